This design comes from an exercise in tuning for small area and a short achievable clock period on the open sky130 flow, not from production work. At most, simulation tests tie the RTL to the original design; equivalence was not proved. The runs stand in the order in which they began. Some may have run side by side, so a run need not build on the results above it, and the first need not be the original design. The series may have gaps, and a smaller design here may also do less where the tests do not look. For runs 2 to 6, 20 to 22 and 24, only the layout was checked, not whether the RTL still works. Power is estimated from default activity; no workload was simulated.

### flow/constraint.sdc
create_clock -name core_clock -period 6.8 [get_ports {clk_i}]
set_input_delay 1.3600 -clock core_clock [delete_from_list [all_inputs] [get_ports {clk_i}]]
set_output_delay 1.3600 -clock core_clock [all_outputs]
set_load 0.01 [all_outputs]
### flow/config.mk
export PLATFORM = sky130hd
export DESIGN_NAME = matrix_multiplier
export DESIGN_NICKNAME = matrix_multiplier
export VERILOG_FILES = /design/flow/design.v
export SDC_FILE = /design/flow/constraint.sdc
export NUM_CORES = 4
export LEC_CHECK = 0
export CAP_MARGIN = 20
export CORE_MARGIN = 2
export CORE_UTILIZATION = 40
export SLEW_MARGIN = 20
### flow/run.sh
#!/bin/bash
# synth_recipe.tcl (not shown) runs the flow's synth.tcl, then flattens the netlist and writes it again
# the make line also repeats each setting of config.mk as NAME=value (left out here)
make -C /OpenROAD-flow-scripts/flow DESIGN_CONFIG=/design/flow/config.mk WORK_HOME=/design/flow/orfs CLKGATE_MAP_FILE= SYNTH_SCRIPT=/design/flow/synth_recipe.tcl finish
### flow/design.v
`timescale 1ns/1ps
module matrix_multiplier #(
  parameter int DATA_WIDTH = 8,
  parameter int A_ROWS = 2,
  parameter int B_COLUMNS = 2,
  parameter int A_COLUMNS_B_ROWS = 2,
  parameter int C_DATA_WIDTH = (2 * DATA_WIDTH) + $clog2(A_COLUMNS_B_ROWS)
) (
  input                           clk_i,
  input                           reset_i,
  input                           valid_i,
  output logic                    valid_o,
  input        [A_ROWS * A_COLUMNS_B_ROWS * DATA_WIDTH-1:0]   a_i,
  input        [A_COLUMNS_B_ROWS * B_COLUMNS * DATA_WIDTH-1:0] b_i,
  output logic [A_ROWS * B_COLUMNS * C_DATA_WIDTH-1:0]         c_o
);
  logic [C_DATA_WIDTH-1:0] c_calc[A_ROWS * B_COLUMNS];
  always @(*) begin : multiply
    logic [C_DATA_WIDTH-1:0] c_element;
    for (int i = 0; i < A_ROWS; i = i + 1) begin : C_ROWS
      for (int j = 0; j < B_COLUMNS; j = j + 1) begin : C_COLUMNS
        c_element = 0;
        for (int k = 0; k < A_COLUMNS_B_ROWS; k = k + 1) begin : DOT_PRODUCT
          c_element = c_element + (a_i[((i * A_COLUMNS_B_ROWS) + k) * DATA_WIDTH +: DATA_WIDTH] * b_i[((k * B_COLUMNS) + j) * DATA_WIDTH +: DATA_WIDTH]);
        end
        c_calc[(i * B_COLUMNS) + j] = c_element;
      end
    end
  end
  always @(posedge clk_i) begin : proc_reg
    if (reset_i) begin
      valid_o <= 1'b0;
      for (int idx = 0; idx < (A_ROWS * B_COLUMNS); idx++) begin
        c_o[idx * C_DATA_WIDTH +: C_DATA_WIDTH] <= '0;
      end
    end else begin
      valid_o <= valid_i;
      for (int idx = 0; idx < (A_ROWS * B_COLUMNS); idx++) begin
        c_o[idx * C_DATA_WIDTH +: C_DATA_WIDTH] <= c_calc[idx];
      end
    end
  end
endmodule
==> results_dict.tcl, run 1 <==
set metrics [dict create \
    status "finished clean" \
    slowest_delay_ns 0.51 \
    htree_levels 3 \
    worst_ep_arrival_time_ns 6.89 \
    synth_cells 2189 \
    synth_compound_area_share_pct 5.451 \
    synth_xor_area_share_pct 0.8884 \
    fin_tns_setup_ns 0 \
    hold_path_class "primary input to flop" \
    synth_edf_count 0 \
    slowest_stage "fa_1" \
    drc 0 \
    wl_per_cell_um 15.00 \
    setup_viol 0 \
    initialDrtViolationCount 624 \
    first_global_vias 16270 \
    ys_warn_count 2 \
    clockBufferDepth 2 \
    dr.pass1.iters 7 \
    clkSinkCount 69 \
    layout-drive-gt1-share_pct 11.53 \
    numCtsBuffers 9 \
    yosys.area_share.simple_pct 18.33 \
    synth_nets 2904 \
    fin_nets 3219 \
    diodes 0 \
    synthFlopType "dfxtp_1" \
    cts-root-buf "clkbuf_16" \
    critPathCapture "c_o[50]$_SDFF_PP0_" \
    synth_area_per_cell_um2 9.008 \
    path_delay_family "adder cells" \
    layoutNonFillerInstCount 3171 \
    fmax_ghz 0.1508 \
    gp_congestion 0.8839 \
    num_vias 14710 \
    place_inst 3156 \
    final_common_cell "inv_1" \
    path_common_cell "fa_1" \
    gr-usage-all-layers_pct 20.13 \
    maxCapViolCount 0 \
    die_y_um 226.0 \
    ys_ff_latch 69 \
    hold_viol_final 0 \
    path_cells "clkdlybuf4s50_1, buf_12, and2_1, fa_1, inv_1, fa_1, fa_1, inv_1, fa_1, fa_1, inv_1, fa_1, inv_1, ha_1, a21o_1, a31o_1, a221o_1, a221oi_2, mux2_1" \
    synthMuxAreaShare_pct 0.9138 \
    final.min_clock_period_ns 6.631 \
    layout_common_cells "inv_1 (530), fa_1 (388), and2_1 (339)" \
    grt_pass1_wl_um 81110 \
    synthAdderAreaFrac_pct 55.89 \
    path_class "primary input to flop" \
    drv_slew 0 \
    cp-start-kind "primary input" \
    synth_cell_type_count 53 \
    grt_max_degree 50 \
    crit_start "a_i[20]" \
    synthArstFlopShare_pct 0 \
    slew_headroom_pct 57.15 \
    start_util_pct 40.36 \
    rsz0062_at_grt "false" \
    portBuffers 135 \
    crit_cells 19 \
    cts_tree "done" \
    critPathCaptureType "flop" \
    cp_max_fo 16 \
    clkTransAtPathRegs_ns 0.06 \
    synth_top_family_by_area "adder cells" \
    worstHoldStart "reset_i" \
    path_buf_inv 6 \
    core_area_mm2 0.04885 \
    via_per_inst 4.638 \
    ios 136 \
    gr-total-overflow 0 \
    die_area_mm2 0.05109 \
    die_width_um 226.0 \
    crit_required_ns 7.06 \
    worstMarginPinSlew_ns 0.6407 \
    dpl.hpwl_um 42450 \
    synth.cell_area_mm2 0.01972 \
    post-route-period-util_pct 97.52 \
    num_rows 81 \
    grt_antenna_before_repair 2 \
    drt-total-wl_um 47570 \
    ant_nets 0 \
    yosysSeqAreaShare_pct 7.006 \
    syn_to_final_growth_pct 22.14 \
]
-- layout make-up --
class,instances,area [µm²]
Inverter,530,1989
Sequential cell,69,1381
Clock buffer,12,246.5
Clock inverter,2,35.03
Multi-Input combinational cell,1515,16090
Fill cell,4664,24770
Timing Repair Buffer,379,3506
Tap cell,664,830.8
-- kinds of logic after synthesis --
family | after synthesis
xor+xnor | 20
mux | 16
simple gates | 676
compound gates | 155
buf+inv | 605
flops | 69
fa+ha+maj | 648
-- metal layers --
layer	part of all wire, %	track usage, %
met3	3.8	2.342
met1	46	26.94
met5	0	0
met4	2.2	5.709
met2	48	34.37
-- cells in the mapped netlist, types with 2 or more instances --
cell	n	area [µm²]
a2111oi_2	2	30.03
a211o_1	4	35.03
a211oi_1	21	157.7
a21boi_0	2	15.01
a21o_1	21	157.7
a21oi_1	29	145.1
a221oi_1	2	17.52
a31o_2	2	17.52
a31oi_1	4	25.02
a41oi_1	4	35.03
and2_1	339	2121
and3_1	11	68.82
and4_1	4	35.03
clkbuf_1	74	277.8
dfxtp_1	69	1381
fa_1	388	7767
ha_1	260	3253
inv_1	530	1989
mux2_1	3	33.78
mux2_2	13	146.4
nand2_1	190	713.2
nand2b_1	6	37.54
nand3_1	13	65.06
nand4_1	3	18.77
nor2_1	50	187.7
nor2b_1	36	225.2
nor3_1	12	60.06
o2111ai_1	2	17.52
o211ai_1	3	22.52
o21a_1	11	82.58
o21ai_0	26	130.1
o21bai_1	3	22.52
o22ai_1	6	37.54
o31a_1	2	17.52
or2_2	6	37.54
or3_1	2	12.51
or4_1	2	15.01
xnor2_1	13	113.9
xor2_1	7	61.31
-- timing repair --
item / 4_1_cts / 5_1_grt
resized for setup: 0 / 17
hold buffers: 0 / 0
setup endpoints to repair: 0 / 13
setup buffers: 0 / 1
-- per-stage QoR --
stage | instance area (µm²) | utilization (%) | hold slack (ns) | worst slack [ns]
floorplan | 19720 | - | 1.488 | 0.2952
global placement | 23750 | 48.62 | 1.794 | -0.2399
detailed placement | 23750 | 48.62 | 1.788 | -0.2850
CTS | 24030 | 49.20 | 1.385 | 0.1175
global route | 24080 | 49.30 | 1.423 | 0.005734
finish | 24080 | 49.30 | 1.398 | 0.1686
-- state kept, by name, summed over array words and instances (netlist names) --
signal and count:
valid_o 1, c_o 68
-- worst min-delay path by stage --
stage                              end  slack (ns)  depth (start not counted)
finish              c_o[29]$_SDFF_PP0_        1.40                          2
global route        c_o[29]$_SDFF_PP0_        1.42                          2
CTS                 c_o[29]$_SDFF_PP0_        1.38                          2
detailed placement  c_o[29]$_SDFF_PP0_        1.79                          2
global placement    c_o[29]$_SDFF_PP0_        1.79                          2
floorplan           valid_o$_SDFF_PP0_        1.49                          1
Power of run 1 is not shown: the default activity estimate is doubtful for this run.
==> run 2: too many edits to list; what changed since run 1 <==
flow/design.v: 43 -> 1236 lines; modules unchanged: 0
  matrix_multiplier: edited, 42 -> 1225 lines, shown in part
  mm_fa: new, 4 lines
  mm_xn: new, 3 lines
  mm_or: new, 3 lines
==> module matrix_multiplier, changes in run 2, first 24 of 1238 lines <==
@@ -13,30 +13,1213 @@
   input        [A_COLUMNS_B_ROWS * B_COLUMNS * DATA_WIDTH-1:0] b_i,
   output logic [A_ROWS * B_COLUMNS * C_DATA_WIDTH-1:0]         c_o
 );
-  logic [C_DATA_WIDTH-1:0] c_calc[A_ROWS * B_COLUMNS];
-  always @(*) begin : multiply
-    logic [C_DATA_WIDTH-1:0] c_element;
-    for (int i = 0; i < A_ROWS; i = i + 1) begin : C_ROWS
-      for (int j = 0; j < B_COLUMNS; j = j + 1) begin : C_COLUMNS
-        c_element = 0;
-        for (int k = 0; k < A_COLUMNS_B_ROWS; k = k + 1) begin : DOT_PRODUCT
-          c_element = c_element + (a_i[((i * A_COLUMNS_B_ROWS) + k) * DATA_WIDTH +: DATA_WIDTH] * b_i[((k * B_COLUMNS) + j) * DATA_WIDTH +: DATA_WIDTH]);
-        end
-        c_calc[(i * B_COLUMNS) + j] = c_element;
-      end
-    end
+  logic [31:0] a_q, b_q;
+  wire pp0_1, pp0_2, pp0_3, pp0_4, pp0_5, pp0_6, pp0_7, pp0_8, pp0_9, pp0_10, pp0_11, pp0_12, pp0_13, pp0_14, pp0_15, pp0_16;
+  wire pp0_17, pp0_18, pp0_19, pp0_20, pp0_21, pp0_22, pp0_23, pp0_24, pp0_25, pp0_26, pp0_27, pp0_28, pp0_29, pp0_30, pp0_31, pp0_32;
+  wire pp0_33, pp0_34, pp0_35, pp0_36, pp0_37, pp0_38, pp0_39, pp0_40, pp0_41, pp0_42, pp0_43, pp0_44, pp0_45, pp0_46, pp0_47, pp0_48;
+  wire pp0_49, pp0_50, pp0_51, pp0_52, pp0_53, pp0_54, pp0_55, pp0_56, pp0_57, pp0_58, pp0_59, pp0_60, pp0_61, pp0_62, pp0_63, pp0_64;
+  wire pp0_65, pp0_66, pp0_67, pp0_68, pp0_69, pp0_70, pp0_71, pp0_72, pp0_73, pp0_74, pp0_75, pp0_76, pp0_77, pp0_78, pp0_79, pp0_80;
+  wire pp0_81, pp0_82, pp0_83, pp0_84, pp0_85, pp0_86, pp0_87, pp0_88, pp0_89, pp0_90, pp0_91, pp0_92, pp0_93, pp0_94, pp0_95, pp0_96;
+  wire pp0_97, pp0_98, pp0_99, pp0_100, pp0_101, pp0_102, pp0_103, pp0_104, pp0_105, pp0_106, pp0_107, pp0_108, pp0_109, pp0_110, pp0_111, pp0_112;
==> module mm_fa as of run 2 <==
module mm_fa (input a, input b, input c, output s, output co);
  assign s = a ^ b ^ c;
  assign co = (a & b) | (a & c) | (b & c);
endmodule
==> module mm_xn as of run 2 <==
module mm_xn (input a, input b, output y);
  assign y = ~(a ^ b);
endmodule
==> module mm_or as of run 2 <==
module mm_or (input a, input b, output y);
  assign y = a | b;
endmodule
--- a/flow/config.mk
+++ b/flow/config.mk
@@ -9,3 +9,4 @@
 export CORE_MARGIN = 2
 export CORE_UTILIZATION = 40
 export SLEW_MARGIN = 20
+export SYNTH_HIERARCHICAL = 1
==> run 2 against run 1 <==
Still clean. Synthesized cell count fell by 22%. Global-route usage up 1.5 points. Critical path depth down 8. Cell area decreased by 18%. Fmax is 39% higher. Critical endpoint is now c_o[33]. Largest cell class unchanged. Highest routed layer unchanged.
==> results_dict.tcl, run 2 <==
set metrics [dict create \
    status "finished clean" \
    post-route-period-util_pct 70.15 \
    grt_pass1_wl_um 74460 \
    clockBufferDepth 2 \
    gp_congestion 0.8678 \
    synth.largest_area_cell "fa_1" \
    path_class "flop to primary output" \
    gr-total-overflow 0 \
    synthArstFlopShare_pct 0 \
    worstMarginPinSlew_ns 1.035 \
    num_vias 12370 \
    cts_hold_buf 0 \
    cts-root-buf "clkbuf_16" \
    final_cell_area_mm2 0.01979 \
    dr.pass1.iters 6 \
    grt_max_degree 17 \
    slew_headroom_pct 30.91 \
    r2r-start "a_q[1]$_DFF_P_" \
    gr-usage-all-layers_pct 21.62 \
    min_to "v_q[1]$_SDFF_PP0_" \
    place_inst 2295 \
    drc 0 \
    start_util_pct 40.64 \
    reg.largest.list "a_q (32), b_q (32), v_q (2)" \
    synth_cell_type_count 56 \
    synth_area_per_cell_um2 10.31 \
    ys_warn_count 7 \
    power_density_mw_per_mm2 438.8 \
    drt-total-wl_um 46670 \
    drv_slew 0 \
    rsz0062_at_grt "false" \
    r2r_end "cse1_981$_DFF_P_" \
    fin_tns_setup_ns 0 \
    synth_common_cells "nand2_1 (542), fa_1 (388), dfxtp_1 (194)" \
    fin_nets 2252 \
    cts_tree "done" \
    synth_edf_count 0 \
    clkTransAtPathRegs_ns 0.08 \
    clk_latency_ns 0.47 \
    fin_skew_ns 0.01368 \
    first_global_vias 13640 \
    layoutNonFillerInstCount 2327 \
    power_uw 8686 \
    dpl.hpwl_um 35140 \
    core_area_mm2 0.04317 \
    p_leak_uw 0.007258 \
    via_per_inst 5.318 \
    num_rows 76 \
    numCtsBuffers 17 \
    maxCapViolCount 0 \
    fin_ws_ns 2.030 \
    setup_viol 0 \
    syn_to_final_growth_pct 12.83 \
    worstHoldStart "v_q[0]$_SDFF_PP0_" \
    ios 136 \
    final.min_clock_period_ns 4.770 \
    post_dp_cell_area_mm2 0.01918 \
    die_width_um 213.4 \
    hold_viol_final 0 \
    layout-drive-gt1-share_pct 2.470 \
    wl_per_cell_um 20.05 \
    cts_resized 0 \
    critPathCaptureType "primary output" \
    yosysSeqAreaShare_pct 22.14 \
    yosysMostFrequentCell "nand2_1" \
    initialDrtViolationCount 730 \
    crit_required_ns 5.44 \
    ir_drop_mv 0.3620 \
    hold_path_class "flop to flop" \
    die_area_mm2 0.04555 \
    synth_cells 1701 \
    cp_max_fo 4 \
    ant_nets 0 \
    dp_worst_setup_slack_ns 2.424 \
    cp-start-kind "flop" \
    postCtsSetupRepairBufs 0 \
    rrSetupSlack_ns 2.52 \
    holdPathStages 1 \
    clkSinkCount 194 \
    htree_levels 4 \
    grt_antenna_before_repair 0 \
    layout_common_cells "nand2_1 (542), fa_1 (388), dfxtp_1 (194)" \
    worst_ep_arrival_time_ns 3.41 \
    synth_top_area_share_pct 44.28 \
    r2r_cells 7 \
    fmax_ghz 0.2096 \
    synth.cell_area_mm2 0.01754 \
    ys_ff_latch 194 \
    final_common_cell "nand2_1" \
    synth_nets 2224 \
    synthFlopType "dfxtp_1" \
    portBuffers 135 \
    die_y_um 213.4 \
    ys_top_cells_by_area "fa_1 (44%), dfxtp_1 (22%), nand2_1 (12%)" \
]
-- run 2: report_power, final --
part / leakage [µW] / internal, µW / total [µW] / switching (µW)
Clock: 0.000297 / 615 / 1100 / 483
Combinational: 0.00533 / 2970 / 5880 / 2910
Sequential: 0.00163 / 1490 / 1710 / 221
-- run 2: layout make-up --
class | instances | area [µm²]
well taps | 585 | 732.0
inverters | 31 | 116.4
diodes | 1 | 2.502
repair buffers | 141 | 1396
clock inverters | 13 | 185.2
flip-flops and latches | 194 | 3884
fillers | 4051 | 23380
multi-input cells | 1344 | 13050
clock buffers | 18 | 429.2
-- run 2: modules after synthesis (local to each module, per instance) --
module / cells / cell area [µm²] / flip-flops and latches / times used
mm_xn: 1 / 8.758 / 0 / 36
matrix_multiplier: 1245 / 9315 / 194 / 1
mm_fa: 1 / 20.02 / 0 / 384
mm_or: 1 / 6.256 / 0 / 36
-- run 2: worst max-delay path: stages, from the launching register on --
cell             delay (ns)
dfxtp_1                0.31
inv_1                  0.10
ha_1                   0.15
inv_1                  0.04
fa_1                   0.39
a21oi_1                0.20
o21ai_1                0.12
a22o_1                 0.26
a311o_1                0.41
a31o_1                 0.23
a21oi_1                0.16
clkdlybuf4s50_1        0.55
-- run 2: worst max path at each step --
stage	start	endpoint
2_1_floorplan	a_q[16]$_DFF_P_	cse2_1221$_DFF_P_
3_3_place_gp	cse2_1207$_DFF_P_	c_o[50]
3_5_place_dp	cse2_1207$_DFF_P_	c_o[50]
4_1_cts	cse2_1207$_DFF_P_	c_o[50]
5_1_grt	cse2_1207$_DFF_P_	c_o[50]
6_report	cse1_965$_DFF_P_	c_o[33]
-- run 2: cells by family after synthesis --
kind of cell	count (synthesis)	synth area share, %
simple gates	650	15.14
fa+ha+maj	456	49.13
flops	194	22.14
buf+inv	163	3.488
compound gates	149	5.649
xor+xnor	87	4.343
mux	2	0.1141
-- run 2: per-layer routing --
metal  global-route usage, %  wire [µm]  up-vias
li1                        -          -     5345
met1                   28.63      19560     6423
met2                   35.78      22780      534
met3                   4.277       3276       72
met4                   7.064       1047        0
met5                       0          0        -
-- run 2: per-stage QoR --
stage | util (%) | hold WS [ns]
after floorplan | - | 0.4138
after global placement | 44.42 | 0.4245
after detailed placement | 44.42 | 0.4472
after CTS | 45.84 | 0.4610
after global routing | 45.84 | 0.4727
final | 45.85 | 0.4535
--- run 3: outline of the changes from run 2 ---
flow/design.v: 1236 -> 1097 lines; modules unchanged: 3
  matrix_multiplier: edited, 1225 -> 1086 lines, shown in part
==> module matrix_multiplier as of run 3, first 23 of 1086 lines <==
module matrix_multiplier #(
  parameter int DATA_WIDTH = 8,
  parameter int A_ROWS = 2,
  parameter int B_COLUMNS = 2,
  parameter int A_COLUMNS_B_ROWS = 2,
  parameter int C_DATA_WIDTH = (2 * DATA_WIDTH) + $clog2(A_COLUMNS_B_ROWS)
) (
  input                           clk_i,
  input                           reset_i,
  input                           valid_i,
  output logic                    valid_o,
  input        [A_ROWS * A_COLUMNS_B_ROWS * DATA_WIDTH-1:0]   a_i,
  input        [A_COLUMNS_B_ROWS * B_COLUMNS * DATA_WIDTH-1:0] b_i,
  output logic [A_ROWS * B_COLUMNS * C_DATA_WIDTH-1:0]         c_o
);
  wire pp0_1, pp0_2, pp0_3, pp0_4, pp0_5, pp0_6, pp0_7, pp0_8, pp0_9, pp0_10, pp0_11, pp0_12, pp0_13, pp0_14, pp0_15, pp0_16;
  wire pp0_17, pp0_18, pp0_19, pp0_20, pp0_21, pp0_22, pp0_23, pp0_24, pp0_25, pp0_26, pp0_27, pp0_28, pp0_29, pp0_30, pp0_31, pp0_32;
  wire pp0_33, pp0_34, pp0_35, pp0_36, pp0_37, pp0_38, pp0_39, pp0_40, pp0_41, pp0_42, pp0_43, pp0_44, pp0_45, pp0_46, pp0_47, pp0_48;
  wire pp0_49, pp0_50, pp0_51, pp0_52, pp0_53, pp0_54, pp0_55, pp0_56, pp0_57, pp0_58, pp0_59, pp0_60, pp0_61, pp0_62, pp0_63, pp0_64;
  wire pp0_65, pp0_66, pp0_67, pp0_68, pp0_69, pp0_70, pp0_71, pp0_72, pp0_73, pp0_74, pp0_75, pp0_76, pp0_77, pp0_78, pp0_79, pp0_80;
  wire pp0_81, pp0_82, pp0_83, pp0_84, pp0_85, pp0_86, pp0_87, pp0_88, pp0_89, pp0_90, pp0_91, pp0_92, pp0_93, pp0_94, pp0_95, pp0_96;
  wire pp0_97, pp0_98, pp0_99, pp0_100, pp0_101, pp0_102, pp0_103, pp0_104, pp0_105, pp0_106, pp0_107, pp0_108, pp0_109, pp0_110, pp0_111, pp0_112;
  wire pp0_113, pp0_114, pp0_115, pp0_116, pp0_117, pp0_118, pp0_119, pp0_120, pp0_121, pp0_122, pp0_123, pp0_124, pp0_125, pp0_126, pp0_127, pp0_128;
==> run 3 against run 2 <==
Via count down 0.27%. Setup slack worse by 1.7 ns. Clock-buffer cell count down 6. Critical path type is now primary input to flop.
==> results_dict.tcl, run 3 <==
set metrics [dict create \
    yosysMostFrequentCell "nand2_1" \
    drv_slew 0 \
    yosysSeqAreaShare_pct 8.959 \
    num_rows 71 \
    reg.largest.list "c_o (68), v_q (1)" \
    layout-drive-gt1-share_pct 7.762 \
    ys_top_cells_by_area "fa_1 (50%), nand2_1 (13%), dfxtp_1 (9.0%)" \
    die_area_mm2 0.04013 \
    gr-total-overflow 0 \
    dpl.hpwl_um 34470 \
    cts_hold_buf 0 \
    cts_resized 0 \
    portBuffers 135 \
    clockBufferDepth 2 \
    grt_use_met1_pct 27.94 \
    use_met2_pct 35.96 \
    path_common_cell "fa_1" \
    gr-usage-all-layers_pct 21.39 \
    grt_pass1_wl_um 67880 \
    start_util_pct 40.74 \
    synth_area_per_cell_um2 9.390 \
    status "finished clean" \
    synth_top_area_share_pct 50.38 \
    synth_nets 2165 \
    fin_nets 2298 \
    cts-root-buf "clkbuf_16" \
    wl_per_cell_um 18.23 \
    largest_reg_flops 68 \
    syn_to_final_growth_pct 18.25 \
    via_per_inst 5.391 \
    critPathCaptureType "flop" \
    synth_cells 1642 \
    drt-total-wl_um 41740 \
    postCtsSetupRepairBufs 0 \
    die_width_um 200.3 \
    cts_tree "done" \
    slew_headroom_pct 58.63 \
    fmax_ghz 0.1555 \
    slowest_stage "clkdlybuf4s50_1" \
    synth.cell_area_mm2 0.01542 \
    synth.largest_area_cell "fa_1" \
    fillerInstances 3624 \
    final.min_clock_period_ns 6.429 \
    dr.pass1.iters 7 \
    grt_antenna_before_repair 1 \
    worstMarginPinSlew_ns 0.6185 \
    diodes 0 \
    synth_cell_type_count 56 \
    core_area_mm2 0.03784 \
    synthArstFlopShare_pct 0 \
    regArea_mm2 0.001381 \
    worst_ep_arrival_time_ns 6.71 \
    crit_required_ns 7.08 \
    ant_nets 0 \
    synthFlopType "dfxtp_1" \
    htree_levels 3 \
    top_usage_layer "met2" \
    maxCapViolCount 0 \
    worstHoldStart "reset_i" \
    path_cells "clkdlybuf4s50_1, nand2_1, fa_1, fa_1, fa_1, fa_1, fa_1, fa_1, ha_1, a21oi_1, o21ai_1, or4_1, o211ai_1" \
    final_common_cell "nand2_1" \
    clkSinkCount 69 \
    initialDrtViolationCount 739 \
    hold_path_class "primary input to flop" \
    post-route-period-util_pct 94.54 \
    ios 136 \
    grt_max_degree 17 \
    layout_common_cells "nand2_1 (544), fa_1 (388), clkdlybuf4s50_1 (135)" \
    numCtsBuffers 9 \
    cp_max_fo 8 \
    path_class "primary input to flop" \
    ys_ff_latch 69 \
    crit_start "b_i[6]" \
    rsz0062_at_grt "false" \
    hold_viol_final 0 \
    grtUsageMet3_pct 4.133 \
    clkTransAtPathRegs_ns 0.05 \
    first_global_vias 13260 \
    slowest_delay_ns 0.76 \
    path_buf_inv 1 \
    gp_congestion 0.8584 \
    drc 0 \
    synth_common_cells "nand2_1 (544), fa_1 (388), clkbuf_1 (121)" \
    path_delay_family "adder cells" \
    cp-start-kind "primary input" \
    ys_warn_count 7 \
    setup_viol 0 \
    die_y_um 200.3 \
    synth_edf_count 0 \
    fin_tns_setup_ns 0 \
    multi_input_area_mm2 0.01345 \
    regMostFlops "c_o" \
    num_vias 12340 \
]
-- run 3: kinds of logic (layout without fill, tap and decap cells) --
logic type                 after synthesis  in the layout  share of synthesized area [%]
muxes                                    3              3                         0.1948
DFF                                     69             69                          8.959
xor gates and xnor gates                74             74                          4.204
AOI/OAI and AO/OA                      186            186                          8.180
and+or+nand+nor                        699            699                          18.75
buffers and inverters                  155            291                          3.822
adders and majority gates              456            456                          55.90
-- run 3: through the flow --
step                      util [%]  cells  instance area, µm²  setup slack, ns  hold slack (ns)
after floorplan                  -   1642               15420           0.4295            1.432
after global placement       47.43   2275               17950          0.07344            1.900
after detailed placement     47.43   2275               17950          0.03644            1.918
after CTS                    48.18   2289               18230           0.4047            1.534
after global routing         48.18   2289               18230           0.1022            1.548
final                        48.18   2289               18230           0.3711            1.558
-- run 3: metal layers --
| metal | vias to the layer above | routed length, µm | share of wire [%] |
|---|---|---|---|
| met1 | 6292 | 17060 | 41 |
| li1 | 5492 | - | - |
| met5 | - | 0 | 0 |
| met3 | 79 | 3012 | 7.2 |
| met2 | 478 | 20620 | 49 |
| met4 | 0 | 1046 | 2.5 |
-- run 3: cell type report --
| type | instances | area share (%) |
|---|---|---|
| multi-input cells | 1418 | 73.76 |
| inverters | 26 | 0.5353 |
| repair buffers | 251 | 13.08 |
| clock inverters | 2 | 0.1921 |
| well taps | 511 | 3.507 |
| clock buffers | 12 | 1.352 |
| flip-flops and latches | 69 | 7.576 |
-- run 3: per-module statistics from Yosys (local to each module, per instance) --
| module | cell area (µm²) | times used | flip-flops and latches |
|---|---|---|---|
| matrix_multiplier | 7191 | 1 | 69 |
| mm_fa | 20.02 | 384 | 0 |
| mm_or | 6.256 | 36 | 0 |
| mm_xn | 8.758 | 36 | 0 |
-- run 3: path summary, 6_finish.rpt --
check / end / slack [ns] / cells after the start
max: c_o[49]$_DFF_P_ / 0.37 / 13
min: v_q$_SDFF_PP0_ / 1.56 / 2
Power of run 3 is not shown: the default activity estimate is doubtful for this run.
--- run 4: outline of the changes from run 3 ---
flow/design.v: 1097 -> 1576 lines; modules unchanged: 3
  matrix_multiplier: edited, 1086 -> 1565 lines, shown in part
==> module matrix_multiplier as of run 4, first 24 of 1565 lines <==
module matrix_multiplier #(
  parameter int DATA_WIDTH = 8,
  parameter int A_ROWS = 2,
  parameter int B_COLUMNS = 2,
  parameter int A_COLUMNS_B_ROWS = 2,
  parameter int C_DATA_WIDTH = (2 * DATA_WIDTH) + $clog2(A_COLUMNS_B_ROWS)
) (
  input                           clk_i,
  input                           reset_i,
  input                           valid_i,
  output logic                    valid_o,
  input        [A_ROWS * A_COLUMNS_B_ROWS * DATA_WIDTH-1:0]   a_i,
  input        [A_COLUMNS_B_ROWS * B_COLUMNS * DATA_WIDTH-1:0] b_i,
  output logic [A_ROWS * B_COLUMNS * C_DATA_WIDTH-1:0]         c_o
);
  logic [31:0] a_q, b_q;
  wire pp0_1, pp0_2, pp0_3, pp0_4, pp0_5, pp0_6, pp0_7, pp0_8, pp0_9, pp0_10, pp0_11, pp0_12, pp0_13, pp0_14, pp0_15, pp0_16;
  wire pp0_17, pp0_18, pp0_19, pp0_20, pp0_21, pp0_22, pp0_23, pp0_24, pp0_25, pp0_26, pp0_27, pp0_28, pp0_29, pp0_30, pp0_31, pp0_32;
  wire pp0_33, pp0_34, pp0_35, pp0_36, pp0_37, pp0_38, pp0_39, pp0_40, pp0_41, pp0_42, pp0_43, pp0_44, pp0_45, pp0_46, pp0_47, pp0_48;
  wire pp0_49, pp0_50, pp0_51, pp0_52, pp0_53, pp0_54, pp0_55, pp0_56, pp0_57, pp0_58, pp0_59, pp0_60, pp0_61, pp0_62, pp0_63, pp0_64;
  wire pp0_65, pp0_66, pp0_67, pp0_68, pp0_69, pp0_70, pp0_71, pp0_72, pp0_73, pp0_74, pp0_75, pp0_76, pp0_77, pp0_78, pp0_79, pp0_80;
  wire pp0_81, pp0_82, pp0_83, pp0_84, pp0_85, pp0_86, pp0_87, pp0_88, pp0_89, pp0_90, pp0_91, pp0_92, pp0_93, pp0_94, pp0_95, pp0_96;
  wire pp0_97, pp0_98, pp0_99, pp0_100, pp0_101, pp0_102, pp0_103, pp0_104, pp0_105, pp0_106, pp0_107, pp0_108, pp0_109, pp0_110, pp0_111, pp0_112;
  wire pp0_113, pp0_114, pp0_115, pp0_116, pp0_117, pp0_118, pp0_119, pp0_120, pp0_121, pp0_122, pp0_123, pp0_124, pp0_125, pp0_126, pp0_127, pp0_128;
==> run 4 against run 3 <==
Fmax increased by 130%. Sequential share of layout area up 32 points. Via count grew 21%. Worst hold slack worse by 1.2 ns. Non-clock buffer count shrank 111. Wire length grew 44%. Largest cell class unchanged. Highest routed layer is now met5.
==> results_dict.tcl, run 4 <==
set metrics [dict create \
    status "finished clean" \
    gr-total-overflow 0 \
    htree_levels 2 \
    synth_top_area_share_pct 46.10 \
    synthArstFlopShare_pct 0 \
    ys_warn_count 7 \
    synth_top_family_by_area "adder cells" \
    setup_viol 0 \
    slew_headroom_pct 27.42 \
    ys_top_cells_by_area "dfxtp_1 (46%), fa_1 (31%), nand2_1 (8.0%)" \
    start_util_pct 40.35 \
    cts_resized 0 \
    path_delay_family "buffers and inverters" \
    die_area_mm2 0.06544 \
    die_y_um 255.8 \
    dpl.hpwl_um 43640 \
    clk_latency_ns 0.63 \
    slowest_delay_ns 0.54 \
    synth_area_per_cell_um2 12.12 \
    clkSinkCount 584 \
    fin_nets 2687 \
    cp-start-kind "flop" \
    p_leak_uw 0.01126 \
    slowest_stage "clkdlybuf4s50_1" \
    num_rows 92 \
    path_buf_inv 1 \
    synth_edf_count 0 \
    synth_xor_area_share_pct 3.004 \
    portBuffers 135 \
    synthFlopType "dfxtp_1" \
    clkTransAtPathRegs_ns 0.06 \
    reg.largest.list "c_o (68), a_q (32), b_q (32)" \
    final.min_clock_period_ns 2.851 \
    worst_ep_arrival_time_ns 1.49 \
    synth_cell_type_count 56 \
    layout-drive-gt1-share_pct 5.377 \
    synth_cells 2093 \
    ios 136 \
    maxCapViolCount 0 \
    dr.pass1.iters 5 \
    synth.largest_area_cell "dfxtp_1" \
    numCtsBuffers 61 \
    synthAdderAreaFrac_pct 33.98 \
    syn_to_final_growth_pct 16.10 \
    grt_max_degree 17 \
    synthMuxAreaShare_pct 0.07893 \
    path_class "flop to primary output" \
    crit_required_ns 5.44 \
    hold_viol_final 0 \
    rsz0062_at_grt "false" \
    post-route-period-util_pct 41.92 \
    fmax_ghz 0.3508 \
    yosysMostFrequentCell "dfxtp_1" \
    path_cells "clkdlybuf4s50_1" \
    worstMarginPinSlew_ns 1.087 \
    final_common_cell "dfxtp_1" \
    clockBufferDepth 3 \
    cts_tree "done" \
    fin_skew_ns 0.03604 \
    grt_antenna_before_repair 5 \
    gp_congestion 0.8416 \
    ir_drop_mv 0.2400 \
    synth_compound_area_share_pct 3.907 \
    largest_reg_flops 68 \
    post-route-util_pct 46.85 \
    drv_slew 0 \
    power_density_mw_per_mm2 441.4 \
    cts-root-buf "clkbuf_16" \
    cp_max_fo 1 \
    fin_tns_setup_ns 0 \
    postCtsSetupRepairBufs 0 \
    layout_common_cells "dfxtp_1 (584), nand2_1 (542), fa_1 (388)" \
    wl_per_cell_um 19.67 \
    yosysSeqAreaShare_pct 46.10 \
    synth.cell_area_mm2 0.02536 \
    cts_hold_buf 0 \
    grt_pass1_wl_um 94160 \
    synth_nets 2616 \
    drt-total-wl_um 60200 \
    core_area_mm2 0.06285 \
    yosys.area_share.simple_pct 10.52 \
    hold_path_class "flop to flop" \
    synth_common_cells "dfxtp_1 (584), nand2_1 (542), fa_1 (388)" \
    num_vias 14870 \
    via_per_inst 4.860 \
    first_global_vias 16280 \
    ys_ff_latch 584 \
    gr-usage-all-layers_pct 18.74 \
    die_width_um 255.8 \
    initialDrtViolationCount 987 \
    regMostFlops "c_o" \
    hold_slack_ns 0.3263 \
    critPathCaptureType "primary output" \
    ant_nets 0 \
    drc 0 \
]
==> run 4: cell types whose count changed after synthesis, sizes merged, moves of 6 or more <==
cell	delta
a21o	+6
o21ai	-12
dfxtp	+515
o211ai	-13
a211oi	-10
a21oi	-7
xnor2	+8
nor2	-25
clkbuf	+7
and2	-6
nor2b	+7
nand3	-13
==> run 4: metal layers <==
| layer | wire length, µm | track usage [%] |
|---|---|---|
| met2 | 28150 | 29.85 |
| met4 | 1736 | 6.270 |
| met1 | 26650 | 25.59 |
| met3 | 3645 | 3.872 |
| met5 | 8 | 0 |
==> run 4: layout make-up <==
class                   instances  area [µm²]
diodes                          1       2.502
clock buffers                  81        1763
clock inverters                31       365.4
fillers                      5640       33400
inverters                      31       116.4
multi-input cells            1346       13060
flip-flops and latches        584       11690
well taps                     846        1059
repair buffers                140        1389
==> run 4: cell families after synthesis <==
group / count (synthesis)
and+or+nand+nor: 652
buffers and inverters: 163
DFF: 584
AOI/OAI and AO/OA: 149
muxes: 2
xor gates and xnor gates: 87
adders and majority gates: 456
==> run 4: path summary, 6_finish.rpt <==
path                           from                 to  slack [ns]  cells after the start
hold / removal    r3e3_1588$_DFF_P_  cse3_1770$_DFF_P_        0.33                      0
setup reg to reg    b_q[15]$_DFF_P_  r3e3_1629$_DFF_P_        4.16                      4
setup / recovery    c_o[13]$_DFF_P_            c_o[13]        3.95                      1
hold reg to reg   r3e3_1588$_DFF_P_  cse3_1770$_DFF_P_        0.33                      0
==> run 4: power breakdown <==
group          internal [µW]  leakage, µW  switching (µW)
clock network           2050      0.00104            1420
logic                   2300      0.00533            2510
registers               4280      0.00489             433
==> run 4: metrics by stage <==
stage,area (µm²),power (µW),std cells,setup slack (ns)
after global routing,29440,13980,3059,3.878
final,29450,13000,3060,3.949
after CTS,29440,13200,3059,3.890
after global placement,27310,9594,2947,4.235
after floorplan,25360,7953,2093,4.303
after detailed placement,27310,9659,2947,4.154
==> run 4: Yosys stat by module (local to each module, per instance) <==
module | cells | cell area (µm²) | copies in the design
mm_xn | 1 | 8.758 | 36
mm_or | 1 | 6.256 | 36
mm_fa | 1 | 20.02 | 384
matrix_multiplier | 1637 | 17140 | 1
==> run 5, diff against run 4 <==
==> flow/design.v: back to that of run 2 <==
--- a/flow/config.mk
+++ b/flow/config.mk
@@ -5,8 +5,10 @@
 export SDC_FILE = /design/flow/constraint.sdc
 export NUM_CORES = 4
 export LEC_CHECK = 0
+export ABC_CLOCK_PERIOD_IN_PS = 3800
 export CAP_MARGIN = 20
 export CORE_MARGIN = 2
 export CORE_UTILIZATION = 40
+export SETUP_SLACK_MARGIN = 3.0
 export SLEW_MARGIN = 20
 export SYNTH_HIERARCHICAL = 1
==> run 5 against run 4 <==
Sequential cell count down 390. Total power down 29%. Sequential power down 63%. Die area down 30%. Sequential share of layout area down 21 points.
==> results_dict.tcl, run 5 <==
set metrics [dict create \
    cts_tree "done" \
    diodes 0 \
    synth_cells 1701 \
    power_density_mw_per_mm2 425.2 \
    final.min_clock_period_ns 4.197 \
    cp_max_fo 4 \
    synth.cell_area_mm2 0.01754 \
    slew_headroom_pct 35.94 \
    fmax_ghz 0.2382 \
    power_uw 9181 \
    synthFlopType "dfxtp_1" \
    drt-total-wl_um 50320 \
    clkSinkCount 194 \
    status "finished clean" \
    dr.pass1.iters 7 \
    worst_ep_arrival_time_ns 2.84 \
    cts-root-buf "clkbuf_16" \
    htree_levels 4 \
    syn_to_final_growth_pct 23.07 \
    grt_antenna_before_repair 0 \
    reg.largest.list "a_q (32), b_q (32), v_q (2)" \
    fin_nets 2386 \
    layout-drive-gt1-share_pct 20.96 \
    gr-usage-all-layers_pct 22.50 \
    num_rows 76 \
    grt_pass1_wl_um 76590 \
    synth_common_cells "nand2_1 (542), fa_1 (388), dfxtp_1 (194)" \
    grt_max_degree 17 \
    maxCapViolCount 0 \
    initialDrtViolationCount 758 \
    ir_drop_mv 0.3451 \
    synth_nets 2224 \
    fin_skew_ns 0.01514 \
    ys_warn_count 7 \
    core_area_mm2 0.04317 \
    start_util_pct 40.64 \
    numCtsBuffers 17 \
    hold_path_class "flop to flop" \
    crit_required_ns 5.44 \
    cts_hold_buf 0 \
    fin_tns_setup_ns 0 \
    die_area_mm2 0.04555 \
    die_y_um 213.4 \
    worstMarginPinSlew_ns 0.9595 \
    ios 136 \
    yosysSeqAreaShare_pct 22.14 \
    gr-total-overflow 0 \
    post-route-period-util_pct 61.73 \
    portBuffers 135 \
    gp_congestion 0.8503 \
    wl_per_cell_um 20.46 \
    synth_area_per_cell_um2 10.31 \
    p_leak_uw 0.008105 \
    ys_top_cells_by_area "fa_1 (44%), dfxtp_1 (22%), nand2_1 (12%)" \
    via_per_inst 5.278 \
    ant_nets 0 \
    rsz0062_at_grt "true" \
    setup_viol 0 \
    cp-start-kind "flop" \
    clkTransAtPathRegs_ns 0.07 \
    num_vias 12990 \
    dpl.hpwl_um 35110 \
    final_common_cell "nand2_1" \
    rrSetupSlack_ns 3.05 \
    clockBufferDepth 2 \
    synth_edf_count 0 \
    first_global_vias 14190 \
    synth_cell_type_count 56 \
    yosysMostFrequentCell "nand2_1" \
    die_width_um 213.4 \
    layout_common_cells "nand2_1 (540), fa_1 (381), dfxtp_1 (122)" \
    clk_latency_ns 0.47 \
    hold_viol_final 0 \
    ys_ff_latch 194 \
    path_class "flop to primary output" \
    synth.largest_area_cell "fa_1" \
    critPathCaptureType "primary output" \
    synth_top_area_share_pct 44.28 \
    drc 0 \
    synthArstFlopShare_pct 0 \
    drv_slew 0 \
]
==> run 5: changes by cell type after synthesis, sizes merged <==
cell / change
dfxtp: -390
nor2b: -2
==> run 5: report_power, final <==
group / switching [µW] / total (µW) / internal, µW
Sequential: 238 / 1730 / 1490
Combinational: 3250 / 6280 / 3030
Clock: 473 / 1170 / 702
Total: 3960 / 9180 / 5220
==> run 5: worst max-delay path, cell delays in order (launching register included) <==
cell and delay [ns]:
dfxtp_2 0.32, inv_2 0.08, ha_4 0.13, inv_2 0.03, fa_2 0.36, a21oi_4 0.17
o21ai_2 0.08, a22o_1 0.25, a311o_1 0.41, a31o_1 0.24, a21oi_2 0.14, buf_2 0.15
==> run 5: final cells by class <==
type | count | area [µm²]
Fill cell | 3937 | 21580
Multi-Input combinational cell | 1344 | 13710
Tap cell | 585 | 732.0
Timing Repair Buffer | 275 | 2325
Clock buffer | 20 | 446.7
Sequential cell | 194 | 4029
Inverter | 31 | 123.9
Clock inverter | 11 | 222.7
==> run 5: worst paths after layout <==
check / to / start / cells past startpoint
hold reg to reg: v_q[1]$_SDFF_PP0_ / v_q[0]$_SDFF_PP0_ / 1
setup reg to reg: cse0_735$_DFF_P_ / b_q[6]$_DFF_P_ / 8
setup / recovery: c_o[33] / cse1_966$_DFF_P_ / 11
hold / removal: v_q[1]$_SDFF_PP0_ / v_q[0]$_SDFF_PP0_ / 1
==> run 5: cell families after synthesis <==
family	count (synthesis)	share of synthesized area [%]
AO/OA/AOI/OAI	149	5.649
XOR/XNOR	87	4.343
adder cells (fa/ha/maj)	456	49.13
buffers and inverters	163	3.488
flip-flops	194	22.14
multiplexers	2	0.1141
AND/OR/NAND/NOR	650	15.14
==> run 5: metal layers <==
layer | vias to the layer above | share of wire [%] | global-route usage (%)
li1 | 5629 | - | -
met1 | 6732 | 41 | 28.46
met2 | 529 | 49 | 37.86
met3 | 95 | 7.1 | 4.862
met4 | 0 | 2.9 | 8.716
met5 | - | 0 | 0
==> run 5: what timing repair did <==
action,in CTS,in global routing
setup endpoints to repair,102,98
gates cloned,0,1
setup buffers,70,63
pin swaps,74,71
resized for setup,337,100
==> run 5: through the flow <==
step           worst slack (ns)  instances  utilization [%]  hold slack [ns]  instance area [µm²]
2_1_floorplan             2.994       1701                -           0.4138                17730
3_3_place_gp              2.529       2295            44.42           0.4271                19180
3_5_place_dp              2.536       2295            44.42           0.4366                19180
4_1_cts                   2.630       2396            48.25           0.4569                20830
5_1_grt                   2.486       2460            50.01           0.4657                21590
6_report                  2.603       2460            50.01           0.4506                21590
==> run 5: modules after synthesis (local to each module, per instance) <==
module             flops+latches  cells inside  copies in the design  cell area [µm²]
mm_or                          0             1                    36            6.256
mm_xn                          0             1                    36            8.758
matrix_multiplier            194          1245                     1             9315
mm_fa                          0             1                   384            20.02
==> run 6: too many edits to list; what changed since run 5 <==
flow/design.v: 1236 -> 1284 lines; modules unchanged: 3
  matrix_multiplier: edited, 1225 -> 1273 lines, shown in part
==> module matrix_multiplier as of run 6, first 24 of 1273 lines <==
module matrix_multiplier #(
  parameter int DATA_WIDTH = 8,
  parameter int A_ROWS = 2,
  parameter int B_COLUMNS = 2,
  parameter int A_COLUMNS_B_ROWS = 2,
  parameter int C_DATA_WIDTH = (2 * DATA_WIDTH) + $clog2(A_COLUMNS_B_ROWS)
) (
  input                           clk_i,
  input                           reset_i,
  input                           valid_i,
  output logic                    valid_o,
  input        [A_ROWS * A_COLUMNS_B_ROWS * DATA_WIDTH-1:0]   a_i,
  input        [A_COLUMNS_B_ROWS * B_COLUMNS * DATA_WIDTH-1:0] b_i,
  output logic [A_ROWS * B_COLUMNS * C_DATA_WIDTH-1:0]         c_o
);
  logic [31:0] a_q, b_q;
  wire pp0_1, pp0_2, pp0_3, pp0_4, pp0_5, pp0_6, pp0_7, pp0_8, pp0_9, pp0_10, pp0_11, pp0_12, pp0_13, pp0_14, pp0_15, pp0_16;
  wire pp0_17, pp0_18, pp0_19, pp0_20, pp0_21, pp0_22, pp0_23, pp0_24, pp0_25, pp0_26, pp0_27, pp0_28, pp0_29, pp0_30, pp0_31, pp0_32;
  wire pp0_33, pp0_34, pp0_35, pp0_36, pp0_37, pp0_38, pp0_39, pp0_40, pp0_41, pp0_42, pp0_43, pp0_44, pp0_45, pp0_46, pp0_47, pp0_48;
  wire pp0_49, pp0_50, pp0_51, pp0_52, pp0_53, pp0_54, pp0_55, pp0_56, pp0_57, pp0_58, pp0_59, pp0_60, pp0_61, pp0_62, pp0_63, pp0_64;
  wire pp0_65, pp0_66, pp0_67, pp0_68, pp0_69, pp0_70, pp0_71, pp0_72, pp0_73, pp0_74, pp0_75, pp0_76, pp0_77, pp0_78, pp0_79, pp0_80;
  wire pp0_81, pp0_82, pp0_83, pp0_84, pp0_85, pp0_86, pp0_87, pp0_88, pp0_89, pp0_90, pp0_91, pp0_92, pp0_93, pp0_94, pp0_95, pp0_96;
  wire pp0_97, pp0_98, pp0_99, pp0_100, pp0_101, pp0_102, pp0_103, pp0_104, pp0_105, pp0_106, pp0_107, pp0_108, pp0_109, pp0_110, pp0_111, pp0_112;
  wire pp0_113, pp0_114, pp0_115, pp0_116, pp0_117, pp0_118, pp0_119, pp0_120, pp0_121, pp0_122, pp0_123, pp0_124, pp0_125, pp0_126, pp0_127, pp0_128;
--- a/flow/config.mk
+++ b/flow/config.mk
@@ -5,10 +5,10 @@
 export SDC_FILE = /design/flow/constraint.sdc
 export NUM_CORES = 4
 export LEC_CHECK = 0
-export ABC_CLOCK_PERIOD_IN_PS = 3800
+export ABC_CLOCK_PERIOD_IN_PS = 3200
 export CAP_MARGIN = 20
 export CORE_MARGIN = 2
 export CORE_UTILIZATION = 40
-export SETUP_SLACK_MARGIN = 3.0
+export SETUP_SLACK_MARGIN = 3.6
 export SLEW_MARGIN = 20
 export SYNTH_HIERARCHICAL = 1
==> run 6 against run 5 <==
Total power increased by 26%. Non-clock buffer count decreased by 139. Critical path depth decreased by 6. Sequential share of layout area increased by 7.8 points. Largest cell class unchanged.
==> results_dict.tcl, run 6 <==
set metrics [dict create \
    cts-root-buf "clkbuf_16" \
    worst_ep_arrival_time_ns 3.50 \
    drv_slew 0 \
    worstHoldStart "r4e0_315$_DFF_P_" \
    fmax_ghz 0.3243 \
    dr.pass1.iters 18 \
    num_vias 12110 \
    r2r-start "a_q[31]$_DFF_P_" \
    synth_area_per_cell_um2 11.14 \
    layoutNonFillerInstCount 2379 \
    grt_pass1_wl_um 72860 \
    via_per_inst 5.091 \
    critPathCaptureType "flop" \
    maxCapViolCount 0 \
    ys_warn_count 7 \
    hold_path_class "flop to flop" \
    power_density_mw_per_mm2 527.2 \
    fin_skew_ns 0.02583 \
    wl_per_cell_um 18.91 \
    worstMarginPinSlew_ns 0.7464 \
    cts_tree "done" \
    fin_tns_setup_ns 0 \
    r2r_end "r4e2_1117$_DFF_P_" \
    crit_required_ns 7.21 \
    ant_nets 0 \
    power_uw 11610 \
    gr-usage-all-layers_pct 18.91 \
    r2r_cells 5 \
    hold_viol_final 0 \
    synth.largest_area_cell "fa_1" \
    place_inst 2316 \
    cp-start-kind "flop" \
    fin_nets 2265 \
    die_area_mm2 0.04919 \
    synth_common_cells "nand2_1 (530), fa_1 (408), dfxtp_1 (287)" \
    status "finished clean" \
    yosysMostFrequentCell "nand2_1" \
    reg.largest.list "c_o (68), a_q (32), b_q (32)" \
    ys_ff_latch 287 \
    synth_cell_type_count 47 \
    gr-total-overflow 0 \
    slew_headroom_pct 50.17 \
    gp_congestion 0.8264 \
    numCtsBuffers 35 \
    synth_nets 2222 \
    synthFlopType "dfxtp_1" \
    post-route-period-util_pct 45.34 \
    holdPathStages 1 \
    final_common_cell "nand2_1" \
    cp_max_fo 16 \
    start_util_pct 40.66 \
    die_y_um 221.8 \
    cts_hold_buf 0 \
    postCtsSetupRepairBufs 0 \
    drc 0 \
    clkSinkCount 287 \
    htree_levels 2 \
    largest_reg_flops 68 \
    clkTransAtPathRegs_ns 0.06 \
    synthArstFlopShare_pct 0 \
    path_class "flop to flop" \
    grt_max_degree 17 \
    synth_top_area_share_pct 43.05 \
    yosysSeqAreaShare_pct 30.28 \
    crit_start "a_q[31]$_DFF_P_" \
    ir_drop_mv 0.3072 \
    post_dp_cell_area_mm2 0.02060 \
    p_leak_uw 0.008155 \
    first_global_vias 13500 \
    final.min_clock_period_ns 3.083 \
    num_rows 79 \
    rrSetupSlack_ns 3.72 \
    initialDrtViolationCount 805 \
    synth.cell_area_mm2 0.01897 \
    drt-total-wl_um 44990 \
    core_area_mm2 0.04665 \
    min_to "c_o[0]$_DFF_P_" \
    ios 136 \
    rsz0062_at_grt "false" \
    clockBufferDepth 3 \
    dpl.hpwl_um 33110 \
    final_cell_area_mm2 0.02202 \
    setup_viol 0 \
    grt_antenna_before_repair 0 \
    synth_cells 1703 \
    syn_to_final_growth_pct 16.06 \
    die_width_um 221.8 \
    layout_common_cells "nand2_1 (530), fa_1 (408), dfxtp_1 (225)" \
    portBuffers 135 \
    clk_latency_ns 0.55 \
    ys_top_cells_by_area "fa_1 (43%), dfxtp_1 (30%), nand2_1 (10%)" \
    synth_edf_count 0 \
    post-route-util_pct 47.19 \
    regMostFlops "c_o" \
    layout-drive-gt1-share_pct 8.521 \
    diodes 0 \
]
==> run 6: worst max-delay path by stage <==
stage	slack (ns)	end
floorplan	3.79	r4e2_1091$_DFF_P_
global placement	3.50	r4e3_1491$_DFF_P_
detailed placement	3.51	r4e2_1096$_DFF_P_
CTS	3.60	r4e2_1093$_DFF_P_
global route	3.61	r4e2_1117$_DFF_P_
finish	3.72	r4e2_1117$_DFF_P_
==> run 6: per-stage QoR <==
step	hold WS (ns)	worst slack, ns
2_1_floorplan	0.3379	3.791
5_1_grt	0.3632	3.614
6_report	0.3562	3.717
3_3_place_gp	0.3403	3.499
4_1_cts	0.3560	3.601
3_5_place_dp	0.3415	3.511
==> run 6: critical path, cell delays in order (launching register included) <==
cell     delay [ns]
dfxtp_1        0.80
nand2_1        0.15
fa_1           0.54
fa_1           0.47
fa_1           0.52
fa_1           0.48
==> run 6: what timing repair did <==
| item | in CTS | in global routing |
|---|---|---|
| endpoints found under the hold margin | 0 | 0 |
| setup endpoints to repair | 66 | 74 |
| resized for setup | 41 | 21 |
==> run 6: cell type report <==
| cell class | count | area (µm²) |
|---|---|---|
| multi-input cells | 1238 | 12560 |
| well taps | 607 | 759.5 |
| fillers | 4243 | 24640 |
| repair buffers | 136 | 1359 |
| clock inverters | 21 | 355.3 |
| clock buffers | 42 | 984.7 |
| inverters | 48 | 180.2 |
| flip-flops and latches | 287 | 5823 |
==> run 6: where the power goes <==
part | internal, µW | leakage, µW | switching, µW | total, µW
Sequential | 2390 | 0.00241 | 377 | 2760
Combinational | 3160 | 0.00510 | 3530 | 6700
Clock | 1380 | 0.000646 | 767 | 2150
==> run 6: logic make-up after synthesis <==
kind of cell	count (synthesis)	synth area share [%]
muxes	1	0.05276
adders and majority gates	452	45.95
xor gates and xnor gates	63	2.908
and+or+nand+nor	629	13.67
DFF	287	30.28
AOI/OAI and AO/OA	93	3.601
buffers and inverters	178	3.528
==> run 6: routing by layer <==
layer,up-vias,share of wire [%],global-route usage [%]
met5,-,0,0
met2,469,49,31.19
met3,96,7.0,4.121
met1,6266,42,24.63
met4,0,2.7,6.779
li1,5280,-,-
==> run 6: per-module statistics from Yosys (local to each module, per instance) <==
module	flip-flops and latches	cell area, µm²	cells
matrix_multiplier	287	10340	1227
mm_xn	0	8.758	1
mm_fa	0	20.02	1
mm_or	0	6.256	1
--- run 7: outline of the changes from run 6 ---
flow/design.v: 1284 -> 1446 lines; modules unchanged: 3
  matrix_multiplier: edited, 1273 -> 1435 lines, shown in part
==> module matrix_multiplier as of run 7, first 24 of 1435 lines <==
module matrix_multiplier #(
  parameter int DATA_WIDTH = 8,
  parameter int A_ROWS = 2,
  parameter int B_COLUMNS = 2,
  parameter int A_COLUMNS_B_ROWS = 2,
  parameter int C_DATA_WIDTH = (2 * DATA_WIDTH) + $clog2(A_COLUMNS_B_ROWS)
) (
  input                           clk_i,
  input                           reset_i,
  input                           valid_i,
  output logic                    valid_o,
  input        [A_ROWS * A_COLUMNS_B_ROWS * DATA_WIDTH-1:0]   a_i,
  input        [A_COLUMNS_B_ROWS * B_COLUMNS * DATA_WIDTH-1:0] b_i,
  output logic [A_ROWS * B_COLUMNS * C_DATA_WIDTH-1:0]         c_o
);
  logic [31:0] a_q, b_q;
  wire pp0_1, pp0_2, pp0_3, pp0_4, pp0_5, pp0_6, pp0_7, pp0_8, pp0_9, pp0_10, pp0_11, pp0_12, pp0_13, pp0_14, pp0_15, pp0_16;
  wire pp0_17, pp0_18, pp0_19, pp0_20, pp0_21, pp0_22, pp0_23, pp0_24, pp0_25, pp0_26, pp0_27, pp0_28, pp0_29, pp0_30, pp0_31, pp0_32;
  wire pp0_33, pp0_34, pp0_35, pp0_36, pp0_37, pp0_38, pp0_39, pp0_40, pp0_41, pp0_42, pp0_43, pp0_44, pp0_45, pp0_46, pp0_47, pp0_48;
  wire pp0_49, pp0_50, pp0_51, pp0_52, pp0_53, pp0_54, pp0_55, pp0_56, pp0_57, pp0_58, pp0_59, pp0_60, pp0_61, pp0_62, pp0_63, pp0_64;
  wire pp0_65, pp0_66, pp0_67, pp0_68, pp0_69, pp0_70, pp0_71, pp0_72, pp0_73, pp0_74, pp0_75, pp0_76, pp0_77, pp0_78, pp0_79, pp0_80;
  wire pp0_81, pp0_82, pp0_83, pp0_84, pp0_85, pp0_86, pp0_87, pp0_88, pp0_89, pp0_90, pp0_91, pp0_92, pp0_93, pp0_94, pp0_95, pp0_96;
  wire pp0_97, pp0_98, pp0_99, pp0_100, pp0_101, pp0_102, pp0_103, pp0_104, pp0_105, pp0_106, pp0_107, pp0_108, pp0_109, pp0_110, pp0_111, pp0_112;
  wire pp0_113, pp0_114, pp0_115, pp0_116, pp0_117, pp0_118, pp0_119, pp0_120, pp0_121, pp0_122, pp0_123, pp0_124, pp0_125, pp0_126, pp0_127, pp0_128;
--- a/flow/config.mk
+++ b/flow/config.mk
@@ -5,10 +5,10 @@
 export SDC_FILE = /design/flow/constraint.sdc
 export NUM_CORES = 4
 export LEC_CHECK = 0
-export ABC_CLOCK_PERIOD_IN_PS = 3200
+export ABC_CLOCK_PERIOD_IN_PS = 2200
 export CAP_MARGIN = 20
 export CORE_MARGIN = 2
 export CORE_UTILIZATION = 40
-export SETUP_SLACK_MARGIN = 3.6
+export SETUP_SLACK_MARGIN = 4.6
 export SLEW_MARGIN = 20
 export SYNTH_HIERARCHICAL = 1
==> run 7 against run 6 <==
Clock skew down 0.0099 ns. Worst hold slack worse by 0.030 ns. Die area up 16%. Cell area up 34%. Total power down 2.7%. Still clean on timing, DRC and antenna. Synthesized cell count up 9.2%. Global-route usage up 2.6 points.
==> results_dict.tcl, run 7 <==
set metrics [dict create \
    ir_drop_mv 0.2190 \
    cts-root-buf "clkbuf_16" \
    dpl.hpwl_um 36130 \
    setup_viol 0 \
    num_vias 15000 \
    synth_cell_type_count 45 \
    fmax_ghz 0.4201 \
    critPathCapture "c_o[34]" \
    yosysSeqAreaShare_pct 40.19 \
    ant_nets 0 \
    largest_reg_flops 68 \
    synth_top_area_share_pct 40.19 \
    r2r-start "a_q[27]$_DFF_P_" \
    slowest_delay_ns 0.31 \
    portBuffers 135 \
    power_density_mw_per_mm2 382.7 \
    layout-drive-gt1-share_pct 30.92 \
    hold_viol_final 0 \
    gp_congestion 0.8428 \
    synth_area_per_cell_um2 11.89 \
    via_per_inst 5.202 \
    power_frac_seq_pct 35.2 \
    maxCapViolCount 0 \
    grt_max_degree 17 \
    ios 136 \
    clk_latency_ns 0.58 \
    power_frac_comb_pct 41.3 \
    htree_levels 2 \
    synth.cell_area_mm2 0.02212 \
    reg.largest.list "c_o (68), a_q (32), b_q (32)" \
    fin_ws_ns 4.420 \
    status "finished clean" \
    clockPowerShare_pct 23.6 \
    p_int_uw 7454 \
    syn_to_final_growth_pct 33.48 \
    diodes 0 \
    crit_cells 1 \
    multi_input_area_mm2 0.01325 \
    critPathCaptureType "primary output" \
    crit_required_ns 5.44 \
    drv_slew 0 \
    crit_start "c_o[34]$_DFF_P_" \
    synth_cells 1860 \
    final.min_clock_period_ns 2.380 \
    path_buf_inv 1 \
    die_area_mm2 0.05719 \
    cts_tree "done" \
    slew_headroom_pct 60.66 \
    cp_max_fo 1 \
    first_global_vias 16250 \
    p_sw_share_pct 34.04 \
    path_class "flop to primary output" \
    final_cell_area_mm2 0.02952 \
    p_switching_uw 3846 \
    synthFlopType "dfxtp_1" \
    numCtsBuffers 47 \
    ys_ff_latch 444 \
    hold_path_class "flop to flop" \
    path_cells "buf_2" \
    post-route-period-util_pct 35.00 \
    num_rows 86 \
    synth.largest_area_cell "dfxtp_1" \
    die_y_um 239.2 \
    slowest_stage "dfxtp_1" \
    ys_warn_count 7 \
    clockBufferDepth 3 \
    fillerInstances 4463 \
    worstMarginPinSlew_ns 0.5840 \
    fin_tns_setup_ns 0 \
    clkTransAtPathRegs_ns 0.06 \
    initialDrtViolationCount 1608 \
    cts_hold_buf 0 \
    hold_slack_ns 0.3262 \
    rrSetupSlack_ns 4.45 \
    fin_nets 2664 \
    ys_top_cells_by_area "dfxtp_1 (40%), fa_1 (37%), nand2_1 (8.8%)" \
    wl_per_cell_um 21.27 \
    dp_worst_setup_slack_ns 3.950 \
    rsz0062_at_grt "true" \
    synthArstFlopShare_pct 0 \
    cp-start-kind "flop" \
    core_area_mm2 0.05488 \
    regArea_mm2 0.009186 \
    worst_ep_arrival_time_ns 1.02 \
    synth_edf_count 0 \
    drc 0 \
    post_dp_cell_area_mm2 0.02410 \
    gr-usage-all-layers_pct 21.52 \
    grt_antenna_before_repair 4 \
    r2r_cells 6 \
    dr.pass1.iters 5 \
    r2r_end "r3e3_1586$_DFF_P_" \
    synth_nets 2379 \
    path_delay_family "flip-flops" \
    start_util_pct 40.31 \
    grt_pass1_wl_um 91750 \
    drt-total-wl_um 61350 \
    gr-total-overflow 0 \
    die_width_um 239.2 \
    fin_skew_ns 0.01589 \
    regMostFlops "c_o" \
    clkSinkCount 444 \
    synth_common_cells "nand2_1 (518), dfxtp_1 (444), fa_1 (404)" \
    p_leak_uw 0.01152 \
    yosysMostFrequentCell "nand2_1" \
    final_common_cell "nand2_1" \
    layout_common_cells "nand2_1 (411), fa_1 (337), dfxtp_1 (334)" \
]
-- run 7: cell types whose count changed in the layout (fill, tap and decap cells not counted), sizes merged, moves of 10 or more --
cell / change
clkbuf: +19
clkdlybuf4s50: -69
xnor2: +12
nand2: -12
nor2: +13
buf: +297
inv: -10
dfxtp: +157
-- run 7: modules after synthesis (local to each module, per instance) --
module / area, µm² / copies in the design
matrix_multiplier: 13570 / 1
mm_xn: 8.758 / 36
mm_or: 6.256 / 36
mm_fa: 20.02 / 400
-- run 7: worst min path at each step --
stage	startpoint	end	slack, ns	depth (start not counted)
after global routing	r3e0_292$_DFF_P_	cse0_397$_DFF_P_	0.33	0
after global placement	r3e2_1139$_DFF_P_	cse2_1244$_DFF_P_	0.31	0
after floorplan	r3e0_291$_DFF_P_	cse0_396$_DFF_P_	0.31	0
after CTS	r3e2_1138$_DFF_P_	cse2_1243$_DFF_P_	0.33	0
final	r3e0_292$_DFF_P_	cse0_397$_DFF_P_	0.33	0
after detailed placement	r3e2_1138$_DFF_P_	cse2_1243$_DFF_P_	0.31	0
-- run 7: timing repair --
action                                  4_1_cts  5_1_grt
buffers inserted                            196       31
endpoints found under the setup margin      216      168
pin swaps                                    72       76
cloned                                        2        0
gates resized for setup                     581      178
-- run 7: routing by layer --
layer / part of all wire (%) / wire (µm) / vias up / track usage (%)
met5: 0.10 / 62 / - / 0
met4: 3.5 / 2122 / 8 / 7.803
met3: 12 / 7523 / 195 / 6.882
met2: 47 / 28650 / 924 / 34.24
met1: 37 / 22990 / 7563 / 27.59
li1: - / - / 6313 / -
-- run 7: layout make-up --
class | instances | area share (%)
clock buffers | 61 | 4.577
inverters | 37 | 0.4704
flip-flops and latches | 444 | 31.11
clock inverters | 23 | 0.9281
well taps | 704 | 2.983
repair buffers | 364 | 15.04
multi-input cells | 1251 | 44.89
-- run 7: kinds of logic (layout without fill, tap and decap cells) --
group / Yosys count / after routing / share of synthesized area [%]
fa+ha+maj: 452 / 452 / 39.28
buf+inv: 165 / 485 / 2.800
xor+xnor: 70 / 70 / 2.772
flops: 444 / 444 / 40.19
compound gates: 99 / 99 / 3.162
simple gates: 630 / 630 / 11.80
-- run 7: metrics by stage --
step           instances  util [%]  power (µW)
2_1_floorplan       1860         -        7041
3_3_place_gp        2571     43.91        8316
3_5_place_dp        2571     43.91        8420
4_1_cts             2853     52.06       11270
5_1_grt             2884     53.80       12190
6_report            2884     53.80       11300
-- run 7: worst register-to-register path, stage by stage (launching register included) --
cell,delay [ns]
dfxtp_4,0.39
buf_4,0.12
buf_6,0.10
nand2_1,0.08
fa_1,0.50
fa_2,0.61
fa_1,0.42
-- run 7: power by group through the flow --
stage / logic (µW) / clock network (µW) / registers, µW
final: 4660 / 2660 / 3970
after global routing: 5270 / 2840 / 4070
after CTS: 4560 / 2740 / 3970
after detailed placement: 4320 / 0 / 4100
after global placement: 4230 / 0 / 4080
after floorplan: 3070 / 0 / 3970
==> run 8, diff against run 7 <==
--- a/flow/config.mk
+++ b/flow/config.mk
@@ -5,10 +5,10 @@
 export SDC_FILE = /design/flow/constraint.sdc
 export NUM_CORES = 4
 export LEC_CHECK = 0
-export ABC_CLOCK_PERIOD_IN_PS = 2200
+export ABC_CLOCK_PERIOD_IN_PS = 2600
 export CAP_MARGIN = 20
 export CORE_MARGIN = 2
 export CORE_UTILIZATION = 40
-export SETUP_SLACK_MARGIN = 4.6
+export SETUP_SLACK_MARGIN = 4.2
 export SLEW_MARGIN = 20
 export SYNTH_HIERARCHICAL = 1
==> run 8 against run 7 <==
Still clean. Synthesized area did not move. Via count fell by 11%. Wire length fell by 21%. Cell area fell by 13%. Clock skew rose by 0.0085 ns. Global-route usage fell by 3.7 points. Sequential share of layout area rose by 4.0 points. Total power fell by 4.3%. Utilization fell by 7.3 points. Critical endpoint is now c_o[17]. Largest cell class unchanged.
==> results_dict.tcl, run 8 <==
set metrics [dict create \
    diodes 0 \
    grt_antenna_before_repair 0 \
    start_util_pct 40.31 \
    path_delay_family "flip-flops" \
    power_density_mw_per_mm2 423.4 \
    path_class "flop to primary output" \
    fin_skew_ns 0.02437 \
    synth.largest_area_cell "dfxtp_1" \
    ant_nets 0 \
    synthArstFlopShare_pct 0 \
    path_cells "dlygate4sd2_1" \
    first_global_vias 15060 \
    slowest_stage "dfxtp_1" \
    ys_top_cells_by_area "dfxtp_1 (40%), fa_1 (37%), nand2_1 (8.8%)" \
    post-route-util_pct 46.55 \
    worst_ep_arrival_time_ns 1.18 \
    fillerInstances 5029 \
    status "finished clean" \
    clkTransAtPathRegs_ns 0.06 \
    num_rows 86 \
    regMostFlops "c_o" \
    synth_nets 2379 \
    crit_required_ns 5.44 \
    initialDrtViolationCount 925 \
    portBuffers 135 \
    die_area_mm2 0.05719 \
    slowest_delay_ns 0.32 \
    cts-root-buf "clkbuf_16" \
    dpl.hpwl_um 35770 \
    fin_tns_setup_ns 0 \
    dr.pass1.iters 6 \
    cts_resized 128 \
    hold_viol_final 0 \
    post-route-period-util_pct 37.33 \
    path_buf_inv 1 \
    power_uw 10820 \
    syn_to_final_growth_pct 15.48 \
    die_width_um 239.2 \
    worstMarginPinSlew_ns 0.4784 \
    ys_ff_latch 444 \
    synth_edf_count 0 \
    clockBufferDepth 3 \
    final.min_clock_period_ns 2.539 \
    synth.cell_area_mm2 0.02212 \
    gr-total-overflow 0 \
    clk_latency_ns 0.59 \
    gr-usage-all-layers_pct 17.80 \
    hold_path_class "flop to flop" \
    fmax_ghz 0.3939 \
    p_leak_uw 0.009728 \
    regArea_mm2 0.008966 \
    grt_pass1_wl_um 79060 \
    htree_levels 2 \
    ys_warn_count 7 \
    maxCapViolCount 0 \
    drt-total-wl_um 48690 \
    slew_headroom_pct 68.11 \
    drv_slew 0 \
    cp_max_fo 1 \
    cts_hold_buf 0 \
    via_per_inst 5.013 \
    yosysMostFrequentCell "nand2_1" \
    hold_slack_ns 0.3135 \
    synth_top_area_share_pct 40.19 \
    wl_per_cell_um 18.30 \
    reg.largest.list "c_o (68), a_q (32), b_q (32)" \
    rsz0062_at_grt "false" \
    cp-start-kind "flop" \
    cts_tree "done" \
    synth_cells 1860 \
    gp_congestion 0.8241 \
    postCtsSetupRepairBufs 0 \
    ios 136 \
    numCtsBuffers 49 \
    setup_viol 0 \
    rrSetupSlack_ns 4.30 \
    synthFlopType "dfxtp_1" \
    die_y_um 239.2 \
    largest_reg_flops 68 \
    layout-drive-gt1-share_pct 7.716 \
    synth_cell_type_count 45 \
    fin_nets 2439 \
    clkSinkCount 444 \
    core_area_mm2 0.05488 \
    final_common_cell "nand2_1" \
    critPathCaptureType "primary output" \
    layout_common_cells "nand2_1 (518), fa_1 (404), dfxtp_1 (382)" \
    yosysSeqAreaShare_pct 40.19 \
    synth_common_cells "nand2_1 (518), dfxtp_1 (444), fa_1 (404)" \
    synth_area_per_cell_um2 11.89 \
    num_vias 13340 \
    drc 0 \
    grt_max_degree 17 \
    multi_input_area_mm2 0.01261 \
    ir_drop_mv 0.2072 \
]
-- run 8: cell counts after synthesis --
No cell type changed its count.
-- run 8: cells by family (layout without fill, tap and decap cells) --
| family | Yosys count | count (layout) | share of synthesized area (%) |
|---|---|---|---|
| xor+xnor | 70 | 70 | 2.772 |
| simple gates | 630 | 630 | 11.80 |
| flops | 444 | 444 | 40.19 |
| compound gates | 99 | 99 | 3.162 |
| buf+inv | 165 | 262 | 2.800 |
| fa+ha+maj | 452 | 452 | 39.28 |
-- run 8: path summary, 6_finish.rpt --
kind                      from                end  depth (start not counted)
max            c_o[17]$_DFF_P_            c_o[17]                          1
min reg2reg  r3e2_1137$_DFF_P_  cse2_1242$_DFF_P_                          0
min          r3e2_1137$_DFF_P_  cse2_1242$_DFF_P_                          0
max reg2reg     b_q[6]$_DFF_P_  r3e2_1149$_DFF_P_                          4
-- run 8: layer usage --
layer  share of wire, %  wire, µm  GRT usage (%)  up-vias
met2                 50     24540          30.70      474
li1                   -         -              -     5828
met4                2.5      1198          5.890        0
met5                  0         0              0        -
met3                6.0      2944          2.979       90
met1                 41     20010          22.76     6947
-- run 8: final cells by class --
| class | count | share of cell area, % |
|---|---|---|
| tap | 704 | 3.448 |
| clock inverter | 15 | 0.7690 |
| sequential | 444 | 35.10 |
| multi-input combinational | 1251 | 49.37 |
| timing repair buffer | 137 | 5.016 |
| clock buffer | 73 | 5.751 |
| inverter | 37 | 0.5437 |
-- run 8: stage by stage --
stage	worst slack (ns)	instances	cell area, µm²
2_1_floorplan	4.303	1860	22120
3_3_place_gp	4.037	2573	23890
3_5_place_dp	3.990	2573	23890
4_1_cts	4.203	2661	25540
5_1_grt	4.213	2661	25540
6_report	4.261	2661	25540
-- run 8: Yosys stat by module (local to each module, per instance) --
module             area [µm²]  cells inside  copies in the design  flip-flops and latches
mm_xn                   8.758             1                    36                       0
mm_or                   6.256             1                    36                       0
matrix_multiplier       13570          1388                     1                     444
mm_fa                   20.02             1                   400                       0
-- run 8: power by group --
group / total (µW) / internal [µW] / switching (µW)
Clock: 2690 / 1640 / 1050
Combinational: 4120 / 1980 / 2140
Sequential: 4000 / 3550 / 458
Total: 10800 / 7170 / 3650
==> run 9, diff against run 8 <==
--- a/flow/config.mk
+++ b/flow/config.mk
@@ -5,10 +5,8 @@
 export SDC_FILE = /design/flow/constraint.sdc
 export NUM_CORES = 4
 export LEC_CHECK = 0
-export ABC_CLOCK_PERIOD_IN_PS = 2600
 export CAP_MARGIN = 20
 export CORE_MARGIN = 2
 export CORE_UTILIZATION = 40
-export SETUP_SLACK_MARGIN = 4.2
 export SLEW_MARGIN = 20
 export SYNTH_HIERARCHICAL = 1
==> run 9 against run 8 <==
Still clean. Clock power hardly changed. First-iteration DRC count up 5.9%. Synthesized area unchanged. Critical path depth unchanged. Utilization barely moved. Global-route usage hardly changed.
==> results_dict.tcl, run 9 <==
set metrics [dict create \
    regMostFlops "c_o" \
    synth_edf_count 0 \
    synth_cells 1860 \
    fin_nets 2439 \
    maxCapViolCount 0 \
    status "finished clean" \
    synth.cell_area_mm2 0.02212 \
    path_cells "clkdlybuf4s50_1" \
    diodes 0 \
    clockBufferDepth 3 \
    cts_hold_buf 0 \
    portBuffers 135 \
    ys_warn_count 7 \
    synth_common_cells "nand2_1 (518), dfxtp_1 (444), fa_1 (404)" \
    grt_pass1_wl_um 78980 \
    ant_nets 0 \
    crit_required_ns 5.44 \
    numCtsBuffers 49 \
    synth_area_per_cell_um2 11.89 \
    path_delay_family "buffers and inverters" \
    post-route-period-util_pct 41.42 \
    die_y_um 239.2 \
    worstMarginPinSlew_ns 0.8846 \
    fmax_ghz 0.3550 \
    ios 136 \
    final_cell_area_mm2 0.02555 \
    clkTransAtPathRegs_ns 0.06 \
    slowest_stage "clkdlybuf4s50_1" \
    drc 0 \
    fin_tns_setup_ns 0 \
    synth_top_area_share_pct 40.19 \
    cts_tree "done" \
    path_class "flop to primary output" \
    p_leak_uw 0.009618 \
    grt_max_degree 17 \
    gr-usage-all-layers_pct 17.78 \
    drv_slew 0 \
    path_buf_inv 1 \
    dr.pass1.iters 5 \
    ys_ff_latch 444 \
    yosysMostFrequentCell "nand2_1" \
    power_uw 10950 \
    synth.largest_area_cell "dfxtp_1" \
    final.min_clock_period_ns 2.817 \
    layoutNonFillerInstCount 2661 \
    die_width_um 239.2 \
    ir_drop_mv 0.2076 \
    fin_skew_ns 0.02243 \
    post_dp_cell_area_mm2 0.02389 \
    cp_max_fo 1 \
    layout-drive-gt1-share_pct 4.548 \
    synth_nets 2379 \
    cts-root-buf "clkbuf_16" \
    slew_headroom_pct 40.95 \
    initialDrtViolationCount 980 \
    wl_per_cell_um 18.29 \
    cp-start-kind "flop" \
    hold_viol_final 0 \
    rsz0062_at_grt "false" \
    htree_levels 2 \
    core_area_mm2 0.05488 \
    first_global_vias 15030 \
    largest_reg_flops 68 \
    postCtsSetupRepairBufs 0 \
    num_rows 86 \
    final_common_cell "nand2_1" \
    hold_path_class "flop to flop" \
    reg.largest.list "c_o (68), a_q (32), b_q (32)" \
    setup_viol 0 \
    clk_latency_ns 0.59 \
    die_area_mm2 0.05719 \
    via_per_inst 5.028 \
    worst_ep_arrival_time_ns 1.46 \
    clkSinkCount 444 \
    ys_top_cells_by_area "dfxtp_1 (40%), fa_1 (37%), nand2_1 (8.8%)" \
    layout_common_cells "nand2_1 (518), dfxtp_1 (444), fa_1 (404)" \
    cts_resized 0 \
    fin_ws_ns 3.983 \
    power_density_mw_per_mm2 428.7 \
    syn_to_final_growth_pct 15.52 \
    synth_cell_type_count 45 \
    yosysSeqAreaShare_pct 40.19 \
    synthFlopType "dfxtp_1" \
    dp_worst_setup_slack_ns 3.990 \
    num_vias 13380 \
    synthArstFlopShare_pct 0 \
    gr-total-overflow 0 \
    grt_antenna_before_repair 0 \
    gp_congestion 0.8241 \
    critPathCaptureType "primary output" \
    dpl.hpwl_um 35770 \
    drt-total-wl_um 48660 \
    start_util_pct 40.31 \
    slowest_delay_ns 0.54 \
    place_inst 2573 \
]
run 9: power breakdown:
part           internal, µW  switching [µW]
combinational          2110            2140
sequential             3540             466
clock                  1640            1050
total                  7300            3650
run 9: area by class of cell:
type | instances | area [µm²]
Fill cell | 5006 | 29330
Multi-Input combinational cell | 1251 | 12610
Sequential cell | 444 | 8889
Clock buffer | 73 | 1469
Timing Repair Buffer | 137 | 1366
Tap cell | 704 | 880.8
Clock inverter | 15 | 196.4
Inverter | 37 | 138.9
run 9: metrics by stage:
step / hold slack, ns / utilization (%)
after global placement: 0.3125 / 43.52
after floorplan: 0.3096 / -
after global routing: 0.3227 / 46.56
after detailed placement: 0.3132 / 43.52
final: 0.3146 / 46.56
after CTS: 0.3181 / 46.56
run 9: logic make-up (layout without fill, tap and decap cells):
| kind of cell | count (synthesis) | in the layout | share of synthesized area (%) |
|---|---|---|---|
| and+or+nand+nor | 630 | 630 | 11.80 |
| adders and majority gates | 452 | 452 | 39.28 |
| DFF | 444 | 444 | 40.19 |
| buffers and inverters | 165 | 262 | 2.800 |
| AOI/OAI and AO/OA | 99 | 99 | 3.162 |
| xor gates and xnor gates | 70 | 70 | 2.772 |
run 9: worst paths after layout:
path	slack [ns]	depth (start not counted)	from	end
worst min-delay path	0.31	0	r3e2_1137$_DFF_P_	cse2_1242$_DFF_P_
worst max-delay path	3.98	1	c_o[17]$_DFF_P_	c_o[17]
worst min register to register	0.31	0	r3e2_1137$_DFF_P_	cse2_1242$_DFF_P_
worst max register to register	3.99	4	a_q[25]$_DFF_P_	r3e3_1575$_DFF_P_
run 9: modules after synthesis (local to each module, per instance):
| module | cells | cell area [µm²] | times used | flops+latches |
|---|---|---|---|---|
| mm_or | 1 | 6.256 | 36 | 0 |
| mm_fa | 1 | 20.02 | 400 | 0 |
| mm_xn | 1 | 8.758 | 36 | 0 |
| matrix_multiplier | 1388 | 13570 | 1 | 444 |
run 9: worst register-to-register path: stages (launching register included):
cell     delay (ns)
dfxtp_1        0.89
nand2_1        0.21
fa_1           0.55
fa_1           0.59
fa_1           0.45
run 9: metal layers:
layer,vias up,part of all wire (%),global-route usage [%]
met4,0,2.4,5.890
met1,7012,41,22.77
met5,-,0,0
li1,5826,-,-
met2,457,51,30.64
met3,84,6.5,2.979
==> run 10, diff against run 9 <==
==> flow/flow/run.sh (new file) <==
#!/bin/bash
# Own flow: the standard layout (standard.sh), with the ports buffered by
# plain buf_1 cells instead of the delay-buffer cell buffer_ports picks itself.
# Every input and output port still gets its own buffer.
set -euo pipefail
export BUFFER_PORTS_ARGS="-buffer_cell sky130_fd_sc_hd__buf_1"
bash standard.sh > standard.log 2>&1
==> flow/standard.sh (new file) <==
#!/bin/bash
# synth_recipe.tcl (not shown) runs the flow's synth.tcl, then flattens the netlist and writes it again
# the make line also repeats each setting of config.mk as NAME=value (left out here)
make -C /OpenROAD-flow-scripts/flow DESIGN_CONFIG=/design/flow/config.mk WORK_HOME=/design/flow/orfs CLKGATE_MAP_FILE= SYNTH_SCRIPT=/design/flow/synth_recipe.tcl "${@:-finish}"
--- a/flow/config.mk
+++ b/flow/config.mk
@@ -5,8 +5,10 @@
 export SDC_FILE = /design/flow/constraint.sdc
 export NUM_CORES = 4
 export LEC_CHECK = 0
+export ABC_CLOCK_PERIOD_IN_PS = 2600
 export CAP_MARGIN = 20
 export CORE_MARGIN = 2
 export CORE_UTILIZATION = 40
+export SETUP_SLACK_MARGIN = 4.2
 export SLEW_MARGIN = 20
 export SYNTH_HIERARCHICAL = 1
removed: flow/run.sh
==> run 10 against run 9 <==
Wire length down 1.2%. Clock-buffer cell count down 11. First-iteration DRC count up 8.9%. Fmax up 13%. Register-to-register slack better by 0.32 ns. Worst hold slack better by 0.0098 ns. Non-clock buffer count unchanged. Critical path depth up 3. Still clean. Total power down 1.1%.
==> results_dict.tcl, run 10 <==
set metrics [dict create \
    status "finished clean" \
    fin_nets 2440 \
    clkTransAtPathRegs_ns 0.06 \
    synth_edf_count 0 \
    portBuffers 135 \
    synthFlopType "dfxtp_1" \
    synth.cell_area_mm2 0.02212 \
    clockPowerShare_pct 26.1 \
    regMostFlops "c_o" \
    wl_per_cell_um 18.03 \
    crit_required_ns 7.28 \
    routed.top_layer "met4" \
    power_frac_comb_pct 36.9 \
    postCtsSetupRepairBufs 0 \
    cp_max_fo 16 \
    wl_met2_um 23430 \
    dr.pass1.iters 5 \
    htree_levels 2 \
    holdPathStages 0 \
    die_width_um 239.2 \
    first_global_vias 15000 \
    slew_headroom_pct 65.24 \
    r2r_end "r3e0_296$_DFF_P_" \
    post-route-period-util_pct 36.65 \
    setup_viol 0 \
    r2r-start "a_q[3]$_DFF_P_" \
    cts_resized 58 \
    die_area_mm2 0.05719 \
    hold_path_class "flop to flop" \
    synth_common_cells "nand2_1 (518), dfxtp_1 (444), fa_1 (404)" \
    grt_antenna_before_repair 0 \
    worstMarginPinSlew_ns 0.5169 \
    core_area_mm2 0.05488 \
    final_common_cell "nand2_1" \
    diodes 0 \
    yosysSeqAreaShare_pct 40.19 \
    final_cell_area_mm2 0.02489 \
    ios 136 \
    hold_viol_final 0 \
    maxCapViolCount 0 \
    grt_pass1_wl_um 77560 \
    gp_congestion 0.8561 \
    num_vias 13480 \
    p_int_uw 7097 \
    reg.largest.list "c_o (68), a_q (32), b_q (32)" \
    synthArstFlopShare_pct 0 \
    worstHoldStart "r3e3_1608$_DFF_P_" \
    path_cells "nand2_1, fa_1, fa_1, fa_1" \
    slowest_stage "fa_1" \
    dp_worst_setup_slack_ns 3.992 \
    fin_skew_ns 0.02213 \
    layout-drive-gt1-share_pct 8.308 \
    gr-total-overflow 0 \
    cts_tree "done" \
    synth_cell_type_count 45 \
    p_switching_uw 3739 \
    numCtsBuffers 50 \
    met1_length_um 18800 \
    clockBufferDepth 3 \
    synth_area_per_cell_um2 11.89 \
    start_util_pct 40.31 \
    rsz0062_at_grt "false" \
    clkSinkCount 444 \
    wl_met3_um 4058 \
    fin_ws_ns 4.308 \
    drc 0 \
    path_delay_family "adder cells" \
    initialDrtViolationCount 1067 \
    grt_max_degree 17 \
    p_leak_uw 0.009294 \
    p_sw_share_pct 34.50 \
    cp-start-kind "flop" \
    synth_top_area_share_pct 40.19 \
    num_rows 86 \
    ys_warn_count 7 \
    multi_input_area_mm2 0.01261 \
    cts-root-buf "clkbuf_16" \
    post_dp_cell_area_mm2 0.02304 \
    ys_ff_latch 444 \
    via_per_inst 5.054 \
    slowest_delay_ns 0.63 \
    drv_slew 0 \
    synth_nets 2379 \
    critPathCaptureType "flop" \
    min_to "cse3_1691$_DFF_P_" \
    cts_hold_buf 0 \
    r2r_cells 4 \
    fmax_ghz 0.4012 \
    ir_drop_mv 0.2523 \
    fin_tns_setup_ns 0 \
    power_density_mw_per_mm2 435.3 \
    regArea_mm2 0.008969 \
    power_uw 10840 \
    rrSetupSlack_ns 4.31 \
    yosysMostFrequentCell "nand2_1" \
    fillerInstances 5003 \
    syn_to_final_growth_pct 12.54 \
    synth.largest_area_cell "dfxtp_1" \
    gr-usage-all-layers_pct 17.57 \
    largest_reg_flops 68 \
    drt-total-wl_um 48080 \
    path_buf_inv 0 \
    ys_top_cells_by_area "dfxtp_1 (40%), fa_1 (37%), nand2_1 (8.8%)" \
    power_frac_seq_pct 37.0 \
    ant_nets 0 \
    layout_common_cells "nand2_1 (518), fa_1 (404), dfxtp_1 (382)" \
    worst_ep_arrival_time_ns 2.97 \
    die_y_um 239.2 \
    synth_cells 1860 \
    path_common_cell "fa_1" \
    final.min_clock_period_ns 2.492 \
    dpl.hpwl_um 35460 \
    clk_latency_ns 0.60 \
    path_class "flop to flop" \
]
run 10: worst max-delay path by stage:
stage	startpoint	to	slack, ns	cells after the start
final	a_q[3]$_DFF_P_	r3e0_296$_DFF_P_	4.31	4
after detailed placement	a_q[25]$_DFF_P_	r3e3_1575$_DFF_P_	3.99	4
after global placement	a_q[25]$_DFF_P_	r3e2_1152$_DFF_P_	4.03	4
after global routing	a_q[25]$_DFF_P_	r3e3_1575$_DFF_P_	4.22	4
after floorplan	a_q[16]$_DFF_P_	r3e2_1140$_DFF_P_	4.30	6
after CTS	a_q[12]$_DFF_P_	r3e1_745$_DFF_P_	4.20	4
run 10: stage by stage:
stage / hold WS, ns / instances / utilization, %
2_1_floorplan: 0.3096 / 1860 / -
3_3_place_gp: 0.3113 / 2573 / 41.99
3_5_place_dp: 0.3121 / 2573 / 41.99
4_1_cts: 0.3244 / 2666 / 45.35
5_1_grt: 0.3306 / 2666 / 45.36
6_report: 0.3245 / 2666 / 45.36
run 10: metal layers:
metal | track usage (%) | vias up
li1 | - | 5849
met1 | 21.82 | 6882
met2 | 29.16 | 612
met3 | 4.561 | 132
met4 | 7.216 | 0
met5 | 0.2597 | -
run 10: cells by family (layout without fill, tap and decap cells):
kind of cell	Yosys count	in the layout	synth area share, %
AND/OR/NAND/NOR	630	630	11.80
adder cells (fa/ha/maj)	452	452	39.28
flip-flops	444	444	40.19
buffers and inverters	165	267	2.800
AO/OA/AOI/OAI	99	99	3.162
XOR/XNOR	70	70	2.772
run 10: final cells by class:
cell class / count / area share (%)
multi-input combinational: 1251 / 50.66
tap: 704 / 3.539
timing repair buffer: 137 / 2.096
sequential: 444 / 36.03
clock inverter: 31 / 1.588
inverter: 37 / 0.5579
clock buffer: 62 / 5.529
run 10: per-module statistics from Yosys (local to each module, per instance):
module / flops+latches / area (µm²) / copies in the design / cells
matrix_multiplier: 444 / 13570 / 1 / 1388
mm_fa: 0 / 20.02 / 400 / 1
mm_or: 0 / 6.256 / 36 / 1
mm_xn: 0 / 8.758 / 36 / 1
run 10: power by group through the flow:
stage / Clock, µW / Sequential (µW) / Combinational (µW)
floorplan: 0 / 3970 / 3010
global placement: 0 / 4060 / 4030
detailed placement: 0 / 4080 / 4120
CTS: 2910 / 4030 / 4150
global route: 3020 / 4110 / 4690
finish: 2830 / 4010 / 4000
==> run 11, diff against run 10 <==
--- a/flow/config.mk
+++ b/flow/config.mk
@@ -5,10 +5,12 @@
 export SDC_FILE = /design/flow/constraint.sdc
 export NUM_CORES = 4
 export LEC_CHECK = 0
-export ABC_CLOCK_PERIOD_IN_PS = 2600
+export ABC_CLOCK_PERIOD_IN_PS = 2500
 export CAP_MARGIN = 20
 export CORE_MARGIN = 2
 export CORE_UTILIZATION = 40
-export SETUP_SLACK_MARGIN = 4.2
+export CTS_CLUSTER_DIAMETER = 80
+export CTS_CLUSTER_SIZE = 28
+export SETUP_SLACK_MARGIN = 4.3
 export SLEW_MARGIN = 20
 export SYNTH_HIERARCHICAL = 1
==> run 11 against run 10 <==
Worst hold slack gained 0.0088 ns. Register-to-register slack gained 0.03 ns. Sequential share of layout area increased by 0.97 points. Largest cell class unchanged. Global-route usage shrank 0.34 points. Clock-buffer cell count decreased by 32. Non-clock buffer count unchanged. Die area unchanged. Synthesized area did not move. Critical endpoint is now r3e3_1586$_DFF_P_.
==> results_dict.tcl, run 11 <==
set metrics [dict create \
    synth_edf_count 0 \
    synthArstFlopShare_pct 0 \
    synth.cell_area_mm2 0.02212 \
    hold_path_class "flop to flop" \
    via_per_inst 5.046 \
    cts-root-buf "clkbuf_16" \
    yosys.area_share.simple_pct 11.80 \
    ys_ff_latch 444 \
    synthAdderAreaFrac_pct 39.28 \
    ir_drop_mv 0.2262 \
    synth_top_family_by_area "adder cells" \
    clockBufferDepth 3 \
    wl_per_cell_um 18.14 \
    num_rows 86 \
    ant_nets 0 \
    postCtsSetupRepairBufs 0 \
    synth_cell_type_count 45 \
    regArea_mm2 0.009039 \
    worstMarginPinSlew_ns 0.5130 \
    clkTransAtPathRegs_ns 0.09 \
    fillerInstances 5027 \
    yosysMostFrequentCell "nand2_1" \
    path_buf_inv 0 \
    final.min_clock_period_ns 2.460 \
    drv_slew 0 \
    die_width_um 239.2 \
    synth_top_area_share_pct 40.19 \
    grt_max_degree 29 \
    synth_common_cells "nand2_1 (518), dfxtp_1 (444), fa_1 (404)" \
    path_delay_family "adder cells" \
    hold_viol_final 0 \
    synthMuxAreaShare_pct 0 \
    synthFlopType "dfxtp_1" \
    rsz0062_at_grt "true" \
    gp_congestion 0.8561 \
    diodes 0 \
    core_area_mm2 0.05488 \
    layoutNonFillerInstCount 2625 \
    portBuffers 135 \
    syn_to_final_growth_pct 10.45 \
    crit_required_ns 7.29 \
    cts_tree "done" \
    synth.largest_area_cell "dfxtp_1" \
    clkSinkCount 444 \
    grt_pass1_wl_um 76420 \
    fin_tns_setup_ns 0 \
    slew_headroom_pct 65.51 \
    cp_max_fo 16 \
    r2r-start "a_q[21]$_DFF_P_" \
    power_density_mw_per_mm2 413.8 \
    synth_area_per_cell_um2 11.89 \
    fin_nets 2420 \
    synth_cells 1860 \
    htree_levels 1 \
    yosysSeqAreaShare_pct 40.19 \
    multi_input_area_mm2 0.01261 \
    dpl.hpwl_um 35460 \
    slowest_delay_ns 0.61 \
    place_inst 2573 \
    critPathCaptureType "flop" \
    ios 136 \
    setup_viol 0 \
    clk_latency_ns 0.62 \
    numCtsBuffers 30 \
    dr.pass1.iters 5 \
    synth_nets 2379 \
    ys_top_cells_by_area "dfxtp_1 (40%), fa_1 (37%), nand2_1 (8.8%)" \
    ys_warn_count 7 \
    fmax_ghz 0.4065 \
    cp-start-kind "flop" \
    layout_common_cells "nand2_1 (518), fa_1 (404), dfxtp_1 (380)" \
    fin_skew_ns 0.02126 \
    largest_reg_flops 68 \
    gr-total-overflow 0 \
    first_global_vias 14700 \
    drc 0 \
    synth_compound_area_share_pct 3.162 \
    status "finished clean" \
    worstHoldStart "r3e2_1138$_DFF_P_" \
    die_area_mm2 0.05719 \
    p_leak_uw 0.009113 \
    worst_ep_arrival_time_ns 2.95 \
    reg.largest.list "c_o (68), a_q (32), b_q (32)" \
    gr-usage-all-layers_pct 17.23 \
    initialDrtViolationCount 1058 \
    slowest_stage "dfxtp_2" \
    die_y_um 239.2 \
    post-route-period-util_pct 36.18 \
    layout-drive-gt1-share_pct 8.850 \
    crit_start "a_q[21]$_DFF_P_" \
    grt_antenna_before_repair 0 \
    num_vias 13250 \
    path_class "flop to flop" \
    start_util_pct 40.31 \
    regMostFlops "c_o" \
    synth_xor_area_share_pct 2.772 \
    drt-total-wl_um 47610 \
    path_common_cell "fa_1" \
    path_cells "nand2_1, fa_1, fa_1, fa_1" \
    final_common_cell "nand2_1" \
    maxCapViolCount 0 \
]
run 11: cell counts after synthesis:
Identical to the previous run, type by type.
run 11: stage by stage:
step	hold WS, ns	worst slack [ns]	cell area (µm²)	total power, µW	util (%)
after floorplan	0.3096	4.303	22120	6972	-
after global placement	0.3113	4.026	23040	8092	41.99
after detailed placement	0.3121	3.992	23040	8202	41.99
after CTS	0.3294	4.287	24330	10340	44.34
after global routing	0.3243	4.296	24430	11070	44.52
final	0.3333	4.340	24430	10110	44.52
run 11: what timing repair did:
item,4_1_cts,5_1_grt
gates resized for setup,85,49
hold buffers,0,0
setup endpoints to repair,151,67
run 11: layout make-up:
type	count	share of cell area, %
clock inverters	22	1.787
clock buffers	30	3.073
flip-flops and latches	444	37.00
multi-input cells	1251	51.62
well taps	704	3.605
inverters	37	0.5685
repair buffers	137	2.351
run 11: power by group:
group / leakage (µW) / total, µW / internal (µW) / switching (µW)
clock network: 0.000549 / 2080 / 956 / 1130
registers: 0.00373 / 4000 / 3530 / 462
logic: 0.00483 / 4030 / 1890 / 2140
total: 0.00911 / 10100 / 6380 / 3730
run 11: logic make-up (layout without fill, tap and decap cells):
kind of cell | after synthesis | in the layout
XOR/XNOR | 70 | 70
AO/OA/AOI/OAI | 99 | 99
AND/OR/NAND/NOR | 630 | 630
buffers and inverters | 165 | 226
flip-flops | 444 | 444
adder cells (fa/ha/maj) | 452 | 452
run 11: path summary, 6_finish.rpt:
| check | end | depth (start not counted) | slack (ns) |
|---|---|---|---|
| hold / removal | cse2_1243$_DFF_P_ | 0 | 0.33 |
| setup reg to reg | r3e3_1586$_DFF_P_ | 4 | 4.34 |
| hold reg to reg | cse2_1243$_DFF_P_ | 0 | 0.33 |
| setup / recovery | r3e3_1586$_DFF_P_ | 4 | 4.34 |
run 11: routing by layer:
| metal | GRT usage [%] | up-vias | share of wire (%) | wire length [µm] |
|---|---|---|---|---|
| li1 | - | 5772 | - | - |
| met1 | 21.78 | 6760 | 39 | 18620 |
| met2 | 29.07 | 600 | 49 | 23280 |
| met3 | 4.192 | 113 | 8.7 | 4123 |
| met4 | 5.587 | 0 | 3.3 | 1589 |
| met5 | 0 | - | 0 | 0 |
run 11: per-module statistics from Yosys (local to each module, per instance):
module             flip-flops and latches  area (µm²)  copies in the design  cells inside
matrix_multiplier                     444       13570                     1          1388
mm_fa                                   0       20.02                   400             1
mm_xn                                   0       8.758                    36             1
mm_or                                   0       6.256                    36             1
==> run 12, diff against run 11 <==
--- a/flow/config.mk
+++ b/flow/config.mk
@@ -5,12 +5,12 @@
 export SDC_FILE = /design/flow/constraint.sdc
 export NUM_CORES = 4
 export LEC_CHECK = 0
-export ABC_CLOCK_PERIOD_IN_PS = 2500
+export ABC_CLOCK_PERIOD_IN_PS = 2350
 export CAP_MARGIN = 20
 export CORE_MARGIN = 2
 export CORE_UTILIZATION = 40
 export CTS_CLUSTER_DIAMETER = 80
 export CTS_CLUSTER_SIZE = 28
-export SETUP_SLACK_MARGIN = 4.3
+export SETUP_SLACK_MARGIN = 4.45
 export SLEW_MARGIN = 20
 export SYNTH_HIERARCHICAL = 1
==> run 12 against run 11 <==
Still clean. Worst hold slack worse by 0.019 ns. Synthesized area stayed put. Clock-buffer cell count is 1 higher. Wire length is 13% higher. Synthesized cell count stayed put. Setup slack worse by 0.013 ns. Total power is 2.0% higher. Critical endpoint is now c_o[53].
==> results_dict.tcl, run 12 <==
set metrics [dict create \
    synth_common_cells "nand2_1 (518), dfxtp_1 (444), fa_1 (404)" \
    setup_viol 0 \
    drc 0 \
    rrSetupSlack_ns 4.44 \
    slowest_stage "dfxtp_1" \
    rsz0062_at_grt "true" \
    start_util_pct 40.31 \
    fin_tns_setup_ns 0 \
    diodes 0 \
    synth_area_per_cell_um2 11.89 \
    via_per_inst 5.132 \
    path_delay_family "flip-flops" \
    gp_congestion 0.8263 \
    initialDrtViolationCount 1227 \
    gr-total-overflow 0 \
    cts_tree "done" \
    path_buf_inv 1 \
    slowest_delay_ns 0.36 \
    clkSinkCount 444 \
    post-route-util_pct 47.40 \
    syn_to_final_growth_pct 17.59 \
    dpl.hpwl_um 35530 \
    grt_max_degree 29 \
    ir_drop_mv 0.2365 \
    path_class "flop to primary output" \
    clk_latency_ns 0.62 \
    cp-start-kind "flop" \
    yosysMostFrequentCell "nand2_1" \
    synthArstFlopShare_pct 0 \
    synth_top_area_share_pct 40.19 \
    core_area_mm2 0.05488 \
    die_width_um 239.2 \
    p_leak_uw 0.009933 \
    ios 136 \
    final_common_cell "nand2_1" \
    status "finished clean" \
    layout_common_cells "nand2_1 (517), fa_1 (404), dfxtp_1 (351)" \
    reg.largest.list "c_o (68), a_q (32), b_q (32)" \
    hold_slack_ns 0.3146 \
    numCtsBuffers 29 \
    fmax_ghz 0.4044 \
    ys_top_cells_by_area "dfxtp_1 (40%), fa_1 (37%), nand2_1 (8.8%)" \
    power_density_mw_per_mm2 396.5 \
    worst_ep_arrival_time_ns 1.11 \
    synth_cells 1860 \
    critPathCaptureType "primary output" \
    wl_per_cell_um 19.78 \
    layout-drive-gt1-share_pct 16.18 \
    post-route-period-util_pct 36.37 \
    first_global_vias 14990 \
    ys_ff_latch 444 \
    slew_headroom_pct 66.29 \
    path_cells "buf_2" \
    clkTransAtPathRegs_ns 0.10 \
    hold_viol_final 0 \
    portBuffers 135 \
    synth_cell_type_count 45 \
    synth.largest_area_cell "dfxtp_1" \
    power_uw 10310 \
    regMostFlops "c_o" \
    drt-total-wl_um 53900 \
    ys_warn_count 7 \
    htree_levels 1 \
    grt_antenna_before_repair 0 \
    num_vias 13990 \
    dr.pass1.iters 5 \
    largest_reg_flops 68 \
    cp_max_fo 1 \
    hold_path_class "flop to flop" \
    synth.cell_area_mm2 0.02212 \
    fin_nets 2520 \
    maxCapViolCount 0 \
    worstMarginPinSlew_ns 0.5014 \
    gr-usage-all-layers_pct 17.61 \
    grt_pass1_wl_um 78190 \
    num_rows 86 \
    drv_slew 0 \
    ant_nets 0 \
    synth_nets 2379 \
    yosysSeqAreaShare_pct 40.19 \
    synthFlopType "dfxtp_1" \
    crit_required_ns 5.44 \
    cts-root-buf "clkbuf_16" \
    clockBufferDepth 3 \
    final.min_clock_period_ns 2.473 \
    fin_skew_ns 0.03323 \
    synth_edf_count 0 \
    die_area_mm2 0.05719 \
    die_y_um 239.2 \
]
==> run 12: cell types whose count changed in the layout (fill, tap and decap cells not counted), moves of 7 or more <==
cell      before  now
buf_2         22   40
dfxtp_2       36   29
buf_6          0   46
dfxtp_1      380  351
buf_4          2   43
buf_12         0   35
buf_1         93   66
clkbuf_2      20    0
dfxtp_4       28   64
==> run 12: worst register-to-register path, stage by stage (launching register included) <==
cell	delay (ns)
dfxtp_4	0.52
nand2_1	0.17
fa_1	0.55
fa_1	0.52
fa_1	0.54
==> run 12: where the power goes <==
| group | total (µW) | internal [µW] | switching, µW |
|---|---|---|---|
| logic | 4290 | 2070 | 2220 |
| registers | 3980 | 3540 | 437 |
| clock network | 2050 | 970 | 1080 |
| total | 10300 | 6580 | 3730 |
==> run 12: worst paths after layout <==
| check | startpoint | end | cells after the start |
|---|---|---|---|
| setup / recovery | c_o[53]$_DFF_P_ | c_o[53] | 1 |
| hold reg to reg | r3e0_293$_DFF_P_ | cse0_398$_DFF_P_ | 0 |
| setup reg to reg | a_q[5]$_DFF_P_ | r3e1_754$_DFF_P_ | 4 |
| hold / removal | r3e0_293$_DFF_P_ | cse0_398$_DFF_P_ | 0 |
==> run 12: repair_timing <==
item / in CTS / in global routing
pin swaps: 0 / 15
endpoints found under the setup margin: 203 / 123
resized for setup: 234 / 45
buffers inserted: 12 / 91
cloned: 0 / 0
hold buffers: 0 / 0
==> run 12: cell families (layout without fill, tap and decap cells) <==
| kind of cell | Yosys count | in the layout | share of synthesized area, % |
|---|---|---|---|
| compound gates | 99 | 99 | 3.162 |
| xor+xnor | 70 | 70 | 2.772 |
| fa+ha+maj | 452 | 452 | 39.28 |
| buf+inv | 165 | 326 | 2.800 |
| flops | 444 | 444 | 40.19 |
| simple gates | 630 | 630 | 11.80 |
==> run 12: routing by layer <==
layer  GRT usage, %  wire length, µm
met1          22.65            20860
met2          30.09            26060
met3          3.580             5378
met4          5.114             1602
met5              0                0
==> run 12: Yosys stat by module (local to each module, per instance) <==
| module | flops+latches | area [µm²] | cells inside |
|---|---|---|---|
| matrix_multiplier | 444 | 13570 | 1388 |
| mm_fa | 0 | 20.02 | 1 |
| mm_xn | 0 | 8.758 | 1 |
| mm_or | 0 | 6.256 | 1 |
==> run 12: cell type report <==
class	count	area, µm²
tap	704	880.8
sequential	444	9165
inverter	37	138.9
multi-input combinational	1251	12610
clock buffer	31	753.2
timing repair buffer	238	2078
fill	4860	28870
clock inverter	20	380.4
==> run 12: stage by stage <==
step	cell area [µm²]	setup WS (ns)	instances
after floorplan	22410	4.451	1860
after global placement	23030	3.998	2571
after detailed placement	23030	4.008	2571
after CTS	24780	4.338	2634
after global routing	26010	4.267	2725
final	26010	4.327	2725
==> run 13, diff against run 12 <==
==> flow/flow/run.sh (replaced) <==
#!/bin/bash
# Own flow: the standard layout (standard.sh), with the ports buffered by
# plain buf_1 cells instead of the delay-buffer cell buffer_ports picks itself
# (every input and output port still gets its own buffer), and a clock tree
# built without dummy loads.
set -euo pipefail
export BUFFER_PORTS_ARGS="-buffer_cell sky130_fd_sc_hd__buf_1"
export CTS_ARGS="-sink_clustering_enable -repair_clock_nets -sink_clustering_size 28 -sink_clustering_max_diameter 80 -dont_use_dummy_load"
bash standard.sh > standard.log 2>&1
==> run 13 against run 12 <==
Global-route usage fell by 0.088 points. Sequential share of layout area rose by 0.37 points. Worst hold slack improved by 0.0052 ns. Critical path type unchanged. Critical endpoint is now c_o[36].
==> results_dict.tcl, run 13 <==
set metrics [dict create \
    fin_ws_ns 4.347 \
    layout_common_cells "nand2_1 (518), fa_1 (402), dfxtp_1 (351)" \
    synthArstFlopShare_pct 0 \
    synth.largest_area_cell "dfxtp_1" \
    synth.cell_area_mm2 0.02212 \
    path_delay_family "flip-flops" \
    p_switching_uw 3495 \
    gr-total-overflow 0 \
    first_global_vias 14930 \
    place_inst 2571 \
    ant_nets 0 \
    power_frac_seq_pct 40.4 \
    start_util_pct 40.31 \
    core_area_mm2 0.05488 \
    cp-start-kind "flop" \
    slowest_delay_ns 0.35 \
    layout-drive-gt1-share_pct 16.06 \
    crit_start "c_o[36]$_DFF_P_" \
    clockPowerShare_pct 16.2 \
    hold_slack_ns 0.3198 \
    dpl.hpwl_um 35530 \
    clkTransAtPathRegs_ns 0.10 \
    final_cell_area_mm2 0.02574 \
    fillerInstances 4900 \
    ys_warn_count 7 \
    cp_max_fo 1 \
    synth_area_per_cell_um2 11.89 \
    clk_latency_ns 0.62 \
    final_common_cell "nand2_1" \
    post_dp_cell_area_mm2 0.02303 \
    fin_nets 2538 \
    clkSinkCount 444 \
    hold_viol_final 0 \
    yosysMostFrequentCell "nand2_1" \
    drc 0 \
    gp_congestion 0.8263 \
    synth_cells 1860 \
    num_vias 14040 \
    critPathCaptureType "primary output" \
    path_cells "buf_2" \
    synth_edf_count 0 \
    die_width_um 239.2 \
    grt_pass1_wl_um 77770 \
    p_leak_uw 0.009835 \
    ys_ff_latch 444 \
    num_rows 86 \
    power_frac_comb_pct 43.4 \
    yosysSeqAreaShare_pct 40.19 \
    diodes 0 \
    path_buf_inv 1 \
    fmax_ghz 0.4076 \
    final.min_clock_period_ns 2.453 \
    power_density_mw_per_mm2 383.3 \
    p_int_uw 6371 \
    rsz0062_at_grt "true" \
    synth_common_cells "nand2_1 (518), dfxtp_1 (444), fa_1 (404)" \
    synthFlopType "dfxtp_1" \
    drv_slew 0 \
    initialDrtViolationCount 1214 \
    path_class "flop to primary output" \
    synth_cell_type_count 45 \
    gr-usage-all-layers_pct 17.52 \
    maxCapViolCount 0 \
    slowest_stage "dfxtp_1" \
    hold_path_class "flop to flop" \
    ios 136 \
    portBuffers 135 \
    grt_max_degree 29 \
    syn_to_final_growth_pct 16.36 \
    post-route-period-util_pct 36.08 \
    worstHoldStart "r3e0_293$_DFF_P_" \
    p_sw_share_pct 35.43 \
    dp_worst_setup_slack_ns 4.008 \
    status "finished clean" \
    cts_tree "done" \
    grt_antenna_before_repair 0 \
    worst_ep_arrival_time_ns 1.09 \
    crit_required_ns 5.44 \
    numCtsBuffers 29 \
    setup_viol 0 \
    slew_headroom_pct 66.53 \
    die_area_mm2 0.05719 \
    cts-root-buf "clkbuf_16" \
    die_y_um 239.2 \
    fin_skew_ns 0.06012 \
    worstMarginPinSlew_ns 0.4979 \
    r2r-start "b_q[30]$_DFF_P_" \
    clockBufferDepth 3 \
    synth_top_area_share_pct 40.19 \
    synth_nets 2379 \
    htree_levels 1 \
    ys_top_cells_by_area "dfxtp_1 (40%), fa_1 (37%), nand2_1 (8.8%)" \
    largest_reg_flops 68 \
    wl_per_cell_um 19.68 \
    fin_tns_setup_ns 0 \
    dr.pass1.iters 5 \
    drt-total-wl_um 53560 \
    ir_drop_mv 0.2360 \
    regMostFlops "c_o" \
    via_per_inst 5.161 \
    reg.largest.list "c_o (68), a_q (32), b_q (32)" \
    layoutNonFillerInstCount 2721 \
]
run 13: repair_timing:
action                                 CTS  global route
setup endpoints to repair              203           121
hold buffers                             0             0
pin swaps                                0            22
endpoints found under the hold margin    0             0
gates resized for setup                234            53
setup buffers                           22            99
run 13: kinds of logic after synthesis:
| group | after synthesis | share of synthesized area [%] |
|---|---|---|
| AO/OA/AOI/OAI | 99 | 3.162 |
| buffers and inverters | 165 | 2.800 |
| adder cells (fa/ha/maj) | 452 | 39.28 |
| AND/OR/NAND/NOR | 630 | 11.80 |
| flip-flops | 444 | 40.19 |
| XOR/XNOR | 70 | 2.772 |
run 13: worst register-to-register path, stage by stage (launching register included):
cell and delay (ns):
dfxtp_4 0.45, buf_4 0.23, nand2_1 0.10, fa_1 0.55, fa_1 0.45, fa_1 0.48
run 13: final cells by class:
class | instances | area [µm²] | area share [%]
Timing Repair Buffer | 256 | 2212 | 8.595
Tap cell | 704 | 880.8 | 3.422
Inverter | 37 | 138.9 | 0.5396
Multi-Input combinational cell | 1251 | 12620 | 49.02
Clock buffer | 29 | 725.7 | 2.820
Sequential cell | 444 | 9165 | 35.61
run 13: power groups by stage:
stage | Sequential [µW] | Combinational (µW) | Clock [µW]
global placement | 4070 | 4000 | 0
floorplan | 3970 | 3030 | 0
global route | 4080 | 4980 | 1760
detailed placement | 4080 | 4080 | 0
finish | 3990 | 4290 | 1590
CTS | 4030 | 4250 | 1660
run 13: modules after synthesis (local to each module, per instance):
module,flops+latches,copies in the design,cells inside
matrix_multiplier,444,1,1388
mm_fa,0,400,1
mm_or,0,36,1
mm_xn,0,36,1
run 13: final timing paths:
check | to | slack, ns | cells after the start
max | c_o[36] | 4.35 | 1
min | cse0_398$_DFF_P_ | 0.32 | 0
max reg2reg | r3e3_1572$_DFF_P_ | 4.42 | 5
min reg2reg | cse0_398$_DFF_P_ | 0.32 | 0
run 13: layer usage:
layer	routed length, µm	vias up	track usage (%)
li1	-	6001	-
met1	20960	7203	22.49
met2	26060	712	30.03
met3	4940	126	3.510
met4	1596	0	5.095
met5	0	-	0
run 13: through the flow:
step	power, µW	util (%)
after floorplan	6992	-
after global placement	8065	41.96
after detailed placement	8156	41.96
after CTS	9933	44.58
after global routing	10810	46.90
final	9866	46.90
==> run 14, diff against run 13 <==
==> flow/flow/run.sh (replaced) <==
#!/bin/bash
# Own flow: the standard layout (standard.sh), with the ports buffered by
# plain buf_1 cells instead of the delay-buffer cell buffer_ports picks itself.
# Every input and output port still gets its own buffer.
set -euo pipefail
export BUFFER_PORTS_ARGS="-buffer_cell sky130_fd_sc_hd__buf_1"
bash standard.sh > standard.log 2>&1
==> flow/config.mk (replaced) <==
export PLATFORM = sky130hd
export DESIGN_NAME = matrix_multiplier
export DESIGN_NICKNAME = matrix_multiplier
export VERILOG_FILES = /design/flow/design.v
export SDC_FILE = /design/flow/constraint.sdc
export NUM_CORES = 4
export LEC_CHECK = 0
export ABC_CLOCK_PERIOD_IN_PS = 2400
export CAP_MARGIN = 20
export CORE_MARGIN = 2
export CORE_UTILIZATION = 70
export PLACE_DENSITY = 0.8
export SETUP_SLACK_MARGIN = 4.4
export SLEW_MARGIN = 20
export SYNTH_HIERARCHICAL = 1
==> run 14 against run 13 <==
First-iteration DRC count is 0.41% higher. Cell area is 4.1% lower. Critical path depth stayed put. Critical path type unchanged. Still clean on timing, DRC and antenna. Die area is 42% lower.
==> results_dict.tcl, run 14 <==
set metrics [dict create \
    synth_cell_type_count 45 \
    rrSetupSlack_ns 4.38 \
    worstMarginPinSlew_ns 0.4566 \
    final.min_clock_period_ns 2.421 \
    die_width_um 181.8 \
    gp_congestion 0.8944 \
    grt_max_degree 17 \
    grt_antenna_before_repair 0 \
    yosysMostFrequentCell "nand2_1" \
    clockBufferDepth 3 \
    worst_ep_arrival_time_ns 1.06 \
    r2r_end "r3e0_306$_DFF_P_" \
    fin_nets 2442 \
    dr.pass1.iters 6 \
    cts_tree "done" \
    ios 136 \
    p_switching_uw 3696 \
    hold_viol_final 0 \
    p_sw_share_pct 34.30 \
    ys_top_cells_by_area "dfxtp_1 (40%), fa_1 (37%), nand2_1 (8.8%)" \
    fin_skew_ns 0.02990 \
    hold_path_class "flop to flop" \
    gr-usage-all-layers_pct 30.53 \
    cp_max_fo 1 \
    synthArstFlopShare_pct 0 \
    post-route-period-util_pct 35.61 \
    fmax_ghz 0.4130 \
    clk_latency_ns 0.58 \
    num_vias 14100 \
    clkSinkCount 444 \
    layoutNonFillerInstCount 2361 \
    portBuffers 135 \
    crit_required_ns 5.44 \
    synth.largest_area_cell "dfxtp_1" \
    layout-drive-gt1-share_pct 11.43 \
    drc 0 \
    final_cell_area_mm2 0.02467 \
    p_leak_uw 0.009485 \
    final_common_cell "nand2_1" \
    hold_slack_ns 0.3180 \
    r2r_cells 4 \
    synth_common_cells "nand2_1 (518), dfxtp_1 (444), fa_1 (404)" \
    path_delay_family "flip-flops" \
    power_density_mw_per_mm2 436.7 \
    syn_to_final_growth_pct 11.56 \
    path_cells "clkbuf_2" \
    path_class "flop to primary output" \
    synth_top_area_share_pct 40.19 \
    gr-total-overflow 0 \
    holdPathStages 0 \
    maxCapViolCount 0 \
    slew_headroom_pct 69.30 \
    synth_area_per_cell_um2 11.89 \
    p_int_uw 7080 \
    wl_per_cell_um 20.98 \
    rsz0062_at_grt "true" \
    multi_input_area_mm2 0.01261 \
    ant_nets 0 \
    clkTransAtPathRegs_ns 0.07 \
    cts-root-buf "clkbuf_16" \
    r2r-start "a_q[9]$_DFF_P_" \
    ys_ff_latch 444 \
    fin_tns_setup_ns 0 \
    post_dp_cell_area_mm2 0.02266 \
    largest_reg_flops 68 \
    slowest_delay_ns 0.35 \
    fillerInstances 1828 \
    num_rows 65 \
    ys_warn_count 7 \
    initialDrtViolationCount 1219 \
    power_frac_comb_pct 38.3 \
    status "finished clean" \
    clockPowerShare_pct 24.5 \
    reg.largest.list "c_o (68), a_q (32), b_q (32)" \
    htree_levels 2 \
    path_buf_inv 1 \
    regArea_mm2 0.009120 \
    grt_pass1_wl_um 76930 \
    dpl.hpwl_um 32720 \
    die_y_um 181.8 \
    regMostFlops "c_o" \
    synth_edf_count 0 \
    cts_hold_buf 0 \
    numCtsBuffers 45 \
    worstHoldStart "r3e1_715$_DFF_P_" \
    via_per_inst 5.970 \
    ir_drop_mv 0.2767 \
    drv_slew 0 \
    drt-total-wl_um 49540 \
    synth.cell_area_mm2 0.02212 \
    synthFlopType "dfxtp_1" \
    first_global_vias 15390 \
    core_area_mm2 0.03131 \
    start_util_pct 70.64 \
    cp-start-kind "flop" \
    place_inst 2270 \
    critPathCaptureType "primary output" \
    setup_viol 0 \
    power_frac_seq_pct 37.2 \
    synth_cells 1860 \
    synth_nets 2379 \
    slowest_stage "dfxtp_1" \
    diodes 0 \
    die_area_mm2 0.03304 \
    layout_common_cells "nand2_1 (518), fa_1 (404), dfxtp_1 (379)" \
    min_to "cse1_820$_DFF_P_" \
    yosysSeqAreaShare_pct 40.19 \
]
==> run 14: cell count changes in the layout (fill, tap and decap cells not counted), sizes merged <==
cell and change:
bufinv +6, inv +3, clkinvlp +1, buf -143, clkinv +12, clkbuf +63
==> run 14: area by class of cell <==
type | count | share of cell area (%)
multi-input combinational | 1251 | 51.11
sequential | 444 | 36.96
clock buffer | 61 | 5.385
timing repair buffer | 144 | 2.819
tap | 402 | 2.038
clock inverter | 22 | 1.126
inverter | 37 | 0.5629
==> run 14: worst max path at each step <==
stage | startpoint | to | depth (start not counted)
after detailed placement | a_q[13]$_DFF_P_ | r3e1_754$_DFF_P_ | 4
after global placement | b_q[3]$_DFF_P_ | r3e0_294$_DFF_P_ | 4
after global routing | a_q[7]$_DFF_P_ | r3e1_749$_DFF_P_ | 4
after CTS | a_q[12]$_DFF_P_ | r3e1_749$_DFF_P_ | 4
after floorplan | a_q[19]$_DFF_P_ | r3e2_1168$_DFF_P_ | 6
final | c_o[2]$_DFF_P_ | c_o[2] | 1
==> run 14: power by group through the flow <==
| stage | Clock [µW] | Sequential [µW] | Combinational [µW] |
|---|---|---|---|
| floorplan | 0 | 3970 | 3010 |
| global placement | 0 | 4030 | 3850 |
| detailed placement | 0 | 4060 | 4020 |
| CTS | 2670 | 4020 | 4140 |
| global route | 2780 | 4090 | 4720 |
| finish | 2640 | 4010 | 4130 |
==> run 14: cells by family after synthesis <==
| group | Yosys count | share of synthesized area [%] |
|---|---|---|
| compound gates | 99 | 3.162 |
| simple gates | 630 | 11.80 |
| buf+inv | 165 | 2.800 |
| xor+xnor | 70 | 2.772 |
| flops | 444 | 40.19 |
| fa+ha+maj | 452 | 39.28 |
==> run 14: timing repair <==
| item | in CTS | in global routing |
|---|---|---|
| endpoints found under the setup margin | 159 | 122 |
| pin swaps | 0 | 0 |
| buffers inserted | 0 | 8 |
| gates resized for setup | 108 | 81 |
==> run 14: stage by stage <==
stage / setup slack [ns] / total power [µW] / utilization [%]
floorplan: 4.400 / 6978 / -
global placement: 4.105 / 7885 / 72.36
detailed placement: 4.026 / 8078 / 72.36
CTS: 4.334 / 10830 / 78.00
global route: 4.342 / 11590 / 78.81
finish: 4.379 / 10780 / 78.81
==> run 14: Yosys stat by module, one instance, submodules excluded <==
module / cells inside / flip-flops and latches
matrix_multiplier: 1388 / 444
mm_fa: 1 / 0
mm_or: 1 / 0
mm_xn: 1 / 0
==> run 14: metal layers <==
metal	GRT usage [%]	routed length (µm)	part of all wire, %
met5	0	0	0
met4	15.67	2459	5.0
met3	6.859	4804	9.7
met2	52.48	25330	51
met1	36.41	16950	34
==> run 15, diff against run 14 <==
--- a/flow/config.mk
+++ b/flow/config.mk
@@ -8,8 +8,7 @@
 export ABC_CLOCK_PERIOD_IN_PS = 2400
 export CAP_MARGIN = 20
 export CORE_MARGIN = 2
-export CORE_UTILIZATION = 70
-export PLACE_DENSITY = 0.8
+export CORE_UTILIZATION = 60
 export SETUP_SLACK_MARGIN = 4.4
 export SLEW_MARGIN = 20
 export SYNTH_HIERARCHICAL = 1
==> run 15 against run 14 <==
First-iteration DRC count down 47%. Wire length down 5.8%. Non-clock buffer count down 5. Clock-buffer cell count up 1. Clock skew down 0.011 ns. Critical endpoint is now c_o[17]. Still clean. Critical path type unchanged. Die area up 16%. Synthesized area unchanged. Clock power up 11%. Register-to-register slack better by 0.07 ns.
==> results_dict.tcl, run 15 <==
set metrics [dict create \
    setup_viol 0 \
    cts_hold_buf 0 \
    synthFlopType "dfxtp_1" \
    num_vias 13270 \
    wl_per_cell_um 19.24 \
    synth_cell_type_count 45 \
    reg.largest.list "c_o (68), a_q (32), b_q (32)" \
    min_to "cse1_820$_DFF_P_" \
    ir_drop_mv 0.3940 \
    fmax_ghz 0.4209 \
    dp_worst_setup_slack_ns 4.065 \
    power_density_mw_per_mm2 440.3 \
    yosysSeqAreaShare_pct 40.19 \
    ios 136 \
    start_util_pct 60.71 \
    slowest_delay_ns 0.33 \
    maxCapViolCount 0 \
    crit_required_ns 5.44 \
    dr.pass1.iters 5 \
    numCtsBuffers 47 \
    layout_common_cells "nand2_1 (518), fa_1 (404), dfxtp_1 (368)" \
    drv_slew 0 \
    final_cell_area_mm2 0.02498 \
    synth_top_area_share_pct 40.19 \
    worstHoldStart "r3e1_715$_DFF_P_" \
    status "finished clean" \
    post-route-period-util_pct 34.94 \
    p_leak_uw 0.009560 \
    p_int_uw 7367 \
    ys_warn_count 7 \
    initialDrtViolationCount 651 \
    fin_skew_ns 0.01892 \
    path_delay_family "flip-flops" \
    die_y_um 196 \
    fin_ws_ns 4.424 \
    critPathCaptureType "primary output" \
    slowest_stage "dfxtp_2" \
    synthArstFlopShare_pct 0 \
    num_rows 70 \
    synth_nets 2379 \
    p_sw_share_pct 33.01 \
    clkTransAtPathRegs_ns 0.06 \
    gr-total-overflow 0 \
    grt_antenna_before_repair 0 \
    cp_max_fo 1 \
    rsz0062_at_grt "true" \
    drc 0 \
    synth.largest_area_cell "dfxtp_1" \
    p_switching_uw 3631 \
    post_dp_cell_area_mm2 0.02275 \
    clk_latency_ns 0.58 \
    first_global_vias 14680 \
    die_width_um 196 \
    layout-drive-gt1-share_pct 12.21 \
    r2r-start "b_q[4]$_DFF_P_" \
    r2r_cells 4 \
    worstMarginPinSlew_ns 0.4731 \
    via_per_inst 5.470 \
    die_area_mm2 0.03842 \
    clockBufferDepth 3 \
    hold_path_class "flop to flop" \
    path_cells "buf_6" \
    power_frac_comb_pct 36.9 \
    core_area_mm2 0.03643 \
    clockPowerShare_pct 26.7 \
    fin_tns_setup_ns 0 \
    ys_top_cells_by_area "dfxtp_1 (40%), fa_1 (37%), nand2_1 (8.8%)" \
    synth.cell_area_mm2 0.02212 \
    holdPathStages 0 \
    gr-usage-all-layers_pct 25.62 \
    syn_to_final_growth_pct 12.93 \
    synth_cells 1860 \
    final_common_cell "nand2_1" \
    crit_start "c_o[17]$_DFF_P_" \
    cts-root-buf "clkbuf_16" \
    drt-total-wl_um 46650 \
    diodes 0 \
    grt_pass1_wl_um 75350 \
    htree_levels 2 \
    synth_edf_count 0 \
    ant_nets 0 \
    hold_viol_final 0 \
    synth_common_cells "nand2_1 (518), dfxtp_1 (444), fa_1 (404)" \
    synth_area_per_cell_um2 11.89 \
    slew_headroom_pct 68.19 \
    ys_ff_latch 444 \
    largest_reg_flops 68 \
    fin_nets 2439 \
    path_class "flop to primary output" \
    dpl.hpwl_um 33600 \
    grt_max_degree 17 \
    worst_ep_arrival_time_ns 1.02 \
    power_frac_seq_pct 36.4 \
    portBuffers 135 \
    yosysMostFrequentCell "nand2_1" \
    clkSinkCount 444 \
    layoutNonFillerInstCount 2425 \
    cts_tree "done" \
    rrSetupSlack_ns 4.45 \
    gp_congestion 0.8773 \
    cp-start-kind "flop" \
    final.min_clock_period_ns 2.376 \
    regMostFlops "c_o" \
    power_uw 11000 \
    r2r_end "r3e0_296$_DFF_P_" \
    path_buf_inv 1 \
    place_inst 2337 \
]
## run 15: cell counts after synthesis
No cell type changed its count.
## run 15: worst max-delay path by stage
stage / end / slack [ns] / depth (start not counted)
5_1_grt: c_o[1] / 4.40 / 1
2_1_floorplan: r3e2_1168$_DFF_P_ / 4.40 / 6
3_3_place_gp: r3e1_740$_DFF_P_ / 4.06 / 4
4_1_cts: c_o[17] / 4.39 / 1
6_report: c_o[17] / 4.42 / 1
3_5_place_dp: r3e3_1563$_DFF_P_ / 4.07 / 4
## run 15: kinds of logic (layout without fill, tap and decap cells)
family,count (synthesis),in the layout,share of synthesized area (%)
adders and majority gates,452,452,39.28
and+or+nand+nor,630,630,11.80
xor gates and xnor gates,70,70,2.772
AOI/OAI and AO/OA,99,99,3.162
DFF,444,444,40.19
buffers and inverters,165,262,2.800
## run 15: area by class of cell
type	instances	area, µm²
well taps	468	585.6
fillers	2695	11460
clock inverters	24	466.7
clock buffers	62	1345
multi-input cells	1251	12610
flip-flops and latches	444	9136
repair buffers	139	695.7
inverters	37	138.9
## run 15: power by group through the flow
| stage | Combinational, µW | Clock, µW | Sequential [µW] |
|---|---|---|---|
| final | 4060 | 2940 | 4000 |
| after global routing | 4710 | 3100 | 4100 |
| after CTS | 4120 | 3000 | 4010 |
| after detailed placement | 4020 | 0 | 4070 |
| after global placement | 3920 | 0 | 4050 |
| after floorplan | 3010 | 0 | 3970 |
## run 15: Yosys stat by module (local to each module, per instance)
module,area (µm²),flip-flops and latches
matrix_multiplier,13570,444
mm_fa,20.02,0
mm_or,6.256,0
mm_xn,8.758,0
## run 15: metal layers
layer | global-route usage [%] | up-vias | part of all wire (%)
met2 | 44.08 | 507 | 51
li1 | - | 5839 | -
met4 | 9.877 | 0 | 3.3
met5 | 0 | - | 0
met3 | 5.003 | 106 | 6.7
met1 | 32.33 | 6813 | 39
## run 15: stage by stage
| stage | hold WS, ns | util [%] |
|---|---|---|
| after floorplan | 0.3096 | - |
| after global placement | 0.3107 | 62.43 |
| after detailed placement | 0.3136 | 62.43 |
| after CTS | 0.3249 | 68.09 |
| after global routing | 0.3227 | 68.56 |
| final | 0.3204 | 68.56 |
## run 15: timing repair
item / 4_1_cts / 5_1_grt
gates cloned: 0 / 0
endpoints found under the hold margin: 0 / 0
setup buffers: 0 / 2
gates resized for setup: 161 / 57
pin swaps: 0 / 0
setup endpoints to repair: 203 / 92
==> run 16, diff against run 15 <==
--- a/flow/config.mk
+++ b/flow/config.mk
@@ -8,7 +8,8 @@
 export ABC_CLOCK_PERIOD_IN_PS = 2400
 export CAP_MARGIN = 20
 export CORE_MARGIN = 2
-export CORE_UTILIZATION = 60
+export CORE_UTILIZATION = 40
+export CTS_BUF_LIST = sky130_fd_sc_hd__clkbuf_4 sky130_fd_sc_hd__clkbuf_8 sky130_fd_sc_hd__clkbuf_16
 export SETUP_SLACK_MARGIN = 4.4
 export SLEW_MARGIN = 20
 export SYNTH_HIERARCHICAL = 1
==> run 16 against run 15 <==
Still clean. Critical endpoint is now c_o[44]. Total power increased by 0.32%. Utilization decreased by 22 points. Die area increased by 49%.
==> results_dict.tcl, run 16 <==
set metrics [dict create \
    status "finished clean" \
    reg.largest.list "c_o (68), a_q (32), b_q (32)" \
    grt_pass1_wl_um 77760 \
    synth.cell_area_mm2 0.02212 \
    rrSetupSlack_ns 4.44 \
    portBuffers 135 \
    numCtsBuffers 49 \
    initialDrtViolationCount 1030 \
    fin_skew_ns 0.03136 \
    gp_congestion 0.8489 \
    synthArstFlopShare_pct 0 \
    ys_ff_latch 444 \
    synth_cell_type_count 45 \
    fmax_ghz 0.4199 \
    layout_common_cells "nand2_1 (518), fa_1 (404), dfxtp_1 (354)" \
    hold_viol_final 0 \
    synth_top_family_by_area "adder cells" \
    drv_slew 0 \
    path_buf_inv 1 \
    slew_headroom_pct 67.99 \
    path_cells "buf_6" \
    gr-total-overflow 0 \
    p_leak_uw 0.009577 \
    hold_slack_ns 0.3105 \
    cts-root-buf "clkbuf_16" \
    critPathCaptureType "primary output" \
    final.min_clock_period_ns 2.382 \
    fin_tns_setup_ns 0 \
    synth_cells 1860 \
    slowest_delay_ns 0.32 \
    clk_latency_ns 0.60 \
    synth_compound_area_share_pct 3.162 \
    die_width_um 239.2 \
    yosys.area_share.simple_pct 11.80 \
    ys_warn_count 7 \
    cts_tree "done" \
    worstMarginPinSlew_ns 0.4761 \
    cts_hold_buf 0 \
    htree_levels 2 \
    clockBufferDepth 3 \
    num_vias 13390 \
    via_per_inst 5.031 \
    die_y_um 239.2 \
    path_delay_family "flip-flops" \
    crit_cells 1 \
    diodes 0 \
    synth_xor_area_share_pct 2.772 \
    synthAdderAreaFrac_pct 39.28 \
    final_common_cell "nand2_1" \
    layout-drive-gt1-share_pct 13.28 \
    grt_max_degree 17 \
    num_rows 86 \
    start_util_pct 40.31 \
    grt_antenna_before_repair 0 \
    ant_nets 0 \
    synthFlopType "dfxtp_1" \
    post-route-period-util_pct 35.02 \
    setup_viol 0 \
    synthMuxAreaShare_pct 0 \
    maxCapViolCount 0 \
    die_area_mm2 0.05719 \
    synth_area_per_cell_um2 11.89 \
    clkSinkCount 444 \
    hold_path_class "flop to flop" \
    slowest_stage "dfxtp_2" \
    dr.pass1.iters 5 \
    clkTransAtPathRegs_ns 0.06 \
    wl_per_cell_um 18.05 \
    gr-usage-all-layers_pct 17.56 \
    synth_common_cells "nand2_1 (518), dfxtp_1 (444), fa_1 (404)" \
    ios 136 \
    power_density_mw_per_mm2 435.4 \
    dpl.hpwl_um 35290 \
    first_global_vias 15140 \
    regMostFlops "c_o" \
    synth_edf_count 0 \
    ys_top_cells_by_area "dfxtp_1 (40%), fa_1 (37%), nand2_1 (8.8%)" \
    yosysSeqAreaShare_pct 40.19 \
    path_class "flop to primary output" \
    rsz0062_at_grt "true" \
    fin_nets 2437 \
    holdPathStages 0 \
    synth_nets 2379 \
    synth_top_area_share_pct 40.19 \
    r2r_cells 4 \
    ir_drop_mv 0.2398 \
    synth.largest_area_cell "dfxtp_1" \
    syn_to_final_growth_pct 14.56 \
    largest_reg_flops 68 \
    core_area_mm2 0.05488 \
    postCtsSetupRepairBufs 0 \
    drc 0 \
    cp-start-kind "flop" \
    crit_required_ns 5.44 \
    drt-total-wl_um 48040 \
    worst_ep_arrival_time_ns 1.02 \
    yosysMostFrequentCell "nand2_1" \
    cp_max_fo 1 \
]
[run 16: cell counts after synthesis]
No cell type changed its count.
[run 16: Yosys stat by module, one instance, submodules excluded]
module	cell area, µm²	copies in the design
mm_xn	8.758	36
mm_fa	20.02	400
matrix_multiplier	13570	1
mm_or	6.256	36
[run 16: per-stage QoR]
stage | utilization, % | power (µW) | cells | instance area (µm²) | setup slack [ns]
2_1_floorplan | - | 6978 | 1860 | 22200 | 4.400
3_3_place_gp | 41.96 | 8081 | 2571 | 23030 | 4.064
3_5_place_dp | 41.96 | 8173 | 2571 | 23030 | 4.032
4_1_cts | 45.88 | 11240 | 2662 | 25180 | 4.372
5_1_grt | 46.17 | 11990 | 2662 | 25340 | 4.385
6_report | 46.17 | 11030 | 2662 | 25340 | 4.418
[run 16: worst paths after layout]
path                     start                end
max            c_o[44]$_DFF_P_            c_o[44]
min          r3e2_1185$_DFF_P_  cse2_1268$_DFF_P_
max reg2reg     b_q[4]$_DFF_P_   r3e0_296$_DFF_P_
min reg2reg  r3e2_1185$_DFF_P_  cse2_1268$_DFF_P_
[run 16: per-layer routing]
layer  vias up  GRT usage, %  share of wire, %  routed length [µm]
li1       5839             -                 -                   -
met1      6925         21.95                40               19290
met2       533         30.31                50               24040
met3        96         3.464               7.1                3392
met4         0         6.212               2.7                1316
met5         -             0                 0                   0
[run 16: layout make-up]
class	count	area (µm²)
fill	4984	29540
multi-input combinational	1251	12610
sequential	444	9156
clock buffer	61	1370
tap	704	880.8
timing repair buffer	135	768.2
clock inverter	30	414.1
inverter	37	138.9
[run 16: cells by family after synthesis]
family	count (synthesis)
simple gates	630
buf+inv	165
compound gates	99
xor+xnor	70
fa+ha+maj	452
flops	444
[run 16: power breakdown]
part           internal, µW  leakage [µW]  switching, µW
Combinational          2000       0.00496           2140
Sequential             3550       0.00375            477
Clock                  1780      0.000875           1090
Total                  7330       0.00958           3710
[run 16: timing repair]
item                                    4_1_cts  5_1_grt
endpoints found under the hold margin         0        0
gates resized for setup                     193       57
endpoints found under the setup margin      201      121
==> run 17, diff against run 16 <==
--- a/flow/config.mk
+++ b/flow/config.mk
@@ -9,7 +9,7 @@
 export CAP_MARGIN = 20
 export CORE_MARGIN = 2
 export CORE_UTILIZATION = 40
-export CTS_BUF_LIST = sky130_fd_sc_hd__clkbuf_4 sky130_fd_sc_hd__clkbuf_8 sky130_fd_sc_hd__clkbuf_16
+export CTS_BUF_LIST = sky130_fd_sc_hd__clkbuf_8
 export SETUP_SLACK_MARGIN = 4.4
 export SLEW_MARGIN = 20
 export SYNTH_HIERARCHICAL = 1
==> run 17 against run 16 <==
Worst hold slack got worse by 0.0061 ns. Global-route usage increased by 0.20 points. Cell area about the same. Sequential cell count is the same. Via count increased by 1.6%. Clock skew about the same. Total power is 2.5% lower. Largest power group unchanged. Synthesized cell count is the same. Register-to-register slack improved by 0.03 ns. Die area is the same. Clock-buffer cell count increased by 30. Critical path type unchanged. Still clean on timing, DRC and antenna. Synthesized area unchanged.
==> results_dict.tcl, run 17 <==
set metrics [dict create \
    path_delay_family "flip-flops" \
    grt_use_met1_pct 21.71 \
    crit_cells 1 \
    regMostFlops "c_o" \
    drt-total-wl_um 49220 \
    multi_input_area_mm2 0.01261 \
    core_area_mm2 0.05488 \
    fin_tns_setup_ns 0 \
    gp_congestion 0.8489 \
    power_uw 10760 \
    final.min_clock_period_ns 2.445 \
    power_density_mw_per_mm2 424.9 \
    final_common_cell "nand2_1" \
    top_usage_layer "met2" \
    start_util_pct 40.31 \
    slowest_delay_ns 0.32 \
    ios 136 \
    synth.cell_area_mm2 0.02212 \
    clk_latency_ns 0.65 \
    path_class "flop to primary output" \
    cts-root-buf "clkbuf_8" \
    slowest_stage "dfxtp_1" \
    worstMarginPinSlew_ns 0.4761 \
    reg.largest.list "c_o (68), a_q (32), b_q (32)" \
    holdPathStages 0 \
    die_width_um 239.2 \
    synth_area_per_cell_um2 11.89 \
    ant_nets 0 \
    p_sw_share_pct 34.51 \
    rsz0062_at_grt "true" \
    r2r-start "a_q[1]$_DFF_P_" \
    hold_path_class "flop to flop" \
    synth_cell_type_count 45 \
    path_buf_inv 1 \
    status "finished clean" \
    post_dp_cell_area_mm2 0.02303 \
    dpl.hpwl_um 35290 \
    path_cells "buf_2" \
    regArea_mm2 0.009161 \
    grt_antenna_before_repair 0 \
    layout_common_cells "nand2_1 (518), fa_1 (404), dfxtp_1 (352)" \
    r2r_cells 4 \
    cp_max_fo 1 \
    cts_hold_buf 0 \
    wl_per_cell_um 18.14 \
    use_met2_pct 30.00 \
    slew_headroom_pct 67.99 \
    clkTransAtPathRegs_ns 0.06 \
    cp-start-kind "flop" \
    synth_top_area_share_pct 40.19 \
    synth_nets 2379 \
    maxCapViolCount 0 \
    grt_max_degree 17 \
    hold_viol_final 0 \
    power_frac_comb_pct 38.6 \
    largest_reg_flops 68 \
    min_to "cse1_820$_DFF_P_" \
    ys_top_cells_by_area "dfxtp_1 (40%), fa_1 (37%), nand2_1 (8.8%)" \
    p_switching_uw 3711 \
    fin_skew_ns 0.03113 \
    drv_slew 0 \
    die_area_mm2 0.05719 \
    worst_ep_arrival_time_ns 1.09 \
    num_vias 13600 \
    fillerInstances 5047 \
    diodes 0 \
    layout-drive-gt1-share_pct 14.73 \
    drc 0 \
    synth.largest_area_cell "dfxtp_1" \
    grtUsageMet3_pct 5.035 \
    ys_warn_count 7 \
    ir_drop_mv 0.1985 \
    clockPowerShare_pct 24.0 \
    p_leak_uw 0.009643 \
    grt_pass1_wl_um 78180 \
    clockBufferDepth 3 \
    synth_edf_count 0 \
    critPathCaptureType "primary output" \
    synthFlopType "dfxtp_1" \
    r2r_end "r3e1_734$_DFF_P_" \
    via_per_inst 5.013 \
    yosysMostFrequentCell "nand2_1" \
    worstHoldStart "r3e1_715$_DFF_P_" \
    place_inst 2571 \
    die_y_um 239.2 \
    initialDrtViolationCount 968 \
    post-route-period-util_pct 35.96 \
    p_int_uw 7044 \
    rrSetupSlack_ns 4.47 \
    fin_nets 2471 \
    htree_levels 3 \
    gr-usage-all-layers_pct 17.76 \
    layoutNonFillerInstCount 2713 \
    cts_tree "done" \
    first_global_vias 15360 \
    fmax_ghz 0.4090 \
    synth_common_cells "nand2_1 (518), dfxtp_1 (444), fa_1 (404)" \
    final_cell_area_mm2 0.02531 \
    power_frac_seq_pct 37.4 \
    setup_viol 0 \
    numCtsBuffers 77 \
    yosysSeqAreaShare_pct 40.19 \
    synthArstFlopShare_pct 0 \
    synth_cells 1860 \
    num_rows 86 \
    crit_required_ns 5.44 \
    clkSinkCount 444 \
    syn_to_final_growth_pct 14.45 \
    portBuffers 135 \
    dr.pass1.iters 5 \
    gr-total-overflow 0 \
    ys_ff_latch 444 \
]
## run 17: cell count changes in the layout (fill, tap and decap cells not counted), moves of 3 or more
cell / before / now
clkbuf_16: 51 / 0
inv_6: 3 / 0
clkinv_4: 4 / 1
clkbuf_8: 3 / 92
clkinvlp_4: 5 / 9
buf_12: 0 / 3
inv_1: 37 / 54
clkbuf_4: 7 / 0
## run 17: final cells by class
class | count | share of cell area, %
Multi-Input combinational cell | 1251 | 49.82
Sequential cell | 444 | 36.19
Clock buffer | 91 | 4.948
Tap cell | 704 | 3.480
Timing Repair Buffer | 141 | 3.415
Clock inverter | 45 | 1.601
Inverter | 37 | 0.5486
## run 17: worst reg2reg max path, stage by stage, from the launching register on
cell	delay, ns
dfxtp_4	0.49
nand2_1	0.14
fa_1	0.53
fa_1	0.53
fa_1	0.48
## run 17: kinds of logic (layout without fill, tap and decap cells)
kind of cell | after synthesis | count (layout) | share of synthesized area [%]
flops | 444 | 444 | 40.19
xor+xnor | 70 | 70 | 2.772
simple gates | 630 | 630 | 11.80
compound gates | 99 | 99 | 3.162
fa+ha+maj | 452 | 452 | 39.28
buf+inv | 165 | 314 | 2.800
## run 17: per-module statistics from Yosys (local to each module, per instance)
module,area [µm²],cells inside,flip-flops and latches,times used
matrix_multiplier,13570,1388,444,1
mm_fa,20.02,1,0,400
mm_or,6.256,1,0,36
mm_xn,8.758,1,0,36
## run 17: per-stage QoR
stage	hold slack [ns]	setup WS, ns	utilization [%]
3_5_place_dp	0.3132	4.032	41.96
3_3_place_gp	0.3108	4.064	41.96
6_report	0.3044	4.355	46.13
4_1_cts	0.3121	4.264	45.68
2_1_floorplan	0.3096	4.400	-
5_1_grt	0.3193	4.272	46.13
## run 17: worst max path at each step
| stage | start | to |
|---|---|---|
| after floorplan | a_q[19]$_DFF_P_ | r3e2_1168$_DFF_P_ |
| after global placement | b_q[4]$_DFF_P_ | r3e0_296$_DFF_P_ |
| after detailed placement | b_q[4]$_DFF_P_ | r3e0_296$_DFF_P_ |
| after CTS | c_o[44]$_DFF_P_ | c_o[44] |
| after global routing | c_o[51]$_DFF_P_ | c_o[51] |
| final | c_o[51]$_DFF_P_ | c_o[51] |
## run 17: power by group through the flow
| stage | logic (µW) | registers, µW | clock network, µW |
|---|---|---|---|
| 6_report | 4150 | 4030 | 2580 |
| 5_1_grt | 4820 | 4120 | 2800 |
| 4_1_cts | 4240 | 4040 | 2680 |
| 3_5_place_dp | 4100 | 4080 | 0 |
| 3_3_place_gp | 4020 | 4060 | 0 |
| 2_1_floorplan | 3010 | 3970 | 0 |
## run 17: routing by layer
metal / up-vias / wire length (µm) / share of wire, %
met5: - / 0 / 0
met4: 0 / 1279 / 2.6
met3: 101 / 4079 / 8.3
met2: 570 / 24360 / 49
met1: 7019 / 19500 / 40
li1: 5911 / - / -
## run 17: what timing repair did
item                                    in CTS  in global routing
cloned                                       0                  0
endpoints found under the setup margin     202                156
gates resized for setup                    203                 51
setup buffers                                0                  6
==> run 18, diff against run 17 <==
--- a/flow/config.mk
+++ b/flow/config.mk
@@ -9,7 +9,6 @@
 export CAP_MARGIN = 20
 export CORE_MARGIN = 2
 export CORE_UTILIZATION = 40
-export CTS_BUF_LIST = sky130_fd_sc_hd__clkbuf_8
 export SETUP_SLACK_MARGIN = 4.4
 export SLEW_MARGIN = 20
 export SYNTH_HIERARCHICAL = 1
==> run 18 against run 17 <==
Sequential cell count is the same. Fmax grew 2.7%. Combinational power is essentially flat. Synthesized cell count is the same.
==> results_dict.tcl, run 18 <==
set metrics [dict create \
    crit_required_ns 5.44 \
    gp_congestion 0.8489 \
    cts-root-buf "clkbuf_16" \
    r2r-start "b_q[4]$_DFF_P_" \
    num_vias 13430 \
    via_per_inst 5.045 \
    synthAdderAreaFrac_pct 39.28 \
    synth_compound_area_share_pct 3.162 \
    hold_path_class "flop to flop" \
    wl_per_cell_um 18.10 \
    grt_antenna_before_repair 0 \
    post-route-period-util_pct 35.03 \
    synth_cells 1860 \
    fin_skew_ns 0.03083 \
    largest_reg_flops 68 \
    synth_cell_type_count 45 \
    num_rows 86 \
    ys_warn_count 7 \
    grt_max_degree 17 \
    regMostFlops "c_o" \
    r2r_cells 4 \
    cts_tree "done" \
    synthArstFlopShare_pct 0 \
    ios 136 \
    ys_top_cells_by_area "dfxtp_1 (40%), fa_1 (37%), nand2_1 (8.8%)" \
    maxCapViolCount 0 \
    gr-total-overflow 0 \
    layout-drive-gt1-share_pct 12.97 \
    fin_ws_ns 4.418 \
    core_area_mm2 0.05488 \
    drv_slew 0 \
    cts_hold_buf 0 \
    ant_nets 0 \
    slew_headroom_pct 67.99 \
    worstHoldStart "r3e2_1185$_DFF_P_" \
    clk_latency_ns 0.60 \
    synth_area_per_cell_um2 11.89 \
    layout_common_cells "nand2_1 (518), fa_1 (404), dfxtp_1 (353)" \
    first_global_vias 15150 \
    slowest_delay_ns 0.32 \
    die_area_mm2 0.05719 \
    dpl.hpwl_um 35290 \
    ys_ff_latch 444 \
    final.min_clock_period_ns 2.382 \
    r2r_end "r3e0_296$_DFF_P_" \
    synthFlopType "dfxtp_1" \
    rrSetupSlack_ns 4.44 \
    start_util_pct 40.31 \
    holdPathStages 0 \
    setup_viol 0 \
    synth_top_family_by_area "adder cells" \
    cp-start-kind "flop" \
    fin_tns_setup_ns 0 \
    postCtsSetupRepairBufs 0 \
    synth_nets 2379 \
    numCtsBuffers 49 \
    synth_xor_area_share_pct 2.772 \
    path_cells "buf_6" \
    reg.largest.list "c_o (68), a_q (32), b_q (32)" \
    clockBufferDepth 3 \
    syn_to_final_growth_pct 14.45 \
    drc 0 \
    cp_max_fo 1 \
    diodes 0 \
    gr-usage-all-layers_pct 17.59 \
    synth_common_cells "nand2_1 (518), dfxtp_1 (444), fa_1 (404)" \
    synth_edf_count 0 \
    power_uw 11010 \
    htree_levels 2 \
    worstMarginPinSlew_ns 0.4761 \
    slowest_stage "dfxtp_2" \
    power_density_mw_per_mm2 434.8 \
    yosysSeqAreaShare_pct 40.19 \
    clkTransAtPathRegs_ns 0.06 \
    hold_viol_final 0 \
    critPathCaptureType "primary output" \
    initialDrtViolationCount 978 \
    yosys.area_share.simple_pct 11.80 \
    fin_nets 2437 \
    p_leak_uw 0.009553 \
    min_to "cse2_1268$_DFF_P_" \
    path_class "flop to primary output" \
    fillerInstances 4989 \
    fmax_ghz 0.4198 \
    path_buf_inv 1 \
    crit_start "c_o[44]$_DFF_P_" \
    synth_top_area_share_pct 40.19 \
    portBuffers 135 \
    die_y_um 239.2 \
    ir_drop_mv 0.2258 \
    synth.cell_area_mm2 0.02212 \
    rsz0062_at_grt "true" \
    synthMuxAreaShare_pct 0 \
    drt-total-wl_um 48190 \
    worst_ep_arrival_time_ns 1.02 \
    path_delay_family "flip-flops" \
    dp_worst_setup_slack_ns 4.032 \
    die_width_um 239.2 \
    grt_pass1_wl_um 77910 \
    final_common_cell "nand2_1" \
    yosysMostFrequentCell "nand2_1" \
    clkSinkCount 444 \
    status "finished clean" \
    dr.pass1.iters 5 \
    synth.largest_area_cell "dfxtp_1" \
]
## run 18: cell counts after synthesis
Identical to the previous run, type by type.
## run 18: cell type report
cell class                      instances  area, µm²  share of cell area (%)
Timing Repair Buffer                  135      768.2                   3.035
Inverter                               37      138.9                  0.5486
Multi-Input combinational cell       1251      12610                   49.82
Clock buffer                           61       1344                   5.308
Sequential cell                       444       9158                   36.18
Tap cell                              704      880.8                   3.480
Clock inverter                         30      414.1                   1.636
## run 18: how the worst max path moves through the flow
stage               slack, ns           endpoint  cells past startpoint
global route             4.38            c_o[43]                      1
global placement         4.06   r3e0_296$_DFF_P_                      4
floorplan                4.40  r3e2_1168$_DFF_P_                      6
detailed placement       4.03   r3e0_296$_DFF_P_                      4
finish                   4.42            c_o[44]                      1
CTS                      4.37            c_o[44]                      1
## run 18: logic make-up after synthesis
kind of cell / Yosys count
xor gates and xnor gates: 70
AOI/OAI and AO/OA: 99
adders and majority gates: 452
and+or+nand+nor: 630
DFF: 444
buffers and inverters: 165
## run 18: timing repair
| action | 4_1_cts | 5_1_grt |
|---|---|---|
| cloned | 0 | 0 |
| gates resized for setup | 196 | 55 |
| endpoints found under the setup margin | 201 | 121 |
## run 18: per-layer routing
metal	up-vias	global-route usage, %	share of wire, %
met5	-	0	0
met2	545	30.37	50
met3	93	3.395	7.4
met1	6954	22.06	40
met4	0	6.117	2.7
li1	5837	-	-
## run 18: worst register-to-register path, delay by kind of cell (launching register included)
family / cells / cell delay, ns
fa+ha+maj: 3 / 1.58
flops: 1 / 0.51
simple gates: 1 / 0.14
## run 18: report_power, final
part / switching, µW / internal (µW) / total [µW] / leakage [µW]
sequential: 479 / 3550 / 4030 / 0.00375
combinational: 2140 / 2000 / 4130 / 0.00496
clock: 1090 / 1750 / 2840 / 0.000852
total: 3710 / 7300 / 11000 / 0.00955
## run 18: modules after synthesis, one instance, submodules excluded
module	copies in the design	cells inside	flops+latches
matrix_multiplier	1	1388	444
mm_fa	400	1	0
mm_or	36	1	0
mm_xn	36	1	0
## run 18: stage by stage
stage | std cells | area [µm²] | utilization [%] | hold slack, ns
after global routing | 2662 | 25310 | 46.13 | 0.3240
after floorplan | 1860 | 22200 | - | 0.3096
final | 2662 | 25310 | 46.13 | 0.3110
after global placement | 2571 | 23030 | 41.96 | 0.3108
after detailed placement | 2571 | 23030 | 41.96 | 0.3132
after CTS | 2662 | 25150 | 45.84 | 0.3108
==> run 19, diff against run 18 <==
--- a/flow/config.mk
+++ b/flow/config.mk
@@ -5,6 +5,7 @@
 export SDC_FILE = /design/flow/constraint.sdc
 export NUM_CORES = 4
 export LEC_CHECK = 0
+export ABC_AREA = 1
 export ABC_CLOCK_PERIOD_IN_PS = 2400
 export CAP_MARGIN = 20
 export CORE_MARGIN = 2
==> run 19 against run 18 <==
Combinational power is 8.2% higher. Synthesized area is 5.2% higher. Fmax is 0.31% lower. Via count is 13% higher. Clock-buffer cell count stayed put. Synthesized cell count is 25% higher. Utilization hardly changed. Cell area is 4.9% higher. Critical endpoint is now c_o[0]. Highest routed layer unchanged.
==> results_dict.tcl, run 19 <==
set metrics [dict create \
    ios 136 \
    dp_worst_setup_slack_ns 4.044 \
    wl_per_cell_um 16.06 \
    post-route-period-util_pct 35.14 \
    worstMarginPinSlew_ns 0.4223 \
    initialDrtViolationCount 991 \
    synthArstFlopShare_pct 0 \
    hold_path_class "flop to flop" \
    cts_hold_buf 0 \
    worst_ep_arrival_time_ns 1.03 \
    yosysSeqAreaShare_pct 38.21 \
    die_area_mm2 0.06009 \
    fin_skew_ns 0.02840 \
    fin_nets 2908 \
    slowest_stage "dfxtp_2" \
    regMostFlops "c_o" \
    fillerInstances 5266 \
    first_global_vias 16650 \
    synth_area_per_cell_um2 10.01 \
    ys_warn_count 7 \
    cts-root-buf "clkbuf_16" \
    dr.pass1.iters 5 \
    ys_ff_latch 444 \
    cp_max_fo 1 \
    cts_tree "done" \
    synth_xor_area_share_pct 0.7531 \
    yosys.area_share.simple_pct 16.49 \
    via_per_inst 4.754 \
    ir_drop_mv 0.2107 \
    holdPathStages 0 \
    critPathCaptureType "primary output" \
    r2r_cells 4 \
    synth_cells 2324 \
    path_buf_inv 1 \
    clkTransAtPathRegs_ns 0.06 \
    reg.largest.list "c_o (68), a_q (32), b_q (32)" \
    grt_antenna_before_repair 0 \
    path_cells "buf_6" \
    synthMuxAreaShare_pct 0 \
    regArea_mm2 0.009161 \
    clk_latency_ns 0.60 \
    rsz0062_at_grt "true" \
    crit_cells 1 \
    final.min_clock_period_ns 2.389 \
    drc 0 \
    layout-drive-gt1-share_pct 10.93 \
    synth_nets 2843 \
    path_class "flop to primary output" \
    setup_viol 0 \
    ant_nets 0 \
    gr-total-overflow 0 \
    fin_ws_ns 4.411 \
    diodes 0 \
    path_delay_family "flip-flops" \
    drt-total-wl_um 51220 \
    synthAdderAreaFrac_pct 37.35 \
    power_density_mw_per_mm2 422.9 \
    numCtsBuffers 50 \
    maxCapViolCount 0 \
    yosysMostFrequentCell "nand2_1" \
    crit_required_ns 5.44 \
    start_util_pct 40.39 \
    clkSinkCount 444 \
    syn_to_final_growth_pct 14.15 \
    fin_tns_setup_ns 0 \
    synthFlopType "dfxtp_1" \
    status "finished clean" \
    num_rows 88 \
    grt_pass1_wl_um 83400 \
    final_common_cell "nand2_1" \
    core_area_mm2 0.05759 \
    gp_congestion 0.8530 \
    gr-usage-all-layers_pct 17.64 \
    fmax_ghz 0.4185 \
    die_width_um 245.1 \
    synth_edf_count 0 \
    synth_compound_area_share_pct 0.7316 \
    layout_common_cells "nand2_1 (852), fa_1 (404), dfxtp_1 (350)" \
    p_leak_uw 0.01157 \
    hold_viol_final 0 \
    clockBufferDepth 3 \
    cp-start-kind "flop" \
    synth.cell_area_mm2 0.02326 \
    portBuffers 135 \
    ys_top_cells_by_area "dfxtp_1 (38%), fa_1 (35%), nand2_1 (14%)" \
    die_y_um 245.1 \
    multi_input_area_mm2 0.01287 \
    dpl.hpwl_um 38450 \
    synth.largest_area_cell "dfxtp_1" \
    synth_top_area_share_pct 38.21 \
    grt_max_degree 17 \
    synth_top_family_by_area "adder cells" \
    drv_slew 0 \
    slew_headroom_pct 71.85 \
    post-route-util_pct 46.11 \
    synth_common_cells "nand2_1 (852), dfxtp_1 (444), fa_1 (404)" \
    synth_cell_type_count 22 \
    slowest_delay_ns 0.32 \
    num_vias 15160 \
    htree_levels 2 \
    largest_reg_flops 68 \
]
==> run 19: changes by cell type after synthesis, sizes merged, moves of 13 or more <==
cell	change
nand4	+13
a21o	-14
o21ai	-15
nand2	+342
nor2	+25
nand3	+28
or2	-33
xnor2	-52
nor2b	-15
inv	+231
==> run 19: final cells by class <==
class	count	area share [%]
clock inverter	27	1.286
tap	765	3.605
inverter	272	3.845
multi-input combinational	1480	48.47
timing repair buffer	141	3.195
clock buffer	61	5.094
sequential	444	34.50
==> run 19: worst paths after layout <==
check	start	endpoint	slack, ns
min	r3e1_715$_DFF_P_	cse1_820$_DFF_P_	0.31
max reg2reg	b_q[3]$_DFF_P_	r3e0_294$_DFF_P_	4.45
min reg2reg	r3e1_715$_DFF_P_	cse1_820$_DFF_P_	0.31
max	c_o[0]$_DFF_P_	c_o[0]	4.41
==> run 19: cells by family after synthesis <==
family / count (synthesis)
simple gates: 976
fa+ha+maj: 452
flops: 444
buf+inv: 400
compound gates: 32
xor+xnor: 20
==> run 19: power by group <==
group / internal [µW] / switching [µW] / leakage (µW)
Sequential: 3540 / 483 / 0.00375
Clock: 1650 / 1090 / 0.000817
Combinational: 1940 / 2530 / 0.00701
==> run 19: per-stage QoR <==
stage	power [µW]	hold WS (ns)	cells	instance area, µm²
2_1_floorplan	7196	0.3096	2324	23340
3_3_place_gp	8411	0.3101	3097	24250
3_5_place_dp	8503	0.3121	3097	24250
4_1_cts	11430	0.3012	3185	26280
5_1_grt	12330	0.3170	3190	26550
6_report	11230	0.3058	3190	26550
==> run 19: per-module statistics from Yosys (local to each module, per instance) <==
module,times used,cell area (µm²),cells inside,flip-flops and latches
mm_fa,400,20.02,1,0
matrix_multiplier,1,14170,1636,444
mm_xn,36,18.77,5,0
mm_or,36,11.26,3,0
==> run 19: routing by layer <==
layer | GRT usage [%] | wire, µm | share of wire [%]
met2 | 30.21 | 25460 | 50
met4 | 6.062 | 1451 | 2.8
met3 | 3.827 | 4000 | 7.8
met5 | 0 | 0 | 0
met1 | 22.02 | 20310 | 40
==> run 19: repair_timing <==
item	4_1_cts	5_1_grt
setup endpoints to repair	202	141
buffers inserted	0	5
resized for setup	185	71
endpoints found under the hold margin	0	0
==> run 20, diff against run 19 <==
--- a/flow/design.v
+++ b/flow/design.v
@@ -36,92 +36,91 @@
   wire s0_289, c0_290, s0_340, c0_341, s0_342, c0_343, s0_344, c0_345, s0_346, c0_347, s0_348, c0_349, s0_350, c0_351, s0_352, c0_353;
   wire s0_354, c0_355, s0_356, c0_357, s0_358, c0_359, s0_360, c0_361, s0_362, c0_363, s0_364, c0_365, s0_366, c0_367, s0_368, c0_369;
   wire s0_370, c0_371, s0_372, c0_373, s0_374, c0_375, s0_376, c0_377, s0_378, c0_379, s0_380, c0_381, s0_382, c0_383, s0_384, c0_385;
-  wire s0_386, c0_387, s0_388, c0_389, s0_390, c0_391, s0_392, c0_393, s0_394, c0_395, pp1_424, pp1_425, pp1_426, pp1_427, pp1_428, pp1_429;
-  wire pp1_430, pp1_431, pp1_432, pp1_433, pp1_434, pp1_435, pp1_436, pp1_437, pp1_438, pp1_439, pp1_440, pp1_441, pp1_442, pp1_443, pp1_444, pp1_445;
-  wire pp1_446, pp1_447, pp1_448, pp1_449, pp1_450, pp1_451, pp1_452, pp1_453, pp1_454, pp1_455, pp1_456, pp1_457, pp1_458, pp1_459, pp1_460, pp1_461;
-  wire pp1_462, pp1_463, pp1_464, pp1_465, pp1_466, pp1_467, pp1_468, pp1_469, pp1_470, pp1_471, pp1_472, pp1_473, pp1_474, pp1_475, pp1_476, pp1_477;
-  wire pp1_478, pp1_479, pp1_480, pp1_481, pp1_482, pp1_483, pp1_484, pp1_485, pp1_486, pp1_487, pp1_488, pp1_489, pp1_490, pp1_491, pp1_492, pp1_493;
-  wire pp1_494, pp1_495, pp1_496, pp1_497, pp1_498, pp1_499, pp1_500, pp1_501, pp1_502, pp1_503, pp1_504, pp1_505, pp1_506, pp1_507, pp1_508, pp1_509;
-  wire pp1_510, pp1_511, pp1_512, pp1_513, pp1_514, pp1_515, pp1_516, pp1_517, pp1_518, pp1_519, pp1_520, pp1_521, pp1_522, pp1_523, pp1_524, pp1_525;
-  wire pp1_526, pp1_527, pp1_528, pp1_529, pp1_530, pp1_531, pp1_532, pp1_533, pp1_534, pp1_535, pp1_536, pp1_537, pp1_538, pp1_539, pp1_540, pp1_541;
-  wire pp1_542, pp1_543, pp1_544, pp1_545, pp1_546, pp1_547, pp1_548, pp1_549, pp1_550, pp1_551, s1_552, c1_553, s1_554, c1_555, s1_556, c1_557;
-  wire s1_558, c1_559, s1_560, c1_561, s1_562, c1_563, s1_564, c1_565, s1_566, c1_567, s1_568, c1_569, s1_570, c1_571, s1_572, c1_573;
-  wire s1_574, c1_575, s1_576, c1_577, s1_578, c1_579, s1_580, c1_581, s1_582, c1_583, s1_584, c1_585, s1_586, c1_587, s1_588, c1_589;
-  wire s1_590, c1_591, s1_592, c1_593, s1_594, c1_595, s1_596, c1_597, s1_598, c1_599, s1_600, c1_601, s1_602, c1_603, s1_604, c1_605;
-  wire s1_606, c1_607, s1_608, c1_609, s1_610, c1_611, s1_612, c1_613, s1_614, c1_615, s1_616, c1_617, s1_618, c1_619, s1_620, c1_621;
-  wire s1_622, c1_623, s1_624, c1_625, s1_626, c1_627, s1_628, c1_629, s1_630, c1_631, s1_632, c1_633, s1_634, c1_635, s1_636, c1_637;
-  wire s1_638, c1_639, s1_640, c1_641, s1_642, c1_643, s1_644, c1_645, s1_646, c1_647, s1_648, c1_649, s1_650, c1_651, s1_652, c1_653;
-  wire s1_654, c1_655, s1_656, c1_657, s1_658, c1_659, s1_660, c1_661, s1_662, c1_663, s1_664, c1_665, s1_666, c1_667, s1_668, c1_669;
-  wire s1_670, c1_671, s1_672, c1_673, s1_674, c1_675, s1_676, c1_677, s1_678, c1_679, s1_680, c1_681, s1_682, c1_683, s1_684, c1_685;
-  wire s1_686, c1_687, s1_688, c1_689, s1_690, c1_691, s1_692, c1_693, s1_694, c1_695, s1_696, c1_697, s1_698, c1_699, s1_700, c1_701;
-  wire s1_702, c1_703, s1_704, c1_705, s1_706, c1_707, s1_708, c1_709, s1_710, c1_711, s1_712, c1_713, s1_763, c1_764, s1_765, c1_766;
-  wire s1_767, c1_768, s1_769, c1_770, s1_771, c1_772, s1_773, c1_774, s1_775, c1_776, s1_777, c1_778, s1_779, c1_780, s1_781, c1_782;
-  wire s1_783, c1_784, s1_785, c1_786, s1_787, c1_788, s1_789, c1_790, s1_791, c1_792, s1_793, c1_794, s1_795, c1_796, s1_797, c1_798;
-  wire s1_799, c1_800, s1_801, c1_802, s1_803, c1_804, s1_805, c1_806, s1_807, c1_808, s1_809, c1_810, s1_811, c1_812, s1_813, c1_814;
-  wire s1_815, c1_816, s1_817, c1_818, pp2_847, pp2_848, pp2_849, pp2_850, pp2_851, pp2_852, pp2_853, pp2_854, pp2_855, pp2_856, pp2_857, pp2_858;
-  wire pp2_859, pp2_860, pp2_861, pp2_862, pp2_863, pp2_864, pp2_865, pp2_866, pp2_867, pp2_868, pp2_869, pp2_870, pp2_871, pp2_872, pp2_873, pp2_874;
-  wire pp2_875, pp2_876, pp2_877, pp2_878, pp2_879, pp2_880, pp2_881, pp2_882, pp2_883, pp2_884, pp2_885, pp2_886, pp2_887, pp2_888, pp2_889, pp2_890;
-  wire pp2_891, pp2_892, pp2_893, pp2_894, pp2_895, pp2_896, pp2_897, pp2_898, pp2_899, pp2_900, pp2_901, pp2_902, pp2_903, pp2_904, pp2_905, pp2_906;
-  wire pp2_907, pp2_908, pp2_909, pp2_910, pp2_911, pp2_912, pp2_913, pp2_914, pp2_915, pp2_916, pp2_917, pp2_918, pp2_919, pp2_920, pp2_921, pp2_922;
-  wire pp2_923, pp2_924, pp2_925, pp2_926, pp2_927, pp2_928, pp2_929, pp2_930, pp2_931, pp2_932, pp2_933, pp2_934, pp2_935, pp2_936, pp2_937, pp2_938;
-  wire pp2_939, pp2_940, pp2_941, pp2_942, pp2_943, pp2_944, pp2_945, pp2_946, pp2_947, pp2_948, pp2_949, pp2_950, pp2_951, pp2_952, pp2_953, pp2_954;
-  wire pp2_955, pp2_956, pp2_957, pp2_958, pp2_959, pp2_960, pp2_961, pp2_962, pp2_963, pp2_964, pp2_965, pp2_966, pp2_967, pp2_968, pp2_969, pp2_970;
-  wire pp2_971, pp2_972, pp2_973, pp2_974, s2_975, c2_976, s2_977, c2_978, s2_979, c2_980, s2_981, c2_982, s2_983, c2_984, s2_985, c2_986;
-  wire s2_987, c2_988, s2_989, c2_990, s2_991, c2_992, s2_993, c2_994, s2_995, c2_996, s2_997, c2_998, s2_999, c2_1000, s2_1001, c2_1002;
-  wire s2_1003, c2_1004, s2_1005, c2_1006, s2_1007, c2_1008, s2_1009, c2_1010, s2_1011, c2_1012, s2_1013, c2_1014, s2_1015, c2_1016, s2_1017, c2_1018;
-  wire s2_1019, c2_1020, s2_1021, c2_1022, s2_1023, c2_1024, s2_1025, c2_1026, s2_1027, c2_1028, s2_1029, c2_1030, s2_1031, c2_1032, s2_1033, c2_1034;
-  wire s2_1035, c2_1036, s2_1037, c2_1038, s2_1039, c2_1040, s2_1041, c2_1042, s2_1043, c2_1044, s2_1045, c2_1046, s2_1047, c2_1048, s2_1049, c2_1050;
-  wire s2_1051, c2_1052, s2_1053, c2_1054, s2_1055, c2_1056, s2_1057, c2_1058, s2_1059, c2_1060, s2_1061, c2_1062, s2_1063, c2_1064, s2_1065, c2_1066;
-  wire s2_1067, c2_1068, s2_1069, c2_1070, s2_1071, c2_1072, s2_1073, c2_1074, s2_1075, c2_1076, s2_1077, c2_1078, s2_1079, c2_1080, s2_1081, c2_1082;
-  wire s2_1083, c2_1084, s2_1085, c2_1086, s2_1087, c2_1088, s2_1089, c2_1090, s2_1091, c2_1092, s2_1093, c2_1094, s2_1095, c2_1096, s2_1097, c2_1098;
-  wire s2_1099, c2_1100, s2_1101, c2_1102, s2_1103, c2_1104, s2_1105, c2_1106, s2_1107, c2_1108, s2_1109, c2_1110, s2_1111, c2_1112, s2_1113, c2_1114;
-  wire s2_1115, c2_1116, s2_1117, c2_1118, s2_1119, c2_1120, s2_1121, c2_1122, s2_1123, c2_1124, s2_1125, c2_1126, s2_1127, c2_1128, s2_1129, c2_1130;
-  wire s2_1131, c2_1132, s2_1133, c2_1134, s2_1135, c2_1136, s2_1186, c2_1187, s2_1188, c2_1189, s2_1190, c2_1191, s2_1192, c2_1193, s2_1194, c2_1195;
-  wire s2_1196, c2_1197, s2_1198, c2_1199, s2_1200, c2_1201, s2_1202, c2_1203, s2_1204, c2_1205, s2_1206, c2_1207, s2_1208, c2_1209, s2_1210, c2_1211;
-  wire s2_1212, c2_1213, s2_1214, c2_1215, s2_1216, c2_1217, s2_1218, c2_1219, s2_1220, c2_1221, s2_1222, c2_1223, s2_1224, c2_1225, s2_1226, c2_1227;
-  wire s2_1228, c2_1229, s2_1230, c2_1231, s2_1232, c2_1233, s2_1234, c2_1235, s2_1236, c2_1237, s2_1238, c2_1239, s2_1240, c2_1241, pp3_1270, pp3_1271;
-  wire pp3_1272, pp3_1273, pp3_1274, pp3_1275, pp3_1276, pp3_1277, pp3_1278, pp3_1279, pp3_1280, pp3_1281, pp3_1282, pp3_1283, pp3_1284, pp3_1285, pp3_1286, pp3_1287;
-  wire pp3_1288, pp3_1289, pp3_1290, pp3_1291, pp3_1292, pp3_1293, pp3_1294, pp3_1295, pp3_1296, pp3_1297, pp3_1298, pp3_1299, pp3_1300, pp3_1301, pp3_1302, pp3_1303;
-  wire pp3_1304, pp3_1305, pp3_1306, pp3_1307, pp3_1308, pp3_1309, pp3_1310, pp3_1311, pp3_1312, pp3_1313, pp3_1314, pp3_1315, pp3_1316, pp3_1317, pp3_1318, pp3_1319;
-  wire pp3_1320, pp3_1321, pp3_1322, pp3_1323, pp3_1324, pp3_1325, pp3_1326, pp3_1327, pp3_1328, pp3_1329, pp3_1330, pp3_1331, pp3_1332, pp3_1333, pp3_1334, pp3_1335;
-  wire pp3_1336, pp3_1337, pp3_1338, pp3_1339, pp3_1340, pp3_1341, pp3_1342, pp3_1343, pp3_1344, pp3_1345, pp3_1346, pp3_1347, pp3_1348, pp3_1349, pp3_1350, pp3_1351;
-  wire pp3_1352, pp3_1353, pp3_1354, pp3_1355, pp3_1356, pp3_1357, pp3_1358, pp3_1359, pp3_1360, pp3_1361, pp3_1362, pp3_1363, pp3_1364, pp3_1365, pp3_1366, pp3_1367;
-  wire pp3_1368, pp3_1369, pp3_1370, pp3_1371, pp3_1372, pp3_1373, pp3_1374, pp3_1375, pp3_1376, pp3_1377, pp3_1378, pp3_1379, pp3_1380, pp3_1381, pp3_1382, pp3_1383;
-  wire pp3_1384, pp3_1385, pp3_1386, pp3_1387, pp3_1388, pp3_1389, pp3_1390, pp3_1391, pp3_1392, pp3_1393, pp3_1394, pp3_1395, pp3_1396, pp3_1397, s3_1398, c3_1399;
-  wire s3_1400, c3_1401, s3_1402, c3_1403, s3_1404, c3_1405, s3_1406, c3_1407, s3_1408, c3_1409, s3_1410, c3_1411, s3_1412, c3_1413, s3_1414, c3_1415;
-  wire s3_1416, c3_1417, s3_1418, c3_1419, s3_1420, c3_1421, s3_1422, c3_1423, s3_1424, c3_1425, s3_1426, c3_1427, s3_1428, c3_1429, s3_1430, c3_1431;
-  wire s3_1432, c3_1433, s3_1434, c3_1435, s3_1436, c3_1437, s3_1438, c3_1439, s3_1440, c3_1441, s3_1442, c3_1443, s3_1444, c3_1445, s3_1446, c3_1447;
-  wire s3_1448, c3_1449, s3_1450, c3_1451, s3_1452, c3_1453, s3_1454, c3_1455, s3_1456, c3_1457, s3_1458, c3_1459, s3_1460, c3_1461, s3_1462, c3_1463;
-  wire s3_1464, c3_1465, s3_1466, c3_1467, s3_1468, c3_1469, s3_1470, c3_1471, s3_1472, c3_1473, s3_1474, c3_1475, s3_1476, c3_1477, s3_1478, c3_1479;
-  wire s3_1480, c3_1481, s3_1482, c3_1483, s3_1484, c3_1485, s3_1486, c3_1487, s3_1488, c3_1489, s3_1490, c3_1491, s3_1492, c3_1493, s3_1494, c3_1495;
-  wire s3_1496, c3_1497, s3_1498, c3_1499, s3_1500, c3_1501, s3_1502, c3_1503, s3_1504, c3_1505, s3_1506, c3_1507, s3_1508, c3_1509, s3_1510, c3_1511;
-  wire s3_1512, c3_1513, s3_1514, c3_1515, s3_1516, c3_1517, s3_1518, c3_1519, s3_1520, c3_1521, s3_1522, c3_1523, s3_1524, c3_1525, s3_1526, c3_1527;
-  wire s3_1528, c3_1529, s3_1530, c3_1531, s3_1532, c3_1533, s3_1534, c3_1535, s3_1536, c3_1537, s3_1538, c3_1539, s3_1540, c3_1541, s3_1542, c3_1543;
-  wire s3_1544, c3_1545, s3_1546, c3_1547, s3_1548, c3_1549, s3_1550, c3_1551, s3_1552, c3_1553, s3_1554, c3_1555, s3_1556, c3_1557, s3_1558, c3_1559;
-  wire s3_1609, c3_1610, s3_1611, c3_1612, s3_1613, c3_1614, s3_1615, c3_1616, s3_1617, c3_1618, s3_1619, c3_1620, s3_1621, c3_1622, s3_1623, c3_1624;
-  wire s3_1625, c3_1626, s3_1627, c3_1628, s3_1629, c3_1630, s3_1631, c3_1632, s3_1633, c3_1634, s3_1635, c3_1636, s3_1637, c3_1638, s3_1639, c3_1640;
-  wire s3_1641, c3_1642, s3_1643, c3_1644, s3_1645, c3_1646, s3_1647, c3_1648, s3_1649, c3_1650, s3_1651, c3_1652, s3_1653, c3_1654, s3_1655, c3_1656;
-  wire s3_1657, c3_1658, s3_1659, c3_1660, s3_1661, c3_1662, s3_1663, c3_1664;
+  wire s0_386, c0_387, s0_388, c0_389, s0_390, c0_391, s0_392, c0_393, s0_394, c0_395, s0_396, c0_397, pp1_424, pp1_425, pp1_426, pp1_427;
+  wire pp1_428, pp1_429, pp1_430, pp1_431, pp1_432, pp1_433, pp1_434, pp1_435, pp1_436, pp1_437, pp1_438, pp1_439, pp1_440, pp1_441, pp1_442, pp1_443;
+  wire pp1_444, pp1_445, pp1_446, pp1_447, pp1_448, pp1_449, pp1_450, pp1_451, pp1_452, pp1_453, pp1_454, pp1_455, pp1_456, pp1_457, pp1_458, pp1_459;
+  wire pp1_460, pp1_461, pp1_462, pp1_463, pp1_464, pp1_465, pp1_466, pp1_467, pp1_468, pp1_469, pp1_470, pp1_471, pp1_472, pp1_473, pp1_474, pp1_475;
+  wire pp1_476, pp1_477, pp1_478, pp1_479, pp1_480, pp1_481, pp1_482, pp1_483, pp1_484, pp1_485, pp1_486, pp1_487, pp1_488, pp1_489, pp1_490, pp1_491;
+  wire pp1_492, pp1_493, pp1_494, pp1_495, pp1_496, pp1_497, pp1_498, pp1_499, pp1_500, pp1_501, pp1_502, pp1_503, pp1_504, pp1_505, pp1_506, pp1_507;
+  wire pp1_508, pp1_509, pp1_510, pp1_511, pp1_512, pp1_513, pp1_514, pp1_515, pp1_516, pp1_517, pp1_518, pp1_519, pp1_520, pp1_521, pp1_522, pp1_523;
+  wire pp1_524, pp1_525, pp1_526, pp1_527, pp1_528, pp1_529, pp1_530, pp1_531, pp1_532, pp1_533, pp1_534, pp1_535, pp1_536, pp1_537, pp1_538, pp1_539;
+  wire pp1_540, pp1_541, pp1_542, pp1_543, pp1_544, pp1_545, pp1_546, pp1_547, pp1_548, pp1_549, pp1_550, pp1_551, s1_552, c1_553, s1_554, c1_555;
+  wire s1_556, c1_557, s1_558, c1_559, s1_560, c1_561, s1_562, c1_563, s1_564, c1_565, s1_566, c1_567, s1_568, c1_569, s1_570, c1_571;
+  wire s1_572, c1_573, s1_574, c1_575, s1_576, c1_577, s1_578, c1_579, s1_580, c1_581, s1_582, c1_583, s1_584, c1_585, s1_586, c1_587;
+  wire s1_588, c1_589, s1_590, c1_591, s1_592, c1_593, s1_594, c1_595, s1_596, c1_597, s1_598, c1_599, s1_600, c1_601, s1_602, c1_603;
+  wire s1_604, c1_605, s1_606, c1_607, s1_608, c1_609, s1_610, c1_611, s1_612, c1_613, s1_614, c1_615, s1_616, c1_617, s1_618, c1_619;
+  wire s1_620, c1_621, s1_622, c1_623, s1_624, c1_625, s1_626, c1_627, s1_628, c1_629, s1_630, c1_631, s1_632, c1_633, s1_634, c1_635;
+  wire s1_636, c1_637, s1_638, c1_639, s1_640, c1_641, s1_642, c1_643, s1_644, c1_645, s1_646, c1_647, s1_648, c1_649, s1_650, c1_651;
+  wire s1_652, c1_653, s1_654, c1_655, s1_656, c1_657, s1_658, c1_659, s1_660, c1_661, s1_662, c1_663, s1_664, c1_665, s1_666, c1_667;
+  wire s1_668, c1_669, s1_670, c1_671, s1_672, c1_673, s1_674, c1_675, s1_676, c1_677, s1_678, c1_679, s1_680, c1_681, s1_682, c1_683;
+  wire s1_684, c1_685, s1_686, c1_687, s1_688, c1_689, s1_690, c1_691, s1_692, c1_693, s1_694, c1_695, s1_696, c1_697, s1_698, c1_699;
+  wire s1_700, c1_701, s1_702, c1_703, s1_704, c1_705, s1_706, c1_707, s1_708, c1_709, s1_710, c1_711, s1_712, c1_713, s1_763, c1_764;
+  wire s1_765, c1_766, s1_767, c1_768, s1_769, c1_770, s1_771, c1_772, s1_773, c1_774, s1_775, c1_776, s1_777, c1_778, s1_779, c1_780;
+  wire s1_781, c1_782, s1_783, c1_784, s1_785, c1_786, s1_787, c1_788, s1_789, c1_790, s1_791, c1_792, s1_793, c1_794, s1_795, c1_796;
+  wire s1_797, c1_798, s1_799, c1_800, s1_801, c1_802, s1_803, c1_804, s1_805, c1_806, s1_807, c1_808, s1_809, c1_810, s1_811, c1_812;
+  wire s1_813, c1_814, s1_815, c1_816, s1_817, c1_818, s1_819, c1_820, pp2_847, pp2_848, pp2_849, pp2_850, pp2_851, pp2_852, pp2_853, pp2_854;
+  wire pp2_855, pp2_856, pp2_857, pp2_858, pp2_859, pp2_860, pp2_861, pp2_862, pp2_863, pp2_864, pp2_865, pp2_866, pp2_867, pp2_868, pp2_869, pp2_870;
+  wire pp2_871, pp2_872, pp2_873, pp2_874, pp2_875, pp2_876, pp2_877, pp2_878, pp2_879, pp2_880, pp2_881, pp2_882, pp2_883, pp2_884, pp2_885, pp2_886;
+  wire pp2_887, pp2_888, pp2_889, pp2_890, pp2_891, pp2_892, pp2_893, pp2_894, pp2_895, pp2_896, pp2_897, pp2_898, pp2_899, pp2_900, pp2_901, pp2_902;
+  wire pp2_903, pp2_904, pp2_905, pp2_906, pp2_907, pp2_908, pp2_909, pp2_910, pp2_911, pp2_912, pp2_913, pp2_914, pp2_915, pp2_916, pp2_917, pp2_918;
+  wire pp2_919, pp2_920, pp2_921, pp2_922, pp2_923, pp2_924, pp2_925, pp2_926, pp2_927, pp2_928, pp2_929, pp2_930, pp2_931, pp2_932, pp2_933, pp2_934;
+  wire pp2_935, pp2_936, pp2_937, pp2_938, pp2_939, pp2_940, pp2_941, pp2_942, pp2_943, pp2_944, pp2_945, pp2_946, pp2_947, pp2_948, pp2_949, pp2_950;
+  wire pp2_951, pp2_952, pp2_953, pp2_954, pp2_955, pp2_956, pp2_957, pp2_958, pp2_959, pp2_960, pp2_961, pp2_962, pp2_963, pp2_964, pp2_965, pp2_966;
+  wire pp2_967, pp2_968, pp2_969, pp2_970, pp2_971, pp2_972, pp2_973, pp2_974, s2_975, c2_976, s2_977, c2_978, s2_979, c2_980, s2_981, c2_982;
+  wire s2_983, c2_984, s2_985, c2_986, s2_987, c2_988, s2_989, c2_990, s2_991, c2_992, s2_993, c2_994, s2_995, c2_996, s2_997, c2_998;
+  wire s2_999, c2_1000, s2_1001, c2_1002, s2_1003, c2_1004, s2_1005, c2_1006, s2_1007, c2_1008, s2_1009, c2_1010, s2_1011, c2_1012, s2_1013, c2_1014;
+  wire s2_1015, c2_1016, s2_1017, c2_1018, s2_1019, c2_1020, s2_1021, c2_1022, s2_1023, c2_1024, s2_1025, c2_1026, s2_1027, c2_1028, s2_1029, c2_1030;
+  wire s2_1031, c2_1032, s2_1033, c2_1034, s2_1035, c2_1036, s2_1037, c2_1038, s2_1039, c2_1040, s2_1041, c2_1042, s2_1043, c2_1044, s2_1045, c2_1046;
+  wire s2_1047, c2_1048, s2_1049, c2_1050, s2_1051, c2_1052, s2_1053, c2_1054, s2_1055, c2_1056, s2_1057, c2_1058, s2_1059, c2_1060, s2_1061, c2_1062;
+  wire s2_1063, c2_1064, s2_1065, c2_1066, s2_1067, c2_1068, s2_1069, c2_1070, s2_1071, c2_1072, s2_1073, c2_1074, s2_1075, c2_1076, s2_1077, c2_1078;
+  wire s2_1079, c2_1080, s2_1081, c2_1082, s2_1083, c2_1084, s2_1085, c2_1086, s2_1087, c2_1088, s2_1089, c2_1090, s2_1091, c2_1092, s2_1093, c2_1094;
+  wire s2_1095, c2_1096, s2_1097, c2_1098, s2_1099, c2_1100, s2_1101, c2_1102, s2_1103, c2_1104, s2_1105, c2_1106, s2_1107, c2_1108, s2_1109, c2_1110;
+  wire s2_1111, c2_1112, s2_1113, c2_1114, s2_1115, c2_1116, s2_1117, c2_1118, s2_1119, c2_1120, s2_1121, c2_1122, s2_1123, c2_1124, s2_1125, c2_1126;
+  wire s2_1127, c2_1128, s2_1129, c2_1130, s2_1131, c2_1132, s2_1133, c2_1134, s2_1135, c2_1136, s2_1186, c2_1187, s2_1188, c2_1189, s2_1190, c2_1191;
+  wire s2_1192, c2_1193, s2_1194, c2_1195, s2_1196, c2_1197, s2_1198, c2_1199, s2_1200, c2_1201, s2_1202, c2_1203, s2_1204, c2_1205, s2_1206, c2_1207;
+  wire s2_1208, c2_1209, s2_1210, c2_1211, s2_1212, c2_1213, s2_1214, c2_1215, s2_1216, c2_1217, s2_1218, c2_1219, s2_1220, c2_1221, s2_1222, c2_1223;
+  wire s2_1224, c2_1225, s2_1226, c2_1227, s2_1228, c2_1229, s2_1230, c2_1231, s2_1232, c2_1233, s2_1234, c2_1235, s2_1236, c2_1237, s2_1238, c2_1239;
+  wire s2_1240, c2_1241, s2_1242, c2_1243, pp3_1270, pp3_1271, pp3_1272, pp3_1273, pp3_1274, pp3_1275, pp3_1276, pp3_1277, pp3_1278, pp3_1279, pp3_1280, pp3_1281;
+  wire pp3_1282, pp3_1283, pp3_1284, pp3_1285, pp3_1286, pp3_1287, pp3_1288, pp3_1289, pp3_1290, pp3_1291, pp3_1292, pp3_1293, pp3_1294, pp3_1295, pp3_1296, pp3_1297;
+  wire pp3_1298, pp3_1299, pp3_1300, pp3_1301, pp3_1302, pp3_1303, pp3_1304, pp3_1305, pp3_1306, pp3_1307, pp3_1308, pp3_1309, pp3_1310, pp3_1311, pp3_1312, pp3_1313;
+  wire pp3_1314, pp3_1315, pp3_1316, pp3_1317, pp3_1318, pp3_1319, pp3_1320, pp3_1321, pp3_1322, pp3_1323, pp3_1324, pp3_1325, pp3_1326, pp3_1327, pp3_1328, pp3_1329;
+  wire pp3_1330, pp3_1331, pp3_1332, pp3_1333, pp3_1334, pp3_1335, pp3_1336, pp3_1337, pp3_1338, pp3_1339, pp3_1340, pp3_1341, pp3_1342, pp3_1343, pp3_1344, pp3_1345;
+  wire pp3_1346, pp3_1347, pp3_1348, pp3_1349, pp3_1350, pp3_1351, pp3_1352, pp3_1353, pp3_1354, pp3_1355, pp3_1356, pp3_1357, pp3_1358, pp3_1359, pp3_1360, pp3_1361;
+  wire pp3_1362, pp3_1363, pp3_1364, pp3_1365, pp3_1366, pp3_1367, pp3_1368, pp3_1369, pp3_1370, pp3_1371, pp3_1372, pp3_1373, pp3_1374, pp3_1375, pp3_1376, pp3_1377;
+  wire pp3_1378, pp3_1379, pp3_1380, pp3_1381, pp3_1382, pp3_1383, pp3_1384, pp3_1385, pp3_1386, pp3_1387, pp3_1388, pp3_1389, pp3_1390, pp3_1391, pp3_1392, pp3_1393;
+  wire pp3_1394, pp3_1395, pp3_1396, pp3_1397, s3_1398, c3_1399, s3_1400, c3_1401, s3_1402, c3_1403, s3_1404, c3_1405, s3_1406, c3_1407, s3_1408, c3_1409;
+  wire s3_1410, c3_1411, s3_1412, c3_1413, s3_1414, c3_1415, s3_1416, c3_1417, s3_1418, c3_1419, s3_1420, c3_1421, s3_1422, c3_1423, s3_1424, c3_1425;
+  wire s3_1426, c3_1427, s3_1428, c3_1429, s3_1430, c3_1431, s3_1432, c3_1433, s3_1434, c3_1435, s3_1436, c3_1437, s3_1438, c3_1439, s3_1440, c3_1441;
+  wire s3_1442, c3_1443, s3_1444, c3_1445, s3_1446, c3_1447, s3_1448, c3_1449, s3_1450, c3_1451, s3_1452, c3_1453, s3_1454, c3_1455, s3_1456, c3_1457;
+  wire s3_1458, c3_1459, s3_1460, c3_1461, s3_1462, c3_1463, s3_1464, c3_1465, s3_1466, c3_1467, s3_1468, c3_1469, s3_1470, c3_1471, s3_1472, c3_1473;
+  wire s3_1474, c3_1475, s3_1476, c3_1477, s3_1478, c3_1479, s3_1480, c3_1481, s3_1482, c3_1483, s3_1484, c3_1485, s3_1486, c3_1487, s3_1488, c3_1489;
+  wire s3_1490, c3_1491, s3_1492, c3_1493, s3_1494, c3_1495, s3_1496, c3_1497, s3_1498, c3_1499, s3_1500, c3_1501, s3_1502, c3_1503, s3_1504, c3_1505;
+  wire s3_1506, c3_1507, s3_1508, c3_1509, s3_1510, c3_1511, s3_1512, c3_1513, s3_1514, c3_1515, s3_1516, c3_1517, s3_1518, c3_1519, s3_1520, c3_1521;
+  wire s3_1522, c3_1523, s3_1524, c3_1525, s3_1526, c3_1527, s3_1528, c3_1529, s3_1530, c3_1531, s3_1532, c3_1533, s3_1534, c3_1535, s3_1536, c3_1537;
+  wire s3_1538, c3_1539, s3_1540, c3_1541, s3_1542, c3_1543, s3_1544, c3_1545, s3_1546, c3_1547, s3_1548, c3_1549, s3_1550, c3_1551, s3_1552, c3_1553;
+  wire s3_1554, c3_1555, s3_1556, c3_1557, s3_1558, c3_1559, s3_1609, c3_1610, s3_1611, c3_1612, s3_1613, c3_1614, s3_1615, c3_1616, s3_1617, c3_1618;
+  wire s3_1619, c3_1620, s3_1621, c3_1622, s3_1623, c3_1624, s3_1625, c3_1626, s3_1627, c3_1628, s3_1629, c3_1630, s3_1631, c3_1632, s3_1633, c3_1634;
+  wire s3_1635, c3_1636, s3_1637, c3_1638, s3_1639, c3_1640, s3_1641, c3_1642, s3_1643, c3_1644, s3_1645, c3_1646, s3_1647, c3_1648, s3_1649, c3_1650;
+  wire s3_1651, c3_1652, s3_1653, c3_1654, s3_1655, c3_1656, s3_1657, c3_1658, s3_1659, c3_1660, s3_1661, c3_1662, s3_1663, c3_1664, s3_1665, c3_1666;
   logic r3e0_291, r3e0_292, r3e0_293, r3e0_294, r3e0_295, r3e0_296, r3e0_297, r3e0_298, r3e0_299, r3e0_300, r3e0_301, r3e0_302, r3e0_303, r3e0_304, r3e0_305, r3e0_306;
   logic r3e0_307, r3e0_308, r3e0_309, r3e0_310, r3e0_311, r3e0_312, r3e0_313, r3e0_314, r3e0_315, r3e0_316, r3e0_317, r3e0_318, r3e0_319, r3e0_320, r3e0_321, r3e0_322;
   logic r3e0_323, r3e0_324, r3e0_325, r3e0_326, r3e0_327, r3e0_328, r3e0_329, r3e0_330, r3e0_331, r3e0_332, r3e0_333, r3e0_334, r3e0_335, r3e0_336, r3e0_337, r3e0_338;
-  logic r3e0_339, cse0_396, cse0_397, cse0_398, cse0_399, cse0_400, cse0_401, cse0_402, cse0_403, cse0_404, cse0_405, cse0_406, cse0_407, cse0_408, cse0_409, cse0_410;
-  logic cse0_411, cse0_412, cse0_413, cse0_414, cse0_415, cse0_416, cse0_417, cse0_418, cse0_419, cse0_420, cse0_421, cse0_422, cse0_423, r3e1_714, r3e1_715, r3e1_716;
-  logic r3e1_717, r3e1_718, r3e1_719, r3e1_720, r3e1_721, r3e1_722, r3e1_723, r3e1_724, r3e1_725, r3e1_726, r3e1_727, r3e1_728, r3e1_729, r3e1_730, r3e1_731, r3e1_732;
-  logic r3e1_733, r3e1_734, r3e1_735, r3e1_736, r3e1_737, r3e1_738, r3e1_739, r3e1_740, r3e1_741, r3e1_742, r3e1_743, r3e1_744, r3e1_745, r3e1_746, r3e1_747, r3e1_748;
-  logic r3e1_749, r3e1_750, r3e1_751, r3e1_752, r3e1_753, r3e1_754, r3e1_755, r3e1_756, r3e1_757, r3e1_758, r3e1_759, r3e1_760, r3e1_761, r3e1_762, cse1_819, cse1_820;
-  logic cse1_821, cse1_822, cse1_823, cse1_824, cse1_825, cse1_826, cse1_827, cse1_828, cse1_829, cse1_830, cse1_831, cse1_832, cse1_833, cse1_834, cse1_835, cse1_836;
-  logic cse1_837, cse1_838, cse1_839, cse1_840, cse1_841, cse1_842, cse1_843, cse1_844, cse1_845, cse1_846, r3e2_1137, r3e2_1138, r3e2_1139, r3e2_1140, r3e2_1141, r3e2_1142;
-  logic r3e2_1143, r3e2_1144, r3e2_1145, r3e2_1146, r3e2_1147, r3e2_1148, r3e2_1149, r3e2_1150, r3e2_1151, r3e2_1152, r3e2_1153, r3e2_1154, r3e2_1155, r3e2_1156, r3e2_1157, r3e2_1158;
-  logic r3e2_1159, r3e2_1160, r3e2_1161, r3e2_1162, r3e2_1163, r3e2_1164, r3e2_1165, r3e2_1166, r3e2_1167, r3e2_1168, r3e2_1169, r3e2_1170, r3e2_1171, r3e2_1172, r3e2_1173, r3e2_1174;
-  logic r3e2_1175, r3e2_1176, r3e2_1177, r3e2_1178, r3e2_1179, r3e2_1180, r3e2_1181, r3e2_1182, r3e2_1183, r3e2_1184, r3e2_1185, cse2_1242, cse2_1243, cse2_1244, cse2_1245, cse2_1246;
-  logic cse2_1247, cse2_1248, cse2_1249, cse2_1250, cse2_1251, cse2_1252, cse2_1253, cse2_1254, cse2_1255, cse2_1256, cse2_1257, cse2_1258, cse2_1259, cse2_1260, cse2_1261, cse2_1262;
-  logic cse2_1263, cse2_1264, cse2_1265, cse2_1266, cse2_1267, cse2_1268, cse2_1269, r3e3_1560, r3e3_1561, r3e3_1562, r3e3_1563, r3e3_1564, r3e3_1565, r3e3_1566, r3e3_1567, r3e3_1568;
-  logic r3e3_1569, r3e3_1570, r3e3_1571, r3e3_1572, r3e3_1573, r3e3_1574, r3e3_1575, r3e3_1576, r3e3_1577, r3e3_1578, r3e3_1579, r3e3_1580, r3e3_1581, r3e3_1582, r3e3_1583, r3e3_1584;
-  logic r3e3_1585, r3e3_1586, r3e3_1587, r3e3_1588, r3e3_1589, r3e3_1590, r3e3_1591, r3e3_1592, r3e3_1593, r3e3_1594, r3e3_1595, r3e3_1596, r3e3_1597, r3e3_1598, r3e3_1599, r3e3_1600;
-  logic r3e3_1601, r3e3_1602, r3e3_1603, r3e3_1604, r3e3_1605, r3e3_1606, r3e3_1607, r3e3_1608, cse3_1665, cse3_1666, cse3_1667, cse3_1668, cse3_1669, cse3_1670, cse3_1671, cse3_1672;
-  logic cse3_1673, cse3_1674, cse3_1675, cse3_1676, cse3_1677, cse3_1678, cse3_1679, cse3_1680, cse3_1681, cse3_1682, cse3_1683, cse3_1684, cse3_1685, cse3_1686, cse3_1687, cse3_1688;
-  logic cse3_1689, cse3_1690, cse3_1691, cse3_1692;
+  logic r3e0_339, cse0_398, cse0_399, cse0_400, cse0_401, cse0_402, cse0_403, cse0_404, cse0_405, cse0_406, cse0_407, cse0_408, cse0_409, cse0_410, cse0_411, cse0_412;
+  logic cse0_413, cse0_414, cse0_415, cse0_416, cse0_417, cse0_418, cse0_419, cse0_420, cse0_421, cse0_422, cse0_423, r3e1_714, r3e1_715, r3e1_716, r3e1_717, r3e1_718;
+  logic r3e1_719, r3e1_720, r3e1_721, r3e1_722, r3e1_723, r3e1_724, r3e1_725, r3e1_726, r3e1_727, r3e1_728, r3e1_729, r3e1_730, r3e1_731, r3e1_732, r3e1_733, r3e1_734;
+  logic r3e1_735, r3e1_736, r3e1_737, r3e1_738, r3e1_739, r3e1_740, r3e1_741, r3e1_742, r3e1_743, r3e1_744, r3e1_745, r3e1_746, r3e1_747, r3e1_748, r3e1_749, r3e1_750;
+  logic r3e1_751, r3e1_752, r3e1_753, r3e1_754, r3e1_755, r3e1_756, r3e1_757, r3e1_758, r3e1_759, r3e1_760, r3e1_761, r3e1_762, cse1_821, cse1_822, cse1_823, cse1_824;
+  logic cse1_825, cse1_826, cse1_827, cse1_828, cse1_829, cse1_830, cse1_831, cse1_832, cse1_833, cse1_834, cse1_835, cse1_836, cse1_837, cse1_838, cse1_839, cse1_840;
+  logic cse1_841, cse1_842, cse1_843, cse1_844, cse1_845, cse1_846, r3e2_1137, r3e2_1138, r3e2_1139, r3e2_1140, r3e2_1141, r3e2_1142, r3e2_1143, r3e2_1144, r3e2_1145, r3e2_1146;
+  logic r3e2_1147, r3e2_1148, r3e2_1149, r3e2_1150, r3e2_1151, r3e2_1152, r3e2_1153, r3e2_1154, r3e2_1155, r3e2_1156, r3e2_1157, r3e2_1158, r3e2_1159, r3e2_1160, r3e2_1161, r3e2_1162;
+  logic r3e2_1163, r3e2_1164, r3e2_1165, r3e2_1166, r3e2_1167, r3e2_1168, r3e2_1169, r3e2_1170, r3e2_1171, r3e2_1172, r3e2_1173, r3e2_1174, r3e2_1175, r3e2_1176, r3e2_1177, r3e2_1178;
+  logic r3e2_1179, r3e2_1180, r3e2_1181, r3e2_1182, r3e2_1183, r3e2_1184, r3e2_1185, cse2_1244, cse2_1245, cse2_1246, cse2_1247, cse2_1248, cse2_1249, cse2_1250, cse2_1251, cse2_1252;
+  logic cse2_1253, cse2_1254, cse2_1255, cse2_1256, cse2_1257, cse2_1258, cse2_1259, cse2_1260, cse2_1261, cse2_1262, cse2_1263, cse2_1264, cse2_1265, cse2_1266, cse2_1267, cse2_1268;
+  logic cse2_1269, r3e3_1560, r3e3_1561, r3e3_1562, r3e3_1563, r3e3_1564, r3e3_1565, r3e3_1566, r3e3_1567, r3e3_1568, r3e3_1569, r3e3_1570, r3e3_1571, r3e3_1572, r3e3_1573, r3e3_1574;
+  logic r3e3_1575, r3e3_1576, r3e3_1577, r3e3_1578, r3e3_1579, r3e3_1580, r3e3_1581, r3e3_1582, r3e3_1583, r3e3_1584, r3e3_1585, r3e3_1586, r3e3_1587, r3e3_1588, r3e3_1589, r3e3_1590;
+  logic r3e3_1591, r3e3_1592, r3e3_1593, r3e3_1594, r3e3_1595, r3e3_1596, r3e3_1597, r3e3_1598, r3e3_1599, r3e3_1600, r3e3_1601, r3e3_1602, r3e3_1603, r3e3_1604, r3e3_1605, r3e3_1606;
+  logic r3e3_1607, r3e3_1608, cse3_1667, cse3_1668, cse3_1669, cse3_1670, cse3_1671, cse3_1672, cse3_1673, cse3_1674, cse3_1675, cse3_1676, cse3_1677, cse3_1678, cse3_1679, cse3_1680;
+  logic cse3_1681, cse3_1682, cse3_1683, cse3_1684, cse3_1685, cse3_1686, cse3_1687, cse3_1688, cse3_1689, cse3_1690, cse3_1691, cse3_1692;
   assign pp0_1 = ~(a_q[0] & b_q[0]);
   assign pp0_2 = ~(a_q[0] & b_q[1]);
   assign pp0_3 = ~(a_q[0] & b_q[2]);
@@ -335,39 +334,39 @@
   mm_fa u_s0_289 (.a(s0_253), .b(c0_202), .c(c0_252), .s(s0_289), .co(c0_290));
   mm_xn u_s0_340 (.a(r3e0_294), .b(r3e0_295), .y(s0_340));
   mm_or u_c0_341 (.a(r3e0_294), .b(r3e0_295), .y(c0_341));
-  mm_xn u_s0_342 (.a(r3e0_306), .b(r3e0_307), .y(s0_342));
-  mm_or u_c0_343 (.a(r3e0_306), .b(r3e0_307), .y(c0_343));
-  mm_fa u_s0_344 (.a(r3e0_311), .b(r3e0_312), .c(r3e0_313), .s(s0_344), .co(c0_345));
-  mm_xn u_s0_346 (.a(r3e0_314), .b(r3e0_315), .y(s0_346));
-  mm_or u_c0_347 (.a(r3e0_314), .b(r3e0_315), .y(c0_347));
-  mm_fa u_s0_348 (.a(r3e0_317), .b(r3e0_318), .c(r3e0_319), .s(s0_348), .co(c0_349));
-  mm_xn u_s0_350 (.a(r3e0_320), .b(r3e0_321), .y(s0_350));
-  mm_or u_c0_351 (.a(r3e0_320), .b(r3e0_321), .y(c0_351));
-  mm_fa u_s0_352 (.a(r3e0_322), .b(r3e0_323), .c(r3e0_324), .s(s0_352), .co(c0_353));
-  mm_fa u_s0_354 (.a(r3e0_326), .b(r3e0_327), .c(r3e0_328), .s(s0_354), .co(c0_355));
-  mm_xn u_s0_356 (.a(r3e0_296), .b(r3e0_297), .y(s0_356));
-  mm_or u_c0_357 (.a(r3e0_296), .b(r3e0_297), .y(c0_357));
-  mm_fa u_s0_358 (.a(r3e0_299), .b(r3e0_300), .c(r3e0_301), .s(s0_358), .co(c0_359));
-  mm_xn u_s0_360 (.a(r3e0_303), .b(r3e0_304), .y(s0_360));
-  mm_or u_c0_361 (.a(r3e0_303), .b(r3e0_304), .y(c0_361));
-  mm_fa u_s0_362 (.a(s0_342), .b(r3e0_308), .c(r3e0_309), .s(s0_362), .co(c0_363));
-  mm_fa u_s0_364 (.a(s0_344), .b(s0_346), .c(r3e0_316), .s(s0_364), .co(c0_365));
-  mm_fa u_s0_366 (.a(s0_348), .b(s0_350), .c(c0_345), .s(s0_366), .co(c0_367));
-  mm_fa u_s0_368 (.a(s0_352), .b(r3e0_325), .c(c0_349), .s(s0_368), .co(c0_369));
-  mm_fa u_s0_370 (.a(s0_354), .b(r3e0_329), .c(r3e0_330), .s(s0_370), .co(c0_371));
-  mm_fa u_s0_372 (.a(r3e0_331), .b(r3e0_332), .c(r3e0_333), .s(s0_372), .co(c0_373));
-  mm_xn u_s0_374 (.a(s0_356), .b(r3e0_298), .y(s0_374));
-  mm_or u_c0_375 (.a(s0_356), .b(r3e0_298), .y(c0_375));
-  mm_fa u_s0_376 (.a(s0_358), .b(r3e0_302), .c(c0_357), .s(s0_376), .co(c0_377));
-  mm_fa u_s0_378 (.a(s0_360), .b(r3e0_305), .c(c0_359), .s(s0_378), .co(c0_379));
-  mm_fa u_s0_380 (.a(s0_362), .b(r3e0_310), .c(c0_361), .s(s0_380), .co(c0_381));
-  mm_fa u_s0_382 (.a(s0_364), .b(c0_343), .c(c0_363), .s(s0_382), .co(c0_383));
-  mm_fa u_s0_384 (.a(s0_366), .b(c0_347), .c(c0_365), .s(s0_384), .co(c0_385));
-  mm_fa u_s0_386 (.a(s0_368), .b(c0_351), .c(c0_367), .s(s0_386), .co(c0_387));
-  mm_fa u_s0_388 (.a(s0_370), .b(c0_353), .c(c0_369), .s(s0_388), .co(c0_389));
-  mm_fa u_s0_390 (.a(s0_372), .b(c0_355), .c(c0_371), .s(s0_390), .co(c0_391));
-  mm_fa u_s0_392 (.a(r3e0_334), .b(r3e0_335), .c(c0_373), .s(s0_392), .co(c0_393));
-  mm_fa u_s0_394 (.a(r3e0_336), .b(r3e0_337), .c(r3e0_338), .s(s0_394), .co(c0_395));
+  mm_fa u_s0_342 (.a(r3e0_296), .b(r3e0_297), .c(r3e0_298), .s(s0_342), .co(c0_343));
+  mm_xn u_s0_344 (.a(c0_341), .b(s0_342), .y(s0_344));
+  mm_or u_c0_345 (.a(c0_341), .b(s0_342), .y(c0_345));
+  mm_fa u_s0_346 (.a(r3e0_299), .b(r3e0_300), .c(r3e0_301), .s(s0_346), .co(c0_347));
+  mm_fa u_s0_348 (.a(r3e0_302), .b(c0_343), .c(s0_346), .s(s0_348), .co(c0_349));
+  mm_xn u_s0_350 (.a(c0_345), .b(s0_348), .y(s0_350));
+  mm_or u_c0_351 (.a(c0_345), .b(s0_348), .y(c0_351));
+  mm_fa u_s0_352 (.a(r3e0_303), .b(r3e0_304), .c(r3e0_305), .s(s0_352), .co(c0_353));
+  mm_fa u_s0_354 (.a(c0_347), .b(s0_352), .c(c0_349), .s(s0_354), .co(c0_355));
+  mm_fa u_s0_356 (.a(r3e0_306), .b(r3e0_307), .c(r3e0_308), .s(s0_356), .co(c0_357));
+  mm_fa u_s0_358 (.a(r3e0_309), .b(r3e0_310), .c(c0_353), .s(s0_358), .co(c0_359));
+  mm_xn u_s0_360 (.a(s0_356), .b(s0_358), .y(s0_360));
+  mm_or u_c0_361 (.a(s0_356), .b(s0_358), .y(c0_361));
+  mm_fa u_s0_362 (.a(r3e0_311), .b(r3e0_312), .c(r3e0_313), .s(s0_362), .co(c0_363));
+  mm_fa u_s0_364 (.a(r3e0_314), .b(r3e0_315), .c(r3e0_316), .s(s0_364), .co(c0_365));
+  mm_fa u_s0_366 (.a(c0_357), .b(s0_362), .c(s0_364), .s(s0_366), .co(c0_367));
+  mm_xn u_s0_368 (.a(c0_359), .b(s0_366), .y(s0_368));
+  mm_or u_c0_369 (.a(c0_359), .b(s0_366), .y(c0_369));
+  mm_fa u_s0_370 (.a(r3e0_317), .b(r3e0_318), .c(r3e0_319), .s(s0_370), .co(c0_371));
+  mm_fa u_s0_372 (.a(r3e0_320), .b(r3e0_321), .c(c0_363), .s(s0_372), .co(c0_373));
+  mm_fa u_s0_374 (.a(c0_365), .b(s0_370), .c(c0_367), .s(s0_374), .co(c0_375));
+  mm_xn u_s0_376 (.a(s0_372), .b(c0_369), .y(s0_376));
+  mm_or u_c0_377 (.a(s0_372), .b(c0_369), .y(c0_377));
+  mm_fa u_s0_378 (.a(r3e0_322), .b(r3e0_323), .c(r3e0_324), .s(s0_378), .co(c0_379));
+  mm_fa u_s0_380 (.a(r3e0_325), .b(c0_371), .c(s0_378), .s(s0_380), .co(c0_381));
+  mm_fa u_s0_382 (.a(c0_373), .b(s0_380), .c(c0_375), .s(s0_382), .co(c0_383));
+  mm_fa u_s0_384 (.a(r3e0_326), .b(r3e0_327), .c(r3e0_328), .s(s0_384), .co(c0_385));
+  mm_fa u_s0_386 (.a(r3e0_329), .b(r3e0_330), .c(c0_379), .s(s0_386), .co(c0_387));
+  mm_fa u_s0_388 (.a(s0_384), .b(c0_381), .c(s0_386), .s(s0_388), .co(c0_389));
+  mm_fa u_s0_390 (.a(r3e0_331), .b(r3e0_332), .c(r3e0_333), .s(s0_390), .co(c0_391));
+  mm_fa u_s0_392 (.a(c0_385), .b(s0_390), .c(c0_387), .s(s0_392), .co(c0_393));
+  mm_fa u_s0_394 (.a(r3e0_334), .b(r3e0_335), .c(c0_391), .s(s0_394), .co(c0_395));
+  mm_fa u_s0_396 (.a(r3e0_336), .b(r3e0_337), .c(r3e0_338), .s(s0_396), .co(c0_397));
   assign pp1_424 = ~(a_q[0] & b_q[8]);
   assign pp1_425 = ~(a_q[0] & b_q[9]);
   assign pp1_426 = ~(a_q[0] & b_q[10]);
@@ -581,39 +580,39 @@
   mm_fa u_s1_712 (.a(s1_676), .b(c1_625), .c(c1_675), .s(s1_712), .co(c1_713));
   mm_xn u_s1_763 (.a(r3e1_717), .b(r3e1_718), .y(s1_763));
   mm_or u_c1_764 (.a(r3e1_717), .b(r3e1_718), .y(c1_764));
-  mm_xn u_s1_765 (.a(r3e1_729), .b(r3e1_730), .y(s1_765));
-  mm_or u_c1_766 (.a(r3e1_729), .b(r3e1_730), .y(c1_766));
-  mm_fa u_s1_767 (.a(r3e1_734), .b(r3e1_735), .c(r3e1_736), .s(s1_767), .co(c1_768));
-  mm_xn u_s1_769 (.a(r3e1_737), .b(r3e1_738), .y(s1_769));
-  mm_or u_c1_770 (.a(r3e1_737), .b(r3e1_738), .y(c1_770));
-  mm_fa u_s1_771 (.a(r3e1_740), .b(r3e1_741), .c(r3e1_742), .s(s1_771), .co(c1_772));
-  mm_xn u_s1_773 (.a(r3e1_743), .b(r3e1_744), .y(s1_773));
-  mm_or u_c1_774 (.a(r3e1_743), .b(r3e1_744), .y(c1_774));
-  mm_fa u_s1_775 (.a(r3e1_745), .b(r3e1_746), .c(r3e1_747), .s(s1_775), .co(c1_776));
-  mm_fa u_s1_777 (.a(r3e1_749), .b(r3e1_750), .c(r3e1_751), .s(s1_777), .co(c1_778));
-  mm_xn u_s1_779 (.a(r3e1_719), .b(r3e1_720), .y(s1_779));
-  mm_or u_c1_780 (.a(r3e1_719), .b(r3e1_720), .y(c1_780));
-  mm_fa u_s1_781 (.a(r3e1_722), .b(r3e1_723), .c(r3e1_724), .s(s1_781), .co(c1_782));
-  mm_xn u_s1_783 (.a(r3e1_726), .b(r3e1_727), .y(s1_783));
-  mm_or u_c1_784 (.a(r3e1_726), .b(r3e1_727), .y(c1_784));
-  mm_fa u_s1_785 (.a(s1_765), .b(r3e1_731), .c(r3e1_732), .s(s1_785), .co(c1_786));
-  mm_fa u_s1_787 (.a(s1_767), .b(s1_769), .c(r3e1_739), .s(s1_787), .co(c1_788));
-  mm_fa u_s1_789 (.a(s1_771), .b(s1_773), .c(c1_768), .s(s1_789), .co(c1_790));
-  mm_fa u_s1_791 (.a(s1_775), .b(r3e1_748), .c(c1_772), .s(s1_791), .co(c1_792));
-  mm_fa u_s1_793 (.a(s1_777), .b(r3e1_752), .c(r3e1_753), .s(s1_793), .co(c1_794));
-  mm_fa u_s1_795 (.a(r3e1_754), .b(r3e1_755), .c(r3e1_756), .s(s1_795), .co(c1_796));
-  mm_xn u_s1_797 (.a(s1_779), .b(r3e1_721), .y(s1_797));
-  mm_or u_c1_798 (.a(s1_779), .b(r3e1_721), .y(c1_798));
-  mm_fa u_s1_799 (.a(s1_781), .b(r3e1_725), .c(c1_780), .s(s1_799), .co(c1_800));
-  mm_fa u_s1_801 (.a(s1_783), .b(r3e1_728), .c(c1_782), .s(s1_801), .co(c1_802));
-  mm_fa u_s1_803 (.a(s1_785), .b(r3e1_733), .c(c1_784), .s(s1_803), .co(c1_804));
-  mm_fa u_s1_805 (.a(s1_787), .b(c1_766), .c(c1_786), .s(s1_805), .co(c1_806));
-  mm_fa u_s1_807 (.a(s1_789), .b(c1_770), .c(c1_788), .s(s1_807), .co(c1_808));
-  mm_fa u_s1_809 (.a(s1_791), .b(c1_774), .c(c1_790), .s(s1_809), .co(c1_810));
-  mm_fa u_s1_811 (.a(s1_793), .b(c1_776), .c(c1_792), .s(s1_811), .co(c1_812));
-  mm_fa u_s1_813 (.a(s1_795), .b(c1_778), .c(c1_794), .s(s1_813), .co(c1_814));
-  mm_fa u_s1_815 (.a(r3e1_757), .b(r3e1_758), .c(c1_796), .s(s1_815), .co(c1_816));
-  mm_fa u_s1_817 (.a(r3e1_759), .b(r3e1_760), .c(r3e1_761), .s(s1_817), .co(c1_818));
+  mm_fa u_s1_765 (.a(r3e1_719), .b(r3e1_720), .c(r3e1_721), .s(s1_765), .co(c1_766));
+  mm_xn u_s1_767 (.a(c1_764), .b(s1_765), .y(s1_767));
+  mm_or u_c1_768 (.a(c1_764), .b(s1_765), .y(c1_768));
+  mm_fa u_s1_769 (.a(r3e1_722), .b(r3e1_723), .c(r3e1_724), .s(s1_769), .co(c1_770));
+  mm_fa u_s1_771 (.a(r3e1_725), .b(c1_766), .c(s1_769), .s(s1_771), .co(c1_772));
+  mm_xn u_s1_773 (.a(c1_768), .b(s1_771), .y(s1_773));
+  mm_or u_c1_774 (.a(c1_768), .b(s1_771), .y(c1_774));
+  mm_fa u_s1_775 (.a(r3e1_726), .b(r3e1_727), .c(r3e1_728), .s(s1_775), .co(c1_776));
+  mm_fa u_s1_777 (.a(c1_770), .b(s1_775), .c(c1_772), .s(s1_777), .co(c1_778));
+  mm_fa u_s1_779 (.a(r3e1_729), .b(r3e1_730), .c(r3e1_731), .s(s1_779), .co(c1_780));
+  mm_fa u_s1_781 (.a(r3e1_732), .b(r3e1_733), .c(c1_776), .s(s1_781), .co(c1_782));
+  mm_xn u_s1_783 (.a(s1_779), .b(s1_781), .y(s1_783));
+  mm_or u_c1_784 (.a(s1_779), .b(s1_781), .y(c1_784));
+  mm_fa u_s1_785 (.a(r3e1_734), .b(r3e1_735), .c(r3e1_736), .s(s1_785), .co(c1_786));
+  mm_fa u_s1_787 (.a(r3e1_737), .b(r3e1_738), .c(r3e1_739), .s(s1_787), .co(c1_788));
+  mm_fa u_s1_789 (.a(c1_780), .b(s1_785), .c(s1_787), .s(s1_789), .co(c1_790));
+  mm_xn u_s1_791 (.a(c1_782), .b(s1_789), .y(s1_791));
+  mm_or u_c1_792 (.a(c1_782), .b(s1_789), .y(c1_792));
+  mm_fa u_s1_793 (.a(r3e1_740), .b(r3e1_741), .c(r3e1_742), .s(s1_793), .co(c1_794));
+  mm_fa u_s1_795 (.a(r3e1_743), .b(r3e1_744), .c(c1_786), .s(s1_795), .co(c1_796));
+  mm_fa u_s1_797 (.a(c1_788), .b(s1_793), .c(c1_790), .s(s1_797), .co(c1_798));
+  mm_xn u_s1_799 (.a(s1_795), .b(c1_792), .y(s1_799));
+  mm_or u_c1_800 (.a(s1_795), .b(c1_792), .y(c1_800));
+  mm_fa u_s1_801 (.a(r3e1_745), .b(r3e1_746), .c(r3e1_747), .s(s1_801), .co(c1_802));
+  mm_fa u_s1_803 (.a(r3e1_748), .b(c1_794), .c(s1_801), .s(s1_803), .co(c1_804));
+  mm_fa u_s1_805 (.a(c1_796), .b(s1_803), .c(c1_798), .s(s1_805), .co(c1_806));
+  mm_fa u_s1_807 (.a(r3e1_749), .b(r3e1_750), .c(r3e1_751), .s(s1_807), .co(c1_808));
+  mm_fa u_s1_809 (.a(r3e1_752), .b(r3e1_753), .c(c1_802), .s(s1_809), .co(c1_810));
+  mm_fa u_s1_811 (.a(s1_807), .b(c1_804), .c(s1_809), .s(s1_811), .co(c1_812));
+  mm_fa u_s1_813 (.a(r3e1_754), .b(r3e1_755), .c(r3e1_756), .s(s1_813), .co(c1_814));
+  mm_fa u_s1_815 (.a(c1_808), .b(s1_813), .c(c1_810), .s(s1_815), .co(c1_816));
+  mm_fa u_s1_817 (.a(r3e1_757), .b(r3e1_758), .c(c1_814), .s(s1_817), .co(c1_818));
+  mm_fa u_s1_819 (.a(r3e1_759), .b(r3e1_760), .c(r3e1_761), .s(s1_819), .co(c1_820));
   assign pp2_847 = ~(a_q[16] & b_q[0]);
   assign pp2_848 = ~(a_q[16] & b_q[1]);
   assign pp2_849 = ~(a_q[16] & b_q[2]);
@@ -827,39 +826,39 @@
   mm_fa u_s2_1135 (.a(s2_1099), .b(c2_1048), .c(c2_1098), .s(s2_1135), .co(c2_1136));
   mm_xn u_s2_1186 (.a(r3e2_1140), .b(r3e2_1141), .y(s2_1186));
   mm_or u_c2_1187 (.a(r3e2_1140), .b(r3e2_1141), .y(c2_1187));
-  mm_xn u_s2_1188 (.a(r3e2_1152), .b(r3e2_1153), .y(s2_1188));
-  mm_or u_c2_1189 (.a(r3e2_1152), .b(r3e2_1153), .y(c2_1189));
-  mm_fa u_s2_1190 (.a(r3e2_1157), .b(r3e2_1158), .c(r3e2_1159), .s(s2_1190), .co(c2_1191));
-  mm_xn u_s2_1192 (.a(r3e2_1160), .b(r3e2_1161), .y(s2_1192));
-  mm_or u_c2_1193 (.a(r3e2_1160), .b(r3e2_1161), .y(c2_1193));
-  mm_fa u_s2_1194 (.a(r3e2_1163), .b(r3e2_1164), .c(r3e2_1165), .s(s2_1194), .co(c2_1195));
-  mm_xn u_s2_1196 (.a(r3e2_1166), .b(r3e2_1167), .y(s2_1196));
-  mm_or u_c2_1197 (.a(r3e2_1166), .b(r3e2_1167), .y(c2_1197));
-  mm_fa u_s2_1198 (.a(r3e2_1168), .b(r3e2_1169), .c(r3e2_1170), .s(s2_1198), .co(c2_1199));
-  mm_fa u_s2_1200 (.a(r3e2_1172), .b(r3e2_1173), .c(r3e2_1174), .s(s2_1200), .co(c2_1201));
-  mm_xn u_s2_1202 (.a(r3e2_1142), .b(r3e2_1143), .y(s2_1202));
-  mm_or u_c2_1203 (.a(r3e2_1142), .b(r3e2_1143), .y(c2_1203));
-  mm_fa u_s2_1204 (.a(r3e2_1145), .b(r3e2_1146), .c(r3e2_1147), .s(s2_1204), .co(c2_1205));
-  mm_xn u_s2_1206 (.a(r3e2_1149), .b(r3e2_1150), .y(s2_1206));
-  mm_or u_c2_1207 (.a(r3e2_1149), .b(r3e2_1150), .y(c2_1207));
-  mm_fa u_s2_1208 (.a(s2_1188), .b(r3e2_1154), .c(r3e2_1155), .s(s2_1208), .co(c2_1209));
-  mm_fa u_s2_1210 (.a(s2_1190), .b(s2_1192), .c(r3e2_1162), .s(s2_1210), .co(c2_1211));
-  mm_fa u_s2_1212 (.a(s2_1194), .b(s2_1196), .c(c2_1191), .s(s2_1212), .co(c2_1213));
-  mm_fa u_s2_1214 (.a(s2_1198), .b(r3e2_1171), .c(c2_1195), .s(s2_1214), .co(c2_1215));
-  mm_fa u_s2_1216 (.a(s2_1200), .b(r3e2_1175), .c(r3e2_1176), .s(s2_1216), .co(c2_1217));
-  mm_fa u_s2_1218 (.a(r3e2_1177), .b(r3e2_1178), .c(r3e2_1179), .s(s2_1218), .co(c2_1219));
-  mm_xn u_s2_1220 (.a(s2_1202), .b(r3e2_1144), .y(s2_1220));
-  mm_or u_c2_1221 (.a(s2_1202), .b(r3e2_1144), .y(c2_1221));
-  mm_fa u_s2_1222 (.a(s2_1204), .b(r3e2_1148), .c(c2_1203), .s(s2_1222), .co(c2_1223));
-  mm_fa u_s2_1224 (.a(s2_1206), .b(r3e2_1151), .c(c2_1205), .s(s2_1224), .co(c2_1225));
-  mm_fa u_s2_1226 (.a(s2_1208), .b(r3e2_1156), .c(c2_1207), .s(s2_1226), .co(c2_1227));
-  mm_fa u_s2_1228 (.a(s2_1210), .b(c2_1189), .c(c2_1209), .s(s2_1228), .co(c2_1229));
-  mm_fa u_s2_1230 (.a(s2_1212), .b(c2_1193), .c(c2_1211), .s(s2_1230), .co(c2_1231));
-  mm_fa u_s2_1232 (.a(s2_1214), .b(c2_1197), .c(c2_1213), .s(s2_1232), .co(c2_1233));
-  mm_fa u_s2_1234 (.a(s2_1216), .b(c2_1199), .c(c2_1215), .s(s2_1234), .co(c2_1235));
-  mm_fa u_s2_1236 (.a(s2_1218), .b(c2_1201), .c(c2_1217), .s(s2_1236), .co(c2_1237));
-  mm_fa u_s2_1238 (.a(r3e2_1180), .b(r3e2_1181), .c(c2_1219), .s(s2_1238), .co(c2_1239));
-  mm_fa u_s2_1240 (.a(r3e2_1182), .b(r3e2_1183), .c(r3e2_1184), .s(s2_1240), .co(c2_1241));
+  mm_fa u_s2_1188 (.a(r3e2_1142), .b(r3e2_1143), .c(r3e2_1144), .s(s2_1188), .co(c2_1189));
+  mm_xn u_s2_1190 (.a(c2_1187), .b(s2_1188), .y(s2_1190));
+  mm_or u_c2_1191 (.a(c2_1187), .b(s2_1188), .y(c2_1191));
+  mm_fa u_s2_1192 (.a(r3e2_1145), .b(r3e2_1146), .c(r3e2_1147), .s(s2_1192), .co(c2_1193));
+  mm_fa u_s2_1194 (.a(r3e2_1148), .b(c2_1189), .c(s2_1192), .s(s2_1194), .co(c2_1195));
+  mm_xn u_s2_1196 (.a(c2_1191), .b(s2_1194), .y(s2_1196));
+  mm_or u_c2_1197 (.a(c2_1191), .b(s2_1194), .y(c2_1197));
+  mm_fa u_s2_1198 (.a(r3e2_1149), .b(r3e2_1150), .c(r3e2_1151), .s(s2_1198), .co(c2_1199));
+  mm_fa u_s2_1200 (.a(c2_1193), .b(s2_1198), .c(c2_1195), .s(s2_1200), .co(c2_1201));
+  mm_fa u_s2_1202 (.a(r3e2_1152), .b(r3e2_1153), .c(r3e2_1154), .s(s2_1202), .co(c2_1203));
+  mm_fa u_s2_1204 (.a(r3e2_1155), .b(r3e2_1156), .c(c2_1199), .s(s2_1204), .co(c2_1205));
+  mm_xn u_s2_1206 (.a(s2_1202), .b(s2_1204), .y(s2_1206));
+  mm_or u_c2_1207 (.a(s2_1202), .b(s2_1204), .y(c2_1207));
+  mm_fa u_s2_1208 (.a(r3e2_1157), .b(r3e2_1158), .c(r3e2_1159), .s(s2_1208), .co(c2_1209));
+  mm_fa u_s2_1210 (.a(r3e2_1160), .b(r3e2_1161), .c(r3e2_1162), .s(s2_1210), .co(c2_1211));
+  mm_fa u_s2_1212 (.a(c2_1203), .b(s2_1208), .c(s2_1210), .s(s2_1212), .co(c2_1213));
+  mm_xn u_s2_1214 (.a(c2_1205), .b(s2_1212), .y(s2_1214));
+  mm_or u_c2_1215 (.a(c2_1205), .b(s2_1212), .y(c2_1215));
+  mm_fa u_s2_1216 (.a(r3e2_1163), .b(r3e2_1164), .c(r3e2_1165), .s(s2_1216), .co(c2_1217));
+  mm_fa u_s2_1218 (.a(r3e2_1166), .b(r3e2_1167), .c(c2_1209), .s(s2_1218), .co(c2_1219));
+  mm_fa u_s2_1220 (.a(c2_1211), .b(s2_1216), .c(c2_1213), .s(s2_1220), .co(c2_1221));
+  mm_xn u_s2_1222 (.a(s2_1218), .b(c2_1215), .y(s2_1222));
+  mm_or u_c2_1223 (.a(s2_1218), .b(c2_1215), .y(c2_1223));
+  mm_fa u_s2_1224 (.a(r3e2_1168), .b(r3e2_1169), .c(r3e2_1170), .s(s2_1224), .co(c2_1225));
+  mm_fa u_s2_1226 (.a(r3e2_1171), .b(c2_1217), .c(s2_1224), .s(s2_1226), .co(c2_1227));
+  mm_fa u_s2_1228 (.a(c2_1219), .b(s2_1226), .c(c2_1221), .s(s2_1228), .co(c2_1229));
+  mm_fa u_s2_1230 (.a(r3e2_1172), .b(r3e2_1173), .c(r3e2_1174), .s(s2_1230), .co(c2_1231));
+  mm_fa u_s2_1232 (.a(r3e2_1175), .b(r3e2_1176), .c(c2_1225), .s(s2_1232), .co(c2_1233));
+  mm_fa u_s2_1234 (.a(s2_1230), .b(c2_1227), .c(s2_1232), .s(s2_1234), .co(c2_1235));
+  mm_fa u_s2_1236 (.a(r3e2_1177), .b(r3e2_1178), .c(r3e2_1179), .s(s2_1236), .co(c2_1237));
+  mm_fa u_s2_1238 (.a(c2_1231), .b(s2_1236), .c(c2_1233), .s(s2_1238), .co(c2_1239));
+  mm_fa u_s2_1240 (.a(r3e2_1180), .b(r3e2_1181), .c(c2_1237), .s(s2_1240), .co(c2_1241));
+  mm_fa u_s2_1242 (.a(r3e2_1182), .b(r3e2_1183), .c(r3e2_1184), .s(s2_1242), .co(c2_1243));
   assign pp3_1270 = ~(a_q[16] & b_q[8]);
   assign pp3_1271 = ~(a_q[16] & b_q[9]);
   assign pp3_1272 = ~(a_q[16] & b_q[10]);
@@ -1073,47 +1072,299 @@
   mm_fa u_s3_1558 (.a(s3_1522), .b(c3_1471), .c(c3_1521), .s(s3_1558), .co(c3_1559));
   mm_xn u_s3_1609 (.a(r3e3_1563), .b(r3e3_1564), .y(s3_1609));
   mm_or u_c3_1610 (.a(r3e3_1563), .b(r3e3_1564), .y(c3_1610));
-  mm_xn u_s3_1611 (.a(r3e3_1575), .b(r3e3_1576), .y(s3_1611));
-  mm_or u_c3_1612 (.a(r3e3_1575), .b(r3e3_1576), .y(c3_1612));
-  mm_fa u_s3_1613 (.a(r3e3_1580), .b(r3e3_1581), .c(r3e3_1582), .s(s3_1613), .co(c3_1614));
-  mm_xn u_s3_1615 (.a(r3e3_1583), .b(r3e3_1584), .y(s3_1615));
-  mm_or u_c3_1616 (.a(r3e3_1583), .b(r3e3_1584), .y(c3_1616));
-  mm_fa u_s3_1617 (.a(r3e3_1586), .b(r3e3_1587), .c(r3e3_1588), .s(s3_1617), .co(c3_1618));
-  mm_xn u_s3_1619 (.a(r3e3_1589), .b(r3e3_1590), .y(s3_1619));
-  mm_or u_c3_1620 (.a(r3e3_1589), .b(r3e3_1590), .y(c3_1620));
-  mm_fa u_s3_1621 (.a(r3e3_1591), .b(r3e3_1592), .c(r3e3_1593), .s(s3_1621), .co(c3_1622));
-  mm_fa u_s3_1623 (.a(r3e3_1595), .b(r3e3_1596), .c(r3e3_1597), .s(s3_1623), .co(c3_1624));
-  mm_xn u_s3_1625 (.a(r3e3_1565), .b(r3e3_1566), .y(s3_1625));
-  mm_or u_c3_1626 (.a(r3e3_1565), .b(r3e3_1566), .y(c3_1626));
-  mm_fa u_s3_1627 (.a(r3e3_1568), .b(r3e3_1569), .c(r3e3_1570), .s(s3_1627), .co(c3_1628));
-  mm_xn u_s3_1629 (.a(r3e3_1572), .b(r3e3_1573), .y(s3_1629));
-  mm_or u_c3_1630 (.a(r3e3_1572), .b(r3e3_1573), .y(c3_1630));
-  mm_fa u_s3_1631 (.a(s3_1611), .b(r3e3_1577), .c(r3e3_1578), .s(s3_1631), .co(c3_1632));
-  mm_fa u_s3_1633 (.a(s3_1613), .b(s3_1615), .c(r3e3_1585), .s(s3_1633), .co(c3_1634));
-  mm_fa u_s3_1635 (.a(s3_1617), .b(s3_1619), .c(c3_1614), .s(s3_1635), .co(c3_1636));
-  mm_fa u_s3_1637 (.a(s3_1621), .b(r3e3_1594), .c(c3_1618), .s(s3_1637), .co(c3_1638));
-  mm_fa u_s3_1639 (.a(s3_1623), .b(r3e3_1598), .c(r3e3_1599), .s(s3_1639), .co(c3_1640));
-  mm_fa u_s3_1641 (.a(r3e3_1600), .b(r3e3_1601), .c(r3e3_1602), .s(s3_1641), .co(c3_1642));
-  mm_xn u_s3_1643 (.a(s3_1625), .b(r3e3_1567), .y(s3_1643));
-  mm_or u_c3_1644 (.a(s3_1625), .b(r3e3_1567), .y(c3_1644));
-  mm_fa u_s3_1645 (.a(s3_1627), .b(r3e3_1571), .c(c3_1626), .s(s3_1645), .co(c3_1646));
-  mm_fa u_s3_1647 (.a(s3_1629), .b(r3e3_1574), .c(c3_1628), .s(s3_1647), .co(c3_1648));
-  mm_fa u_s3_1649 (.a(s3_1631), .b(r3e3_1579), .c(c3_1630), .s(s3_1649), .co(c3_1650));
-  mm_fa u_s3_1651 (.a(s3_1633), .b(c3_1612), .c(c3_1632), .s(s3_1651), .co(c3_1652));
-  mm_fa u_s3_1653 (.a(s3_1635), .b(c3_1616), .c(c3_1634), .s(s3_1653), .co(c3_1654));
-  mm_fa u_s3_1655 (.a(s3_1637), .b(c3_1620), .c(c3_1636), .s(s3_1655), .co(c3_1656));
-  mm_fa u_s3_1657 (.a(s3_1639), .b(c3_1622), .c(c3_1638), .s(s3_1657), .co(c3_1658));
-  mm_fa u_s3_1659 (.a(s3_1641), .b(c3_1624), .c(c3_1640), .s(s3_1659), .co(c3_1660));
-  mm_fa u_s3_1661 (.a(r3e3_1603), .b(r3e3_1604), .c(c3_1642), .s(s3_1661), .co(c3_1662));
-  mm_fa u_s3_1663 (.a(r3e3_1605), .b(r3e3_1606), .c(r3e3_1607), .s(s3_1663), .co(c3_1664));
-  wire [17:0] sum0n = {1'b1, cse0_422, cse0_420, cse0_418, cse0_416, cse0_414, cse0_412, cse0_410, cse0_408, cse0_406, cse0_404, cse0_402, cse0_400, cse0_399, cse0_398, cse0_397, cse0_396, 1'b1} + {1'b1, cse0_423, cse0_421, cse0_419, cse0_417, cse0_415, cse0_413, cse0_411, cse0_409, cse0_407, cse0_405, cse0_403, cse0_401, 1'b1, 1'b1, 1'b1, 1'b1, 1'b1};
-  wire [16:0] sum0 = ~sum0n[17:1];
-  wire [17:0] sum1n = {1'b1, cse1_845, cse1_843, cse1_841, cse1_839, cse1_837, cse1_835, cse1_833, cse1_831, cse1_829, cse1_827, cse1_825, cse1_823, cse1_822, cse1_821, cse1_820, cse1_819, 1'b1} + {1'b1, cse1_846, cse1_844, cse1_842, cse1_840, cse1_838, cse1_836, cse1_834, cse1_832, cse1_830, cse1_828, cse1_826, cse1_824, 1'b1, 1'b1, 1'b1, 1'b1, 1'b1};
-  wire [16:0] sum1 = ~sum1n[17:1];
-  wire [17:0] sum2n = {1'b1, cse2_1268, cse2_1266, cse2_1264, cse2_1262, cse2_1260, cse2_1258, cse2_1256, cse2_1254, cse2_1252, cse2_1250, cse2_1248, cse2_1246, cse2_1245, cse2_1244, cse2_1243, cse2_1242, 1'b1} + {1'b1, cse2_1269, cse2_1267, cse2_1265, cse2_1263, cse2_1261, cse2_1259, cse2_1257, cse2_1255, cse2_1253, cse2_1251, cse2_1249, cse2_1247, 1'b1, 1'b1, 1'b1, 1'b1, 1'b1};
-  wire [16:0] sum2 = ~sum2n[17:1];
-  wire [17:0] sum3n = {1'b1, cse3_1691, cse3_1689, cse3_1687, cse3_1685, cse3_1683, cse3_1681, cse3_1679, cse3_1677, cse3_1675, cse3_1673, cse3_1671, cse3_1669, cse3_1668, cse3_1667, cse3_1666, cse3_1665, 1'b1} + {1'b1, cse3_1692, cse3_1690, cse3_1688, cse3_1686, cse3_1684, cse3_1682, cse3_1680, cse3_1678, cse3_1676, cse3_1674, cse3_1672, cse3_1670, 1'b1, 1'b1, 1'b1, 1'b1, 1'b1};
-  wire [16:0] sum3 = ~sum3n[17:1];
+  mm_fa u_s3_1611 (.a(r3e3_1565), .b(r3e3_1566), .c(r3e3_1567), .s(s3_1611), .co(c3_1612));
+  mm_xn u_s3_1613 (.a(c3_1610), .b(s3_1611), .y(s3_1613));
+  mm_or u_c3_1614 (.a(c3_1610), .b(s3_1611), .y(c3_1614));
+  mm_fa u_s3_1615 (.a(r3e3_1568), .b(r3e3_1569), .c(r3e3_1570), .s(s3_1615), .co(c3_1616));
+  mm_fa u_s3_1617 (.a(r3e3_1571), .b(c3_1612), .c(s3_1615), .s(s3_1617), .co(c3_1618));
+  mm_xn u_s3_1619 (.a(c3_1614), .b(s3_1617), .y(s3_1619));
+  mm_or u_c3_1620 (.a(c3_1614), .b(s3_1617), .y(c3_1620));
+  mm_fa u_s3_1621 (.a(r3e3_1572), .b(r3e3_1573), .c(r3e3_1574), .s(s3_1621), .co(c3_1622));
+  mm_fa u_s3_1623 (.a(c3_1616), .b(s3_1621), .c(c3_1618), .s(s3_1623), .co(c3_1624));
+  mm_fa u_s3_1625 (.a(r3e3_1575), .b(r3e3_1576), .c(r3e3_1577), .s(s3_1625), .co(c3_1626));
+  mm_fa u_s3_1627 (.a(r3e3_1578), .b(r3e3_1579), .c(c3_1622), .s(s3_1627), .co(c3_1628));
+  mm_xn u_s3_1629 (.a(s3_1625), .b(s3_1627), .y(s3_1629));
+  mm_or u_c3_1630 (.a(s3_1625), .b(s3_1627), .y(c3_1630));
+  mm_fa u_s3_1631 (.a(r3e3_1580), .b(r3e3_1581), .c(r3e3_1582), .s(s3_1631), .co(c3_1632));
+  mm_fa u_s3_1633 (.a(r3e3_1583), .b(r3e3_1584), .c(r3e3_1585), .s(s3_1633), .co(c3_1634));
+  mm_fa u_s3_1635 (.a(c3_1626), .b(s3_1631), .c(s3_1633), .s(s3_1635), .co(c3_1636));
+  mm_xn u_s3_1637 (.a(c3_1628), .b(s3_1635), .y(s3_1637));
+  mm_or u_c3_1638 (.a(c3_1628), .b(s3_1635), .y(c3_1638));
+  mm_fa u_s3_1639 (.a(r3e3_1586), .b(r3e3_1587), .c(r3e3_1588), .s(s3_1639), .co(c3_1640));
+  mm_fa u_s3_1641 (.a(r3e3_1589), .b(r3e3_1590), .c(c3_1632), .s(s3_1641), .co(c3_1642));
+  mm_fa u_s3_1643 (.a(c3_1634), .b(s3_1639), .c(c3_1636), .s(s3_1643), .co(c3_1644));
+  mm_xn u_s3_1645 (.a(s3_1641), .b(c3_1638), .y(s3_1645));
+  mm_or u_c3_1646 (.a(s3_1641), .b(c3_1638), .y(c3_1646));
+  mm_fa u_s3_1647 (.a(r3e3_1591), .b(r3e3_1592), .c(r3e3_1593), .s(s3_1647), .co(c3_1648));
+  mm_fa u_s3_1649 (.a(r3e3_1594), .b(c3_1640), .c(s3_1647), .s(s3_1649), .co(c3_1650));
+  mm_fa u_s3_1651 (.a(c3_1642), .b(s3_1649), .c(c3_1644), .s(s3_1651), .co(c3_1652));
+  mm_fa u_s3_1653 (.a(r3e3_1595), .b(r3e3_1596), .c(r3e3_1597), .s(s3_1653), .co(c3_1654));
+  mm_fa u_s3_1655 (.a(r3e3_1598), .b(r3e3_1599), .c(c3_1648), .s(s3_1655), .co(c3_1656));
+  mm_fa u_s3_1657 (.a(s3_1653), .b(c3_1650), .c(s3_1655), .s(s3_1657), .co(c3_1658));
+  mm_fa u_s3_1659 (.a(r3e3_1600), .b(r3e3_1601), .c(r3e3_1602), .s(s3_1659), .co(c3_1660));
+  mm_fa u_s3_1661 (.a(c3_1654), .b(s3_1659), .c(c3_1656), .s(s3_1661), .co(c3_1662));
+  mm_fa u_s3_1663 (.a(r3e3_1603), .b(r3e3_1604), .c(c3_1660), .s(s3_1663), .co(c3_1664));
+  mm_fa u_s3_1665 (.a(r3e3_1605), .b(r3e3_1606), .c(r3e3_1607), .s(s3_1665), .co(c3_1666));
+  wire a0_g0 = 1'b1 & 1'b1;
+  wire a0_p0 = 1'b1 ^ 1'b1;
+  wire a0_g1 = cse0_404 & cse0_405;
+  wire a0_p1 = cse0_404 ^ cse0_405;
+  wire a0_g2 = cse0_406 & cse0_407;
+  wire a0_p2 = cse0_406 ^ cse0_407;
+  wire a0_g3 = cse0_408 & cse0_409;
+  wire a0_p3 = cse0_408 ^ cse0_409;
+  wire a0_g4 = cse0_410 & cse0_411;
+  wire a0_p4 = cse0_410 ^ cse0_411;
+  wire a0_g5 = cse0_412 & cse0_413;
+  wire a0_p5 = cse0_412 ^ cse0_413;
+  wire a0_g6 = cse0_414 & cse0_415;
+  wire a0_p6 = cse0_414 ^ cse0_415;
+  wire a0_g7 = cse0_416 & cse0_417;
+  wire a0_p7 = cse0_416 ^ cse0_417;
+  wire a0_g8 = cse0_418 & cse0_419;
+  wire a0_p8 = cse0_418 ^ cse0_419;
+  wire a0_g9 = cse0_420 & cse0_421;
+  wire a0_p9 = cse0_420 ^ cse0_421;
+  wire a0_g10 = cse0_422 & cse0_423;
+  wire a0_p10 = cse0_422 ^ cse0_423;
+  wire a0_g11 = 1'b1 & 1'b1;
+  wire a0_p11 = 1'b1 ^ 1'b1;
+  wire a0_G1 = a0_g1 | (a0_p1 & a0_g0);
+  wire a0_P1 = a0_p1 & a0_p0;
+  wire a0_G2 = a0_g3 | (a0_p3 & a0_g2);
+  wire a0_P2 = a0_p3 & a0_p2;
+  wire a0_G3 = a0_g5 | (a0_p5 & a0_g4);
+  wire a0_P3 = a0_p5 & a0_p4;
+  wire a0_G4 = a0_g7 | (a0_p7 & a0_g6);
+  wire a0_P4 = a0_p7 & a0_p6;
+  wire a0_G5 = a0_g9 | (a0_p9 & a0_g8);
+  wire a0_P5 = a0_p9 & a0_p8;
+  wire a0_G6 = a0_g11 | (a0_p11 & a0_g10);
+  wire a0_P6 = a0_p11 & a0_p10;
+  wire a0_G7 = a0_g2 | (a0_p2 & a0_G1);
+  wire a0_P7 = a0_p2 & a0_P1;
+  wire a0_G8 = a0_G2 | (a0_P2 & a0_G1);
+  wire a0_P8 = a0_P2 & a0_P1;
+  wire a0_G9 = a0_g6 | (a0_p6 & a0_G3);
+  wire a0_P9 = a0_p6 & a0_P3;
+  wire a0_G10 = a0_G4 | (a0_P4 & a0_G3);
+  wire a0_P10 = a0_P4 & a0_P3;
+  wire a0_G11 = a0_g10 | (a0_p10 & a0_G5);
+  wire a0_P11 = a0_p10 & a0_P5;
+  wire a0_G12 = a0_G6 | (a0_P6 & a0_G5);
+  wire a0_P12 = a0_P6 & a0_P5;
+  wire a0_G13 = a0_g4 | (a0_p4 & a0_G8);
+  wire a0_P13 = a0_p4 & a0_P8;
+  wire a0_G14 = a0_G3 | (a0_P3 & a0_G8);
+  wire a0_P14 = a0_P3 & a0_P8;
+  wire a0_G15 = a0_G9 | (a0_P9 & a0_G8);
+  wire a0_P15 = a0_P9 & a0_P8;
+  wire a0_G16 = a0_G10 | (a0_P10 & a0_G8);
+  wire a0_P16 = a0_P10 & a0_P8;
+  wire a0_G17 = a0_g8 | (a0_p8 & a0_G16);
+  wire a0_P17 = a0_p8 & a0_P16;
+  wire a0_G18 = a0_G5 | (a0_P5 & a0_G16);
+  wire a0_P18 = a0_P5 & a0_P16;
+  wire a0_G19 = a0_G11 | (a0_P11 & a0_G16);
+  wire a0_P19 = a0_P11 & a0_P16;
+  wire a0_G20 = a0_G12 | (a0_P12 & a0_G16);
+  wire a0_P20 = a0_P12 & a0_P16;
+  wire [16:0] sum0 = {~(a0_p11 ^ a0_G19), ~(a0_p10 ^ a0_G18), ~(a0_p9 ^ a0_G17), ~(a0_p8 ^ a0_G16), ~(a0_p7 ^ a0_G15), ~(a0_p6 ^ a0_G14), ~(a0_p5 ^ a0_G13), ~(a0_p4 ^ a0_G8), ~(a0_p3 ^ a0_G7), ~(a0_p2 ^ a0_G1), ~(a0_p1 ^ a0_g0), ~cse0_403, ~cse0_402, ~cse0_401, ~cse0_400, ~cse0_399, ~cse0_398};
+  wire a1_g0 = 1'b1 & 1'b1;
+  wire a1_p0 = 1'b1 ^ 1'b1;
+  wire a1_g1 = cse1_827 & cse1_828;
+  wire a1_p1 = cse1_827 ^ cse1_828;
+  wire a1_g2 = cse1_829 & cse1_830;
+  wire a1_p2 = cse1_829 ^ cse1_830;
+  wire a1_g3 = cse1_831 & cse1_832;
+  wire a1_p3 = cse1_831 ^ cse1_832;
+  wire a1_g4 = cse1_833 & cse1_834;
+  wire a1_p4 = cse1_833 ^ cse1_834;
+  wire a1_g5 = cse1_835 & cse1_836;
+  wire a1_p5 = cse1_835 ^ cse1_836;
+  wire a1_g6 = cse1_837 & cse1_838;
+  wire a1_p6 = cse1_837 ^ cse1_838;
+  wire a1_g7 = cse1_839 & cse1_840;
+  wire a1_p7 = cse1_839 ^ cse1_840;
+  wire a1_g8 = cse1_841 & cse1_842;
+  wire a1_p8 = cse1_841 ^ cse1_842;
+  wire a1_g9 = cse1_843 & cse1_844;
+  wire a1_p9 = cse1_843 ^ cse1_844;
+  wire a1_g10 = cse1_845 & cse1_846;
+  wire a1_p10 = cse1_845 ^ cse1_846;
+  wire a1_g11 = 1'b1 & 1'b1;
+  wire a1_p11 = 1'b1 ^ 1'b1;
+  wire a1_G1 = a1_g1 | (a1_p1 & a1_g0);
+  wire a1_P1 = a1_p1 & a1_p0;
+  wire a1_G2 = a1_g3 | (a1_p3 & a1_g2);
+  wire a1_P2 = a1_p3 & a1_p2;
+  wire a1_G3 = a1_g5 | (a1_p5 & a1_g4);
+  wire a1_P3 = a1_p5 & a1_p4;
+  wire a1_G4 = a1_g7 | (a1_p7 & a1_g6);
+  wire a1_P4 = a1_p7 & a1_p6;
+  wire a1_G5 = a1_g9 | (a1_p9 & a1_g8);
+  wire a1_P5 = a1_p9 & a1_p8;
+  wire a1_G6 = a1_g11 | (a1_p11 & a1_g10);
+  wire a1_P6 = a1_p11 & a1_p10;
+  wire a1_G7 = a1_g2 | (a1_p2 & a1_G1);
+  wire a1_P7 = a1_p2 & a1_P1;
+  wire a1_G8 = a1_G2 | (a1_P2 & a1_G1);
+  wire a1_P8 = a1_P2 & a1_P1;
+  wire a1_G9 = a1_g6 | (a1_p6 & a1_G3);
+  wire a1_P9 = a1_p6 & a1_P3;
+  wire a1_G10 = a1_G4 | (a1_P4 & a1_G3);
+  wire a1_P10 = a1_P4 & a1_P3;
+  wire a1_G11 = a1_g10 | (a1_p10 & a1_G5);
+  wire a1_P11 = a1_p10 & a1_P5;
+  wire a1_G12 = a1_G6 | (a1_P6 & a1_G5);
+  wire a1_P12 = a1_P6 & a1_P5;
+  wire a1_G13 = a1_g4 | (a1_p4 & a1_G8);
+  wire a1_P13 = a1_p4 & a1_P8;
+  wire a1_G14 = a1_G3 | (a1_P3 & a1_G8);
+  wire a1_P14 = a1_P3 & a1_P8;
+  wire a1_G15 = a1_G9 | (a1_P9 & a1_G8);
+  wire a1_P15 = a1_P9 & a1_P8;
+  wire a1_G16 = a1_G10 | (a1_P10 & a1_G8);
+  wire a1_P16 = a1_P10 & a1_P8;
+  wire a1_G17 = a1_g8 | (a1_p8 & a1_G16);
+  wire a1_P17 = a1_p8 & a1_P16;
+  wire a1_G18 = a1_G5 | (a1_P5 & a1_G16);
+  wire a1_P18 = a1_P5 & a1_P16;
+  wire a1_G19 = a1_G11 | (a1_P11 & a1_G16);
+  wire a1_P19 = a1_P11 & a1_P16;
+  wire a1_G20 = a1_G12 | (a1_P12 & a1_G16);
+  wire a1_P20 = a1_P12 & a1_P16;
+  wire [16:0] sum1 = {~(a1_p11 ^ a1_G19), ~(a1_p10 ^ a1_G18), ~(a1_p9 ^ a1_G17), ~(a1_p8 ^ a1_G16), ~(a1_p7 ^ a1_G15), ~(a1_p6 ^ a1_G14), ~(a1_p5 ^ a1_G13), ~(a1_p4 ^ a1_G8), ~(a1_p3 ^ a1_G7), ~(a1_p2 ^ a1_G1), ~(a1_p1 ^ a1_g0), ~cse1_826, ~cse1_825, ~cse1_824, ~cse1_823, ~cse1_822, ~cse1_821};
+  wire a2_g0 = 1'b1 & 1'b1;
+  wire a2_p0 = 1'b1 ^ 1'b1;
+  wire a2_g1 = cse2_1250 & cse2_1251;
+  wire a2_p1 = cse2_1250 ^ cse2_1251;
+  wire a2_g2 = cse2_1252 & cse2_1253;
+  wire a2_p2 = cse2_1252 ^ cse2_1253;
+  wire a2_g3 = cse2_1254 & cse2_1255;
+  wire a2_p3 = cse2_1254 ^ cse2_1255;
+  wire a2_g4 = cse2_1256 & cse2_1257;
+  wire a2_p4 = cse2_1256 ^ cse2_1257;
+  wire a2_g5 = cse2_1258 & cse2_1259;
+  wire a2_p5 = cse2_1258 ^ cse2_1259;
+  wire a2_g6 = cse2_1260 & cse2_1261;
+  wire a2_p6 = cse2_1260 ^ cse2_1261;
+  wire a2_g7 = cse2_1262 & cse2_1263;
+  wire a2_p7 = cse2_1262 ^ cse2_1263;
+  wire a2_g8 = cse2_1264 & cse2_1265;
+  wire a2_p8 = cse2_1264 ^ cse2_1265;
+  wire a2_g9 = cse2_1266 & cse2_1267;
+  wire a2_p9 = cse2_1266 ^ cse2_1267;
+  wire a2_g10 = cse2_1268 & cse2_1269;
+  wire a2_p10 = cse2_1268 ^ cse2_1269;
+  wire a2_g11 = 1'b1 & 1'b1;
+  wire a2_p11 = 1'b1 ^ 1'b1;
+  wire a2_G1 = a2_g1 | (a2_p1 & a2_g0);
+  wire a2_P1 = a2_p1 & a2_p0;
+  wire a2_G2 = a2_g3 | (a2_p3 & a2_g2);
+  wire a2_P2 = a2_p3 & a2_p2;
+  wire a2_G3 = a2_g5 | (a2_p5 & a2_g4);
+  wire a2_P3 = a2_p5 & a2_p4;
+  wire a2_G4 = a2_g7 | (a2_p7 & a2_g6);
+  wire a2_P4 = a2_p7 & a2_p6;
+  wire a2_G5 = a2_g9 | (a2_p9 & a2_g8);
+  wire a2_P5 = a2_p9 & a2_p8;
+  wire a2_G6 = a2_g11 | (a2_p11 & a2_g10);
+  wire a2_P6 = a2_p11 & a2_p10;
+  wire a2_G7 = a2_g2 | (a2_p2 & a2_G1);
+  wire a2_P7 = a2_p2 & a2_P1;
+  wire a2_G8 = a2_G2 | (a2_P2 & a2_G1);
+  wire a2_P8 = a2_P2 & a2_P1;
+  wire a2_G9 = a2_g6 | (a2_p6 & a2_G3);
+  wire a2_P9 = a2_p6 & a2_P3;
+  wire a2_G10 = a2_G4 | (a2_P4 & a2_G3);
+  wire a2_P10 = a2_P4 & a2_P3;
+  wire a2_G11 = a2_g10 | (a2_p10 & a2_G5);
+  wire a2_P11 = a2_p10 & a2_P5;
+  wire a2_G12 = a2_G6 | (a2_P6 & a2_G5);
+  wire a2_P12 = a2_P6 & a2_P5;
+  wire a2_G13 = a2_g4 | (a2_p4 & a2_G8);
+  wire a2_P13 = a2_p4 & a2_P8;
+  wire a2_G14 = a2_G3 | (a2_P3 & a2_G8);
+  wire a2_P14 = a2_P3 & a2_P8;
+  wire a2_G15 = a2_G9 | (a2_P9 & a2_G8);
+  wire a2_P15 = a2_P9 & a2_P8;
+  wire a2_G16 = a2_G10 | (a2_P10 & a2_G8);
+  wire a2_P16 = a2_P10 & a2_P8;
+  wire a2_G17 = a2_g8 | (a2_p8 & a2_G16);
+  wire a2_P17 = a2_p8 & a2_P16;
+  wire a2_G18 = a2_G5 | (a2_P5 & a2_G16);
+  wire a2_P18 = a2_P5 & a2_P16;
+  wire a2_G19 = a2_G11 | (a2_P11 & a2_G16);
+  wire a2_P19 = a2_P11 & a2_P16;
+  wire a2_G20 = a2_G12 | (a2_P12 & a2_G16);
+  wire a2_P20 = a2_P12 & a2_P16;
+  wire [16:0] sum2 = {~(a2_p11 ^ a2_G19), ~(a2_p10 ^ a2_G18), ~(a2_p9 ^ a2_G17), ~(a2_p8 ^ a2_G16), ~(a2_p7 ^ a2_G15), ~(a2_p6 ^ a2_G14), ~(a2_p5 ^ a2_G13), ~(a2_p4 ^ a2_G8), ~(a2_p3 ^ a2_G7), ~(a2_p2 ^ a2_G1), ~(a2_p1 ^ a2_g0), ~cse2_1249, ~cse2_1248, ~cse2_1247, ~cse2_1246, ~cse2_1245, ~cse2_1244};
+  wire a3_g0 = 1'b1 & 1'b1;
+  wire a3_p0 = 1'b1 ^ 1'b1;
+  wire a3_g1 = cse3_1673 & cse3_1674;
+  wire a3_p1 = cse3_1673 ^ cse3_1674;
+  wire a3_g2 = cse3_1675 & cse3_1676;
+  wire a3_p2 = cse3_1675 ^ cse3_1676;
+  wire a3_g3 = cse3_1677 & cse3_1678;
+  wire a3_p3 = cse3_1677 ^ cse3_1678;
+  wire a3_g4 = cse3_1679 & cse3_1680;
+  wire a3_p4 = cse3_1679 ^ cse3_1680;
+  wire a3_g5 = cse3_1681 & cse3_1682;
+  wire a3_p5 = cse3_1681 ^ cse3_1682;
+  wire a3_g6 = cse3_1683 & cse3_1684;
+  wire a3_p6 = cse3_1683 ^ cse3_1684;
+  wire a3_g7 = cse3_1685 & cse3_1686;
+  wire a3_p7 = cse3_1685 ^ cse3_1686;
+  wire a3_g8 = cse3_1687 & cse3_1688;
+  wire a3_p8 = cse3_1687 ^ cse3_1688;
+  wire a3_g9 = cse3_1689 & cse3_1690;
+  wire a3_p9 = cse3_1689 ^ cse3_1690;
+  wire a3_g10 = cse3_1691 & cse3_1692;
+  wire a3_p10 = cse3_1691 ^ cse3_1692;
+  wire a3_g11 = 1'b1 & 1'b1;
+  wire a3_p11 = 1'b1 ^ 1'b1;
+  wire a3_G1 = a3_g1 | (a3_p1 & a3_g0);
+  wire a3_P1 = a3_p1 & a3_p0;
+  wire a3_G2 = a3_g3 | (a3_p3 & a3_g2);
+  wire a3_P2 = a3_p3 & a3_p2;
+  wire a3_G3 = a3_g5 | (a3_p5 & a3_g4);
+  wire a3_P3 = a3_p5 & a3_p4;
+  wire a3_G4 = a3_g7 | (a3_p7 & a3_g6);
+  wire a3_P4 = a3_p7 & a3_p6;
+  wire a3_G5 = a3_g9 | (a3_p9 & a3_g8);
+  wire a3_P5 = a3_p9 & a3_p8;
+  wire a3_G6 = a3_g11 | (a3_p11 & a3_g10);
+  wire a3_P6 = a3_p11 & a3_p10;
+  wire a3_G7 = a3_g2 | (a3_p2 & a3_G1);
+  wire a3_P7 = a3_p2 & a3_P1;
+  wire a3_G8 = a3_G2 | (a3_P2 & a3_G1);
+  wire a3_P8 = a3_P2 & a3_P1;
+  wire a3_G9 = a3_g6 | (a3_p6 & a3_G3);
+  wire a3_P9 = a3_p6 & a3_P3;
+  wire a3_G10 = a3_G4 | (a3_P4 & a3_G3);
+  wire a3_P10 = a3_P4 & a3_P3;
+  wire a3_G11 = a3_g10 | (a3_p10 & a3_G5);
+  wire a3_P11 = a3_p10 & a3_P5;
+  wire a3_G12 = a3_G6 | (a3_P6 & a3_G5);
+  wire a3_P12 = a3_P6 & a3_P5;
+  wire a3_G13 = a3_g4 | (a3_p4 & a3_G8);
+  wire a3_P13 = a3_p4 & a3_P8;
+  wire a3_G14 = a3_G3 | (a3_P3 & a3_G8);
+  wire a3_P14 = a3_P3 & a3_P8;
+  wire a3_G15 = a3_G9 | (a3_P9 & a3_G8);
+  wire a3_P15 = a3_P9 & a3_P8;
+  wire a3_G16 = a3_G10 | (a3_P10 & a3_G8);
+  wire a3_P16 = a3_P10 & a3_P8;
+  wire a3_G17 = a3_g8 | (a3_p8 & a3_G16);
+  wire a3_P17 = a3_p8 & a3_P16;
+  wire a3_G18 = a3_G5 | (a3_P5 & a3_G16);
+  wire a3_P18 = a3_P5 & a3_P16;
+  wire a3_G19 = a3_G11 | (a3_P11 & a3_G16);
+  wire a3_P19 = a3_P11 & a3_P16;
+  wire a3_G20 = a3_G12 | (a3_P12 & a3_G16);
+  wire a3_P20 = a3_P12 & a3_P16;
+  wire [16:0] sum3 = {~(a3_p11 ^ a3_G19), ~(a3_p10 ^ a3_G18), ~(a3_p9 ^ a3_G17), ~(a3_p8 ^ a3_G16), ~(a3_p7 ^ a3_G15), ~(a3_p6 ^ a3_G14), ~(a3_p5 ^ a3_G13), ~(a3_p4 ^ a3_G8), ~(a3_p3 ^ a3_G7), ~(a3_p2 ^ a3_G1), ~(a3_p1 ^ a3_g0), ~cse3_1672, ~cse3_1671, ~cse3_1670, ~cse3_1669, ~cse3_1668, ~cse3_1667};
   logic [3:0] v_q;
   always_ff @(posedge clk_i) begin
     if (reset_i) v_q <= '0;
@@ -1172,34 +1423,32 @@
     r3e0_337 <= c0_254;
     r3e0_338 <= c0_290;
     r3e0_339 <= c0_256;
-    cse0_396 <= r3e0_291;
-    cse0_397 <= r3e0_292;
-    cse0_398 <= r3e0_293;
-    cse0_399 <= s0_340;
-    cse0_400 <= s0_374;
-    cse0_401 <= c0_341;
-    cse0_402 <= s0_376;
-    cse0_403 <= c0_375;
-    cse0_404 <= s0_378;
-    cse0_405 <= c0_377;
-    cse0_406 <= s0_380;
-    cse0_407 <= c0_379;
-    cse0_408 <= s0_382;
-    cse0_409 <= c0_381;
-    cse0_410 <= s0_384;
-    cse0_411 <= c0_383;
-    cse0_412 <= s0_386;
-    cse0_413 <= c0_385;
+    cse0_398 <= r3e0_291;
+    cse0_399 <= r3e0_292;
+    cse0_400 <= r3e0_293;
+    cse0_401 <= s0_340;
+    cse0_402 <= s0_344;
+    cse0_403 <= s0_350;
+    cse0_404 <= c0_351;
+    cse0_405 <= s0_354;
+    cse0_406 <= s0_360;
+    cse0_407 <= c0_355;
+    cse0_408 <= c0_361;
+    cse0_409 <= s0_368;
+    cse0_410 <= s0_374;
+    cse0_411 <= s0_376;
+    cse0_412 <= c0_377;
+    cse0_413 <= s0_382;
     cse0_414 <= s0_388;
-    cse0_415 <= c0_387;
-    cse0_416 <= s0_390;
-    cse0_417 <= c0_389;
-    cse0_418 <= s0_392;
-    cse0_419 <= c0_391;
-    cse0_420 <= s0_394;
-    cse0_421 <= c0_393;
+    cse0_415 <= c0_383;
+    cse0_416 <= c0_389;
+    cse0_417 <= s0_392;
+    cse0_418 <= s0_394;
+    cse0_419 <= c0_393;
+    cse0_420 <= s0_396;
+    cse0_421 <= c0_395;
     cse0_422 <= r3e0_339;
-    cse0_423 <= c0_395;
+    cse0_423 <= c0_397;
     r3e1_714 <= s1_552;
     r3e1_715 <= s1_628;
     r3e1_716 <= s1_680;
@@ -1249,34 +1498,32 @@
     r3e1_760 <= c1_677;
     r3e1_761 <= c1_713;
     r3e1_762 <= c1_679;
-    cse1_819 <= r3e1_714;
-    cse1_820 <= r3e1_715;
-    cse1_821 <= r3e1_716;
-    cse1_822 <= s1_763;
-    cse1_823 <= s1_797;
-    cse1_824 <= c1_764;
-    cse1_825 <= s1_799;
-    cse1_826 <= c1_798;
-    cse1_827 <= s1_801;
-    cse1_828 <= c1_800;
-    cse1_829 <= s1_803;
-    cse1_830 <= c1_802;
-    cse1_831 <= s1_805;
-    cse1_832 <= c1_804;
-    cse1_833 <= s1_807;
-    cse1_834 <= c1_806;
-    cse1_835 <= s1_809;
-    cse1_836 <= c1_808;
+    cse1_821 <= r3e1_714;
+    cse1_822 <= r3e1_715;
+    cse1_823 <= r3e1_716;
+    cse1_824 <= s1_763;
+    cse1_825 <= s1_767;
+    cse1_826 <= s1_773;
+    cse1_827 <= c1_774;
+    cse1_828 <= s1_777;
+    cse1_829 <= s1_783;
+    cse1_830 <= c1_778;
+    cse1_831 <= c1_784;
+    cse1_832 <= s1_791;
+    cse1_833 <= s1_797;
+    cse1_834 <= s1_799;
+    cse1_835 <= c1_800;
+    cse1_836 <= s1_805;
     cse1_837 <= s1_811;
-    cse1_838 <= c1_810;
-    cse1_839 <= s1_813;
-    cse1_840 <= c1_812;
-    cse1_841 <= s1_815;
-    cse1_842 <= c1_814;
-    cse1_843 <= s1_817;
-    cse1_844 <= c1_816;
+    cse1_838 <= c1_806;
+    cse1_839 <= c1_812;
+    cse1_840 <= s1_815;
+    cse1_841 <= s1_817;
+    cse1_842 <= c1_816;
+    cse1_843 <= s1_819;
+    cse1_844 <= c1_818;
     cse1_845 <= r3e1_762;
-    cse1_846 <= c1_818;
+    cse1_846 <= c1_820;
     r3e2_1137 <= s2_975;
     r3e2_1138 <= s2_1051;
     r3e2_1139 <= s2_1103;
@@ -1326,34 +1573,32 @@
     r3e2_1183 <= c2_1100;
     r3e2_1184 <= c2_1136;
     r3e2_1185 <= c2_1102;
-    cse2_1242 <= r3e2_1137;
-    cse2_1243 <= r3e2_1138;
-    cse2_1244 <= r3e2_1139;
-    cse2_1245 <= s2_1186;
-    cse2_1246 <= s2_1220;
-    cse2_1247 <= c2_1187;
-    cse2_1248 <= s2_1222;
-    cse2_1249 <= c2_1221;
-    cse2_1250 <= s2_1224;
-    cse2_1251 <= c2_1223;
-    cse2_1252 <= s2_1226;
-    cse2_1253 <= c2_1225;
-    cse2_1254 <= s2_1228;
-    cse2_1255 <= c2_1227;
-    cse2_1256 <= s2_1230;
-    cse2_1257 <= c2_1229;
-    cse2_1258 <= s2_1232;
-    cse2_1259 <= c2_1231;
+    cse2_1244 <= r3e2_1137;
+    cse2_1245 <= r3e2_1138;
+    cse2_1246 <= r3e2_1139;
+    cse2_1247 <= s2_1186;
+    cse2_1248 <= s2_1190;
+    cse2_1249 <= s2_1196;
+    cse2_1250 <= c2_1197;
+    cse2_1251 <= s2_1200;
+    cse2_1252 <= s2_1206;
+    cse2_1253 <= c2_1201;
+    cse2_1254 <= c2_1207;
+    cse2_1255 <= s2_1214;
+    cse2_1256 <= s2_1220;
+    cse2_1257 <= s2_1222;
+    cse2_1258 <= c2_1223;
+    cse2_1259 <= s2_1228;
     cse2_1260 <= s2_1234;
-    cse2_1261 <= c2_1233;
-    cse2_1262 <= s2_1236;
-    cse2_1263 <= c2_1235;
-    cse2_1264 <= s2_1238;
-    cse2_1265 <= c2_1237;
-    cse2_1266 <= s2_1240;
-    cse2_1267 <= c2_1239;
+    cse2_1261 <= c2_1229;
+    cse2_1262 <= c2_1235;
+    cse2_1263 <= s2_1238;
+    cse2_1264 <= s2_1240;
+    cse2_1265 <= c2_1239;
+    cse2_1266 <= s2_1242;
+    cse2_1267 <= c2_1241;
     cse2_1268 <= r3e2_1185;
-    cse2_1269 <= c2_1241;
+    cse2_1269 <= c2_1243;
     r3e3_1560 <= s3_1398;
     r3e3_1561 <= s3_1474;
     r3e3_1562 <= s3_1526;
@@ -1403,34 +1648,32 @@
     r3e3_1606 <= c3_1523;
     r3e3_1607 <= c3_1559;
     r3e3_1608 <= c3_1525;
-    cse3_1665 <= r3e3_1560;
-    cse3_1666 <= r3e3_1561;
-    cse3_1667 <= r3e3_1562;
-    cse3_1668 <= s3_1609;
-    cse3_1669 <= s3_1643;
-    cse3_1670 <= c3_1610;
-    cse3_1671 <= s3_1645;
-    cse3_1672 <= c3_1644;
-    cse3_1673 <= s3_1647;
-    cse3_1674 <= c3_1646;
-    cse3_1675 <= s3_1649;
-    cse3_1676 <= c3_1648;
-    cse3_1677 <= s3_1651;
-    cse3_1678 <= c3_1650;
-    cse3_1679 <= s3_1653;
-    cse3_1680 <= c3_1652;
-    cse3_1681 <= s3_1655;
-    cse3_1682 <= c3_1654;
+    cse3_1667 <= r3e3_1560;
+    cse3_1668 <= r3e3_1561;
+    cse3_1669 <= r3e3_1562;
+    cse3_1670 <= s3_1609;
+    cse3_1671 <= s3_1613;
+    cse3_1672 <= s3_1619;
+    cse3_1673 <= c3_1620;
+    cse3_1674 <= s3_1623;
+    cse3_1675 <= s3_1629;
+    cse3_1676 <= c3_1624;
+    cse3_1677 <= c3_1630;
+    cse3_1678 <= s3_1637;
+    cse3_1679 <= s3_1643;
+    cse3_1680 <= s3_1645;
+    cse3_1681 <= c3_1646;
+    cse3_1682 <= s3_1651;
     cse3_1683 <= s3_1657;
-    cse3_1684 <= c3_1656;
-    cse3_1685 <= s3_1659;
-    cse3_1686 <= c3_1658;
-    cse3_1687 <= s3_1661;
-    cse3_1688 <= c3_1660;
-    cse3_1689 <= s3_1663;
-    cse3_1690 <= c3_1662;
+    cse3_1684 <= c3_1652;
+    cse3_1685 <= c3_1658;
+    cse3_1686 <= s3_1661;
+    cse3_1687 <= s3_1663;
+    cse3_1688 <= c3_1662;
+    cse3_1689 <= s3_1665;
+    cse3_1690 <= c3_1664;
     cse3_1691 <= r3e3_1608;
-    cse3_1692 <= c3_1664;
+    cse3_1692 <= c3_1666;
     c_o <= {sum3, sum2, sum1, sum0};
   end
 endmodule
--- a/flow/config.mk
+++ b/flow/config.mk
@@ -5,7 +5,6 @@
 export SDC_FILE = /design/flow/constraint.sdc
 export NUM_CORES = 4
 export LEC_CHECK = 0
-export ABC_AREA = 1
 export ABC_CLOCK_PERIOD_IN_PS = 2400
 export CAP_MARGIN = 20
 export CORE_MARGIN = 2
==> run 20 against run 19 <==
Wire length down 11%. Cell count down 21%. Clock power about the same. Synthesized cell count down 25%. Largest cell class unchanged. Die area down 8.0%. Highest routed layer is now met5. Sequential share of layout area up 2.1 points. Setup slack better by 0.017 ns. Non-clock buffer count down 4.
==> results_dict.tcl, run 20 <==
set metrics [dict create \
    met1_length_um 17130 \
    yosysSeqAreaShare_pct 40.84 \
    hold_slack_ns 0.3250 \
    die_width_um 235.2 \
    first_global_vias 13800 \
    layoutNonFillerInstCount 2527 \
    synth_area_per_cell_um2 12.26 \
    wl_per_cell_um 18.09 \
    initialDrtViolationCount 760 \
    regMostFlops "c_o" \
    die_y_um 235.2 \
    path_buf_inv 1 \
    yosysMostFrequentCell "nand2_1" \
    path_cells "buf_6" \
    holdPathStages 0 \
    synth_nets 2271 \
    synth_top_area_share_pct 40.84 \
    slowest_delay_ns 0.32 \
    dr.pass1.iters 5 \
    synth.largest_area_cell "dfxtp_1" \
    gr-total-overflow 0 \
    layout_common_cells "nand2_1 (518), fa_1 (420), dfxtp_1 (337)" \
    portBuffers 135 \
    synthFlopType "dfxtp_1" \
    final_common_cell "nand2_1" \
    hold_viol_final 0 \
    dpl.hpwl_um 33390 \
    ant_nets 0 \
    maxCapViolCount 0 \
    worstHoldStart "r3e1_762$_DFF_P_" \
    numCtsBuffers 47 \
    via_per_inst 4.927 \
    routed.top_layer "met5" \
    crit_required_ns 5.44 \
    synth_xor_area_share_pct 2.295 \
    layout-drive-gt1-share_pct 13.70 \
    synth_edf_count 0 \
    r2r_cells 4 \
    die_area_mm2 0.05530 \
    largest_reg_flops 68 \
    post-route-period-util_pct 34.88 \
    synthArstFlopShare_pct 0 \
    grt_max_degree 17 \
    num_rows 84 \
    fin_skew_ns 0.02288 \
    drt-total-wl_um 45720 \
    place_inst 2440 \
    worstMarginPinSlew_ns 0.4671 \
    slowest_stage "dfxtp_2" \
    dp_worst_setup_slack_ns 4.003 \
    clkTransAtPathRegs_ns 0.06 \
    clk_latency_ns 0.58 \
    syn_to_final_growth_pct 14.92 \
    fin_nets 2329 \
    start_util_pct 40.59 \
    synth_top_family_by_area "adder cells" \
    path_class "flop to primary output" \
    gr-usage-all-layers_pct 16.93 \
    drc 0 \
    synth_compound_area_share_pct 1.452 \
    ys_ff_latch 436 \
    power_density_mw_per_mm2 415.9 \
    grt_antenna_before_repair 2 \
    power_uw 10220 \
    num_vias 12450 \
    fin_tns_setup_ns 0 \
    yosys.area_share.simple_pct 10.50 \
    wl_met2_um 23400 \
    cts_tree "done" \
    ys_top_cells_by_area "dfxtp_1 (41%), fa_1 (39%), nand2_1 (9.1%)" \
    r2r-start "a_q[30]$_DFF_P_" \
    reg.largest.list "c_o (68), a_q (32), b_q (32)" \
    htree_levels 2 \
    path_delay_family "flip-flops" \
    synth_common_cells "nand2_1 (518), dfxtp_1 (436), fa_1 (420)" \
    final.min_clock_period_ns 2.372 \
    clockBufferDepth 3 \
    synthMuxAreaShare_pct 0 \
    ys_warn_count 7 \
    cts_hold_buf 0 \
    r2r_end "r3e2_1163$_DFF_P_" \
    cp_max_fo 1 \
    min_to "cse1_845$_DFF_P_" \
    hold_path_class "flop to flop" \
    cts-root-buf "clkbuf_16" \
    synth_cells 1744 \
    status "finished clean" \
    ir_drop_mv 0.2298 \
    diodes 0 \
    grt_pass1_wl_um 73010 \
    synthAdderAreaFrac_pct 41.68 \
    p_leak_uw 0.009304 \
    rsz0062_at_grt "true" \
    ios 136 \
    core_area_mm2 0.05266 \
    drv_slew 0 \
    slew_headroom_pct 68.64 \
    wl_met3_um 3901 \
    worst_ep_arrival_time_ns 1.01 \
    fmax_ghz 0.4216 \
    clkSinkCount 436 \
    gp_congestion 0.8332 \
    synth_cell_type_count 25 \
    setup_viol 0 \
    rrSetupSlack_ns 4.44 \
    critPathCaptureType "primary output" \
    fin_ws_ns 4.428 \
    crit_start "c_o[47]$_DFF_P_" \
    synth.cell_area_mm2 0.02137 \
    cp-start-kind "flop" \
]
[run 20: cell count changes in the layout (fill, tap and decap cells not counted), sizes merged, moves of 12 or more]
cell,previous run,this run
a21oi,20,8
fa,404,420
inv,274,59
nand2,860,518
nand3,36,4
nand4,16,0
nor2,44,0
or2,4,32
xnor2,8,52
[run 20: power breakdown]
group          total (µW)  internal (µW)  switching, µW
clock network        2730           1690           1030
registers            4000           3490            502
logic                3490           1800           1700
[run 20: how the worst max path moves through the flow]
stage | cells past startpoint | slack, ns | endpoint
after floorplan | 6 | 4.40 | r3e2_1168$_DFF_P_
after global placement | 4 | 4.04 | r3e1_740$_DFF_P_
after detailed placement | 4 | 4.00 | r3e1_740$_DFF_P_
after CTS | 1 | 4.38 | c_o[41]
after global routing | 4 | 4.36 | r3e2_1163$_DFF_P_
final | 1 | 4.43 | c_o[47]
[run 20: worst register-to-register path: cells and delay by family, from the launching register on]
family	cells	cell delay, ns
adders and majority gates	3	1.53
and+or+nand+nor	1	0.15
DFF	1	0.56
[run 20: timing repair]
| action | in CTS | in global routing |
|---|---|---|
| buffers inserted | 0 | 1 |
| gates cloned | 0 | 0 |
| gates resized for setup | 210 | 58 |
| endpoints found under the setup margin | 203 | 133 |
| pin swaps | 0 | 0 |
[run 20: per-module statistics from Yosys, one instance, submodules excluded]
module | flops+latches | cells | cell area (µm²) | copies in the design
mm_or | 0 | 1 | 6.256 | 32
mm_fa | 0 | 1 | 20.02 | 408
matrix_multiplier | 436 | 1272 | 12720 | 1
mm_xn | 0 | 1 | 8.758 | 32
[run 20: per-layer routing]
layer	vias up	track usage [%]
li1	5335	-
met1	6414	20.39
met2	601	28.95
met3	98	4.714
met4	2	6.252
met5	-	0
[run 20: per-stage QoR]
| stage | util, % | cell area, µm² |
|---|---|---|
| floorplan | - | 21450 |
| global placement | 42.29 | 22270 |
| detailed placement | 42.29 | 22270 |
| CTS | 46.29 | 24370 |
| global route | 46.65 | 24560 |
| finish | 46.65 | 24560 |
[run 20: cell families after synthesis]
kind of cell / after synthesis
AO/OA/AOI/OAI: 42
XOR/XNOR: 56
adder cells (fa/ha/maj): 460
buffers and inverters: 184
flip-flops: 436
AND/OR/NAND/NOR: 566
[run 20: final cells by class]
cell class              instances  area [µm²]
repair buffers                137       845.8
multi-input cells            1124       11950
clock buffers                  61        1331
fillers                      4656       28090
clock inverters                25       357.8
inverters                      56       210.2
well taps                     688       860.8
flip-flops and latches        436        9002
==> run 21: too many edits to list; what changed since run 20 <==
flow/design.v: 1689 -> 1754 lines; modules unchanged: 3
  matrix_multiplier: edited, 1678 -> 1743 lines, shown in part
==> module matrix_multiplier as of run 21, first 24 of 1743 lines <==
module matrix_multiplier #(
  parameter int DATA_WIDTH = 8,
  parameter int A_ROWS = 2,
  parameter int B_COLUMNS = 2,
  parameter int A_COLUMNS_B_ROWS = 2,
  parameter int C_DATA_WIDTH = (2 * DATA_WIDTH) + $clog2(A_COLUMNS_B_ROWS)
) (
  input                           clk_i,
  input                           reset_i,
  input                           valid_i,
  output logic                    valid_o,
  input        [A_ROWS * A_COLUMNS_B_ROWS * DATA_WIDTH-1:0]   a_i,
  input        [A_COLUMNS_B_ROWS * B_COLUMNS * DATA_WIDTH-1:0] b_i,
  output logic [A_ROWS * B_COLUMNS * C_DATA_WIDTH-1:0]         c_o
);
  logic [31:0] a_q, b_q;
  wire pp0_1, pp0_2, pp0_3, pp0_4, pp0_5, pp0_6, pp0_7, pp0_8, pp0_9, pp0_10, pp0_11, pp0_12, pp0_13, pp0_14, pp0_15, pp0_16;
  wire pp0_17, pp0_18, pp0_19, pp0_20, pp0_21, pp0_22, pp0_23, pp0_24, pp0_25, pp0_26, pp0_27, pp0_28, pp0_29, pp0_30, pp0_31, pp0_32;
  wire pp0_33, pp0_34, pp0_35, pp0_36, pp0_37, pp0_38, pp0_39, pp0_40, pp0_41, pp0_42, pp0_43, pp0_44, pp0_45, pp0_46, pp0_47, pp0_48;
  wire pp0_49, pp0_50, pp0_51, pp0_52, pp0_53, pp0_54, pp0_55, pp0_56, pp0_57, pp0_58, pp0_59, pp0_60, pp0_61, pp0_62, pp0_63, pp0_64;
  wire pp0_65, pp0_66, pp0_67, pp0_68, pp0_69, pp0_70, pp0_71, pp0_72, pp0_73, pp0_74, pp0_75, pp0_76, pp0_77, pp0_78, pp0_79, pp0_80;
  wire pp0_81, pp0_82, pp0_83, pp0_84, pp0_85, pp0_86, pp0_87, pp0_88, pp0_89, pp0_90, pp0_91, pp0_92, pp0_93, pp0_94, pp0_95, pp0_96;
  wire pp0_97, pp0_98, pp0_99, pp0_100, pp0_101, pp0_102, pp0_103, pp0_104, pp0_105, pp0_106, pp0_107, pp0_108, pp0_109, pp0_110, pp0_111, pp0_112;
  wire pp0_113, pp0_114, pp0_115, pp0_116, pp0_117, pp0_118, pp0_119, pp0_120, pp0_121, pp0_122, pp0_123, pp0_124, pp0_125, pp0_126, pp0_127, pp0_128;
==> run 21 against run 20 <==
Clock power decreased by 5%. Setup slack better by 0.0017 ns. Synthesized area is 1.9% higher. Sequential cell count grew 8. Sequential power rose by 2%. Synthesized cell count grew 3.4%. Critical endpoint unchanged. Largest power group unchanged.
==> results_dict.tcl, run 21 <==
set metrics [dict create \
    synthFlopType "dfxtp_1" \
    largest_reg_flops 68 \
    grt_pass1_wl_um 77180 \
    slowest_delay_ns 0.32 \
    yosysSeqAreaShare_pct 40.83 \
    maxCapViolCount 0 \
    clkSinkCount 444 \
    cts_tree "done" \
    synth_nets 2330 \
    clockBufferDepth 3 \
    r2r-start "a_q[19]$_DFF_P_" \
    num_rows 85 \
    worstHoldStart "r3e3_1608$_DFF_P_" \
    ant_nets 0 \
    final_common_cell "nand2_1" \
    setup_viol 0 \
    synth_area_per_cell_um2 12.08 \
    gr-total-overflow 0 \
    synth_cell_type_count 31 \
    slew_headroom_pct 70.25 \
    p_int_uw 6934 \
    die_width_um 237.3 \
    via_per_inst 4.975 \
    drt-total-wl_um 48420 \
    worstMarginPinSlew_ns 0.4463 \
    diodes 0 \
    cts-root-buf "clkbuf_16" \
    synth_edf_count 0 \
    hold_path_class "flop to flop" \
    drc 0 \
    min_to "cse3_1691$_DFF_P_" \
    core_area_mm2 0.05381 \
    grt_antenna_before_repair 1 \
    clkTransAtPathRegs_ns 0.06 \
    post-route-period-util_pct 34.86 \
    clk_latency_ns 0.58 \
    crit_required_ns 5.44 \
    fin_tns_setup_ns 0 \
    start_util_pct 40.46 \
    p_switching_uw 3474 \
    synth_top_area_share_pct 40.83 \
    num_vias 12890 \
    p_leak_uw 0.009384 \
    ys_warn_count 7 \
    final.min_clock_period_ns 2.370 \
    reg.largest.list "c_o (68), a_q (32), b_q (32)" \
    power_density_mw_per_mm2 418.5 \
    power_frac_comb_pct 35.9 \
    p_sw_share_pct 33.38 \
    gr-usage-all-layers_pct 17.77 \
    path_delay_family "flip-flops" \
    regMostFlops "c_o" \
    critPathCaptureType "primary output" \
    yosysMostFrequentCell "nand2_1" \
    die_area_mm2 0.05631 \
    synth_cells 1803 \
    synth.largest_area_cell "dfxtp_1" \
    fin_nets 2389 \
    numCtsBuffers 47 \
    cp-start-kind "flop" \
    layout_common_cells "nand2_1 (522), fa_1 (412), dfxtp_1 (347)" \
    rsz0062_at_grt "true" \
    hold_viol_final 0 \
    ys_ff_latch 444 \
    rrSetupSlack_ns 4.44 \
    cp_max_fo 1 \
    wl_per_cell_um 18.69 \
    fin_ws_ns 4.430 \
    path_class "flop to primary output" \
    status "finished clean" \
    worst_ep_arrival_time_ns 1.01 \
    htree_levels 2 \
    fmax_ghz 0.4219 \
    slowest_stage "dfxtp_2" \
    path_buf_inv 1 \
    first_global_vias 14330 \
    grt_max_degree 17 \
    synth.cell_area_mm2 0.02177 \
    ys_top_cells_by_area "dfxtp_1 (41%), fa_1 (38%), nand2_1 (9.0%)" \
    crit_cells 1 \
    ir_drop_mv 0.2164 \
    drv_slew 0 \
    die_y_um 237.3 \
    dpl.hpwl_um 34990 \
    dr.pass1.iters 5 \
    syn_to_final_growth_pct 14.24 \
    synth_common_cells "nand2_1 (522), dfxtp_1 (444), fa_1 (412)" \
    power_frac_seq_pct 39.2 \
    dp_worst_setup_slack_ns 4.014 \
    synthArstFlopShare_pct 0 \
    r2r_end "r3e2_1152$_DFF_P_" \
    ios 136 \
    holdPathStages 0 \
    fin_skew_ns 0.01916 \
    portBuffers 135 \
    clockPowerShare_pct 24.9 \
    initialDrtViolationCount 870 \
    gp_congestion 0.8302 \
    layout-drive-gt1-share_pct 13.25 \
    path_cells "buf_6" \
    r2r_cells 4 \
]
==> run 21: cells by family after synthesis <==
kind of cell | share of synthesized area, %
xor+xnor | 2.735
flops | 40.83
simple gates | 10.96
fa+ha+maj | 40.64
buf+inv | 3.121
compound gates | 1.718
==> run 21: final cells by class <==
type / instances / area, µm²
repair buffers: 138 / 853.3
clock buffers: 63 / 1359
fillers: 4842 / 28940
well taps: 696 / 870.8
clock inverters: 19 / 220.2
flip-flops and latches: 444 / 9165
inverters: 53 / 198.9
multi-input cells: 1178 / 12200
==> run 21: through the flow <==
| stage | cell area [µm²] | util, % | power (µW) | cells | hold WS, ns |
|---|---|---|---|---|---|
| floorplan | 21850 | - | 6646 | 1803 | 0.3096 |
| global placement | 22670 | 42.13 | 7700 | 2506 | 0.3098 |
| detailed placement | 22670 | 42.13 | 7789 | 2506 | 0.3121 |
| CTS | 24750 | 45.99 | 10630 | 2588 | 0.3242 |
| global route | 24870 | 46.22 | 11330 | 2591 | 0.3296 |
| finish | 24870 | 46.22 | 10410 | 2591 | 0.3251 |
==> run 21: what timing repair did <==
| item | CTS | global route |
|---|---|---|
| resized for setup | 238 | 28 |
| gates cloned | 0 | 0 |
| hold buffers | 0 | 0 |
| endpoints found under the setup margin | 202 | 79 |
| buffers inserted | 0 | 3 |
==> run 21: per-layer routing <==
| layer | GRT usage [%] | vias up | routed length [µm] |
|---|---|---|---|
| met5 | 0 | - | 0 |
| met4 | 7.623 | 0 | 1688 |
| met3 | 3.914 | 128 | 3609 |
| met2 | 28.97 | 581 | 23140 |
| met1 | 22.93 | 6627 | 19980 |
| li1 | - | 5554 | - |
==> run 21: per-module statistics from Yosys (local to each module, per instance) <==
module             cell area (µm²)  times used  flops+latches  cells inside
mm_or                        6.256          36              0             1
mm_fa                        20.02         400              0             1
mm_xn                        8.758          36              0             1
matrix_multiplier            13220           1            444          1331
==> run 21: power by group through the flow <==
stage / clock (µW) / sequential (µW) / combinational (µW)
after floorplan: 0 / 4000 / 2650
after global placement: 0 / 4110 / 3590
after detailed placement: 0 / 4120 / 3670
after CTS: 2670 / 4100 / 3860
after global routing: 2780 / 4180 / 4370
final: 2600 / 4080 / 3740
==> run 21: worst max-delay path by stage <==
stage	start	endpoint	slack (ns)
after floorplan	a_q[19]$_DFF_P_	r3e2_1168$_DFF_P_	4.40
after global placement	b_q[19]$_DFF_P_	r3e2_1152$_DFF_P_	4.04
after detailed placement	b_q[19]$_DFF_P_	r3e2_1152$_DFF_P_	4.01
after CTS	c_o[46]$_DFF_P_	c_o[46]	4.37
after global routing	b_q[15]$_DFF_P_	r3e1_729$_DFF_P_	4.37
final	c_o[47]$_DFF_P_	c_o[47]	4.43
==> run 22, diff against run 21 <==
==> flow/design.v: back to that of run 20 <==
==> flow/flow/run.sh (replaced) <==
#!/bin/bash
# Own flow: the standard layout (standard.sh), with the ports buffered by
# plain buf_1 cells instead of the delay-buffer cell buffer_ports picks itself
# (every input and output port still gets its own buffer), and a clock tree
# built without dummy loads (same clustering as the standard flow).
set -euo pipefail
export BUFFER_PORTS_ARGS="-buffer_cell sky130_fd_sc_hd__buf_1"
export CTS_ARGS="-sink_clustering_enable -repair_clock_nets -dont_use_dummy_load"
bash standard.sh > standard.log 2>&1
==> run 22 against run 21 <==
Still clean on timing, DRC and antenna. Synthesized area decreased by 1.8%. Critical path depth unchanged. First-iteration DRC count decreased by 13%. Sequential share of layout area increased by 0.63 points.
==> results_dict.tcl, run 22 <==
set metrics [dict create \
    status "finished clean" \
    drv_slew 0 \
    use_met2_pct 28.95 \
    hold_path_class "flop to flop" \
    clk_latency_ns 0.57 \
    largest_reg_flops 68 \
    gr-total-overflow 0 \
    fin_nets 2331 \
    wl_per_cell_um 18.35 \
    die_width_um 235.2 \
    ys_ff_latch 436 \
    ys_warn_count 7 \
    clockPowerShare_pct 22.1 \
    yosysMostFrequentCell "nand2_1" \
    synth_top_area_share_pct 40.84 \
    p_leak_uw 0.009055 \
    reg.largest.list "c_o (68), a_q (32), b_q (32)" \
    cts_hold_buf 0 \
    dr.pass1.iters 5 \
    worstMarginPinSlew_ns 0.4280 \
    synthFlopType "dfxtp_1" \
    cp_max_fo 1 \
    gr-usage-all-layers_pct 16.83 \
    crit_cells 1 \
    setup_viol 0 \
    layout-drive-gt1-share_pct 11.49 \
    synth_edf_count 0 \
    path_class "flop to primary output" \
    ys_top_cells_by_area "dfxtp_1 (41%), fa_1 (39%), nand2_1 (9.1%)" \
    p_switching_uw 3086 \
    clkSinkCount 436 \
    fmax_ghz 0.4230 \
    hold_viol_final 0 \
    htree_levels 2 \
    crit_start "c_o[53]$_DFF_P_" \
    portBuffers 135 \
    slew_headroom_pct 70.73 \
    dpl.hpwl_um 33390 \
    final_common_cell "nand2_1" \
    grt_max_degree 17 \
    slowest_stage "dfxtp_2" \
    cts-root-buf "clkbuf_16" \
    slowest_delay_ns 0.32 \
    drc 0 \
    post_dp_cell_area_mm2 0.02227 \
    clkTransAtPathRegs_ns 0.06 \
    ir_drop_mv 0.2251 \
    num_vias 12370 \
    fin_ws_ns 4.436 \
    power_density_mw_per_mm2 397.6 \
    ant_nets 0 \
    final_cell_area_mm2 0.02399 \
    grt_pass1_wl_um 72530 \
    synth.largest_area_cell "dfxtp_1" \
    worst_ep_arrival_time_ns 1.00 \
    r2r_cells 4 \
    synth.cell_area_mm2 0.02137 \
    post-route-util_pct 45.56 \
    fillerInstances 4697 \
    synth_common_cells "nand2_1 (518), dfxtp_1 (436), fa_1 (420)" \
    first_global_vias 13720 \
    cp-start-kind "flop" \
    synthArstFlopShare_pct 0 \
    power_frac_comb_pct 36.2 \
    critPathCaptureType "primary output" \
    rsz0062_at_grt "true" \
    synth_cells 1744 \
    diodes 0 \
    synth_nets 2271 \
    maxCapViolCount 0 \
    dp_worst_setup_slack_ns 4.003 \
    r2r_end "r3e0_303$_DFF_P_" \
    via_per_inst 4.966 \
    gp_congestion 0.8332 \
    crit_required_ns 5.44 \
    start_util_pct 40.59 \
    yosysSeqAreaShare_pct 40.84 \
    top_usage_layer "met2" \
    fin_skew_ns 0.03264 \
    final.min_clock_period_ns 2.364 \
    die_area_mm2 0.05530 \
    hold_slack_ns 0.3229 \
    synth_area_per_cell_um2 12.26 \
    critPathCapture "c_o[53]" \
    initialDrtViolationCount 759 \
    rrSetupSlack_ns 4.45 \
    core_area_mm2 0.05266 \
    path_buf_inv 1 \
    p_int_uw 6453 \
    ios 136 \
    cts_tree "done" \
    grt_use_met1_pct 20.17 \
    fin_tns_setup_ns 0 \
    numCtsBuffers 47 \
    r2r-start "b_q[5]$_DFF_P_" \
    p_sw_share_pct 32.35 \
    clockBufferDepth 3 \
    die_y_um 235.2 \
    syn_to_final_growth_pct 12.25 \
    post-route-period-util_pct 34.76 \
    layout_common_cells "nand2_1 (518), fa_1 (420), dfxtp_1 (351)" \
    path_delay_family "flip-flops" \
    regMostFlops "c_o" \
    power_frac_seq_pct 41.8 \
    synth_cell_type_count 25 \
    num_rows 84 \
    drt-total-wl_um 45690 \
    grtUsageMet3_pct 4.714 \
    grt_antenna_before_repair 1 \
    path_cells "buf_6" \
]
-- run 22: area by class of cell --
cell class / instances / area [µm²] / share of cell area (%)
Sequential cell: 436 / 8992 / 37.48
Clock buffer: 47 / 1176 / 4.902
Multi-Input combinational cell: 1124 / 11950 / 49.83
Timing Repair Buffer: 139 / 798.3 / 3.327
Tap cell: 688 / 860.8 / 3.588
Inverter: 56 / 210.2 / 0.8761
-- run 22: what timing repair did --
action                                 4_1_cts  5_1_grt
gates resized for setup                    186       58
endpoints found under the hold margin        0        0
setup endpoints to repair                  191      111
cloned                                       0        0
buffers inserted                             0        3
-- run 22: worst min-delay path by stage --
stage | start | endpoint | slack, ns | depth (start not counted)
after detailed placement | r3e3_1560$_DFF_P_ | cse3_1667$_DFF_P_ | 0.31 | 0
after CTS | r3e3_1560$_DFF_P_ | cse3_1667$_DFF_P_ | 0.32 | 0
final | r3e1_762$_DFF_P_ | cse1_845$_DFF_P_ | 0.32 | 0
after global placement | r3e2_1138$_DFF_P_ | cse2_1245$_DFF_P_ | 0.31 | 0
after floorplan | r3e0_291$_DFF_P_ | cse0_398$_DFF_P_ | 0.31 | 0
after global routing | r3e2_1138$_DFF_P_ | cse2_1245$_DFF_P_ | 0.33 | 0
-- run 22: kinds of logic (layout without fill, tap and decap cells) --
logic type / count (synthesis) / after routing / synth area share [%]
buf+inv: 184 / 242 / 3.231
fa+ha+maj: 460 / 460 / 41.68
compound gates: 42 / 42 / 1.452
flops: 436 / 436 / 40.84
xor+xnor: 56 / 56 / 2.295
simple gates: 566 / 566 / 10.50
-- run 22: per-layer routing --
layer / share of wire, % / wire, µm
met1: 37 / 17110
met2: 51 / 23120
met3: 8.8 / 4014
met4: 3.2 / 1444
met5: 0 / 0
-- run 22: through the flow --
stage	instances	power (µW)
floorplan	1744	6438
global placement	2440	7382
detailed placement	2440	7491
CTS	2487	9747
global route	2490	10410
finish	2490	9540
-- run 22: power by group through the flow --
stage	Sequential [µW]	Combinational (µW)	Clock (µW)
2_1_floorplan	3930	2510	0
3_3_place_gp	4020	3360	0
3_5_place_dp	4040	3450	0
4_1_cts	4000	3550	2190
5_1_grt	4080	4030	2300
6_report	3980	3450	2100
-- run 22: per-module statistics from Yosys, one instance, submodules excluded --
| module | cells inside | flip-flops and latches | cell area, µm² | times used |
|---|---|---|---|---|
| mm_fa | 1 | 0 | 20.02 | 408 |
| mm_or | 1 | 0 | 6.256 | 32 |
| matrix_multiplier | 1272 | 436 | 12720 | 1 |
| mm_xn | 1 | 0 | 8.758 | 32 |
## Run 23: large edit since run 22, in outline
flow/design.v: 1689 -> 1658 lines; modules unchanged: 3
  matrix_multiplier: edited, 1678 -> 1647 lines, shown in part
==> module matrix_multiplier as of run 23, first 24 of 1647 lines <==
module matrix_multiplier #(
  parameter int DATA_WIDTH = 8,
  parameter int A_ROWS = 2,
  parameter int B_COLUMNS = 2,
  parameter int A_COLUMNS_B_ROWS = 2,
  parameter int C_DATA_WIDTH = (2 * DATA_WIDTH) + $clog2(A_COLUMNS_B_ROWS)
) (
  input                           clk_i,
  input                           reset_i,
  input                           valid_i,
  output logic                    valid_o,
  input        [A_ROWS * A_COLUMNS_B_ROWS * DATA_WIDTH-1:0]   a_i,
  input        [A_COLUMNS_B_ROWS * B_COLUMNS * DATA_WIDTH-1:0] b_i,
  output logic [A_ROWS * B_COLUMNS * C_DATA_WIDTH-1:0]         c_o
);
  logic [31:0] a_q, b_q;
  wire pp0_1, pp0_2, pp0_3, pp0_4, pp0_5, pp0_6, pp0_7, pp0_8, pp0_9, pp0_10, pp0_11, pp0_12, pp0_13, pp0_14, pp0_15, pp0_16;
  wire pp0_17, pp0_18, pp0_19, pp0_20, pp0_21, pp0_22, pp0_23, pp0_24, pp0_25, pp0_26, pp0_27, pp0_28, pp0_29, pp0_30, pp0_31, pp0_32;
  wire pp0_33, pp0_34, pp0_35, pp0_36, pp0_37, pp0_38, pp0_39, pp0_40, pp0_41, pp0_42, pp0_43, pp0_44, pp0_45, pp0_46, pp0_47, pp0_48;
  wire pp0_49, pp0_50, pp0_51, pp0_52, pp0_53, pp0_54, pp0_55, pp0_56, pp0_57, pp0_58, pp0_59, pp0_60, pp0_61, pp0_62, pp0_63, pp0_64;
  wire pp0_65, pp0_66, pp0_67, pp0_68, pp0_69, pp0_70, pp0_71, pp0_72, pp0_73, pp0_74, pp0_75, pp0_76, pp0_77, pp0_78, pp0_79, pp0_80;
  wire pp0_81, pp0_82, pp0_83, pp0_84, pp0_85, pp0_86, pp0_87, pp0_88, pp0_89, pp0_90, pp0_91, pp0_92, pp0_93, pp0_94, pp0_95, pp0_96;
  wire pp0_97, pp0_98, pp0_99, pp0_100, pp0_101, pp0_102, pp0_103, pp0_104, pp0_105, pp0_106, pp0_107, pp0_108, pp0_109, pp0_110, pp0_111, pp0_112;
  wire pp0_113, pp0_114, pp0_115, pp0_116, pp0_117, pp0_118, pp0_119, pp0_120, pp0_121, pp0_122, pp0_123, pp0_124, pp0_125, pp0_126, pp0_127, pp0_128;
==> run 23 against run 22 <==
Largest power group unchanged. Critical path depth did not move. Synthesized cell count down 0.92%. Clock-buffer cell count fell by 1. Via count down 0.95%. First-iteration DRC count is 21% higher. Clock skew increased by 0.013 ns. Still clean. Largest cell class unchanged. Die area shrank 0.67%. Combinational power about the same. Fmax shrank 0.30%. Synthesized area down 0.68%.
==> results_dict.tcl, run 23 <==
set metrics [dict create \
    initialDrtViolationCount 919 \
    gp_congestion 0.8428 \
    maxCapViolCount 0 \
    synth_common_cells "nand2_1 (518), dfxtp_1 (432), fa_1 (424)" \
    clockBufferDepth 3 \
    num_vias 12250 \
    synth_top_area_share_pct 40.74 \
    ir_drop_mv 0.2085 \
    fin_skew_ns 0.04566 \
    wl_per_cell_um 18.10 \
    final_common_cell "nand2_1" \
    cts_tree "done" \
    clk_latency_ns 0.58 \
    synthArstFlopShare_pct 0 \
    reg.largest.list "c_o (68), a_q (32), b_q (32)" \
    hold_path_class "flop to flop" \
    die_y_um 234.4 \
    fin_ws_ns 4.429 \
    synth_edf_count 0 \
    p_leak_uw 0.008934 \
    crit_required_ns 5.44 \
    post_dp_cell_area_mm2 0.02212 \
    die_width_um 234.4 \
    first_global_vias 13720 \
    dr.pass1.iters 5 \
    hold_viol_final 0 \
    power_uw 9443 \
    synth_cells 1728 \
    fillerInstances 4775 \
    power_density_mw_per_mm2 397.0 \
    rsz0062_at_grt "true" \
    synth.cell_area_mm2 0.02123 \
    path_class "flop to primary output" \
    synth_nets 2255 \
    diodes 0 \
    path_cells "buf_2" \
    synthFlopType "dfxtp_1" \
    layout-drive-gt1-share_pct 12.10 \
    ys_warn_count 7 \
    regArea_mm2 0.008920 \
    r2r_end "r3e0_303$_DFF_P_" \
    path_delay_family "flip-flops" \
    die_area_mm2 0.05493 \
    setup_viol 0 \
    ys_top_cells_by_area "dfxtp_1 (41%), fa_1 (40%), nand2_1 (9.2%)" \
    path_buf_inv 1 \
    yosysSeqAreaShare_pct 40.74 \
    numCtsBuffers 46 \
    status "finished clean" \
    worstMarginPinSlew_ns 0.3846 \
    clkSinkCount 432 \
    grt_antenna_before_repair 0 \
    ios 136 \
    htree_levels 2 \
    critPathCaptureType "primary output" \
    ys_ff_latch 432 \
    synth_cell_type_count 26 \
    syn_to_final_growth_pct 12.05 \
    start_util_pct 40.40 \
    holdPathStages 0 \
    post-route-util_pct 45.26 \
    clkTransAtPathRegs_ns 0.06 \
    dpl.hpwl_um 33040 \
    yosysMostFrequentCell "nand2_1" \
    rrSetupSlack_ns 4.45 \
    synth.largest_area_cell "dfxtp_1" \
    cp_max_fo 1 \
    via_per_inst 4.953 \
    final_cell_area_mm2 0.02379 \
    r2r-start "b_q[3]$_DFF_P_" \
    slowest_stage "dfxtp_2" \
    dp_worst_setup_slack_ns 3.980 \
    worstHoldStart "r3e2_1140$_DFF_P_" \
    cp-start-kind "flop" \
    grt_max_degree 17 \
    core_area_mm2 0.05255 \
    gr-usage-all-layers_pct 16.98 \
    portBuffers 135 \
    r2r_cells 4 \
    drt-total-wl_um 44760 \
    gr-total-overflow 0 \
    layout_common_cells "nand2_1 (518), fa_1 (424), dfxtp_1 (341)" \
    slew_headroom_pct 74.36 \
    synth_area_per_cell_um2 12.28 \
    cts-root-buf "clkbuf_16" \
    min_to "cse2_1249$_DFF_P_" \
    slowest_delay_ns 0.31 \
    drc 0 \
    grt_pass1_wl_um 71740 \
    num_rows 84 \
    fmax_ghz 0.4218 \
    worst_ep_arrival_time_ns 1.01 \
    post-route-period-util_pct 34.87 \
    largest_reg_flops 68 \
    final.min_clock_period_ns 2.371 \
    fin_tns_setup_ns 0 \
    fin_nets 2314 \
    drv_slew 0 \
    multi_input_area_mm2 0.01190 \
    regMostFlops "c_o" \
    ant_nets 0 \
]
[run 23: changes by cell type in the layout (fill, tap and decap cells not counted), moves of 4 or more]
| cell | before | now |
|---|---|---|
| nand2b_1 | 2 | 6 |
| o21a_1 | 10 | 0 |
| xnor2_1 | 52 | 46 |
| clkbuf_2 | 12 | 4 |
| dfxtp_1 | 351 | 341 |
| buf_2 | 33 | 41 |
| fa_1 | 420 | 424 |
| dfxtp_2 | 22 | 28 |
| a31oi_1 | 0 | 4 |
| ha_1 | 40 | 36 |
| a21oi_1 | 8 | 4 |
[run 23: timing repair]
action                                  in CTS  in global routing
resized for setup                          189                 56
cloned                                       0                  0
setup buffers                                0                  4
hold buffers                                 0                  0
endpoints found under the setup margin     196                 85
[run 23: modules after synthesis (local to each module, per instance)]
module / flip-flops and latches / times used / cells
mm_xn: 0 / 32 / 1
mm_or: 0 / 32 / 1
mm_fa: 0 / 412 / 1
matrix_multiplier: 432 / 1 / 1252
[run 23: worst max-delay path by stage]
stage | startpoint | endpoint | depth (start not counted)
6_report | c_o[54]$_DFF_P_ | c_o[54] | 1
3_3_place_gp | a_q[10]$_DFF_P_ | r3e0_303$_DFF_P_ | 4
5_1_grt | b_q[20]$_DFF_P_ | r3e0_317$_DFF_P_ | 4
3_5_place_dp | a_q[10]$_DFF_P_ | r3e0_303$_DFF_P_ | 4
2_1_floorplan | a_q[19]$_DFF_P_ | r3e2_1170$_DFF_P_ | 6
4_1_cts | b_q[2]$_DFF_P_ | r3e0_303$_DFF_P_ | 4
[run 23: cell families after synthesis]
| logic type | share of synthesized area [%] |
|---|---|
| AO/OA/AOI/OAI | 1.067 |
| XOR/XNOR | 2.145 |
| adder cells (fa/ha/maj) | 42.11 |
| buffers and inverters | 3.201 |
| flip-flops | 40.74 |
| AND/OR/NAND/NOR | 10.74 |
[run 23: area by class of cell]
type	instances	area share, %
multi-input combinational	1115	50.03
tap	688	3.619
inverter	53	0.8364
timing repair buffer	139	3.172
sequential	432	37.50
clock buffer	46	4.840
[run 23: layer usage]
layer	vias to the layer above	part of all wire, %	global-route usage (%)
li1	5222	-	-
met1	6353	38	20.65
met2	567	51	29.60
met3	107	7.8	3.733
met4	0	3.2	6.230
met5	-	0	0
[run 23: stage by stage]
stage / hold slack (ns) / std cells
final: 0.3194 / 2473
after detailed placement: 0.3121 / 2423
after CTS: 0.3227 / 2469
after floorplan: 0.3096 / 1728
after global routing: 0.3209 / 2473
after global placement: 0.3105 / 2423
[run 23: report_power, final]
group          internal (µW)  leakage, µW  total [µW]  switching, µW
Combinational           1730      0.00472        3420           1690
Clock                   1180     0.000567        2080            894
Sequential              3460      0.00365        3950            492
Total                   6370      0.00893        9440           3070
==> run 24, diff against run 23 <==
--- a/flow/design.v
+++ b/flow/design.v
@@ -1142,31 +1142,27 @@
   wire a0_P4 = a0_p7 & a0_p6;
   wire a0_G5 = a0_g9 | (a0_p9 & a0_g8);
   wire a0_P5 = a0_p9 & a0_p8;
-  wire a0_G6 = a0_g2 | (a0_p2 & a0_G1);
-  wire a0_P6 = a0_p2 & a0_P1;
-  wire a0_G7 = a0_G2 | (a0_P2 & a0_G1);
-  wire a0_P7 = a0_P2 & a0_P1;
-  wire a0_G8 = a0_g6 | (a0_p6 & a0_G3);
-  wire a0_P8 = a0_p6 & a0_P3;
-  wire a0_G9 = a0_G4 | (a0_P4 & a0_G3);
-  wire a0_P9 = a0_P4 & a0_P3;
-  wire a0_G10 = a0_g10 | (a0_p10 & a0_G5);
-  wire a0_P10 = a0_p10 & a0_P5;
-  wire a0_G11 = a0_g4 | (a0_p4 & a0_G7);
-  wire a0_P11 = a0_p4 & a0_P7;
-  wire a0_G12 = a0_G3 | (a0_P3 & a0_G7);
-  wire a0_P12 = a0_P3 & a0_P7;
-  wire a0_G13 = a0_G8 | (a0_P8 & a0_G7);
-  wire a0_P13 = a0_P8 & a0_P7;
-  wire a0_G14 = a0_G9 | (a0_P9 & a0_G7);
-  wire a0_P14 = a0_P9 & a0_P7;
-  wire a0_G15 = a0_g8 | (a0_p8 & a0_G14);
-  wire a0_P15 = a0_p8 & a0_P14;
-  wire a0_G16 = a0_G5 | (a0_P5 & a0_G14);
-  wire a0_P16 = a0_P5 & a0_P14;
-  wire a0_G17 = a0_G10 | (a0_P10 & a0_G14);
-  wire a0_P17 = a0_P10 & a0_P14;
-  wire [16:0] sum0 = {~(a0_p10 ^ a0_G16), ~(a0_p9 ^ a0_G15), ~(a0_p8 ^ a0_G14), ~(a0_p7 ^ a0_G13), ~(a0_p6 ^ a0_G12), ~(a0_p5 ^ a0_G11), ~(a0_p4 ^ a0_G7), ~(a0_p3 ^ a0_G6), ~(a0_p2 ^ a0_G1), ~(a0_p1 ^ a0_g0), ~cse0_406, ~cse0_405, ~cse0_404, ~cse0_403, ~cse0_402, ~cse0_401, ~cse0_400};
+  wire a0_G6 = a0_G2 | (a0_P2 & a0_G1);
+  wire a0_P6 = a0_P2 & a0_P1;
+  wire a0_G7 = a0_G4 | (a0_P4 & a0_G3);
+  wire a0_P7 = a0_P4 & a0_P3;
+  wire a0_G8 = a0_G7 | (a0_P7 & a0_G6);
+  wire a0_P8 = a0_P7 & a0_P6;
+  wire a0_G9 = a0_G3 | (a0_P3 & a0_G6);
+  wire a0_P9 = a0_P3 & a0_P6;
+  wire a0_G10 = a0_G5 | (a0_P5 & a0_G8);
+  wire a0_P10 = a0_P5 & a0_P8;
+  wire a0_G11 = a0_g2 | (a0_p2 & a0_G1);
+  wire a0_P11 = a0_p2 & a0_P1;
+  wire a0_G12 = a0_g4 | (a0_p4 & a0_G6);
+  wire a0_P12 = a0_p4 & a0_P6;
+  wire a0_G13 = a0_g6 | (a0_p6 & a0_G9);
+  wire a0_P13 = a0_p6 & a0_P9;
+  wire a0_G14 = a0_g8 | (a0_p8 & a0_G8);
+  wire a0_P14 = a0_p8 & a0_P8;
+  wire a0_G15 = a0_g10 | (a0_p10 & a0_G10);
+  wire a0_P15 = a0_p10 & a0_P10;
+  wire [16:0] sum0 = {~(a0_p10 ^ a0_G10), ~(a0_p9 ^ a0_G14), ~(a0_p8 ^ a0_G8), ~(a0_p7 ^ a0_G13), ~(a0_p6 ^ a0_G9), ~(a0_p5 ^ a0_G12), ~(a0_p4 ^ a0_G6), ~(a0_p3 ^ a0_G11), ~(a0_p2 ^ a0_G1), ~(a0_p1 ^ a0_g0), ~cse0_406, ~cse0_405, ~cse0_404, ~cse0_403, ~cse0_402, ~cse0_401, ~cse0_400};
   wire a1_g0 = 1'b1 & 1'b1;
   wire a1_p0 = 1'b1 ^ 1'b1;
   wire a1_g1 = cse1_831 & cse1_832;
@@ -1199,31 +1195,27 @@
   wire a1_P4 = a1_p7 & a1_p6;
   wire a1_G5 = a1_g9 | (a1_p9 & a1_g8);
   wire a1_P5 = a1_p9 & a1_p8;
-  wire a1_G6 = a1_g2 | (a1_p2 & a1_G1);
-  wire a1_P6 = a1_p2 & a1_P1;
-  wire a1_G7 = a1_G2 | (a1_P2 & a1_G1);
-  wire a1_P7 = a1_P2 & a1_P1;
-  wire a1_G8 = a1_g6 | (a1_p6 & a1_G3);
-  wire a1_P8 = a1_p6 & a1_P3;
-  wire a1_G9 = a1_G4 | (a1_P4 & a1_G3);
-  wire a1_P9 = a1_P4 & a1_P3;
-  wire a1_G10 = a1_g10 | (a1_p10 & a1_G5);
-  wire a1_P10 = a1_p10 & a1_P5;
-  wire a1_G11 = a1_g4 | (a1_p4 & a1_G7);
-  wire a1_P11 = a1_p4 & a1_P7;
-  wire a1_G12 = a1_G3 | (a1_P3 & a1_G7);
-  wire a1_P12 = a1_P3 & a1_P7;
-  wire a1_G13 = a1_G8 | (a1_P8 & a1_G7);
-  wire a1_P13 = a1_P8 & a1_P7;
-  wire a1_G14 = a1_G9 | (a1_P9 & a1_G7);
-  wire a1_P14 = a1_P9 & a1_P7;
-  wire a1_G15 = a1_g8 | (a1_p8 & a1_G14);
-  wire a1_P15 = a1_p8 & a1_P14;
-  wire a1_G16 = a1_G5 | (a1_P5 & a1_G14);
-  wire a1_P16 = a1_P5 & a1_P14;
-  wire a1_G17 = a1_G10 | (a1_P10 & a1_G14);
-  wire a1_P17 = a1_P10 & a1_P14;
-  wire [16:0] sum1 = {~(a1_p10 ^ a1_G16), ~(a1_p9 ^ a1_G15), ~(a1_p8 ^ a1_G14), ~(a1_p7 ^ a1_G13), ~(a1_p6 ^ a1_G12), ~(a1_p5 ^ a1_G11), ~(a1_p4 ^ a1_G7), ~(a1_p3 ^ a1_G6), ~(a1_p2 ^ a1_G1), ~(a1_p1 ^ a1_g0), ~cse1_830, ~cse1_829, ~cse1_828, ~cse1_827, ~cse1_826, ~cse1_825, ~cse1_824};
+  wire a1_G6 = a1_G2 | (a1_P2 & a1_G1);
+  wire a1_P6 = a1_P2 & a1_P1;
+  wire a1_G7 = a1_G4 | (a1_P4 & a1_G3);
+  wire a1_P7 = a1_P4 & a1_P3;
+  wire a1_G8 = a1_G7 | (a1_P7 & a1_G6);
+  wire a1_P8 = a1_P7 & a1_P6;
+  wire a1_G9 = a1_G3 | (a1_P3 & a1_G6);
+  wire a1_P9 = a1_P3 & a1_P6;
+  wire a1_G10 = a1_G5 | (a1_P5 & a1_G8);
+  wire a1_P10 = a1_P5 & a1_P8;
+  wire a1_G11 = a1_g2 | (a1_p2 & a1_G1);
+  wire a1_P11 = a1_p2 & a1_P1;
+  wire a1_G12 = a1_g4 | (a1_p4 & a1_G6);
+  wire a1_P12 = a1_p4 & a1_P6;
+  wire a1_G13 = a1_g6 | (a1_p6 & a1_G9);
+  wire a1_P13 = a1_p6 & a1_P9;
+  wire a1_G14 = a1_g8 | (a1_p8 & a1_G8);
+  wire a1_P14 = a1_p8 & a1_P8;
+  wire a1_G15 = a1_g10 | (a1_p10 & a1_G10);
+  wire a1_P15 = a1_p10 & a1_P10;
+  wire [16:0] sum1 = {~(a1_p10 ^ a1_G10), ~(a1_p9 ^ a1_G14), ~(a1_p8 ^ a1_G8), ~(a1_p7 ^ a1_G13), ~(a1_p6 ^ a1_G9), ~(a1_p5 ^ a1_G12), ~(a1_p4 ^ a1_G6), ~(a1_p3 ^ a1_G11), ~(a1_p2 ^ a1_G1), ~(a1_p1 ^ a1_g0), ~cse1_830, ~cse1_829, ~cse1_828, ~cse1_827, ~cse1_826, ~cse1_825, ~cse1_824};
   wire a2_g0 = 1'b1 & 1'b1;
   wire a2_p0 = 1'b1 ^ 1'b1;
   wire a2_g1 = cse2_1255 & cse2_1256;
@@ -1256,31 +1248,27 @@
   wire a2_P4 = a2_p7 & a2_p6;
   wire a2_G5 = a2_g9 | (a2_p9 & a2_g8);
   wire a2_P5 = a2_p9 & a2_p8;
-  wire a2_G6 = a2_g2 | (a2_p2 & a2_G1);
-  wire a2_P6 = a2_p2 & a2_P1;
-  wire a2_G7 = a2_G2 | (a2_P2 & a2_G1);
-  wire a2_P7 = a2_P2 & a2_P1;
-  wire a2_G8 = a2_g6 | (a2_p6 & a2_G3);
-  wire a2_P8 = a2_p6 & a2_P3;
-  wire a2_G9 = a2_G4 | (a2_P4 & a2_G3);
-  wire a2_P9 = a2_P4 & a2_P3;
-  wire a2_G10 = a2_g10 | (a2_p10 & a2_G5);
-  wire a2_P10 = a2_p10 & a2_P5;
-  wire a2_G11 = a2_g4 | (a2_p4 & a2_G7);
-  wire a2_P11 = a2_p4 & a2_P7;
-  wire a2_G12 = a2_G3 | (a2_P3 & a2_G7);
-  wire a2_P12 = a2_P3 & a2_P7;
-  wire a2_G13 = a2_G8 | (a2_P8 & a2_G7);
-  wire a2_P13 = a2_P8 & a2_P7;
-  wire a2_G14 = a2_G9 | (a2_P9 & a2_G7);
-  wire a2_P14 = a2_P9 & a2_P7;
-  wire a2_G15 = a2_g8 | (a2_p8 & a2_G14);
-  wire a2_P15 = a2_p8 & a2_P14;
-  wire a2_G16 = a2_G5 | (a2_P5 & a2_G14);
-  wire a2_P16 = a2_P5 & a2_P14;
-  wire a2_G17 = a2_G10 | (a2_P10 & a2_G14);
-  wire a2_P17 = a2_P10 & a2_P14;
-  wire [16:0] sum2 = {~(a2_p10 ^ a2_G16), ~(a2_p9 ^ a2_G15), ~(a2_p8 ^ a2_G14), ~(a2_p7 ^ a2_G13), ~(a2_p6 ^ a2_G12), ~(a2_p5 ^ a2_G11), ~(a2_p4 ^ a2_G7), ~(a2_p3 ^ a2_G6), ~(a2_p2 ^ a2_G1), ~(a2_p1 ^ a2_g0), ~cse2_1254, ~cse2_1253, ~cse2_1252, ~cse2_1251, ~cse2_1250, ~cse2_1249, ~cse2_1248};
+  wire a2_G6 = a2_G2 | (a2_P2 & a2_G1);
+  wire a2_P6 = a2_P2 & a2_P1;
+  wire a2_G7 = a2_G4 | (a2_P4 & a2_G3);
+  wire a2_P7 = a2_P4 & a2_P3;
+  wire a2_G8 = a2_G7 | (a2_P7 & a2_G6);
+  wire a2_P8 = a2_P7 & a2_P6;
+  wire a2_G9 = a2_G3 | (a2_P3 & a2_G6);
+  wire a2_P9 = a2_P3 & a2_P6;
+  wire a2_G10 = a2_G5 | (a2_P5 & a2_G8);
+  wire a2_P10 = a2_P5 & a2_P8;
+  wire a2_G11 = a2_g2 | (a2_p2 & a2_G1);
+  wire a2_P11 = a2_p2 & a2_P1;
+  wire a2_G12 = a2_g4 | (a2_p4 & a2_G6);
+  wire a2_P12 = a2_p4 & a2_P6;
+  wire a2_G13 = a2_g6 | (a2_p6 & a2_G9);
+  wire a2_P13 = a2_p6 & a2_P9;
+  wire a2_G14 = a2_g8 | (a2_p8 & a2_G8);
+  wire a2_P14 = a2_p8 & a2_P8;
+  wire a2_G15 = a2_g10 | (a2_p10 & a2_G10);
+  wire a2_P15 = a2_p10 & a2_P10;
+  wire [16:0] sum2 = {~(a2_p10 ^ a2_G10), ~(a2_p9 ^ a2_G14), ~(a2_p8 ^ a2_G8), ~(a2_p7 ^ a2_G13), ~(a2_p6 ^ a2_G9), ~(a2_p5 ^ a2_G12), ~(a2_p4 ^ a2_G6), ~(a2_p3 ^ a2_G11), ~(a2_p2 ^ a2_G1), ~(a2_p1 ^ a2_g0), ~cse2_1254, ~cse2_1253, ~cse2_1252, ~cse2_1251, ~cse2_1250, ~cse2_1249, ~cse2_1248};
   wire a3_g0 = 1'b1 & 1'b1;
   wire a3_p0 = 1'b1 ^ 1'b1;
   wire a3_g1 = cse3_1679 & cse3_1680;
@@ -1313,31 +1301,27 @@
   wire a3_P4 = a3_p7 & a3_p6;
   wire a3_G5 = a3_g9 | (a3_p9 & a3_g8);
   wire a3_P5 = a3_p9 & a3_p8;
-  wire a3_G6 = a3_g2 | (a3_p2 & a3_G1);
-  wire a3_P6 = a3_p2 & a3_P1;
-  wire a3_G7 = a3_G2 | (a3_P2 & a3_G1);
-  wire a3_P7 = a3_P2 & a3_P1;
-  wire a3_G8 = a3_g6 | (a3_p6 & a3_G3);
-  wire a3_P8 = a3_p6 & a3_P3;
-  wire a3_G9 = a3_G4 | (a3_P4 & a3_G3);
-  wire a3_P9 = a3_P4 & a3_P3;
-  wire a3_G10 = a3_g10 | (a3_p10 & a3_G5);
-  wire a3_P10 = a3_p10 & a3_P5;
-  wire a3_G11 = a3_g4 | (a3_p4 & a3_G7);
-  wire a3_P11 = a3_p4 & a3_P7;
-  wire a3_G12 = a3_G3 | (a3_P3 & a3_G7);
-  wire a3_P12 = a3_P3 & a3_P7;
-  wire a3_G13 = a3_G8 | (a3_P8 & a3_G7);
-  wire a3_P13 = a3_P8 & a3_P7;
-  wire a3_G14 = a3_G9 | (a3_P9 & a3_G7);
-  wire a3_P14 = a3_P9 & a3_P7;
-  wire a3_G15 = a3_g8 | (a3_p8 & a3_G14);
-  wire a3_P15 = a3_p8 & a3_P14;
-  wire a3_G16 = a3_G5 | (a3_P5 & a3_G14);
-  wire a3_P16 = a3_P5 & a3_P14;
-  wire a3_G17 = a3_G10 | (a3_P10 & a3_G14);
-  wire a3_P17 = a3_P10 & a3_P14;
-  wire [16:0] sum3 = {~(a3_p10 ^ a3_G16), ~(a3_p9 ^ a3_G15), ~(a3_p8 ^ a3_G14), ~(a3_p7 ^ a3_G13), ~(a3_p6 ^ a3_G12), ~(a3_p5 ^ a3_G11), ~(a3_p4 ^ a3_G7), ~(a3_p3 ^ a3_G6), ~(a3_p2 ^ a3_G1), ~(a3_p1 ^ a3_g0), ~cse3_1678, ~cse3_1677, ~cse3_1676, ~cse3_1675, ~cse3_1674, ~cse3_1673, ~cse3_1672};
+  wire a3_G6 = a3_G2 | (a3_P2 & a3_G1);
+  wire a3_P6 = a3_P2 & a3_P1;
+  wire a3_G7 = a3_G4 | (a3_P4 & a3_G3);
+  wire a3_P7 = a3_P4 & a3_P3;
+  wire a3_G8 = a3_G7 | (a3_P7 & a3_G6);
+  wire a3_P8 = a3_P7 & a3_P6;
+  wire a3_G9 = a3_G3 | (a3_P3 & a3_G6);
+  wire a3_P9 = a3_P3 & a3_P6;
+  wire a3_G10 = a3_G5 | (a3_P5 & a3_G8);
+  wire a3_P10 = a3_P5 & a3_P8;
+  wire a3_G11 = a3_g2 | (a3_p2 & a3_G1);
+  wire a3_P11 = a3_p2 & a3_P1;
+  wire a3_G12 = a3_g4 | (a3_p4 & a3_G6);
+  wire a3_P12 = a3_p4 & a3_P6;
+  wire a3_G13 = a3_g6 | (a3_p6 & a3_G9);
+  wire a3_P13 = a3_p6 & a3_P9;
+  wire a3_G14 = a3_g8 | (a3_p8 & a3_G8);
+  wire a3_P14 = a3_p8 & a3_P8;
+  wire a3_G15 = a3_g10 | (a3_p10 & a3_G10);
+  wire a3_P15 = a3_p10 & a3_P10;
+  wire [16:0] sum3 = {~(a3_p10 ^ a3_G10), ~(a3_p9 ^ a3_G14), ~(a3_p8 ^ a3_G8), ~(a3_p7 ^ a3_G13), ~(a3_p6 ^ a3_G9), ~(a3_p5 ^ a3_G12), ~(a3_p4 ^ a3_G6), ~(a3_p3 ^ a3_G11), ~(a3_p2 ^ a3_G1), ~(a3_p1 ^ a3_g0), ~cse3_1678, ~cse3_1677, ~cse3_1676, ~cse3_1675, ~cse3_1674, ~cse3_1673, ~cse3_1672};
   logic [3:0] v_q;
   always_ff @(posedge clk_i) begin
     if (reset_i) v_q <= '0;
==> run 24 against run 23 <==
Critical path depth is the same. Clock skew rose by 0.0088 ns. Utilization up 0.21 points. Global-route usage is 0.45 points lower. Clock-buffer cell count unchanged. Sequential share of layout area fell by 0.29 points. Critical endpoint is now c_o[53].
==> results_dict.tcl, run 24 <==
set metrics [dict create \
    layout_common_cells "nand2_1 (520), fa_1 (428), dfxtp_1 (330)" \
    htree_levels 2 \
    synth.cell_area_mm2 0.02141 \
    ys_warn_count 7 \
    synth_common_cells "nand2_1 (520), dfxtp_1 (432), fa_1 (428)" \
    wl_met3_um 3338 \
    cts_tree "done" \
    clockBufferDepth 3 \
    cp-start-kind "flop" \
    met1_length_um 17730 \
    power_density_mw_per_mm2 394.2 \
    via_per_inst 4.887 \
    path_delay_family "flip-flops" \
    layout-drive-gt1-share_pct 12.68 \
    grt_antenna_before_repair 0 \
    dpl.hpwl_um 32960 \
    largest_reg_flops 68 \
    cts_hold_buf 0 \
    post-route-period-util_pct 35.05 \
    synth_area_per_cell_um2 12.25 \
    ir_drop_mv 0.2067 \
    synth_nets 2279 \
    die_area_mm2 0.05539 \
    drv_slew 0 \
    wl_per_cell_um 18.06 \
    reg.largest.list "c_o (68), a_q (32), b_q (32)" \
    synth_top_area_share_pct 40.40 \
    num_rows 84 \
    clk_latency_ns 0.59 \
    portBuffers 135 \
    synth_cells 1748 \
    fillerInstances 4802 \
    worstHoldStart "r3e0_293$_DFF_P_" \
    drc 0 \
    synth_edf_count 0 \
    num_vias 12190 \
    die_y_um 235.3 \
    p_leak_uw 0.009100 \
    r2r-start "b_q[6]$_DFF_P_" \
    path_cells "buf_2" \
    fmax_ghz 0.4195 \
    status "finished clean" \
    fin_nets 2339 \
    gr-usage-all-layers_pct 16.53 \
    numCtsBuffers 46 \
    post-route-util_pct 45.48 \
    maxCapViolCount 0 \
    clkSinkCount 432 \
    crit_required_ns 5.44 \
    rsz0062_at_grt "true" \
    worst_ep_arrival_time_ns 1.02 \
    ios 136 \
    first_global_vias 13730 \
    slew_headroom_pct 71.50 \
    ant_nets 0 \
    syn_to_final_growth_pct 12.07 \
    worstMarginPinSlew_ns 0.4275 \
    synthFlopType "dfxtp_1" \
    setup_viol 0 \
    hold_path_class "flop to flop" \
    gp_congestion 0.8149 \
    r2r_cells 4 \
    rrSetupSlack_ns 4.42 \
    ys_ff_latch 432 \
    yosysMostFrequentCell "nand2_1" \
    hold_viol_final 0 \
    gr-total-overflow 0 \
    synthArstFlopShare_pct 0 \
    r2r_end "r3e0_317$_DFF_P_" \
    regMostFlops "c_o" \
    initialDrtViolationCount 811 \
    drt-total-wl_um 45030 \
    grt_max_degree 17 \
    dr.pass1.iters 5 \
    final.min_clock_period_ns 2.384 \
    routed.top_layer "met4" \
    die_width_um 235.3 \
    power_uw 9458 \
    core_area_mm2 0.05276 \
    wl_met2_um 22920 \
    ys_top_cells_by_area "dfxtp_1 (40%), fa_1 (40%), nand2_1 (9.1%)" \
    cts-root-buf "clkbuf_16" \
    slowest_delay_ns 0.31 \
    slowest_stage "dfxtp_1" \
    final_common_cell "nand2_1" \
    diodes 0 \
    fin_skew_ns 0.05447 \
    yosysSeqAreaShare_pct 40.40 \
    grt_pass1_wl_um 71420 \
    holdPathStages 0 \
    fin_tns_setup_ns 0 \
    synth_cell_type_count 22 \
    clkTransAtPathRegs_ns 0.06 \
    min_to "cse0_402$_DFF_P_" \
    path_class "flop to primary output" \
    path_buf_inv 1 \
    synth.largest_area_cell "dfxtp_1" \
    cp_max_fo 1 \
    start_util_pct 40.58 \
    critPathCaptureType "primary output" \
]
==> run 24: per-module statistics from Yosys, one instance, submodules excluded <==
module | copies in the design | cell area (µm²) | cells
mm_fa | 412 | 20.02 | 1
mm_xn | 32 | 8.758 | 1
matrix_multiplier | 1 | 12680 | 1272
mm_or | 32 | 6.256 | 1
==> run 24: layout make-up <==
class	instances	area, µm²	area share, %
multi-input combinational	1120	11940	49.78
sequential	432	8929	37.21
clock buffer	46	1151	4.798
tap	688	860.8	3.588
timing repair buffer	140	853.3	3.557
inverter	68	255.2	1.064
==> run 24: worst max-delay path by stage <==
stage / endpoint / depth (start not counted) / from / slack [ns]
2_1_floorplan: r3e2_1170$_DFF_P_ / 6 / a_q[19]$_DFF_P_ / 4.41
3_3_place_gp: r3e1_727$_DFF_P_ / 4 / a_q[10]$_DFF_P_ / 4.03
3_5_place_dp: r3e0_317$_DFF_P_ / 4 / a_q[10]$_DFF_P_ / 3.93
4_1_cts: c_o[51] / 1 / c_o[51]$_DFF_P_ / 4.37
5_1_grt: c_o[53] / 1 / c_o[53]$_DFF_P_ / 4.36
6_report: c_o[53] / 1 / c_o[53]$_DFF_P_ / 4.42
==> run 24: worst reg2reg max path, cell delays in order, from the launching register on <==
cell and delay, ns:
dfxtp_4 0.51, nand2_1 0.15, fa_1 0.51, fa_1 0.55, fa_1 0.50
==> run 24: timing repair <==
action                                 4_1_cts  5_1_grt
cloned                                       0        0
setup endpoints to repair                  190      120
resized for setup                          196       70
endpoints found under the hold margin        0        0
setup buffers                                0        5
==> run 24: where the power goes <==
part	internal (µW)	total, µW	leakage (µW)	switching [µW]
combinational	1710	3400	0.00489	1690
clock	1180	2090	0.000567	907
sequential	3470	3970	0.00365	503
==> run 24: cell families after synthesis <==
kind of cell | after synthesis | synth area share [%]
AND/OR/NAND/NOR | 572 | 10.62
adder cells (fa/ha/maj) | 464 | 42.13
flip-flops | 432 | 40.40
buffers and inverters | 196 | 3.811
XOR/XNOR | 48 | 1.964
AO/OA/AOI/OAI | 36 | 1.081
==> run 24: per-stage QoR <==
stage                     instance area [µm²]  hold slack [ns]  std cells  setup slack, ns
after floorplan                         21410           0.3096       1748            4.414
after global placement                  22220           0.3101       2443            4.025
after detailed placement                22220           0.3136       2443            3.931
after CTS                               23740           0.2852       2489            4.372
after global routing                    23990           0.2873       2494            4.365
final                                   23990           0.2855       2494            4.416
==> run 24: metal layers <==
| layer | up-vias | global-route usage, % |
|---|---|---|
| li1 | 5271 | - |
| met1 | 6335 | 20.24 |
| met2 | 499 | 29.04 |
| met3 | 82 | 3.788 |
| met4 | 0 | 5.134 |
| met5 | - | 0 |
==> run 25, diff against run 24 <==
==> flow/design.v: back to that of run 23 <==
==> flow/flow/run.sh (replaced) <==
#!/bin/bash
# Own flow: the standard layout (standard.sh), with the ports buffered by
# plain buf_1 cells instead of the delay-buffer cell buffer_ports picks itself
# (every input and output port still gets its own buffer), and a clock tree
# built without dummy loads and with clkbuf_4 leaf buffers.
set -euo pipefail
export BUFFER_PORTS_ARGS="-buffer_cell sky130_fd_sc_hd__buf_1"
export CTS_ARGS="-sink_clustering_enable -repair_clock_nets -dont_use_dummy_load -sink_clustering_buffer sky130_fd_sc_hd__clkbuf_4"
bash standard.sh > standard.log 2>&1
==> run 25 against run 24 <==
Fmax increased by 0.69%. Synthesized cell count fell by 1.1%. Combinational power grew 1%.
==> results_dict.tcl, run 25 <==
set metrics [dict create \
    power_uw 9179 \
    synth.cell_area_mm2 0.02123 \
    dr.pass1.iters 5 \
    setup_viol 0 \
    via_per_inst 4.961 \
    grt_pass1_wl_um 72190 \
    synth.largest_area_cell "dfxtp_1" \
    hold_viol_final 0 \
    path_class "flop to flop" \
    clkSinkCount 432 \
    num_rows 84 \
    largest_reg_flops 68 \
    status "finished clean" \
    reg.largest.list "c_o (68), a_q (32), b_q (32)" \
    syn_to_final_growth_pct 11.62 \
    portBuffers 135 \
    die_y_um 234.4 \
    synth_common_cells "nand2_1 (518), dfxtp_1 (432), fa_1 (424)" \
    maxCapViolCount 0 \
    dpl.hpwl_um 33040 \
    path_buf_inv 0 \
    critPathCaptureType "flop" \
    layout-drive-gt1-share_pct 15.37 \
    crit_required_ns 7.22 \
    slowest_stage "fa_1" \
    ys_ff_latch 432 \
    path_delay_family "adder cells" \
    initialDrtViolationCount 908 \
    synth_edf_count 0 \
    htree_levels 3 \
    slowest_delay_ns 0.54 \
    drv_slew 0 \
    fin_nets 2377 \
    cts-root-buf "clkbuf_16" \
    hold_path_class "flop to flop" \
    ir_drop_mv 0.1801 \
    rsz0062_at_grt "true" \
    fmax_ghz 0.4224 \
    first_global_vias 14230 \
    num_vias 12580 \
    cp-start-kind "flop" \
    clkTransAtPathRegs_ns 0.06 \
    die_width_um 234.4 \
    layout_common_cells "nand2_1 (518), fa_1 (424), dfxtp_1 (337)" \
    start_util_pct 40.40 \
    synth_cells 1728 \
    drt-total-wl_um 44990 \
    hold_slack_ns 0.3086 \
    fin_tns_setup_ns 0 \
    gp_congestion 0.8428 \
    path_common_cell "fa_1" \
    worstMarginPinSlew_ns 0.3241 \
    diodes 0 \
    regMostFlops "c_o" \
    drc 0 \
    power_density_mw_per_mm2 387.4 \
    p_leak_uw 0.008968 \
    numCtsBuffers 107 \
    slew_headroom_pct 78.24 \
    grt_antenna_before_repair 0 \
    worst_ep_arrival_time_ns 2.79 \
    synthArstFlopShare_pct 0 \
    ys_warn_count 7 \
    synth_cell_type_count 26 \
    grt_max_degree 17 \
    synth_top_area_share_pct 40.74 \
    yosysMostFrequentCell "nand2_1" \
    gr-usage-all-layers_pct 17.24 \
    fin_skew_ns 0.06000 \
    cts_tree "done" \
    final_common_cell "nand2_1" \
    yosysSeqAreaShare_pct 40.74 \
    die_area_mm2 0.05493 \
    ios 136 \
    ys_top_cells_by_area "dfxtp_1 (41%), fa_1 (40%), nand2_1 (9.2%)" \
    cp_max_fo 16 \
    synth_area_per_cell_um2 12.28 \
    ant_nets 0 \
    wl_per_cell_um 17.74 \
    clk_latency_ns 0.58 \
    synth_nets 2255 \
    path_cells "nand2_1, fa_1, fa_1, fa_1" \
    post-route-period-util_pct 34.81 \
    final.min_clock_period_ns 2.367 \
    clockBufferDepth 3 \
    synthFlopType "dfxtp_1" \
    core_area_mm2 0.05255 \
    gr-total-overflow 0 \
]
run 25: cell count changes in the layout (fill, tap and decap cells not counted), moves of 4 or more:
cell / before / now
dfxtp_1: 330 / 337
clkbuf_16: 46 / 9
a21o_1: 0 / 7
fa_1: 428 / 424
clkbuf_2: 10 / 6
inv_1: 68 / 53
clkbuf_4: 0 / 98
a21oi_1: 17 / 4
dfxtp_2: 41 / 31
xnor2_1: 40 / 46
o21a_1: 4 / 0
nor2_1: 4 / 0
nor2b_1: 4 / 8
run 25: power breakdown:
group | leakage (µW) | switching, µW | internal, µW
clock | 0.000562 | 886 | 892
combinational | 0.00476 | 1680 | 1760
sequential | 0.00365 | 497 | 3460
total | 0.00897 | 3070 | 6110
run 25: cell type report:
class	instances	area, µm²
Timing Repair Buffer	141	847.1
Sequential cell	432	8927
Clock buffer	107	960.9
Fill cell	4852	28860
Inverter	53	198.9
Tap cell	688	860.8
Multi-Input combinational cell	1115	11900
run 25: modules after synthesis, one instance, submodules excluded:
module	flip-flops and latches	cells	cell area (µm²)
matrix_multiplier	432	1252	12500
mm_or	0	1	6.256
mm_fa	0	1	20.02
mm_xn	0	1	8.758
run 25: final timing paths:
kind	from	to	slack, ns	depth (start not counted)
hold reg to reg	r3e2_1140$_DFF_P_	cse2_1249$_DFF_P_	0.31	0
hold / removal	r3e2_1140$_DFF_P_	cse2_1249$_DFF_P_	0.31	0
setup reg to reg	a_q[5]$_DFF_P_	r3e0_331$_DFF_P_	4.43	4
setup / recovery	a_q[5]$_DFF_P_	r3e0_331$_DFF_P_	4.43	4
run 25: timing repair:
item / CTS / global route
buffers inserted: 0 / 6
hold buffers: 0 / 0
gates resized for setup: 196 / 70
setup endpoints to repair: 192 / 128
run 25: cell families after synthesis:
| family | share of synthesized area [%] |
|---|---|
| AND/OR/NAND/NOR | 10.74 |
| adder cells (fa/ha/maj) | 42.11 |
| flip-flops | 40.74 |
| buffers and inverters | 3.201 |
| XOR/XNOR | 2.145 |
| AO/OA/AOI/OAI | 1.067 |
run 25: worst register-to-register path, cell delays in order (launching register included):
cell and delay [ns]:
dfxtp_4 0.52, nand2_1 0.14, fa_1 0.52, fa_1 0.54, fa_1 0.51
run 25: per-stage QoR:
stage,worst slack (ns),instances,utilization [%],cell area [µm²]
after detailed placement,3.980,2423,42.08,22120
after global routing,4.360,2536,45.09,23700
after global placement,4.051,2423,42.08,22120
after CTS,4.381,2530,44.64,23460
final,4.433,2536,45.09,23700
after floorplan,4.400,1728,-,21310
run 25: routing by layer:
metal / up-vias / share of wire [%] / GRT usage [%]
li1: 5381 / - / -
met1: 6467 / 37 / 20.19
met2: 624 / 51 / 29.08
met3: 108 / 8.8 / 5.411
met4: 0 / 3.3 / 7.645
met5: - / 0 / 0
==> run 26, diff against run 25 <==
==> flow/flow/run.sh (replaced) <==
#!/bin/bash
# Own flow: the standard layout (standard.sh), with the ports buffered by
# plain buf_1 cells instead of the delay-buffer cell buffer_ports picks itself
# (every input and output port still gets its own buffer), and a clock tree
# built without dummy loads and with clkbuf_8 leaf buffers.
set -euo pipefail
export BUFFER_PORTS_ARGS="-buffer_cell sky130_fd_sc_hd__buf_1"
export CTS_ARGS="-sink_clustering_enable -repair_clock_nets -dont_use_dummy_load -sink_clustering_buffer sky130_fd_sc_hd__clkbuf_8"
bash standard.sh > standard.log 2>&1
==> run 26 against run 25 <==
Total power is 0.40% higher. Worst hold slack improved by 0.014 ns. First-iteration DRC count is 11% higher. Critical path depth stayed put. Sequential power hardly changed. Cell area decreased by 0.27%. Clock-buffer cell count down 37. Largest cell class unchanged.
==> results_dict.tcl, run 26 <==
set metrics [dict create \
    status "finished clean" \
    ys_top_cells_by_area "dfxtp_1 (41%), fa_1 (40%), nand2_1 (9.2%)" \
    cts_tree "done" \
    slowest_delay_ns 0.58 \
    yosysMostFrequentCell "nand2_1" \
    syn_to_final_growth_pct 11.32 \
    synth_top_area_share_pct 40.74 \
    start_util_pct 40.40 \
    cp_max_fo 16 \
    die_width_um 234.4 \
    path_delay_family "adder cells" \
    gr-total-overflow 0 \
    dr.pass1.iters 5 \
    ys_warn_count 7 \
    synth.cell_area_mm2 0.02123 \
    final.min_clock_period_ns 2.356 \
    synth_area_per_cell_um2 12.28 \
    clkTransAtPathRegs_ns 0.06 \
    synthArstFlopShare_pct 0 \
    first_global_vias 13910 \
    path_cells "nand2_1, fa_1, fa_1, fa_1" \
    layout_common_cells "nand2_1 (518), fa_1 (424), dfxtp_1 (352)" \
    die_y_um 234.4 \
    synth_cell_type_count 26 \
    synth_cells 1728 \
    drt-total-wl_um 45300 \
    wl_per_cell_um 18.13 \
    cts_hold_buf 0 \
    p_switching_uw 3061 \
    power_density_mw_per_mm2 390.0 \
    layout-drive-gt1-share_pct 12.64 \
    numCtsBuffers 70 \
    hold_viol_final 0 \
    synth.largest_area_cell "dfxtp_1" \
    slew_headroom_pct 79.11 \
    initialDrtViolationCount 1004 \
    p_leak_uw 0.008901 \
    drv_slew 0 \
    hold_path_class "flop to flop" \
    regMostFlops "c_o" \
    fmax_ghz 0.4244 \
    ios 136 \
    power_frac_seq_pct 42.6 \
    final_common_cell "nand2_1" \
    p_int_uw 6155 \
    die_area_mm2 0.05493 \
    diodes 0 \
    path_common_cell "fa_1" \
    ys_ff_latch 432 \
    ant_nets 0 \
    yosysSeqAreaShare_pct 40.74 \
    p_sw_share_pct 33.22 \
    gr-usage-all-layers_pct 17.13 \
    path_buf_inv 0 \
    via_per_inst 4.951 \
    htree_levels 3 \
    core_area_mm2 0.05255 \
    portBuffers 135 \
    clkSinkCount 432 \
    clockPowerShare_pct 20.8 \
    worst_ep_arrival_time_ns 2.75 \
    synthFlopType "dfxtp_1" \
    num_vias 12370 \
    fin_tns_setup_ns 0 \
    dpl.hpwl_um 33040 \
    reg.largest.list "c_o (68), a_q (32), b_q (32)" \
    gp_congestion 0.8428 \
    rsz0062_at_grt "true" \
    grt_max_degree 17 \
    post-route-period-util_pct 34.65 \
    maxCapViolCount 0 \
    synth_common_cells "nand2_1 (518), dfxtp_1 (432), fa_1 (424)" \
    grt_pass1_wl_um 71960 \
    worstMarginPinSlew_ns 0.3111 \
    crit_required_ns 7.20 \
    path_class "flop to flop" \
    power_frac_comb_pct 36.6 \
    fin_skew_ns 0.04089 \
    fin_nets 2340 \
    power_uw 9216 \
    grt_antenna_before_repair 0 \
    setup_viol 0 \
    slowest_stage "fa_1" \
    largest_reg_flops 68 \
    ir_drop_mv 0.1645 \
    clockBufferDepth 3 \
    num_rows 84 \
    clk_latency_ns 0.55 \
    synth_nets 2255 \
    critPathCaptureType "flop" \
    cts-root-buf "clkbuf_16" \
    synth_edf_count 0 \
    drc 0 \
    cp-start-kind "flop" \
]
-- run 26: worst paths after layout --
path                           from           endpoint  slack, ns  cells after the start
hold / removal    r3e2_1140$_DFF_P_  cse2_1249$_DFF_P_       0.32                      0
hold reg to reg   r3e2_1140$_DFF_P_  cse2_1249$_DFF_P_       0.32                      0
setup reg to reg     a_q[3]$_DFF_P_   r3e0_303$_DFF_P_       4.44                      4
setup / recovery     a_q[3]$_DFF_P_   r3e0_303$_DFF_P_       4.44                      4
-- run 26: through the flow --
step	setup slack (ns)	util [%]	cell area (µm²)	instances	hold WS [ns]
floorplan	4.400	-	21310	1728	0.3096
global placement	4.051	42.08	22120	2423	0.3105
detailed placement	3.980	42.08	22120	2423	0.3121
CTS	4.395	44.58	23430	2493	0.3204
global route	4.371	44.97	23630	2499	0.3233
finish	4.444	44.97	23630	2499	0.3224
-- run 26: area by class of cell --
| cell class | instances | area, µm² |
|---|---|---|
| clock buffers | 70 | 1065 |
| fillers | 4810 | 28920 |
| inverters | 53 | 198.9 |
| multi-input cells | 1115 | 11900 |
| flip-flops and latches | 432 | 8909 |
| well taps | 688 | 860.8 |
| repair buffers | 141 | 696.9 |
-- run 26: layer usage --
metal | wire (µm) | up-vias | GRT usage (%)
met5 | 0 | - | 0
met4 | 1385 | 0 | 6.545
met3 | 3739 | 111 | 4.900
met2 | 23080 | 568 | 29.30
met1 | 17100 | 6419 | 20.46
li1 | - | 5274 | -
-- run 26: repair_timing --
| item | CTS | global route |
|---|---|---|
| gates resized for setup | 155 | 61 |
| endpoints found under the hold margin | 0 | 0 |
| endpoints found under the setup margin | 181 | 90 |
| setup buffers | 0 | 6 |
-- run 26: logic make-up after synthesis --
group / share of synthesized area, %
buffers and inverters: 3.201
XOR/XNOR: 2.145
AND/OR/NAND/NOR: 10.74
adder cells (fa/ha/maj): 42.11
AO/OA/AOI/OAI: 1.067
flip-flops: 40.74
-- run 26: modules after synthesis, one instance, submodules excluded --
module,cell area (µm²),cells,flops+latches,copies in the design
matrix_multiplier,12500,1252,432,1
mm_xn,8.758,1,0,32
mm_or,6.256,1,0,32
mm_fa,20.02,1,0,412
-- run 26: power groups by stage --
stage	clock network, µW	logic, µW	registers (µW)
global route	2120	3980	4040
global placement	0	3320	3990
detailed placement	0	3410	4010
floorplan	0	2470	3900
finish	1910	3370	3930
CTS	2010	3480	3960
==> run 27, diff against run 26 <==
==> flow/flow/run.sh (replaced) <==
#!/bin/bash
# Own flow: the standard layout (standard.sh), with the ports buffered by
# plain buf_1 cells instead of the delay-buffer cell buffer_ports picks itself
# (every input and output port still gets its own buffer), and a clock tree
# built without dummy loads, with clusters of up to 14 registers, each driven by a clkbuf_8.
set -euo pipefail
export BUFFER_PORTS_ARGS="-buffer_cell sky130_fd_sc_hd__buf_1"
export CTS_ARGS="-sink_clustering_enable -repair_clock_nets -dont_use_dummy_load -sink_clustering_buffer sky130_fd_sc_hd__clkbuf_8 -sink_clustering_size 14 -sink_clustering_max_diameter 80"
bash standard.sh > standard.log 2>&1
==> run 27 against run 26 <==
Still clean. Wire length is 1.4% lower. Fmax is 0.34% lower. Synthesized cell count stayed put. Synthesized area stayed put. Register-to-register slack hardly changed. Sequential cell count stayed put. Via count is 1.4% lower. Cell count is 1.4% lower. Utilization is 1.0 points lower. Total power is 6.2% lower. Clock skew is 0.0038 ns higher. Critical endpoint is now r3e1_730$_DFF_P_.
==> results_dict.tcl, run 27 <==
set metrics [dict create \
    final.min_clock_period_ns 2.365 \
    fin_nets 2305 \
    ant_nets 0 \
    htree_levels 2 \
    yosysMostFrequentCell "nand2_1" \
    synth_top_family_by_area "adder cells" \
    gr-total-overflow 0 \
    synth.largest_area_cell "dfxtp_1" \
    synth_xor_area_share_pct 2.145 \
    setup_viol 0 \
    path_delay_family "adder cells" \
    clk_latency_ns 0.55 \
    first_global_vias 13650 \
    multi_input_area_mm2 0.01190 \
    maxCapViolCount 0 \
    dpl.hpwl_um 33040 \
    hold_viol_final 0 \
    die_y_um 234.4 \
    wl_per_cell_um 18.13 \
    diodes 0 \
    drv_slew 0 \
    worstHoldStart "r3e1_716$_DFF_P_" \
    ys_top_cells_by_area "dfxtp_1 (41%), fa_1 (40%), nand2_1 (9.2%)" \
    ios 136 \
    reg.largest.list "c_o (68), a_q (32), b_q (32)" \
    final_cell_area_mm2 0.02310 \
    p_leak_uw 0.008633 \
    synth_top_area_share_pct 40.74 \
    clkTransAtPathRegs_ns 0.08 \
    cts_tree "done" \
    largest_reg_flops 68 \
    grt_pass1_wl_um 71240 \
    post-route-period-util_pct 34.77 \
    critPathCaptureType "flop" \
    path_cells "nand2_1, fa_1, fa_1, fa_1" \
    slowest_delay_ns 0.55 \
    synthArstFlopShare_pct 0 \
    num_vias 12200 \
    num_rows 84 \
    post_dp_cell_area_mm2 0.02212 \
    fin_skew_ns 0.04474 \
    power_density_mw_per_mm2 374.1 \
    gp_congestion 0.8428 \
    synth_compound_area_share_pct 1.067 \
    crit_required_ns 7.18 \
    dr.pass1.iters 6 \
    synthMuxAreaShare_pct 0 \
    gr-usage-all-layers_pct 16.90 \
    fmax_ghz 0.4229 \
    crit_start "a_q[0]$_DFF_P_" \
    synth_cell_type_count 26 \
    start_util_pct 40.40 \
    drt-total-wl_um 44680 \
    worstMarginPinSlew_ns 0.3850 \
    synth_area_per_cell_um2 12.28 \
    path_class "flop to flop" \
    path_buf_inv 0 \
    hold_path_class "flop to flop" \
    r2r-start "a_q[0]$_DFF_P_" \
    synthFlopType "dfxtp_1" \
    core_area_mm2 0.05255 \
    ir_drop_mv 0.1782 \
    status "finished clean" \
    fillerInstances 4864 \
    numCtsBuffers 37 \
    syn_to_final_growth_pct 8.841 \
    grt_max_degree 17 \
    cp-start-kind "flop" \
    layout-drive-gt1-share_pct 11.15 \
    final_common_cell "nand2_1" \
    synth_common_cells "nand2_1 (518), dfxtp_1 (432), fa_1 (424)" \
    yosysSeqAreaShare_pct 40.74 \
    path_common_cell "fa_1" \
    layout_common_cells "nand2_1 (518), fa_1 (424), dfxtp_1 (349)" \
    die_width_um 234.4 \
    fin_tns_setup_ns 0 \
    clkSinkCount 432 \
    slowest_stage "fa_1" \
    worst_ep_arrival_time_ns 2.75 \
    slew_headroom_pct 74.33 \
    clockBufferDepth 3 \
    synth_edf_count 0 \
    regArea_mm2 0.008910 \
    grt_antenna_before_repair 0 \
    synth_nets 2255 \
    rsz0062_at_grt "true" \
    ys_warn_count 7 \
    initialDrtViolationCount 845 \
    synth_cells 1728 \
    synth.cell_area_mm2 0.02123 \
    ys_ff_latch 432 \
    cts-root-buf "clkbuf_16" \
    yosys.area_share.simple_pct 10.74 \
    portBuffers 135 \
    cp_max_fo 16 \
    synthAdderAreaFrac_pct 42.11 \
    die_area_mm2 0.05493 \
    drc 0 \
    regMostFlops "c_o" \
    via_per_inst 4.952 \
]
## run 27: cell types whose count changed in the layout (fill, tap and decap cells not counted), moves of 3 or more
cell / change
clkbuf_8: -29
dfxtp_2: +4
clkbuf_2: +14
clkbuf_16: -4
dfxtp_1: -3
buf_2: -14
## run 27: what timing repair did
action	CTS	global route
hold buffers	0	0
setup buffers	0	4
resized for setup	137	86
endpoints found under the setup margin	165	113
## run 27: worst register-to-register path: cells and delay by family, from the launching register on
kind / cells / cell delay [ns]
fa+ha+maj: 3 / 1.58
flops: 1 / 0.50
simple gates: 1 / 0.15
## run 27: layout make-up
cell class              count  share of cell area, %
repair buffers            139                  2.897
flip-flops and latches    432                  38.56
multi-input cells        1115                  51.51
inverters                  53                 0.8610
clock buffers              37                  2.448
well taps                 688                  3.726
## run 27: cell families after synthesis
kind of cell / count (synthesis)
simple gates: 572
fa+ha+maj: 460
flops: 432
buf+inv: 181
xor+xnor: 52
compound gates: 31
## run 27: Yosys stat by module (local to each module, per instance)
module,cells inside,copies in the design,cell area [µm²],flops+latches
matrix_multiplier,1252,1,12500,432
mm_or,1,32,6.256,0
mm_fa,1,412,20.02,0
mm_xn,1,32,8.758,0
## run 27: report_power, final
part	leakage [µW]	switching, µW	total (µW)	internal (µW)
clock network	0.000292	795	1350	557
logic	0.00469	1690	3360	1680
registers	0.00365	484	3930	3450
total	0.00863	2970	8640	5680
## run 27: per-layer routing
layer	vias up	global-route usage [%]	wire [µm]
met3	99	4.061	3565
li1	5198	-	-
met1	6363	20.48	17020
met2	542	29.41	22730
met5	-	0	0
met4	0	5.916	1366
## run 27: path summary, 6_finish.rpt
check	to	slack (ns)	cells after the start
min	cse1_825$_DFF_P_	0.33	0
max	r3e1_730$_DFF_P_	4.44	4
max reg2reg	r3e1_730$_DFF_P_	4.44	4
min reg2reg	cse1_825$_DFF_P_	0.33	0
## run 27: per-stage QoR
stage / setup WS [ns] / total power, µW / hold slack [ns] / instances / util, %
after floorplan: 4.400 / 6375 / 0.3096 / 1728 / -
final: 4.435 / 8644 / 0.3305 / 2464 / 43.97
after CTS: 4.386 / 8837 / 0.3315 / 2460 / 43.57
after global routing: 4.373 / 9535 / 0.3364 / 2464 / 43.97
after global placement: 4.051 / 7312 / 0.3105 / 2423 / 42.08
after detailed placement: 3.980 / 7425 / 0.3121 / 2423 / 42.08
==> run 28, diff against run 27 <==
--- a/flow/config.mk
+++ b/flow/config.mk
@@ -5,10 +5,10 @@
 export SDC_FILE = /design/flow/constraint.sdc
 export NUM_CORES = 4
 export LEC_CHECK = 0
-export ABC_CLOCK_PERIOD_IN_PS = 2400
+export ABC_CLOCK_PERIOD_IN_PS = 2350
 export CAP_MARGIN = 20
 export CORE_MARGIN = 2
 export CORE_UTILIZATION = 40
-export SETUP_SLACK_MARGIN = 4.4
+export SETUP_SLACK_MARGIN = 4.45
 export SLEW_MARGIN = 20
 export SYNTH_HIERARCHICAL = 1
==> run 28 against run 27 <==
Worst hold slack barely moved. Wire length up 2.9%. Sequential cell count unchanged. Critical path type is now flop to primary output. Sequential share of layout area is 1.0 points lower.
==> results_dict.tcl, run 28 <==
set metrics [dict create \
    clkTransAtPathRegs_ns 0.09 \
    maxCapViolCount 0 \
    slowest_delay_ns 0.33 \
    cts-root-buf "clkbuf_16" \
    crit_required_ns 5.44 \
    path_buf_inv 1 \
    yosysSeqAreaShare_pct 40.74 \
    rrSetupSlack_ns 4.46 \
    drc 0 \
    status "finished clean" \
    synth_edf_count 0 \
    drt-total-wl_um 45970 \
    final_cell_area_mm2 0.02383 \
    num_rows 84 \
    ant_nets 0 \
    htree_levels 2 \
    clkSinkCount 432 \
    wl_per_cell_um 18.39 \
    diodes 0 \
    final.min_clock_period_ns 2.343 \
    synth.largest_area_cell "dfxtp_1" \
    cp-start-kind "flop" \
    ys_ff_latch 432 \
    critPathCaptureType "primary output" \
    synth_top_area_share_pct 40.74 \
    gr-total-overflow 0 \
    clockBufferDepth 3 \
    start_util_pct 40.40 \
    post-route-period-util_pct 34.46 \
    ios 136 \
    path_delay_family "flip-flops" \
    hold_viol_final 0 \
    ys_warn_count 7 \
    yosysMostFrequentCell "nand2_1" \
    via_per_inst 4.894 \
    syn_to_final_growth_pct 12.24 \
    dr.pass1.iters 5 \
    num_vias 12230 \
    layout_common_cells "nand2_1 (518), fa_1 (424), dfxtp_1 (323)" \
    grt_max_degree 17 \
    hold_path_class "flop to flop" \
    synth.cell_area_mm2 0.02123 \
    numCtsBuffers 38 \
    wl_met2_um 22470 \
    routed.top_layer "met4" \
    fin_nets 2340 \
    cts_hold_buf 0 \
    slew_headroom_pct 68.72 \
    fin_tns_setup_ns 0 \
    power_density_mw_per_mm2 371.3 \
    grt_antenna_before_repair 0 \
    post_dp_cell_area_mm2 0.02212 \
    die_y_um 234.4 \
    setup_viol 0 \
    final_common_cell "nand2_1" \
    met1_length_um 18110 \
    worst_ep_arrival_time_ns 0.98 \
    synthFlopType "dfxtp_1" \
    fillerInstances 4787 \
    slowest_stage "dfxtp_2" \
    synth_area_per_cell_um2 12.28 \
    cp_max_fo 1 \
    synth_cell_type_count 26 \
    synth_cells 1728 \
    initialDrtViolationCount 779 \
    ys_top_cells_by_area "dfxtp_1 (41%), fa_1 (40%), nand2_1 (9.2%)" \
    core_area_mm2 0.05255 \
    die_area_mm2 0.05493 \
    portBuffers 135 \
    clk_latency_ns 0.54 \
    drv_slew 0 \
    synthArstFlopShare_pct 0 \
    ir_drop_mv 0.2889 \
    gr-usage-all-layers_pct 17.01 \
    regMostFlops "c_o" \
    synth_common_cells "nand2_1 (518), dfxtp_1 (432), fa_1 (424)" \
    layout-drive-gt1-share_pct 14.47 \
    path_cells "buf_6" \
    dpl.hpwl_um 32880 \
    worstMarginPinSlew_ns 0.4658 \
    rsz0062_at_grt "true" \
    first_global_vias 13660 \
    synth_nets 2255 \
    path_class "flop to primary output" \
    reg.largest.list "c_o (68), a_q (32), b_q (32)" \
    fmax_ghz 0.4268 \
    wl_met3_um 3954 \
    fin_skew_ns 0.04481 \
    cts_tree "done" \
    grt_pass1_wl_um 71680 \
    post-route-util_pct 45.34 \
    largest_reg_flops 68 \
    gp_congestion 0.8289 \
    power_uw 8846 \
    p_leak_uw 0.008951 \
    die_width_um 234.4 \
]
-- run 28: cell type report --
type / instances / area, µm² / area share (%)
Inverter: 53 / 198.9 / 0.8350
Tap cell: 688 / 860.8 / 3.613
Clock buffer: 38 / 579.3 / 2.431
Multi-Input combinational cell: 1115 / 11900 / 49.95
Timing Repair Buffer: 173 / 1343 / 5.635
Sequential cell: 432 / 8945 / 37.54
-- run 28: metrics by stage --
| step | setup WS, ns | instances | hold WS, ns |
|---|---|---|---|
| 2_1_floorplan | 4.451 | 1728 | 0.3096 |
| 3_3_place_gp | 4.070 | 2423 | 0.3102 |
| 3_5_place_dp | 4.024 | 2423 | 0.3136 |
| 4_1_cts | 4.409 | 2464 | 0.3318 |
| 5_1_grt | 4.394 | 2499 | 0.3357 |
| 6_report | 4.457 | 2499 | 0.3303 |
-- run 28: final timing paths --
kind                          from  cells past startpoint           endpoint
setup / recovery   c_o[58]$_DFF_P_                      1            c_o[58]
setup reg to reg   b_q[12]$_DFF_P_                      4  r3e3_1578$_DFF_P_
hold / removal    r3e1_716$_DFF_P_                      0   cse1_825$_DFF_P_
hold reg to reg   r3e1_716$_DFF_P_                      0   cse1_825$_DFF_P_
-- run 28: power breakdown --
group / internal [µW] / switching (µW) / total [µW]
sequential: 3460 / 490 / 3950
clock: 570 / 812 / 1380
combinational: 1810 / 1710 / 3510
total: 5840 / 3010 / 8850
-- run 28: layer usage --
layer	up-vias	track usage [%]
met1	6314	21.45
met3	91	3.624
met5	-	0
met4	0	6.722
met2	556	28.63
li1	5268	-
-- run 28: what timing repair did --
item                       CTS  global route
buffers inserted             3            35
setup endpoints to repair  204           115
resized for setup          257            38
pin swaps                    0             2
-- run 28: Yosys stat by module, one instance, submodules excluded --
module	cell area (µm²)	times used	flip-flops and latches
matrix_multiplier	12500	1	432
mm_fa	20.02	412	0
mm_xn	8.758	32	0
mm_or	6.256	32	0
-- run 28: cell families after synthesis --
kind of cell | after synthesis | synth area share, %
fa+ha+maj | 460 | 42.11
buf+inv | 181 | 3.201
simple gates | 572 | 10.74
xor+xnor | 52 | 2.145
flops | 432 | 40.74
compound gates | 31 | 1.067
==> run 29, diff against run 28 <==
==> flow/flow/run.sh (replaced) <==
#!/bin/bash
# Own flow: the standard layout (standard.sh), with the ports buffered by
# plain buf_1 cells instead of the delay-buffer cell buffer_ports picks itself
# (every input and output port still gets its own buffer), and a clock tree
# built without dummy loads, with clusters of up to 14 registers within 60 um, each driven by a clkbuf_8.
set -euo pipefail
export BUFFER_PORTS_ARGS="-buffer_cell sky130_fd_sc_hd__buf_1"
export CTS_ARGS="-sink_clustering_enable -repair_clock_nets -dont_use_dummy_load -sink_clustering_buffer sky130_fd_sc_hd__clkbuf_8 -sink_clustering_size 14 -sink_clustering_max_diameter 60"
bash standard.sh > standard.log 2>&1
--- a/flow/config.mk
+++ b/flow/config.mk
@@ -5,10 +5,10 @@
 export SDC_FILE = /design/flow/constraint.sdc
 export NUM_CORES = 4
 export LEC_CHECK = 0
-export ABC_CLOCK_PERIOD_IN_PS = 2350
+export ABC_CLOCK_PERIOD_IN_PS = 2400
 export CAP_MARGIN = 20
 export CORE_MARGIN = 2
 export CORE_UTILIZATION = 40
-export SETUP_SLACK_MARGIN = 4.45
+export SETUP_SLACK_MARGIN = 4.4
 export SLEW_MARGIN = 20
 export SYNTH_HIERARCHICAL = 1
==> run 29 against run 28 <==
Worst hold slack worse by 0.0071 ns. Cell area is 2.1% lower. Global-route usage is 0.079 points lower. Clock power is 4% higher. Largest power group unchanged.
==> results_dict.tcl, run 29 <==
set metrics [dict create \
    status "finished clean" \
    layout_common_cells "nand2_1 (518), fa_1 (424), dfxtp_1 (347)" \
    path_class "flop to flop" \
    gr-total-overflow 0 \
    die_area_mm2 0.05493 \
    ios 136 \
    die_width_um 234.4 \
    syn_to_final_growth_pct 9.931 \
    cts_tree "done" \
    post_dp_cell_area_mm2 0.02212 \
    yosysSeqAreaShare_pct 40.74 \
    regMostFlops "c_o" \
    final_common_cell "nand2_1" \
    setup_viol 0 \
    portBuffers 135 \
    final_cell_area_mm2 0.02334 \
    cp_max_fo 16 \
    cts_hold_buf 0 \
    core_area_mm2 0.05255 \
    worst_ep_arrival_time_ns 2.74 \
    path_cells "nand2_1, fa_1, fa_1, fa_1" \
    grt_max_degree 17 \
    yosysMostFrequentCell "nand2_1" \
    largest_reg_flops 68 \
    synth_common_cells "nand2_1 (518), dfxtp_1 (432), fa_1 (424)" \
    maxCapViolCount 0 \
    path_common_cell "fa_1" \
    die_y_um 234.4 \
    multi_input_area_mm2 0.01190 \
    clk_latency_ns 0.55 \
    synth_cells 1728 \
    slowest_stage "fa_1" \
    ys_ff_latch 432 \
    synth.largest_area_cell "dfxtp_1" \
    cp-start-kind "flop" \
    rsz0062_at_grt "true" \
    fmax_ghz 0.4243 \
    worstMarginPinSlew_ns 0.3790 \
    dp_worst_setup_slack_ns 3.980 \
    fillerInstances 4843 \
    hold_path_class "flop to flop" \
    clkSinkCount 432 \
    first_global_vias 13700 \
    wl_per_cell_um 18.12 \
    via_per_inst 4.938 \
    slew_headroom_pct 74.73 \
    dr.pass1.iters 6 \
    crit_required_ns 7.19 \
    layout-drive-gt1-share_pct 11.35 \
    grt_antenna_before_repair 0 \
    dpl.hpwl_um 33040 \
    ant_nets 0 \
    clkTransAtPathRegs_ns 0.08 \
    final.min_clock_period_ns 2.357 \
    critPathCaptureType "flop" \
    diodes 0 \
    synth.cell_area_mm2 0.02123 \
    synth_area_per_cell_um2 12.28 \
    fin_nets 2317 \
    start_util_pct 40.40 \
    grt_pass1_wl_um 71440 \
    ys_top_cells_by_area "dfxtp_1 (41%), fa_1 (40%), nand2_1 (9.2%)" \
    ir_drop_mv 0.2034 \
    gp_congestion 0.8428 \
    regArea_mm2 0.008912 \
    synthArstFlopShare_pct 0 \
    synth_cell_type_count 26 \
    fin_ws_ns 4.443 \
    p_leak_uw 0.008716 \
    num_rows 84 \
    synth_edf_count 0 \
    power_density_mw_per_mm2 376.3 \
    drt-total-wl_um 44850 \
    htree_levels 2 \
    clockBufferDepth 3 \
    fin_skew_ns 0.04357 \
    ys_warn_count 7 \
    synth_top_area_share_pct 40.74 \
    power_uw 8781 \
    num_vias 12230 \
    cts-root-buf "clkbuf_16" \
    hold_viol_final 0 \
    numCtsBuffers 43 \
    reg.largest.list "c_o (68), a_q (32), b_q (32)" \
    post-route-period-util_pct 34.66 \
    drv_slew 0 \
    synth_nets 2255 \
    synthFlopType "dfxtp_1" \
    fin_tns_setup_ns 0 \
    drc 0 \
    initialDrtViolationCount 840 \
    gr-usage-all-layers_pct 16.93 \
    slowest_delay_ns 0.60 \
]
==> run 29: cell counts after synthesis <==
No cell type changed its count.
==> run 29: cell type report <==
type | count | area share, %
inverters | 53 | 0.8525
clock buffers | 43 | 2.777
flip-flops and latches | 432 | 38.19
repair buffers | 145 | 3.496
multi-input cells | 1115 | 50.99
well taps | 688 | 3.689
==> run 29: logic make-up after synthesis <==
| logic type | synth area share [%] |
|---|---|
| flops | 40.74 |
| xor+xnor | 2.145 |
| fa+ha+maj | 42.11 |
| simple gates | 10.74 |
| buf+inv | 3.201 |
| compound gates | 1.067 |
==> run 29: critical path, delay by kind of cell (launching register included) <==
family,cells,cell delay (ns)
fa+ha+maj,3,1.56
flops,1,0.53
simple gates,1,0.13
==> run 29: per-stage QoR <==
stage,hold slack (ns),std cells,utilization [%]
final,0.3232,2476,44.41
after global routing,0.3246,2476,44.41
after floorplan,0.3096,1728,-
after CTS,0.3234,2466,43.87
after global placement,0.3105,2423,42.08
after detailed placement,0.3121,2423,42.08
==> run 29: Yosys stat by module (local to each module, per instance) <==
module	area, µm²	flip-flops and latches
mm_or	6.256	0
mm_xn	8.758	0
matrix_multiplier	12500	432
mm_fa	20.02	0
==> run 29: what timing repair did <==
item / CTS / global route
gates resized for setup: 152 / 80
pin swaps: 0 / 0
endpoints found under the setup margin: 165 / 107
setup buffers: 0 / 10
==> run 29: power breakdown <==
group / internal (µW) / switching (µW) / leakage, µW
Clock: 632 / 805 / 0.000335
Sequential: 3450 / 492 / 0.00365
Combinational: 1720 / 1690 / 0.00473
Total: 5800 / 2980 / 0.00872
==> run 29: final timing paths <==
check	startpoint	end	slack [ns]	depth (start not counted)
worst max-delay path	a_q[10]$_DFF_P_	r3e0_303$_DFF_P_	4.44	4
worst min-delay path	r3e3_1563$_DFF_P_	cse3_1672$_DFF_P_	0.32	0
worst max register to register	a_q[10]$_DFF_P_	r3e0_303$_DFF_P_	4.44	4
worst min register to register	r3e3_1563$_DFF_P_	cse3_1672$_DFF_P_	0.32	0
==> run 29: layer usage <==
metal	GRT usage, %	vias up	wire length, µm
met2	29.29	556	22860
met4	5.739	0	1324
met3	4.304	91	3707
met1	20.59	6355	16960
li1	-	5224	-
met5	0	-	0
==> run 30, diff against run 29 <==
==> flow/flow/run.sh (replaced) <==
#!/bin/bash
# Own flow: the standard layout (standard.sh), with the ports buffered by
# plain buf_1 cells instead of the delay-buffer cell buffer_ports picks itself
# (every input and output port still gets its own buffer), and a clock tree
# built without dummy loads, with clusters of up to 14 registers, each driven by a clkbuf_8.
set -euo pipefail
export BUFFER_PORTS_ARGS="-buffer_cell sky130_fd_sc_hd__buf_1"
export CTS_ARGS="-sink_clustering_enable -repair_clock_nets -dont_use_dummy_load -sink_clustering_buffer sky130_fd_sc_hd__clkbuf_8 -sink_clustering_size 14 -sink_clustering_max_diameter 80"
bash standard.sh > standard.log 2>&1
--- a/flow/config.mk
+++ b/flow/config.mk
@@ -8,7 +8,8 @@
 export ABC_CLOCK_PERIOD_IN_PS = 2400
 export CAP_MARGIN = 20
 export CORE_MARGIN = 2
-export CORE_UTILIZATION = 40
+export CORE_UTILIZATION = 55
+export PLACE_DENSITY = 0.7
 export SETUP_SLACK_MARGIN = 4.4
 export SLEW_MARGIN = 20
 export SYNTH_HIERARCHICAL = 1
==> run 30 against run 29 <==
Still clean on timing, DRC and antenna. Wire length decreased by 3.8%. Worst hold slack worse by 0.021 ns. First-iteration DRC count is 6.8% higher. Utilization increased by 16 points. Non-clock buffer count fell by 10. Total power fell by 2.2%. Cell count down 7.8%. Critical path type is now flop to primary output. Largest cell class unchanged.
==> results_dict.tcl, run 30 <==
set metrics [dict create \
    status "finished clean" \
    gr-usage-all-layers_pct 22.39 \
    grt_max_degree 17 \
    fin_skew_ns 0.04215 \
    yosysSeqAreaShare_pct 40.74 \
    wl_per_cell_um 18.90 \
    cts_resized 84 \
    gr-total-overflow 0 \
    grt_pass1_wl_um 70700 \
    worst_ep_arrival_time_ns 0.99 \
    cts-root-buf "clkbuf_16" \
    dr.pass1.iters 6 \
    hold_path_class "flop to flop" \
    num_rows 71 \
    portBuffers 135 \
    die_width_um 200.5 \
    final_common_cell "nand2_1" \
    p_leak_uw 0.008436 \
    fin_nets 2301 \
    rrSetupSlack_ns 4.45 \
    numCtsBuffers 37 \
    diodes 0 \
    synthArstFlopShare_pct 0 \
    synth.cell_area_mm2 0.02123 \
    die_area_mm2 0.04018 \
    drc 0 \
    post_dp_cell_area_mm2 0.02189 \
    slowest_stage "dfxtp_1" \
    reg.largest.list "c_o (68), a_q (32), b_q (32)" \
    layoutNonFillerInstCount 2283 \
    ys_top_cells_by_area "dfxtp_1 (41%), fa_1 (40%), nand2_1 (9.2%)" \
    final_cell_area_mm2 0.02271 \
    fillerInstances 3080 \
    synth_area_per_cell_um2 12.28 \
    drv_slew 0 \
    ir_drop_mv 0.2802 \
    slew_headroom_pct 72.43 \
    min_to "cse3_1695$_DFF_P_" \
    setup_viol 0 \
    first_global_vias 14070 \
    power_uw 8588 \
    path_cells "buf_1" \
    r2r-start "a_q[14]$_DFF_P_" \
    ys_ff_latch 432 \
    grt_antenna_before_repair 0 \
    rsz0062_at_grt "true" \
    start_util_pct 56.09 \
    initialDrtViolationCount 897 \
    dpl.hpwl_um 31590 \
    crit_required_ns 5.44 \
    cts_hold_buf 0 \
    synth_top_area_share_pct 40.74 \
    core_area_mm2 0.03784 \
    fin_tns_setup_ns 0 \
    clockBufferDepth 3 \
    path_delay_family "flip-flops" \
    clkSinkCount 432 \
    drt-total-wl_um 43150 \
    layout-drive-gt1-share_pct 6.828 \
    post-route-period-util_pct 34.55 \
    path_buf_inv 1 \
    cts_tree "done" \
    synth_common_cells "nand2_1 (518), dfxtp_1 (432), fa_1 (424)" \
    synth_cell_type_count 26 \
    largest_reg_flops 68 \
    yosysMostFrequentCell "nand2_1" \
    synth_nets 2255 \
    clk_latency_ns 0.51 \
    syn_to_final_growth_pct 6.979 \
    path_class "flop to primary output" \
    clkTransAtPathRegs_ns 0.08 \
    synth.largest_area_cell "dfxtp_1" \
    die_y_um 200.5 \
    worstMarginPinSlew_ns 0.4136 \
    hold_viol_final 0 \
    r2r_cells 4 \
    fmax_ghz 0.4257 \
    htree_levels 2 \
    postCtsSetupRepairBufs 0 \
    regMostFlops "c_o" \
    place_inst 2246 \
    synth_cells 1728 \
    power_density_mw_per_mm2 378.2 \
    maxCapViolCount 0 \
    cp_max_fo 1 \
    num_vias 12340 \
    final.min_clock_period_ns 2.349 \
    r2r_end "r3e1_755$_DFF_P_" \
    synthFlopType "dfxtp_1" \
    ios 136 \
    critPathCaptureType "primary output" \
    gp_congestion 0.8416 \
    cp-start-kind "flop" \
    ant_nets 0 \
    layout_common_cells "nand2_1 (518), fa_1 (424), dfxtp_1 (367)" \
    slowest_delay_ns 0.33 \
    via_per_inst 5.404 \
    holdPathStages 0 \
    worstHoldStart "r3e3_1611$_DFF_P_" \
    ys_warn_count 7 \
    synth_edf_count 0 \
]
-- run 30: per-layer routing --
layer  GRT usage [%]  part of all wire, %  vias to the layer above
li1                -                    -                     5197
met1           27.06                   36                     6304
met2           37.83                   50                      672
met3           5.649                  8.9                      164
met4           10.66                  4.9                        0
met5               0                    0                        -
-- run 30: worst max-delay path by stage --
stage	start	to	slack [ns]	depth (start not counted)
6_report	c_o[3]$_DFF_P_	c_o[3]	4.45	1
5_1_grt	a_q[6]$_DFF_P_	r3e1_758$_DFF_P_	4.38	4
4_1_cts	a_q[8]$_DFF_P_	r3e0_299$_DFF_P_	4.39	4
3_5_place_dp	b_q[21]$_DFF_P_	r3e0_299$_DFF_P_	4.05	4
3_3_place_gp	a_q[5]$_DFF_P_	r3e1_755$_DFF_P_	4.08	4
2_1_floorplan	a_q[19]$_DFF_P_	r3e2_1170$_DFF_P_	4.40	6
-- run 30: cell families (layout without fill, tap and decap cells) --
group | count (synthesis) | after routing | share of synthesized area, %
and+or+nand+nor | 572 | 572 | 10.74
buffers and inverters | 181 | 225 | 3.201
adders and majority gates | 460 | 460 | 42.11
DFF | 432 | 432 | 40.74
xor gates and xnor gates | 52 | 52 | 2.145
AOI/OAI and AO/OA | 31 | 31 | 1.067
-- run 30: layout make-up --
type / instances / area [µm²] / share of cell area [%]
timing repair buffer: 135 / 520.5 / 2.292
sequential: 432 / 8885 / 39.12
inverter: 53 / 198.9 / 0.8760
clock buffer: 37 / 565.5 / 2.490
multi-input combinational: 1115 / 11900 / 52.40
tap: 511 / 639.4 / 2.815
-- run 30: power breakdown --
part / leakage, µW / switching, µW / internal (µW)
clock: 0.000292 / 797 / 557
sequential: 0.00365 / 482 / 3430
combinational: 0.00450 / 1700 / 1620
total: 0.00844 / 2980 / 5610
-- run 30: per-stage QoR --
| stage | utilization, % | setup slack [ns] | hold slack (ns) |
|---|---|---|---|
| 2_1_floorplan | - | 4.400 | 0.3096 |
| 3_3_place_gp | 57.85 | 4.081 | 0.3108 |
| 3_5_place_dp | 57.85 | 4.050 | 0.3121 |
| 4_1_cts | 59.69 | 4.395 | 0.3017 |
| 5_1_grt | 60.01 | 4.385 | 0.3017 |
| 6_report | 60.01 | 4.451 | 0.3017 |
-- run 30: per-module statistics from Yosys (local to each module, per instance) --
module / times used / flip-flops and latches
mm_or: 32 / 0
matrix_multiplier: 1 / 432
mm_xn: 32 / 0
mm_fa: 412 / 0
==> run 31, diff against run 30 <==
--- a/flow/config.mk
+++ b/flow/config.mk
@@ -8,8 +8,8 @@
 export ABC_CLOCK_PERIOD_IN_PS = 2400
 export CAP_MARGIN = 20
 export CORE_MARGIN = 2
-export CORE_UTILIZATION = 55
-export PLACE_DENSITY = 0.7
+export CORE_UTILIZATION = 60
+export PLACE_DENSITY = 0.75
 export SETUP_SLACK_MARGIN = 4.4
 export SLEW_MARGIN = 20
 export SYNTH_HIERARCHICAL = 1
==> run 31 against run 30 <==
Fmax down 0.18%. Via count increased by 0.27%. Cell count shrank 2.2%. Global-route usage is 1.8 points higher. Sequential power barely moved. Synthesized area unchanged. Die area fell by 8.2%.
==> results_dict.tcl, run 31 <==
set metrics [dict create \
    status "finished clean" \
    drt-total-wl_um 42490 \
    clockBufferDepth 3 \
    r2r_end "r3e1_727$_DFF_P_" \
    path_delay_family "flip-flops" \
    slowest_stage "dfxtp_1" \
    drv_slew 0 \
    crit_cells 1 \
    grt_pass1_wl_um 68170 \
    p_leak_uw 0.008451 \
    cp-start-kind "flop" \
    r2r_cells 4 \
    initialDrtViolationCount 944 \
    regMostFlops "c_o" \
    holdPathStages 0 \
    synth_nets 2255 \
    die_width_um 192.1 \
    grt_max_degree 17 \
    setup_viol 0 \
    power_frac_comb_pct 38.7 \
    ys_top_cells_by_area "dfxtp_1 (41%), fa_1 (40%), nand2_1 (9.2%)" \
    gr-total-overflow 0 \
    synth_edf_count 0 \
    fillerInstances 2576 \
    power_frac_seq_pct 45.6 \
    crit_start "c_o[30]$_DFF_P_" \
    fmax_ghz 0.4249 \
    clkSinkCount 432 \
    hold_slack_ns 0.3311 \
    largest_reg_flops 68 \
    first_global_vias 13630 \
    rsz0062_at_grt "true" \
    via_per_inst 5.540 \
    start_util_pct 61.15 \
    synth.cell_area_mm2 0.02123 \
    diodes 0 \
    yosysSeqAreaShare_pct 40.74 \
    r2r-start "a_q[0]$_DFF_P_" \
    wl_per_cell_um 19.03 \
    post-route-util_pct 65.39 \
    synthFlopType "dfxtp_1" \
    power_density_mw_per_mm2 378.1 \
    cts-root-buf "clkbuf_16" \
    layout-drive-gt1-share_pct 6.637 \
    post-route-period-util_pct 34.61 \
    gr-usage-all-layers_pct 24.16 \
    rrSetupSlack_ns 4.45 \
    clkTransAtPathRegs_ns 0.09 \
    synthArstFlopShare_pct 0 \
    path_cells "buf_1" \
    dpl.hpwl_um 30920 \
    final.min_clock_period_ns 2.353 \
    ant_nets 0 \
    hold_path_class "flop to flop" \
    slowest_delay_ns 0.33 \
    cts_hold_buf 0 \
    dp_worst_setup_slack_ns 4.033 \
    yosysMostFrequentCell "nand2_1" \
    p_int_uw 5614 \
    ir_drop_mv 0.2153 \
    drc 0 \
    fin_nets 2307 \
    num_vias 12370 \
    die_area_mm2 0.03690 \
    fin_skew_ns 0.03609 \
    slew_headroom_pct 72.70 \
    syn_to_final_growth_pct 6.937 \
    dr.pass1.iters 5 \
    portBuffers 135 \
    p_sw_share_pct 34.58 \
    ys_warn_count 7 \
    critPathCaptureType "primary output" \
    synth_cells 1728 \
    critPathCapture "c_o[30]" \
    synth_common_cells "nand2_1 (518), dfxtp_1 (432), fa_1 (424)" \
    layout_common_cells "nand2_1 (518), fa_1 (424), dfxtp_1 (368)" \
    ys_ff_latch 432 \
    fin_ws_ns 4.447 \
    path_class "flop to primary output" \
    synth_cell_type_count 26 \
    synth.largest_area_cell "dfxtp_1" \
    crit_required_ns 5.44 \
    clockPowerShare_pct 15.7 \
    synth_area_per_cell_um2 12.28 \
    grt_antenna_before_repair 0 \
    htree_levels 2 \
    maxCapViolCount 0 \
    num_rows 68 \
    fin_tns_setup_ns 0 \
    numCtsBuffers 37 \
    synth_top_area_share_pct 40.74 \
    core_area_mm2 0.03471 \
    cts_tree "done" \
    hold_viol_final 0 \
    gp_congestion 0.8524 \
    cp_max_fo 1 \
    p_switching_uw 2968 \
    reg.largest.list "c_o (68), a_q (32), b_q (32)" \
    clk_latency_ns 0.52 \
    path_buf_inv 1 \
    die_y_um 192.1 \
    worstMarginPinSlew_ns 0.4095 \
    final_common_cell "nand2_1" \
    ios 136 \
    worst_ep_arrival_time_ns 0.99 \
]
## run 31: cell counts after synthesis
No cell type changed its count.
## run 31: worst reg2reg max path, stage by stage, from the launching register on
cell and delay [ns]:
dfxtp_4 0.49, nand2_1 0.14, fa_1 0.53, fa_1 0.56, fa_1 0.50
## run 31: worst min-delay path by stage
stage                                   end               from  slack, ns
final                      cse0_400$_DFF_P_   r3e0_291$_DFF_P_       0.33
after detailed placement  cse2_1248$_DFF_P_  r3e2_1139$_DFF_P_       0.31
after global routing      cse3_1672$_DFF_P_  r3e3_1563$_DFF_P_       0.34
after CTS                  cse0_400$_DFF_P_   r3e0_291$_DFF_P_       0.33
after global placement     cse0_400$_DFF_P_   r3e0_291$_DFF_P_       0.31
after floorplan            cse0_400$_DFF_P_   r3e0_291$_DFF_P_       0.31
## run 31: power groups by stage
stage	registers, µW	logic, µW	clock network [µW]
final	3910	3320	1350
after global routing	4010	3900	1490
after CTS	3930	3430	1390
after detailed placement	3990	3420	0
after global placement	3960	3260	0
after floorplan	3900	2470	0
## run 31: metal layers
| layer | global-route usage, % | vias to the layer above | wire, µm |
|---|---|---|---|
| li1 | - | 5205 | - |
| met1 | 28.80 | 6336 | 15150 |
| met2 | 41.46 | 674 | 21660 |
| met3 | 6.158 | 155 | 3694 |
| met4 | 10.95 | 0 | 1984 |
| met5 | 0 | - | 0 |
## run 31: stage by stage
stage | std cells | area (µm²) | total power (µW)
after floorplan | 1728 | 21310 | 6375
after global placement | 2190 | 21820 | 7220
after detailed placement | 2190 | 21820 | 7414
after CTS | 2227 | 22540 | 8759
after global routing | 2233 | 22700 | 9402
final | 2233 | 22700 | 8582
## run 31: logic make-up (layout without fill, tap and decap cells)
kind of cell               after synthesis  after routing  synth area share [%]
adders and majority gates              460            460                 42.11
buffers and inverters                  181            231                 3.201
and+or+nand+nor                        572            572                 10.74
AOI/OAI and AO/OA                       31             31                 1.067
xor gates and xnor gates                52             52                 2.145
DFF                                    432            432                 40.74
## run 31: cell type report
type,count,area (µm²),area share [%]
Multi-Input combinational cell,1115,11900,52.42
Sequential cell,432,8886,39.14
Timing Repair Buffer,141,580.6,2.557
Tap cell,455,569.3,2.508
Clock buffer,37,565.5,2.491
Inverter,53,198.9,0.8764
## run 31: what timing repair did
| item | in CTS | in global routing |
|---|---|---|
| resized for setup | 91 | 39 |
| pin swaps | 0 | 0 |
| buffers inserted | 0 | 6 |
| setup endpoints to repair | 132 | 82 |
| gates cloned | 0 | 0 |
## run 31: modules after synthesis (local to each module, per instance)
| module | flip-flops and latches | cells | cell area [µm²] | times used |
|---|---|---|---|---|
| mm_fa | 0 | 1 | 20.02 | 412 |
| mm_or | 0 | 1 | 6.256 | 32 |
| mm_xn | 0 | 1 | 8.758 | 32 |
| matrix_multiplier | 432 | 1252 | 12500 | 1 |
==> run 32, diff against run 31 <==
--- a/flow/config.mk
+++ b/flow/config.mk
@@ -8,8 +8,8 @@
 export ABC_CLOCK_PERIOD_IN_PS = 2400
 export CAP_MARGIN = 20
 export CORE_MARGIN = 2
-export CORE_UTILIZATION = 60
-export PLACE_DENSITY = 0.75
+export CORE_UTILIZATION = 50
+export PLACE_DENSITY = 0.65
 export SETUP_SLACK_MARGIN = 4.4
 export SLEW_MARGIN = 20
 export SYNTH_HIERARCHICAL = 1
==> run 32 against run 31 <==
Critical endpoint is now c_o[17]. Clock power about the same. Highest routed layer unchanged. Largest cell class unchanged. Fmax up 0.26%. Critical path depth unchanged. Still clean on timing, DRC and antenna. Cell count up 3.6%.
==> results_dict.tcl, run 32 <==
set metrics [dict create \
    die_area_mm2 0.04412 \
    slowest_delay_ns 0.33 \
    regArea_mm2 0.008891 \
    holdPathStages 0 \
    path_cells "buf_2" \
    synth_area_per_cell_um2 12.28 \
    synth.largest_area_cell "dfxtp_1" \
    ys_ff_latch 432 \
    synth_cells 1728 \
    yosysSeqAreaShare_pct 40.74 \
    synth_edf_count 0 \
    slowest_stage "dfxtp_2" \
    synth.cell_area_mm2 0.02123 \
    worst_ep_arrival_time_ns 0.99 \
    clockBufferDepth 3 \
    cts_tree "done" \
    postCtsSetupRepairBufs 0 \
    ios 136 \
    cp-start-kind "flop" \
    ys_top_cells_by_area "dfxtp_1 (41%), fa_1 (40%), nand2_1 (9.2%)" \
    largest_reg_flops 68 \
    path_buf_inv 1 \
    clkTransAtPathRegs_ns 0.09 \
    rrSetupSlack_ns 4.47 \
    start_util_pct 50.61 \
    worstMarginPinSlew_ns 0.4471 \
    synth_common_cells "nand2_1 (518), dfxtp_1 (432), fa_1 (424)" \
    fmax_ghz 0.4260 \
    r2r_cells 4 \
    gr-usage-all-layers_pct 20.24 \
    core_area_mm2 0.04195 \
    maxCapViolCount 0 \
    worstHoldStart "r3e1_715$_DFF_P_" \
    drt-total-wl_um 42040 \
    drv_slew 0 \
    regMostFlops "c_o" \
    final.min_clock_period_ns 2.347 \
    gp_congestion 0.8305 \
    p_leak_uw 0.008568 \
    fin_tns_setup_ns 0 \
    layout-drive-gt1-share_pct 9.532 \
    syn_to_final_growth_pct 7.556 \
    grt_antenna_before_repair 0 \
    post-route-util_pct 54.43 \
    num_rows 75 \
    ant_nets 0 \
    status "finished clean" \
    hold_path_class "flop to flop" \
    final_common_cell "nand2_1" \
    power_density_mw_per_mm2 376.6 \
    num_vias 12050 \
    r2r_end "r3e2_1147$_DFF_P_" \
    die_width_um 210.0 \
    path_class "flop to primary output" \
    portBuffers 135 \
    yosysMostFrequentCell "nand2_1" \
    synthArstFlopShare_pct 0 \
    layout_common_cells "nand2_1 (518), fa_1 (424), dfxtp_1 (362)" \
    min_to "cse1_824$_DFF_P_" \
    synth_nets 2255 \
    wl_per_cell_um 18.18 \
    cts_hold_buf 0 \
    first_global_vias 13670 \
    synth_top_area_share_pct 40.74 \
    grt_pass1_wl_um 68770 \
    setup_viol 0 \
    rsz0062_at_grt "true" \
    reg.largest.list "c_o (68), a_q (32), b_q (32)" \
    r2r-start "a_q[16]$_DFF_P_" \
    cts-root-buf "clkbuf_16" \
    synthFlopType "dfxtp_1" \
    drc 0 \
    slew_headroom_pct 69.98 \
    hold_viol_final 0 \
    ir_drop_mv 0.2218 \
    dpl.hpwl_um 31220 \
    initialDrtViolationCount 767 \
    critPathCaptureType "primary output" \
    clkSinkCount 432 \
    multi_input_area_mm2 0.01190 \
    path_delay_family "flip-flops" \
    fin_nets 2302 \
    synth_cell_type_count 26 \
    numCtsBuffers 38 \
    fillerInstances 3471 \
    fin_skew_ns 0.03633 \
    layoutNonFillerInstCount 2313 \
    clk_latency_ns 0.54 \
    grt_max_degree 17 \
    dr.pass1.iters 5 \
    die_y_um 210.0 \
    post-route-period-util_pct 34.52 \
    gr-total-overflow 0 \
    ys_warn_count 7 \
    via_per_inst 5.208 \
    crit_required_ns 5.44 \
    htree_levels 2 \
    place_inst 2274 \
    cp_max_fo 1 \
]
-- run 32: cell count changes in the layout (fill, tap and decap cells not counted), moves of 2 or more --
| cell | delta |
|---|---|
| buf_1 | -50 |
| buf_12 | -2 |
| buf_2 | +24 |
| buf_4 | -4 |
| buf_6 | +2 |
| clkbuf_2 | +24 |
| dfxtp_1 | -6 |
| dfxtp_2 | +7 |
-- run 32: cell families after synthesis --
group                    share of synthesized area (%)
XOR/XNOR                                         2.145
AND/OR/NAND/NOR                                  10.74
buffers and inverters                            3.201
flip-flops                                       40.74
AO/OA/AOI/OAI                                    1.067
adder cells (fa/ha/maj)                          42.11
-- run 32: worst max-delay path by stage --
stage                    start                end  slack (ns)  cells after the start
2_1_floorplan  a_q[19]$_DFF_P_  r3e2_1170$_DFF_P_        4.40                      6
3_3_place_gp    a_q[6]$_DFF_P_   r3e1_758$_DFF_P_        4.07                      4
3_5_place_dp    a_q[4]$_DFF_P_   r3e0_326$_DFF_P_        4.06                      4
4_1_cts        c_o[23]$_DFF_P_            c_o[23]        4.40                      1
5_1_grt        a_q[31]$_DFF_P_  r3e3_1589$_DFF_P_        4.35                      4
6_report       c_o[17]$_DFF_P_            c_o[17]        4.45                      1
-- run 32: what timing repair did --
item,CTS,global route
gates resized for setup,113,74
setup endpoints to repair,158,118
pin swaps,0,0
hold endpoints to repair,0,0
gates cloned,0,0
-- run 32: where the power goes --
part	total [µW]	internal (µW)	switching, µW
clock network	1370	570	798
logic	3320	1650	1670
registers	3910	3440	475
-- run 32: modules after synthesis, one instance, submodules excluded --
module	area, µm²	flip-flops and latches	copies in the design
matrix_multiplier	12500	432	1
mm_or	6.256	0	32
mm_xn	8.758	0	32
mm_fa	20.02	0	412
-- run 32: layout make-up --
cell class | count | share of cell area (%)
inverter | 53 | 0.8713
clock buffer | 38 | 2.537
timing repair buffer | 135 | 2.565
antenna | 1 | 0.01096
tap | 539 | 2.954
sequential | 432 | 38.94
multi-input combinational | 1115 | 52.12
-- run 32: per-stage QoR --
stage                     cell area, µm²  total power, µW  hold slack (ns)  setup slack [ns]
final                              22830             8599           0.2946             4.453
after global routing               22830             9465           0.2889             4.354
after floorplan                    21310             6375           0.3096             4.400
after CTS                          22670             8795           0.2873             4.401
after global placement             21930             7268           0.3104             4.068
after detailed placement           21930             7380           0.3121             4.056
-- run 32: routing by layer --
layer	track usage [%]	vias to the layer above	share of wire (%)
met5	0	-	0
met4	7.606	0	3.6
met3	5.468	101	7.6
met2	34.73	495	51
met1	24.60	6247	38
li1	-	5202	-

==> static timing again, ports no longer ideal <==
The results above use ideal ports. As a check the final layouts listed here were re-extracted and re-timed, cells and wires unchanged.
Step 1 (the two cells are an assumption about what drives the block):
set clk [get_ports {clk_i}]
set_driving_cell -lib_cell sky130_fd_sc_hd__clkbuf_16 $clk
set_driving_cell -lib_cell sky130_fd_sc_hd__buf_2 [delete_from_list [all_inputs] $clk]
Step 2 times the ports against the registers' clock, not the clock port: input delays grow and output delays shrink by t, the midpoint of the rising clock arrivals with the driver on.
Slacks: ideal / step 1 / step 2; pairs: ideal / step 1.
run | t, ns | slack for setup (ns) | hold slack, ns
run 1 | 0.422 | 0.169 / 0.192 / -0.230 | 1.398 / 1.375 / 1.797
run 2 | 0.518 | 2.030 / 1.974 / 2.492 | 0.453 / 0.453 / 0.453
run 3 | 0.411 | 0.371 / 0.394 / -0.017 | 1.558 / 1.533 / 1.944
run 4 | 0.676 | 3.949 / 3.889 / 4.162 | 0.326 / 0.326 / 0.326
run 5 | 0.518 | 2.603 / 2.548 / 3.051 | 0.451 / 0.451 / 0.451
run 6 | 0.593 | 3.717 / 3.717 / 3.717 | 0.356 / 0.356 / 0.356
run 7 | 0.624 | 4.420 / 4.366 / 4.446 | 0.326 / 0.326 / 0.326
run 8 | 0.634 | 4.261 / 4.203 / 4.302 | 0.313 / 0.313 / 0.313
run 9 | 0.634 | 3.983 / 3.925 / 3.985 | 0.315 / 0.315 / 0.315
run 10 | 0.643 | 4.308 / 4.308 / 4.308 | 0.324 / 0.324 / 0.324
run 11 | 0.665 | 4.340 / 4.300 / 4.340 | 0.333 / 0.333 / 0.333
run 12 | 0.655 | 4.327 / 4.270 / 4.435 | 0.315 / 0.315 / 0.315
run 13 | 0.644 | 4.347 / 4.288 / 4.424 | 0.320 / 0.320 / 0.320
run 14 | 0.618 | 4.379 / 4.329 / 4.382 | 0.318 / 0.318 / 0.318
run 15 | 0.623 | 4.424 / 4.370 / 4.448 | 0.320 / 0.320 / 0.320
run 16 | 0.637 | 4.418 / 4.361 / 4.443 | 0.310 / 0.310 / 0.310
run 17 | 0.683 | 4.355 / 4.305 / 4.473 | 0.304 / 0.304 / 0.304
run 18 | 0.637 | 4.418 / 4.361 / 4.440 | 0.311 / 0.311 / 0.311
run 19 | 0.645 | 4.411 / 4.353 / 4.449 | 0.306 / 0.306 / 0.306
run 20 | 0.617 | 4.428 / 4.377 / 4.441 | 0.325 / 0.325 / 0.325
run 21 | 0.627 | 4.430 / 4.374 / 4.443 | 0.325 / 0.325 / 0.325
run 22 | 0.605 | 4.436 / 4.386 / 4.449 | 0.323 / 0.323 / 0.323
run 23 | 0.609 | 4.429 / 4.380 / 4.445 | 0.319 / 0.319 / 0.319
run 24 | 0.617 | 4.416 / 4.363 / 4.423 | 0.286 / 0.286 / 0.286
run 25 | 0.598 | 4.433 / 4.387 / 4.433 | 0.309 / 0.309 / 0.309
run 26 | 0.583 | 4.444 / 4.398 / 4.444 | 0.322 / 0.322 / 0.322
run 27 | 0.577 | 4.435 / 4.398 / 4.435 | 0.330 / 0.330 / 0.330
run 28 | 0.572 | 4.457 / 4.403 / 4.458 | 0.330 / 0.330 / 0.330
run 29 | 0.573 | 4.443 / 4.399 / 4.443 | 0.323 / 0.323 / 0.323
run 30 | 0.551 | 4.451 / 4.400 / 4.454 | 0.302 / 0.302 / 0.302
run 31 | 0.551 | 4.447 / 4.394 / 4.449 | 0.331 / 0.331 / 0.331
run 32 | 0.574 | 4.453 / 4.400 / 4.473 | 0.295 / 0.295 / 0.295
With both steps, setup timing fails in run 1 and run 3, where it was met with ideal ports. For run 1, which loses most, drivers alone change the setup slack by +0.023 ns; drivers and shift together by -0.399 ns.
